Source: an optimization exercise on an open RTL-to-GDS flow (aim: small area and a short achievable clock period). Production flows keep margins and buffers that such runs may drop.
Where RTL was checked, it was by simulation tests only, not by an equivalence proof against the original.
The runs stand in the order in which they began. Some may have run side by side, so a run need not build on the results above it, and the first need not be the original design.
Not every run is shown, and edits may drop behaviour that the tests do not exercise.
No functional check of the RTL was part of runs 2 to 12, 14 to 17, 23 to 27, 34 to 37, 42, 43 and 46.
Power figures rest on the tool's default switching activity, not on a simulated workload.

`constraint.sdc`:
```
create_clock -name core_clock -period 13.0 [get_ports {clk}]
set_input_delay 2.6000 -clock core_clock [delete_from_list [all_inputs] [get_ports {clk}]]
set_output_delay 2.6000 -clock core_clock [all_outputs]
set_load 0.01 [all_outputs]
```
`design.v`:
```
module lab4(Dout, Din, clk, reset);
parameter b0=7, b1=17, b2=32, b3=46, b4=52, b5=61, b6=73, b7=61, b8=52, b9=46, b10=32, b11=17, b12=7;
output	[17:0]	Dout;
input 	[7:0] 	Din;
input 		clk, reset;
reg [7:0] r0, r1, r2, r3, r4, r5, r6, r7, r8, r9, r10, r11;
always @(posedge clk) begin
    if (!reset) begin
        r0 <= 0; r1 <= 0; r2 <= 0; r3 <= 0; r4 <= 0; r5 <= 0; 
        r6 <= 0; r7 <= 0; r8 <= 0; r9 <= 0; r10 <= 0; r11 <= 0;
    end else begin
        r0  <= Din;
        r1  <= r0;
        r2  <= r1;
        r3  <= r2;
        r4  <= r3;
        r5  <= r4;
        r6  <= r5;
        r7  <= r6;
        r8  <= r7;
        r9  <= r8;
        r10 <= r9;
        r11 <= r10;
    end
end
assign Dout = (Din * b0) + (r0 * b1) + (r1 * b2) + (r2 * b3) + 
              (r3 * b4) + (r4 * b5) + (r5 * b6) + (r6 * b7) + 
              (r7 * b8) + (r8 * b9) + (r9 * b10) + (r10 * b11) + (r11 * b12);
endmodule
```
`run.sh`:
```
#!/bin/bash
# synth_recipe.tcl (not shown) runs the flow's synth.tcl, then flattens the netlist and writes it again
# the make line also repeats each setting of config.mk as NAME=value (left out here)
make -C /OpenROAD-flow-scripts/flow DESIGN_CONFIG=/design/flow/config.mk WORK_HOME=/design/flow/orfs CLKGATE_MAP_FILE= SYNTH_SCRIPT=/design/flow/synth_recipe.tcl finish
```
`config.mk`:
```
export PLATFORM = sky130hd
export DESIGN_NAME = lab4
export DESIGN_NICKNAME = lab4
export VERILOG_FILES = /design/flow/design.v
export SDC_FILE = /design/flow/constraint.sdc
export NUM_CORES = 4
export LEC_CHECK = 0
export CAP_MARGIN = 20
export CORE_MARGIN = 2
export CORE_UTILIZATION = 40
export SLEW_MARGIN = 20
```
==> metrics.md, run 1 <==
| Metric | Value |
|---|---|
| Sw Ratio | between 40 and 50% |
| Critical path destination | Dout[17] |
| Avg WL per Cell | approximately 16 um |
| Hold WC Path Type | reg2reg |
| Rel. slew slack | between 40% and 50% |
| Main combinational cell family by area after synthesis | adder cells |
| Seq pwr share | 20.3% |
| Synth Area in Simple Gates | between 7 and 8% |
| Clock Skew | between 10 and 15 ps |
| Sequential cell area fraction in the yosys report | ~15% |
| F_max | 0.08097 GHz |
| Post-Synth Adder-Cell Area | between 50 and 60% |
| Post-Syn Instances | between 1,000 and 1,500 |
| Outcome | timing/DRC/antenna clean |
| Routed Antenna Nets | 0 |
| DRC errors left | 0 |
| Bufs on Longest Clock Path | 2 |
| Clock tree sinks | 96 |
| Sw Pwr | ~620 uW |
| Lkg Pwr | about 7.6 nW |
| Vias in the first global route | approximately 8,600 |
| Final wirelength | roughly 27,000 um |
| Chip height | 185.9 um |
| Initial Util | about two fifths |
| Row count | 66 |
| Post-Syn Area | 13,230 sq um |
| Fill cell count | ~3,200 |
| Post-synthesis register bit count | 96 |
| Layout cells sized above 1 | 2.133% |
| Critical setup path kind | in2out |
| Fraction of registers with async set/reset | 0% |
| GRT Total Usage | 17.65% |
| Post-Syn Nets | between 1,500 and 2,000 |
| Setup ws final | about 650 ps |
| CTS resizes | 0 |
| Top_reg_cell synth | dfxtp_1 |
| Synth Warn # | 1 |
| Setup_tns | 0 ps |
| Worst r2r src | r6[5]$_SDFF_PN0_ |
| Post-layout min period | 12,350 ps |
| First-pass GRT wire length | between 40,000 and 50,000 um |
| Slew at the pin with the worst max-slew slack | about 810 ps |
| PwrDens | ~110 nW/um^2 |
| Root buffer cell | clkbuf_16 |
| DR pass1 iterations | 4 |
| Period utilisation layout | a little over nine tenths |
| P&R area growth vs syn | 8.236% |
| Initial antenna violation count | 0 |
| Die ar. | about 35,000 sq um |
| Final Hold Fails | 0 |
| Critical Path Fanout Max | 3 |
| Total CTS buffers | 9 |
| Setup violators final | 0 |
| Yosys cell types | between 40 and 50 |
| Placement Setup Slack | between 600 and 700 ps |
| CTS H-Tree Depth | 3 |
| CTS tree | built |
| Largest net degree at the start of global routing | 97 |
| Pint | about 880 uW |
| CP required | approximately 10,000 ps |
| DR vias/cell | around 4.6 |
| Mux share of post-synthesis cell area | less than 1% |
| Flop-to-flop setup slack | around 12,000 ps |
| Number of flops mapped to enable cells by yosys | 0 |
| Peak supply drop | 0.1390 mV |
| Final net count | around 1,800 |
| Clock power frac | between 10% and 20% |
| Die X | between 150 and 200 um |
| Reg2reg end | r7[5]$_SDFF_PN0_ |
| Syn avg cell area | 10.35 sq um |
| Combinational power share | between 60% and 70% |
| CTS Hold Bufs | 0 |
| Critical path arrival | roughly 10000 ps |
| Clk slew on worst S/H paths | around 70 ps |
| Antenna diode count | 0 |
| DR vias | approximately 8,000 |
| # Max-Cap Violations | 0 |
| Total core area | ~33,000 sq um |
| Synth Area in Compound Gates | a little over 4% |
| Post-DP HPWL | about 24,000 um |
| Crit path from | Din[2] |
| Ports | 28 |
| GR Overflow Total | 0 |
| Post-CTS setup buffers | 0 |
| Clock Latency Late Sink | around 360 ps |
| Port bufs | 27 |
| Iter 0 DRT Violations | ~260 |
| R2R depth | 1 |
| Post-Synth XOR/XNOR Area | 2.714% |
| Routability cong. | about 0.83 |
| Max Transition Viols Final | 0 |
| RSZ-0062 raised after global routing | false |
| Critical Path Sink Type | output pin |
| Crit path launch type | input port |
==> final cells by class <==
| type | count | area [sq um] | area share, % |
|---|---|---|---|
| Clock buffer | 9 | 225.2 | 1.573 |
| Timing Repair Buffer | 29 | 282.8 | 1.974 |
| Clock inverter | 7 | 66.31 | 0.4630 |
| Sequential cell | 96 | 1922 | 13.42 |
| Multi-Input combinational cell | 785 | 9819 | 68.57 |
| Tap cell | 442 | 553.0 | 3.862 |
| Inverter | 387 | 1453 | 10.14 |
==> cell families after synthesis <==
kind of cell               after synthesis
AOI/OAI and AO/OA                       80
xor gates and xnor gates                41
adders and majority gates              477
buffers and inverters                  397
DFF                                     96
muxes                                    1
and+or+nand+nor                        186
==> layout by cell type (no fill, tap or decap), types with 9 or more instances in the layout <==
| master | synthesis | routed |
|---|---|---|
| inv_1 | 387 | 387 |
| fa_1 | 252 | 252 |
| ha_1 | 225 | 225 |
| and2_1 | 98 | 98 |
| dfxtp_1 | 96 | 96 |
| nor2_1 | 33 | 33 |
| a21oi_1 | 27 | 27 |
| clkdlybuf4s50_1 | 0 | 26 |
| xnor2_1 | 23 | 23 |
| xor2_1 | 18 | 18 |
| o21ai_0 | 15 | 15 |
| nor3_1 | 13 | 13 |
| nand3_1 | 10 | 10 |
| nand2_1 | 9 | 9 |
| clkbuf_16 | 0 | 9 |
==> worst min path at each step <==
stage | start | end | slack, ps | depth (start not counted)
2_1_floorplan | r9[2]$_SDFF_PN0_ | r10[2]$_SDFF_PN0_ | 430 | 1
4_1_cts | r9[3]$_SDFF_PN0_ | r10[3]$_SDFF_PN0_ | 480 | 1
5_1_grt | r9[2]$_SDFF_PN0_ | r10[2]$_SDFF_PN0_ | 490 | 1
3_3_place_gp | r9[2]$_SDFF_PN0_ | r10[2]$_SDFF_PN0_ | 450 | 1
6_report | r9[3]$_SDFF_PN0_ | r10[3]$_SDFF_PN0_ | 470 | 1
3_5_place_dp | r9[2]$_SDFF_PN0_ | r10[2]$_SDFF_PN0_ | 460 | 1
==> through the flow <==
step	util, %	power (mW)	instances	instance area (sq um)	hold WS (ps)
after floorplan	-	0.9055	1278	13230	429.8
after global placement	43.12	1.248	1739	14030	445.8
after detailed placement	43.12	1.255	1739	14030	457.6
after CTS	44.02	1.532	1755	14320	478.7
after global routing	44.02	1.645	1755	14320	491.4
final	44.02	1.506	1755	14320	467.0
==> worst max-delay path: stages <==
cell             delay (ps)
clkdlybuf4s50_1         520
inv_1                   110
fa_1                    540
inv_1                    50
fa_1                    470
inv_1                    50
fa_1                    550
inv_1                    50
ha_1                    260
inv_1                    50
fa_1                    540
fa_1                    460
fa_1                    540
inv_1                    50
fa_1                    520
fa_1                    500
a211oi_1                540
o21ai_2                 190
a31o_1                  280
a21oi_2                 160
xnor2_1                 130
clkdlybuf4s50_1         570
==> Yosys cell counts (2+ instances only) <==
| cell type | n | share of area [%] |
|---|---|---|
| nand2_1 | 9 | 0.26 |
| nand2b_1 | 2 | 0.095 |
| nor2_1 | 33 | 0.94 |
| a21o_1 | 6 | 0.34 |
| clkbuf_1 | 10 | 0.28 |
| a31o_1 | 2 | 0.13 |
| nor4_1 | 3 | 0.14 |
| inv_1 | 387 | 11 |
| fa_1 | 252 | 38 |
| o311ai_0 | 2 | 0.13 |
| or3_1 | 6 | 0.28 |
| o22ai_1 | 4 | 0.19 |
| ha_1 | 225 | 21 |
| o21ai_0 | 15 | 0.57 |
| a211oi_1 | 5 | 0.28 |
| xor2_1 | 18 | 1.2 |
| o41ai_2 | 3 | 0.37 |
| xnor2_1 | 23 | 1.5 |
| dfxtp_1 | 96 | 15 |
| a21oi_1 | 27 | 1.0 |
| nor3_1 | 13 | 0.49 |
| nor2b_1 | 6 | 0.28 |
| nand3_1 | 10 | 0.38 |
| o21a_1 | 2 | 0.11 |
| and2_1 | 98 | 4.6 |
| o211ai_1 | 3 | 0.17 |
==> routing by layer <==
layer / global-route usage [%] / share of wire [%] / routed length [um] / up-vias
met5: 0 / 0 / 0 / -
met4: 4.031 / 1.8 / 503 / 0
met3: 2.191 / 2.3 / 620 / 23
met2: 30.29 / 51 / 13860 / 76
met1: 23.83 / 45 / 12250 / 4032
li1: - / - / - / 3905
==> power groups by stage <==
stage          clock network (mW)  registers [mW]  logic (mW)
6_report                    0.268           0.306       0.932
5_1_grt                     0.291           0.307        1.05
4_1_cts                     0.278           0.306       0.948
3_5_place_dp                    0           0.313       0.942
3_3_place_gp                    0           0.313       0.935
2_1_floorplan                   0           0.308       0.598
==> inputs of run 2 (changes only) <==
==> design.v (replaced) <==
module lab4(Dout, Din, clk, reset);
parameter b0=7, b1=17, b2=32, b3=46, b4=52, b5=61, b6=73, b7=61, b8=52, b9=46, b10=32, b11=17, b12=7;
output	[17:0]	Dout;
input 	[7:0] 	Din;
input 		clk, reset;
reg [7:0] r0, r1, r2, r3, r4, r5, r6, r7, r8, r9, r10;
reg [16:0] s;
wire [16:0] s_next = (Din * b1) + (r0 * b2) + (r1 * b3) + (r2 * b4) +
                     (r3 * b5) + (r4 * b6) + (r5 * b7) + (r6 * b8) +
                     (r7 * b9) + (r8 * b10) + (r9 * b11) + (r10 * b12);
always @(posedge clk) begin
    if (!reset) begin
        r0 <= 0; r1 <= 0; r2 <= 0; r3 <= 0; r4 <= 0; r5 <= 0;
        r6 <= 0; r7 <= 0; r8 <= 0; r9 <= 0; r10 <= 0;
        s  <= 0;
    end else begin
        r0  <= Din;
        r1  <= r0;
        r2  <= r1;
        r3  <= r2;
        r4  <= r3;
        r5  <= r4;
        r6  <= r5;
        r7  <= r6;
        r8  <= r7;
        r9  <= r8;
        r10 <= r9;
        s   <= s_next;
    end
end
assign Dout = (Din * b0) + s;
endmodule
==> run 2 against run 1 <==
Net effect: clock skew increased by 1.5 ps; combinational power increased by 3.0%; core utilization down 0.11 points; final cell count rose by 3.3%; non-clock buffer count stayed put; sequential share of layout area grew 0.86 points; highest routed layer unchanged; global-route usage grew 0.40 points.
==> metrics.md, run 2 <==
| Metric | Value |
|---|---|
| P&R area growth vs syn | 8.004% (was 8.236%) |
| Max stage delay on crit path | 600 ps (was 570 ps) |
| Post-Syn Instances | 1,331 (was 1,278) |
| Setup violators final | 0 (unchanged) |
| Fill cell count | 3,285 (was 3,169) |
| Largest net degree at the start of global routing | 69 (was 97) |
| Largest Register | s |
| F_max | 0.1087 GHz (was 0.08097 GHz) |
| Post-synthesis register bit count | 105 (was 96) |
| Period utilisation layout | 70.79% (was 95.00%) |
| Post-Syn Area | 13,630 sq um (was 13,230 sq um) |
| Outcome | timing/DRC/antenna clean (unchanged) |
| CP required | 10,400 ps (about the same) |
| Max Transition Viols Final | 0 (unchanged) |
| CP max stage cell | fa_1 (was clkdlybuf4s50_1) |
| Cell mode on critical path | fa_1 (unchanged) |
| GR Overflow Total | 0 (unchanged) |
| DR pass1 iterations | 5 (was 4) |
| Final Hold Fails | 0 (unchanged) |
| Critical Path Sink Type | output pin (unchanged) |
| Initial antenna violation count | 0 (unchanged) |
| Iter 0 DRT Violations | 287 (was 256) |
| Post-Syn Nets | 1,825 (was 1,765) |
| Cell taking the most area after synthesis | fa_1 (unchanged) |
| R2R depth | 28 (was 1) |
| Synth Warn # | 1 (unchanged) |
| Yosys cell types | 49 (was 44) |
| Top_reg_cell synth | dfxtp_1 (unchanged) |
| Max reg flops | 17 |
| CTS resizes | 0 (unchanged) |
| Post-DP HPWL | 25,700 um (was 24,030 um) |
| Critical Path Fanout Max | 6 (was 3) |
| Avg WL per Cell | 16.28 um (was 15.52 um) |
| Final net count | 1,854 (was 1,795) |
| Routed Antenna Nets | 0 (unchanged) |
| Hold WC Path Type | reg2reg (unchanged) |
| Total CTS buffers | 9 (unchanged) |
| CTS tree | built (unchanged) |
| Antenna diode count | 0 (unchanged) |
| Post-CTS setup buffers | 0 (unchanged) |
| Total core area | 33,530 sq um (was 32,540 sq um) |
| Critical setup path kind | in2out (unchanged) |
| Hold path endpoint | r9[0]$_SDFF_PN0_ (was r10[3]$_SDFF_PN0_) |
| PwrDens | 108.9 nW/um^2 (was 105.1 nW/um^2) |
| Root buffer cell | clkbuf_16 (unchanged) |
| Row count | 67 (was 66) |
| Clock Skew | 11.67 ps (was 10.20 ps) |
| Top-count cell post-synth | inv_1 (unchanged) |
| Clock tree sinks | 105 (was 96) |
| Die ar. | 35,570 sq um (was 34,550 sq um) |
| HP Start | r8[0]$_SDFF_PN0_ (was r9[3]$_SDFF_PN0_) |
| Reg2reg end | s[14]$_SDFF_PN0_ (was r7[5]$_SDFF_PN0_) |
| Post-layout min period | 9203 ps (was 12,350 ps) |
| Worst r2r src | r7[0]$_SDFF_PN0_ (was r6[5]$_SDFF_PN0_) |
| Critical path arrival | 6600 ps (was 9750 ps) |
| Setup_tns | 0 ps (unchanged) |
| Synth top area cells | fa_1 36%, ha_1 22%, dfxtp_1 15% (was fa_1 38%, ha_1 21%, dfxtp_1 15%) |
| Layout cells sized above 1 | 2.125% (was 2.133%) |
| Number of flops mapped to enable cells by yosys | 0 (unchanged) |
| RSZ-0062 raised after global routing | false (unchanged) |
| CP bufs+invs | 4 (was 8) |
| Clk slew on worst S/H paths | 70 ps (about the same) |
| Commonest cells post-synth | 368 x inv_1, 246 x fa_1, 238 x ha_1 (was 387 x inv_1, 252 x fa_1, 225 x ha_1) |
| Bufs on Longest Clock Path | 2 (unchanged) |
| Rel. slew slack | 43.39% (was 46.13%) |
| Flop-to-flop setup slack | 4220 ps (was 12,100 ps) |
| Chip height | 188.6 um (was 185.9 um) |
| Sequential cell area fraction in the yosys report | 15.42% (was 14.52%) |
| Initial Util | 40.65% (was 40.67%) |
| Die X | 188.6 um (was 185.9 um) |
| Fraction of registers with async set/reset | 0% (unchanged) |
| DR vias | 8,442 (was 8,036) |
| WHS Path Cells | 1 (unchanged) |
| Commonest non-fill, non-tap cells in the layout | 368 x inv_1, 246 x fa_1, 238 x ha_1, 105 x dfxtp_1, 76 x nor2_1 (was 387 x inv_1, 252 x fa_1, 225 x ha_1, 98 x and2_1, 96 x dfxtp_1) |
| GRT Total Usage | 18.05% (was 17.65%) |
| Design area | 14,720 sq um (was 14,320 sq um) |
| CTS H-Tree Depth | 3 (unchanged) |
| Cells along the critical path | clkdlybuf4s50_1 > fa_1 > inv_1 > fa_1 > inv_1 > fa_1 > a21o_1 > a21oi_1 > o21ai_1 > a21o_1 > a21oi_2 > xnor2_1 > clkdlybuf4s50_1 (was clkdlybuf4s50_1 > inv_1 > fa_1 > inv_1 > fa_1 > inv_1 > fa_1 > inv_1 > ha_1 > inv_1 > fa_1 > fa_1 > fa_1 > inv_1 > fa_1 > fa_1 > a211oi_1 > o21ai_2 > a31o_1 > a21oi_2 > xnor2_1 > clkdlybuf4s50_1) |
| CP top delay family | adder cells (unchanged) |
| Crit path launch type | input port (unchanged) |
| # Max-Cap Violations | 0 (unchanged) |
| Routability cong. | 0.8447 (was 0.8349) |
| Final wirelength | 29,510 um (was 27,230 um) |
| Vias in the first global route | 9,385 (was 8,576) |
| Clock Latency Late Sink | 360 ps (about the same) |
| Ports | 28 (unchanged) |
| Lkg Pwr | 7.634 nW (was 7.558 nW) |
| Peak supply drop | 0.08910 mV (was 0.1390 mV) |
| Syn avg cell area | 10.24 sq um (was 10.35 sq um) |
| Commonest non-fill, non-tap cell in the layout | inv_1 (unchanged) |
| Slew at the pin with the worst max-slew slack | 844.0 ps (was 808.0 ps) |
| DRC errors left | 0 (unchanged) |
| CTS Hold Bufs | 0 (unchanged) |
| Area after DPL | 14,430 sq um (was 14,030 sq um) |
| DR vias/cell | 4.656 (was 4.579) |
| Port bufs | 27 (unchanged) |
| Share of the synthesized area in the top cell type | 36.13% (was 38.13%) |
| First-pass GRT wire length | 49,130 um (was 45,730 um) |
==> run 2: worst max path at each step <==
stage / from / end / cells after the start
after floorplan: r7[1]$_SDFF_PN0_ / s[16]$_SDFF_PN0_ / 28
after global placement: Din[1] / Dout[11] / 13
after detailed placement: Din[1] / Dout[11] / 13
after CTS: Din[1] / Dout[11] / 13
after global routing: Din[1] / Dout[11] / 13
final: Din[0] / Dout[11] / 13
==> run 2: cell families (layout without fill, tap and decap cells) <==
family,count (synthesis),after routing,share of synthesized area [%]
adder cells (fa/ha/maj),484,484,57.97
buffers and inverters,380,414,10.46
AND/OR/NAND/NOR,205,205,7.765
AO/OA/AOI/OAI,106,106,5.094
flip-flops,105,105,15.42
XOR/XNOR,50,50,3.212
multiplexers,1,1,0.07343
==> run 2: power breakdown <==
group | switching, mW | internal, mW
sequential | 0.0172 | 0.344
combinational | 0.518 | 0.442
clock | 0.139 | 0.142
total | 0.675 | 0.928
==> run 2: through the flow <==
step	worst slack [ps]	utilization, %	hold slack, ps	cells	power, mW
after floorplan	4974	-	447.6	1331	1.055
after global placement	3874	43.04	489.2	1797	1.325
after detailed placement	3819	43.04	490.0	1797	1.328
after CTS	3805	43.91	506.7	1813	1.616
after global routing	3636	43.91	526.5	1813	1.747
final	3797	43.91	504.7	1813	1.603
==> run 2: area by class of cell <==
class | instances | area, sq um | share of cell area, %
Clock buffer | 11 | 252.7 | 1.717
Clock inverter | 5 | 38.79 | 0.2634
Inverter | 369 | 1385 | 9.408
Multi-Input combinational cell | 846 | 10100 | 68.62
Sequential cell | 105 | 2102 | 14.28
Tap cell | 448 | 560.5 | 3.807
Timing Repair Buffer | 29 | 280.3 | 1.904
==> run 2: per-layer routing <==
layer / vias to the layer above / share of wire, % / GRT usage (%) / wire length (um)
met5: - / 0 / 0 / 0
met4: 0 / 2.3 / 4.597 / 664
met3: 29 / 1.9 / 2.030 / 556
met2: 79 / 50 / 31.82 / 14890
met1: 4234 / 45 / 23.64 / 13400
li1: 4100 / - / - / -
## Run 3: large edit since run 2, in outline
design.v: 32 -> 418 lines; modules unchanged: 0
  lab4: edited, 32 -> 418 lines, not shown
==> run 3 against run 2 <==
Net effect: critical path depth fell by 1; critical endpoint is now Dout[12]; final cell count fell by 41%; maximum frequency fell by 1.8%; sequential power rose by 1%; core utilization rose by 1.0 points; critical path type unchanged; clock power fell by 6%; still clean on timing, DRC and antenna; die area fell by 39%; first-iteration DRC count fell by 31%.
==> metrics.md, run 3 <==
| Metric | Value |
|---|---|
| DR pass1 iterations | 4 (was 5) |
| Post-Syn Nets | 985 (was 1,825) |
| Hold WC Path Type | reg2reg (unchanged) |
| RSZ-0062 raised after global routing | false (unchanged) |
| Share of the synthesized area in the top cell type | 41.58% (was 36.13%) |
| # Max-Cap Violations | 0 (unchanged) |
| Iter 0 DRT Violations | 197 (was 287) |
| Initial antenna violation count | 0 (unchanged) |
| DR vias | 4,824 (was 8,442) |
| DR vias/cell | 4.483 (was 4.656) |
| Outcome | timing/DRC/antenna clean (unchanged) |
| Synth top area cells | fa_1 42%, dfxtp_1 25%, inv_1 10% (was fa_1 36%, ha_1 22%, dfxtp_1 15%) |
| Ports | 28 (unchanged) |
| Syn avg cell area | 10.68 sq um (was 10.24 sq um) |
| Post-Syn Instances | 775 (was 1,331) |
| GR Overflow Total | 0 (unchanged) |
| Critical Path Fanout Max | 7 (was 6) |
| Setup ws final | 3626 ps (was 3797 ps) |
| Largest net degree at the start of global routing | 108 (was 69) |
| Post-synthesis register bit count | 105 (unchanged) |
| Routed Antenna Nets | 0 (unchanged) |
| Die ar. | 21,870 sq um (was 35,570 sq um) |
| HP Start | r2[2]$_SDFF_PN0_ (was r8[0]$_SDFF_PN0_) |
| Total core area | 20,300 sq um (was 33,530 sq um) |
| Avg WL per Cell | 14.71 um (was 16.28 um) |
| Top-count cell post-synth | inv_1 (unchanged) |
| Max reg flops | 17 (unchanged) |
| GRT Total Usage | 15.78% (was 18.05%) |
| Chip height | 147.9 um (was 188.6 um) |
| WHS Path Cells | 1 (unchanged) |
| F_max | 0.1067 GHz (was 0.1087 GHz) |
| Cell taking the most area after synthesis | fa_1 (unchanged) |
| Post-DP HPWL | 13,360 um (was 25,700 um) |
| Hold path endpoint | r3[2]$_SDFF_PN0_ (was r9[0]$_SDFF_PN0_) |
| Initial Util | 40.79% (was 40.65%) |
| Post-CTS setup buffers | 0 (unchanged) |
| CTS tree | built (unchanged) |
| Rel. slew slack | 41.96% (was 43.39%) |
| CTS resizes | 0 (unchanged) |
| CTS Hold Bufs | 0 (unchanged) |
| Number of flops mapped to enable cells by yosys | 0 (unchanged) |
| Critical path arrival | 6770 ps (was 6600 ps) |
| CTS H-Tree Depth | 3 (unchanged) |
| Final Hold Fails | 0 (unchanged) |
| Commonest non-fill, non-tap cell in the layout | inv_1 (unchanged) |
| Post-layout min period | 9374 ps (was 9203 ps) |
| Synth Warn # | 1 (unchanged) |
| Slew at the pin with the worst max-slew slack | 870.6 ps (was 844.0 ps) |
| Layout cells sized above 1 | 3.350% (was 2.125%) |
| Root buffer cell | clkbuf_16 (unchanged) |
| Final net count | 1,011 (was 1,854) |
| Clock Skew | 12.41 ps (was 11.67 ps) |
| Reg2reg end | s[13]$_SDFF_PN1_ (was s[14]$_SDFF_PN0_) |
| Setup violators final | 0 (unchanged) |
| Largest Register | s (unchanged) |
| Top_reg_cell synth | dfxtp_1 (unchanged) |
| Fraction of registers with async set/reset | 0% (unchanged) |
| Critical Path Sink Type | output pin (unchanged) |
| Worst r2r src | r9[6]$_SDFF_PN0_ (was r7[0]$_SDFF_PN0_) |
| CP required | 10,400 ps (about the same) |
| Lkg Pwr | 4.160 nW (was 7.634 nW) |
| Max Transition Viols Final | 0 (unchanged) |
| Crit path launch type | input port (unchanged) |
| First-pass GRT wire length | 26,180 um (was 49,130 um) |
| Fill cell count | 1,945 (was 3,285) |
| Row count | 52 (was 67) |
| Post-Syn Area | 8280 sq um (was 13,630 sq um) |
| DRC errors left | 0 (unchanged) |
| R2R depth | 22 (was 28) |
| Die X | 147.9 um (was 188.6 um) |
| Placement Setup Slack | 3622 ps (was 3819 ps) |
| Sequential cell area fraction in the yosys report | 25.39% (was 15.42%) |
| Peak supply drop | 0.1182 mV (was 0.08910 mV) |
| P&R area growth vs syn | 10.15% (was 8.004%) |
| Critical setup path kind | in2out (unchanged) |
| Total CTS buffers | 9 (unchanged) |
| Clock tree sinks | 105 (unchanged) |
| Period utilisation layout | 72.11% (was 70.79%) |
| Yosys cell types | 47 (was 49) |
| Final wirelength | 15,830 um (was 29,510 um) |
| Routability cong. | 0.8442 (was 0.8447) |
| Commonest cells post-synth | 227 x inv_1, 172 x fa_1, 105 x dfxtp_1 (was 368 x inv_1, 246 x fa_1, 238 x ha_1) |
| Commonest non-fill, non-tap cells in the layout | 227 x inv_1, 172 x fa_1, 105 x dfxtp_1, 95 x and2_1, 28 x ha_1 (was 368 x inv_1, 246 x fa_1, 238 x ha_1, 105 x dfxtp_1, 76 x nor2_1) |
| Flop-to-flop setup slack | 6000 ps (was 4220 ps) |
| Antenna diode count | 0 (unchanged) |
| Vias in the first global route | 5,197 (was 9,385) |
| PwrDens | 173.0 nW/um^2 (was 108.9 nW/um^2) |
| Bufs on Longest Clock Path | 2 (unchanged) |
| Port bufs | 26 (was 27) |
| Clk slew on worst S/H paths | 80 ps (was 70 ps) |
| Clock Latency Late Sink | 360 ps (about the same) |
| Setup_tns | 0 ps (unchanged) |
| Crit path from | Din[7] (was Din[0]) |
run 3: cell count changes after synthesis, moves of 10 or more:
cell | before | now
ha_1 | 238 | 28
inv_1 | 368 | 227
fa_1 | 246 | 172
nor2_1 | 76 | 5
xnor2_1 | 38 | 6
and2_1 | 66 | 95
o21ai_0 | 25 | 9
a21oi_1 | 29 | 19
nor2b_1 | 12 | 2
run 3: where the power goes:
group | switching, mW | total [mW] | internal, mW
logic | 0.490 | 0.948 | 0.458
clock network | 0.132 | 0.265 | 0.133
registers | 0.0161 | 0.365 | 0.349
total | 0.638 | 1.58 | 0.940
run 3: per-stage QoR:
step / area (sq um) / power, mW / util [%] / cells / hold slack (ps)
final: 9121 / 1.578 / 44.93 / 1076 / 446.7
after floorplan: 8280 / 1.060 / - / 775 / 429.8
after global routing: 9121 / 1.726 / 44.93 / 1076 / 468.9
after CTS: 9121 / 1.597 / 44.93 / 1076 / 453.8
after detailed placement: 8832 / 1.325 / 43.51 / 1060 / 439.5
after global placement: 8832 / 1.314 / 43.51 / 1060 / 435.6
run 3: metal layers:
metal | share of wire [%] | track usage [%] | routed length [um]
met1 | 45 | 21.41 | 7134
met5 | 0 | 0 | 0
met3 | 3.9 | 2.346 | 624
met2 | 49 | 26.56 | 7789
met4 | 1.8 | 4.476 | 279
run 3: logic make-up (layout without fill, tap and decap cells):
logic type | count (synthesis) | in the layout | share of synthesized area, %
flops | 105 | 105 | 25.39
simple gates | 154 | 154 | 11.11
buf+inv | 239 | 270 | 10.88
other cells | 1 | 1 | 0.04529
xor+xnor | 17 | 17 | 1.798
fa+ha+maj | 200 | 200 | 45.81
compound gates | 56 | 56 | 4.518
mux | 3 | 3 | 0.4532
run 3: critical path, cell delays in order:
cell and delay (ps):
clkdlybuf4s50_1 650, inv_1 180, fa_1 420, fa_1 400, fa_1 390, fa_1 630, nand3_1 130, o21a_1 220
a41oi_4 250, nand2_2 110, mux2_4 310, clkdlybuf4s50_1 470
run 3: area by class of cell:
class,count,area [sq um],share of cell area (%)
inverters,227,852.1,9.342
clock buffers,9,225.2,2.469
well taps,270,337.8,3.704
clock inverters,7,63.81,0.6996
repair buffers,27,262.8,2.881
flip-flops and latches,105,2102,23.05
multi-input cells,431,5278,57.86
run 3: worst max path at each step:
stage,endpoint,slack [ps],cells past startpoint
finish,Dout[12],3630,12
global route,Dout[12],3440,12
CTS,Dout[12],3620,12
detailed placement,Dout[12],3620,12
global placement,Dout[12],3690,12
floorplan,Dout[12],5060,10
==> run 4: too many edits to list; what changed since run 3 <==
design.v: 418 -> 449 lines; modules unchanged: 0
  lab4: edited, 418 -> 449 lines, not shown
==> run 4 against run 3 <==
Net effect: still clean; maximum frequency grew 1.9%; register-to-register slack worse by 900 ps; synthesized area fell by 2.2%; core utilization down 0.37 points; first-iteration DRC count fell by 19%; worst setup slack better by 170 ps; global-route usage fell by 0.97 points; sequential share of layout area up 0.49 points; count of clock-buffer cells in the layout is 3 higher; routed wire length is 8.6% lower; combinational power is 27% lower; via count shrank 7.3%; critical path type unchanged; largest power group unchanged.
==> metrics.md, run 4 <==
| Metric | Value |
|---|---|
| Final Hold Fails | 0 (unchanged) |
| Sequential cell area fraction in the yosys report | 25.95% (was 25.39%) |
| Final net count | 980 (was 1,011) |
| Clk slew on worst S/H paths | 60 ps (was 80 ps) |
| DR pass1 iterations | 5 (was 4) |
| CTS resizes | 0 (unchanged) |
| Peak supply drop | 0.09340 mV (was 0.1182 mV) |
| Layout cells sized above 1 | 2.724% (was 3.350%) |
| Max Transition Viols Final | 0 (unchanged) |
| Cell mode on critical path | fa_1 (unchanged) |
| Setup violators final | 0 (unchanged) |
| Bufs on Longest Clock Path | 2 (unchanged) |
| Fraction of registers with async set/reset | 0% (unchanged) |
| Largest net degree at the start of global routing | 106 (was 108) |
| Worst r2r src | r4[6]$_SDFF_PN0_ (was r9[6]$_SDFF_PN0_) |
| Reg area | 2102 sq um (unchanged) |
| Hold_ws | 452.1 ps (was 446.7 ps) |
| CP top delay family | adder cells (unchanged) |
| GR Overflow Total | 0 (unchanged) |
| First-pass GRT wire length | 23,970 um (was 26,180 um) |
| Crit path from | Din[7] (unchanged) |
| Max stage delay on crit path | 720 ps (was 650 ps) |
| Critical Path Sink Type | output pin (unchanged) |
| Clock power frac | 20.3% (was 16.8%) |
| Seq pwr share | 27.5% (was 23.2%) |
| Crit path launch type | input port (unchanged) |
| Fill cell count | 1,953 (was 1,945) |
| Commonest non-fill, non-tap cell in the layout | inv_1 (unchanged) |
| DR vias | 4,471 (was 4,824) |
| F_max | 0.1087 GHz (was 0.1067 GHz) |
| Clock Latency Late Sink | 360 ps (about the same) |
| CTS Hold Bufs | 0 (unchanged) |
| Area of the multi-input gates | 4992 sq um (was 5278 sq um) |
| Period utilisation layout | 70.77% (was 72.11%) |
| Routed Antenna Nets | 0 (unchanged) |
| Commonest non-fill, non-tap cells in the layout | 254 x inv_1, 181 x fa_1, 105 x dfxtp_1, 95 x and2_1, 25 x clkdlybuf4s50_1 (was 227 x inv_1, 172 x fa_1, 105 x dfxtp_1, 95 x and2_1, 28 x ha_1) |
| Share of the synthesized area in the top cell type | 44.73% (was 41.58%) |
| Max reg flops | 17 (unchanged) |
| # Max-Cap Violations | 0 (unchanged) |
| Post-DP HPWL | 12,040 um (was 13,360 um) |
| Port bufs | 26 (unchanged) |
| RSZ-0062 raised after global routing | false (unchanged) |
| CP max stage cell | clkdlybuf4s50_1 (unchanged) |
| Syn avg cell area | 10.92 sq um (was 10.68 sq um) |
| Hold WC Path Type | reg2reg (unchanged) |
| Flop-to-flop setup slack | 5100 ps (was 6000 ps) |
| Post-Route Utilization | 44.57% (was 44.93%) |
| Number of flops mapped to enable cells by yosys | 0 (unchanged) |
| Row count | 52 (unchanged) |
| Post-Syn Instances | 742 (was 775) |
| HP Start | r3[4]$_SDFF_PN0_ (was r2[2]$_SDFF_PN0_) |
| Die X | 146.3 um (was 147.9 um) |
| Initial Util | 40.42% (was 40.79%) |
| Top_reg_cell synth | dfxtp_1 (unchanged) |
| Setup_tns | 0 ps (unchanged) |
| Total core area | 20,040 sq um (was 20,300 sq um) |
| Lkg Pwr | 4.145 nW (was 4.160 nW) |
| Die ar. | 21,410 sq um (was 21,870 sq um) |
| Chip height | 146.3 um (was 147.9 um) |
| Initial antenna violation count | 0 (unchanged) |
| Slew at the pin with the worst max-slew slack | 860.8 ps (was 870.6 ps) |
| Critical setup path kind | in2out (unchanged) |
| Largest Register | s (unchanged) |
| Synth top area cells | fa_1 45%, dfxtp_1 26%, inv_1 12% (was fa_1 42%, dfxtp_1 25%, inv_1 10%) |
| Vias in the first global route | 4,675 (was 5,197) |
| Total CTS buffers | 9 (unchanged) |
| Cell taking the most area after synthesis | fa_1 (unchanged) |
| Ports | 28 (unchanged) |
| Synth Warn # | 1 (unchanged) |
| CP bufs+invs | 3 (unchanged) |
| P&R area growth vs syn | 10.26% (was 10.15%) |
| Antenna diode count | 0 (unchanged) |
| DR vias/cell | 4.295 (was 4.483) |
| Routability cong. | 0.8389 (was 0.8442) |
| Yosys cell types | 36 (was 47) |
| Rel. slew slack | 42.61% (was 41.96%) |
| Critical Path Fanout Max | 6 (was 7) |
| Post-CTS setup buffers | 0 (unchanged) |
| Sw Pwr | 478.2 uW (was 638.1 uW) |
| CP required | 10,400 ps (about the same) |
| Post-Syn Area | 8100 sq um (was 8280 sq um) |
| Combinational power share | 52.2% (was 60.0%) |
| Post-synthesis register bit count | 105 (unchanged) |
| Cells along the critical path | clkdlybuf4s50_1 > fa_1 > inv_1 > fa_1 > fa_1 > fa_1 > and4b_1 > nand2_1 > o21ai_1 > nor3_2 > mux2_1 > clkdlybuf4s50_1 (was clkdlybuf4s50_1 > inv_1 > fa_1 > fa_1 > fa_1 > fa_1 > nand3_1 > o21a_1 > a41oi_4 > nand2_2 > mux2_4 > clkdlybuf4s50_1) |
| Avg WL per Cell | 13.90 um (was 14.71 um) |
| Commonest cells post-synth | 254 x inv_1, 181 x fa_1, 105 x dfxtp_1 (was 227 x inv_1, 172 x fa_1, 105 x dfxtp_1) |
| Sw Ratio | 35.87% (was 40.43%) |
| CTS H-Tree Depth | 3 (unchanged) |
| GRT Total Usage | 14.81% (was 15.78%) |
| Root buffer cell | clkbuf_16 (unchanged) |
| DRC errors left | 0 (unchanged) |
| Pint | 854.8 uW (was 940.2 uW) |
| Top-count cell post-synth | inv_1 (unchanged) |
| PwrDens | 149.3 nW/um^2 (was 173.0 nW/um^2) |
| Outcome | timing/DRC/antenna clean (unchanged) |
| Post-Syn Nets | 956 (was 985) |
| Clock Skew | 6.780 ps (was 12.41 ps) |
| CTS tree | built (unchanged) |
| Clock tree sinks | 105 (unchanged) |
| Iter 0 DRT Violations | 159 (was 197) |
| Critical path arrival | 6600 ps (was 6770 ps) |
| Post-layout min period | 9201 ps (was 9374 ps) |
| Final wirelength | 14,470 um (was 15,830 um) |
==> run 4: changes by cell type in the layout (fill, tap and decap cells not counted), sizes merged, moves of 4 or more <==
cell | before | now
fa | 172 | 181
nand2 | 20 | 12
nand3 | 7 | 2
o211ai | 4 | 0
ha | 28 | 23
nor2 | 5 | 0
o21ai | 10 | 5
xor2 | 11 | 5
a21oi | 19 | 4
inv | 228 | 255
==> run 4: through the flow <==
step / area (sq um) / setup WS, ps / cells / power [mW]
finish: 8931 / 3799 / 1041 / 1.333
global route: 8931 / 3630 / 1041 / 1.483
CTS: 8931 / 3805 / 1041 / 1.360
detailed placement: 8643 / 3809 / 1025 / 1.082
global placement: 8643 / 3886 / 1025 / 1.072
floorplan: 8100 / 5199 / 742 / 0.8649
==> run 4: per-layer routing <==
metal	vias up	share of wire [%]	track usage, %
li1	2101	-	-
met1	2290	44	20.01
met2	67	50	24.36
met3	13	4.4	3.125
met4	0	1.2	4.223
met5	-	0	0
==> run 4: power by group through the flow <==
stage          Combinational, mW  Clock (mW)  Sequential, mW
6_report                   0.696       0.270           0.366
5_1_grt                    0.823       0.291           0.369
4_1_cts                    0.716       0.278           0.366
3_5_place_dp               0.708           0           0.374
3_3_place_gp               0.698           0           0.374
2_1_floorplan              0.497           0           0.368
==> run 4: final cells by class <==
cell class | instances | share of cell area, %
multi-input cells | 370 | 55.90
clock inverters | 4 | 0.5744
well taps | 270 | 3.783
repair buffers | 26 | 2.886
flip-flops and latches | 105 | 23.54
inverters | 254 | 10.68
clock buffers | 12 | 2.648
==> run 4: final timing paths <==
path / cells past startpoint / to
hold reg to reg: 1 / r4[4]$_SDFF_PN0_
setup / recovery: 12 / Dout[12]
setup reg to reg: 28 / s[15]$_SDFF_PN1_
hold / removal: 1 / r4[4]$_SDFF_PN0_
==> run 4: kinds of logic after synthesis <==
kind of cell | Yosys count | share of synthesized area [%]
other | 1 | 0.04629
adder cells (fa/ha/maj) | 204 | 48.29
multiplexers | 1 | 0.1390
AO/OA/AOI/OAI | 21 | 1.699
AND/OR/NAND/NOR | 129 | 9.948
XOR/XNOR | 14 | 1.514
flip-flops | 105 | 25.95
buffers and inverters | 267 | 12.42
==> run 5: too many edits to list; what changed since run 4 <==
design.v: 449 -> 461 lines; modules unchanged: 0
  lab4: edited, 449 -> 449 lines, not shown
  fa: new, 6 lines
  ha: new, 6 lines
==> module fa as of run 5 <==
module fa(a, b, c, s, co);
input a, b, c;
output s, co;
assign s = a ^ b ^ c;
assign co = (a & b) | (c & (a ^ b));
endmodule
==> module ha as of run 5 <==
module ha(a, b, s, co);
input a, b;
output s, co;
assign s = a ^ b;
assign co = a & b;
endmodule
--- a/config.mk
+++ b/config.mk
@@ -11 +11,3 @@
 export SLEW_MARGIN = 20
+export SYNTH_HIERARCHICAL = 1
+export SYNTH_MINIMUM_KEEP_SIZE = 0
==> run 5 against run 4 <==
Net effect: still clean; critical path depth decreased by 1; maximum frequency decreased by 2.3%; routed wire length decreased by 6.0%; synthesized area decreased by 8.7%; critical path type unchanged.
==> metrics.md, run 5 <==
| Metric | Value |
|---|---|
| Outcome | timing/DRC/antenna clean (unchanged) |
| Synth top area cells | fa_1 49%, dfxtp_1 28%, and2_1 8.0% (was fa_1 45%, dfxtp_1 26%, inv_1 12%) |
| Critical setup path kind | in2out (unchanged) |
| Setup_tns | 0 ps (unchanged) |
| Post-synthesis register bit count | 105 (unchanged) |
| Final wirelength | 13,600 um (was 14,470 um) |
| Slew at the pin with the worst max-slew slack | 766.6 ps (was 860.8 ps) |
| Total CTS buffers | 9 (unchanged) |
| Lkg Pwr | 3.526 nW (was 4.145 nW) |
| Synth Warn # | 7 (was 1) |
| Setup violators final | 0 (unchanged) |
| Rel. slew slack | 48.89% (was 42.61%) |
| Commonest non-fill, non-tap cells in the layout | 181 x fa_1, 105 x dfxtp_1, 95 x and2_1, 51 x inv_1, 25 x clkdlybuf4s50_1 (was 254 x inv_1, 181 x fa_1, 105 x dfxtp_1, 95 x and2_1, 25 x clkdlybuf4s50_1) |
| DRC errors left | 0 (unchanged) |
| Final net count | 782 (was 980) |
| Clock tree sinks | 105 (unchanged) |
| Cell taking the most area after synthesis | fa_1 (unchanged) |
| # Max-Cap Violations | 0 (unchanged) |
| Clock Skew | 12.93 ps (was 6.780 ps) |
| Number of flops mapped to enable cells by yosys | 0 (unchanged) |
| Initial antenna violation count | 0 (unchanged) |
| Post-Syn Instances | 543 (was 742) |
| Top-count cell post-synth | fa_1 (was inv_1) |
| Post-CTS setup buffers | 0 (unchanged) |
| GRT Total Usage | 15.39% (was 14.81%) |
| P&R area growth vs syn | 10.95% (was 10.26%) |
| Critical Path Sink Type | output pin (unchanged) |
| Yosys cell types | 37 (was 36) |
| Total Power | 1.351 mW (was 1.333 mW) |
| DR pass1 iterations | 4 (was 5) |
| Initial Util | 41.02% (was 40.42%) |
| DR vias | 3,761 (was 4,471) |
| RSZ-0062 raised after global routing | false (unchanged) |
| GR Overflow Total | 0 (unchanged) |
| Max stage delay on crit path | 700 ps (was 720 ps) |
| Max Transition Viols Final | 0 (unchanged) |
| CTS tree | built (unchanged) |
| Bufs on Longest Clock Path | 2 (unchanged) |
| Die ar. | 19,590 sq um (was 21,410 sq um) |
| Cell mode on critical path | fa_1 (unchanged) |
| Post-layout min period | 9420 ps (was 9201 ps) |
| Period utilisation layout | 72.46% (was 70.77%) |
| Crit path launch type | input port (unchanged) |
| Largest Register | s (unchanged) |
| CP required | 10,400 ps (about the same) |
| Layout cells sized above 1 | 3.665% (was 2.724%) |
| Commonest non-fill, non-tap cell in the layout | fa_1 (was inv_1) |
| Routed Antenna Nets | 0 (unchanged) |
| Commonest cells post-synth | 181 x fa_1, 105 x dfxtp_1, 95 x and2_1 (was 254 x inv_1, 181 x fa_1, 105 x dfxtp_1) |
| F_max | 0.1062 GHz (was 0.1087 GHz) |
| PwrDens | 164.7 nW/um^2 (was 149.3 nW/um^2) |
| Vias in the first global route | 4,474 (was 4,675) |
| First-pass GRT wire length | 22,870 um (was 23,970 um) |
| Clk slew on worst S/H paths | 70 ps (was 60 ps) |
| Critical path arrival | 6820 ps (was 6600 ps) |
| Critical Path Fanout Max | 7 (was 6) |
| Sequential cell area fraction in the yosys report | 28.43% (was 25.95%) |
| Clock Latency Late Sink | 350 ps (was 360 ps) |
| CTS H-Tree Depth | 3 (unchanged) |
| Antenna diode count | 0 (unchanged) |
| DR vias/cell | 4.690 (was 4.295) |
| Dpl cells | 786 (was 1,025) |
| Peak supply drop | 0.1690 mV (was 0.09340 mV) |
| CTS Hold Bufs | 0 (unchanged) |
| CP top delay family | adder cells (unchanged) |
| Syn avg cell area | 13.62 sq um (was 10.92 sq um) |
| Final Hold Fails | 0 (unchanged) |
| Avg WL per Cell | 16.96 um (was 13.90 um) |
| Row count | 49 (was 52) |
| Ports | 28 (unchanged) |
| Post-Syn Area | 7395 sq um (was 8100 sq um) |
| Root buffer cell | clkbuf_16 (unchanged) |
| CP max stage cell | clkdlybuf4s50_1 (unchanged) |
| Cells along the critical path | clkdlybuf4s50_1 > inv_1 > fa_1 > fa_1 > fa_1 > fa_1 > and3_1 > and3_1 > mux2i_1 > xor2_1 > clkdlybuf4s50_1 (was clkdlybuf4s50_1 > fa_1 > inv_1 > fa_1 > fa_1 > fa_1 > and4b_1 > nand2_1 > o21ai_1 > nor3_2 > mux2_1 > clkdlybuf4s50_1) |
| Fill cell count | 1,627 (was 1,953) |
| Post-Syn Nets | 757 (was 956) |
| Total core area | 18,020 sq um (was 20,040 sq um) |
| Hold WC Path Type | reg2reg (unchanged) |
| Design area | 8204 sq um (was 8931 sq um) |
| Share of the synthesized area in the top cell type | 49.00% (was 44.73%) |
| Iter 0 DRT Violations | 130 (was 159) |
| CTS resizes | 0 (unchanged) |
| Chip height | 140.0 um (was 146.3 um) |
| Post-DP HPWL | 11,520 um (was 12,040 um) |
| Area after DPL | 7884 sq um (was 8643 sq um) |
| Routability cong. | 0.8345 (was 0.8389) |
| Max reg flops | 17 (unchanged) |
| Fraction of registers with async set/reset | 0% (unchanged) |
| Top_reg_cell synth | dfxtp_1 (unchanged) |
| Non-Filler Instances | 802 (was 1,041) |
| Largest net degree at the start of global routing | 106 (unchanged) |
| CP bufs+invs | 3 (unchanged) |
| Port bufs | 26 (unchanged) |
| Die X | 140.0 um (was 146.3 um) |
-- run 5: changes by cell type in the layout (fill, tap and decap cells not counted), moves of 2 or more --
| cell | change |
|---|---|
| inv_1 | -203 |
| mux2i_1 | +4 |
| nand2_1 | -5 |
| nand2b_1 | +4 |
| nand4b_1 | +2 |
| nor2_1 | +8 |
| o211ai_1 | +2 |
| o21ai_0 | -2 |
| o31ai_1 | -3 |
-- run 5: cell families (layout without fill, tap and decap cells) --
family | after synthesis | in the layout | synth area share, %
simple gates | 131 | 131 | 10.71
buf+inv | 64 | 94 | 3.401
other cells | 1 | 1 | 0.05071
flops | 105 | 105 | 28.43
xor+xnor | 15 | 15 | 2.031
compound gates | 18 | 18 | 1.793
mux | 5 | 5 | 0.6938
fa+ha+maj | 204 | 204 | 52.89
-- run 5: path summary, 6_finish.rpt --
path | start | to | slack, ps | cells past startpoint
setup / recovery | Din[7] | Dout[15] | 3580 | 11
hold / removal | r8[4]$_SDFF_PN0_ | r9[4]$_SDFF_PN0_ | 460 | 1
setup reg to reg | r1[0]$_SDFF_PN0_ | s[16]$_SDFF_PN1_ | 4860 | 22
hold reg to reg | r8[4]$_SDFF_PN0_ | r9[4]$_SDFF_PN0_ | 460 | 1
-- run 5: layout make-up --
cell class                 count  area, sq um  area share (%)
multi-input combinational    374         5041           61.45
sequential                   105         2102           25.62
tap                          229        286.5           3.492
timing repair buffer          27        262.8           3.203
clock buffer                  12        246.5           3.004
inverter                      51        191.4           2.333
clock inverter                 4        73.82          0.8998
-- run 5: Yosys stat by module (local to each module, per instance) --
module  flip-flops and latches  cell area (sq um)
ha                           0              12.51
fa                           0              20.02
lab4                       105               3679
-- run 5: report_power, final --
| group | switching [mW] | internal [mW] |
|---|---|---|
| Sequential | 0.0174 | 0.350 |
| Combinational | 0.318 | 0.368 |
| Clock | 0.123 | 0.175 |
| Total | 0.458 | 0.893 |
-- run 5: stage by stage --
step	utilization [%]	hold WS, ps	worst slack, ps
after floorplan	-	429.8	5021
after global placement	43.74	443.8	3658
after detailed placement	43.74	440.5	3551
after CTS	45.52	456.5	3543
after global routing	45.52	488.7	3251
final	45.52	455.5	3580
-- run 5: per-layer routing --
metal  wire length [um]  vias to the layer above  share of wire (%)  track usage (%)
met5                  0                        -                  0                0
li1                   -                     1709                  -                -
met1               6255                     1991                 46            20.99
met4                165                        0                1.2            4.316
met3                418                       12                3.1            2.598
met2               6763                       49                 50            25.70
==> inputs of run 6 (changes only) <==
--- a/config.mk
+++ b/config.mk
@@ -10,2 +10,3 @@
 export CORE_UTILIZATION = 40
+export SETUP_SLACK_MARGIN = 5
 export SLEW_MARGIN = 20
==> run 6 against run 5 <==
Net effect: final cell count is 2.2% higher; worst setup slack better by 1400 ps; final area is 3.4% higher; clock skew hardly changed; core utilization is 1.6 points higher; non-clock buffer count is 18 higher; sequential share of layout area is 0.71 points lower; critical endpoint is now Dout[13].
==> metrics.md, run 6 <==
| Metric | Value |
|---|---|
| Initial Util | 41.02% (unchanged) |
| Outcome | timing/DRC/antenna clean (unchanged) |
| Avg WL per Cell | 17.22 um (was 16.96 um) |
| Yosys cell types | 37 (unchanged) |
| Largest Register | s (unchanged) |
| Clock power frac | 21.7% (was 22.0%) |
| Clock tree sinks | 105 (unchanged) |
| Crit path launch type | input port (unchanged) |
| DRC errors left | 0 (unchanged) |
| Sw Ratio | 34.44% (was 33.89%) |
| First-pass GRT wire length | 23,460 um (was 22,870 um) |
| F_max | 0.1241 GHz (was 0.1062 GHz) |
| Fill cell count | 1,589 (was 1,627) |
| Row count | 49 (unchanged) |
| Share of the synthesized area in the top cell type | 49.00% (unchanged) |
| Post-Syn Instances | 543 (unchanged) |
| Period utilisation layout | 61.98% (was 72.46%) |
| Max Transition Viols Final | 0 (unchanged) |
| Slew at the pin with the worst max-slew slack | 789.1 ps (was 766.6 ps) |
| GR Overflow Total | 0 (unchanged) |
| Commonest cells post-synth | 181 x fa_1, 105 x dfxtp_1, 95 x and2_1 (unchanged) |
| Rel. slew slack | 47.39% (was 48.89%) |
| Port bufs | 26 (unchanged) |
| Synth Warn # | 7 (unchanged) |
| Iter 0 DRT Violations | 144 (was 130) |
| Hold WC Path Type | reg2reg (unchanged) |
| Synth top area cells | fa_1 49%, dfxtp_1 28%, and2_1 8.0% (unchanged) |
| Clock Skew | 12.54 ps (was 12.93 ps) |
| DR vias/cell | 4.701 (was 4.690) |
| Largest net degree at the start of global routing | 106 (unchanged) |
| Fraction of registers with async set/reset | 0% (unchanged) |
| Commonest non-fill, non-tap cell in the layout | fa_1 (unchanged) |
| Sw Pwr | 471.4 uW (was 457.9 uW) |
| Post-synthesis register bit count | 105 (unchanged) |
| PwrDens | 161.3 nW/um^2 (was 164.7 nW/um^2) |
| Final Hold Fails | 0 (unchanged) |
| Final net count | 800 (was 782) |
| # Max-Cap Violations | 0 (unchanged) |
| Antenna diode count | 0 (unchanged) |
| Post-layout min period | 8057 ps (was 9420 ps) |
| Critical Path Fanout Max | 4 (was 7) |
| Total core area | 18,020 sq um (unchanged) |
| Top-count cell post-synth | fa_1 (unchanged) |
| Clk slew on worst S/H paths | 70 ps (about the same) |
| Combinational power share | 51.4% (was 50.8%) |
| Die X | 140.0 um (unchanged) |
| Setup_tns | 0 ps (unchanged) |
| Post-DP HPWL | 11,520 um (unchanged) |
| Cell taking the most area after synthesis | fa_1 (unchanged) |
| Critical Path Sink Type | output pin (unchanged) |
| DR pass1 iterations | 4 (unchanged) |
| Post-Syn Nets | 757 (unchanged) |
| Sequential cell area fraction in the yosys report | 28.43% (unchanged) |
| CP required | 10,400 ps (about the same) |
| Ports | 28 (unchanged) |
| GRT Total Usage | 15.81% (was 15.39%) |
| Critical setup path kind | in2out (unchanged) |
| Vias in the first global route | 4,568 (was 4,474) |
| Syn avg cell area | 13.62 sq um (unchanged) |
| Pint | 897.5 uW (was 893.2 uW) |
| CTS H-Tree Depth | 3 (unchanged) |
| Number of flops mapped to enable cells by yosys | 0 (unchanged) |
| Layout cells sized above 1 | 16.24% (was 3.665%) |
| Die ar. | 19,590 sq um (unchanged) |
| Peak supply drop | 0.1766 mV (was 0.1690 mV) |
| Seq pwr share | 26.9% (was 27.2%) |
| Root buffer cell | clkbuf_16 (unchanged) |
| Clock Latency Late Sink | 350 ps (about the same) |
| Post-Syn Area | 7395 sq um (unchanged) |
| Final wirelength | 14,120 um (was 13,600 um) |
| Post-Route Utilization | 47.07% (was 45.52%) |
| Critical path arrival | 5460 ps (was 6820 ps) |
| Routability cong. | 0.8345 (unchanged) |
| Max stage delay on crit path | 570 ps (was 700 ps) |
| RSZ-0062 raised after global routing | true (was false) |
| Setup violators final | 0 (unchanged) |
| Total CTS buffers | 9 (unchanged) |
| Bufs on Longest Clock Path | 2 (unchanged) |
| Cell mode on critical path | fa_2 (was fa_1) |
| DR vias | 3,855 (was 3,761) |
| Top_reg_cell synth | dfxtp_1 (unchanged) |
| Lkg Pwr | 3.605 nW (was 3.526 nW) |
| Commonest non-fill, non-tap cells in the layout | 153 x fa_1, 98 x dfxtp_1, 95 x and2_1, 50 x inv_1, 28 x fa_2 (was 181 x fa_1, 105 x dfxtp_1, 95 x and2_1, 51 x inv_1, 25 x clkdlybuf4s50_1) |
| CP max stage cell | fa_2 (was clkdlybuf4s50_1) |
| Chip height | 140.0 um (unchanged) |
| Max reg flops | 17 (unchanged) |
| Cells along the critical path | buf_12 > fa_2 > fa_2 > fa_2 > fa_2 > and3_1 > and3_4 > buf_6 > buf_6 > mux2i_4 > xor2_1 > buf_2 (was clkdlybuf4s50_1 > inv_1 > fa_1 > fa_1 > fa_1 > fa_1 > and3_1 > and3_1 > mux2i_1 > xor2_1 > clkdlybuf4s50_1) |
| Routed Antenna Nets | 0 (unchanged) |
| Initial antenna violation count | 0 (unchanged) |
| P&R area growth vs syn | 14.74% (was 10.95%) |
| CTS tree | built (unchanged) |
| CTS Hold Bufs | 0 (unchanged) |
## run 6: cell counts after synthesis
Identical to the previous run, type by type.
## run 6: area by class of cell
cell class,count,area (sq um),share of cell area [%]
Inverter,51,191.4,2.256
Tap cell,229,286.5,3.377
Multi-Input combinational cell,374,5164,60.86
Clock inverter,4,73.82,0.8701
Sequential cell,105,2113,24.91
Timing Repair Buffer,45,409.1,4.822
Clock buffer,12,246.5,2.905
## run 6: final timing paths
| kind | to | start | slack (ps) | cells after the start |
|---|---|---|---|---|
| setup / recovery | Dout[13] | Din[4] | 4940 | 12 |
| hold / removal | r9[4]$_SDFF_PN0_ | r8[4]$_SDFF_PN0_ | 450 | 1 |
| setup reg to reg | s[16]$_SDFF_PN1_ | r1[0]$_SDFF_PN0_ | 5210 | 22 |
| hold reg to reg | r9[4]$_SDFF_PN0_ | r8[4]$_SDFF_PN0_ | 450 | 1 |
## run 6: Yosys stat by module (local to each module, per instance)
| module | cells inside | cell area, sq um |
|---|---|---|
| fa | 1 | 20.02 |
| ha | 1 | 12.51 |
| lab4 | 354 | 3679 |
## run 6: metrics by stage
stage / std cells / power [mW] / hold slack [ps] / area (sq um) / worst slack [ps]
global placement: 786 / 1.066 / 443.8 / 7884 / 3658
floorplan: 543 / 0.8588 / 429.8 / 7395 / 5021
finish: 820 / 1.369 / 454.2 / 8484 / 4943
CTS: 812 / 1.378 / 456.5 / 8358 / 4943
detailed placement: 786 / 1.075 / 440.5 / 7884 / 3551
global route: 820 / 1.499 / 488.7 / 8484 / 4847
## run 6: repair_timing
item / CTS / global route
pin swaps: 8 / 6
buffers inserted: 10 / 8
gates resized for setup: 90 / 24
setup endpoints to repair: 13 / 11
## run 6: power by group through the flow
stage | clock, mW | combinational, mW | sequential [mW]
finish | 0.297 | 0.703 | 0.368
global route | 0.315 | 0.812 | 0.371
CTS | 0.304 | 0.706 | 0.368
detailed placement | 0 | 0.700 | 0.375
global placement | 0 | 0.691 | 0.375
floorplan | 0 | 0.488 | 0.371
## run 6: critical path: cells and delay by family
| kind | cells | cell delay (ps) |
|---|---|---|
| fa+ha+maj | 4 | 1630 |
| simple gates | 2 | 400 |
| buf+inv | 4 | 450 |
| xor+xnor | 1 | 160 |
| mux | 1 | 210 |
## run 6: metal layers
layer	track usage (%)	routed length, um	up-vias
met1	22.02	6536	2052
met3	2.222	323	13
met4	4.316	223	0
li1	-	-	1741
met5	0	0	-
met2	26.26	7037	49
## run 6: cells by family (layout without fill, tap and decap cells)
logic type | Yosys count | count (layout) | synth area share [%]
mux | 5 | 5 | 0.6938
compound gates | 18 | 18 | 1.793
buf+inv | 64 | 112 | 3.401
other cells | 1 | 1 | 0.05071
xor+xnor | 15 | 15 | 2.031
fa+ha+maj | 204 | 204 | 52.89
simple gates | 131 | 131 | 10.71
flops | 105 | 105 | 28.43
==> run 7: too many edits to list; what changed since run 6 <==
design.v: 461 -> 430 lines; modules unchanged: 2
  lab4: edited, 449 -> 418 lines, not shown
--- a/config.mk
+++ b/config.mk
@@ -10,3 +10,2 @@
 export CORE_UTILIZATION = 40
-export SETUP_SLACK_MARGIN = 5
 export SLEW_MARGIN = 20
==> run 7 against run 6 <==
Net effect: final cell count increased by 15%; sequential power decreased by 1%; synthesized cell count is 20% higher; sequential share of layout area shrank 0.99 points; register-to-register slack improved by 520 ps; non-clock buffer count shrank 18; global-route usage increased by 0.47 points; clock skew decreased by 3.0 ps; final area up 3.6%; total power grew 30%; die area rose by 7.2%; critical path depth shrank 2; largest power group unchanged.
==> metrics.md, run 7 <==
| Metric | Value |
|---|---|
| Setup_tns | 0 ps (unchanged) |
| F_max | 0.1136 GHz (was 0.1241 GHz) |
| Number of flops mapped to enable cells by yosys | 0 (unchanged) |
| Synth Warn # | 7 (unchanged) |
| First-pass GRT wire length | 26,410 um (was 23,460 um) |
| Critical Path Sink Type | output pin (unchanged) |
| DR pass1 iterations | 4 (unchanged) |
| PwrDens | 201.8 nW/um^2 (was 161.3 nW/um^2) |
| Port bufs | 26 (unchanged) |
| Synth top area cells | fa_1 41%, dfxtp_1 26%, and2_1 7.6% (was fa_1 49%, dfxtp_1 28%, and2_1 8.0%) |
| Antenna diode count | 0 (unchanged) |
| Clock Latency Late Sink | 360 ps (was 350 ps) |
| Critical setup path kind | in2out (unchanged) |
| Critical Path Fanout Max | 5 (was 4) |
| Iter 0 DRT Violations | 155 (was 144) |
| GR Overflow Total | 0 (unchanged) |
| Area after DPL | 8481 sq um (was 7884 sq um) |
| Final wirelength | 15,710 um (was 14,120 um) |
| Sequential cell area fraction in the yosys report | 26.45% (was 28.43%) |
| Hold WC Path Type | reg2reg (unchanged) |
| Clock Skew | 9.528 ps (was 12.54 ps) |
| GR Util met3 | 3.365% (was 2.222%) |
| Post-layout min period | 8803 ps (was 8057 ps) |
| Max stage delay on crit path | 750 ps (was 570 ps) |
| Period utilisation layout | 67.71% (was 61.98%) |
| Clk slew on worst S/H paths | 70 ps (about the same) |
| Final Hold Fails | 0 (unchanged) |
| Cells along the critical path | clkdlybuf4s50_1 > inv_1 > fa_1 > ha_1 > a2111oi_4 > o21ai_2 > a311o_1 > and2_4 > mux2_4 > clkdlybuf4s50_1 (was buf_12 > fa_2 > fa_2 > fa_2 > fa_2 > and3_1 > and3_4 > buf_6 > buf_6 > mux2i_4 > xor2_1 > buf_2) |
| Layout cells sized above 1 | 4.431% (was 16.24%) |
| CTS H-Tree Depth | 3 (unchanged) |
| Die X | 144.9 um (was 140.0 um) |
| Cell mode on critical path | clkdlybuf4s50_1 (was fa_2) |
| Rel. slew slack | 40.55% (was 47.39%) |
| Total CTS buffers | 9 (unchanged) |
| Commonest non-fill, non-tap cells in the layout | 163 x fa_1, 105 x dfxtp_1, 96 x and2_1, 58 x inv_1, 47 x ha_1 (was 153 x fa_1, 98 x dfxtp_1, 95 x and2_1, 50 x inv_1, 28 x fa_2) |
| Crit path launch type | input port (unchanged) |
| Bufs on Longest Clock Path | 2 (unchanged) |
| Chip height | 144.9 um (was 140.0 um) |
| Routed Antenna Nets | 0 (unchanged) |
| # Max-Cap Violations | 0 (unchanged) |
| Post-synthesis register bit count | 105 (unchanged) |
| Routability cong. | 0.8949 (was 0.8345) |
| Largest Register | s (unchanged) |
| CP required | 10,400 ps (about the same) |
| Avg WL per Cell | 16.67 um (was 17.22 um) |
| Design area | 8790 sq um (was 8484 sq um) |
| Largest net degree at the start of global routing | 114 (was 106) |
| Post-CTS setup buffers | 0 (was 10) |
| Outcome | timing/DRC/antenna clean (unchanged) |
| CTS Hold Bufs | 0 (unchanged) |
| Peak supply drop | 0.1253 mV (was 0.1766 mV) |
| GR Util met2 | 27.29% (was 26.26%) |
| Final net count | 892 (was 800) |
| GRT Total Usage | 16.28% (was 15.81%) |
| Die ar. | 21,010 sq um (was 19,590 sq um) |
| DR vias/cell | 4.842 (was 4.701) |
| Total core area | 19,460 sq um (was 18,020 sq um) |
| Commonest non-fill, non-tap cell in the layout | fa_1 (unchanged) |
| DRC errors left | 0 (unchanged) |
| Post-Syn Instances | 649 (was 543) |
| Max Transition Viols Final | 0 (unchanged) |
| Initial antenna violation count | 0 (unchanged) |
| Post-Syn Nets | 869 (was 757) |
| Critical path arrival | 6200 ps (was 5460 ps) |
| CP bufs+invs | 3 (was 4) |
| Syn avg cell area | 12.24 sq um (was 13.62 sq um) |
| Post-Syn Area | 7946 sq um (was 7395 sq um) |
| Post-Route Utilization | 45.16% (was 47.07%) |
| Busiest layer in global routing | met2 (unchanged) |
| Setup violators final | 0 (unchanged) |
| CP top delay family | buffers and inverters (was adder cells) |
| Cell taking the most area after synthesis | fa_1 (unchanged) |
| Yosys cell types | 51 (was 37) |
| P&R area growth vs syn | 10.61% (was 14.74%) |
| Slew at the pin with the worst max-slew slack | 891.7 ps (was 789.1 ps) |
| Grt met1 use | 21.95% (was 22.02%) |
| CTS resizes | 0 (was 90) |
| Initial Util | 40.83% (was 41.02%) |
| Top_reg_cell synth | dfxtp_1 (unchanged) |
| Commonest cells post-synth | 163 x fa_1, 105 x dfxtp_1, 96 x and2_1 (was 181 x fa_1, 105 x dfxtp_1, 95 x and2_1) |
| CTS tree | built (unchanged) |
| Fraction of registers with async set/reset | 0% (unchanged) |
| Clock tree sinks | 105 (unchanged) |
| Row count | 51 (was 49) |
| Ports | 28 (unchanged) |
| Root buffer cell | clkbuf_16 (unchanged) |
| Lkg Pwr | 3.873 nW (was 3.605 nW) |
| DR vias | 4,561 (was 3,855) |
| CP max stage cell | clkdlybuf4s50_1 (was fa_2) |
| RSZ-0062 raised after global routing | false (was true) |
| Hold_ws | 449.3 ps (was 454.2 ps) |
| Total Power | 1.774 mW (was 1.369 mW) |
| Share of the synthesized area in the top cell type | 41.06% (was 49.00%) |
| Post-DP HPWL | 13,280 um (was 11,520 um) |
| Vias in the first global route | 5,107 (was 4,568) |
| Top-count cell post-synth | fa_1 (unchanged) |
| Max reg flops | 17 (unchanged) |
## run 7: layout make-up
class | instances | area [sq um]
clock inverters | 7 | 83.83
inverters | 58 | 217.7
flip-flops and latches | 105 | 2102
repair buffers | 27 | 262.8
multi-input cells | 471 | 5567
well taps | 265 | 331.6
clock buffers | 9 | 225.2
fillers | 1783 | 10670
## run 7: per-module statistics from Yosys (local to each module, per instance)
module,times used,cells inside
lab4,1,475
ha,13,1
fa,161,1
## run 7: report_power, final
| group | internal (mW) | leakage [nW] | switching (mW) |
|---|---|---|---|
| logic | 0.529 | 2.86 | 0.594 |
| clock network | 0.154 | 0.155 | 0.132 |
| registers | 0.350 | 0.855 | 0.0147 |
## run 7: worst register-to-register path: cells and delay by family, from the launching register on
kind                       cells  cell delay [ps]
muxes                          1              350
adders and majority gates     13             5510
AOI/OAI and AO/OA              4              870
buffers and inverters          1              110
DFF                            1              320
## run 7: through the flow
| stage | instances | worst slack, ps |
|---|---|---|
| 2_1_floorplan | 649 | 5701 |
| 3_3_place_gp | 926 | 4281 |
| 3_5_place_dp | 926 | 4150 |
| 4_1_cts | 942 | 4168 |
| 5_1_grt | 942 | 4085 |
| 6_report | 942 | 4197 |
## run 7: cells by family (layout without fill, tap and decap cells)
| group | count (synthesis) | count (layout) | share of synthesized area, % |
|---|---|---|---|
| and+or+nand+nor | 161 | 161 | 11.78 |
| xor gates and xnor gates | 20 | 20 | 2.204 |
| other | 1 | 1 | 0.04719 |
| muxes | 8 | 8 | 1.134 |
| buffers and inverters | 73 | 101 | 3.496 |
| DFF | 105 | 105 | 26.45 |
| adders and majority gates | 210 | 210 | 48.46 |
| AOI/OAI and AO/OA | 71 | 71 | 6.424 |
## run 7: worst paths after layout
kind | endpoint | depth (start not counted) | slack (ps) | startpoint
hold / removal | r9[4]$_SDFF_PN0_ | 1 | 450 | r8[4]$_SDFF_PN0_
hold reg to reg | r9[4]$_SDFF_PN0_ | 1 | 450 | r8[4]$_SDFF_PN0_
setup reg to reg | s[15]$_SDFF_PN1_ | 19 | 5730 | r3[0]$_SDFF_PN0_
setup / recovery | Dout[12] | 10 | 4200 | Din[6]
## run 7: routing by layer
layer  vias up  wire length (um)
met2        67              7939
met4         0               159
met1      2353              6990
met3        11               617
met5         -                 0
li1       2130                 -
==> inputs of run 8 (changes only) <==
--- a/config.mk
+++ b/config.mk
@@ -10,2 +10,3 @@
 export CORE_UTILIZATION = 40
+export SETUP_SLACK_MARGIN = 5
 export SLEW_MARGIN = 20
==> run 8 against run 7 <==
Net effect: hold slack is essentially flat; count of clock-buffer cells in the layout stayed put; combinational power barely moved; synthesized cell count unchanged; final cell count is 0.32% higher; clock power about the same; sequential power is essentially flat; register-to-register slack better by 20 ps; core utilization rose by 0.18 points; total power is 0.76% higher; critical path type unchanged; largest cell class unchanged; highest routed layer unchanged.
==> metrics.md, run 8 <==
| Metric | Value |
|---|---|
| Outcome | timing/DRC/antenna clean (unchanged) |
| Port bufs | 26 (unchanged) |
| Post-synthesis register bit count | 105 (unchanged) |
| WHS Path Cells | 1 (unchanged) |
| Antenna diode count | 0 (unchanged) |
| Post-Syn Instances | 649 (unchanged) |
| RSZ-0062 raised after global routing | false (unchanged) |
| Rel. slew slack | 40.34% (was 40.55%) |
| CP top delay family | compound AO/OA/AOI/OAI gates (was buffers and inverters) |
| R2R depth | 19 (unchanged) |
| Final Hold Fails | 0 (unchanged) |
| Lkg Pwr | 3.892 nW (was 3.873 nW) |
| Commonest non-fill, non-tap cell in the layout | fa_1 (unchanged) |
| Post-Syn Nets | 869 (unchanged) |
| Clock tree sinks | 105 (unchanged) |
| Max stage delay on crit path | 470 ps (was 750 ps) |
| Post-Route Utilization | 45.34% (was 45.16%) |
| Slew at the pin with the worst max-slew slack | 894.9 ps (was 891.7 ps) |
| Iter 0 DRT Violations | 155 (unchanged) |
| Largest net degree at the start of global routing | 114 (unchanged) |
| Number of flops mapped to enable cells by yosys | 0 (unchanged) |
| CP bufs+invs | 3 (unchanged) |
| CTS tree | built (unchanged) |
| GRT Total Usage | 16.30% (was 16.28%) |
| Period utilisation layout | 60.94% (was 67.71%) |
| Sequential cell area fraction in the yosys report | 26.45% (unchanged) |
| Synth top area cells | fa_1 41%, dfxtp_1 26%, and2_1 7.6% (unchanged) |
| Top_reg_cell synth | dfxtp_1 (unchanged) |
| Row count | 51 (unchanged) |
| CP required | 10,400 ps (about the same) |
| Routed Antenna Nets | 0 (unchanged) |
| DR vias/cell | 4.872 (was 4.842) |
| Final net count | 895 (was 892) |
| Setup violators final | 0 (unchanged) |
| Final wirelength | 15,830 um (was 15,710 um) |
| Cell taking the most area after synthesis | fa_1 (unchanged) |
| Commonest cells post-synth | 163 x fa_1, 105 x dfxtp_1, 96 x and2_1 (unchanged) |
| Die ar. | 21,010 sq um (unchanged) |
| # Max-Cap Violations | 0 (unchanged) |
| Area after DPL | 8481 sq um (unchanged) |
| Hold_ws | 449.2 ps (was 449.3 ps) |
| Crit path launch type | input port (unchanged) |
| Vias in the first global route | 5,133 (was 5,107) |
| Critical Path Sink Type | output pin (unchanged) |
| Syn avg cell area | 12.24 sq um (unchanged) |
| PwrDens | 202.5 nW/um^2 (was 201.8 nW/um^2) |
| Initial antenna violation count | 0 (unchanged) |
| Clock Skew | 10.07 ps (was 9.528 ps) |
| P&R area growth vs syn | 11.05% (was 10.61%) |
| Critical path arrival | 5320 ps (was 6200 ps) |
| F_max | 0.1262 GHz (was 0.1136 GHz) |
| First-pass GRT wire length | 26,460 um (was 26,410 um) |
| Routability cong. | 0.8949 (unchanged) |
| Peak supply drop | 0.1301 mV (was 0.1253 mV) |
| Post-layout min period | 7923 ps (was 8803 ps) |
| Clock Latency Late Sink | 360 ps (about the same) |
| Post-DP HPWL | 13,280 um (unchanged) |
| Die X | 144.9 um (unchanged) |
| Layout cells sized above 1 | 6.765% (was 4.431%) |
| Yosys cell types | 51 (unchanged) |
| Setup_tns | 0 ps (unchanged) |
| Initial Util | 40.83% (unchanged) |
| Total core area | 19,460 sq um (unchanged) |
| Root buffer cell | clkbuf_16 (unchanged) |
| CTS Hold Bufs | 0 (unchanged) |
| GR Overflow Total | 0 (unchanged) |
| Bufs on Longest Clock Path | 2 (unchanged) |
| Post-Syn Area | 7946 sq um (unchanged) |
| Clk slew on worst S/H paths | 70 ps (about the same) |
| Max Transition Viols Final | 0 (unchanged) |
| Top-count cell post-synth | fa_1 (unchanged) |
| Hold WC Path Type | reg2reg (unchanged) |
| Share of the synthesized area in the top cell type | 41.06% (unchanged) |
| Critical path depth | 10 (unchanged) |
| Max reg flops | 17 (unchanged) |
| Cells along the critical path | clkdlybuf4s15_2 > fa_2 > ha_1 > a2111oi_4 > o21ai_2 > a311o_1 > buf_4 > and2_4 > mux2_4 > dlygate4sd2_1 (was clkdlybuf4s50_1 > inv_1 > fa_1 > ha_1 > a2111oi_4 > o21ai_2 > a311o_1 > and2_4 > mux2_4 > clkdlybuf4s50_1) |
| Ports | 28 (unchanged) |
| Design area | 8825 sq um (was 8790 sq um) |
| Total CTS buffers | 9 (unchanged) |
| Avg WL per Cell | 16.75 um (was 16.67 um) |
| CTS H-Tree Depth | 3 (unchanged) |
| Chip height | 144.9 um (unchanged) |
| DRC errors left | 0 (unchanged) |
| Critical Path Fanout Max | 5 (unchanged) |
| Critical setup path kind | in2out (unchanged) |
| DR vias | 4,604 (was 4,561) |
| Largest Register | s (unchanged) |
| Commonest non-fill, non-tap cells in the layout | 162 x fa_1, 105 x dfxtp_1, 96 x and2_1, 58 x inv_1, 44 x ha_1 (was 163 x fa_1, 105 x dfxtp_1, 96 x and2_1, 58 x inv_1, 47 x ha_1) |
| Fraction of registers with async set/reset | 0% (unchanged) |
| DR pass1 iterations | 4 (unchanged) |
| CP max stage cell | fa_2 (was clkdlybuf4s50_1) |
| Synth Warn # | 7 (unchanged) |
[run 8: stage by stage]
stage	setup WS, ps	total power, mW	cells
finish	5077	1.787	945
floorplan	5701	1.201	649
CTS	4871	1.787	944
global placement	4281	1.478	926
detailed placement	4150	1.502	926
global route	4995	1.941	945
[run 8: per-layer routing]
layer,vias to the layer above,part of all wire (%),track usage [%]
met2,71,51,27.17
met3,11,3.7,3.365
met5,-,0,0
li1,2134,-,-
met4,0,1.0,3.762
met1,2388,45,22.02
[run 8: layout make-up]
class                           instances  area [sq um]
Inverter                               58         217.7
Tap cell                              265         331.6
Fill cell                            1780         10640
Clock buffer                            9         225.2
Multi-Input combinational cell        471          5605
Clock inverter                          7         83.83
Timing Repair Buffer                   30         259.0
Sequential cell                       105          2102
[run 8: kinds of logic (layout without fill, tap and decap cells)]
kind of cell | after synthesis | in the layout | share of synthesized area, %
fa+ha+maj | 210 | 210 | 48.46
mux | 8 | 8 | 1.134
compound gates | 71 | 71 | 6.424
flops | 105 | 105 | 26.45
simple gates | 161 | 161 | 11.78
other cells | 1 | 1 | 0.04719
buf+inv | 73 | 104 | 3.496
xor+xnor | 20 | 20 | 2.204
[run 8: worst reg2reg max path, delay by kind of cell, from the launching register on]
family,cells,cell delay [ps]
buffers and inverters,1,110
multiplexers,1,350
adder cells (fa/ha/maj),13,5510
flip-flops,1,320
AO/OA/AOI/OAI,4,860
[run 8: Yosys stat by module, one instance, submodules excluded]
module,flip-flops and latches,area [sq um],times used
ha,0,12.51,13
lab4,105,4561,1
fa,0,20.02,161
[run 8: final timing paths]
check	start	end	slack, ps
max	Din[2]	Dout[12]	5080
min	r8[4]$_SDFF_PN0_	r9[4]$_SDFF_PN0_	450
max reg2reg	r3[0]$_SDFF_PN0_	s[15]$_SDFF_PN1_	5750
min reg2reg	r8[4]$_SDFF_PN0_	r9[4]$_SDFF_PN0_	450
[run 8: timing repair]
item,CTS,global route
pin swaps,1,2
endpoints found under the hold margin,0,0
endpoints found under the setup margin,12,4
buffers inserted,2,1
gates resized for setup,37,11
[run 8: power by group]
| group | total [mW] | leakage, nW | internal, mW | switching, mW |
|---|---|---|---|---|
| combinational | 1.14 | 2.88 | 0.532 | 0.604 |
| clock | 0.286 | 0.155 | 0.154 | 0.132 |
| sequential | 0.364 | 0.855 | 0.350 | 0.0148 |
| total | 1.79 | 3.89 | 1.04 | 0.751 |
==> inputs of run 9 (changes only) <==
==> design.v: back to that of run 5 <==
==> flow/run.sh (new file) <==
#!/bin/bash
# Standard layout (standard.sh), with a larger setup-slack margin for
# the resizer's repair_timing so that it keeps shortening the critical paths.
set -euo pipefail
MARGIN=7
sed -e "s/\"\${@:-finish}\"/SETUP_SLACK_MARGIN=$MARGIN \"\${@:-finish}\"/" standard.sh > standard_margin.sh
grep -q "SETUP_SLACK_MARGIN=$MARGIN" standard_margin.sh
bash standard_margin.sh > standard.log 2>&1
==> standard.sh (new file) <==
#!/bin/bash
# synth_recipe.tcl (not shown) runs the flow's synth.tcl, then flattens the netlist and writes it again
# the make line also repeats each setting of config.mk as NAME=value (left out here)
make -C /OpenROAD-flow-scripts/flow DESIGN_CONFIG=/design/flow/config.mk WORK_HOME=/design/flow/orfs CLKGATE_MAP_FILE= SYNTH_SCRIPT=/design/flow/synth_recipe.tcl "${@:-finish}"
--- a/config.mk
+++ b/config.mk
@@ -10,3 +10,2 @@
 export CORE_UTILIZATION = 40
-export SETUP_SLACK_MARGIN = 5
 export SLEW_MARGIN = 20
removed: run.sh
==> run 9 against run 8 <==
Net effect: sequential power is 1% higher; count of clock-buffer cells in the layout is 3 higher; critical path depth is 1 higher; largest power group unchanged; non-clock buffer count is 31 higher; critical path type unchanged.
==> metrics.md, run 9 <==
| Metric | Value |
|---|---|
| Avg WL per Cell | 17.36 um (was 16.75 um) |
| Clk slew on worst S/H paths | 70 ps (about the same) |
| Bufs on Longest Clock Path | 2 (unchanged) |
| Max stage delay on crit path | 570 ps (was 470 ps) |
| Routability cong. | 0.8423 (was 0.8949) |
| DR vias | 3,992 (was 4,604) |
| Root buffer cell | clkbuf_16 (unchanged) |
| Total CTS buffers | 9 (unchanged) |
| Die X | 140.0 um (was 144.9 um) |
| Initial antenna violation count | 0 (unchanged) |
| CP required | 10,400 ps (about the same) |
| Crit path launch type | input port (unchanged) |
| PwrDens | 169.1 nW/um^2 (was 202.5 nW/um^2) |
| F_max | 0.1246 GHz (was 0.1262 GHz) |
| Setup violators final | 0 (unchanged) |
| P&R area growth vs syn | 20.49% (was 11.05%) |
| Post-layout min period | 8025 ps (was 7923 ps) |
| Post-synthesis register bit count | 105 (unchanged) |
| Synth Warn # | 7 (unchanged) |
| Metal3 WL | 715 um (was 585 um) |
| Port bufs | 26 (unchanged) |
| # Max-Cap Violations | 0 (unchanged) |
| First-pass GRT wire length | 24,050 um (was 26,460 um) |
| Max Transition Viols Final | 0 (unchanged) |
| Seq pwr share | 24.5% (was 20.4%) |
| Post-DP HPWL | 11,570 um (was 13,280 um) |
| Met2 routed WL | 7253 um (was 8037 um) |
| DRC errors left | 0 (unchanged) |
| Lkg Pwr | 3.714 nW (was 3.892 nW) |
| Final net count | 816 (was 895) |
| CTS H-Tree Depth | 3 (unchanged) |
| Cell taking the most area after synthesis | fa_1 (unchanged) |
| Post-Route Utilization | 49.43% (was 45.34%) |
| Sw Pwr | 533.4 uW (was 751.2 uW) |
| Total core area | 18,020 sq um (was 19,460 sq um) |
| Setup_tns | 0 ps (unchanged) |
| Final Hold Fails | 0 (unchanged) |
| Top-count cell post-synth | fa_1 (unchanged) |
| Row count | 49 (was 51) |
| GRT Total Usage | 16.29% (was 16.30%) |
| Period utilisation layout | 61.73% (was 60.94%) |
| Max reg flops | 17 (unchanged) |
| Post-Route M1 WL | 6217 um (was 7045 um) |
| Share of the synthesized area in the top cell type | 49.00% (was 41.06%) |
| Yosys cell types | 37 (was 51) |
| Slew at the pin with the worst max-slew slack | 837.6 ps (was 894.9 ps) |
| RSZ-0062 raised after global routing | true (was false) |
| Area after DPL | 8054 sq um (was 8481 sq um) |
| Vias in the first global route | 4,567 (was 5,133) |
| Largest net degree at the start of global routing | 106 (was 114) |
| CP max stage cell | fa_2 (unchanged) |
| Post-Syn Area | 7395 sq um (was 7946 sq um) |
| Clock Latency Late Sink | 360 ps (about the same) |
| Critical Path Sink Type | output pin (unchanged) |
| DR vias/cell | 4.775 (was 4.872) |
| Placement Setup Slack | 3675 ps (was 4150 ps) |
| Critical setup path kind | in2out (unchanged) |
| Clock Skew | 16.17 ps (was 10.07 ps) |
| Die ar. | 19,590 sq um (was 21,010 sq um) |
| Hold WC Path Type | reg2reg (unchanged) |
| Post-Syn Nets | 757 (was 869) |
| Pint | 973.0 uW (was 1.036 mW) |
| Commonest non-fill, non-tap cell in the layout | fa_1 (unchanged) |
| Commonest cells post-synth | 181 x fa_1, 105 x dfxtp_1, 95 x and2_1 (was 163 x fa_1, 105 x dfxtp_1, 96 x and2_1) |
| DR pass1 iterations | 4 (unchanged) |
| Clock tree sinks | 105 (unchanged) |
| Ports | 28 (unchanged) |
| Largest Register | s (unchanged) |
| Top_reg_cell synth | dfxtp_1 (unchanged) |
| Peak supply drop | 0.1578 mV (was 0.1301 mV) |
| Outcome | timing/DRC/antenna clean (unchanged) |
| CTS tree | built (unchanged) |
| Setup ws final | 4975 ps (was 5077 ps) |
| Critical path arrival | 5420 ps (was 5320 ps) |
| Initial Util | 41.02% (was 40.83%) |
| Antenna diode count | 0 (unchanged) |
| Fraction of registers with async set/reset | 0% (unchanged) |
| Layout cells sized above 1 | 29.98% (was 6.765%) |
| Fill cell count | 1,579 (was 1,780) |
| Commonest non-fill, non-tap cells in the layout | 129 x fa_1, 95 x and2_1, 92 x dfxtp_1, 52 x fa_2, 46 x inv_1 (was 162 x fa_1, 105 x dfxtp_1, 96 x and2_1, 58 x inv_1, 44 x ha_1) |
| Chip height | 140.0 um (was 144.9 um) |
| Cells along the critical path | buf_12 > fa_2 > fa_2 > fa_2 > fa_2 > and3_1 > and3_4 > buf_12 > xnor2_4 > mux2_4 > buf_6 (was clkdlybuf4s15_2 > fa_2 > ha_1 > a2111oi_4 > o21ai_2 > a311o_1 > buf_4 > and2_4 > mux2_4 > dlygate4sd2_1) |
| Rel. slew slack | 44.16% (was 40.34%) |
| Synth top area cells | fa_1 49%, dfxtp_1 28%, and2_1 8.0% (was fa_1 41%, dfxtp_1 26%, and2_1 7.6%) |
| Routed Antenna Nets | 0 (unchanged) |
| Combinational power share | 57.0% (was 63.6%) |
| Number of flops mapped to enable cells by yosys | 0 (unchanged) |
| Final wirelength | 14,510 um (was 15,830 um) |
| Critical Path Fanout Max | 5 (unchanged) |
| Syn avg cell area | 13.62 sq um (was 12.24 sq um) |
| Cell mode on critical path | fa_2 |
| GR Overflow Total | 0 (unchanged) |
| Iter 0 DRT Violations | 158 (was 155) |
| Sequential cell area fraction in the yosys report | 28.43% (was 26.45%) |
| Sw Ratio | 35.41% (was 42.03%) |
| Clock power frac | 18.5% (was 16.0%) |
| Design area | 8910 sq um (was 8825 sq um) |
| Highest Signal Layer | met4 (unchanged) |
| Post-Syn Instances | 543 (was 649) |
-- run 9: logic make-up after synthesis --
group / share of synthesized area [%]
fa+ha+maj: 52.89
simple gates: 10.71
flops: 28.43
buf+inv: 3.401
compound gates: 1.793
xor+xnor: 2.031
mux: 0.6938
other cells: 0.05071
-- run 9: per-layer routing --
metal  up-vias  track usage (%)
li1       1777                -
met1      2118            21.79
met2        79            26.19
met3        18            4.342
met4         0            5.158
met5         -                0
-- run 9: modules after synthesis (local to each module, per instance) --
| module | cells inside | cell area (sq um) | copies in the design |
|---|---|---|---|
| lab4 | 354 | 3679 | 1 |
| fa | 1 | 20.02 | 180 |
| ha | 1 | 12.51 | 9 |
-- run 9: worst max-delay path: cells and delay by family --
family | cells | cell delay [ps]
buffers and inverters | 3 | 340
XOR/XNOR | 1 | 110
adder cells (fa/ha/maj) | 4 | 1620
multiplexers | 1 | 320
AND/OR/NAND/NOR | 2 | 410
-- run 9: cell type report --
class | instances | area (sq um) | area share [%]
clock buffers | 12 | 246.5 | 2.766
clock inverters | 4 | 51.30 | 0.5758
inverters | 51 | 211.5 | 2.373
multi-input cells | 374 | 5453 | 61.20
flip-flops and latches | 105 | 2123 | 23.83
well taps | 229 | 286.5 | 3.216
repair buffers | 61 | 538.0 | 6.038
-- run 9: final timing paths --
check,start,end,slack (ps),depth (start not counted)
hold reg to reg,r8[7]$_SDFF_PN0_,r9[7]$_SDFF_PN0_,450,1
setup / recovery,Din[4],Dout[12],4980,11
hold / removal,r8[7]$_SDFF_PN0_,r9[7]$_SDFF_PN0_,450,1
setup reg to reg,r9[6]$_SDFF_PN0_,s[16]$_SDFF_PN1_,5450,20
-- run 9: power groups by stage --
stage,Clock (mW),Sequential [mW],Combinational (mW)
finish,0.279,0.369,0.859
global placement,0,0.375,0.760
floorplan,0,0.372,0.554
global route,0.300,0.372,0.974
detailed placement,0,0.376,0.771
CTS,0.287,0.369,0.827
-- run 9: repair_timing --
item,in CTS,in global routing
pin swaps,39,34
endpoints found under the setup margin,25,23
hold buffers,0,0
resized for setup,191,31
setup buffers,26,8
-- run 9: stage by stage --
step | cells | hold WS [ps] | total power [mW]
2_1_floorplan | 543 | 429.8 | 0.9261
6_report | 836 | 447.2 | 1.506
4_1_cts | 828 | 452.8 | 1.483
5_1_grt | 836 | 476.0 | 1.647
3_3_place_gp | 786 | 443.7 | 1.135
3_5_place_dp | 786 | 438.6 | 1.148
--- run 10: outline of the changes from run 9 ---
design.v: 461 -> 489 lines; modules unchanged: 2
  lab4: edited, 449 -> 477 lines, not shown
removed: flow/run.sh
removed: standard.sh
==> run.sh (new file) <==
#!/bin/bash
# synth_recipe.tcl (not shown) runs the flow's synth.tcl, then flattens the netlist and writes it again
# the make line also repeats each setting of config.mk as NAME=value (left out here)
make -C /OpenROAD-flow-scripts/flow DESIGN_CONFIG=/design/flow/config.mk WORK_HOME=/design/flow/orfs CLKGATE_MAP_FILE= SYNTH_SCRIPT=/design/flow/synth_recipe.tcl finish
--- a/config.mk
+++ b/config.mk
@@ -10,2 +10,4 @@
 export CORE_UTILIZATION = 40
+export CTS_BUF_LIST = sky130_fd_sc_hd__clkbuf_8
+export SETUP_SLACK_MARGIN = 5
 export SLEW_MARGIN = 20
==> run 10 against run 9 <==
Net effect: still clean on timing, DRC and antenna; maximum frequency grew 0.94%; final cell count increased by 5.1%; non-clock buffer count decreased by 29; sequential cell count stayed put; count of clock-buffer cells in the layout is 3 lower; total power grew 17%; critical endpoint unchanged; largest power group unchanged.
==> metrics.md, run 10 <==
| Metric | Value |
|---|---|
| RSZ-0062 raised after global routing | false (was true) |
| DR pass1 iterations | 4 (unchanged) |
| Post-layout min period | 7950 ps (was 8025 ps) |
| Die ar. | 19,960 sq um (was 19,590 sq um) |
| Commonest cells post-synth | 171 x fa_1, 105 x dfxtp_1, 69 x inv_1 (was 181 x fa_1, 105 x dfxtp_1, 95 x and2_1) |
| First-pass GRT wire length | 24,560 um (was 24,050 um) |
| Critical Path Fanout Max | 4 (was 5) |
| CTS tree | built (unchanged) |
| Setup_tns | 0 ps (unchanged) |
| Synth Warn # | 7 (unchanged) |
| Die X | 141.3 um (was 140.0 um) |
| Routed Antenna Nets | 0 (unchanged) |
| Commonest non-fill, non-tap cell in the layout | fa_1 (unchanged) |
| Post-Syn Area | 7538 sq um (was 7395 sq um) |
| Non-Filler Instances | 879 (was 836) |
| F_max | 0.1258 GHz (was 0.1246 GHz) |
| GRT Total Usage | 16.40% (was 16.29%) |
| WHS Path Cells | 1 (unchanged) |
| Critical Path Sink Type | output pin (unchanged) |
| CTS H-Tree Depth | 3 (unchanged) |
| Post-Syn Nets | 837 (was 757) |
| Avg WL per Cell | 17.06 um (was 17.36 um) |
| Share of the synthesized area in the top cell type | 45.41% (was 49.00%) |
| Iter 0 DRT Violations | 186 (was 158) |
| Top-count cell post-synth | fa_1 (unchanged) |
| Synth top area cells | fa_1 45%, dfxtp_1 28%, ha_1 7.8% (was fa_1 49%, dfxtp_1 28%, and2_1 8.0%) |
| Bufs on Longest Clock Path | 2 (unchanged) |
| Critical setup path kind | in2out (unchanged) |
| DR vias/cell | 4.825 (was 4.775) |
| Routability cong. | 0.8657 (was 0.8423) |
| Hold_ws | 394.5 ps (was 447.2 ps) |
| R2R depth | 20 (unchanged) |
| Row count | 50 (was 49) |
| Syn avg cell area | 12.38 sq um (was 13.62 sq um) |
| Post-Route Utilization | 44.98% (was 49.43%) |
| PwrDens | 210.1 nW/um^2 (was 169.1 nW/um^2) |
| Clock Latency Late Sink | 390 ps (was 360 ps) |
| GR Overflow Total | 0 (unchanged) |
| Port bufs | 26 (unchanged) |
| Commonest non-fill, non-tap cells in the layout | 171 x fa_1, 105 x dfxtp_1, 69 x inv_1, 50 x nand2_1, 49 x nor2_1 (was 129 x fa_1, 95 x and2_1, 92 x dfxtp_1, 52 x fa_2, 46 x inv_1) |
| Slew at the pin with the worst max-slew slack | 645.1 ps (was 837.6 ps) |
| Total CTS buffers | 9 (unchanged) |
| DR vias | 4,241 (was 3,992) |
| Cell taking the most area after synthesis | fa_1 (unchanged) |
| Dpl cells | 859 (was 786) |
| Critical path arrival | 5350 ps (was 5420 ps) |
| Crit path launch type | input port (unchanged) |
| Lkg Pwr | 3.619 nW (was 3.714 nW) |
| Layout cells sized above 1 | 6.977% (was 29.98%) |
| HP Start | r4[2]$_SDFF_PN0_ (was r8[7]$_SDFF_PN0_) |
| Antenna diode count | 0 (unchanged) |
| Reg2reg end | s[16]$_SDFF_PN1_ (unchanged) |
| Worst r2r src | r1[0]$_SDFF_PN1_ (was r9[6]$_SDFF_PN0_) |
| Total core area | 18,580 sq um (was 18,020 sq um) |
| Post-DP HPWL | 12,680 um (was 11,570 um) |
| Largest net degree at the start of global routing | 67 (was 106) |
| P&R area growth vs syn | 10.85% (was 20.49%) |
| Clock Skew | 11.68 ps (was 16.17 ps) |
| # Max-Cap Violations | 0 (unchanged) |
| Outcome | timing/DRC/antenna clean (unchanged) |
| Clk slew on worst S/H paths | 100 ps (was 70 ps) |
| Post-Route M1 WL | 6635 um (was 6217 um) |
| Period utilisation layout | 61.15% (was 61.73%) |
| Rel. slew slack | 56.99% (was 44.16%) |
| Final net count | 868 (was 816) |
| Fraction of registers with async set/reset | 0% (unchanged) |
| Max Transition Viols Final | 0 (unchanged) |
| Largest Register | s (unchanged) |
| DRC errors left | 0 (unchanged) |
| Met2 routed WL | 7700 um (was 7253 um) |
| Metal3 WL | 395 um (was 715 um) |
| Hold path endpoint | r5[2]$_SDFF_PN1_ (was r9[7]$_SDFF_PN0_) |
| Setup violators final | 0 (unchanged) |
| Post-synthesis register bit count | 105 (unchanged) |
| Yosys cell types | 43 (was 37) |
| Clock tree sinks | 105 (unchanged) |
| Sequential cell area fraction in the yosys report | 27.88% (was 28.43%) |
| Hold WC Path Type | reg2reg (unchanged) |
| Flop-to-flop setup slack | 5790 ps (was 5450 ps) |
| Top_reg_cell synth | dfxtp_1 (unchanged) |
| Chip height | 141.3 um (was 140.0 um) |
| Post-Syn Instances | 609 (was 543) |
| Root buffer cell | clkbuf_8 (was clkbuf_16) |
| Initial antenna violation count | 0 (unchanged) |
| Initial Util | 40.57% (was 41.02%) |
| Max reg flops | 17 (unchanged) |
| CP required | 10,400 ps (about the same) |
| Final wirelength | 15,000 um (was 14,510 um) |
| Vias in the first global route | 4,837 (was 4,567) |
| Total Power | 1.756 mW (was 1.506 mW) |
| Highest Signal Layer | met4 (unchanged) |
| Number of flops mapped to enable cells by yosys | 0 (unchanged) |
| Final Hold Fails | 0 (unchanged) |
| Ports | 28 (unchanged) |
| Peak supply drop | 0.2125 mV (was 0.1578 mV) |
## run 10: changes by cell type in the layout (fill, tap and decap cells not counted), sizes merged, moves of 9 or more
| cell | change |
|---|---|
| nand2 | +43 |
| clkdlybuf4s50 | +11 |
| o21ai | +9 |
| ha | +24 |
| nor2 | +41 |
| fa | -10 |
| inv | +19 |
| and2 | -78 |
| buf | -48 |
## run 10: layout make-up
cell class              count  area [sq um]
multi-input cells         423          5219
well taps                 234         292.8
fillers                  1688         10220
repair buffers             32         274.0
clock inverters             7         86.33
clock buffers               9         123.9
flip-flops and latches    105          2102
inverters                  69         259.0
## run 10: how the worst max path moves through the flow
stage | startpoint | end | slack, ps | depth (start not counted)
finish | Din[5] | Dout[12] | 5050 | 11
global route | Din[5] | Dout[12] | 4970 | 11
CTS | Din[2] | Dout[13] | 4900 | 10
detailed placement | Din[6] | Dout[12] | 4200 | 11
global placement | Din[6] | Dout[12] | 4310 | 11
floorplan | Din[6] | Dout[12] | 5650 | 9
## run 10: what timing repair did
item	4_1_cts	5_1_grt
hold buffers	0	0
pin swaps	4	4
endpoints found under the setup margin	11	6
gates resized for setup	45	16
setup buffers	0	4
## run 10: critical path, cell delays in order
cell	delay, ps
buf_4	140
inv_1	80
fa_1	570
ha_4	230
and2_1	190
o21ai_2	190
a31oi_4	70
a221o_1	420
or2_4	290
mux2_4	290
dlygate4sd2_1	280
## run 10: per-stage QoR
stage	worst slack (ps)	instance area [sq um]
CTS	4902	8300
finish	5050	8357
global route	4967	8357
global placement	4312	8053
detailed placement	4199	8053
floorplan	5651	7538
## run 10: layer usage
| metal | vias to the layer above | global-route usage [%] |
|---|---|---|
| met5 | - | 0 |
| met4 | 0 | 5.368 |
| met3 | 16 | 1.890 |
| met2 | 47 | 28.16 |
| met1 | 2221 | 21.89 |
| li1 | 1957 | - |
## run 10: modules after synthesis (local to each module, per instance)
module,times used,flip-flops and latches
fa,169,0
lab4,1,105
ha,20,0
## run 10: where the power goes
group / switching, mW / total [mW] / internal, mW
logic: 0.589 / 1.17 / 0.581
clock network: 0.124 / 0.216 / 0.0924
registers: 0.0160 / 0.370 / 0.354
## run 10: logic make-up after synthesis
| logic type | synth area share [%] |
|---|---|
| muxes | 0.3319 |
| xor gates and xnor gates | 2.091 |
| DFF | 27.88 |
| other | 0.04974 |
| AOI/OAI and AO/OA | 4.033 |
| and+or+nand+nor | 8.316 |
| buffers and inverters | 4.083 |
| adders and majority gates | 53.21 |
==> inputs of run 11 (changes only) <==
==> flow/run.sh (new file) <==
#!/bin/bash
# Standard layout (standard.sh), with a larger setup-slack margin for
# the resizer's repair_timing so that it keeps shortening the critical paths.
set -euo pipefail
MARGIN=7
sed -e "s/\"\${@:-finish}\"/SETUP_SLACK_MARGIN=$MARGIN \"\${@:-finish}\"/" standard.sh > standard_margin.sh
grep -q "SETUP_SLACK_MARGIN=$MARGIN" standard_margin.sh
bash standard_margin.sh > standard.log 2>&1
==> standard.sh (new file) <==
#!/bin/bash
# synth_recipe.tcl (not shown) runs the flow's synth.tcl, then flattens the netlist and writes it again
# the make line also repeats each setting of config.mk as NAME=value (left out here)
make -C /OpenROAD-flow-scripts/flow DESIGN_CONFIG=/design/flow/config.mk WORK_HOME=/design/flow/orfs CLKGATE_MAP_FILE= SYNTH_SCRIPT=/design/flow/synth_recipe.tcl "${@:-finish}"
--- a/config.mk
+++ b/config.mk
@@ -10,4 +10,2 @@
 export CORE_UTILIZATION = 40
-export CTS_BUF_LIST = sky130_fd_sc_hd__clkbuf_8
-export SETUP_SLACK_MARGIN = 5
 export SLEW_MARGIN = 20
removed: run.sh
==> run 11 against run 10 <==
Net effect: still clean; clock power up 22%; register-to-register slack better by 360 ps; worst setup slack better by 310 ps; largest cell class unchanged.
==> metrics.md, run 11 <==
| Metric | Value |
|---|---|
| DR vias/cell | 4.806 (was 4.825) |
| Synth Warn # | 7 (unchanged) |
| Top_reg_cell synth | dfxtp_1 (unchanged) |
| Total core area | 18,580 sq um (unchanged) |
| Clock tree sinks | 105 (unchanged) |
| CTS H-Tree Depth | 3 (unchanged) |
| Routability cong. | 0.8533 (was 0.8657) |
| Lkg Pwr | 3.936 nW (was 3.619 nW) |
| Critical setup path kind | in2out (unchanged) |
| DRC errors left | 0 (unchanged) |
| Area of the multi-input gates | 5687 sq um (was 5219 sq um) |
| Critical Path Sink Type | output pin (unchanged) |
| Max reg flops | 17 (unchanged) |
| First-pass GRT wire length | 26,410 um (was 24,560 um) |
| Cells along the critical path | buf_12 > fa_1 > ha_4 > a21o_1 > o21ai_4 > a31oi_4 > a221o_1 > or2_4 > mux2_4 > buf_6 (was buf_4 > inv_1 > fa_1 > ha_4 > and2_1 > o21ai_2 > a31oi_4 > a221o_1 > or2_4 > mux2_4 > dlygate4sd2_1) |
| Post-layout min period | 7637 ps (was 7950 ps) |
| Share of the synthesized area in the top cell type | 45.41% (unchanged) |
| Clock Skew | 7.033 ps (was 11.68 ps) |
| Initial antenna violation count | 0 (unchanged) |
| Max Transition Viols Final | 0 (unchanged) |
| Period utilisation layout | 58.75% (was 61.15%) |
| Iter 0 DRT Violations | 161 (was 186) |
| Rel. slew slack | 53.93% (was 56.99%) |
| Final net count | 913 (was 868) |
| Ports | 28 (unchanged) |
| PwrDens | 246.3 nW/um^2 (was 210.1 nW/um^2) |
| Sequential cell area fraction in the yosys report | 27.88% (unchanged) |
| Avg WL per Cell | 17.79 um (was 17.06 um) |
| Post-Route M1 WL | 7088 um (was 6635 um) |
| Die ar. | 19,960 sq um (unchanged) |
| Clk slew on worst S/H paths | 70 ps (was 100 ps) |
| Initial Util | 40.57% (unchanged) |
| CTS tree | built (unchanged) |
| Slew at the pin with the worst max-slew slack | 691.1 ps (was 645.1 ps) |
| Cell taking the most area after synthesis | fa_1 (unchanged) |
| Layout cells sized above 1 | 31.45% (was 6.977%) |
| Fraction of registers with async set/reset | 0% (unchanged) |
| Root buffer cell | clkbuf_16 (was clkbuf_8) |
| Vias in the first global route | 5,187 (was 4,837) |
| Post-Syn Instances | 609 (unchanged) |
| Final Hold Fails | 0 (unchanged) |
| GR Overflow Total | 0 (unchanged) |
| GRT Total Usage | 17.79% (was 16.40%) |
| Critical Path Fanout Max | 4 (unchanged) |
| F_max | 0.1309 GHz (was 0.1258 GHz) |
| DR pass1 iterations | 4 (unchanged) |
| Metal3 WL | 333 um (was 395 um) |
| RSZ-0062 raised after global routing | true (was false) |
| Bufs on Longest Clock Path | 2 (unchanged) |
| P&R area growth vs syn | 24.02% (was 10.85%) |
| Largest net degree at the start of global routing | 67 (unchanged) |
| Commonest non-fill, non-tap cells in the layout | 124 x fa_1, 96 x dfxtp_1, 56 x inv_1, 48 x nand2_1 (was 171 x fa_1, 105 x dfxtp_1, 69 x inv_1, 50 x nand2_1, 49 x nor2_1) |
| DR vias | 4,441 (was 4,241) |
| Die X | 141.3 um (unchanged) |
| Met2 routed WL | 8614 um (was 7700 um) |
| Outcome | timing/DRC/antenna clean (unchanged) |
| Hold_ws | 390.6 ps (was 394.5 ps) |
| Crit path launch type | input port (unchanged) |
| Peak supply drop | 0.2604 mV (was 0.2125 mV) |
| Routed Antenna Nets | 0 (unchanged) |
| Post-Syn Area | 7538 sq um (unchanged) |
| Clock Latency Late Sink | 360 ps (was 390 ps) |
| # Max-Cap Violations | 0 (unchanged) |
| Row count | 50 (unchanged) |
| Critical path arrival | 5040 ps (was 5350 ps) |
| Syn avg cell area | 12.38 sq um (unchanged) |
| Fill cell count | 1,612 (was 1,688) |
| Reg area | 2126 sq um (was 2102 sq um) |
| Total CTS buffers | 9 (unchanged) |
| Post-synthesis register bit count | 105 (unchanged) |
| Number of flops mapped to enable cells by yosys | 0 (unchanged) |
| Yosys cell types | 43 (unchanged) |
| Setup violators final | 0 (unchanged) |
| Antenna diode count | 0 (unchanged) |
| Synth top area cells | fa_1 45%, dfxtp_1 28%, ha_1 7.8% (unchanged) |
| Post-Route Utilization | 50.32% (was 44.98%) |
| Highest Signal Layer | met4 (unchanged) |
| Commonest non-fill, non-tap cell in the layout | fa_1 (unchanged) |
| Flop-to-flop setup slack | 6150 ps (was 5790 ps) |
| CP max stage cell | fa_1 (unchanged) |
| Hold WC Path Type | reg2reg (unchanged) |
| Final wirelength | 16,440 um (was 15,000 um) |
| Post-DP HPWL | 12,820 um (was 12,680 um) |
| Chip height | 141.3 um (unchanged) |
| Post-Syn Nets | 837 (unchanged) |
| Commonest cells post-synth | 171 x fa_1, 105 x dfxtp_1, 69 x inv_1 (unchanged) |
| Max stage delay on crit path | 540 ps (was 570 ps) |
| Top-count cell post-synth | fa_1 (unchanged) |
| CP required | 10,400 ps (about the same) |
| Largest Register | s (unchanged) |
| Port bufs | 26 (unchanged) |
| Setup_tns | 0 ps (unchanged) |
run 11: cell counts after synthesis:
No cell type changed its count.
run 11: path summary, 6_finish.rpt:
| kind | startpoint | to | cells after the start |
|---|---|---|---|
| worst max-delay path | Din[3] | Dout[12] | 10 |
| worst min-delay path | r0[7]$_SDFF_PN0_ | r1[7]$_SDFF_PN1_ | 1 |
| worst max register to register | r4[7]$_SDFF_PN0_ | s[16]$_SDFF_PN1_ | 20 |
| worst min register to register | r0[7]$_SDFF_PN0_ | r1[7]$_SDFF_PN1_ | 1 |
run 11: final cells by class:
class                           count  area share [%]
Clock buffer                       10           2.449
Timing Repair Buffer               77           7.240
Multi-Input combinational cell    423           60.83
Tap cell                          234           3.132
Inverter                           69           3.038
Clock inverter                      6          0.5755
Sequential cell                   105           22.74
run 11: modules after synthesis (local to each module, per instance):
module / flip-flops and latches / copies in the design
lab4: 105 / 1
fa: 0 / 169
ha: 0 / 20
run 11: power by group:
part | internal (mW) | total, mW | switching, mW
clock | 0.132 | 0.263 | 0.131
combinational | 0.870 | 1.67 | 0.798
sequential | 0.353 | 0.371 | 0.0184
total | 1.36 | 2.30 | 0.947
run 11: cells by family after synthesis:
kind of cell / after synthesis / share of synthesized area (%)
buffers and inverters: 81 / 4.083
DFF: 105 / 27.88
other: 1 / 0.04974
AOI/OAI and AO/OA: 44 / 4.033
adders and majority gates: 218 / 53.21
xor gates and xnor gates: 18 / 2.091
and+or+nand+nor: 140 / 8.316
muxes: 2 / 0.3319
run 11: layer usage:
metal,vias up,global-route usage (%)
met4,0,6.526
met2,47,30.71
met3,24,2.835
met5,-,0
li1,2052,-
met1,2318,22.80
run 11: stage by stage:
| stage | instance area [sq um] | instances | worst slack, ps | power, mW |
|---|---|---|---|---|
| after detailed placement | 8218 | 859 | 4329 | 1.644 |
| after global placement | 8218 | 859 | 4391 | 1.613 |
| after CTS | 9066 | 908 | 5343 | 2.150 |
| after global routing | 9349 | 924 | 5312 | 2.501 |
| final | 9349 | 924 | 5363 | 2.302 |
| after floorplan | 7704 | 609 | 5714 | 1.329 |
run 11: critical path: cells and delay by family:
| family | cells | cell delay [ps] |
|---|---|---|
| AOI/OAI and AO/OA | 4 | 870 |
| and+or+nand+nor | 1 | 270 |
| adders and majority gates | 2 | 760 |
| buffers and inverters | 2 | 220 |
| muxes | 1 | 310 |
run 11: repair_timing:
item / in CTS / in global routing
setup buffers: 33 / 16
endpoints found under the setup margin: 26 / 24
hold buffers: 0 / 0
pin swaps: 51 / 42
resized for setup: 211 / 50
## Run 12: large edit since run 11, in outline
design.v: 489 -> 461 lines; modules unchanged: 2
  lab4: edited, 477 -> 449 lines, not shown
removed: flow/run.sh
removed: standard.sh
==> run.sh (new file) <==
#!/bin/bash
# synth_recipe.tcl (not shown) runs the flow's synth.tcl, then flattens the netlist and writes it again
# the make line also repeats each setting of config.mk as NAME=value (left out here)
make -C /OpenROAD-flow-scripts/flow DESIGN_CONFIG=/design/flow/config.mk WORK_HOME=/design/flow/orfs CLKGATE_MAP_FILE= SYNTH_SCRIPT=/design/flow/synth_recipe.tcl finish
--- a/config.mk
+++ b/config.mk
@@ -10,2 +10,4 @@
 export CORE_UTILIZATION = 40
+export CTS_BUF_LIST = sky130_fd_sc_hd__clkbuf_8
+export SETUP_SLACK_MARGIN = 5
 export SLEW_MARGIN = 20
==> run 12 against run 11 <==
Net effect: still clean on timing, DRC and antenna; final area down 13%; core utilization down 3.5 points; non-clock buffer count down 42; count of clock-buffer cells in the layout unchanged; sequential power down 2%.
==> metrics.md, run 12 <==
| Metric | Value |
|---|---|
| Outcome | timing/DRC/antenna clean (unchanged) |
| Top-count cell post-synth | fa_1 (unchanged) |
| P&R area growth vs syn | 13.89% (was 24.02%) |
| Layout cells sized above 1 | 17.56% (was 31.45%) |
| Cell taking the most area after synthesis | fa_1 (unchanged) |
| Post-DP HPWL | 11,070 um (was 12,820 um) |
| DR pass1 iterations | 4 (unchanged) |
| Critical path arrival | 5270 ps (was 5040 ps) |
| Max reg flops | 17 (unchanged) |
| Period utilisation layout | 60.55% (was 58.75%) |
| Top_reg_cell synth | dfxtp_1 (unchanged) |
| Routed Antenna Nets | 0 (unchanged) |
| Final Hold Fails | 0 (unchanged) |
| GR Overflow Total | 0 (unchanged) |
| Setup_tns | 0 ps (unchanged) |
| Chip height | 137.8 um (was 141.3 um) |
| F_max | 0.1270 GHz (was 0.1309 GHz) |
| Largest net degree at the start of global routing | 106 (was 67) |
| Die X | 137.8 um (was 141.3 um) |
| Total CTS buffers | 9 (unchanged) |
| Syn avg cell area | 12.81 sq um (was 12.38 sq um) |
| Post-Syn Instances | 559 (was 609) |
| Initial antenna violation count | 0 (unchanged) |
| Ports | 28 (unchanged) |
| Sequential cell area fraction in the yosys report | 29.36% (was 27.88%) |
| Total Power | 1.385 mW (was 2.302 mW) |
| Critical setup path kind | in2out (unchanged) |
| CP required | 10,400 ps (about the same) |
| Avg WL per Cell | 15.74 um (was 17.79 um) |
| Hold_ws | 389.2 ps (was 390.6 ps) |
| Max Transition Viols Final | 0 (unchanged) |
| GRT Total Usage | 15.45% (was 17.79%) |
| Iter 0 DRT Violations | 184 (was 161) |
| Commonest cells post-synth | 161 x fa_1, 105 x dfxtp_1, 66 x inv_1 (was 171 x fa_1, 105 x dfxtp_1, 69 x inv_1) |
| First-pass GRT wire length | 21,710 um (was 26,410 um) |
| Total core area | 17,420 sq um (was 18,580 sq um) |
| Rel. slew slack | 39.26% (was 53.93%) |
| Commonest non-fill, non-tap cells in the layout | 121 x fa_1, 98 x dfxtp_1, 66 x inv_1, 50 x nand2_1, 40 x fa_2 (was 124 x fa_1, 96 x dfxtp_1, 56 x inv_1, 48 x nand2_1) |
| Crit path launch type | input port (unchanged) |
| CTS H-Tree Depth | 3 (unchanged) |
| Synth top area cells | fa_1 45%, dfxtp_1 29%, ha_1 6.6% (was fa_1 45%, dfxtp_1 28%, ha_1 7.8%) |
| Largest Register | s (unchanged) |
| PwrDens | 169.9 nW/um^2 (was 246.3 nW/um^2) |
| Clock Latency Late Sink | 380 ps (was 360 ps) |
| Synth Warn # | 7 (unchanged) |
| RSZ-0062 raised after global routing | true (unchanged) |
| Critical Path Sink Type | output pin (unchanged) |
| Commonest non-fill, non-tap cell in the layout | fa_1 (unchanged) |
| DRC errors left | 0 (unchanged) |
| Clock Skew | 9.784 ps (was 7.033 ps) |
| Initial Util | 41.11% (was 40.57%) |
| Root buffer cell | clkbuf_8 (was clkbuf_16) |
| Bufs on Longest Clock Path | 2 (unchanged) |
| # Max-Cap Violations | 0 (unchanged) |
| Critical Path Fanout Max | 5 (was 4) |
| Slew at the pin with the worst max-slew slack | 911.1 ps (was 691.1 ps) |
| Post-Syn Area | 7159 sq um (was 7538 sq um) |
| Vias in the first global route | 4,256 (was 5,187) |
| Final wirelength | 12,950 um (was 16,440 um) |
| Yosys cell types | 39 (was 43) |
| CTS Hold Bufs | 0 (unchanged) |
| Peak supply drop | 0.1280 mV (was 0.2604 mV) |
| DR vias/cell | 4.632 (was 4.806) |
| Row count | 48 (was 50) |
| Die ar. | 18,980 sq um (was 19,960 sq um) |
| Share of the synthesized area in the top cell type | 45.02% (was 45.41%) |
| Number of flops mapped to enable cells by yosys | 0 (unchanged) |
| Post-Syn Nets | 768 (was 837) |
| Final net count | 802 (was 913) |
| Fraction of registers with async set/reset | 0% (unchanged) |
| CTS tree | built (unchanged) |
| Clk slew on worst S/H paths | 90 ps (was 70 ps) |
| Post-layout min period | 7872 ps (was 7637 ps) |
| Routability cong. | 0.8685 (was 0.8533) |
| Port bufs | 26 (unchanged) |
| Hold WC Path Type | reg2reg (unchanged) |
| Lkg Pwr | 3.461 nW (was 3.936 nW) |
| DR vias | 3,812 (was 4,441) |
| Post-synthesis register bit count | 105 (unchanged) |
| Setup violators final | 0 (unchanged) |
| Clock tree sinks | 105 (unchanged) |
| Antenna diode count | 0 (unchanged) |
[run 12: what timing repair did]
| action | CTS | global route |
|---|---|---|
| pin swaps | 4 | 23 |
| hold endpoints to repair | 0 | 0 |
| setup endpoints to repair | 13 | 9 |
| buffers inserted | 5 | 3 |
| gates resized for setup | 66 | 37 |
[run 12: critical path, cell delays in order]
cell and delay (ps):
clkdlybuf4s15_2 260, fa_1 550, ha_4 230, a21oi_1 170
o21ai_2 110, o21ai_4 230, a21oi_4 120, or4b_4 570
xnor2_2 140, dlygate4sd2_1 280
[run 12: report_power, final]
group          leakage [nW]  internal (mW)  switching [mW]
clock                 0.108         0.0951           0.112
sequential            0.860          0.350          0.0152
combinational          2.49          0.444           0.369
[run 12: cell type report]
cell class / instances / area, sq um
clock buffer: 10 / 137.6
clock inverter: 6 / 65.06
fill: 1541 / 9263
inverter: 66 / 247.7
multi-input combinational: 376 / 4999
sequential: 105 / 2116
tap: 225 / 281.5
timing repair buffer: 35 / 307.8
[run 12: per-module statistics from Yosys (local to each module, per instance)]
module | times used | flip-flops and latches
lab4 | 1 | 105
ha | 16 | 0
fa | 160 | 0
[run 12: kinds of logic after synthesis]
kind of cell | Yosys count | share of synthesized area (%)
other cells | 1 | 0.05238
mux | 2 | 0.2971
simple gates | 137 | 10.31
xor+xnor | 13 | 1.695
buf+inv | 78 | 4.142
fa+ha+maj | 199 | 51.66
flops | 105 | 29.36
compound gates | 24 | 2.482
[run 12: final timing paths]
| kind | from | to | slack [ps] | cells past startpoint |
|---|---|---|---|---|
| setup / recovery | Din[1] | Dout[16] | 5130 | 10 |
| hold / removal | r0[7]$_SDFF_PN0_ | r1[7]$_SDFF_PN1_ | 390 | 1 |
| hold reg to reg | r0[7]$_SDFF_PN0_ | r1[7]$_SDFF_PN1_ | 390 | 1 |
| setup reg to reg | r1[0]$_SDFF_PN1_ | s[16]$_SDFF_PN1_ | 5220 | 21 |
[run 12: metal layers]
| metal | up-vias | GRT usage [%] | part of all wire [%] | wire length [um] |
|---|---|---|---|---|
| li1 | 1755 | - | - | - |
| met2 | 49 | 24.93 | 49 | 6408 |
| met5 | - | 0 | 0 | 0 |
| met3 | 11 | 3.054 | 2.8 | 368 |
| met4 | 0 | 3.458 | 1.0 | 132 |
| met1 | 1997 | 21.75 | 47 | 6041 |
[run 12: metrics by stage]
stage	instances	area, sq um	util, %	worst slack (ps)
after floorplan	559	7167	-	5013
after global placement	799	7662	43.99	4241
after detailed placement	799	7662	43.99	4194
after CTS	820	8003	45.95	5000
after global routing	823	8154	46.82	4984
final	823	8154	46.82	5128
## Run 13: large edit since run 12, in outline
design.v: 461 -> 459 lines; modules unchanged: 2
  lab4: edited, 449 -> 447 lines, not shown
==> run 13 against run 12 <==
Net effect: core utilization down 2.0 points; synthesized area up 1.7%; via count up 8.7%; total power up 8.4%; hold slack better by 4.1 ps; largest power group unchanged; first-iteration DRC count down 3.3%; still clean; non-clock buffer count down 4; worst setup slack worse by 47 ps; sequential share of layout area up 0.26 points; clock skew about the same; synthesized cell count up 7.5%.
==> metrics.md, run 13 <==
| Metric | Value |
|---|---|
| Iter 0 DRT Violations | 178 (was 184) |
| Non-Filler Instances | 864 (was 823) |
| Routed Antenna Nets | 0 (unchanged) |
| Port bufs | 26 (unchanged) |
| GR Overflow Total | 0 (unchanged) |
| Row count | 49 (was 48) |
| Fill cell count | 1,657 (was 1,541) |
| Bufs on Longest Clock Path | 2 (unchanged) |
| Commonest cells post-synth | 156 x fa_1, 105 x dfxtp_1, 75 x inv_1 (was 161 x fa_1, 105 x dfxtp_1, 66 x inv_1) |
| Crit path launch type | input port (unchanged) |
| DR vias/cell | 4.795 (was 4.632) |
| Final wirelength | 14,450 um (was 12,950 um) |
| Post-Synth XOR/XNOR Area | 2.164% (was 1.695%) |
| R2R depth | 20 (was 21) |
| DR pass1 iterations | 4 (unchanged) |
| Largest net degree at the start of global routing | 66 (was 106) |
| CTS Hold Bufs | 0 (unchanged) |
| Clock Latency Late Sink | 380 ps (about the same) |
| Setup ws final | 5081 ps (was 5128 ps) |
| Clk slew on worst S/H paths | 100 ps (was 90 ps) |
| RSZ-0062 raised after global routing | false (was true) |
| Root buffer cell | clkbuf_8 (unchanged) |
| Fraction of registers with async set/reset | 0% (unchanged) |
| Commonest non-fill, non-tap cells in the layout | 156 x fa_1, 105 x dfxtp_1, 76 x inv_1, 50 x nor2_1, 50 x nand2_1 (was 121 x fa_1, 98 x dfxtp_1, 66 x inv_1, 50 x nand2_1, 40 x fa_2) |
| Flop-to-flop setup slack | 5840 ps (was 5220 ps) |
| Clock tree sinks | 105 (unchanged) |
| Critical setup path kind | in2out (unchanged) |
| Largest Register | s (unchanged) |
| Post-layout min period | 7919 ps (was 7872 ps) |
| GRT Total Usage | 16.66% (was 15.45%) |
| Design area | 8020 sq um (was 8154 sq um) |
| Peak supply drop | 0.1488 mV (was 0.1280 mV) |
| Setup violators final | 0 (unchanged) |
| Post-Syn Nets | 815 (was 768) |
| Final Hold Fails | 0 (unchanged) |
| Clock power frac | 12.4% (was 14.9%) |
| Dpl cells | 846 (was 799) |
| Area after DPL | 7792 sq um (was 7662 sq um) |
| Critical Path Sink Type | output pin (unchanged) |
| Crit path from | Din[2] (was Din[1]) |
| PwrDens | 187.2 nW/um^2 (was 169.9 nW/um^2) |
| CTS H-Tree Depth | 3 (unchanged) |
| Routability cong. | 0.8549 (was 0.8685) |
| Post-DP HPWL | 12,350 um (was 11,070 um) |
| Layout cells sized above 1 | 6.929% (was 17.56%) |
| Outcome | timing/DRC/antenna clean (unchanged) |
| Placement Setup Slack | 4292 ps (was 4194 ps) |
| Final net count | 845 (was 802) |
| Die ar. | 19,310 sq um (was 18,980 sq um) |
| Clock Skew | 9.364 ps (was 9.784 ps) |
| Post-synthesis register bit count | 105 (unchanged) |
| Top_reg_cell synth | dfxtp_1 (unchanged) |
| Combinational power share | 63.1% (was 58.7%) |
| Max reg flops | 17 (unchanged) |
| Mux share of post-synthesis cell area | 0.3435% (was 0.2971%) |
| Worst r2r src | r1[0]$_SDFF_PN1_ (unchanged) |
| Synth Area in Compound Gates | 4.243% (was 2.482%) |
| Post-Syn Area | 7284 sq um (was 7159 sq um) |
| Max Transition Viols Final | 0 (unchanged) |
| Die X | 139.0 um (was 137.8 um) |
| Avg WL per Cell | 16.72 um (was 15.74 um) |
| Setup_tns | 0 ps (unchanged) |
| DR vias | 4,143 (was 3,812) |
| Post-Syn Instances | 601 (was 559) |
| Max stage delay on crit path | 470 ps (was 570 ps) |
| HP Start | r0[7]$_SDFF_PN0_ (unchanged) |
| Initial Util | 40.69% (was 41.11%) |
| Total core area | 17,900 sq um (was 17,420 sq um) |
| Synth top area cells | fa_1 43%, dfxtp_1 29%, ha_1 8.2% (was fa_1 45%, dfxtp_1 29%, ha_1 6.6%) |
| Critical path arrival | 5320 ps (was 5270 ps) |
| Post-Synth Adder-Cell Area | 51.12% (was 51.66%) |
| Total CTS buffers | 9 (unchanged) |
| Critical Path Fanout Max | 6 (was 5) |
| Main combinational cell family by area after synthesis | adder cells (unchanged) |
| Yosys cell types | 46 (was 39) |
| WHS Path Cells | 1 (unchanged) |
| CP max stage cell | fa_1 (was or4b_4) |
| Share of the synthesized area in the top cell type | 42.87% (was 45.02%) |
| Synth Area in Simple Gates | 8.691% (was 10.31%) |
| Rel. slew slack | 54.89% (was 39.26%) |
| Top-count cell post-synth | fa_1 (unchanged) |
| Reg2reg end | s[16]$_SDFF_PN1_ (unchanged) |
| Period utilisation layout | 60.91% (was 60.55%) |
| Initial antenna violation count | 0 (unchanged) |
| Ports | 28 (unchanged) |
| Vias in the first global route | 4,777 (was 4,256) |
| Number of flops mapped to enable cells by yosys | 0 (unchanged) |
| Hold path endpoint | r1[7]$_SDFF_PN1_ (unchanged) |
| Antenna diode count | 0 (unchanged) |
| # Max-Cap Violations | 0 (unchanged) |
| Sw Ratio | 40.18% (was 35.77%) |
| Cells along the critical path | clkdlybuf4s15_2 > fa_1 > ha_4 > a21o_1 > o21ai_2 > a31oi_4 > a221o_1 > or2_4 > mux2_4 > dlygate4sd2_1 (was clkdlybuf4s15_2 > fa_1 > ha_4 > a21oi_1 > o21ai_2 > o21ai_4 > a21oi_4 > or4b_4 > xnor2_2 > dlygate4sd2_1) |
| Hold WC Path Type | reg2reg (unchanged) |
| P&R area growth vs syn | 10.10% (was 13.89%) |
| Seq pwr share | 24.5% (was 26.4%) |
| Pint | 898.3 uW (was 889.6 uW) |
| Lkg Pwr | 3.627 nW (was 3.461 nW) |
| DRC errors left | 0 (unchanged) |
| Chip height | 139.0 um (was 137.8 um) |
| Synth Warn # | 7 (unchanged) |
| Cell taking the most area after synthesis | fa_1 (unchanged) |
| CTS tree | built (unchanged) |
| Sw Pwr | 603.4 uW (was 495.5 uW) |
| First-pass GRT wire length | 24,790 um (was 21,710 um) |
| CP required | 10,400 ps (about the same) |
| Slew at the pin with the worst max-slew slack | 676.7 ps (was 911.1 ps) |
| Commonest non-fill, non-tap cell in the layout | fa_1 (unchanged) |
| Syn avg cell area | 12.12 sq um (was 12.81 sq um) |
| F_max | 0.1263 GHz (was 0.1270 GHz) |
| Sequential cell area fraction in the yosys report | 28.86% (was 29.36%) |
[run 13: stage by stage]
stage	hold WS, ps	total power, mW	utilization, %
floorplan	357.9	1.062	-
global placement	368.3	1.298	43.53
detailed placement	376.6	1.317	43.53
CTS	394.1	1.511	44.60
global route	420.6	1.668	44.80
finish	393.3	1.502	44.80
[run 13: cell families (layout without fill, tap and decap cells)]
family,Yosys count,after routing
compound gates,44,44
xor+xnor,18,18
fa+ha+maj,204,204
buf+inv,87,121
flops,105,105
mux,2,2
other cells,1,1
simple gates,140,140
[run 13: worst max-delay path by stage]
stage	slack (ps)	end	depth (start not counted)
after floorplan	5650	Dout[12]	9
after global placement	4360	Dout[12]	11
after detailed placement	4290	Dout[12]	11
after CTS	4990	Dout[12]	10
after global routing	5000	Dout[12]	10
final	5080	Dout[12]	10
[run 13: critical path: cells and delay by family]
kind	cells	cell delay, ps
AOI/OAI and AO/OA	4	870
muxes	1	290
buffers and inverters	2	530
and+or+nand+nor	1	260
adders and majority gates	2	760
[run 13: power groups by stage]
stage	clock, mW	sequential (mW)	combinational (mW)
floorplan	0	0.370	0.692
global placement	0	0.374	0.924
detailed placement	0	0.375	0.942
CTS	0.195	0.368	0.948
global route	0.203	0.371	1.09
finish	0.187	0.367	0.948
[run 13: routing by layer]
layer / vias to the layer above / GRT usage, % / routed length (um)
met1: 2152 / 22.82 / 6514
met4: 0 / 4.413 / 200
met2: 53 / 27.17 / 7264
li1: 1926 / - / -
met5: - / 0 / 0
met3: 12 / 3.591 / 466
[run 13: layout make-up]
class                   instances  area [sq um]  share of cell area, %
multi-input cells             409          4923                  61.39
clock buffers                  10         137.6                  1.716
repair buffers                 31         257.7                  3.214
flip-flops and latches        105          2102                  26.21
inverters                      75         281.5                  3.510
clock inverters                 5         31.28                 0.3900
well taps                     229         286.5                  3.573
[run 13: repair_timing]
item | in CTS | in global routing
hold endpoints to repair | 0 | 0
buffers inserted | 1 | 2
pin swaps | 3 | 4
resized for setup | 40 | 18
setup endpoints to repair | 10 | 7
[run 13: modules after synthesis, one instance, submodules excluded]
module / cell area, sq um / copies in the design
fa: 20.02 / 154
ha: 12.51 / 19
lab4: 3964 / 1
==> inputs of run 14 (changes only) <==
--- a/design.v
+++ b/design.v
@@ -116,4 +116,5 @@
 wire n110 = ~r10[7];
-wire ts111 = ~(r9[0] ^ r10[0]);
-wire tc112 = r9[0] | r10[0];
+wire ts111, tc112;
+xnor2m uts111 (.a(r9[0]), .b(r10[0]), .y(ts111));
+or2m utc112 (.a(r9[0]), .b(r10[0]), .y(tc112));
 wire ts113, tc114;
@@ -126,4 +127,5 @@
 ha uts119 (.a(pfs87), .b(ts117), .s(ts119), .co(tc120));
-wire ts121 = ~(r9[2] ^ r10[2]);
-wire tc122 = r9[2] | r10[2];
+wire ts121, tc122;
+xnor2m uts121 (.a(r9[2]), .b(r10[2]), .y(ts121));
+or2m utc122 (.a(r9[2]), .b(r10[2]), .y(tc122));
 wire ts123, tc124;
@@ -136,4 +138,5 @@
 ha uts129 (.a(pfs89), .b(ts127), .s(ts129), .co(tc130));
-wire ts131 = ~(r4[0] ^ r9[3]);
-wire tc132 = r4[0] | r9[3];
+wire ts131, tc132;
+xnor2m uts131 (.a(r4[0]), .b(r9[3]), .y(ts131));
+or2m utc132 (.a(r4[0]), .b(r9[3]), .y(tc132));
 wire ts133, tc134;
@@ -150,4 +153,5 @@
 ha uts143 (.a(Din[3]), .b(tc130), .s(ts143), .co(tc144));
-wire ts145 = ~(r4[1] ^ r9[0]);
-wire tc146 = r4[1] | r9[0];
+wire ts145, tc146;
+xnor2m uts145 (.a(r4[1]), .b(r9[0]), .y(ts145));
+or2m utc146 (.a(r4[1]), .b(r9[0]), .y(tc146));
 wire ts147, tc148;
@@ -216,4 +220,5 @@
 ha uts209 (.a(pfs97), .b(tc184), .s(ts209), .co(tc210));
-wire ts211 = ~(r4[4] ^ r0[2]);
-wire tc212 = r4[4] | r0[2];
+wire ts211, tc212;
+xnor2m uts211 (.a(r4[4]), .b(r0[2]), .y(ts211));
+or2m utc212 (.a(r4[4]), .b(r0[2]), .y(tc212));
 wire ts213, tc214;
@@ -244,4 +249,5 @@
 fa uts237 (.a(tc208), .b(tc210), .c(pfs99), .s(ts237), .co(tc238));
-wire ts239 = ~(r4[5] ^ r0[3]);
-wire tc240 = r4[5] | r0[3];
+wire ts239, tc240;
+xnor2m uts239 (.a(r4[5]), .b(r0[3]), .y(ts239));
+or2m utc240 (.a(r4[5]), .b(r0[3]), .y(tc240));
 wire ts241, tc242;
@@ -332,4 +338,5 @@
 fa uts325 (.a(ts321), .b(tc308), .c(ts323), .s(ts325), .co(tc326));
-wire ts327 = ~(r0[7] ^ r8[7]);
-wire tc328 = r0[7] | r8[7];
+wire ts327, tc328;
+xnor2m uts327 (.a(r0[7]), .b(r8[7]), .y(ts327));
+or2m utc328 (.a(r0[7]), .b(r8[7]), .y(tc328));
 wire ts329, tc330;
@@ -344,4 +351,5 @@
 fa uts337 (.a(ts333), .b(tc324), .c(ts335), .s(ts337), .co(tc338));
-wire ts339 = ~(tc328 ^ tc330);
-wire tc340 = tc328 | tc330;
+wire ts339, tc340;
+xnor2m uts339 (.a(tc328), .b(tc330), .y(ts339));
+or2m utc340 (.a(tc328), .b(tc330), .y(tc340));
 wire ts341, tc342;
@@ -352,4 +360,5 @@
 fa uts345 (.a(ts341), .b(tc336), .c(ts343), .s(ts345), .co(tc346));
-wire ts347 = ~(tc340 ^ pfs101);
-wire tc348 = tc340 | pfs101;
+wire ts347, tc348;
+xnor2m uts347 (.a(tc340), .b(pfs101), .y(ts347));
+or2m utc348 (.a(tc340), .b(pfs101), .y(tc348));
 wire ts349, tc350;
@@ -358,8 +367,10 @@
 ha uts351 (.a(tc344), .b(ts349), .s(ts351), .co(tc352));
-wire ts353 = ~(pfc102 ^ tc348);
-wire tc354 = pfc102 | tc348;
+wire ts353, tc354;
+xnor2m uts353 (.a(pfc102), .b(tc348), .y(ts353));
+or2m utc354 (.a(pfc102), .b(tc348), .y(tc354));
 wire ts355, tc356;
 ha uts355 (.a(ts353), .b(tc350), .s(ts355), .co(tc356));
-wire ts357 = ~(tc354 ^ tc356);
-wire tc358 = tc354 | tc356;
+wire ts357, tc358;
+xnor2m uts357 (.a(tc354), .b(tc356), .y(ts357));
+or2m utc358 (.a(tc354), .b(tc356), .y(tc358));
 wire tls359, tlc360;
@@ -384,6 +395,33 @@
 fa utls377 (.a(tc264), .b(ts287), .c(tlc376), .s(tls377), .co(tlc378));
-wire [6:0] sh_a = {ts357, tc352, tc346, tc338, tc326, tc310, tc288};
-wire [6:0] sh_b = {1'b0, ts355, ts351, ts345, ts337, ts325, ts309};
-wire [6:0] sh0 = sh_a + sh_b;
-wire [6:0] sh1 = sh_a + sh_b + 1'b1;
+wire h0s379, h0c380;
+ha uh0s379 (.a(tc288), .b(ts309), .s(h0s379), .co(h0c380));
+wire h0s381, h0c382;
+fa uh0s381 (.a(tc310), .b(ts325), .c(h0c380), .s(h0s381), .co(h0c382));
+wire h0s383, h0c384;
+fa uh0s383 (.a(tc326), .b(ts337), .c(h0c382), .s(h0s383), .co(h0c384));
+wire h0s385, h0c386;
+fa uh0s385 (.a(tc338), .b(ts345), .c(h0c384), .s(h0s385), .co(h0c386));
+wire h0s387, h0c388;
+fa uh0s387 (.a(ts351), .b(tc346), .c(h0c386), .s(h0s387), .co(h0c388));
+wire h0s389, h0c390;
+fa uh0s389 (.a(tc352), .b(ts355), .c(h0c388), .s(h0s389), .co(h0c390));
+wire h0s391, h0c392;
+ha uh0s391 (.a(ts357), .b(h0c390), .s(h0s391), .co(h0c392));
+wire h1s393, h1c394;
+xnor2m uh1s393 (.a(tc288), .b(ts309), .y(h1s393));
+or2m uh1c394 (.a(tc288), .b(ts309), .y(h1c394));
+wire h1s395, h1c396;
+fa uh1s395 (.a(tc310), .b(ts325), .c(h1c394), .s(h1s395), .co(h1c396));
+wire h1s397, h1c398;
+fa uh1s397 (.a(tc326), .b(ts337), .c(h1c396), .s(h1s397), .co(h1c398));
+wire h1s399, h1c400;
+fa uh1s399 (.a(tc338), .b(ts345), .c(h1c398), .s(h1s399), .co(h1c400));
+wire h1s401, h1c402;
+fa uh1s401 (.a(ts351), .b(tc346), .c(h1c400), .s(h1s401), .co(h1c402));
+wire h1s403, h1c404;
+fa uh1s403 (.a(tc352), .b(ts355), .c(h1c402), .s(h1s403), .co(h1c404));
+wire h1s405, h1c406;
+ha uh1s405 (.a(ts357), .b(h1c404), .s(h1s405), .co(h1c406));
+wire [6:0] sh0 = {h0s391, h0s389, h0s387, h0s385, h0s383, h0s381, h0s379};
+wire [6:0] sh1 = {h1s405, h1s403, h1s401, h1s399, h1s397, h1s395, h1s393};
 wire [16:0] s_next = {tlc378 ? sh1 : sh0, tls377, tls375, tls373, tls371, tls369, tls367, tls365, tls363, tls361, tls359};
@@ -418,30 +456,29 @@
 end
-wire n379 = ~Din[0];
-wire n380 = ~Din[1];
-wire n381 = ~Din[2];
-wire n382 = ~Din[3];
-wire n383 = ~Din[4];
-wire n384 = ~Din[5];
-wire n385 = ~Din[6];
-wire n386 = ~Din[7];
-wire os387, oc388;
-ha uos387 (.a(s[3]), .b(Din[0]), .s(os387), .co(oc388));
-wire os389, oc390;
-fa uos389 (.a(s[4]), .b(Din[1]), .c(n383), .s(os389), .co(oc390));
-wire os391, oc392;
-fa uos391 (.a(s[5]), .b(Din[2]), .c(n384), .s(os391), .co(oc392));
-wire os393, oc394;
-fa uos393 (.a(s[6]), .b(Din[3]), .c(n385), .s(os393), .co(oc394));
-wire os395, oc396;
-fa uos395 (.a(s[7]), .b(Din[4]), .c(n386), .s(os395), .co(oc396));
-wire os397, oc398;
-ha uos397 (.a(s[8]), .b(Din[5]), .s(os397), .co(oc398));
-wire os399, oc400;
-ha uos399 (.a(s[9]), .b(Din[6]), .s(os399), .co(oc400));
-wire os401, oc402;
-ha uos401 (.a(s[10]), .b(Din[7]), .s(os401), .co(oc402));
-wire [11:0] lo = {oc402, oc400, oc398, oc396, oc394, oc392, oc390, oc388, n382, s[2], s[1], s[0]} + {1'b0, os401, os399, os397, os395, os393, os391, os389, os387, n381, n380, n379};
-wire [5:0] hi0 = s[16:11];
-wire [5:0] hi1 = s[16:11] + 6'd1;
-assign Dout = {1'b0, lo[11] ? hi1 : hi0, lo[10:0]};
+wire n407 = ~Din[0];
+wire n408 = ~Din[1];
+wire n409 = ~Din[2];
+wire n410 = ~Din[3];
+wire n411 = ~Din[4];
+wire n412 = ~Din[5];
+wire n413 = ~Din[6];
+wire n414 = ~Din[7];
+wire os415, oc416;
+ha uos415 (.a(s[3]), .b(Din[0]), .s(os415), .co(oc416));
+wire os417, oc418;
+fa uos417 (.a(s[4]), .b(Din[1]), .c(n411), .s(os417), .co(oc418));
+wire os419, oc420;
+fa uos419 (.a(s[5]), .b(Din[2]), .c(n412), .s(os419), .co(oc420));
+wire os421, oc422;
+fa uos421 (.a(s[6]), .b(Din[3]), .c(n413), .s(os421), .co(oc422));
+wire os423, oc424;
+fa uos423 (.a(s[7]), .b(Din[4]), .c(n414), .s(os423), .co(oc424));
+wire os425, oc426;
+ha uos425 (.a(s[8]), .b(Din[5]), .s(os425), .co(oc426));
+wire os427, oc428;
+ha uos427 (.a(s[9]), .b(Din[6]), .s(os427), .co(oc428));
+wire os429, oc430;
+ha uos429 (.a(s[10]), .b(Din[7]), .s(os429), .co(oc430));
+wire [11:0] lo = {oc430, oc428, oc426, oc424, oc422, oc420, oc418, oc416, n410, s[2], s[1], s[0]} + {1'b0, os429, os427, os425, os423, os421, os419, os417, os415, n409, n408, n407};
+wire [5:0] ones = {&s[15:11], &s[14:11], &s[13:11], &s[12:11], s[11], 1'b1};
+assign Dout = {1'b0, s[16:11] ^ (ones & {6{lo[11]}}), lo[10:0]};
 endmodule
@@ -453,2 +490,12 @@
 endmodule
+module xnor2m(a, b, y);
+input a, b;
+output y;
+assign y = ~(a ^ b);
+endmodule
+module or2m(a, b, y);
+input a, b;
+output y;
+assign y = a | b;
+endmodule
 module ha(a, b, s, co);
==> run 14 against run 13 <==
Net effect: sequential power about the same; sequential cell count unchanged; synthesized cell count decreased by 9.8%; first-iteration DRC count increased by 2.2%; hold slack improved by 12 ps; clock skew increased by 13 ps; largest cell class unchanged; maximum frequency increased by 0.38%; critical path depth increased by 1; critical endpoint is now Dout[16]; via count decreased by 9.9%.
==> metrics.md, run 14 <==
| Metric | Value |
|---|---|
| Largest net degree at the start of global routing | 106 (was 66) |
| Initial Util | 40.46% (was 40.69%) |
| F_max | 0.1268 GHz (was 0.1263 GHz) |
| CP max stage cell | fa_1 (unchanged) |
| RSZ-0062 raised after global routing | true (was false) |
| Die ar. | 19,140 sq um (was 19,310 sq um) |
| Cell taking the most area after synthesis | fa_1 (unchanged) |
| Max Transition Viols Final | 0 (unchanged) |
| Share of the synthesized area in the top cell type | 45.76% (was 42.87%) |
| Dpl cells | 785 (was 846) |
| Synth Area in Simple Gates | 10.76% (was 8.691%) |
| Fraction of registers with async set/reset | 0% (unchanged) |
| Chip height | 138.3 um (was 139.0 um) |
| Post-Syn Area | 7218 sq um (was 7284 sq um) |
| Iter 0 DRT Violations | 182 (was 178) |
| Port bufs | 26 (unchanged) |
| Routed Antenna Nets | 0 (unchanged) |
| Layout cells sized above 1 | 10.71% (was 6.929%) |
| DR vias | 3,733 (was 4,143) |
| Clock Skew | 21.99 ps (was 9.364 ps) |
| Crit path launch type | input port (unchanged) |
| P&R area growth vs syn | 11.49% (was 10.10%) |
| CTS tree | built (unchanged) |
| CTS H-Tree Depth | 3 (unchanged) |
| Critical Path Fanout Max | 6 (unchanged) |
| Post-DP HPWL | 11,120 um (was 12,350 um) |
| First-pass GRT wire length | 22,300 um (was 24,790 um) |
| # Max-Cap Violations | 0 (unchanged) |
| Setup_tns | 0 ps (unchanged) |
| Max stage delay on crit path | 500 ps (was 470 ps) |
| Cell mode on critical path | o211ai_1 |
| Commonest non-fill, non-tap cells in the layout | 148 x fa_1, 105 x dfxtp_1, 52 x nand2_1, 34 x inv_1, 32 x nor2b_1 (was 156 x fa_1, 105 x dfxtp_1, 76 x inv_1, 50 x nor2_1, 50 x nand2_1) |
| Total CTS buffers | 9 (unchanged) |
| Lkg Pwr | 3.447 nW (was 3.627 nW) |
| Critical setup path kind | in2out (unchanged) |
| Syn avg cell area | 13.32 sq um (was 12.12 sq um) |
| Met2 routed WL | 6627 um (was 7264 um) |
| Post-Synth XOR/XNOR Area | 3.276% (was 2.164%) |
| Critical path arrival | 5290 ps (was 5320 ps) |
| Crit path from | Din[1] (was Din[2]) |
| Largest Register | s (unchanged) |
| Highest Signal Layer | met4 (unchanged) |
| DRC errors left | 0 (unchanged) |
| Main combinational cell family by area after synthesis | adder cells (unchanged) |
| Sequential cell area fraction in the yosys report | 29.12% (was 28.86%) |
| Mux share of post-synthesis cell area | 0.9707% (was 0.3435%) |
| Avg WL per Cell | 16.24 um (was 16.72 um) |
| Slew at the pin with the worst max-slew slack | 896.8 ps (was 676.7 ps) |
| Root buffer cell | clkbuf_8 (unchanged) |
| Post-Syn Instances | 542 (was 601) |
| Clk slew on worst S/H paths | 100 ps (about the same) |
| Post-Syn Nets | 750 (was 815) |
| DR pass1 iterations | 4 (unchanged) |
| Peak supply drop | 0.1570 mV (was 0.1488 mV) |
| Outcome | timing/DRC/antenna clean (unchanged) |
| Post-Synth Adder-Cell Area | 51.48% (was 51.12%) |
| Critical Path Sink Type | output pin (unchanged) |
| Rel. slew slack | 40.21% (was 54.89%) |
| Period utilisation layout | 60.69% (was 60.91%) |
| Total core area | 17,840 sq um (was 17,900 sq um) |
| Fill cell count | 1,603 (was 1,657) |
| Ports | 28 (unchanged) |
| Post-layout min period | 7889 ps (was 7919 ps) |
| Top_reg_cell synth | dfxtp_1 (unchanged) |
| GR Overflow Total | 0 (unchanged) |
| Metal3 WL | 363 um (was 466 um) |
| Commonest cells post-synth | 165 x fa_1, 105 x dfxtp_1, 52 x nand2_1 (was 156 x fa_1, 105 x dfxtp_1, 75 x inv_1) |
| Synth top area cells | fa_1 46%, dfxtp_1 29%, ha_1 5.7% (was fa_1 43%, dfxtp_1 29%, ha_1 8.2%) |
| PwrDens | 185.1 nW/um^2 (was 187.2 nW/um^2) |
| Antenna diode count | 0 (unchanged) |
| Final net count | 782 (was 845) |
| CP top delay family | adder cells (was compound AO/OA/AOI/OAI gates) |
| Max reg flops | 17 (unchanged) |
| Worst r2r src | r2[0]$_SDFF_PN0_ (was r1[0]$_SDFF_PN1_) |
| Yosys cell types | 31 (was 46) |
| HP Start | r6[5]$_SDFF_PN0_ (was r0[7]$_SDFF_PN0_) |
| CP bufs+invs | 3 (was 2) |
| Hold WC Path Type | reg2reg (unchanged) |
| Post-Route M1 WL | 5911 um (was 6514 um) |
| Number of flops mapped to enable cells by yosys | 0 (unchanged) |
| Synth Warn # | 7 (unchanged) |
| Routability cong. | 0.8651 (was 0.8549) |
| Final wirelength | 13,120 um (was 14,450 um) |
| DR vias/cell | 4.620 (was 4.795) |
| Post-synthesis register bit count | 105 (unchanged) |
| Post-Route Utilization | 45.11% (was 44.80%) |
| Vias in the first global route | 4,362 (was 4,777) |
| CP required | 10,400 ps (about the same) |
| Non-Filler Instances | 808 (was 864) |
| Total Power | 1.490 mW (was 1.502 mW) |
| Bufs on Longest Clock Path | 2 (unchanged) |
| Die X | 138.3 um (was 139.0 um) |
| GRT Total Usage | 15.19% (was 16.66%) |
| Final Hold Fails | 0 (unchanged) |
| Clock Latency Late Sink | 400 ps (was 380 ps) |
| Cells along the critical path | clkdlybuf4s18_2 > fa_1 > ha_4 > o211ai_1 > o211ai_1 > and4b_2 > nor3_4 > buf_4 > nor4b_4 > xor2_1 > clkdlybuf4s15_1 (was clkdlybuf4s15_2 > fa_1 > ha_4 > a21o_1 > o21ai_2 > a31oi_4 > a221o_1 > or2_4 > mux2_4 > dlygate4sd2_1) |
| Synth Area in Compound Gates | 1.837% (was 4.243%) |
| Top-count cell post-synth | fa_1 (unchanged) |
| Commonest non-fill, non-tap cell in the layout | fa_1 (unchanged) |
| Setup violators final | 0 (unchanged) |
| Row count | 49 (unchanged) |
| Clock tree sinks | 105 (unchanged) |
| Initial antenna violation count | 0 (unchanged) |
==> run 14: cell count changes after synthesis, sizes merged, moves of 6 or more <==
| cell | change |
|---|---|
| o21ai | -8 |
| nor2 | -45 |
| nor2b | +28 |
| mux2i | +6 |
| ha | -15 |
| xnor2 | +7 |
| and2 | +8 |
| or2 | +10 |
| fa | +9 |
| inv | -41 |
==> run 14: Yosys stat by module (local to each module, per instance) <==
module | flip-flops and latches | copies in the design | cells inside
xnor2m | 0 | 12 | 1
or2m | 0 | 11 | 1
ha | 0 | 22 | 1
fa | 0 | 164 | 1
lab4 | 105 | 1 | 333
==> run 14: logic make-up after synthesis <==
family                   Yosys count
multiplexers                       7
buffers and inverters             47
adder cells (fa/ha/maj)          198
XOR/XNOR                          27
flip-flops                       105
AND/OR/NAND/NOR                  139
other                              1
AO/OA/AOI/OAI                     18
==> run 14: layer usage <==
layer | vias to the layer above | GRT usage, %
met3 | 13 | 3.395
li1 | 1732 | -
met2 | 41 | 25.35
met1 | 1947 | 20.13
met4 | 0 | 4.296
met5 | - | 0
==> run 14: timing repair <==
item | 4_1_cts | 5_1_grt
hold endpoints to repair | 0 | 0
setup buffers | 7 | 0
pin swaps | 6 | 4
hold buffers | 0 | 0
gates resized for setup | 46 | 17
endpoints found under the setup margin | 13 | 7
==> run 14: worst paths after layout <==
check	end	slack, ps	cells after the start
max	Dout[16]	5110	11
max reg2reg	s[16]$_SDFF_PN1_	5160	21
min reg2reg	r7[5]$_SDFF_PN1_	410	1
min	r7[5]$_SDFF_PN1_	410	1
==> run 14: cell type report <==
class                      count  area (sq um)  share of cell area [%]
clock buffer                   9         123.9                   1.539
clock inverter                 7         87.58                   1.088
inverter                      34         127.6                   1.586
multi-input combinational    390          5022                   62.41
sequential                   105          2102                   26.12
tap                          229         286.5                   3.560
timing repair buffer          34         297.8                   3.700
==> run 14: where the power goes <==
part           internal [mW]  switching, mW
logic                  0.473          0.431
clock network         0.0934          0.126
registers              0.351         0.0153
==> run 14: metrics by stage <==
stage               cell area (sq um)  setup slack [ps]  hold slack [ps]
finish                           8048              5111            405.1
global route                     8048              4861            438.1
CTS                              8014              4863            395.5
detailed placement               7715              4333            386.5
global placement                 7715              4409            376.2
floorplan                        7218              5223            361.7
==> inputs of run 15 (changes only) <==
==> flow/run.sh (new file) <==
#!/bin/bash
# Standard layout (standard.sh), with a larger setup-slack margin for
# the resizer's repair_timing so that it keeps shortening the critical paths.
set -euo pipefail
MARGIN=5.5
sed -e "s/\"\${@:-finish}\"/SETUP_SLACK_MARGIN=$MARGIN \"\${@:-finish}\"/" standard.sh > standard_margin.sh
grep -q "SETUP_SLACK_MARGIN=$MARGIN" standard_margin.sh
bash standard_margin.sh > standard.log 2>&1
==> standard.sh (new file) <==
#!/bin/bash
# synth_recipe.tcl (not shown) runs the flow's synth.tcl, then flattens the netlist and writes it again
# the make line also repeats each setting of config.mk as NAME=value (left out here)
make -C /OpenROAD-flow-scripts/flow DESIGN_CONFIG=/design/flow/config.mk WORK_HOME=/design/flow/orfs CLKGATE_MAP_FILE= SYNTH_SCRIPT=/design/flow/synth_recipe.tcl "${@:-finish}"
--- a/config.mk
+++ b/config.mk
@@ -11,3 +11,2 @@
 export CTS_BUF_LIST = sky130_fd_sc_hd__clkbuf_8
-export SETUP_SLACK_MARGIN = 5
 export SLEW_MARGIN = 20
removed: run.sh
==> run 15 against run 14 <==
Net effect: clock skew down 11 ps; worst setup slack better by 340 ps; via count up 3.0%; total power up 6.6%; core utilization up 1.9 points; maximum frequency up 4.5%; final area up 4.2%; hold slack worse by 6.6 ps; register-to-register slack better by 290 ps; clock power down 5%; sequential share of layout area down 1.0 points; global-route usage up 0.18 points; critical endpoint is now s[16]$_SDFF_PN1_; largest cell class unchanged; highest routed layer unchanged.
==> metrics.md, run 15 <==
| Metric | Value |
|---|---|
| Clock tree sinks | 105 (unchanged) |
| Critical setup path kind | reg2reg (was in2out) |
| CP required | 13,240 ps (was 10,400 ps) |
| Initial antenna violation count | 0 (unchanged) |
| Root buffer cell | clkbuf_8 (unchanged) |
| Number of flops mapped to enable cells by yosys | 0 (unchanged) |
| Cell taking the most area after synthesis | fa_1 (unchanged) |
| Design area | 8383 sq um (was 8048 sq um) |
| Post-Route Utilization | 46.99% (was 45.11%) |
| Routability cong. | 0.8437 (was 0.8651) |
| Max reg flops | 17 (unchanged) |
| Commonest non-fill, non-tap cells in the layout | 114 x fa_1, 102 x dfxtp_1, 52 x nand2_1, 51 x fa_2 (was 148 x fa_1, 105 x dfxtp_1, 52 x nand2_1, 34 x inv_1, 32 x nor2b_1) |
| Total core area | 17,840 sq um (unchanged) |
| Fraction of registers with async set/reset | 0% (unchanged) |
| Critical Path Fanout Max | 3 (was 6) |
| Rel. slew slack | 40.01% (was 40.21%) |
| Avg WL per Cell | 16.56 um (was 16.24 um) |
| Outcome | timing/DRC/antenna clean (unchanged) |
| Layout cells sized above 1 | 23.10% (was 10.71%) |
| Port bufs | 26 (unchanged) |
| DR vias | 3,844 (was 3,733) |
| Reg2reg end | s[16]$_SDFF_PN1_ (unchanged) |
| Vias in the first global route | 4,346 (was 4,362) |
| Sequential cell area fraction in the yosys report | 29.12% (unchanged) |
| RSZ-0062 raised after global routing | true (unchanged) |
| Clk slew on worst S/H paths | 100 ps (about the same) |
| Total Power | 1.588 mW (was 1.490 mW) |
| F_max | 0.1324 GHz (was 0.1268 GHz) |
| CP bufs+invs | 0 (was 3) |
| Setup_tns | 0 ps (unchanged) |
| Max stage delay on crit path | 590 ps (was 500 ps) |
| Placement Setup Slack | 4338 ps (was 4333 ps) |
| Die X | 138.3 um (unchanged) |
| Peak supply drop | 0.1517 mV (was 0.1570 mV) |
| Critical path arrival | 7790 ps (was 5290 ps) |
| GRT Total Usage | 15.38% (was 15.19%) |
| Yosys cell types | 31 (unchanged) |
| First-pass GRT wire length | 22,710 um (was 22,300 um) |
| Ports | 28 (unchanged) |
| Commonest cells post-synth | 165 x fa_1, 105 x dfxtp_1, 52 x nand2_1 (unchanged) |
| GR Overflow Total | 0 (unchanged) |
| Synth Warn # | 7 (unchanged) |
| CP top delay family | adder cells (unchanged) |
| Cells along the critical path | ha_4 > fa_2 > fa_2 > fa_2 > fa_2 > fa_2 > fa_2 > fa_2 > fa_1 > fa_1 > fa_2 > ha_4 > or2_4 > fa_2 > fa_2 > fa_2 > fa_2 > fa_2 > ha_1 > mux2i_1 > nand2_1 (was clkdlybuf4s18_2 > fa_1 > ha_4 > o211ai_1 > o211ai_1 > and4b_2 > nor3_4 > buf_4 > nor4b_4 > xor2_1 > clkdlybuf4s15_1) |
| DRC errors left | 0 (unchanged) |
| Worst r2r src | r3[0]$_SDFF_PN1_ (was r2[0]$_SDFF_PN0_) |
| Non-Filler Instances | 822 (was 808) |
| Top-count cell post-synth | fa_1 (unchanged) |
| Post-synthesis register bit count | 105 (unchanged) |
| P&R area growth vs syn | 16.14% (was 11.49%) |
| CP max stage cell | fa_1 (unchanged) |
| Row count | 49 (unchanged) |
| Hold WC Path Type | reg2reg (unchanged) |
| Final wirelength | 13,620 um (was 13,120 um) |
| Lkg Pwr | 3.509 nW (was 3.447 nW) |
| Area after DPL | 7770 sq um (was 7715 sq um) |
| Dpl cells | 785 (unchanged) |
| Critical Path Sink Type | flop (was output pin) |
| Post-DP HPWL | 11,120 um (about the same) |
| Crit path from | r3[0]$_SDFF_PN1_ (was Din[1]) |
| Chip height | 138.3 um (unchanged) |
| Initial Util | 40.46% (unchanged) |
| Period utilisation layout | 58.08% (was 60.69%) |
| Final net count | 796 (was 782) |
| Setup ws final | 5450 ps (was 5111 ps) |
| Critical path destination | s[16]$_SDFF_PN1_ (was Dout[16]) |
| DR vias/cell | 4.676 (was 4.620) |
| Largest Register | s (unchanged) |
| # Max-Cap Violations | 0 (unchanged) |
| Die ar. | 19,140 sq um (unchanged) |
| Commonest non-fill, non-tap cell in the layout | fa_1 (unchanged) |
| Post-Syn Instances | 542 (unchanged) |
| Max Transition Viols Final | 0 (unchanged) |
| Antenna diode count | 0 (unchanged) |
| DR pass1 iterations | 4 (unchanged) |
| PwrDens | 189.4 nW/um^2 (was 185.1 nW/um^2) |
| Post-layout min period | 7550 ps (was 7889 ps) |
| Synth top area cells | fa_1 46%, dfxtp_1 29%, ha_1 5.7% (unchanged) |
| Hold_ws | 398.5 ps (was 405.1 ps) |
| Share of the synthesized area in the top cell type | 45.76% (unchanged) |
| Iter 0 DRT Violations | 186 (was 182) |
| Clock Latency Late Sink | 390 ps (was 400 ps) |
| Cell mode on critical path | fa_2 (was o211ai_1) |
| Clock Skew | 10.59 ps (was 21.99 ps) |
| Bufs on Longest Clock Path | 2 (unchanged) |
| CTS H-Tree Depth | 3 (unchanged) |
| Top_reg_cell synth | dfxtp_1 (unchanged) |
| Syn avg cell area | 13.32 sq um (unchanged) |
| Routed Antenna Nets | 0 (unchanged) |
| Post-Syn Nets | 750 (unchanged) |
| Crit path launch type | flop (was input port) |
| Flop-to-flop setup slack | 5450 ps (was 5160 ps) |
| Setup violators final | 0 (unchanged) |
| Post-Syn Area | 7218 sq um (unchanged) |
| R2R depth | 21 (unchanged) |
| CTS tree | built (unchanged) |
| Largest net degree at the start of global routing | 106 (unchanged) |
| Critical path depth | 21 (was 11) |
| Final Hold Fails | 0 (unchanged) |
| Slew at the pin with the worst max-slew slack | 899.8 ps (was 896.8 ps) |
| Total CTS buffers | 9 (unchanged) |
[run 15: cell counts after synthesis]
Identical to the previous run, type by type.
[run 15: cell families after synthesis]
family                     synth area share [%]
and+or+nand+nor                           10.76
adders and majority gates                 51.48
xor gates and xnor gates                  3.276
other                                   0.05195
AOI/OAI and AO/OA                         1.837
muxes                                    0.9707
buffers and inverters                     2.496
DFF                                       29.12
[run 15: cell type report]
cell class | instances | area [sq um]
inverter | 34 | 130.1
sequential | 105 | 2106
fill | 1597 | 9458
timing repair buffer | 48 | 409.1
multi-input combinational | 390 | 5254
clock buffer | 10 | 137.6
clock inverter | 6 | 60.06
tap | 229 | 286.5
[run 15: per-layer routing]
metal / GRT usage [%] / routed length [um] / vias to the layer above
li1: - / - / 1765
met3: 3.533 / 357 / 12
met1: 20.77 / 6053 / 2031
met2: 25.27 / 6995 / 36
met5: 0 / 0 / -
met4: 4.028 / 210 / 0
[run 15: report_power, final]
group	leakage, nW	switching [mW]	internal, mW
Sequential	0.857	0.0162	0.351
Combinational	2.54	0.470	0.543
Clock	0.109	0.114	0.0934
Total	3.51	0.601	0.987
[run 15: worst register-to-register path: stages, from the launching register on]
cell and delay (ps):
dfxtp_2 350, ha_4 160, fa_2 340, fa_2 360
fa_2 390, fa_2 410, fa_2 370, fa_2 390
fa_2 410, fa_1 590, fa_1 440, fa_2 560
ha_4 210, or2_4 250, fa_2 340, fa_2 340
fa_2 340, fa_2 340, fa_2 330, ha_1 270
mux2i_1 130, nand2_1 80
[run 15: per-module statistics from Yosys, one instance, submodules excluded]
module	copies in the design	flops+latches	cell area, sq um
lab4	1	105	3486
or2m	11	0	6.256
fa	164	0	20.02
ha	22	0	12.51
xnor2m	12	0	8.758
[run 15: worst min-delay path by stage]
stage,from,endpoint,cells after the start
after CTS,r6[0]$_SDFF_PN0_,r7[0]$_SDFF_PN1_,1
after detailed placement,r6[0]$_SDFF_PN0_,r7[0]$_SDFF_PN1_,1
after global routing,r6[0]$_SDFF_PN0_,r7[0]$_SDFF_PN1_,1
after floorplan,r6[0]$_SDFF_PN0_,r7[0]$_SDFF_PN1_,1
final,r6[0]$_SDFF_PN0_,r7[0]$_SDFF_PN1_,1
after global placement,r6[0]$_SDFF_PN0_,r7[0]$_SDFF_PN1_,1
[run 15: what timing repair did]
action,in CTS,in global routing
cloned,0,0
hold buffers,0,0
endpoints found under the setup margin,15,11
pin swaps,37,46
setup buffers,14,7
gates resized for setup,123,34
==> inputs of run 16 (changes only) <==
==> flow/run.sh (replaced) <==
#!/bin/bash
# The standard layout (standard.sh) with two changes to the resizer's
# settings: the port buffers are plain buffers (BUF) instead of the delay-cell
# footprint-mates buffer_ports picks by default, and repair_timing aims for a
# setup slack margin of MARGIN ns.
set -euo pipefail
MARGIN=5.5
BUF=sky130_fd_sc_hd__buf_2
export BUFFER_PORTS_ARGS="-buffer_cell $BUF"
sed -e "s/\"\${@:-finish}\"/SETUP_SLACK_MARGIN=$MARGIN \"\${@:-finish}\"/" standard.sh > standard_margin.sh
grep -q "SETUP_SLACK_MARGIN=$MARGIN" standard_margin.sh
bash standard_margin.sh > standard.log 2>&1
==> run 16 against run 15 <==
Net effect: total power decreased by 3.8%; worst setup slack worse by 17 ps; largest cell class unchanged; via count is 2.0% lower; non-clock buffer count fell by 3; die area is the same; final cell count is 0.36% lower; global-route usage down 0.28 points.
==> metrics.md, run 16 <==
| Metric | Value |
|---|---|
| Clock power frac | 14.6% (was 13.1%) |
| Top_reg_cell synth | dfxtp_1 (unchanged) |
| Synth top area cells | fa_1 46%, dfxtp_1 29%, ha_1 5.7% (unchanged) |
| Critical path arrival | 4970 ps (was 7790 ps) |
| Total core area | 17,840 sq um (unchanged) |
| Largest Register | s (unchanged) |
| Setup ws final | 5433 ps (was 5450 ps) |
| Seq pwr share | 24.0% (was 23.1%) |
| DRC errors left | 0 (unchanged) |
| Root buffer cell | clkbuf_8 (unchanged) |
| Critical Path Sink Type | output pin (was flop) |
| Combinational power share | 61.4% (was 63.8%) |
| Die X | 138.3 um (unchanged) |
| Syn avg cell area | 13.32 sq um (unchanged) |
| Sequential cell area fraction in the yosys report | 29.12% (unchanged) |
| DR vias | 3,768 (was 3,844) |
| F_max | 0.1321 GHz (was 0.1324 GHz) |
| Crit path launch type | input port (was flop) |
| Period utilisation layout | 58.21% (was 58.08%) |
| Largest net degree at the start of global routing | 106 (unchanged) |
| CTS tree | built (unchanged) |
| Commonest cells post-synth | 165 x fa_1, 105 x dfxtp_1, 52 x nand2_1 (unchanged) |
| P&R area growth vs syn | 14.27% (was 16.14%) |
| Max reg flops | 17 (unchanged) |
| Non-Filler Instances | 819 (was 822) |
| Cell taking the most area after synthesis | fa_1 (unchanged) |
| Share of the synthesized area in the top cell type | 45.76% (unchanged) |
| CP required | 10,400 ps (was 13,240 ps) |
| # Max-Cap Violations | 0 (unchanged) |
| Setup violators final | 0 (unchanged) |
| Ports | 28 (unchanged) |
| Hold WC Path Type | reg2reg (unchanged) |
| Bufs on Longest Clock Path | 2 (unchanged) |
| Initial Util | 40.46% (unchanged) |
| Layout cells sized above 1 | 23.39% (was 23.10%) |
| CTS H-Tree Depth | 3 (unchanged) |
| Outcome | timing/DRC/antenna clean (unchanged) |
| Post-DP HPWL | 11,140 um (was 11,120 um) |
| Initial antenna violation count | 0 (unchanged) |
| Avg WL per Cell | 16.20 um (was 16.56 um) |
| Yosys cell types | 31 (unchanged) |
| Area of the multi-input gates | 5177 sq um (was 5254 sq um) |
| Clock tree sinks | 105 (unchanged) |
| Port bufs | 26 (unchanged) |
| Die ar. | 19,140 sq um (unchanged) |
| PwrDens | 185.1 nW/um^2 (was 189.4 nW/um^2) |
| Synth Warn # | 7 (unchanged) |
| Post-Syn Nets | 750 (unchanged) |
| Commonest non-fill, non-tap cells in the layout | 115 x fa_1, 102 x dfxtp_1, 52 x nand2_1, 50 x fa_2, 32 x nor2b_1 (was 114 x fa_1, 102 x dfxtp_1, 52 x nand2_1, 51 x fa_2) |
| Critical Path Fanout Max | 6 (was 3) |
| Fraction of registers with async set/reset | 0% (unchanged) |
| Clk slew on worst S/H paths | 110 ps (was 100 ps) |
| Post-Syn Instances | 542 (unchanged) |
| CTS Hold Bufs | 0 (unchanged) |
| Max Transition Viols Final | 0 (unchanged) |
| Post-layout min period | 7567 ps (was 7550 ps) |
| Clock Skew | 19.10 ps (was 10.59 ps) |
| Slew at the pin with the worst max-slew slack | 899.7 ps (was 899.8 ps) |
| DR pass1 iterations | 5 (was 4) |
| Setup_tns | 0 ps (unchanged) |
| Clock Latency Late Sink | 390 ps (about the same) |
| Lkg Pwr | 3.481 nW (was 3.509 nW) |
| Placement Setup Slack | 5122 ps (was 4338 ps) |
| Chip height | 138.3 um (unchanged) |
| Iter 0 DRT Violations | 145 (was 186) |
| Post-synthesis register bit count | 105 (unchanged) |
| Peak supply drop | 0.1268 mV (was 0.1517 mV) |
| GRT Total Usage | 15.10% (was 15.38%) |
| Fill cell count | 1,565 (was 1,597) |
| Number of flops mapped to enable cells by yosys | 0 (unchanged) |
| GR Overflow Total | 0 (unchanged) |
| Critical setup path kind | in2out (was reg2reg) |
| Routability cong. | 0.8592 (was 0.8437) |
| Commonest non-fill, non-tap cell in the layout | fa_1 (unchanged) |
| DR vias/cell | 4.601 (was 4.676) |
| Antenna diode count | 0 (unchanged) |
| Final Hold Fails | 0 (unchanged) |
| First-pass GRT wire length | 22,200 um (was 22,710 um) |
| Row count | 49 (unchanged) |
| Pint | 929.0 uW (was 987.1 uW) |
| Final net count | 793 (was 796) |
| Routed Antenna Nets | 0 (unchanged) |
| Rel. slew slack | 40.02% (was 40.01%) |
| Reg area | 2106 sq um (unchanged) |
| Sw Ratio | 39.16% (was 37.82%) |
| Top-count cell post-synth | fa_1 (unchanged) |
| Hold_ws | 390.9 ps (was 398.5 ps) |
| Dpl cells | 785 (unchanged) |
| Total CTS buffers | 9 (unchanged) |
| Sw Pwr | 598.0 uW (was 600.5 uW) |
| Post-Route Utilization | 46.23% (was 46.99%) |
| Post-Syn Area | 7218 sq um (unchanged) |
| Final wirelength | 13,270 um (was 13,620 um) |
| RSZ-0062 raised after global routing | true (unchanged) |
| Vias in the first global route | 4,355 (was 4,346) |
==> run 16: changes by cell type in the layout (fill, tap and decap cells not counted), sizes merged, moves of 2 or more <==
cell           previous run  this run
dlymetal6s2s              2         0
dlygate4sd2               2         0
clkdlybuf4s50             6         0
buf                      37        45
==> run 16: stage by stage <==
step           total power [mW]  instance area, sq um
2_1_floorplan             1.063                  7273
3_3_place_gp              1.243                  7645
3_5_place_dp              1.266                  7645
4_1_cts                   1.522                  8097
5_1_grt                   1.692                  8248
6_report                  1.527                  8248
==> run 16: per-layer routing <==
metal / up-vias / global-route usage [%] / share of wire (%)
met3: 10 / 2.875 / 2.5
met4: 0 / 4.189 / 1.2
met1: 1964 / 20.44 / 44
li1: 1758 / - / -
met2: 36 / 25.12 / 52
met5: - / 0 / 0
==> run 16: final timing paths <==
kind	start	to	slack, ps	depth (start not counted)
min reg2reg	r6[0]$_SDFF_PN0_	r7[0]$_SDFF_PN1_	390	1
min	r6[0]$_SDFF_PN0_	r7[0]$_SDFF_PN1_	390	1
max reg2reg	r3[0]$_SDFF_PN1_	s[16]$_SDFF_PN1_	5470	21
max	Din[1]	Dout[14]	5430	11
==> run 16: power groups by stage <==
stage	clock (mW)	sequential, mW	combinational, mW
detailed placement	0	0.373	0.892
CTS	0.231	0.366	0.925
global placement	0	0.373	0.870
floorplan	0	0.370	0.694
finish	0.224	0.366	0.937
global route	0.242	0.369	1.08
==> run 16: area by class of cell <==
| cell class | count | area share (%) |
|---|---|---|
| inverter | 34 | 1.578 |
| multi-input combinational | 390 | 62.77 |
| clock buffer | 10 | 1.669 |
| tap | 229 | 3.474 |
| sequential | 105 | 25.53 |
| clock inverter | 6 | 1.016 |
| timing repair buffer | 45 | 3.959 |
==> run 16: worst max-delay path, cell delays in order <==
cell and delay [ps]:
buf_12 110, fa_1 490, ha_4 310, o211ai_1 110, o211ai_1 250, and4b_2 320
nor3_4 50, buf_12 150, nor4b_4 260, xor2_1 160, buf_2 150
==> run 16: logic make-up (layout without fill, tap and decap cells) <==
family | after synthesis | in the layout | share of synthesized area (%)
xor+xnor | 27 | 27 | 3.276
buf+inv | 47 | 95 | 2.496
simple gates | 139 | 139 | 10.76
other cells | 1 | 1 | 0.05195
flops | 105 | 105 | 29.12
mux | 7 | 7 | 0.9707
compound gates | 18 | 18 | 1.837
fa+ha+maj | 198 | 198 | 51.48
==> run 16: Yosys stat by module, one instance, submodules excluded <==
module | times used | cells inside
fa | 164 | 1
ha | 22 | 1
lab4 | 1 | 333
or2m | 11 | 1
xnor2m | 12 | 1
==> run 16: what timing repair did <==
item / CTS / global route
setup buffers: 10 / 8
pin swaps: 25 / 32
endpoints found under the setup margin: 8 / 9
gates resized for setup: 48 / 24
==> inputs of run 17 (changes only) <==
--- a/flow/run.sh
+++ b/flow/run.sh
@@ -6,3 +6,3 @@
 set -euo pipefail
-MARGIN=5.5
+MARGIN=5
 BUF=sky130_fd_sc_hd__buf_2
==> run 17 against run 16 <==
Net effect: synthesized area did not move; maximum frequency shrank 2.8%; global-route usage about the same; first-iteration DRC count is 37% lower; core utilization shrank 1.6 points; synthesized cell count unchanged; final area is 3.4% lower; routed wire length is 1.0% higher; register-to-register slack got worse by 250 ps; sequential power is essentially flat; hold slack improved by 11 ps; total power is 5.3% lower; critical path type is now reg2reg.
==> metrics.md, run 17 <==
| Metric | Value |
|---|---|
| CTS Hold Bufs | 0 (unchanged) |
| Dpl cells | 785 (unchanged) |
| Crit path launch type | flop (was input port) |
| Commonest cells post-synth | 165 x fa_1, 105 x dfxtp_1, 52 x nand2_1 (unchanged) |
| Chip height | 138.3 um (unchanged) |
| CP bufs+invs | 0 (was 3) |
| CP max stage cell | fa_2 (was fa_1) |
| Top_reg_cell synth | dfxtp_1 (unchanged) |
| Post-DP HPWL | 11,460 um (was 11,140 um) |
| GR Util met3 | 3.221% (was 2.875%) |
| # Max-Cap Violations | 0 (unchanged) |
| CTS H-Tree Depth | 3 (unchanged) |
| Rel. slew slack | 38.24% (was 40.02%) |
| CTS tree | built (unchanged) |
| Total CTS buffers | 9 (unchanged) |
| Peak supply drop | 0.1251 mV (was 0.1268 mV) |
| PwrDens | 181.6 nW/um^2 (was 185.1 nW/um^2) |
| Worst r2r src | r3[0]$_SDFF_PN1_ (unchanged) |
| Yosys cell types | 31 (unchanged) |
| Critical path arrival | 8040 ps (was 4970 ps) |
| Post-synthesis register bit count | 105 (unchanged) |
| Design area | 7965 sq um (was 8248 sq um) |
| Setup violators final | 0 (unchanged) |
| Final wirelength | 13,410 um (was 13,270 um) |
| Setup_tns | 0 ps (unchanged) |
| Synth Warn # | 7 (unchanged) |
| Lkg Pwr | 3.403 nW (was 3.481 nW) |
| CP top delay family | adder cells (unchanged) |
| Critical Path Fanout Max | 3 (was 6) |
| Hold WC Path Type | reg2reg (unchanged) |
| Total core area | 17,840 sq um (unchanged) |
| Final net count | 783 (was 793) |
| Grt met1 use | 19.63% (was 20.44%) |
| Vias in the first global route | 4,331 (was 4,355) |
| Post-Syn Instances | 542 (unchanged) |
| Initial Util | 40.46% (unchanged) |
| Post-Syn Area | 7218 sq um (unchanged) |
| Outcome | timing/DRC/antenna clean (unchanged) |
| HP Start | r6[0]$_SDFF_PN0_ (unchanged) |
| Post-Route Utilization | 44.65% (was 46.23%) |
| GR Overflow Total | 0 (unchanged) |
| Clock Latency Late Sink | 400 ps (was 390 ps) |
| Sequential cell area fraction in the yosys report | 29.12% (unchanged) |
| P&R area growth vs syn | 10.35% (was 14.27%) |
| Slew at the pin with the worst max-slew slack | 926.3 ps (was 899.7 ps) |
| CP required | 13,250 ps (was 10,400 ps) |
| Die ar. | 19,140 sq um (unchanged) |
| DR vias/cell | 4.674 (was 4.601) |
| Ports | 28 (unchanged) |
| Cell taking the most area after synthesis | fa_1 (unchanged) |
| Routed Antenna Nets | 0 (unchanged) |
| Cell mode on critical path | fa_2 |
| Top-count cell post-synth | fa_1 (unchanged) |
| Layout cells sized above 1 | 17.07% (was 23.39%) |
| Area after DPL | 7590 sq um (was 7645 sq um) |
| Largest Register | s (unchanged) |
| Max stage delay on crit path | 560 ps (was 490 ps) |
| RSZ-0062 raised after global routing | false (was true) |
| Reg2reg end | s[16]$_SDFF_PN1_ (unchanged) |
| Max Transition Viols Final | 0 (unchanged) |
| Cells along the critical path | ha_2 > fa_2 > fa_2 > fa_2 > fa_2 > fa_2 > fa_2 > fa_1 > fa_2 > fa_1 > fa_2 > ha_4 > or2_1 > fa_1 > fa_2 > fa_1 > fa_1 > fa_1 > ha_1 > mux2i_1 > nand2_1 (was buf_12 > fa_1 > ha_4 > o211ai_1 > o211ai_1 > and4b_2 > nor3_4 > buf_12 > nor4b_4 > xor2_1 > buf_2) |
| Iter 0 DRT Violations | 91 (was 145) |
| Syn avg cell area | 13.32 sq um (unchanged) |
| First-pass GRT wire length | 22,050 um (was 22,200 um) |
| Critical Path Sink Type | flop (was output pin) |
| DR pass1 iterations | 4 (was 5) |
| Total Power | 1.447 mW (was 1.527 mW) |
| Non-Filler Instances | 809 (was 819) |
| F_max | 0.1285 GHz (was 0.1321 GHz) |
| Clk slew on worst S/H paths | 110 ps (about the same) |
| Clock Skew | 21.30 ps (was 19.10 ps) |
| GRT Total Usage | 15.08% (was 15.10%) |
| R2R depth | 21 (unchanged) |
| Antenna diode count | 0 (unchanged) |
| Avg WL per Cell | 16.57 um (was 16.20 um) |
| Root buffer cell | clkbuf_8 (unchanged) |
| Hold_ws | 401.8 ps (was 390.9 ps) |
| Bufs on Longest Clock Path | 2 (unchanged) |
| Row count | 49 (unchanged) |
| Fill cell count | 1,588 (was 1,565) |
| Clock tree sinks | 105 (unchanged) |
| Post-layout min period | 7785 ps (was 7567 ps) |
| Fraction of registers with async set/reset | 0% (unchanged) |
| Commonest non-fill, non-tap cell in the layout | fa_1 (unchanged) |
| Critical path depth | 21 (was 11) |
| Final Hold Fails | 0 (unchanged) |
| Post-Syn Nets | 750 (unchanged) |
| Flop-to-flop setup slack | 5220 ps (was 5470 ps) |
| Routability cong. | 0.8575 (was 0.8592) |
| Commonest non-fill, non-tap cells in the layout | 127 x fa_1, 105 x dfxtp_1, 52 x nand2_1, 38 x fa_2, 34 x inv_1 (was 115 x fa_1, 102 x dfxtp_1, 52 x nand2_1, 50 x fa_2, 32 x nor2b_1) |
| Die X | 138.3 um (unchanged) |
| Port bufs | 26 (unchanged) |
| GR Util met2 | 25.61% (was 25.12%) |
| Critical setup path kind | reg2reg (was in2out) |
| DRC errors left | 0 (unchanged) |
| WHS Path Cells | 1 (unchanged) |
| Period utilisation layout | 59.88% (was 58.21%) |
| Initial antenna violation count | 0 (unchanged) |
| DR vias | 3,781 (was 3,768) |
| Number of flops mapped to enable cells by yosys | 0 (unchanged) |
| Placement Setup Slack | 4813 ps (was 5122 ps) |
| Largest net degree at the start of global routing | 106 (unchanged) |
| Busiest layer in global routing | met2 (unchanged) |
| Share of the synthesized area in the top cell type | 45.76% (unchanged) |
| Setup ws final | 5215 ps (was 5433 ps) |
| Hold path endpoint | r7[0]$_SDFF_PN1_ (unchanged) |
| Synth top area cells | fa_1 46%, dfxtp_1 29%, ha_1 5.7% (unchanged) |
| Max reg flops | 17 (unchanged) |
-- run 17: cell counts after synthesis --
No cell type changed its count.
-- run 17: area by class of cell --
cell class              instances  area (sq um)  area share (%)
clock buffers                   9         123.9           1.555
flip-flops and latches        105          2102           26.39
clock inverters                 7         66.31          0.8325
multi-input cells             390          5061           63.54
repair buffers                 35         197.7           2.482
well taps                     229         286.5           3.597
inverters                      34         127.6           1.602
-- run 17: how the worst max path moves through the flow --
stage / start / to / slack (ps)
global route: r3[0]$_SDFF_PN1_ / s[16]$_SDFF_PN1_ / 5010
finish: r3[0]$_SDFF_PN1_ / s[16]$_SDFF_PN1_ / 5220
detailed placement: Din[7] / s[16]$_SDFF_PN1_ / 4810
global placement: Din[3] / s[16]$_SDFF_PN1_ / 4900
floorplan: Din[3] / s[16]$_SDFF_PN1_ / 5220
CTS: r2[0]$_SDFF_PN0_ / s[16]$_SDFF_PN1_ / 5010
-- run 17: cells by family after synthesis --
| logic type | Yosys count | synth area share [%] |
|---|---|---|
| AO/OA/AOI/OAI | 18 | 1.837 |
| other | 1 | 0.05195 |
| buffers and inverters | 47 | 2.496 |
| AND/OR/NAND/NOR | 139 | 10.76 |
| multiplexers | 7 | 0.9707 |
| adder cells (fa/ha/maj) | 198 | 51.48 |
| XOR/XNOR | 27 | 3.276 |
| flip-flops | 105 | 29.12 |
-- run 17: timing repair --
action                                  4_1_cts  5_1_grt
gates cloned                                  0        0
gates resized for setup                      21       22
endpoints found under the setup margin        1        1
setup buffers                                 5        3
pin swaps                                    13       17
-- run 17: power breakdown --
group,switching (mW),internal [mW]
clock network,0.126,0.0736
logic,0.441,0.441
registers,0.0150,0.351
total,0.581,0.865
-- run 17: metal layers --
layer  wire (um)  part of all wire, %
met4         179                  1.3
met1        5908                   44
met3         435                  3.2
met2        6886                   51
met5           0                    0
-- run 17: modules after synthesis, one instance, submodules excluded --
module  area, sq um  flip-flops and latches  copies in the design  cells inside
lab4           3486                     105                     1           333
fa            20.02                       0                   164             1
ha            12.51                       0                    22             1
xnor2m        8.758                       0                    12             1
or2m          6.256                       0                    11             1
-- run 17: worst reg2reg max path, cell delays in order, from the launching register on --
cell and delay [ps]:
dfxtp_1 330, ha_2 200, fa_2 400, fa_2 350, fa_2 370, fa_2 420, fa_2 400, fa_2 520
fa_1 430, fa_2 370, fa_1 500, fa_2 560, ha_4 210, or2_1 240, fa_1 390, fa_2 350
fa_1 380, fa_1 380, fa_1 380, ha_1 280, mux2i_1 130, nand2_1 60
==> run 18: too many edits to list; what changed since run 17 <==
design.v: 506 -> 502 lines; modules unchanged: 4
  lab4: edited, 484 -> 475 lines, not shown
  invm: new, 5 lines
==> module invm as of run 18 <==
module invm(a, y);
input a;
output y;
assign y = ~a;
endmodule
==> run 18 against run 17 <==
Net effect: maximum frequency rose by 0.34%; clock power increased by 3%; synthesized area down 1.2%; register-to-register slack improved by 230 ps; critical endpoint is now Dout[15]; highest routed layer unchanged; final area shrank 3.3%; core utilization down 0.29 points; largest cell class unchanged; clock skew shrank 9.6 ps; total power up 13%; final cell count grew 0.25%; global-route usage grew 1.2 points; routed wire length grew 2.5%.
==> metrics.md, run 18 <==
| Metric | Value |
|---|---|
| Post-layout min period | 7758 ps (was 7785 ps) |
| Avg WL per Cell | 16.95 um (was 16.57 um) |
| Fraction of registers with async set/reset | 0% (unchanged) |
| DRC errors left | 0 (unchanged) |
| Chip height | 137.5 um (was 138.3 um) |
| Cell mode on critical path | buf_2 (was fa_2) |
| Synth top area cells | fa_1 46%, dfxtp_1 29%, ha_1 5.3% (was fa_1 46%, dfxtp_1 29%, ha_1 5.7%) |
| Commonest non-fill, non-tap cell in the layout | fa_1 (unchanged) |
| Root buffer cell | clkbuf_8 (unchanged) |
| Initial antenna violation count | 0 (unchanged) |
| CP max stage cell | fa_1 (was fa_2) |
| Crit path launch type | input port (was flop) |
| Hold WC Path Type | reg2reg (unchanged) |
| Cells along the critical path | buf_2 > inv_1 > fa_1 > ha_1 > a21o_2 > a211oi_2 > nor2_2 > a211oi_4 > nand3_1 > xnor2_1 > buf_2 (was ha_2 > fa_2 > fa_2 > fa_2 > fa_2 > fa_2 > fa_2 > fa_1 > fa_2 > fa_1 > fa_2 > ha_4 > or2_1 > fa_1 > fa_2 > fa_1 > fa_1 > fa_1 > ha_1 > mux2i_1 > nand2_1) |
| Post-DP HPWL | 11,760 um (was 11,460 um) |
| Commonest non-fill, non-tap cells in the layout | 164 x fa_1, 105 x dfxtp_1, 52 x nand2_1, 44 x inv_1, 44 x nor2_1 (was 127 x fa_1, 105 x dfxtp_1, 52 x nand2_1, 38 x fa_2, 34 x inv_1) |
| P&R area growth vs syn | 7.947% (was 10.35%) |
| CTS tree | built (unchanged) |
| Syn avg cell area | 12.85 sq um (was 13.32 sq um) |
| PwrDens | 213.0 nW/um^2 (was 181.6 nW/um^2) |
| Clock tree sinks | 105 (unchanged) |
| Top-count cell post-synth | fa_1 (unchanged) |
| Critical Path Fanout Max | 6 (was 3) |
| Top_reg_cell synth | dfxtp_1 (unchanged) |
| CTS H-Tree Depth | 3 (unchanged) |
| Clock Skew | 11.72 ps (was 21.30 ps) |
| GR Overflow Total | 0 (unchanged) |
| Post-Syn Area | 7132 sq um (was 7218 sq um) |
| Critical path arrival | 5160 ps (was 8040 ps) |
| Row count | 48 (was 49) |
| Main combinational cell family by area after synthesis | adder cells (unchanged) |
| Post-Synth XOR/XNOR Area | 3.193% (was 3.276%) |
| Synth Area in Simple Gates | 9.211% (was 10.76%) |
| Largest net degree at the start of global routing | 67 (was 106) |
| Post-Route Utilization | 44.36% (was 44.65%) |
| Port bufs | 26 (unchanged) |
| Setup_tns | 0 ps (unchanged) |
| F_max | 0.1289 GHz (was 0.1285 GHz) |
| Critical Path Sink Type | output pin (was flop) |
| Bufs on Longest Clock Path | 2 (unchanged) |
| Hold_ws | 416.9 ps (was 401.8 ps) |
| Sequential cell area fraction in the yosys report | 29.47% (was 29.12%) |
| Yosys cell types | 40 (was 31) |
| Vias in the first global route | 4,401 (was 4,331) |
| CTS resizes | 0 (was 21) |
| Die X | 137.5 um (was 138.3 um) |
| CP bufs+invs | 3 (was 0) |
| Cell taking the most area after synthesis | fa_1 (unchanged) |
| First-pass GRT wire length | 22,350 um (was 22,050 um) |
| Layout cells sized above 1 | 8.532% (was 17.07%) |
| Post-CTS setup buffers | 0 (was 5) |
| Total core area | 17,360 sq um (was 17,840 sq um) |
| CP required | 10,400 ps (was 13,250 ps) |
| Iter 0 DRT Violations | 161 (was 91) |
| Slew at the pin with the worst max-slew slack | 667.5 ps (was 926.3 ps) |
| Non-Filler Instances | 811 (was 809) |
| DR vias/cell | 4.794 (was 4.674) |
| Final net count | 785 (was 783) |
| Final Hold Fails | 0 (unchanged) |
| RSZ-0062 raised after global routing | false (unchanged) |
| Final wirelength | 13,740 um (was 13,410 um) |
| Share of the synthesized area in the top cell type | 46.04% (was 45.76%) |
| Routability cong. | 0.8382 (was 0.8575) |
| Post-Syn Nets | 759 (was 750) |
| CP top delay family | compound AO/OA/AOI/OAI gates (was adder cells) |
| Dpl cells | 795 (was 785) |
| Synth Warn # | 7 (unchanged) |
| Post-Synth Adder-Cell Area | 51.30% (was 51.48%) |
| Rel. slew slack | 55.50% (was 38.24%) |
| Antenna diode count | 0 (unchanged) |
| Clock Latency Late Sink | 390 ps (was 400 ps) |
| Post-Syn Instances | 555 (was 542) |
| Die ar. | 18,910 sq um (was 19,140 sq um) |
| Clk slew on worst S/H paths | 100 ps (was 110 ps) |
| DR vias | 3,888 (was 3,781) |
| Max Transition Viols Final | 0 (unchanged) |
| # Max-Cap Violations | 0 (unchanged) |
| DR pass1 iterations | 4 (unchanged) |
| Lkg Pwr | 3.440 nW (was 3.403 nW) |
| Max stage delay on crit path | 440 ps (was 560 ps) |
| Ports | 28 (unchanged) |
| Outcome | timing/DRC/antenna clean (unchanged) |
| Commonest cells post-synth | 164 x fa_1, 105 x dfxtp_1, 52 x nand2_1 (was 165 x fa_1, 105 x dfxtp_1, 52 x nand2_1) |
| Largest Register | s (unchanged) |
| Initial Util | 41.09% (was 40.46%) |
| Period utilisation layout | 59.68% (was 59.88%) |
| Routed Antenna Nets | 0 (unchanged) |
| Number of flops mapped to enable cells by yosys | 0 (unchanged) |
| Post-synthesis register bit count | 105 (unchanged) |
| GRT Total Usage | 16.24% (was 15.08%) |
| Max reg flops | 17 (unchanged) |
| Total CTS buffers | 9 (unchanged) |
| Peak supply drop | 0.1723 mV (was 0.1251 mV) |
| Critical setup path kind | in2out (was reg2reg) |
| Synth Area in Compound Gates | 2.561% (was 1.837%) |
| Setup violators final | 0 (unchanged) |
| Mux share of post-synthesis cell area | 1.263% (was 0.9707%) |
## run 18: cell types whose count changed after synthesis, sizes merged, moves of 3 or more
cell | previous run | this run
nor3 | 5 | 1
xor2 | 9 | 3
o211ai | 3 | 0
nor2 | 5 | 45
inv | 34 | 42
and2 | 25 | 16
nand3 | 0 | 4
ha | 33 | 30
nor2b | 32 | 2
xnor2 | 18 | 23
## run 18: final cells by class
type | count | area (sq um)
Fill cell | 1611 | 9658
Sequential cell | 105 | 2102
Timing Repair Buffer | 28 | 145.1
Inverter | 42 | 157.7
Multi-Input combinational cell | 395 | 4820
Clock buffer | 9 | 123.9
Clock inverter | 7 | 68.82
Tap cell | 225 | 281.5
## run 18: Yosys stat by module, one instance, submodules excluded
module,copies in the design,flip-flops and latches
fa,163,0
ha,19,0
invm,9,0
lab4,1,105
or2m,11,0
xnor2m,12,0
## run 18: cells by family after synthesis
logic type,Yosys count
adder cells (fa/ha/maj),194
flip-flops,105
AO/OA/AOI/OAI,22
buffers and inverters,55
XOR/XNOR,26
multiplexers,9
AND/OR/NAND/NOR,143
other,1
## run 18: what timing repair did
item,CTS,global route
hold buffers,0,0
endpoints found under the hold margin,0,0
endpoints found under the setup margin,0,1
## run 18: through the flow
| step | area [sq um] | setup WS [ps] | power [mW] |
|---|---|---|---|
| 3_5_place_dp | 7506 | 5219 | 1.469 |
| 3_3_place_gp | 7506 | 5285 | 1.423 |
| 2_1_floorplan | 7132 | 5768 | 1.220 |
| 6_report | 7699 | 5242 | 1.640 |
| 5_1_grt | 7699 | 5033 | 1.812 |
| 4_1_cts | 7699 | 5203 | 1.678 |
## run 18: final timing paths
path | start | endpoint | slack, ps | depth (start not counted)
worst min register to register | r6[7]$_DFF_P_ | r7[7]$_DFF_P_ | 420 | 1
worst max-delay path | Din[4] | Dout[15] | 5240 | 11
worst max register to register | r3[0]$_DFF_P_ | s[14]$_SDFF_PN1_ | 5450 | 20
worst min-delay path | r6[7]$_DFF_P_ | r7[7]$_DFF_P_ | 420 | 1
## run 18: where the power goes
part           switching, mW  internal, mW
Combinational          0.545         0.521
Sequential            0.0154         0.353
Clock                  0.116        0.0896
Total                  0.676         0.964
## run 18: routing by layer
layer,up-vias,share of wire [%],wire (um),GRT usage (%)
met4,0,1.4,187,4.811
met5,-,0,0,0
li1,1766,-,-,-
met2,50,51,7012,27.31
met1,2059,44,6051,21.17
met3,13,3.6,492,3.532
==> inputs of run 19 (changes only) <==
==> run.sh (new file) <==
#!/bin/bash
# synth_recipe.tcl (not shown) runs the flow's synth.tcl, then flattens the netlist and writes it again
# the make line also repeats each setting of config.mk as NAME=value (left out here)
make -C /OpenROAD-flow-scripts/flow DESIGN_CONFIG=/design/flow/config.mk WORK_HOME=/design/flow/orfs CLKGATE_MAP_FILE= SYNTH_SCRIPT=/design/flow/synth_recipe.tcl finish
--- a/config.mk
+++ b/config.mk
@@ -11,2 +11,3 @@
 export CTS_BUF_LIST = sky130_fd_sc_hd__clkbuf_8
+export SETUP_SLACK_MARGIN = 5
 export SLEW_MARGIN = 20
removed: flow/run.sh
removed: standard.sh
==> run 19 against run 18 <==
Net effect: still clean; sequential cell count did not move; global-route usage barely moved; clock skew rose by 1.3 ps; critical path type unchanged; critical endpoint is now Dout[10].
==> metrics.md, run 19 <==
| Metric | Value |
|---|---|
| Post-Syn Nets | 759 (unchanged) |
| Main combinational cell family by area after synthesis | adder cells (unchanged) |
| Top_reg_cell synth | dfxtp_1 (unchanged) |
| Critical Path Sink Type | output pin (unchanged) |
| Post-layout min period | 7852 ps (was 7758 ps) |
| CTS Hold Bufs | 0 (unchanged) |
| F_max | 0.1274 GHz (was 0.1289 GHz) |
| Synth Warn # | 7 (unchanged) |
| Fraction of registers with async set/reset | 0% (unchanged) |
| Synth Area in Compound Gates | 2.561% (unchanged) |
| Post-Syn Area | 7132 sq um (unchanged) |
| Rel. slew slack | 57.21% (was 55.50%) |
| Setup_tns | 0 ps (unchanged) |
| Commonest non-fill, non-tap cell in the layout | fa_1 (unchanged) |
| Seq pwr share | 21.4% (was 22.5%) |
| Chip height | 137.5 um (unchanged) |
| DR pass1 iterations | 4 (unchanged) |
| Critical setup path kind | in2out (unchanged) |
| Final wirelength | 13,550 um (was 13,740 um) |
| DR vias | 3,860 (was 3,888) |
| DR vias/cell | 4.754 (was 4.794) |
| Max reg flops | 17 (unchanged) |
| Fill cell count | 1,572 (was 1,611) |
| CTS tree | built (unchanged) |
| Initial antenna violation count | 0 (unchanged) |
| Hold WC Path Type | reg2reg (unchanged) |
| Antenna diode count | 0 (unchanged) |
| Die X | 137.5 um (unchanged) |
| Synth Area in Simple Gates | 9.211% (unchanged) |
| Row count | 48 (unchanged) |
| # Max-Cap Violations | 0 (unchanged) |
| Port bufs | 26 (unchanged) |
| CP top delay family | buffers and inverters (was compound AO/OA/AOI/OAI gates) |
| Combinational power share | 64.8% (was 65.0%) |
| Routability cong. | 0.8763 (was 0.8382) |
| Bufs on Longest Clock Path | 2 (unchanged) |
| Cell taking the most area after synthesis | fa_1 (unchanged) |
| CP required | 10,400 ps (about the same) |
| Pint | 1.041 mW (was 964.1 uW) |
| Cells along the critical path | clkdlybuf4s15_2 > inv_1 > fa_1 > ha_1 > or3_1 > a311o_1 > a211o_1 > nand3_1 > clkdlybuf4s50_1 (was buf_2 > inv_1 > fa_1 > ha_1 > a21o_2 > a211oi_2 > nor2_2 > a211oi_4 > nand3_1 > xnor2_1 > buf_2) |
| Root buffer cell | clkbuf_8 (unchanged) |
| Post-Synth Adder-Cell Area | 51.30% (unchanged) |
| Vias in the first global route | 4,376 (was 4,401) |
| CP max stage cell | clkdlybuf4s50_1 (was fa_1) |
| Ports | 28 (unchanged) |
| CTS H-Tree Depth | 3 (unchanged) |
| Largest net degree at the start of global routing | 67 (unchanged) |
| RSZ-0062 raised after global routing | false (unchanged) |
| PwrDens | 218.7 nW/um^2 (was 213.0 nW/um^2) |
| Commonest cells post-synth | 164 x fa_1, 105 x dfxtp_1, 52 x nand2_1 (unchanged) |
| Period utilisation layout | 60.40% (was 59.68%) |
| Total core area | 17,360 sq um (unchanged) |
| Clock Skew | 12.97 ps (was 11.72 ps) |
| Critical Path Fanout Max | 4 (was 6) |
| GRT Total Usage | 16.22% (was 16.24%) |
| Max Transition Viols Final | 0 (unchanged) |
| Die ar. | 18,910 sq um (unchanged) |
| Synth top area cells | fa_1 46%, dfxtp_1 29%, ha_1 5.3% (unchanged) |
| Sequential cell area fraction in the yosys report | 29.47% (unchanged) |
| Avg WL per Cell | 16.69 um (was 16.95 um) |
| Total CTS buffers | 9 (unchanged) |
| Outcome | timing/DRC/antenna clean (unchanged) |
| Commonest non-fill, non-tap cells in the layout | 164 x fa_1, 105 x dfxtp_1, 52 x nand2_1, 44 x nor2_1, 42 x inv_1 (was 164 x fa_1, 105 x dfxtp_1, 52 x nand2_1, 44 x inv_1, 44 x nor2_1) |
| GR Overflow Total | 0 (unchanged) |
| CP bufs+invs | 3 (unchanged) |
| Clock tree sinks | 105 (unchanged) |
| P&R area growth vs syn | 10.65% (was 7.947%) |
| Slew at the pin with the worst max-slew slack | 641.9 ps (was 667.5 ps) |
| Top-count cell post-synth | fa_1 (unchanged) |
| Mux share of post-synthesis cell area | 1.263% (unchanged) |
| Post-DP HPWL | 11,510 um (was 11,760 um) |
| Final net count | 786 (was 785) |
| Placement Setup Slack | 4296 ps (was 5219 ps) |
| Sw Ratio | 39.67% (was 41.22%) |
| Lkg Pwr | 3.476 nW (was 3.440 nW) |
| Clock power frac | 13.8% (was 12.5%) |
| Largest Register | s (unchanged) |
| Post-Synth XOR/XNOR Area | 3.193% (unchanged) |
| Final Hold Fails | 0 (unchanged) |
| Max stage delay on crit path | 540 ps (was 440 ps) |
| Layout cells sized above 1 | 6.474% (was 8.532%) |
| First-pass GRT wire length | 22,580 um (was 22,350 um) |
| Yosys cell types | 40 (unchanged) |
| Number of flops mapped to enable cells by yosys | 0 (unchanged) |
| Routed Antenna Nets | 0 (unchanged) |
| Initial Util | 41.09% (unchanged) |
| Post-Syn Instances | 555 (unchanged) |
| Clock Latency Late Sink | 390 ps (about the same) |
| Peak supply drop | 0.1935 mV (was 0.1723 mV) |
| Post-synthesis register bit count | 105 (unchanged) |
| DRC errors left | 0 (unchanged) |
| Setup violators final | 0 (unchanged) |
| Crit path launch type | input port (unchanged) |
| Setup ws final | 5148 ps (was 5242 ps) |
| Share of the synthesized area in the top cell type | 46.04% (unchanged) |
| Syn avg cell area | 12.85 sq um (unchanged) |
| Sw Pwr | 684.7 uW (was 675.9 uW) |
| Iter 0 DRT Violations | 164 (was 161) |
| Clk slew on worst S/H paths | 100 ps (about the same) |
| Critical path arrival | 5250 ps (was 5160 ps) |
run 19: changes by cell type in the layout (fill, tap and decap cells not counted), moves of 2 or more:
cell and delta:
buf_2 -22, clkdlybuf4s15_2 +4, clkdlybuf4s50_1 +11, dlygate4sd2_1 +6, ha_1 -2, inv_1 -2
inv_6 -2, inv_8 +2
run 19: worst register-to-register path, stage by stage (launching register included):
cell and delay [ps]:
dfxtp_1 330, ha_1 210, fa_1 390, fa_1 410
fa_1 400, fa_1 410, fa_1 430, fa_1 430
fa_1 550, inv_1 70, fa_1 400, ha_1 270
fa_1 520, fa_1 460, or2_1 270, fa_1 390
fa_1 400, fa_1 370, mux2i_1 470, mux2i_1 240
nand2_1 60
run 19: worst paths after layout:
path         cells after the start           from  slack [ps]                to
max                              9         Din[7]        5150          Dout[10]
min                              1  r6[4]$_DFF_P_         420     r7[4]$_DFF_P_
max reg2reg                     20  r3[0]$_DFF_P_        5400  s[16]$_SDFF_PN1_
min reg2reg                      1  r6[4]$_DFF_P_         420     r7[4]$_DFF_P_
run 19: through the flow:
stage          total power [mW]  hold WS, ps  util, %  std cells  area, sq um
2_1_floorplan             1.220        387.1        -        555         7132
3_3_place_gp              1.491        397.1    43.97        795         7631
3_5_place_dp              1.516        400.7    43.97        795         7631
4_1_cts                   1.758        421.3    45.36        812         7874
5_1_grt                   1.908        438.9    45.47        812         7891
6_report                  1.726        415.5    45.47        812         7891
run 19: timing repair:
action	4_1_cts	5_1_grt
gates resized for setup	36	3
setup buffers	1	0
pin swaps	2	0
setup endpoints to repair	11	1
cloned	0	0
run 19: final cells by class:
cell class	count	area, sq um	share of cell area (%)
well taps	225	281.5	3.567
clock buffers	10	137.6	1.744
repair buffers	29	262.8	3.330
multi-input cells	395	4853	61.50
clock inverters	6	96.34	1.221
flip-flops and latches	105	2102	26.64
inverters	42	157.7	1.998
run 19: per-layer routing:
metal	GRT usage (%)	vias to the layer above	wire length (um)
li1	-	1768	-
met1	21.14	2028	5857
met2	27.22	53	6963
met3	4.084	11	581
met4	4.009	0	147
met5	0	-	0
run 19: per-module statistics from Yosys (local to each module, per instance):
module / flops+latches / cells inside
or2m: 0 / 1
lab4: 105 / 341
fa: 0 / 1
invm: 0 / 1
ha: 0 / 1
xnor2m: 0 / 1
run 19: kinds of logic (layout without fill, tap and decap cells):
family,count (synthesis),after routing
fa+ha+maj,194,194
simple gates,143,143
flops,105,105
buf+inv,55,87
xor+xnor,26,26
compound gates,22,22
mux,9,9
other cells,1,1
run 19: power groups by stage:
stage               clock [mW]  combinational, mW  sequential, mW
floorplan                    0              0.847           0.373
global placement             0               1.11           0.376
CTS                      0.244               1.14           0.369
global route             0.261               1.28           0.372
detailed placement           0               1.14           0.376
finish                   0.239               1.12           0.369
==> inputs of run 20 (changes only) <==
==> flow/run.sh (new file) <==
#!/bin/bash
# The standard layout (standard.sh) with two changes to the resizer's
# settings: the port buffers are plain buffers (BUF) instead of the delay-cell
# footprint-mates buffer_ports picks by default, and repair_timing aims for a
# setup slack margin of MARGIN ns.
set -euo pipefail
MARGIN=5
BUF=sky130_fd_sc_hd__buf_2
export BUFFER_PORTS_ARGS="-buffer_cell $BUF"
sed -e "s/\"\${@:-finish}\"/SETUP_SLACK_MARGIN=$MARGIN \"\${@:-finish}\"/" standard.sh > standard_margin.sh
grep -q "SETUP_SLACK_MARGIN=$MARGIN" standard_margin.sh
bash standard_margin.sh > standard.log 2>&1
==> standard.sh (new file) <==
#!/bin/bash
# synth_recipe.tcl (not shown) runs the flow's synth.tcl, then flattens the netlist and writes it again
# the make line also repeats each setting of config.mk as NAME=value (left out here)
make -C /OpenROAD-flow-scripts/flow DESIGN_CONFIG=/design/flow/config.mk WORK_HOME=/design/flow/orfs CLKGATE_MAP_FILE= SYNTH_SCRIPT=/design/flow/synth_recipe.tcl "${@:-finish}"
--- a/config.mk
+++ b/config.mk
@@ -11,3 +11,4 @@
 export CTS_BUF_LIST = sky130_fd_sc_hd__clkbuf_8
-export SETUP_SLACK_MARGIN = 5
+export CTS_CLUSTER_DIAMETER = 150
+export CTS_CLUSTER_SIZE = 35
 export SLEW_MARGIN = 20
removed: run.sh
==> run 20 against run 19 <==
Net effect: still clean on timing, DRC and antenna; first-iteration DRC count decreased by 1.8%; core utilization down 1.1 points; die area did not move; clock power shrank 14%; critical path type unchanged.
==> metrics.md, run 20 <==
| Metric | Value |
|---|---|
| Sequential cell area fraction in the yosys report | 29.47% (unchanged) |
| Routability cong. | 0.8382 (was 0.8763) |
| Top_reg_cell synth | dfxtp_1 (unchanged) |
| DR pass1 iterations | 4 (unchanged) |
| Iter 0 DRT Violations | 161 (was 164) |
| CTS tree | built (unchanged) |
| Fill cell count | 1,611 (was 1,572) |
| Antenna diode count | 0 (unchanged) |
| Initial Util | 41.09% (unchanged) |
| Post-layout min period | 7758 ps (was 7852 ps) |
| Area of the multi-input gates | 4820 sq um (was 4853 sq um) |
| Die X | 137.5 um (unchanged) |
| Max Transition Viols Final | 0 (unchanged) |
| Commonest cells post-synth | 164 x fa_1, 105 x dfxtp_1, 52 x nand2_1 (unchanged) |
| Post-CTS setup buffers | 0 (was 1) |
| GRT Total Usage | 16.24% (was 16.22%) |
| Post-Syn Nets | 759 (unchanged) |
| Critical setup path kind | in2out (unchanged) |
| Synth Warn # | 7 (unchanged) |
| Top-count cell post-synth | fa_1 (unchanged) |
| Cell taking the most area after synthesis | fa_1 (unchanged) |
| Post-DP HPWL | 11,760 um (was 11,510 um) |
| Peak supply drop | 0.1723 mV (was 0.1935 mV) |
| Cells along the critical path | buf_2 > inv_1 > fa_1 > ha_1 > a21o_2 > a211oi_2 > nor2_2 > a211oi_4 > nand3_1 > xnor2_1 > buf_2 (was clkdlybuf4s15_2 > inv_1 > fa_1 > ha_1 > or3_1 > a311o_1 > a211o_1 > nand3_1 > clkdlybuf4s50_1) |
| CTS resizes | 0 (was 36) |
| Cell mode on critical path | buf_2 |
| CTS Hold Bufs | 0 (unchanged) |
| Max stage delay on crit path | 440 ps (was 540 ps) |
| Largest Register | s (unchanged) |
| CTS H-Tree Depth | 3 (unchanged) |
| Commonest non-fill, non-tap cell in the layout | fa_1 (unchanged) |
| Reg area | 2102 sq um (unchanged) |
| DRC errors left | 0 (unchanged) |
| Worst r2r src | r3[0]$_DFF_P_ (unchanged) |
| Highest Signal Layer | met4 (unchanged) |
| Commonest non-fill, non-tap cells in the layout | 164 x fa_1, 105 x dfxtp_1, 52 x nand2_1, 44 x inv_1, 44 x nor2_1 (was 164 x fa_1, 105 x dfxtp_1, 52 x nand2_1, 44 x nor2_1, 42 x inv_1) |
| CP top delay family | compound AO/OA/AOI/OAI gates (was buffers and inverters) |
| HP Start | r6[7]$_DFF_P_ (was r6[4]$_DFF_P_) |
| Critical Path Fanout Max | 6 (was 4) |
| First-pass GRT wire length | 22,350 um (was 22,580 um) |
| Syn avg cell area | 12.85 sq um (unchanged) |
| Final Hold Fails | 0 (unchanged) |
| Fraction of registers with async set/reset | 0% (unchanged) |
| Routed Antenna Nets | 0 (unchanged) |
| Chip height | 137.5 um (unchanged) |
| DR vias | 3,888 (was 3,860) |
| Rel. slew slack | 55.50% (was 57.21%) |
| F_max | 0.1289 GHz (was 0.1274 GHz) |
| Max reg flops | 17 (unchanged) |
| Lkg Pwr | 3.440 nW (was 3.476 nW) |
| Initial antenna violation count | 0 (unchanged) |
| Largest net degree at the start of global routing | 67 (unchanged) |
| Hold WC Path Type | reg2reg (unchanged) |
| Metal3 WL | 492 um (was 581 um) |
| Layout cells sized above 1 | 8.532% (was 6.474%) |
| Avg WL per Cell | 16.95 um (was 16.69 um) |
| Vias in the first global route | 4,401 (was 4,376) |
| Total Power | 1.640 mW (was 1.726 mW) |
| Bufs on Longest Clock Path | 2 (unchanged) |
| Number of flops mapped to enable cells by yosys | 0 (unchanged) |
| CP max stage cell | fa_1 (was clkdlybuf4s50_1) |
| Setup violators final | 0 (unchanged) |
| Total CTS buffers | 9 (unchanged) |
| Port bufs | 26 (unchanged) |
| Ports | 28 (unchanged) |
| Root buffer cell | clkbuf_8 (unchanged) |
| Slew at the pin with the worst max-slew slack | 667.5 ps (was 641.9 ps) |
| Met2 routed WL | 7012 um (was 6963 um) |
| CP required | 10,400 ps (about the same) |
| Flop-to-flop setup slack | 5450 ps (was 5400 ps) |
| Yosys cell types | 40 (unchanged) |
| Clock Latency Late Sink | 390 ps (about the same) |
| Crit path from | Din[4] (was Din[7]) |
| Share of the synthesized area in the top cell type | 46.04% (unchanged) |
| Clock Skew | 11.72 ps (was 12.97 ps) |
| DR vias/cell | 4.794 (was 4.754) |
| Row count | 48 (unchanged) |
| Critical path arrival | 5160 ps (was 5250 ps) |
| Synth top area cells | fa_1 46%, dfxtp_1 29%, ha_1 5.3% (unchanged) |
| CP bufs+invs | 3 (unchanged) |
| GR Overflow Total | 0 (unchanged) |
| RSZ-0062 raised after global routing | false (unchanged) |
| Crit path launch type | input port (unchanged) |
| Final net count | 785 (was 786) |
| Post-Route M1 WL | 6051 um (was 5857 um) |
| Clock tree sinks | 105 (unchanged) |
| Final wirelength | 13,740 um (was 13,550 um) |
| PwrDens | 213.0 nW/um^2 (was 218.7 nW/um^2) |
| Post-Syn Instances | 555 (unchanged) |
| Clk slew on worst S/H paths | 100 ps (about the same) |
| Critical Path Sink Type | output pin (unchanged) |
| Outcome | timing/DRC/antenna clean (unchanged) |
| P&R area growth vs syn | 7.947% (was 10.65%) |
| Post-synthesis register bit count | 105 (unchanged) |
| Period utilisation layout | 59.68% (was 60.40%) |
| Setup_tns | 0 ps (unchanged) |
| Total core area | 17,360 sq um (unchanged) |
| Die ar. | 18,910 sq um (unchanged) |
| # Max-Cap Violations | 0 (unchanged) |
| Post-Syn Area | 7132 sq um (unchanged) |
[run 20: cell counts after synthesis]
No cell type changed its count.
[run 20: worst paths after layout]
kind	end	cells after the start
max reg2reg	s[14]$_SDFF_PN1_	20
min reg2reg	r7[7]$_DFF_P_	1
max	Dout[15]	11
min	r7[7]$_DFF_P_	1
[run 20: modules after synthesis, one instance, submodules excluded]
| module | flops+latches | copies in the design | cells inside | area [sq um] |
|---|---|---|---|---|
| invm | 0 | 9 | 1 | 3.754 |
| lab4 | 105 | 1 | 341 | 3423 |
| xnor2m | 0 | 12 | 1 | 8.758 |
| ha | 0 | 19 | 1 | 12.51 |
| fa | 0 | 163 | 1 | 20.02 |
| or2m | 0 | 11 | 1 | 6.256 |
[run 20: power breakdown]
| group | internal (mW) | switching [mW] |
|---|---|---|
| Clock | 0.0896 | 0.116 |
| Sequential | 0.353 | 0.0154 |
| Combinational | 0.521 | 0.545 |
| Total | 0.964 | 0.676 |
[run 20: cell families (layout without fill, tap and decap cells)]
group                    Yosys count  count (layout)  share of synthesized area, %
other                              1               1                       0.05258
adder cells (fa/ha/maj)          194             194                         51.30
buffers and inverters             55              86                         2.947
AND/OR/NAND/NOR                  143             143                         9.211
multiplexers                       9               9                         1.263
flip-flops                       105             105                         29.47
XOR/XNOR                          26              26                         3.193
AO/OA/AOI/OAI                     22              22                         2.562
[run 20: final cells by class]
type | instances | area share (%)
clock buffer | 9 | 1.609
clock inverter | 7 | 0.8939
inverter | 42 | 2.048
multi-input combinational | 395 | 62.60
sequential | 105 | 27.30
tap | 225 | 3.657
timing repair buffer | 28 | 1.885
[run 20: worst register-to-register path: cells and delay by family (launching register included)]
kind                     cells  cell delay [ps]
adder cells (fa/ha/maj)     15             5980
multiplexers                 2              710
flip-flops                   1              330
AND/OR/NAND/NOR              2              320
buffers and inverters        1               90
[run 20: per-stage QoR]
step	util [%]	setup WS, ps	hold WS (ps)	area, sq um	instances
floorplan	-	5768	387.1	7132	555
CTS	44.36	5203	420.2	7699	811
global placement	43.25	5285	398.1	7506	795
detailed placement	43.25	5219	397.4	7506	795
global route	44.36	5033	438.6	7699	811
finish	44.36	5242	416.9	7699	811
[run 20: metal layers]
metal | GRT usage (%) | vias up
li1 | - | 1766
met1 | 21.17 | 2059
met2 | 27.31 | 50
met3 | 3.532 | 13
met4 | 4.811 | 0
met5 | 0 | -
==> inputs of run 21 (changes only) <==
--- a/flow/run.sh
+++ b/flow/run.sh
@@ -7,3 +7,3 @@
 MARGIN=5
-BUF=sky130_fd_sc_hd__buf_2
+BUF=sky130_fd_sc_hd__buf_1
 export BUFFER_PORTS_ARGS="-buffer_cell $BUF"
--- a/config.mk
+++ b/config.mk
@@ -11,4 +11,2 @@
 export CTS_BUF_LIST = sky130_fd_sc_hd__clkbuf_8
-export CTS_CLUSTER_DIAMETER = 150
-export CTS_CLUSTER_SIZE = 35
 export SLEW_MARGIN = 20
==> run 21 against run 20 <==
Net effect: sequential share of layout area hardly changed; critical path depth up 1; maximum frequency fell by 0.33%; highest routed layer unchanged; still clean on timing, DRC and antenna; total power is 1.2% higher; largest power group unchanged; clock power rose by about 10%.
==> metrics.md, run 21 <==
| Metric | Value |
|---|---|
| Cells along the critical path | buf_1 > inv_1 > fa_1 > ha_1 > o21a_1 > nor2_1 > o2111a_1 > a211oi_4 > buf_4 > buf_4 > xor2_1 > buf_1 (was buf_2 > inv_1 > fa_1 > ha_1 > a21o_2 > a211oi_2 > nor2_2 > a211oi_4 > nand3_1 > xnor2_1 > buf_2) |
| Final net count | 787 (was 785) |
| Root buffer cell | clkbuf_8 (unchanged) |
| CP bufs+invs | 5 (was 3) |
| Cell taking the most area after synthesis | fa_1 (unchanged) |
| Row count | 48 (unchanged) |
| Post-synthesis register bit count | 105 (unchanged) |
| Lkg Pwr | 3.393 nW (was 3.440 nW) |
| Setup_tns | 0 ps (unchanged) |
| Antenna diode count | 0 (unchanged) |
| Routability cong. | 0.8526 (was 0.8382) |
| Placement Setup Slack | 5020 ps (was 5219 ps) |
| Sequential cell area fraction in the yosys report | 29.47% (unchanged) |
| Hold WC Path Type | reg2reg (unchanged) |
| Peak supply drop | 0.1622 mV (was 0.1723 mV) |
| Hold path endpoint | r8[0]$_DFF_P_ (was r7[7]$_DFF_P_) |
| DR vias | 3,862 (was 3,888) |
| Crit path launch type | input port (unchanged) |
| Critical setup path kind | in2out (unchanged) |
| Clock Skew | 16.11 ps (was 11.72 ps) |
| Synth Warn # | 7 (unchanged) |
| Critical Path Sink Type | output pin (unchanged) |
| Vias in the first global route | 4,453 (was 4,401) |
| Total CTS buffers | 9 (unchanged) |
| First-pass GRT wire length | 22,610 um (was 22,350 um) |
| Fraction of registers with async set/reset | 0% (unchanged) |
| DR pass1 iterations | 4 (unchanged) |
| Outcome | timing/DRC/antenna clean (unchanged) |
| Post-DP HPWL | 11,690 um (was 11,760 um) |
| CTS H-Tree Depth | 3 (unchanged) |
| Bufs on Longest Clock Path | 2 (unchanged) |
| Fill cell count | 1,603 (was 1,611) |
| Hold_ws | 417.2 ps (was 416.9 ps) |
| Avg WL per Cell | 16.84 um (was 16.95 um) |
| GRT Total Usage | 16.50% (was 16.24%) |
| Commonest non-fill, non-tap cells in the layout | 164 x fa_1, 105 x dfxtp_1, 52 x nand2_1, 44 x nor2_1, 43 x inv_1 (was 164 x fa_1, 105 x dfxtp_1, 52 x nand2_1, 44 x inv_1, 44 x nor2_1) |
| R2R depth | 20 (unchanged) |
| DRC errors left | 0 (unchanged) |
| Iter 0 DRT Violations | 170 (was 161) |
| Largest Register | s (unchanged) |
| Yosys cell types | 40 (unchanged) |
| Final wirelength | 13,670 um (was 13,740 um) |
| DR vias/cell | 4.756 (was 4.794) |
| P&R area growth vs syn | 8.070% (was 7.947%) |
| Post-Syn Instances | 555 (unchanged) |
| Max Transition Viols Final | 0 (unchanged) |
| Setup ws final | 5216 ps (was 5242 ps) |
| Period utilisation layout | 59.88% (was 59.68%) |
| Number of flops mapped to enable cells by yosys | 0 (unchanged) |
| Top_reg_cell synth | dfxtp_1 (unchanged) |
| F_max | 0.1285 GHz (was 0.1289 GHz) |
| # Max-Cap Violations | 0 (unchanged) |
| Largest net degree at the start of global routing | 67 (unchanged) |
| HP Start | r7[0]$_DFF_P_ (was r6[7]$_DFF_P_) |
| Layout cells sized above 1 | 4.940% (was 8.532%) |
| Clk slew on worst S/H paths | 100 ps (about the same) |
| Port bufs | 26 (unchanged) |
| Worst r2r src | r3[0]$_DFF_P_ (unchanged) |
| WHS Path Cells | 1 (unchanged) |
| Clock tree sinks | 105 (unchanged) |
| Max reg flops | 17 (unchanged) |
| Post-Syn Nets | 759 (unchanged) |
| Routed Antenna Nets | 0 (unchanged) |
| CP top delay family | buffers and inverters (was compound AO/OA/AOI/OAI gates) |
| Post-layout min period | 7784 ps (was 7758 ps) |
| Initial antenna violation count | 0 (unchanged) |
| Setup violators final | 0 (unchanged) |
| Initial Util | 41.09% (unchanged) |
| CTS tree | built (unchanged) |
| Ports | 28 (unchanged) |
| Post-Syn Area | 7132 sq um (unchanged) |
| CTS Hold Bufs | 0 (unchanged) |
| GR Overflow Total | 0 (unchanged) |
| Commonest non-fill, non-tap cell in the layout | fa_1 (unchanged) |
| Flop-to-flop setup slack | 5400 ps (was 5450 ps) |
| Total core area | 17,360 sq um (unchanged) |
| Chip height | 137.5 um (unchanged) |
| RSZ-0062 raised after global routing | false (unchanged) |
| Commonest cells post-synth | 164 x fa_1, 105 x dfxtp_1, 52 x nand2_1 (unchanged) |
| Die ar. | 18,910 sq um (unchanged) |
| Syn avg cell area | 12.85 sq um (unchanged) |
| Die X | 137.5 um (unchanged) |
| Top-count cell post-synth | fa_1 (unchanged) |
| Synth top area cells | fa_1 46%, dfxtp_1 29%, ha_1 5.3% (unchanged) |
| CP max stage cell | fa_1 (unchanged) |
| Max stage delay on crit path | 450 ps (was 440 ps) |
| Clock Latency Late Sink | 390 ps (about the same) |
| PwrDens | 215.4 nW/um^2 (was 213.0 nW/um^2) |
| Slew at the pin with the worst max-slew slack | 666.2 ps (was 667.5 ps) |
| CP required | 10,400 ps (about the same) |
| Reg2reg end | s[16]$_SDFF_PN1_ (was s[14]$_SDFF_PN1_) |
| Critical path arrival | 5180 ps (was 5160 ps) |
| Final Hold Fails | 0 (unchanged) |
| Share of the synthesized area in the top cell type | 46.04% (unchanged) |
| Rel. slew slack | 55.58% (was 55.50%) |
| Critical Path Fanout Max | 6 (unchanged) |
[run 21: power by group]
group	switching (mW)	leakage, nW	total, mW	internal, mW
clock network	0.117	0.109	0.226	0.109
registers	0.0160	0.857	0.369	0.353
logic	0.552	2.43	1.06	0.513
total	0.685	3.39	1.66	0.975
[run 21: cell type report]
cell class | count | area [sq um] | share of cell area (%)
Multi-Input combinational cell | 395 | 4820 | 62.53
Tap cell | 225 | 281.5 | 3.653
Clock inverter | 6 | 91.34 | 1.185
Sequential cell | 105 | 2102 | 27.27
Timing Repair Buffer | 30 | 131.4 | 1.705
Inverter | 42 | 157.7 | 2.045
Clock buffer | 9 | 123.9 | 1.607
[run 21: routing by layer]
layer / vias up / track usage (%) / wire length, um
met5: - / 0 / 0
met3: 14 / 2.318 / 347
li1: 1766 / - / -
met4: 0 / 6.128 / 235
met1: 2029 / 21.80 / 6177
met2: 53 / 27.78 / 6913
[run 21: cells by family after synthesis]
kind of cell	share of synthesized area, %
buffers and inverters	2.947
other	0.05258
AOI/OAI and AO/OA	2.562
and+or+nand+nor	9.211
muxes	1.263
adders and majority gates	51.30
DFF	29.47
xor gates and xnor gates	3.193
[run 21: worst max-delay path by stage]
stage	startpoint	to	slack, ps	depth (start not counted)
6_report	Din[5]	Dout[11]	5220	12
5_1_grt	Din[5]	Dout[15]	5020	12
4_1_cts	Din[4]	Dout[13]	5020	11
3_5_place_dp	Din[4]	Dout[15]	5020	11
3_3_place_gp	Din[4]	Dout[15]	5070	11
2_1_floorplan	Din[4]	Dout[16]	5770	9
[run 21: stage by stage]
stage	util (%)	instances	power (mW)	cell area (sq um)
global placement	43.07	795	1.410	7475
finish	44.41	812	1.660	7707
global route	44.41	812	1.854	7707
CTS	44.31	810	1.684	7690
floorplan	-	555	1.220	7132
detailed placement	43.07	795	1.454	7475
[run 21: timing repair]
| item | CTS | global route |
|---|---|---|
| gates resized for setup | 0 | 2 |
| buffers inserted | 0 | 2 |
| setup endpoints to repair | 0 | 6 |
[run 21: per-module statistics from Yosys (local to each module, per instance)]
module,times used,cells inside,cell area (sq um)
fa,163,1,20.02
ha,19,1,12.51
invm,9,1,3.754
lab4,1,341,3423
or2m,11,1,6.256
xnor2m,12,1,8.758
==> inputs of run 22 (changes only) <==
--- a/flow/run.sh
+++ b/flow/run.sh
@@ -7,3 +7,3 @@
 MARGIN=5
-BUF=sky130_fd_sc_hd__buf_1
+BUF=sky130_fd_sc_hd__buf_2
 export BUFFER_PORTS_ARGS="-buffer_cell $BUF"
--- a/config.mk
+++ b/config.mk
@@ -9,3 +9,3 @@
 export CORE_MARGIN = 2
-export CORE_UTILIZATION = 40
+export CORE_UTILIZATION = 60
 export CTS_BUF_LIST = sky130_fd_sc_hd__clkbuf_8
==> run 22 against run 21 <==
Net effect: still clean; maximum frequency grew 0.52%; non-clock buffer count is 2 lower; routed wire length shrank 4.0%; sequential cell count stayed put; highest routed layer unchanged.
==> metrics.md, run 22 <==
| Metric | Value |
|---|---|
| Commonest cells post-synth | 164 x fa_1, 105 x dfxtp_1, 52 x nand2_1 (unchanged) |
| Placement Setup Slack | 5287 ps (was 5020 ps) |
| P&R area growth vs syn | 6.877% (was 8.070%) |
| RSZ-0062 raised after global routing | false (unchanged) |
| Period utilisation layout | 59.57% (was 59.88%) |
| Cell taking the most area after synthesis | fa_1 (unchanged) |
| Post-Syn Area | 7132 sq um (unchanged) |
| Iter 0 DRT Violations | 175 (was 170) |
| Final net count | 785 (was 787) |
| Post-synthesis register bit count | 105 (unchanged) |
| Crit path from | Din[7] (was Din[5]) |
| Bufs on Longest Clock Path | 2 (unchanged) |
| Routed Antenna Nets | 0 (unchanged) |
| Rel. slew slack | 55.28% (was 55.58%) |
| Setup_tns | 0 ps (unchanged) |
| Outcome | timing/DRC/antenna clean (unchanged) |
| DR pass1 iterations | 15 (was 4) |
| Synth Warn # | 7 (unchanged) |
| F_max | 0.1291 GHz (was 0.1285 GHz) |
| Clk slew on worst S/H paths | 100 ps (about the same) |
| Top-count cell post-synth | fa_1 (unchanged) |
| Post-layout min period | 7744 ps (was 7784 ps) |
| Lkg Pwr | 3.445 nW (was 3.393 nW) |
| GRT Total Usage | 23.64% (was 16.50%) |
| DR vias/cell | 5.284 (was 4.756) |
| Critical path arrival | 5140 ps (was 5180 ps) |
| Top_reg_cell synth | dfxtp_1 (unchanged) |
| R2R depth | 20 (unchanged) |
| PwrDens | 214.1 nW/um^2 (was 215.4 nW/um^2) |
| DR vias | 3,852 (was 3,862) |
| Number of flops mapped to enable cells by yosys | 0 (unchanged) |
| Die X | 113.0 um (was 137.5 um) |
| Total core area | 11,520 sq um (was 17,360 sq um) |
| HP Start | r5[0]$_DFF_P_ (was r7[0]$_DFF_P_) |
| Chip height | 113.0 um (was 137.5 um) |
| Final wirelength | 13,120 um (was 13,670 um) |
| Routability cong. | 0.8475 (was 0.8526) |
| Clock tree sinks | 105 (unchanged) |
| Initial antenna violation count | 0 (unchanged) |
| Reg area | 2102 sq um (unchanged) |
| Fraction of registers with async set/reset | 0% (unchanged) |
| Commonest non-fill, non-tap cell in the layout | fa_1 (unchanged) |
| CTS H-Tree Depth | 3 (unchanged) |
| Total CTS buffers | 9 (unchanged) |
| Layout cells sized above 1 | 8.874% (was 4.940%) |
| CTS Hold Bufs | 0 (unchanged) |
| Post-DP HPWL | 11,140 um (was 11,690 um) |
| Max Transition Viols Final | 0 (unchanged) |
| CTS resizes | 0 (unchanged) |
| Post-Syn Instances | 555 (unchanged) |
| Initial Util | 61.93% (was 41.09%) |
| Final Hold Fails | 0 (unchanged) |
| Share of the synthesized area in the top cell type | 46.04% (unchanged) |
| CP required | 10,400 ps (about the same) |
| Slew at the pin with the worst max-slew slack | 670.8 ps (was 666.2 ps) |
| WHS Path Cells | 1 (unchanged) |
| Clock Skew | 16.65 ps (was 16.11 ps) |
| Largest net degree at the start of global routing | 67 (unchanged) |
| Worst r2r src | r3[0]$_DFF_P_ (unchanged) |
| CTS tree | built (unchanged) |
| Post-CTS setup buffers | 0 (unchanged) |
| Max reg flops | 17 (unchanged) |
| Synth top area cells | fa_1 46%, dfxtp_1 29%, ha_1 5.3% (unchanged) |
| Crit path launch type | input port (unchanged) |
| Post-Syn Nets | 759 (unchanged) |
| Ports | 28 (unchanged) |
| Clock Latency Late Sink | 390 ps (about the same) |
| Antenna diode count | 0 (unchanged) |
| Critical Path Fanout Max | 7 (was 6) |
| Root buffer cell | clkbuf_8 (unchanged) |
| # Max-Cap Violations | 0 (unchanged) |
| Hold WC Path Type | reg2reg (unchanged) |
| Yosys cell types | 40 (unchanged) |
| Setup ws final | 5256 ps (was 5216 ps) |
| Avg WL per Cell | 18.00 um (was 16.84 um) |
| GR Overflow Total | 0 (unchanged) |
| Peak supply drop | 0.1719 mV (was 0.1622 mV) |
| Commonest non-fill, non-tap cells in the layout | 164 x fa_1, 105 x dfxtp_1, 52 x nand2_1, 44 x nor2_1, 42 x inv_1 (was 164 x fa_1, 105 x dfxtp_1, 52 x nand2_1, 44 x nor2_1, 43 x inv_1) |
| DRC errors left | 0 (unchanged) |
| Syn avg cell area | 12.85 sq um (unchanged) |
| Area of the multi-input gates | 4820 sq um (unchanged) |
| Vias in the first global route | 4,313 (was 4,453) |
| Row count | 39 (was 48) |
| Critical setup path kind | in2out (unchanged) |
| Sequential cell area fraction in the yosys report | 29.47% (unchanged) |
| Fill cell count | 883 (was 1,603) |
| First-pass GRT wire length | 22,410 um (was 22,610 um) |
| Largest Register | s (unchanged) |
| Port bufs | 26 (unchanged) |
| Critical Path Sink Type | output pin (unchanged) |
| Setup violators final | 0 (unchanged) |
| Die ar. | 12,770 sq um (was 18,910 sq um) |
-- run 22: cell counts after synthesis --
Identical to the previous run, type by type.
-- run 22: final timing paths --
check	endpoint	slack [ps]
worst max register to register	s[15]$_SDFF_PN1_	5520
worst min-delay path	r6[0]$_DFF_P_	420
worst max-delay path	Dout[16]	5260
worst min register to register	r6[0]$_DFF_P_	420
-- run 22: logic make-up (layout without fill, tap and decap cells) --
logic type / count (synthesis) / in the layout / synth area share (%)
adder cells (fa/ha/maj): 194 / 194 / 51.30
AND/OR/NAND/NOR: 143 / 143 / 9.211
flip-flops: 105 / 105 / 29.47
buffers and inverters: 55 / 86 / 2.947
XOR/XNOR: 26 / 26 / 3.193
AO/OA/AOI/OAI: 22 / 22 / 2.562
multiplexers: 9 / 9 / 1.263
other: 1 / 1 / 0.05258
-- run 22: Yosys stat by module (local to each module, per instance) --
module / cells / times used
fa: 1 / 163
ha: 1 / 19
invm: 1 / 9
lab4: 341 / 1
or2m: 1 / 11
xnor2m: 1 / 12
-- run 22: critical path: stages --
cell,delay (ps)
buf_2,160
inv_1,100
fa_1,390
ha_1,410
a21oi_1,290
nand4b_1,160
o2111ai_1,180
a211oi_4,410
nand4_2,150
xnor2_1,140
buf_2,140
-- run 22: power by group --
part	internal (mW)	switching (mW)
logic	0.512	0.529
registers	0.353	0.0145
clock network	0.103	0.120
total	0.969	0.663
-- run 22: per-layer routing --
metal / track usage [%] / vias up / share of wire (%)
met1: 32.27 / 2002 / 42
li1: - / 1766 / -
met2: 39.56 / 72 / 52
met4: 4.797 / 0 / 0.95
met5: 0 / - / 0
met3: 5.570 / 12 / 5.0
-- run 22: per-stage QoR --
step | utilization, % | cell area, sq um | power [mW] | hold WS, ps | std cells
global placement | 64.29 | 7403 | 1.416 | 398.5 | 713
global route | 66.19 | 7622 | 1.847 | 438.1 | 729
finish | 66.19 | 7622 | 1.632 | 416.6 | 729
floorplan | - | 7132 | 1.220 | 387.1 | 555
detailed placement | 64.29 | 7403 | 1.439 | 399.6 | 713
CTS | 66.19 | 7622 | 1.668 | 418.0 | 729
-- run 22: layout make-up --
cell class,instances,share of cell area (%)
clock buffers,11,1.986
inverters,42,2.068
multi-input cells,395,63.23
repair buffers,28,1.904
clock inverters,5,0.8864
flip-flops and latches,105,27.58
well taps,143,2.347
==> inputs of run 23 (changes only) <==
--- a/design.v
+++ b/design.v
@@ -401,38 +401,25 @@
 fa ub1as373 (.a(tc316), .b(ts327), .c(b1ac372), .s(b1as373), .co(b1ac374));
-wire b1bs375, b1bc376;
-xnor2m ub1bs375 (.a(tc254), .b(ts277), .y(b1bs375));
-or2m ub1bc376 (.a(tc254), .b(ts277), .y(b1bc376));
-wire b1bs377, b1bc378;
-fa ub1bs377 (.a(tc278), .b(ts299), .c(b1bc376), .s(b1bs377), .co(b1bc378));
-wire b1bs379, b1bc380;
-fa ub1bs379 (.a(tc300), .b(ts315), .c(b1bc378), .s(b1bs379), .co(b1bc380));
-wire b1bs381, b1bc382;
-fa ub1bs381 (.a(tc316), .b(ts327), .c(b1bc380), .s(b1bs381), .co(b1bc382));
-wire m383 = tlc366 ? b1bs375 : b1as367;
-wire m384 = tlc366 ? b1bs377 : b1as369;
-wire m385 = tlc366 ? b1bs379 : b1as371;
-wire m386 = tlc366 ? b1bs381 : b1as373;
-wire k387 = tlc366 ? b1bc382 : b1ac374;
-wire b2as388, b2ac389;
-ha ub2as388 (.a(tc328), .b(ts335), .s(b2as388), .co(b2ac389));
-wire b2as390, b2ac391;
-fa ub2as390 (.a(ts341), .b(tc336), .c(b2ac389), .s(b2as390), .co(b2ac391));
-wire b2as392, b2ac393;
-fa ub2as392 (.a(ts345), .b(tc342), .c(b2ac391), .s(b2as392), .co(b2ac393));
-wire b2as394, b2ac395;
-ha ub2as394 (.a(ts347), .b(b2ac393), .s(b2as394), .co(b2ac395));
-wire b2bs396, b2bc397;
-xnor2m ub2bs396 (.a(tc328), .b(ts335), .y(b2bs396));
-or2m ub2bc397 (.a(tc328), .b(ts335), .y(b2bc397));
-wire b2bs398, b2bc399;
-fa ub2bs398 (.a(ts341), .b(tc336), .c(b2bc397), .s(b2bs398), .co(b2bc399));
-wire b2bs400, b2bc401;
-fa ub2bs400 (.a(ts345), .b(tc342), .c(b2bc399), .s(b2bs400), .co(b2bc401));
-wire b2bs402, b2bc403;
-ha ub2bs402 (.a(ts347), .b(b2bc401), .s(b2bs402), .co(b2bc403));
-wire m404 = k387 ? b2bs396 : b2as388;
-wire m405 = k387 ? b2bs398 : b2as390;
-wire m406 = k387 ? b2bs400 : b2as392;
-wire m407 = k387 ? b2bs402 : b2as394;
-wire [16:0] s_next = {m407, m406, m405, m404, m386, m385, m384, m383, tls365, tls363, tls361, tls359, tls357, tls355, tls353, tls351, tls349};
+wire m375 = b1as367 ^ tlc366;
+wire m376 = b1as369 ^ (tlc366 & b1as367);
+wire p377 = b1as367 & b1as369;
+wire m378 = b1as371 ^ (tlc366 & p377);
+wire p379 = p377 & b1as371;
+wire m380 = b1as373 ^ (tlc366 & p379);
+wire p381 = p379 & b1as373;
+wire k382 = b1ac374 | (tlc366 & p381);
+wire b2as383, b2ac384;
+ha ub2as383 (.a(tc328), .b(ts335), .s(b2as383), .co(b2ac384));
+wire b2as385, b2ac386;
+fa ub2as385 (.a(ts341), .b(tc336), .c(b2ac384), .s(b2as385), .co(b2ac386));
+wire b2as387, b2ac388;
+fa ub2as387 (.a(ts345), .b(tc342), .c(b2ac386), .s(b2as387), .co(b2ac388));
+wire b2as389, b2ac390;
+ha ub2as389 (.a(ts347), .b(b2ac388), .s(b2as389), .co(b2ac390));
+wire m391 = b2as383 ^ k382;
+wire m392 = b2as385 ^ (k382 & b2as383);
+wire p393 = b2as383 & b2as385;
+wire m394 = b2as387 ^ (k382 & p393);
+wire p395 = p393 & b2as387;
+wire m396 = b2as389 ^ (k382 & p395);
+wire [16:0] s_next = {m396, m394, m392, m391, m380, m378, m376, m375, tls365, tls363, tls361, tls359, tls357, tls355, tls353, tls351, tls349};
 always @(posedge clk) begin
@@ -455,19 +442,19 @@
 end
-wire os408, oc409;
-ha uos408 (.a(s[3]), .b(Din[0]), .s(os408), .co(oc409));
-wire os410, oc411;
-fa uos410 (.a(s[4]), .b(Din[1]), .c(nDin[4]), .s(os410), .co(oc411));
-wire os412, oc413;
-fa uos412 (.a(s[5]), .b(Din[2]), .c(nDin[5]), .s(os412), .co(oc413));
-wire os414, oc415;
-fa uos414 (.a(s[6]), .b(Din[3]), .c(nDin[6]), .s(os414), .co(oc415));
-wire os416, oc417;
-fa uos416 (.a(s[7]), .b(Din[4]), .c(nDin[7]), .s(os416), .co(oc417));
-wire os418, oc419;
-ha uos418 (.a(s[8]), .b(Din[5]), .s(os418), .co(oc419));
-wire os420, oc421;
-ha uos420 (.a(s[9]), .b(Din[6]), .s(os420), .co(oc421));
-wire os422, oc423;
-ha uos422 (.a(s[10]), .b(Din[7]), .s(os422), .co(oc423));
-wire [11:0] lo = {oc423, oc421, oc419, oc417, oc415, oc413, oc411, oc409, nDin[3], s[2], s[1], s[0]} + {1'b0, os422, os420, os418, os416, os414, os412, os410, os408, nDin[2], nDin[1], nDin[0]};
+wire os397, oc398;
+ha uos397 (.a(s[3]), .b(Din[0]), .s(os397), .co(oc398));
+wire os399, oc400;
+fa uos399 (.a(s[4]), .b(Din[1]), .c(nDin[4]), .s(os399), .co(oc400));
+wire os401, oc402;
+fa uos401 (.a(s[5]), .b(Din[2]), .c(nDin[5]), .s(os401), .co(oc402));
+wire os403, oc404;
+fa uos403 (.a(s[6]), .b(Din[3]), .c(nDin[6]), .s(os403), .co(oc404));
+wire os405, oc406;
+fa uos405 (.a(s[7]), .b(Din[4]), .c(nDin[7]), .s(os405), .co(oc406));
+wire os407, oc408;
+ha uos407 (.a(s[8]), .b(Din[5]), .s(os407), .co(oc408));
+wire os409, oc410;
+ha uos409 (.a(s[9]), .b(Din[6]), .s(os409), .co(oc410));
+wire os411, oc412;
+ha uos411 (.a(s[10]), .b(Din[7]), .s(os411), .co(oc412));
+wire [11:0] lo = {oc412, oc410, oc408, oc406, oc404, oc402, oc400, oc398, nDin[3], s[2], s[1], s[0]} + {1'b0, os411, os409, os407, os405, os403, os401, os399, os397, nDin[2], nDin[1], nDin[0]};
 wire [5:0] ones = {&s[15:11], &s[14:11], &s[13:11], &s[12:11], s[11], 1'b1};
--- a/config.mk
+++ b/config.mk
@@ -9,3 +9,3 @@
 export CORE_MARGIN = 2
-export CORE_UTILIZATION = 60
+export CORE_UTILIZATION = 40
 export CTS_BUF_LIST = sky130_fd_sc_hd__clkbuf_8
==> run 23 against run 22 <==
Net effect: routed wire length up 1.4%; final area down 0.82%; via count down 2.2%; die area up 45%.
==> metrics.md, run 23 <==
| Metric | Value |
|---|---|
| Row count | 48 (was 39) |
| PwrDens | 192.4 nW/um^2 (was 214.1 nW/um^2) |
| P&R area growth vs syn | 8.183% (was 6.877%) |
| Post-layout min period | 7743 ps (was 7744 ps) |
| Setup_tns | 0 ps (unchanged) |
| Peak supply drop | 0.1459 mV (was 0.1719 mV) |
| # Max-Cap Violations | 0 (unchanged) |
| Layout cells sized above 1 | 8.537% (was 8.874%) |
| Slew at the pin with the worst max-slew slack | 639.0 ps (was 670.8 ps) |
| Top-count cell post-synth | fa_1 (unchanged) |
| GRT Total Usage | 16.31% (was 23.64%) |
| Largest net degree at the start of global routing | 67 (unchanged) |
| Hold_ws | 416.1 ps (was 416.6 ps) |
| Die X | 136.2 um (was 113.0 um) |
| WHS Path Cells | 1 (unchanged) |
| F_max | 0.1291 GHz (about the same) |
| Chip height | 136.2 um (was 113.0 um) |
| Routed Antenna Nets | 0 (unchanged) |
| Fraction of registers with async set/reset | 0% (unchanged) |
| Critical Path Fanout Max | 6 (was 7) |
| Root buffer cell | clkbuf_8 (unchanged) |
| Clock tree sinks | 105 (unchanged) |
| CTS tree | built (unchanged) |
| Bufs on Longest Clock Path | 2 (unchanged) |
| Post-CTS setup buffers | 0 (unchanged) |
| Commonest non-fill, non-tap cells in the layout | 159 x fa_1, 105 x dfxtp_1, 49 x nand2_1, 44 x nor2_1, 40 x inv_1 (was 164 x fa_1, 105 x dfxtp_1, 52 x nand2_1, 44 x nor2_1, 42 x inv_1) |
| Worst r2r src | r3[0]$_DFF_P_ (unchanged) |
| CP required | 10,400 ps (about the same) |
| Setup violators final | 0 (unchanged) |
| Post-DP HPWL | 11,350 um (was 11,140 um) |
| Largest Register | s (unchanged) |
| Hold WC Path Type | reg2reg (unchanged) |
| Total core area | 17,180 sq um (was 11,520 sq um) |
| Critical Path Sink Type | output pin (unchanged) |
| Port bufs | 26 (unchanged) |
| Commonest non-fill, non-tap cell in the layout | fa_1 (unchanged) |
| Design area | 7560 sq um (was 7622 sq um) |
| Cell taking the most area after synthesis | fa_1 (unchanged) |
| DR vias | 3,769 (was 3,852) |
| Post-synthesis register bit count | 105 (unchanged) |
| Clock Latency Late Sink | 390 ps (about the same) |
| GR Overflow Total | 0 (unchanged) |
| Top_reg_cell synth | dfxtp_1 (unchanged) |
| Initial antenna violation count | 0 (unchanged) |
| Lkg Pwr | 3.351 nW (was 3.445 nW) |
| Clk slew on worst S/H paths | 80 ps (was 100 ps) |
| Vias in the first global route | 4,288 (was 4,313) |
| Antenna diode count | 0 (unchanged) |
| DR pass1 iterations | 5 (was 15) |
| Max Transition Viols Final | 0 (unchanged) |
| Critical path arrival | 5140 ps (about the same) |
| Final wirelength | 13,310 um (was 13,120 um) |
| R2R depth | 22 (was 20) |
| Critical setup path kind | in2out (unchanged) |
| Final net count | 769 (was 785) |
| Initial Util | 40.68% (was 61.93%) |
| First-pass GRT wire length | 22,240 um (was 22,410 um) |
| DR vias/cell | 4.717 (was 5.284) |
| Fill cell count | 1,631 (was 883) |
| Post-Syn Instances | 542 (was 555) |
| Share of the synthesized area in the top cell type | 45.55% (was 46.04%) |
| Die ar. | 18,540 sq um (was 12,770 sq um) |
| Period utilisation layout | 59.56% (was 59.57%) |
| DRC errors left | 0 (unchanged) |
| Crit path from | Din[4] (was Din[7]) |
| Rel. slew slack | 57.40% (was 55.28%) |
| Clock Skew | 14.80 ps (was 16.65 ps) |
| Commonest cells post-synth | 159 x fa_1, 105 x dfxtp_1, 49 x nand2_1 (was 164 x fa_1, 105 x dfxtp_1, 52 x nand2_1) |
| CTS H-Tree Depth | 3 (unchanged) |
| Final Hold Fails | 0 (unchanged) |
| Outcome | timing/DRC/antenna clean (unchanged) |
| Post-Syn Nets | 742 (was 759) |
| Max reg flops | 17 (unchanged) |
| Total CTS buffers | 9 (unchanged) |
| Iter 0 DRT Violations | 203 (was 175) |
| Area after DPL | 7366 sq um (was 7403 sq um) |
| CTS resizes | 0 (unchanged) |
| HP Start | r6[5]$_DFF_P_ (was r5[0]$_DFF_P_) |
| Yosys cell types | 38 (was 40) |
| Synth Warn # | 7 (unchanged) |
| Syn avg cell area | 12.89 sq um (was 12.85 sq um) |
| Routability cong. | 0.8191 (was 0.8475) |
| Synth top area cells | fa_1 46%, dfxtp_1 30%, ha_1 5.6% (was fa_1 46%, dfxtp_1 29%, ha_1 5.3%) |
| Ports | 28 (unchanged) |
| Avg WL per Cell | 16.66 um (was 18.00 um) |
| RSZ-0062 raised after global routing | false (unchanged) |
| Post-Syn Area | 6988 sq um (was 7132 sq um) |
| Number of flops mapped to enable cells by yosys | 0 (unchanged) |
| CTS Hold Bufs | 0 (unchanged) |
| Sequential cell area fraction in the yosys report | 30.08% (was 29.47%) |
| Crit path launch type | input port (unchanged) |
run 23: cell families after synthesis:
group / Yosys count / synth area share, %
adders and majority gates: 190 / 51.10
xor gates and xnor gates: 29 / 3.635
and+or+nand+nor: 146 / 10.13
DFF: 105 / 30.08
buffers and inverters: 51 / 2.793
other: 1 / 0.05366
AOI/OAI and AO/OA: 20 / 2.202
run 23: Yosys stat by module (local to each module, per instance):
module	copies in the design	cells	cell area, sq um	flip-flops and latches
ha	18	1	12.51	0
fa	158	1	20.02	0
lab4	1	338	3422	105
invm	9	1	3.754	0
or2m	9	1	6.256	0
xnor2m	10	1	8.758	0
run 23: metrics by stage:
| step | total power, mW | instances | util, % | setup slack (ps) |
|---|---|---|---|---|
| 2_1_floorplan | 1.077 | 542 | - | 5751 |
| 3_3_place_gp | 1.258 | 783 | 42.88 | 5367 |
| 3_5_place_dp | 1.272 | 783 | 42.88 | 5280 |
| 4_1_cts | 1.480 | 799 | 44.01 | 5282 |
| 5_1_grt | 1.628 | 799 | 44.01 | 5067 |
| 6_report | 1.454 | 799 | 44.01 | 5257 |
run 23: layer usage:
metal  vias up  track usage, %  part of all wire, %
met4         0           4.861                  1.8
met5         -               0                    0
met1      1969           20.98                   43
li1       1729               -                    -
met3        18           4.288                  4.7
met2        53           27.16                   50
run 23: cell type report:
class	count	area, sq um	area share, %
clock buffer	9	123.9	1.639
multi-input combinational	386	4691	62.05
sequential	105	2102	27.81
tap	225	281.5	3.724
clock inverter	7	70.07	0.9268
timing repair buffer	28	145.1	1.920
inverter	39	146.4	1.936
run 23: worst paths after layout:
check	slack [ps]	to
setup / recovery	5260	Dout[14]
hold / removal	420	r7[5]$_DFF_P_
setup reg to reg	5540	s[16]$_SDFF_PN1_
hold reg to reg	420	r7[5]$_DFF_P_
run 23: worst max-delay path, stage by stage:
cell and delay, ps:
buf_2 190, inv_1 100, fa_1 440, ha_1 360, a21oi_1 180, o211ai_1 140
and4b_4 250, o21a_4 220, nor4b_2 330, xor2_1 180, buf_2 150
run 23: power breakdown:
group / internal, mW / switching, mW
combinational: 0.441 / 0.444
sequential: 0.353 / 0.0148
clock: 0.0890 / 0.113
==> inputs of run 24 (changes only) <==
--- a/flow/run.sh
+++ b/flow/run.sh
@@ -6,3 +6,3 @@
 set -euo pipefail
-MARGIN=5
+MARGIN=4.5
 BUF=sky130_fd_sc_hd__buf_2
==> run 24 against run 23 <==
Net effect: via count is the same; maximum frequency is the same; synthesized cell count is the same; critical path depth is the same; total power is the same; non-clock buffer count is the same; sequential power is essentially flat; combinational power is essentially flat; clock power is essentially flat; count of clock-buffer cells in the layout is the same; clock skew is the same; core utilization is the same; critical path type unchanged; largest power group unchanged.
==> metrics.md, run 24 <==
| Metric | Value |
|---|---|
| Final wirelength | 13,310 um (unchanged) |
| Port bufs | 26 (unchanged) |
| Total core area | 17,180 sq um (unchanged) |
| Post-Syn Area | 6988 sq um (unchanged) |
| GR Overflow Total | 0 (unchanged) |
| Iter 0 DRT Violations | 203 (unchanged) |
| Critical path depth | 11 (unchanged) |
| Hold_ws | 416.1 ps (unchanged) |
| Post-Syn Nets | 742 (unchanged) |
| Slew at the pin with the worst max-slew slack | 639.0 ps (unchanged) |
| Number of flops mapped to enable cells by yosys | 0 (unchanged) |
| Commonest non-fill, non-tap cell in the layout | fa_1 (unchanged) |
| Peak supply drop | 0.1459 mV (unchanged) |
| Largest net degree at the start of global routing | 67 (unchanged) |
| Synth Area in Simple Gates | 10.13% (unchanged) |
| Clock tree sinks | 105 (unchanged) |
| Setup_tns | 0 ps (unchanged) |
| DRC errors left | 0 (unchanged) |
| Chip height | 136.2 um (unchanged) |
| Post-synthesis register bit count | 105 (unchanged) |
| HP Start | r6[5]$_DFF_P_ (unchanged) |
| Final Hold Fails | 0 (unchanged) |
| Die ar. | 18,540 sq um (unchanged) |
| WHS Path Cells | 1 (unchanged) |
| Routability cong. | 0.8191 (unchanged) |
| Post-CTS setup buffers | 0 (unchanged) |
| Clock Skew | 14.80 ps (unchanged) |
| Max reg flops | 17 (unchanged) |
| Routed Antenna Nets | 0 (unchanged) |
| RSZ-0062 raised after global routing | false (unchanged) |
| Root buffer cell | clkbuf_8 (unchanged) |
| Crit path launch type | input port (unchanged) |
| DR vias | 3,769 (unchanged) |
| Initial antenna violation count | 0 (unchanged) |
| Critical setup path kind | in2out (unchanged) |
| R2R depth | 22 (unchanged) |
| Synth Area in Compound Gates | 2.202% (unchanged) |
| Post-Synth XOR/XNOR Area | 3.635% (unchanged) |
| Period utilisation layout | 59.56% (unchanged) |
| Top-count cell post-synth | fa_1 (unchanged) |
| Post-Syn Instances | 542 (unchanged) |
| CP top delay family | adder cells (unchanged) |
| Final net count | 769 (unchanged) |
| Mux share of post-synthesis cell area | 0% (unchanged) |
| Dpl cells | 783 (unchanged) |
| Layout cells sized above 1 | 8.537% (unchanged) |
| Max Transition Viols Final | 0 (unchanged) |
| Placement Setup Slack | 5280 ps (unchanged) |
| Commonest cells post-synth | 159 x fa_1, 105 x dfxtp_1, 49 x nand2_1 (unchanged) |
| Critical path arrival | 5140 ps (about the same) |
| Vias in the first global route | 4,288 (unchanged) |
| Outcome | timing/DRC/antenna clean (unchanged) |
| Post-DP HPWL | 11,350 um (unchanged) |
| Synth Warn # | 7 (unchanged) |
| Critical Path Fanout Max | 6 (unchanged) |
| Die X | 136.2 um (unchanged) |
| Initial Util | 40.68% (unchanged) |
| Synth top area cells | fa_1 46%, dfxtp_1 30%, ha_1 5.6% (unchanged) |
| Cell mode on critical path | buf_2 (unchanged) |
| Clk slew on worst S/H paths | 80 ps (about the same) |
| Main combinational cell family by area after synthesis | adder cells (unchanged) |
| CTS Hold Bufs | 0 (unchanged) |
| Syn avg cell area | 12.89 sq um (unchanged) |
| Max stage delay on crit path | 440 ps (about the same) |
| First-pass GRT wire length | 22,240 um (unchanged) |
| Share of the synthesized area in the top cell type | 45.55% (unchanged) |
| CP max stage cell | fa_1 (unchanged) |
| Bufs on Longest Clock Path | 2 (unchanged) |
| CTS tree | built (unchanged) |
| CTS resizes | 0 (unchanged) |
| CTS H-Tree Depth | 3 (unchanged) |
| Total CTS buffers | 9 (unchanged) |
| Row count | 48 (unchanged) |
| Yosys cell types | 38 (unchanged) |
| Post-Synth Adder-Cell Area | 51.10% (unchanged) |
| Critical Path Sink Type | output pin (unchanged) |
| Commonest non-fill, non-tap cells in the layout | 159 x fa_1, 105 x dfxtp_1, 49 x nand2_1, 44 x nor2_1, 40 x inv_1 (unchanged) |
| Lkg Pwr | 3.351 nW (unchanged) |
| Crit path from | Din[4] (unchanged) |
| CP required | 10,400 ps (about the same) |
| Avg WL per Cell | 16.66 um (unchanged) |
| DR pass1 iterations | 5 (unchanged) |
| Fill cell count | 1,631 (unchanged) |
| PwrDens | 192.4 nW/um^2 (unchanged) |
| Rel. slew slack | 57.40% (unchanged) |
| F_max | 0.1291 GHz (unchanged) |
| Sequential cell area fraction in the yosys report | 30.08% (unchanged) |
| GRT Total Usage | 16.31% (unchanged) |
| Worst r2r src | r3[0]$_DFF_P_ (unchanged) |
| Antenna diode count | 0 (unchanged) |
| Cells along the critical path | buf_2 > inv_1 > fa_1 > ha_1 > a21oi_1 > o211ai_1 > and4b_4 > o21a_4 > nor4b_2 > xor2_1 > buf_2 (unchanged) |
| Setup violators final | 0 (unchanged) |
| Setup ws final | 5257 ps (unchanged) |
| Largest Register | s (unchanged) |
| Clock Latency Late Sink | 390 ps (about the same) |
| # Max-Cap Violations | 0 (unchanged) |
| P&R area growth vs syn | 8.183% (unchanged) |
| Ports | 28 (unchanged) |
| Hold WC Path Type | reg2reg (unchanged) |
| CP bufs+invs | 3 (unchanged) |
| Post-layout min period | 7743 ps (unchanged) |
| Non-Filler Instances | 799 (unchanged) |
| Top_reg_cell synth | dfxtp_1 (unchanged) |
| Cell taking the most area after synthesis | fa_1 (unchanged) |
| DR vias/cell | 4.717 (unchanged) |
| Fraction of registers with async set/reset | 0% (unchanged) |
## run 24: cell counts after synthesis
No cell type changed its count.
## run 24: cell type report
class | instances | area, sq um | share of cell area, %
clock buffers | 9 | 123.9 | 1.639
clock inverters | 7 | 70.07 | 0.9268
inverters | 39 | 146.4 | 1.936
multi-input cells | 386 | 4691 | 62.05
flip-flops and latches | 105 | 2102 | 27.81
well taps | 225 | 281.5 | 3.724
repair buffers | 28 | 145.1 | 1.920
## run 24: kinds of logic (layout without fill, tap and decap cells)
family | Yosys count | in the layout
compound gates | 20 | 20
simple gates | 146 | 146
fa+ha+maj | 190 | 190
xor+xnor | 29 | 29
other cells | 1 | 1
flops | 105 | 105
buf+inv | 51 | 83
## run 24: layer usage
metal / GRT usage [%] / vias up / share of wire [%]
li1: - / 1729 / -
met1: 20.98 / 1969 / 43
met2: 27.16 / 53 / 50
met3: 4.288 / 18 / 4.7
met4: 4.861 / 0 / 1.8
met5: 0 / - / 0
## run 24: power by group
group          leakage (nW)  switching [mW]  internal (mW)
Combinational          2.39           0.444          0.441
Sequential            0.857          0.0148          0.353
Clock                 0.105           0.113         0.0890
## run 24: path summary, 6_finish.rpt
kind | to | slack [ps]
worst min-delay path | r7[5]$_DFF_P_ | 420
worst max-delay path | Dout[14] | 5260
worst max register to register | s[16]$_SDFF_PN1_ | 5540
worst min register to register | r7[5]$_DFF_P_ | 420
## run 24: modules after synthesis (local to each module, per instance)
module | flip-flops and latches | cell area, sq um | cells inside | copies in the design
fa | 0 | 20.02 | 1 | 158
xnor2m | 0 | 8.758 | 1 | 10
lab4 | 105 | 3422 | 338 | 1
invm | 0 | 3.754 | 1 | 9
or2m | 0 | 6.256 | 1 | 9
ha | 0 | 12.51 | 1 | 18
## run 24: through the flow
stage	instance area (sq um)	util, %	total power [mW]
after floorplan	6988	-	1.077
after global placement	7366	42.88	1.258
after detailed placement	7366	42.88	1.272
after CTS	7560	44.01	1.480
after global routing	7560	44.01	1.628
final	7560	44.01	1.454
## run 24: worst reg2reg max path, cell delays in order (launching register included)
cell and delay (ps):
dfxtp_1 330, ha_1 220, fa_1 390, fa_1 590, inv_1 80, fa_1 430, fa_1 420, fa_1 400
fa_1 400, fa_1 390, fa_1 370, ha_1 260, fa_1 520, fa_1 410, ha_1 210, fa_1 380
fa_1 380, fa_1 480, a21o_1 190, and3_1 200, nand2_1 80, xor2_1 140, nand2_1 60
==> inputs of run 25 (changes only) <==
--- a/flow/run.sh
+++ b/flow/run.sh
@@ -6,3 +6,3 @@
 set -euo pipefail
-MARGIN=4.5
+MARGIN=5
 BUF=sky130_fd_sc_hd__buf_2
--- a/config.mk
+++ b/config.mk
@@ -7,2 +7,3 @@
 export LEC_CHECK = 0
+export ABC_AREA = 1
 export CAP_MARGIN = 20
==> run 25 against run 24 <==
Net effect: final cell count rose by 17%; total power rose by 5.6%; synthesized cell count rose by 24%; via count rose by 13%; sequential cell count did not move; core utilization barely moved; worst setup slack improved by 360 ps; clock power barely moved; die area rose by 4.8%; routed wire length rose by 11%; largest power group unchanged.
==> metrics.md, run 25 <==
| Metric | Value |
|---|---|
| Ports | 28 (unchanged) |
| Number of flops mapped to enable cells by yosys | 0 (unchanged) |
| Top_reg_cell synth | dfxtp_1 (unchanged) |
| Slew at the pin with the worst max-slew slack | 714.7 ps (was 639.0 ps) |
| Period utilisation layout | 56.76% (was 59.56%) |
| Commonest cells post-synth | 159 x fa_1, 130 x nand2_1, 116 x inv_1 (was 159 x fa_1, 105 x dfxtp_1, 49 x nand2_1) |
| Post-CTS setup buffers | 0 (unchanged) |
| Setup_tns | 0 ps (unchanged) |
| Post-synthesis register bit count | 105 (unchanged) |
| Initial antenna violation count | 0 (unchanged) |
| Final wirelength | 14,830 um (was 13,310 um) |
| Critical setup path kind | in2out (unchanged) |
| Antenna diode count | 0 (unchanged) |
| Post-DP HPWL | 12,820 um (was 11,350 um) |
| DR pass1 iterations | 5 (unchanged) |
| Routability cong. | 0.8586 (was 0.8191) |
| Fraction of registers with async set/reset | 0% (unchanged) |
| Avg WL per Cell | 15.93 um (was 16.66 um) |
| CP required | 10,400 ps (about the same) |
| CTS H-Tree Depth | 3 (unchanged) |
| Lkg Pwr | 3.837 nW (was 3.351 nW) |
| Clk slew on worst S/H paths | 90 ps (was 80 ps) |
| Reg area | 2102 sq um (unchanged) |
| First-pass GRT wire length | 24,500 um (was 22,240 um) |
| PwrDens | 193.9 nW/um^2 (was 192.4 nW/um^2) |
| GRT Total Usage | 16.55% (was 16.31%) |
| Clock Skew | 8.994 ps (was 14.80 ps) |
| Commonest non-fill, non-tap cells in the layout | 159 x fa_1, 130 x nand2_1, 118 x inv_1, 105 x dfxtp_1, 46 x nor2_1 (was 159 x fa_1, 105 x dfxtp_1, 49 x nand2_1, 44 x nor2_1, 40 x inv_1) |
| Critical Path Fanout Max | 4 (was 6) |
| # Max-Cap Violations | 0 (unchanged) |
| Worst r2r src | r2[0]$_DFF_P_ (was r3[0]$_DFF_P_) |
| Die X | 139.4 um (was 136.2 um) |
| Outcome | timing/DRC/antenna clean (unchanged) |
| Hold_ws | 413.5 ps (was 416.1 ps) |
| Syn avg cell area | 10.95 sq um (was 12.89 sq um) |
| Crit path launch type | input port (unchanged) |
| Synth top area cells | fa_1 43%, dfxtp_1 29%, nand2_1 6.7% (was fa_1 46%, dfxtp_1 30%, ha_1 5.6%) |
| Post-Syn Area | 7336 sq um (was 6988 sq um) |
| Vias in the first global route | 4,624 (was 4,288) |
| Post-layout min period | 7379 ps (was 7743 ps) |
| GR Overflow Total | 0 (unchanged) |
| Share of the synthesized area in the top cell type | 43.39% (was 45.55%) |
| Bufs on Longest Clock Path | 2 (unchanged) |
| Post-Route Utilization | 44.06% (was 44.01%) |
| DRC errors left | 0 (unchanged) |
| CTS tree | built (unchanged) |
| Sequential cell area fraction in the yosys report | 28.65% (was 30.08%) |
| CTS resizes | 0 (unchanged) |
| Iter 0 DRT Violations | 261 (was 203) |
| P&R area growth vs syn | 7.897% (was 8.183%) |
| Layout cells sized above 1 | 9.259% (was 8.537%) |
| Die ar. | 19,440 sq um (was 18,540 sq um) |
| Total core area | 17,960 sq um (was 17,180 sq um) |
| Hold WC Path Type | reg2reg (unchanged) |
| Root buffer cell | clkbuf_8 (unchanged) |
| Max Transition Viols Final | 0 (unchanged) |
| Chip height | 139.4 um (was 136.2 um) |
| Clock tree sinks | 105 (unchanged) |
| Critical Path Sink Type | output pin (unchanged) |
| DR vias/cell | 4.578 (was 4.717) |
| Rel. slew slack | 52.36% (was 57.40%) |
| Setup violators final | 0 (unchanged) |
| Cell taking the most area after synthesis | fa_1 (unchanged) |
| Flop-to-flop setup slack | 5680 ps (was 5540 ps) |
| HP Start | r7[0]$_DFF_P_ (was r6[5]$_DFF_P_) |
| Final net count | 897 (was 769) |
| Post-Syn Instances | 670 (was 542) |
| Fill cell count | 1,677 (was 1,631) |
| RSZ-0062 raised after global routing | false (unchanged) |
| Total CTS buffers | 9 (unchanged) |
| Commonest non-fill, non-tap cell in the layout | fa_1 (unchanged) |
| Post-Syn Nets | 870 (was 742) |
| Largest Register | s (unchanged) |
| Row count | 49 (was 48) |
| Clock Latency Late Sink | 380 ps (was 390 ps) |
| Largest net degree at the start of global routing | 67 (unchanged) |
| Critical path arrival | 4780 ps (was 5140 ps) |
| F_max | 0.1355 GHz (was 0.1291 GHz) |
| DR vias | 4,262 (was 3,769) |
| Routed Antenna Nets | 0 (unchanged) |
| CTS Hold Bufs | 0 (unchanged) |
| Yosys cell types | 33 (was 38) |
| Synth Warn # | 7 (unchanged) |
| Final Hold Fails | 0 (unchanged) |
| Area of the multi-input gates | 4746 sq um (was 4691 sq um) |
| Crit path from | Din[6] (was Din[4]) |
| Initial Util | 40.84% (was 40.68%) |
| Top-count cell post-synth | fa_1 (unchanged) |
| Max reg flops | 17 (unchanged) |
| Total Power | 1.535 mW (was 1.454 mW) |
| Port bufs | 26 (unchanged) |
| Peak supply drop | 0.1589 mV (was 0.1459 mV) |
run 25: cell types whose count changed after synthesis, sizes merged, moves of 3 or more:
cell    delta
nor2       +4
a21oi      +7
xor2       -7
inv       +78
nand2b     -7
or2        -9
and2      -18
nor2b      -3
xnor2     -10
nor3       -3
nand3     +18
a21o       -3
nand2     +93
run 25: final cells by class:
class                   count  area share, %
multi-input cells         436          59.96
well taps                 229          3.620
flip-flops and latches    105          26.56
clock inverters             6         0.7430
repair buffers             28          1.834
clock buffers              10          1.739
inverters                 117          5.549
run 25: cells by family (layout without fill, tap and decap cells):
| kind of cell | count (synthesis) | in the layout | share of synthesized area [%] |
|---|---|---|---|
| flip-flops | 105 | 105 | 28.65 |
| AND/OR/NAND/NOR | 217 | 217 | 13.00 |
| buffers and inverters | 129 | 161 | 6.652 |
| other | 1 | 1 | 0.05112 |
| AO/OA/AOI/OAI | 16 | 16 | 1.535 |
| XOR/XNOR | 12 | 12 | 1.433 |
| adder cells (fa/ha/maj) | 190 | 190 | 48.68 |
run 25: where the power goes:
part	switching (mW)	internal, mW	leakage [nW]
registers	0.0139	0.353	0.857
logic	0.523	0.442	2.88
clock network	0.110	0.0934	0.105
run 25: stage by stage:
step | setup WS (ps) | instance area, sq um | cells
6_report | 5621 | 7915 | 931
2_1_floorplan | 5850 | 7336 | 670
3_5_place_dp | 5471 | 7719 | 915
5_1_grt | 5315 | 7915 | 931
3_3_place_gp | 5551 | 7719 | 915
4_1_cts | 5602 | 7915 | 931
run 25: Yosys stat by module (local to each module, per instance):
module  times used  flops+latches
invm             9              0
fa             158              0
ha              18              0
lab4             1            105
or2m             9              0
xnor2m          10              0
run 25: per-layer routing:
metal	global-route usage, %	vias up	share of wire, %
li1	-	2026	-
met1	21.91	2174	43
met2	28.59	55	52
met3	3.338	7	3.7
met4	3.137	0	0.90
met5	0	-	0
run 25: worst paths after layout:
check / endpoint / cells after the start
worst max-delay path: Dout[9] / 11
worst min-delay path: r8[0]$_DFF_P_ / 1
worst max register to register: s[14]$_SDFF_PN1_ / 21
worst min register to register: r8[0]$_DFF_P_ / 1
run 25: critical path, cell delays in order:
cell and delay [ps]:
buf_2 160, inv_1 180, fa_1 460, ha_1 370, a21oi_1 200, nand2_2 90
a21oi_1 250, nor2_1 80, nor2_1 120, xnor2_1 130, buf_2 150
==> inputs of run 26 (changes only) <==
--- a/design.v
+++ b/design.v
@@ -443,11 +443,16 @@
 wire os397, oc398;
-ha uos397 (.a(s[3]), .b(Din[0]), .s(os397), .co(oc398));
+xn3 uos397 (.a(s[3]), .b(Din[3]), .c(Din[0]), .y(os397));
+mjn uoc398 (.a(s[3]), .b(Din[3]), .c(Din[0]), .y(oc398));
 wire os399, oc400;
-fa uos399 (.a(s[4]), .b(Din[1]), .c(nDin[4]), .s(os399), .co(oc400));
+xn3 uos399 (.a(s[4]), .b(Din[4]), .c(Din[1]), .y(os399));
+mjn uoc400 (.a(s[4]), .b(Din[4]), .c(Din[1]), .y(oc400));
 wire os401, oc402;
-fa uos401 (.a(s[5]), .b(Din[2]), .c(nDin[5]), .s(os401), .co(oc402));
+xn3 uos401 (.a(s[5]), .b(Din[5]), .c(Din[2]), .y(os401));
+mjn uoc402 (.a(s[5]), .b(Din[5]), .c(Din[2]), .y(oc402));
 wire os403, oc404;
-fa uos403 (.a(s[6]), .b(Din[3]), .c(nDin[6]), .s(os403), .co(oc404));
+xn3 uos403 (.a(s[6]), .b(Din[6]), .c(Din[3]), .y(os403));
+mjn uoc404 (.a(s[6]), .b(Din[6]), .c(Din[3]), .y(oc404));
 wire os405, oc406;
-fa uos405 (.a(s[7]), .b(Din[4]), .c(nDin[7]), .s(os405), .co(oc406));
+xn3 uos405 (.a(s[7]), .b(Din[7]), .c(Din[4]), .y(os405));
+mjn uoc406 (.a(s[7]), .b(Din[7]), .c(Din[4]), .y(oc406));
 wire os407, oc408;
@@ -458,3 +463,64 @@
 ha uos411 (.a(s[10]), .b(Din[7]), .s(os411), .co(oc412));
-wire [11:0] lo = {oc412, oc410, oc408, oc406, oc404, oc402, oc400, oc398, nDin[3], s[2], s[1], s[0]} + {1'b0, os411, os409, os407, os405, os403, os401, os399, os397, nDin[2], nDin[1], nDin[0]};
+wire pp0, gg0;
+xnm upp0 (.a(s[0]), .b(Din[0]), .y(pp0));
+anm ugg0 (.a(s[0]), .b(Din[0]), .y(gg0));
+wire pp1, gg1;
+xnm upp1 (.a(s[1]), .b(Din[1]), .y(pp1));
+anm ugg1 (.a(s[1]), .b(Din[1]), .y(gg1));
+wire pp2, gg2;
+xnm upp2 (.a(s[2]), .b(Din[2]), .y(pp2));
+anm ugg2 (.a(s[2]), .b(Din[2]), .y(gg2));
+wire pp3 = os397;
+wire gg3 = 1'b0;
+wire pp4, gg4;
+ha upp4 (.a(os399), .b(oc398), .s(pp4), .co(gg4));
+wire pp5, gg5;
+ha upp5 (.a(os401), .b(oc400), .s(pp5), .co(gg5));
+wire pp6, gg6;
+ha upp6 (.a(os403), .b(oc402), .s(pp6), .co(gg6));
+wire pp7, gg7;
+ha upp7 (.a(os405), .b(oc404), .s(pp7), .co(gg7));
+wire pp8, gg8;
+ha upp8 (.a(os407), .b(oc406), .s(pp8), .co(gg8));
+wire pp9, gg9;
+ha upp9 (.a(os409), .b(oc408), .s(pp9), .co(gg9));
+wire pp10, gg10;
+ha upp10 (.a(os411), .b(oc410), .s(pp10), .co(gg10));
+wire G0_1 = gg1 | (pp1 & gg0);
+wire P0_1 = pp1 & pp0;
+wire G0_3 = gg3 | (pp3 & gg2);
+wire P0_3 = pp3 & pp2;
+wire G0_5 = gg5 | (pp5 & gg4);
+wire P0_5 = pp5 & pp4;
+wire G0_7 = gg7 | (pp7 & gg6);
+wire P0_7 = pp7 & pp6;
+wire G0_9 = gg9 | (pp9 & gg8);
+wire P0_9 = pp9 & pp8;
+wire G1_2 = gg2 | (pp2 & G0_1);
+wire P1_2 = pp2 & P0_1;
+wire G1_3 = G0_3 | (P0_3 & G0_1);
+wire P1_3 = P0_3 & P0_1;
+wire G1_6 = gg6 | (pp6 & G0_5);
+wire P1_6 = pp6 & P0_5;
+wire G1_7 = G0_7 | (P0_7 & G0_5);
+wire P1_7 = P0_7 & P0_5;
+wire G1_10 = gg10 | (pp10 & G0_9);
+wire P1_10 = pp10 & P0_9;
+wire G2_4 = gg4 | (pp4 & G1_3);
+wire P2_4 = pp4 & P1_3;
+wire G2_5 = G0_5 | (P0_5 & G1_3);
+wire P2_5 = P0_5 & P1_3;
+wire G2_6 = G1_6 | (P1_6 & G1_3);
+wire P2_6 = P1_6 & P1_3;
+wire G2_7 = G1_7 | (P1_7 & G1_3);
+wire P2_7 = P1_7 & P1_3;
+wire G3_8 = gg8 | (pp8 & G2_7);
+wire P3_8 = pp8 & P2_7;
+wire G3_9 = G0_9 | (P0_9 & G2_7);
+wire P3_9 = P0_9 & P2_7;
+wire G3_10 = G1_10 | (P1_10 & G2_7);
+wire P3_10 = P1_10 & P2_7;
+wire [10:0] lo_s = {pp10 ^ G3_9, pp9 ^ G3_8, pp8 ^ G2_7, pp7 ^ G2_6, pp6 ^ G2_5, pp5 ^ G2_4, pp4 ^ G1_3, pp3 ^ G1_2, pp2 ^ G0_1, pp1 ^ gg0, pp0};
+wire lo_c = G3_10 | oc412;
+wire [11:0] lo = {lo_c, lo_s};
 wire [5:0] ones = {&s[15:11], &s[14:11], &s[13:11], &s[12:11], s[11], 1'b1};
@@ -478,2 +544,22 @@
 endmodule
+module xn3(a, b, c, y);
+input a, b, c;
+output y;
+assign y = a ^ ~b ^ c;
+endmodule
+module mjn(a, b, c, y);
+input a, b, c;
+output y;
+assign y = (a & ~b) | (c & (a | ~b));
+endmodule
+module xnm(a, b, y);
+input a, b;
+output y;
+assign y = ~(a ^ b);
+endmodule
+module anm(a, b, y);
+input a, b;
+output y;
+assign y = a & ~b;
+endmodule
 module invm(a, y);
--- a/flow/run.sh
+++ b/flow/run.sh
@@ -6,3 +6,3 @@
 set -euo pipefail
-MARGIN=5
+MARGIN=5.6
 BUF=sky130_fd_sc_hd__buf_2
--- a/config.mk
+++ b/config.mk
@@ -7,3 +7,2 @@
 export LEC_CHECK = 0
-export ABC_AREA = 1
 export CAP_MARGIN = 20
==> run 26 against run 25 <==
Net effect: still clean; synthesized cell count shrank 19%; routed wire length down 5.7%; clock skew increased by 11 ps; maximum frequency up 1.6%; die area is 4.4% lower; critical path depth unchanged; sequential power barely moved; core utilization grew 2.0 points; final cell count fell by 13%; via count fell by 8.9%; worst setup slack better by 110 ps; critical endpoint is now Dout[16]; highest routed layer unchanged.
==> metrics.md, run 26 <==
| Metric | Value |
|---|---|
| Total Power | 1.616 mW (was 1.535 mW) |
| Clk slew on worst S/H paths | 110 ps (was 90 ps) |
| Commonest cells post-synth | 154 x fa_1, 105 x dfxtp_1, 50 x nand2_1 (was 159 x fa_1, 130 x nand2_1, 116 x inv_1) |
| Largest net degree at the start of global routing | 67 (unchanged) |
| Area of the multi-input gates | 4885 sq um (was 4746 sq um) |
| Critical Path Fanout Max | 7 (was 4) |
| Synth Warn # | 7 (unchanged) |
| CTS H-Tree Depth | 3 (unchanged) |
| Avg WL per Cell | 17.17 um (was 15.93 um) |
| Hold WC Path Type | reg2reg (unchanged) |
| Total CTS buffers | 9 (unchanged) |
| Placement Setup Slack | 5364 ps (was 5471 ps) |
| Number of flops mapped to enable cells by yosys | 0 (unchanged) |
| Syn avg cell area | 12.90 sq um (was 10.95 sq um) |
| Share of the synthesized area in the top cell type | 44.02% (was 43.39%) |
| Commonest non-fill, non-tap cells in the layout | 116 x fa_1, 103 x dfxtp_1, 50 x nand2_1, 45 x nor2_1, 44 x inv_1 (was 159 x fa_1, 130 x nand2_1, 118 x inv_1, 105 x dfxtp_1, 46 x nor2_1) |
| PwrDens | 203.4 nW/um^2 (was 193.9 nW/um^2) |
| Routed Antenna Nets | 0 (unchanged) |
| Initial antenna violation count | 0 (unchanged) |
| Initial Util | 40.64% (was 40.84%) |
| CTS tree | built (unchanged) |
| Critical Path Sink Type | output pin (unchanged) |
| Lkg Pwr | 3.460 nW (was 3.837 nW) |
| Iter 0 DRT Violations | 176 (was 261) |
| # Max-Cap Violations | 0 (unchanged) |
| Fraction of registers with async set/reset | 0% (unchanged) |
| RSZ-0062 raised after global routing | true (was false) |
| Largest Register | s (unchanged) |
| Die X | 136.3 um (was 139.4 um) |
| Setup ws final | 5733 ps (was 5621 ps) |
| Sequential cell area fraction in the yosys report | 30.01% (was 28.65%) |
| Commonest non-fill, non-tap cell in the layout | fa_1 (unchanged) |
| Post-layout min period | 7267 ps (was 7379 ps) |
| Cell taking the most area after synthesis | fa_1 (unchanged) |
| Clock Skew | 19.77 ps (was 8.994 ps) |
| Fill cell count | 1,545 (was 1,677) |
| Setup_tns | 0 ps (unchanged) |
| Peak supply drop | 0.1737 mV (was 0.1589 mV) |
| Slew at the pin with the worst max-slew slack | 680.7 ps (was 714.7 ps) |
| Dpl cells | 783 (was 915) |
| DR vias/cell | 4.771 (was 4.578) |
| Port bufs | 26 (unchanged) |
| CTS Hold Bufs | 0 (unchanged) |
| Bufs on Longest Clock Path | 2 (unchanged) |
| Ports | 28 (unchanged) |
| GR Overflow Total | 0 (unchanged) |
| Die ar. | 18,580 sq um (was 19,440 sq um) |
| Post-Syn Instances | 543 (was 670) |
| Critical setup path kind | in2out (unchanged) |
| DR pass1 iterations | 4 (was 5) |
| Post-synthesis register bit count | 105 (unchanged) |
| Final Hold Fails | 0 (unchanged) |
| Setup violators final | 0 (unchanged) |
| Critical path arrival | 4670 ps (was 4780 ps) |
| Final net count | 779 (was 897) |
| Rel. slew slack | 54.62% (was 52.36%) |
| Non-Filler Instances | 814 (was 931) |
| Max Transition Viols Final | 0 (unchanged) |
| Synth top area cells | fa_1 44%, dfxtp_1 30%, ha_1 5.5% (was fa_1 43%, dfxtp_1 29%, nand2_1 6.7%) |
| Total core area | 17,240 sq um (was 17,960 sq um) |
| Reg area | 2105 sq um (was 2102 sq um) |
| Final wirelength | 13,980 um (was 14,830 um) |
| Post-Syn Area | 7004 sq um (was 7336 sq um) |
| Layout cells sized above 1 | 20.88% (was 9.259%) |
| DR vias | 3,884 (was 4,262) |
| Chip height | 136.3 um (was 139.4 um) |
| Top-count cell post-synth | fa_1 (unchanged) |
| Vias in the first global route | 4,375 (was 4,624) |
| Routability cong. | 0.8499 (was 0.8586) |
| Row count | 48 (was 49) |
| GRT Total Usage | 16.80% (was 16.55%) |
| DRC errors left | 0 (unchanged) |
| Max reg flops | 17 (unchanged) |
| First-pass GRT wire length | 22,770 um (was 24,500 um) |
| Design area | 7945 sq um (was 7915 sq um) |
| Post-DP HPWL | 11,500 um (was 12,820 um) |
| Yosys cell types | 38 (was 33) |
| Period utilisation layout | 55.90% (was 56.76%) |
| Post-Syn Nets | 738 (was 870) |
| P&R area growth vs syn | 13.43% (was 7.897%) |
| Clock tree sinks | 105 (unchanged) |
| Outcome | timing/DRC/antenna clean (unchanged) |
| Antenna diode count | 0 (unchanged) |
| F_max | 0.1376 GHz (was 0.1355 GHz) |
| Root buffer cell | clkbuf_8 (unchanged) |
| Clock Latency Late Sink | 400 ps (was 380 ps) |
| Area after DPL | 7375 sq um (was 7719 sq um) |
| CP required | 10,400 ps (about the same) |
| Top_reg_cell synth | dfxtp_1 (unchanged) |
| Crit path launch type | input port (unchanged) |
run 26: critical path: stages:
cell      delay (ps)
buf_4            160
inv_1             60
maj3_2           290
ha_1             320
a21oi_1           90
a21oi_2          240
a32oi_4          180
buf_4            180
a211oi_4         250
xor2_1           150
buf_2            140
run 26: logic make-up (layout without fill, tap and decap cells):
kind of cell / count (synthesis) / after routing / synth area share, %
adder cells (fa/ha/maj): 190 / 190 / 50.36
AND/OR/NAND/NOR: 136 / 136 / 9.146
flip-flops: 105 / 105 / 30.01
buffers and inverters: 56 / 102 / 3.108
XOR/XNOR: 32 / 32 / 4.984
AO/OA/AOI/OAI: 23 / 23 / 2.340
other: 1 / 1 / 0.05354
run 26: stage by stage:
stage                     hold WS, ps  util, %
after floorplan                 387.1        -
after global placement          395.4    42.78
after detailed placement        400.9    42.78
after CTS                       421.7    44.72
after global routing            420.1    46.09
final                           414.7    46.09
run 26: what timing repair did:
action,CTS,global route
pin swaps,9,28
setup buffers,8,7
resized for setup,19,48
setup endpoints to repair,5,9
run 26: power by group:
group	switching, mW	internal [mW]
Sequential	0.0155	0.353
Combinational	0.484	0.533
Clock	0.120	0.110
Total	0.620	0.996
run 26: per-module statistics from Yosys, one instance, submodules excluded, a selection:
module	times used	flops+latches	area [sq um]	cells inside
xnor2m	10	0	8.758	1
fa	154	0	20.02	1
xn3	5	0	22.52	1
ha	24	0	12.51	1
or2m	9	0	6.256	1
invm	9	0	3.754	1
mjn	5	0	15.01	2
run 26: path summary, 6_finish.rpt:
kind / slack (ps) / from / endpoint / depth (start not counted)
worst max register to register: 5780 / r6[0]$_DFF_P_ / s[16]$_SDFF_PN1_ / 19
worst min register to register: 410 / r2[7]$_DFF_P_ / r3[7]$_DFF_P_ / 1
worst max-delay path: 5730 / Din[3] / Dout[16] / 11
worst min-delay path: 410 / r2[7]$_DFF_P_ / r3[7]$_DFF_P_ / 1
run 26: layout make-up:
class,count,area share [%]
multi-input combinational,382,61.48
sequential,105,26.49
timing repair buffer,43,3.606
tap,225,3.543
inverter,43,2.031
clock buffer,9,1.559
clock inverter,7,1.291
run 26: per-layer routing:
metal | vias to the layer above | track usage, % | share of wire, %
li1 | 1755 | - | -
met1 | 2050 | 21.72 | 43
met2 | 60 | 28.59 | 51
met3 | 19 | 3.244 | 4.0
met4 | 0 | 5.266 | 1.7
met5 | - | 0 | 0
==> inputs of run 27 (changes only) <==
--- a/flow/run.sh
+++ b/flow/run.sh
@@ -6,3 +6,3 @@
 set -euo pipefail
-MARGIN=5.6
+MARGIN=5
 BUF=sky130_fd_sc_hd__buf_2
==> run 27 against run 26 <==
Net effect: die area unchanged; register-to-register slack worse by 300 ps; synthesized area unchanged; sequential power about the same; first-iteration DRC count up 11%; clock power about the same.
==> metrics.md, run 27 <==
| Metric | Value |
|---|---|
| Routability cong. | 0.8499 (unchanged) |
| Period utilisation layout | 57.88% (was 55.90%) |
| Post-Syn Area | 7004 sq um (unchanged) |
| Initial antenna violation count | 0 (unchanged) |
| Final wirelength | 13,650 um (was 13,980 um) |
| Dpl cells | 783 (unchanged) |
| DR vias/cell | 4.738 (was 4.771) |
| Clk slew on worst S/H paths | 110 ps (about the same) |
| Chip height | 136.3 um (unchanged) |
| Top-count cell post-synth | fa_1 (unchanged) |
| Peak supply drop | 0.1516 mV (was 0.1737 mV) |
| Share of the synthesized area in the top cell type | 44.02% (unchanged) |
| Port bufs | 26 (unchanged) |
| R2R depth | 21 (was 19) |
| Commonest cells post-synth | 154 x fa_1, 105 x dfxtp_1, 50 x nand2_1 (unchanged) |
| Post-synthesis register bit count | 105 (unchanged) |
| Initial Util | 40.64% (unchanged) |
| WHS Path Cells | 1 (unchanged) |
| Critical Path Fanout Max | 3 (was 7) |
| CP required | 13,260 ps (was 10,400 ps) |
| DR vias | 3,786 (was 3,884) |
| Critical path arrival | 7780 ps (was 4670 ps) |
| Critical setup path kind | reg2reg (was in2out) |
| Crit path launch type | flop (was input port) |
| Clock tree sinks | 105 (unchanged) |
| Post-Syn Nets | 738 (unchanged) |
| Setup_tns | 0 ps (unchanged) |
| Final Hold Fails | 0 (unchanged) |
| DR pass1 iterations | 5 (was 4) |
| CTS Hold Bufs | 0 (unchanged) |
| Commonest non-fill, non-tap cells in the layout | 154 x fa_1, 105 x dfxtp_1, 50 x nand2_1, 45 x nor2_1, 44 x inv_1 (was 116 x fa_1, 103 x dfxtp_1, 50 x nand2_1, 45 x nor2_1, 44 x inv_1) |
| Bufs on Longest Clock Path | 2 (unchanged) |
| Max stage delay on crit path | 560 ps (was 320 ps) |
| Cells along the critical path | ha_1 > fa_1 > fa_1 > inv_1 > fa_1 > fa_1 > fa_1 > fa_1 > fa_1 > fa_1 > ha_1 > fa_1 > fa_1 > ha_1 > fa_1 > fa_1 > fa_1 > a21oi_2 > or3b_4 > xor2_1 > nand2_1 (was buf_4 > inv_1 > maj3_2 > ha_1 > a21oi_1 > a21oi_2 > a32oi_4 > buf_4 > a211oi_4 > xor2_1 > buf_2) |
| Largest Register | s (unchanged) |
| Total Power | 1.505 mW (was 1.616 mW) |
| Fraction of registers with async set/reset | 0% (unchanged) |
| Outcome | timing/DRC/antenna clean (unchanged) |
| DRC errors left | 0 (unchanged) |
| GRT Total Usage | 16.57% (was 16.80%) |
| Final net count | 764 (was 779) |
| Largest net degree at the start of global routing | 67 (unchanged) |
| F_max | 0.1329 GHz (was 0.1376 GHz) |
| PwrDens | 198.0 nW/um^2 (was 203.4 nW/um^2) |
| Ports | 28 (unchanged) |
| Routed Antenna Nets | 0 (unchanged) |
| Hold_ws | 417.3 ps (was 414.7 ps) |
| Synth top area cells | fa_1 44%, dfxtp_1 30%, ha_1 5.5% (unchanged) |
| Hold WC Path Type | reg2reg (unchanged) |
| Iter 0 DRT Violations | 195 (was 176) |
| Sequential cell area fraction in the yosys report | 30.01% (unchanged) |
| Cell mode on critical path | fa_1 (was buf_4) |
| Antenna diode count | 0 (unchanged) |
| Synth Warn # | 7 (unchanged) |
| Top_reg_cell synth | dfxtp_1 (unchanged) |
| Total CTS buffers | 9 (unchanged) |
| Number of flops mapped to enable cells by yosys | 0 (unchanged) |
| Clock Latency Late Sink | 400 ps (about the same) |
| Layout cells sized above 1 | 10.10% (was 20.88%) |
| CTS resizes | 0 (was 19) |
| GR Overflow Total | 0 (unchanged) |
| Post-DP HPWL | 11,500 um (unchanged) |
| Cell taking the most area after synthesis | fa_1 (unchanged) |
| Clock Skew | 19.40 ps (was 19.77 ps) |
| Critical Path Sink Type | flop (was output pin) |
| P&R area growth vs syn | 8.521% (was 13.43%) |
| # Max-Cap Violations | 0 (unchanged) |
| Non-Filler Instances | 799 (was 814) |
| Lkg Pwr | 3.426 nW (was 3.460 nW) |
| Setup violators final | 0 (unchanged) |
| Rel. slew slack | 54.91% (was 54.62%) |
| Commonest non-fill, non-tap cell in the layout | fa_1 (unchanged) |
| First-pass GRT wire length | 22,430 um (was 22,770 um) |
| Yosys cell types | 38 (unchanged) |
| Post-Route Utilization | 44.10% (was 46.09%) |
| Max reg flops | 17 (unchanged) |
| Syn avg cell area | 12.90 sq um (unchanged) |
| Post-layout min period | 7525 ps (was 7267 ps) |
| Die ar. | 18,580 sq um (unchanged) |
| Max Transition Viols Final | 0 (unchanged) |
| Fill cell count | 1,578 (was 1,545) |
| Avg WL per Cell | 17.09 um (was 17.17 um) |
| Post-CTS setup buffers | 0 (was 8) |
| Total core area | 17,240 sq um (unchanged) |
| Slew at the pin with the worst max-slew slack | 676.4 ps (was 680.7 ps) |
| CTS tree | built (unchanged) |
| RSZ-0062 raised after global routing | false (was true) |
| Post-Syn Instances | 543 (unchanged) |
| Row count | 48 (unchanged) |
| Root buffer cell | clkbuf_8 (unchanged) |
| Vias in the first global route | 4,299 (was 4,375) |
| CP max stage cell | fa_1 (was ha_1) |
| Die X | 136.3 um (unchanged) |
| CTS H-Tree Depth | 3 (unchanged) |
run 27: worst max-delay path: cells and delay by family, from the launching register on:
family	cells	cell delay (ps)
AO/OA/AOI/OAI	1	90
flip-flops	1	330
adder cells (fa/ha/maj)	16	6320
buffers and inverters	1	80
AND/OR/NAND/NOR	2	460
XOR/XNOR	1	130
run 27: final timing paths:
| path | end | slack (ps) | startpoint |
|---|---|---|---|
| worst max-delay path | s[16]$_SDFF_PN1_ | 5480 | r3[0]$_DFF_P_ |
| worst min-delay path | r3[7]$_DFF_P_ | 420 | r2[7]$_DFF_P_ |
| worst max register to register | s[16]$_SDFF_PN1_ | 5480 | r3[0]$_DFF_P_ |
| worst min register to register | r3[7]$_DFF_P_ | 420 | r2[7]$_DFF_P_ |
run 27: Yosys stat by module, one instance, submodules excluded:
module / flops+latches / copies in the design / cells inside
lab4: 105 / 1 / 316
xn3: 0 / 5 / 1
fa: 0 / 154 / 1
mjn: 0 / 5 / 2
anm: 0 / 3 / 1
ha: 0 / 24 / 1
xnm: 0 / 3 / 1
xnor2m: 0 / 10 / 1
or2m: 0 / 9 / 1
invm: 0 / 9 / 1
run 27: cells by family after synthesis:
logic type      after synthesis  synth area share, %
simple gates                136                9.146
other cells                   1              0.05354
xor+xnor                     32                4.984
flops                       105                30.01
fa+ha+maj                   190                50.36
buf+inv                      56                3.108
compound gates               23                2.340
run 27: layout make-up:
class	count	area (sq um)	area share [%]
clock buffers	9	123.9	1.630
clock inverters	7	102.6	1.350
inverters	43	161.4	2.123
multi-input cells	382	4684	61.63
flip-flops and latches	105	2102	27.65
well taps	225	281.5	3.704
repair buffers	28	145.1	1.909
run 27: report_power, final:
part | internal (mW) | leakage (nW) | switching [mW] | total [mW]
Combinational | 0.452 | 2.45 | 0.455 | 0.907
Clock | 0.110 | 0.118 | 0.120 | 0.230
Sequential | 0.353 | 0.857 | 0.0154 | 0.368
run 27: per-layer routing:
metal / wire length [um] / up-vias / global-route usage, %
li1: - / 1727 / -
met3: 441 / 19 / 3.132
met5: 0 / - / 0
met1: 6059 / 1989 / 21.42
met4: 236 / 0 / 5.208
met2: 6912 / 51 / 28.25
run 27: through the flow:
stage	setup slack, ps	area (sq um)
after floorplan	5745	7004
after detailed placement	5364	7375
after global routing	5201	7601
after global placement	5428	7375
final	5475	7601
after CTS	5428	7601
==> inputs of run 28 (changes only) <==
--- a/design.v
+++ b/design.v
@@ -389,37 +389,41 @@
 fa utls361 (.a(ts197), .b(ts199), .c(tlc360), .s(tls361), .co(tlc362));
-wire tls363, tlc364;
-fa utls363 (.a(ts225), .b(ts227), .c(tlc362), .s(tls363), .co(tlc364));
-wire tls365, tlc366;
-fa utls365 (.a(ts251), .b(ts253), .c(tlc364), .s(tls365), .co(tlc366));
+wire b1as363, b1ac364;
+ha ub1as363 (.a(ts225), .b(ts227), .s(b1as363), .co(b1ac364));
+wire b1as365, b1ac366;
+fa ub1as365 (.a(ts251), .b(b1ac364), .c(ts253), .s(b1as365), .co(b1ac366));
 wire b1as367, b1ac368;
-ha ub1as367 (.a(tc254), .b(ts277), .s(b1as367), .co(b1ac368));
-wire b1as369, b1ac370;
-fa ub1as369 (.a(tc278), .b(ts299), .c(b1ac368), .s(b1as369), .co(b1ac370));
-wire b1as371, b1ac372;
-fa ub1as371 (.a(tc300), .b(ts315), .c(b1ac370), .s(b1as371), .co(b1ac372));
-wire b1as373, b1ac374;
-fa ub1as373 (.a(tc316), .b(ts327), .c(b1ac372), .s(b1as373), .co(b1ac374));
-wire m375 = b1as367 ^ tlc366;
-wire m376 = b1as369 ^ (tlc366 & b1as367);
-wire p377 = b1as367 & b1as369;
-wire m378 = b1as371 ^ (tlc366 & p377);
-wire p379 = p377 & b1as371;
-wire m380 = b1as373 ^ (tlc366 & p379);
-wire p381 = p379 & b1as373;
-wire k382 = b1ac374 | (tlc366 & p381);
-wire b2as383, b2ac384;
-ha ub2as383 (.a(tc328), .b(ts335), .s(b2as383), .co(b2ac384));
-wire b2as385, b2ac386;
-fa ub2as385 (.a(ts341), .b(tc336), .c(b2ac384), .s(b2as385), .co(b2ac386));
-wire b2as387, b2ac388;
-fa ub2as387 (.a(ts345), .b(tc342), .c(b2ac386), .s(b2as387), .co(b2ac388));
-wire b2as389, b2ac390;
-ha ub2as389 (.a(ts347), .b(b2ac388), .s(b2as389), .co(b2ac390));
-wire m391 = b2as383 ^ k382;
-wire m392 = b2as385 ^ (k382 & b2as383);
-wire p393 = b2as383 & b2as385;
-wire m394 = b2as387 ^ (k382 & p393);
-wire p395 = p393 & b2as387;
-wire m396 = b2as389 ^ (k382 & p395);
-wire [16:0] s_next = {m396, m394, m392, m391, m380, m378, m376, m375, tls365, tls363, tls361, tls359, tls357, tls355, tls353, tls351, tls349};
+fa ub1as367 (.a(tc254), .b(ts277), .c(b1ac366), .s(b1as367), .co(b1ac368));
+wire m369 = b1as363 ^ tlc362;
+wire m370 = b1as365 ^ (tlc362 & b1as363);
+wire p371 = b1as363 & b1as365;
+wire m372 = b1as367 ^ (tlc362 & p371);
+wire p373 = p371 & b1as367;
+wire k374 = b1ac368 | (tlc362 & p373);
+wire b2as375, b2ac376;
+ha ub2as375 (.a(tc278), .b(ts299), .s(b2as375), .co(b2ac376));
+wire b2as377, b2ac378;
+fa ub2as377 (.a(tc300), .b(ts315), .c(b2ac376), .s(b2as377), .co(b2ac378));
+wire b2as379, b2ac380;
+fa ub2as379 (.a(tc316), .b(ts327), .c(b2ac378), .s(b2as379), .co(b2ac380));
+wire m381 = b2as375 ^ k374;
+wire m382 = b2as377 ^ (k374 & b2as375);
+wire p383 = b2as375 & b2as377;
+wire m384 = b2as379 ^ (k374 & p383);
+wire p385 = p383 & b2as379;
+wire k386 = b2ac380 | (k374 & p385);
+wire b3as387, b3ac388;
+ha ub3as387 (.a(tc328), .b(ts335), .s(b3as387), .co(b3ac388));
+wire b3as389, b3ac390;
+fa ub3as389 (.a(ts341), .b(tc336), .c(b3ac388), .s(b3as389), .co(b3ac390));
+wire b3as391, b3ac392;
+fa ub3as391 (.a(ts345), .b(tc342), .c(b3ac390), .s(b3as391), .co(b3ac392));
+wire b3as393, b3ac394;
+ha ub3as393 (.a(ts347), .b(b3ac392), .s(b3as393), .co(b3ac394));
+wire m395 = b3as387 ^ k386;
+wire m396 = b3as389 ^ (k386 & b3as387);
+wire p397 = b3as387 & b3as389;
+wire m398 = b3as391 ^ (k386 & p397);
+wire p399 = p397 & b3as391;
+wire m400 = b3as393 ^ (k386 & p399);
+wire [16:0] s_next = {m400, m398, m396, m395, m384, m382, m381, m372, m370, m369, tls361, tls359, tls357, tls355, tls353, tls351, tls349};
 always @(posedge clk) begin
@@ -442,23 +446,23 @@
 end
-wire os397, oc398;
-xn3 uos397 (.a(s[3]), .b(Din[3]), .c(Din[0]), .y(os397));
-mjn uoc398 (.a(s[3]), .b(Din[3]), .c(Din[0]), .y(oc398));
-wire os399, oc400;
-xn3 uos399 (.a(s[4]), .b(Din[4]), .c(Din[1]), .y(os399));
-mjn uoc400 (.a(s[4]), .b(Din[4]), .c(Din[1]), .y(oc400));
 wire os401, oc402;
-xn3 uos401 (.a(s[5]), .b(Din[5]), .c(Din[2]), .y(os401));
-mjn uoc402 (.a(s[5]), .b(Din[5]), .c(Din[2]), .y(oc402));
+xn3 uos401 (.a(s[3]), .b(Din[3]), .c(Din[0]), .y(os401));
+mjn uoc402 (.a(s[3]), .b(Din[3]), .c(Din[0]), .y(oc402));
 wire os403, oc404;
-xn3 uos403 (.a(s[6]), .b(Din[6]), .c(Din[3]), .y(os403));
-mjn uoc404 (.a(s[6]), .b(Din[6]), .c(Din[3]), .y(oc404));
+xn3 uos403 (.a(s[4]), .b(Din[4]), .c(Din[1]), .y(os403));
+mjn uoc404 (.a(s[4]), .b(Din[4]), .c(Din[1]), .y(oc404));
 wire os405, oc406;
-xn3 uos405 (.a(s[7]), .b(Din[7]), .c(Din[4]), .y(os405));
-mjn uoc406 (.a(s[7]), .b(Din[7]), .c(Din[4]), .y(oc406));
+xn3 uos405 (.a(s[5]), .b(Din[5]), .c(Din[2]), .y(os405));
+mjn uoc406 (.a(s[5]), .b(Din[5]), .c(Din[2]), .y(oc406));
 wire os407, oc408;
-ha uos407 (.a(s[8]), .b(Din[5]), .s(os407), .co(oc408));
+xn3 uos407 (.a(s[6]), .b(Din[6]), .c(Din[3]), .y(os407));
+mjn uoc408 (.a(s[6]), .b(Din[6]), .c(Din[3]), .y(oc408));
 wire os409, oc410;
-ha uos409 (.a(s[9]), .b(Din[6]), .s(os409), .co(oc410));
+xn3 uos409 (.a(s[7]), .b(Din[7]), .c(Din[4]), .y(os409));
+mjn uoc410 (.a(s[7]), .b(Din[7]), .c(Din[4]), .y(oc410));
 wire os411, oc412;
-ha uos411 (.a(s[10]), .b(Din[7]), .s(os411), .co(oc412));
+ha uos411 (.a(s[8]), .b(Din[5]), .s(os411), .co(oc412));
+wire os413, oc414;
+ha uos413 (.a(s[9]), .b(Din[6]), .s(os413), .co(oc414));
+wire os415, oc416;
+ha uos415 (.a(s[10]), .b(Din[7]), .s(os415), .co(oc416));
 wire pp0, gg0;
@@ -472,18 +476,18 @@
 anm ugg2 (.a(s[2]), .b(Din[2]), .y(gg2));
-wire pp3 = os397;
+wire pp3 = os401;
 wire gg3 = 1'b0;
 wire pp4, gg4;
-ha upp4 (.a(os399), .b(oc398), .s(pp4), .co(gg4));
+ha upp4 (.a(os403), .b(oc402), .s(pp4), .co(gg4));
 wire pp5, gg5;
-ha upp5 (.a(os401), .b(oc400), .s(pp5), .co(gg5));
+ha upp5 (.a(os405), .b(oc404), .s(pp5), .co(gg5));
 wire pp6, gg6;
-ha upp6 (.a(os403), .b(oc402), .s(pp6), .co(gg6));
+ha upp6 (.a(os407), .b(oc406), .s(pp6), .co(gg6));
 wire pp7, gg7;
-ha upp7 (.a(os405), .b(oc404), .s(pp7), .co(gg7));
+ha upp7 (.a(os409), .b(oc408), .s(pp7), .co(gg7));
 wire pp8, gg8;
-ha upp8 (.a(os407), .b(oc406), .s(pp8), .co(gg8));
+ha upp8 (.a(os411), .b(oc410), .s(pp8), .co(gg8));
 wire pp9, gg9;
-ha upp9 (.a(os409), .b(oc408), .s(pp9), .co(gg9));
+ha upp9 (.a(os413), .b(oc412), .s(pp9), .co(gg9));
 wire pp10, gg10;
-ha upp10 (.a(os411), .b(oc410), .s(pp10), .co(gg10));
+ha upp10 (.a(os415), .b(oc414), .s(pp10), .co(gg10));
 wire G0_1 = gg1 | (pp1 & gg0);
@@ -523,3 +527,3 @@
 wire [10:0] lo_s = {pp10 ^ G3_9, pp9 ^ G3_8, pp8 ^ G2_7, pp7 ^ G2_6, pp6 ^ G2_5, pp5 ^ G2_4, pp4 ^ G1_3, pp3 ^ G1_2, pp2 ^ G0_1, pp1 ^ gg0, pp0};
-wire lo_c = G3_10 | oc412;
+wire lo_c = G3_10 | oc416;
 wire [11:0] lo = {lo_c, lo_s};
==> run 28 against run 27 <==
Net effect: maximum frequency increased by 1.6%; critical endpoint is now Dout[12]; first-iteration DRC count decreased by 20%; final cell count increased by 0.38%; critical path type is now in2out; largest power group unchanged; synthesized area increased by 0.25%.
==> metrics.md, run 28 <==
| Metric | Value |
|---|---|
| Outcome | timing/DRC/antenna clean (unchanged) |
| Die ar. | 18,630 sq um (was 18,580 sq um) |
| Top_reg_cell synth | dfxtp_1 (unchanged) |
| DRC errors left | 0 (unchanged) |
| Routed Antenna Nets | 0 (unchanged) |
| Commonest non-fill, non-tap cell in the layout | fa_1 (unchanged) |
| Share of the synthesized area in the top cell type | 43.62% (was 44.02%) |
| Ports | 28 (unchanged) |
| Total CTS buffers | 9 (unchanged) |
| Sw Pwr | 624.6 uW (was 590.2 uW) |
| Row count | 48 (unchanged) |
| Clock Latency Late Sink | 400 ps (about the same) |
| Critical Path Sink Type | output pin (was flop) |
| Seq pwr share | 23.8% (was 24.5%) |
| Reg2reg end | s[14]$_SDFF_PN1_ (was s[16]$_SDFF_PN1_) |
| GRT Total Usage | 16.33% (was 16.57%) |
| Post-CTS setup buffers | 0 (unchanged) |
| Final Hold Fails | 0 (unchanged) |
| Post-DP HPWL | 11,290 um (was 11,500 um) |
| DR pass1 iterations | 4 (was 5) |
| Non-Filler Instances | 802 (was 799) |
| Crit path from | Din[7] (was r3[0]$_DFF_P_) |
| DR vias | 3,814 (was 3,786) |
| Critical Path Fanout Max | 6 (was 3) |
| R2R depth | 20 (was 21) |
| Dpl cells | 786 (was 783) |
| Clock tree sinks | 105 (unchanged) |
| Final wirelength | 13,550 um (was 13,650 um) |
| First-pass GRT wire length | 22,200 um (was 22,430 um) |
| Post-Route Utilization | 44.07% (was 44.10%) |
| Routability cong. | 0.8499 (unchanged) |
| Setup violators final | 0 (unchanged) |
| Port bufs | 26 (unchanged) |
| Placement Setup Slack | 5575 ps (was 5364 ps) |
| Bufs on Longest Clock Path | 2 (unchanged) |
| CP bufs+invs | 2 (was 1) |
| Peak supply drop | 0.1344 mV (was 0.1516 mV) |
| Post-Syn Area | 7022 sq um (was 7004 sq um) |
| GR Overflow Total | 0 (unchanged) |
| Post-Syn Nets | 742 (was 738) |
| Max reg flops | 17 (unchanged) |
| RSZ-0062 raised after global routing | false (unchanged) |
| CP required | 10,400 ps (was 13,260 ps) |
| Iter 0 DRT Violations | 156 (was 195) |
| Sw Ratio | 40.28% (was 39.21%) |
| Chip height | 136.5 um (was 136.3 um) |
| F_max | 0.1350 GHz (was 0.1329 GHz) |
| Critical setup path kind | in2out (was reg2reg) |
| Critical path destination | Dout[12] (was s[16]$_SDFF_PN1_) |
| Initial antenna violation count | 0 (unchanged) |
| Crit path launch type | input port (was flop) |
| Yosys cell types | 37 (was 38) |
| DR vias/cell | 4.756 (was 4.738) |
| Max stage delay on crit path | 370 ps (was 560 ps) |
| Commonest cells post-synth | 153 x fa_1, 105 x dfxtp_1, 49 x nand2_1 (was 154 x fa_1, 105 x dfxtp_1, 50 x nand2_1) |
| Antenna diode count | 0 (unchanged) |
| Worst r2r src | r6[0]$_DFF_P_ (was r3[0]$_DFF_P_) |
| Vias in the first global route | 4,371 (was 4,299) |
| Combinational power share | 62.3% (was 60.2%) |
| Hold WC Path Type | reg2reg (unchanged) |
| WHS Path Cells | 1 (unchanged) |
| P&R area growth vs syn | 8.179% (was 8.521%) |
| CP top delay family | adder cells (unchanged) |
| Max Transition Viols Final | 0 (unchanged) |
| CTS tree | built (unchanged) |
| Syn avg cell area | 12.86 sq um (was 12.90 sq um) |
| Clock Skew | 21.68 ps (was 19.40 ps) |
| Critical path arrival | 4810 ps (was 7780 ps) |
| Post-Syn Instances | 546 (was 543) |
| Clock power frac | 13.9% (was 15.3%) |
| PwrDens | 204.2 nW/um^2 (was 198.0 nW/um^2) |
| Lkg Pwr | 3.428 nW (was 3.426 nW) |
| Largest Register | s (unchanged) |
| Die X | 136.5 um (was 136.3 um) |
| Cell taking the most area after synthesis | fa_1 (unchanged) |
| Number of flops mapped to enable cells by yosys | 0 (unchanged) |
| Top-count cell post-synth | fa_1 (unchanged) |
| Rel. slew slack | 54.96% (was 54.91%) |
| Slew at the pin with the worst max-slew slack | 675.6 ps (was 676.4 ps) |
| CTS resizes | 0 (unchanged) |
| Total core area | 17,240 sq um (unchanged) |
| Critical path depth | 10 (was 21) |
| Final net count | 768 (was 764) |
| Initial Util | 40.74% (was 40.64%) |
| CTS H-Tree Depth | 3 (unchanged) |
| # Max-Cap Violations | 0 (unchanged) |
| CP max stage cell | xnor3_1 (was fa_1) |
| Layout cells sized above 1 | 9.879% (was 10.10%) |
| Fill cell count | 1,585 (was 1,578) |
| Flop-to-flop setup slack | 5680 ps (was 5480 ps) |
| Setup_tns | 0 ps (unchanged) |
| Setup ws final | 5591 ps (was 5475 ps) |
| Sequential cell area fraction in the yosys report | 29.94% (was 30.01%) |
| CTS Hold Bufs | 0 (unchanged) |
| Fraction of registers with async set/reset | 0% (unchanged) |
| Root buffer cell | clkbuf_8 (unchanged) |
| Commonest non-fill, non-tap cells in the layout | 153 x fa_1, 105 x dfxtp_1, 49 x nand2_1, 46 x nor2_1, 44 x inv_1 (was 154 x fa_1, 105 x dfxtp_1, 50 x nand2_1, 45 x nor2_1, 44 x inv_1) |
| Avg WL per Cell | 16.89 um (was 17.09 um) |
| Cells along the critical path | buf_2 > xnor3_1 > ha_1 > a21oi_1 > nand2_1 > a32oi_2 > nand2_1 > ha_1 > xor2_1 > buf_2 (was ha_1 > fa_1 > fa_1 > inv_1 > fa_1 > fa_1 > fa_1 > fa_1 > fa_1 > fa_1 > ha_1 > fa_1 > fa_1 > ha_1 > fa_1 > fa_1 > fa_1 > a21oi_2 > or3b_4 > xor2_1 > nand2_1) |
| Clk slew on worst S/H paths | 90 ps (was 110 ps) |
| Post-synthesis register bit count | 105 (unchanged) |
| Post-layout min period | 7409 ps (was 7525 ps) |
| Synth top area cells | fa_1 44%, dfxtp_1 30%, ha_1 5.9% (was fa_1 44%, dfxtp_1 30%, ha_1 5.5%) |
| Synth Warn # | 7 (unchanged) |
| Period utilisation layout | 56.99% (was 57.88%) |
| Largest net degree at the start of global routing | 67 (unchanged) |
| Pint | 926.2 uW (was 915.0 uW) |
==> run 28: metrics by stage <==
stage / total power [mW] / hold WS, ps / area [sq um]
after floorplan: 1.134 / 387.1 / 7022
after global placement: 1.329 / 393.1 / 7392
after detailed placement: 1.361 / 401.2 / 7392
after CTS: 1.584 / 421.2 / 7596
after global routing: 1.719 / 436.3 / 7596
final: 1.551 / 418.4 / 7596
==> run 28: final cells by class <==
type,instances,area (sq um),area share [%]
multi-input cells,385,4702,61.90
flip-flops and latches,105,2102,27.67
well taps,225,281.5,3.706
inverters,43,161.4,2.125
repair buffers,28,145.1,1.911
clock buffers,10,137.6,1.812
clock inverters,6,66.31,0.8730
==> run 28: modules after synthesis (local to each module, per instance) <==
module,copies in the design,cells,flip-flops and latches,area (sq um)
fa,153,1,0,20.02
invm,9,1,0,3.754
xnm,3,1,0,8.758
lab4,1,319,105,3213
mjn,5,2,0,15.01
ha,25,1,0,12.51
or2m,9,1,0,6.256
anm,3,1,0,13.76
xn3,5,1,0,22.52
xnor2m,10,1,0,8.758
==> run 28: routing by layer <==
layer | track usage, % | wire [um] | vias to the layer above
met5 | 0 | 0 | -
met4 | 5.729 | 252 | 0
met3 | 3.407 | 414 | 20
met2 | 26.75 | 6587 | 60
met1 | 21.62 | 6291 | 2003
li1 | - | - | 1731
==> run 28: worst min path at each step <==
stage,start,endpoint
after floorplan,r0[0]$_DFF_P_,r1[0]$_DFF_P_
after global placement,r5[0]$_DFF_P_,r6[0]$_DFF_P_
after detailed placement,r6[3]$_DFF_P_,r7[3]$_DFF_P_
after CTS,r6[7]$_DFF_P_,r7[7]$_DFF_P_
after global routing,r5[0]$_DFF_P_,r6[0]$_DFF_P_
final,r6[7]$_DFF_P_,r7[7]$_DFF_P_
==> run 28: power groups by stage <==
| stage | logic (mW) | registers [mW] | clock network, mW |
|---|---|---|---|
| final | 0.966 | 0.369 | 0.216 |
| after global placement | 0.953 | 0.376 | 0 |
| after CTS | 0.991 | 0.369 | 0.223 |
| after floorplan | 0.762 | 0.372 | 0 |
| after global routing | 1.11 | 0.372 | 0.236 |
| after detailed placement | 0.984 | 0.377 | 0 |
==> run 28: logic make-up after synthesis <==
logic type      share of synthesized area, %
simple gates                           8.945
xor+xnor                               5.221
fa+ha+maj                              50.30
compound gates                         2.441
other cells                          0.05341
flops                                  29.94
buf+inv                                3.100
==> inputs of run 29 (changes only) <==
==> flow/run.sh (replaced) <==
#!/bin/bash
# The standard layout (standard.sh) with these changes to its settings:
#  - the port buffers are plain buffers (BUF) instead of the delay-cell
#    footprint-mates that buffer_ports picks by default;
#  - repair_timing aims for a setup slack margin of MARGIN ns;
#  - clock tree synthesis inserts no dummy loads.
# Everything else (synthesis, floorplan, power grid, placement, routing) is
# the standard flow's.  The make output goes to standard.log; ORFS keeps each
# step's log under orfs/logs.
set -euo pipefail
MARGIN=5
BUF=sky130_fd_sc_hd__buf_2
export BUFFER_PORTS_ARGS="-buffer_cell $BUF"
export CTS_ARGS="-sink_clustering_enable -repair_clock_nets -buf_list sky130_fd_sc_hd__clkbuf_8 -dont_use_dummy_load"
sed -e "s/\"\${@:-finish}\"/SETUP_SLACK_MARGIN=$MARGIN \"\${@:-finish}\"/" standard.sh > standard_margin.sh
grep -q "SETUP_SLACK_MARGIN=$MARGIN" standard_margin.sh
bash standard_margin.sh > standard.log 2>&1
==> run 29 against run 28 <==
Net effect: still clean; total power decreased by 3.0%; count of clock-buffer cells in the layout fell by 1; clock skew increased by 2.0 ps; global-route usage barely moved; combinational power is essentially flat; non-clock buffer count unchanged; routed wire length shrank 0.11%; critical path depth unchanged; final area decreased by 1.1%; via count decreased by 1.0%; maximum frequency is essentially flat; first-iteration DRC count down 21%; critical path type unchanged; largest cell class unchanged; highest routed layer unchanged.
==> metrics.md, run 29 <==
| Metric | Value |
|---|---|
| Total core area | 17,240 sq um (unchanged) |
| Lkg Pwr | 3.387 nW (was 3.428 nW) |
| Commonest cells post-synth | 153 x fa_1, 105 x dfxtp_1, 49 x nand2_1 (unchanged) |
| Critical Path Sink Type | output pin (unchanged) |
| CTS H-Tree Depth | 3 (unchanged) |
| Sw Ratio | 40.59% (was 40.28%) |
| Crit path launch type | input port (unchanged) |
| Routability cong. | 0.8499 (unchanged) |
| Avg WL per Cell | 17.02 um (was 16.89 um) |
| Antenna diode count | 0 (unchanged) |
| Period utilisation layout | 56.98% (was 56.99%) |
| Yosys cell types | 37 (unchanged) |
| Max Transition Viols Final | 0 (unchanged) |
| Clk slew on worst S/H paths | 90 ps (about the same) |
| Root buffer cell | clkbuf_8 (unchanged) |
| Die ar. | 18,630 sq um (unchanged) |
| DRC errors left | 0 (unchanged) |
| DR pass1 iterations | 6 (was 4) |
| Post-Syn Nets | 742 (unchanged) |
| CTS resizes | 0 (unchanged) |
| Die X | 136.5 um (unchanged) |
| Commonest non-fill, non-tap cell in the layout | fa_1 (unchanged) |
| Final wirelength | 13,530 um (was 13,550 um) |
| R2R depth | 19 (was 20) |
| Clock tree sinks | 105 (unchanged) |
| Fraction of registers with async set/reset | 0% (unchanged) |
| Synth top area cells | fa_1 44%, dfxtp_1 30%, ha_1 5.9% (unchanged) |
| Commonest non-fill, non-tap cells in the layout | 153 x fa_1, 105 x dfxtp_1, 49 x nand2_1, 46 x nor2_1, 43 x inv_1 (was 153 x fa_1, 105 x dfxtp_1, 49 x nand2_1, 46 x nor2_1, 44 x inv_1) |
| Number of flops mapped to enable cells by yosys | 0 (unchanged) |
| CTS Hold Bufs | 0 (unchanged) |
| Cell taking the most area after synthesis | fa_1 (unchanged) |
| Post-Syn Area | 7022 sq um (unchanged) |
| Row count | 48 (unchanged) |
| Outcome | timing/DRC/antenna clean (unchanged) |
| CP required | 10,400 ps (about the same) |
| Clock power frac | 11.1% (was 13.9%) |
| Vias in the first global route | 4,365 (was 4,371) |
| GRT Total Usage | 16.31% (was 16.33%) |
| Initial antenna violation count | 0 (unchanged) |
| Bufs on Longest Clock Path | 2 (unchanged) |
| F_max | 0.1350 GHz (about the same) |
| Fill cell count | 1,589 (was 1,585) |
| # Max-Cap Violations | 0 (unchanged) |
| Peak supply drop | 0.1344 mV (about the same) |
| Crit path from | Din[7] (unchanged) |
| Post-CTS setup buffers | 0 (unchanged) |
| Top_reg_cell synth | dfxtp_1 (unchanged) |
| Placement Setup Slack | 5575 ps (unchanged) |
| Hold_ws | 415.0 ps (was 418.4 ps) |
| DR vias/cell | 4.750 (was 4.756) |
| Setup violators final | 0 (unchanged) |
| Post-Route Utilization | 43.60% (was 44.07%) |
| Ports | 28 (unchanged) |
| Post-Syn Instances | 546 (unchanged) |
| Clock Skew | 23.69 ps (was 21.68 ps) |
| Flop-to-flop setup slack | 5650 ps (was 5680 ps) |
| Routed Antenna Nets | 0 (unchanged) |
| Iter 0 DRT Violations | 124 (was 156) |
| Initial Util | 40.74% (unchanged) |
| Synth Warn # | 7 (unchanged) |
| Top-count cell post-synth | fa_1 (unchanged) |
| PwrDens | 200.2 nW/um^2 (was 204.2 nW/um^2) |
| Chip height | 136.5 um (unchanged) |
| Hold WC Path Type | reg2reg (unchanged) |
| RSZ-0062 raised after global routing | false (unchanged) |
| Pint | 894.1 uW (was 926.2 uW) |
| Sequential cell area fraction in the yosys report | 29.94% (unchanged) |
| Slew at the pin with the worst max-slew slack | 668.4 ps (was 675.6 ps) |
| Final Hold Fails | 0 (unchanged) |
| GR Overflow Total | 0 (unchanged) |
| Critical path arrival | 4810 ps (about the same) |
| Seq pwr share | 24.5% (was 23.8%) |
| Largest Register | s (unchanged) |
| Rel. slew slack | 55.44% (was 54.96%) |
| Max reg flops | 17 (unchanged) |
| Total CTS buffers | 9 (unchanged) |
| Syn avg cell area | 12.86 sq um (unchanged) |
| Worst r2r src | r6[0]$_DFF_P_ (unchanged) |
| Critical setup path kind | in2out (unchanged) |
| Critical Path Fanout Max | 6 (unchanged) |
| Post-synthesis register bit count | 105 (unchanged) |
| Post-DP HPWL | 11,290 um (unchanged) |
| Port bufs | 26 (unchanged) |
| CTS tree | built (unchanged) |
| Setup ws final | 5592 ps (was 5591 ps) |
| First-pass GRT wire length | 22,170 um (was 22,200 um) |
| DR vias | 3,776 (was 3,814) |
| Final net count | 768 (unchanged) |
| Combinational power share | 64.4% (was 62.3%) |
| Clock Latency Late Sink | 390 ps (was 400 ps) |
| Setup_tns | 0 ps (unchanged) |
| Layout cells sized above 1 | 8.947% (was 9.879%) |
| Reg2reg end | s[14]$_SDFF_PN1_ (unchanged) |
| P&R area growth vs syn | 7.039% (was 8.179%) |
| Largest net degree at the start of global routing | 67 (unchanged) |
| Sw Pwr | 610.9 uW (was 624.6 uW) |
| Critical path destination | Dout[12] (unchanged) |
| Share of the synthesized area in the top cell type | 43.62% (unchanged) |
| Post-layout min period | 7408 ps (was 7409 ps) |
-- run 29: stage by stage --
step	power, mW	instance area (sq um)	instances
floorplan	1.134	7022	546
global route	1.670	7516	795
CTS	1.537	7516	795
global placement	1.329	7392	786
detailed placement	1.361	7392	786
finish	1.505	7516	795
-- run 29: cell type report --
class	count	area, sq um	share of cell area [%]
repair buffers	28	145.1	1.931
multi-input cells	385	4702	62.56
clock buffers	9	123.9	1.648
well taps	225	281.5	3.746
flip-flops and latches	105	2102	27.97
inverters	43	161.4	2.147
-- run 29: worst max-delay path, stage by stage --
cell and delay, ps:
buf_2 230, xnor3_1 370, ha_1 370, a21oi_1 180
nand2_1 110, a32oi_2 340, nand2_1 100, ha_1 210
xor2_1 150, buf_2 140
-- run 29: worst min path at each step --
stage	start	endpoint	slack (ps)	cells past startpoint
after floorplan	r0[0]$_DFF_P_	r1[0]$_DFF_P_	390	1
after global placement	r5[0]$_DFF_P_	r6[0]$_DFF_P_	390	1
after detailed placement	r6[3]$_DFF_P_	r7[3]$_DFF_P_	400	1
after CTS	r0[5]$_DFF_P_	r1[5]$_DFF_P_	410	1
after global routing	r0[5]$_DFF_P_	r1[5]$_DFF_P_	420	1
final	r0[5]$_DFF_P_	r1[5]$_DFF_P_	420	1
-- run 29: per-module statistics from Yosys, one instance, submodules excluded --
module | cells inside | cell area (sq um) | times used | flops+latches
ha | 1 | 12.51 | 25 | 0
or2m | 1 | 6.256 | 9 | 0
invm | 1 | 3.754 | 9 | 0
anm | 1 | 13.76 | 3 | 0
xn3 | 1 | 22.52 | 5 | 0
fa | 1 | 20.02 | 153 | 0
xnor2m | 1 | 8.758 | 10 | 0
mjn | 2 | 15.01 | 5 | 0
xnm | 1 | 8.758 | 3 | 0
lab4 | 319 | 3213 | 1 | 105
-- run 29: kinds of logic after synthesis --
family	Yosys count	share of synthesized area, %
adders and majority gates	191	50.30
and+or+nand+nor	136	8.945
DFF	105	29.94
buffers and inverters	56	3.100
xor gates and xnor gates	34	5.221
AOI/OAI and AO/OA	23	2.441
other	1	0.05341
-- run 29: power by group through the flow --
stage	combinational, mW	clock [mW]	sequential (mW)
3_3_place_gp	0.953	0	0.376
4_1_cts	0.993	0.174	0.369
2_1_floorplan	0.762	0	0.372
6_report	0.969	0.167	0.369
3_5_place_dp	0.984	0	0.377
5_1_grt	1.11	0.188	0.372
-- run 29: metal layers --
metal  track usage [%]  routed length [um]  vias up
met1             21.51                6244     1978
met5                 0                   0        -
met3             3.407                 431       20
met4             5.440                 231        0
li1                  -                   -     1724
met2             26.94                6623       54
==> inputs of run 30 (changes only) <==
--- a/design.v
+++ b/design.v
@@ -8,11 +8,2 @@
 invm u_nrst (.a(reset), .y(nrst));
-wire [7:0] nDin;
-invm u_nd0 (.a(Din[0]), .y(nDin[0]));
-invm u_nd1 (.a(Din[1]), .y(nDin[1]));
-invm u_nd2 (.a(Din[2]), .y(nDin[2]));
-invm u_nd3 (.a(Din[3]), .y(nDin[3]));
-invm u_nd4 (.a(Din[4]), .y(nDin[4]));
-invm u_nd5 (.a(Din[5]), .y(nDin[5]));
-invm u_nd6 (.a(Din[6]), .y(nDin[6]));
-invm u_nd7 (.a(Din[7]), .y(nDin[7]));
 wire pas1, pac2;
@@ -434,3 +425,3 @@
     end
-    r0 <= ~(nDin | {8{nrst}});
+    r0 <= Din & {8{reset}};
     r1 <= ~(r0 & {8{reset}});
==> run 30 against run 29 <==
Net effect: still clean on timing, DRC and antenna; die area down 0.13%; combinational power up 0.7%; worst setup slack worse by 11 ps; routed wire length down 4.2%; clock power about the same; clock skew down 4.5 ps; global-route usage down 0.53 points; register-to-register slack better by 60 ps; total power up 0.36%; sequential share of layout area up 0.065 points; critical path type unchanged; highest routed layer unchanged.
==> metrics.md, run 30 <==
| Metric | Value |
|---|---|
| Final Hold Fails | 0 (unchanged) |
| Iter 0 DRT Violations | 192 (was 124) |
| Clock tree sinks | 105 (unchanged) |
| Routed Antenna Nets | 0 (unchanged) |
| Post-Synth XOR/XNOR Area | 5.228% (was 5.221%) |
| Vias in the first global route | 4,306 (was 4,365) |
| GRT Total Usage | 15.78% (was 16.31%) |
| Clock Skew | 19.21 ps (was 23.69 ps) |
| Final wirelength | 12,960 um (was 13,530 um) |
| Dpl cells | 777 (was 786) |
| Flop-to-flop setup slack | 5710 ps (was 5650 ps) |
| Crit path launch type | input port (unchanged) |
| Sw Pwr | 616.1 uW (was 610.9 uW) |
| Critical path arrival | 4820 ps (was 4810 ps) |
| Post-Synth Adder-Cell Area | 50.37% (was 50.30%) |
| Final net count | 759 (was 768) |
| Synth Warn # | 7 (unchanged) |
| Port bufs | 26 (unchanged) |
| Routability cong. | 0.8681 (was 0.8499) |
| Bufs on Longest Clock Path | 2 (unchanged) |
| Root buffer cell | clkbuf_8 (unchanged) |
| Post-Syn Nets | 734 (was 742) |
| Initial Util | 40.68% (was 40.74%) |
| Initial antenna violation count | 0 (unchanged) |
| Peak supply drop | 0.1342 mV (was 0.1344 mV) |
| Outcome | timing/DRC/antenna clean (unchanged) |
| Chip height | 136.4 um (was 136.5 um) |
| Syn avg cell area | 13.03 sq um (was 12.86 sq um) |
| Hold WC Path Type | reg2reg (unchanged) |
| Fraction of registers with async set/reset | 0% (unchanged) |
| Synth Area in Compound Gates | 2.445% (was 2.441%) |
| Critical path destination | Dout[12] (unchanged) |
| Critical setup path kind | in2out (unchanged) |
| GR Overflow Total | 0 (unchanged) |
| Ports | 28 (unchanged) |
| DR vias | 3,689 (was 3,776) |
| Clock Latency Late Sink | 380 ps (was 390 ps) |
| Max reg flops | 17 (unchanged) |
| RSZ-0062 raised after global routing | false (unchanged) |
| Share of the synthesized area in the top cell type | 43.68% (was 43.62%) |
| Number of flops mapped to enable cells by yosys | 0 (unchanged) |
| Fill cell count | 1,595 (was 1,589) |
| Synth top area cells | fa_1 44%, dfxtp_1 30%, ha_1 5.9% (unchanged) |
| Clk slew on worst S/H paths | 90 ps (about the same) |
| Commonest cells post-synth | 153 x fa_1, 105 x dfxtp_1, 49 x nand2_1 (unchanged) |
| Post-Syn Instances | 538 (was 546) |
| Post-DP HPWL | 11,020 um (was 11,290 um) |
| Mux share of post-synthesis cell area | 0% (unchanged) |
| DR pass1 iterations | 4 (was 6) |
| Post-synthesis register bit count | 105 (unchanged) |
| CTS tree | built (unchanged) |
| Top-count cell post-synth | fa_1 (unchanged) |
| Crit path from | Din[7] (unchanged) |
| Total CTS buffers | 9 (unchanged) |
| Setup_tns | 0 ps (unchanged) |
| Combinational power share | 64.6% (was 64.4%) |
| Largest Register | s (unchanged) |
| Main combinational cell family by area after synthesis | adder cells (unchanged) |
| Antenna diode count | 0 (unchanged) |
| DR vias/cell | 4.693 (was 4.750) |
| CP required | 10,400 ps (about the same) |
| Layout cells sized above 1 | 8.913% (was 8.947%) |
| Yosys cell types | 38 (was 37) |
| Post-CTS setup buffers | 0 (unchanged) |
| Area after DPL | 7375 sq um (was 7392 sq um) |
| DRC errors left | 0 (unchanged) |
| # Max-Cap Violations | 0 (unchanged) |
| Non-Filler Instances | 786 (was 795) |
| Max Transition Viols Final | 0 (unchanged) |
| Sequential cell area fraction in the yosys report | 29.98% (was 29.94%) |
| Clock power frac | 10.9% (was 11.1%) |
| Post-Syn Area | 7012 sq um (was 7022 sq um) |
| Sw Ratio | 40.79% (was 40.59%) |
| Slew at the pin with the worst max-slew slack | 997.1 ps (was 668.4 ps) |
| Lkg Pwr | 3.345 nW (was 3.387 nW) |
| Row count | 48 (unchanged) |
| Commonest non-fill, non-tap cell in the layout | fa_1 (unchanged) |
| R2R depth | 20 (was 19) |
| P&R area growth vs syn | 6.941% (was 7.039%) |
| Design area | 7498 sq um (was 7516 sq um) |
| Worst r2r src | r6[0]$_DFF_P_ (unchanged) |
| Critical Path Fanout Max | 6 (unchanged) |
| Synth Area in Simple Gates | 9.243% (was 8.945%) |
| Post-layout min period | 7419 ps (was 7408 ps) |
| Period utilisation layout | 57.07% (was 56.98%) |
| Cell taking the most area after synthesis | fa_1 (unchanged) |
| Hold_ws | 411.8 ps (was 415.0 ps) |
| Top_reg_cell synth | dfxtp_1 (unchanged) |
| Rel. slew slack | 33.45% (was 55.44%) |
| Die ar. | 18,610 sq um (was 18,630 sq um) |
| Avg WL per Cell | 16.49 um (was 17.02 um) |
| Largest net degree at the start of global routing | 75 (was 67) |
| Pint | 894.3 uW (was 894.1 uW) |
| First-pass GRT wire length | 21,710 um (was 22,170 um) |
| F_max | 0.1348 GHz (was 0.1350 GHz) |
| Setup violators final | 0 (unchanged) |
| Commonest non-fill, non-tap cells in the layout | 153 x fa_1, 105 x dfxtp_1, 49 x nand2_1, 38 x nor2_1, 35 x inv_1 (was 153 x fa_1, 105 x dfxtp_1, 49 x nand2_1, 46 x nor2_1, 43 x inv_1) |
| CTS resizes | 0 (unchanged) |
| PwrDens | 201.4 nW/um^2 (was 200.2 nW/um^2) |
| Seq pwr share | 24.4% (was 24.5%) |
| Critical Path Sink Type | output pin (unchanged) |
| Die X | 136.4 um (was 136.5 um) |
| Reg2reg end | s[14]$_SDFF_PN1_ (unchanged) |
| CTS H-Tree Depth | 3 (unchanged) |
| Total core area | 17,240 sq um (unchanged) |
| CTS Hold Bufs | 0 (unchanged) |
==> run 30: cell count changes in the layout (fill, tap and decap cells not counted) <==
cell and change:
nor2_1 -8, and2_1 +8, inv_1 -8, buf_4 -1
==> run 30: worst max-delay path, cell delays in order <==
cell and delay (ps):
buf_2 230, xnor3_1 360, ha_1 380, a21oi_1 170, nand2_1 110, a32oi_2 330, nand2_1 120, ha_1 210
xor2_1 160, buf_2 160
==> run 30: worst min-delay path by stage <==
stage                       start       endpoint  slack, ps  cells past startpoint
floorplan           r0[0]$_DFF_P_  r1[0]$_DFF_P_        390                      1
global route        r6[5]$_DFF_P_  r7[5]$_DFF_P_        440                      1
CTS                 r0[4]$_DFF_P_  r1[4]$_DFF_P_        420                      1
global placement    r6[5]$_DFF_P_  r7[5]$_DFF_P_        390                      1
finish              r6[4]$_DFF_P_  r7[4]$_DFF_P_        410                      1
detailed placement  r2[0]$_DFF_P_  r3[0]$_DFF_P_        400                      1
==> run 30: metrics by stage <==
step,power (mW),setup WS [ps],utilization (%)
final,1.510,5581,43.50
after CTS,1.540,5577,43.50
after global placement,1.329,5675,42.78
after detailed placement,1.371,5576,42.78
after global routing,1.661,5381,43.50
after floorplan,1.134,6004,-
==> run 30: Yosys stat by module (local to each module, per instance) <==
module  cell area [sq um]  copies in the design
lab4                 3233                     1
xn3                 22.52                     5
fa                  20.02                   153
ha                  12.51                    25
invm                3.754                     1
or2m                6.256                     9
mjn                 15.01                     5
xnor2m              8.758                    10
xnm                 8.758                     3
anm                 13.76                     3
==> run 30: power by group through the flow <==
stage	Combinational, mW	Clock, mW	Sequential, mW
floorplan	0.762	0	0.372
global placement	0.953	0	0.376
detailed placement	0.994	0	0.377
CTS	1.00	0.170	0.370
global route	1.10	0.184	0.373
finish	0.976	0.165	0.369
==> run 30: final cells by class <==
cell class                 instances  area (sq um)  share of cell area (%)
multi-input combinational        385          4722                   62.97
sequential                       105          2102                   28.03
tap                              225         281.5                   3.754
timing repair buffer              27         137.6                   1.835
inverter                          35         131.4                   1.752
clock buffer                       9         123.9                   1.652
==> run 30: cell families after synthesis <==
family,after synthesis
compound gates,23
flops,105
buf+inv,48
xor+xnor,34
simple gates,136
other cells,1
fa+ha+maj,191
==> run 30: layer usage <==
| layer | wire length [um] | share of wire [%] | vias up | GRT usage, % |
|---|---|---|---|---|
| li1 | - | - | 1710 | - |
| met1 | 6114 | 47 | 1917 | 21.95 |
| met2 | 6254 | 48 | 47 | 25.49 |
| met3 | 412 | 3.2 | 15 | 3.132 |
| met4 | 182 | 1.4 | 0 | 4.051 |
| met5 | 0 | 0 | - | 0 |
==> inputs of run 31 (changes only) <==
--- a/flow/run.sh
+++ b/flow/run.sh
@@ -10,3 +10,3 @@
 set -euo pipefail
-MARGIN=5
+MARGIN=5.8
 BUF=sky130_fd_sc_hd__buf_2
==> run 31 against run 30 <==
Net effect: routed wire length up 2.8%; combinational power is 9.6% higher; non-clock buffer count increased by 15; register-to-register slack better by 320 ps; die area did not move; count of clock-buffer cells in the layout did not move; global-route usage grew 0.12 points; maximum frequency up 4.0%; core utilization rose by 2.1 points; synthesized area stayed put; final cell count increased by 1.9%; largest power group unchanged.
==> metrics.md, run 31 <==
| Metric | Value |
|---|---|
| Outcome | timing/DRC/antenna clean (unchanged) |
| Iter 0 DRT Violations | 209 (was 192) |
| Setup_tns | 0 ps (unchanged) |
| Post-synthesis register bit count | 105 (unchanged) |
| P&R area growth vs syn | 12.08% (was 6.941%) |
| Period utilisation layout | 54.87% (was 57.07%) |
| Post-Syn Area | 7012 sq um (unchanged) |
| Final net count | 774 (was 759) |
| Commonest cells post-synth | 153 x fa_1, 105 x dfxtp_1, 49 x nand2_1 (unchanged) |
| Post-DP HPWL | 11,020 um (unchanged) |
| Post-Syn Instances | 538 (unchanged) |
| Final wirelength | 13,320 um (was 12,960 um) |
| Critical Path Sink Type | output pin (unchanged) |
| Slew at the pin with the worst max-slew slack | 1006 ps (was 997.1 ps) |
| Root buffer cell | clkbuf_8 (unchanged) |
| Chip height | 136.4 um (unchanged) |
| Layout cells sized above 1 | 19.44% (was 8.913%) |
| Total core area | 17,240 sq um (unchanged) |
| Top_reg_cell synth | dfxtp_1 (unchanged) |
| DR vias/cell | 4.713 (was 4.693) |
| Routed Antenna Nets | 0 (unchanged) |
| Ports | 28 (unchanged) |
| # Max-Cap Violations | 0 (unchanged) |
| Crit path launch type | input port (unchanged) |
| Cell taking the most area after synthesis | fa_1 (unchanged) |
| DR vias | 3,775 (was 3,689) |
| CTS tree | built (unchanged) |
| First-pass GRT wire length | 21,850 um (was 21,710 um) |
| Clk slew on worst S/H paths | 90 ps (about the same) |
| Setup violators final | 0 (unchanged) |
| Avg WL per Cell | 16.63 um (was 16.49 um) |
| Rel. slew slack | 32.89% (was 33.45%) |
| Peak supply drop | 0.1521 mV (was 0.1342 mV) |
| Row count | 48 (unchanged) |
| Post-layout min period | 7133 ps (was 7419 ps) |
| F_max | 0.1402 GHz (was 0.1348 GHz) |
| DRC errors left | 0 (unchanged) |
| Max Transition Viols Final | 0 (unchanged) |
| Critical path arrival | 4530 ps (was 4820 ps) |
| Max reg flops | 17 (unchanged) |
| GRT Total Usage | 15.91% (was 15.78%) |
| PwrDens | 204.8 nW/um^2 (was 201.4 nW/um^2) |
| Die ar. | 18,610 sq um (unchanged) |
| Routability cong. | 0.8681 (unchanged) |
| Final Hold Fails | 0 (unchanged) |
| Clock tree sinks | 105 (unchanged) |
| CP required | 10,400 ps (about the same) |
| Post-Route Utilization | 45.59% (was 43.50%) |
| Clock Latency Late Sink | 370 ps (was 380 ps) |
| Number of flops mapped to enable cells by yosys | 0 (unchanged) |
| Port bufs | 26 (unchanged) |
| Antenna diode count | 0 (unchanged) |
| CTS Hold Bufs | 0 (unchanged) |
| Bufs on Longest Clock Path | 2 (unchanged) |
| Top-count cell post-synth | fa_1 (unchanged) |
| Vias in the first global route | 4,326 (was 4,306) |
| Lkg Pwr | 3.397 nW (was 3.345 nW) |
| Commonest non-fill, non-tap cell in the layout | fa_1 (unchanged) |
| Fraction of registers with async set/reset | 0% (unchanged) |
| Die X | 136.4 um (unchanged) |
| Critical Path Fanout Max | 3 (was 6) |
| Share of the synthesized area in the top cell type | 43.68% (unchanged) |
| CTS H-Tree Depth | 3 (unchanged) |
| Largest net degree at the start of global routing | 75 (unchanged) |
| Hold WC Path Type | reg2reg (unchanged) |
| Initial Util | 40.68% (unchanged) |
| Initial antenna violation count | 0 (unchanged) |
| Syn avg cell area | 13.03 sq um (unchanged) |
| Total Power | 1.609 mW (was 1.510 mW) |
| Sequential cell area fraction in the yosys report | 29.98% (unchanged) |
| Post-Syn Nets | 734 (unchanged) |
| Commonest non-fill, non-tap cells in the layout | 122 x fa_1, 105 x dfxtp_1, 48 x nand2_1, 36 x nor2_1, 35 x inv_1 (was 153 x fa_1, 105 x dfxtp_1, 49 x nand2_1, 38 x nor2_1, 35 x inv_1) |
| Yosys cell types | 38 (unchanged) |
| DR pass1 iterations | 4 (unchanged) |
| Clock Skew | 17.23 ps (was 19.21 ps) |
| Synth Warn # | 7 (unchanged) |
| RSZ-0062 raised after global routing | true (was false) |
| Total CTS buffers | 9 (unchanged) |
| GR Overflow Total | 0 (unchanged) |
| Largest Register | s (unchanged) |
| Critical setup path kind | in2out (unchanged) |
| Synth top area cells | fa_1 44%, dfxtp_1 30%, ha_1 5.9% (unchanged) |
==> run 31: cell counts after synthesis <==
Identical to the previous run, type by type.
==> run 31: repair_timing <==
action | CTS | global route
gates resized for setup | 20 | 45
setup buffers | 3 | 12
endpoints found under the setup margin | 10 | 13
endpoints found under the hold margin | 0 | 0
pin swaps | 6 | 21
==> run 31: kinds of logic (layout without fill, tap and decap cells) <==
group,Yosys count,in the layout,share of synthesized area (%)
other cells,1,1,0.05348
buf+inv,48,86,2.677
compound gates,23,23,2.445
simple gates,136,136,9.244
flops,105,105,29.98
xor+xnor,34,34,5.228
fa+ha+maj,191,191,50.37
==> run 31: path summary, 6_finish.rpt <==
kind | from | slack [ps] | to | depth (start not counted)
setup / recovery | Din[5] | 5870 | Dout[9] | 11
hold / removal | r0[4]$_DFF_P_ | 410 | r1[4]$_DFF_P_ | 1
setup reg to reg | r3[0]$_DFF_P_ | 6030 | s[14]$_SDFF_PN1_ | 20
hold reg to reg | r0[4]$_DFF_P_ | 410 | r1[4]$_DFF_P_ | 1
==> run 31: per-module statistics from Yosys, one instance, submodules excluded <==
module  copies in the design  cell area, sq um  flops+latches
lab4                       1              3233            105
xn3                        5             22.52              0
fa                       153             20.02              0
mjn                        5             15.01              0
anm                        3             13.76              0
ha                        25             12.51              0
xnm                        3             8.758              0
xnor2m                    10             8.758              0
or2m                       9             6.256              0
invm                       1             3.754              0
==> run 31: metal layers <==
| layer | vias up | GRT usage, % | wire (um) |
|---|---|---|---|
| li1 | 1737 | - | - |
| met1 | 1961 | 22.01 | 6206 |
| met3 | 14 | 3.132 | 418 |
| met2 | 63 | 25.85 | 6492 |
| met5 | - | 0 | 0 |
| met4 | 0 | 4.051 | 208 |
==> run 31: where the power goes <==
group,leakage (nW),internal [mW],switching [mW],total (mW)
logic,2.48,0.536,0.539,1.07
clock network,0.0647,0.0625,0.102,0.164
registers,0.857,0.353,0.0166,0.370
==> run 31: area by class of cell <==
class	count	area, sq um
Clock buffer	9	123.9
Fill cell	1561	9378
Inverter	35	131.4
Multi-Input combinational cell	385	4926
Sequential cell	105	2102
Tap cell	225	281.5
Timing Repair Buffer	42	294.0
==> run 31: through the flow <==
stage	worst slack [ps]	hold WS [ps]	cell area [sq um]	std cells
floorplan	6004	387.1	7012	538
global placement	5675	393.5	7375	777
detailed placement	5576	400.3	7375	777
CTS	5787	416.1	7616	789
global route	5769	435.7	7859	801
finish	5867	411.4	7859	801
==> run 31: critical path, stage by stage <==
cell      delay (ps)
buf_12           100
xnor3_1          380
ha_4             270
o211ai_1         180
nand2_1          140
buf_4            160
o21a_1           120
ha_2             180
nor2_2           120
xnor2_1          130
buf_2            160
==> inputs of run 32 (changes only) <==
--- a/flow/run.sh
+++ b/flow/run.sh
@@ -10,6 +10,6 @@
 set -euo pipefail
-MARGIN=5.8
+MARGIN=5
 BUF=sky130_fd_sc_hd__buf_2
 export BUFFER_PORTS_ARGS="-buffer_cell $BUF"
-export CTS_ARGS="-sink_clustering_enable -repair_clock_nets -buf_list sky130_fd_sc_hd__clkbuf_8 -dont_use_dummy_load"
+export CTS_ARGS="-sink_clustering_enable -repair_clock_nets -buf_list sky130_fd_sc_hd__clkbuf_4 -root_buf sky130_fd_sc_hd__clkbuf_8 -sink_clustering_size 10 -sink_clustering_max_diameter 60 -dont_use_dummy_load"
 sed -e "s/\"\${@:-finish}\"/SETUP_SLACK_MARGIN=$MARGIN \"\${@:-finish}\"/" standard.sh > standard_margin.sh
==> run 32 against run 31 <==
Net effect: synthesized cell count stayed put; combinational power is 9% lower; worst setup slack worse by 290 ps; sequential cell count stayed put; largest cell class unchanged; highest routed layer unchanged.
==> metrics.md, run 32 <==
| Metric | Value |
|---|---|
| CTS tree | built (unchanged) |
| Post-layout min period | 7419 ps (was 7133 ps) |
| PwrDens | 201.4 nW/um^2 (was 204.8 nW/um^2) |
| CTS Hold Bufs | 0 (unchanged) |
| Crit path launch type | input port (unchanged) |
| Commonest non-fill, non-tap cells in the layout | 153 x fa_1, 105 x dfxtp_1, 49 x nand2_1, 38 x nor2_1, 35 x inv_1 (was 122 x fa_1, 105 x dfxtp_1, 48 x nand2_1, 36 x nor2_1, 35 x inv_1) |
| Chip height | 136.4 um (unchanged) |
| F_max | 0.1348 GHz (was 0.1402 GHz) |
| GR Overflow Total | 0 (unchanged) |
| P&R area growth vs syn | 6.941% (was 12.08%) |
| Post-Syn Nets | 734 (unchanged) |
| Final Hold Fails | 0 (unchanged) |
| Lkg Pwr | 3.345 nW (was 3.397 nW) |
| Post-DP HPWL | 11,020 um (unchanged) |
| Root buffer cell | clkbuf_8 (unchanged) |
| Synth top area cells | fa_1 44%, dfxtp_1 30%, ha_1 5.9% (unchanged) |
| WHS Path Cells | 1 (unchanged) |
| Iter 0 DRT Violations | 192 (was 209) |
| DR vias | 3,689 (was 3,775) |
| Syn avg cell area | 13.03 sq um (unchanged) |
| CP required | 10,400 ps (about the same) |
| Row count | 48 (unchanged) |
| Critical path arrival | 4820 ps (was 4530 ps) |
| Seq pwr share | 24.4% (was 23.0%) |
| Vias in the first global route | 4,306 (was 4,326) |
| Reg2reg end | s[14]$_SDFF_PN1_ (unchanged) |
| Share of the synthesized area in the top cell type | 43.68% (unchanged) |
| Commonest non-fill, non-tap cell in the layout | fa_1 (unchanged) |
| Critical Path Fanout Max | 6 (was 3) |
| Clock tree sinks | 105 (unchanged) |
| Initial antenna violation count | 0 (unchanged) |
| HP Start | r6[4]$_DFF_P_ (was r0[4]$_DFF_P_) |
| DR pass1 iterations | 4 (unchanged) |
| Largest net degree at the start of global routing | 75 (unchanged) |
| Max Transition Viols Final | 0 (unchanged) |
| Yosys cell types | 38 (unchanged) |
| Period utilisation layout | 57.07% (was 54.87%) |
| Placement Setup Slack | 5576 ps (unchanged) |
| DRC errors left | 0 (unchanged) |
| Post-CTS setup buffers | 0 (was 3) |
| Setup_tns | 0 ps (unchanged) |
| Flop-to-flop setup slack | 5710 ps (was 6030 ps) |
| Sw Pwr | 616.1 uW (was 657.1 uW) |
| Slew at the pin with the worst max-slew slack | 997.1 ps (was 1006 ps) |
| Outcome | timing/DRC/antenna clean (unchanged) |
| Post-Syn Instances | 538 (unchanged) |
| Avg WL per Cell | 16.49 um (was 16.63 um) |
| CTS resizes | 0 (was 20) |
| Hold WC Path Type | reg2reg (unchanged) |
| Post-Syn Area | 7012 sq um (unchanged) |
| RSZ-0062 raised after global routing | false (was true) |
| Routed Antenna Nets | 0 (unchanged) |
| Rel. slew slack | 33.45% (was 32.89%) |
| First-pass GRT wire length | 21,710 um (was 21,850 um) |
| Clk slew on worst S/H paths | 90 ps (about the same) |
| Clock Latency Late Sink | 380 ps (was 370 ps) |
| GRT Total Usage | 15.78% (was 15.91%) |
| Dpl cells | 777 (unchanged) |
| Final wirelength | 12,960 um (was 13,320 um) |
| Combinational power share | 64.6% (was 66.8%) |
| Commonest cells post-synth | 153 x fa_1, 105 x dfxtp_1, 49 x nand2_1 (unchanged) |
| Fill cell count | 1,595 (was 1,561) |
| Largest Register | s (unchanged) |
| Area after DPL | 7375 sq um (unchanged) |
| Fraction of registers with async set/reset | 0% (unchanged) |
| Non-Filler Instances | 786 (was 801) |
| Die ar. | 18,610 sq um (unchanged) |
| Design area | 7498 sq um (was 7859 sq um) |
| Total Power | 1.510 mW (was 1.609 mW) |
| Die X | 136.4 um (unchanged) |
| R2R depth | 20 (unchanged) |
| Clock Skew | 19.21 ps (was 17.23 ps) |
| Setup violators final | 0 (unchanged) |
| DR vias/cell | 4.693 (was 4.713) |
| Number of flops mapped to enable cells by yosys | 0 (unchanged) |
| Post-synthesis register bit count | 105 (unchanged) |
| Pint | 894.3 uW (was 952.0 uW) |
| Layout cells sized above 1 | 8.913% (was 19.44%) |
| Critical Path Sink Type | output pin (unchanged) |
| Worst r2r src | r6[0]$_DFF_P_ (was r3[0]$_DFF_P_) |
| Top_reg_cell synth | dfxtp_1 (unchanged) |
| Bufs on Longest Clock Path | 2 (unchanged) |
| Sequential cell area fraction in the yosys report | 29.98% (unchanged) |
| Max reg flops | 17 (unchanged) |
| Initial Util | 40.68% (unchanged) |
| Final net count | 759 (was 774) |
| Port bufs | 26 (unchanged) |
| Total CTS buffers | 9 (unchanged) |
| # Max-Cap Violations | 0 (unchanged) |
| CTS H-Tree Depth | 3 (unchanged) |
| Synth Warn # | 7 (unchanged) |
| Top-count cell post-synth | fa_1 (unchanged) |
| Sw Ratio | 40.79% (was 40.84%) |
| Routability cong. | 0.8681 (unchanged) |
| Antenna diode count | 0 (unchanged) |
| Total core area | 17,240 sq um (unchanged) |
| Setup ws final | 5581 ps (was 5867 ps) |
| Peak supply drop | 0.1342 mV (was 0.1521 mV) |
| Cell taking the most area after synthesis | fa_1 (unchanged) |
| Critical setup path kind | in2out (unchanged) |
| Ports | 28 (unchanged) |
| Hold path endpoint | r7[4]$_DFF_P_ (was r1[4]$_DFF_P_) |
| Clock power frac | 10.9% (was 10.2%) |
## run 32: cell counts after synthesis
Identical to the previous run, type by type.
## run 32: worst max-delay path, cell delays in order
cell and delay, ps:
buf_2 230, xnor3_1 360, ha_1 380, a21oi_1 170, nand2_1 110, a32oi_2 330
nand2_1 120, ha_1 210, xor2_1 160, buf_2 160
## run 32: how the worst max path moves through the flow
stage / start / depth (start not counted) / slack (ps) / endpoint
global placement: Din[6] / 10 / 5680 / Dout[12]
CTS: Din[7] / 10 / 5580 / Dout[12]
finish: Din[7] / 10 / 5580 / Dout[12]
floorplan: Din[3] / 14 / 6000 / s[14]$_SDFF_PN1_
global route: Din[7] / 10 / 5380 / Dout[12]
detailed placement: Din[3] / 15 / 5580 / s[14]$_SDFF_PN1_
## run 32: area by class of cell
cell class / count / area, sq um / share of cell area [%]
multi-input combinational: 385 / 4722 / 62.97
sequential: 105 / 2102 / 28.03
tap: 225 / 281.5 / 3.754
timing repair buffer: 27 / 137.6 / 1.835
inverter: 35 / 131.4 / 1.752
clock buffer: 9 / 123.9 / 1.652
## run 32: layer usage
layer / track usage [%] / up-vias / routed length [um]
met5: 0 / - / 0
met4: 4.051 / 0 / 182
met3: 3.132 / 15 / 412
met2: 25.49 / 47 / 6254
met1: 21.95 / 1917 / 6114
li1: - / 1710 / -
## run 32: stage by stage
| step | util (%) | hold WS [ps] |
|---|---|---|
| final | 43.50 | 411.8 |
| after global routing | 43.50 | 435.6 |
| after CTS | 43.50 | 416.1 |
| after detailed placement | 42.78 | 400.3 |
| after global placement | 42.78 | 393.5 |
| after floorplan | - | 387.1 |
## run 32: power by group through the flow
| stage | clock network [mW] | logic [mW] | registers [mW] |
|---|---|---|---|
| after floorplan | 0 | 0.762 | 0.372 |
| after global placement | 0 | 0.953 | 0.376 |
| after detailed placement | 0 | 0.994 | 0.377 |
| after CTS | 0.170 | 1.00 | 0.370 |
| after global routing | 0.184 | 1.10 | 0.373 |
| final | 0.165 | 0.976 | 0.369 |
## run 32: cells by family (layout without fill, tap and decap cells)
kind of cell / count (synthesis) / after routing / synth area share [%]
fa+ha+maj: 191 / 191 / 50.37
simple gates: 136 / 136 / 9.244
flops: 105 / 105 / 29.98
buf+inv: 48 / 71 / 2.677
xor+xnor: 34 / 34 / 5.228
compound gates: 23 / 23 / 2.445
other cells: 1 / 1 / 0.05348
## run 32: Yosys stat by module (local to each module, per instance)
module  cell area, sq um  cells  flip-flops and latches  copies in the design
mjn                15.01      2                       0                     5
xn3                22.52      1                       0                     5
fa                 20.02      1                       0                   153
invm               3.754      1                       0                     1
xnm                8.758      1                       0                     3
anm                13.76      1                       0                     3
or2m               6.256      1                       0                     9
ha                 12.51      1                       0                    25
lab4                3233    319                     105                     1
xnor2m             8.758      1                       0                    10
==> inputs of run 33 (changes only) <==
--- a/flow/run.sh
+++ b/flow/run.sh
@@ -10,7 +10,7 @@
 set -euo pipefail
-MARGIN=5
+MARGIN=5.4
 BUF=sky130_fd_sc_hd__buf_2
 export BUFFER_PORTS_ARGS="-buffer_cell $BUF"
-export CTS_ARGS="-sink_clustering_enable -repair_clock_nets -buf_list sky130_fd_sc_hd__clkbuf_4 -root_buf sky130_fd_sc_hd__clkbuf_8 -sink_clustering_size 10 -sink_clustering_max_diameter 60 -dont_use_dummy_load"
-sed -e "s/\"\${@:-finish}\"/SETUP_SLACK_MARGIN=$MARGIN \"\${@:-finish}\"/" standard.sh > standard_margin.sh
+export CTS_ARGS="-sink_clustering_enable -repair_clock_nets -buf_list sky130_fd_sc_hd__clkbuf_8 -dont_use_dummy_load"
+sed -e "s/\"\${@:-finish}\"/SETUP_SLACK_MARGIN=$MARGIN RECOVER_POWER=100 \"\${@:-finish}\"/" standard.sh > standard_margin.sh
 grep -q "SETUP_SLACK_MARGIN=$MARGIN" standard_margin.sh
==> run 33 against run 32 <==
Net effect: the layout now fails its checks (capacitance limit, slew limit); die area unchanged; non-clock buffer count unchanged; final area down 0.50%; synthesized area unchanged; final cell count unchanged; critical endpoint unchanged; largest cell class unchanged; largest power group unchanged; highest routed layer unchanged.
==> metrics.md, run 33 <==
| Metric | Value |
|---|---|
| Avg WL per Cell | 16.51 um (was 16.49 um) |
| RSZ-0062 raised after global routing | false (unchanged) |
| Pint | 884.8 uW (was 894.3 uW) |
| GRT Total Usage | 15.78% (unchanged) |
| Die X | 136.4 um (unchanged) |
| Synth Area in Simple Gates | 9.243% (unchanged) |
| Period utilisation layout | 58.47% (was 57.07%) |
| Critical Path Fanout Max | 7 (was 6) |
| Synth Warn # | 7 (unchanged) |
| Post-Syn Nets | 734 (unchanged) |
| Root buffer cell | clkbuf_8 (unchanged) |
| Seq pwr share | 24.6% (was 24.4%) |
| Sequential cell area fraction in the yosys report | 29.98% (unchanged) |
| CP max stage cell | a32oi_1 (was ha_1) |
| Clock tree sinks | 105 (unchanged) |
| Commonest non-fill, non-tap cells in the layout | 153 x fa_1, 105 x dfxtp_1, 49 x nand2_1, 38 x nor2_1, 35 x inv_1 (unchanged) |
| Main combinational cell family by area after synthesis | adder cells (unchanged) |
| DR pass1 iterations | 4 (unchanged) |
| Fraction of registers with async set/reset | 0% (unchanged) |
| Setup_tns | 0 ps (unchanged) |
| Setup ws final | 5399 ps (was 5581 ps) |
| Share of the synthesized area in the top cell type | 43.68% (unchanged) |
| Flop-to-flop setup slack | 5600 ps (was 5710 ps) |
| Post-Syn Area | 7012 sq um (unchanged) |
| Chip height | 136.4 um (unchanged) |
| Synth Area in Compound Gates | 2.445% (unchanged) |
| Slew at the pin with the worst max-slew slack | 3075 ps (was 997.1 ps) |
| CTS H-Tree Depth | 3 (unchanged) |
| Critical Path Sink Type | output pin (unchanged) |
| Peak supply drop | 0.1328 mV (was 0.1342 mV) |
| Post-Route Utilization | 43.29% (was 43.50%) |
| Final Hold Fails | 0 (unchanged) |
| Non-Filler Instances | 786 (unchanged) |
| Routability cong. | 0.8681 (unchanged) |
| Top_reg_cell synth | dfxtp_1 (unchanged) |
| Crit path launch type | input port (unchanged) |
| Post-Synth Adder-Cell Area | 50.37% (unchanged) |
| Max Transition Viols Final | 75 (was 0) |
| Post-DP HPWL | 11,020 um (unchanged) |
| Bufs on Longest Clock Path | 2 (unchanged) |
| P&R area growth vs syn | 6.406% (was 6.941%) |
| Routed Antenna Nets | 0 (unchanged) |
| Failed Checks | capacitance limit, slew limit |
| First-pass GRT wire length | 21,710 um (unchanged) |
| Lkg Pwr | 3.288 nW (was 3.345 nW) |
| Iter 0 DRT Violations | 201 (was 192) |
| Dpl cells | 777 (unchanged) |
| Post-Synth XOR/XNOR Area | 5.228% (unchanged) |
| Sw Ratio | 41.04% (was 40.79%) |
| PwrDens | 201.1 nW/um^2 (was 201.4 nW/um^2) |
| Hold WC Path Type | reg2reg (unchanged) |
| Outcome | failed layout checks (was timing/DRC/antenna clean) |
| Post-synthesis register bit count | 105 (unchanged) |
| Ports | 28 (unchanged) |
| DR vias/cell | 4.714 (was 4.693) |
| Cell taking the most area after synthesis | fa_1 (unchanged) |
| Initial Util | 40.68% (unchanged) |
| Critical path arrival | 5000 ps (was 4820 ps) |
| Commonest non-fill, non-tap cell in the layout | fa_1 (unchanged) |
| Syn avg cell area | 13.03 sq um (unchanged) |
| Largest net degree at the start of global routing | 75 (unchanged) |
| Antenna diode count | 0 (unchanged) |
| F_max | 0.1316 GHz (was 0.1348 GHz) |
| Initial antenna violation count | 0 (unchanged) |
| Row count | 48 (unchanged) |
| Clk slew on worst S/H paths | 90 ps (about the same) |
| Post-layout min period | 7601 ps (was 7419 ps) |
| Max stage delay on crit path | 490 ps (was 380 ps) |
| Post-Syn Instances | 538 (unchanged) |
| Sw Pwr | 615.8 uW (was 616.1 uW) |
| Yosys cell types | 38 (unchanged) |
| Total CTS buffers | 9 (unchanged) |
| GR Overflow Total | 0 (unchanged) |
| Commonest cells post-synth | 153 x fa_1, 105 x dfxtp_1, 49 x nand2_1 (unchanged) |
| Total Power | 1.501 mW (was 1.510 mW) |
| Placement Setup Slack | 5576 ps (unchanged) |
| DR vias | 3,705 (was 3,689) |
| Vias in the first global route | 4,306 (unchanged) |
| Max reg flops | 17 (unchanged) |
| Final net count | 759 (unchanged) |
| Clock Skew | 22.78 ps (was 19.21 ps) |
| Setup violators final | 0 (unchanged) |
| Cells along the critical path | clkbuf_1 > maj3_1 > ha_1 > a21oi_1 > a21oi_1 > a32oi_1 > nand2_1 > ha_1 > xor2_1 > clkbuf_1 (was buf_2 > xnor3_1 > ha_1 > a21oi_1 > nand2_1 > a32oi_2 > nand2_1 > ha_1 > xor2_1 > buf_2) |
| Final wirelength | 12,970 um (was 12,960 um) |
| Clock Latency Late Sink | 380 ps (about the same) |
| CTS tree | built (unchanged) |
| Synth top area cells | fa_1 44%, dfxtp_1 30%, ha_1 5.9% (unchanged) |
| CP required | 10,400 ps (about the same) |
| Port bufs | 26 (unchanged) |
| Critical setup path kind | in2out (unchanged) |
| Rel. slew slack | -105.0% (was 33.45%) |
| Largest Register | s (unchanged) |
| Top-count cell post-synth | fa_1 (unchanged) |
| Total core area | 17,240 sq um (unchanged) |
| Die ar. | 18,610 sq um (unchanged) |
| Layout cells sized above 1 | 5.704% (was 8.913%) |
| Mux share of post-synthesis cell area | 0% (unchanged) |
| Combinational power share | 64.4% (was 64.6%) |
| # Max-Cap Violations | 1 (was 0) |
| Clock power frac | 10.9% (about the same) |
| DRC errors left | 0 (unchanged) |
| Number of flops mapped to enable cells by yosys | 0 (unchanged) |
[run 33: area by class of cell]
cell class | count | area (sq um)
Multi-Input combinational cell | 385 | 4705
Inverter | 35 | 131.4
Sequential cell | 105 | 2102
Tap cell | 225 | 281.5
Fill cell | 1608 | 9776
Clock buffer | 9 | 123.9
Timing Repair Buffer | 27 | 117.6
[run 33: critical path, delay by kind of cell]
| family | cells | cell delay, ps |
|---|---|---|
| XOR/XNOR | 1 | 160 |
| AND/OR/NAND/NOR | 1 | 140 |
| AO/OA/AOI/OAI | 3 | 720 |
| adder cells (fa/ha/maj) | 3 | 950 |
| buffers and inverters | 2 | 420 |
[run 33: per-stage QoR]
stage / hold slack [ps] / cell area, sq um
after floorplan: 387.1 / 7012
after global placement: 393.5 / 7375
after detailed placement: 400.3 / 7375
after CTS: 416.1 / 7498
after global routing: 435.6 / 7461
final: 408.3 / 7461
[run 33: power by group through the flow]
stage,sequential [mW],clock [mW],combinational (mW)
6_report,0.370,0.164,0.967
2_1_floorplan,0.372,0,0.762
3_5_place_dp,0.377,0,0.994
5_1_grt,0.373,0.184,1.09
4_1_cts,0.370,0.170,1.00
3_3_place_gp,0.376,0,0.953
[run 33: per-module statistics from Yosys (local to each module, per instance), a selection]
module	flops+latches	cells
mjn	0	2
fa	0	1
anm	0	1
lab4	105	319
xn3	0	1
ha	0	1
xnor2m	0	1
[run 33: path summary, 6_finish.rpt]
| path | startpoint | end | depth (start not counted) |
|---|---|---|---|
| max | Din[0] | Dout[12] | 10 |
| min | r6[4]$_DFF_P_ | r7[4]$_DFF_P_ | 1 |
| max reg2reg | r6[0]$_DFF_P_ | s[14]$_SDFF_PN1_ | 20 |
| min reg2reg | r6[4]$_DFF_P_ | r7[4]$_DFF_P_ | 1 |
[run 33: logic make-up after synthesis]
kind of cell,Yosys count
fa+ha+maj,191
simple gates,136
flops,105
buf+inv,48
xor+xnor,34
compound gates,23
other cells,1
[run 33: what timing repair did]
action	in CTS	in global routing
endpoints found under the hold margin	0	0
resized for setup	0	1
setup endpoints to repair	0	1
buffers inserted	0	0
hold buffers	0	0
[run 33: routing by layer]
metal	wire (um)	vias to the layer above	global-route usage, %
met3	485	13	3.132
met2	6308	54	25.49
met5	0	-	0
li1	-	1709	-
met4	193	0	4.051
met1	5986	1929	21.95
==> inputs of run 34 (changes only) <==
--- a/design.v
+++ b/design.v
@@ -380,41 +380,57 @@
 fa utls361 (.a(ts197), .b(ts199), .c(tlc360), .s(tls361), .co(tlc362));
-wire b1as363, b1ac364;
-ha ub1as363 (.a(ts225), .b(ts227), .s(b1as363), .co(b1ac364));
-wire b1as365, b1ac366;
-fa ub1as365 (.a(ts251), .b(b1ac364), .c(ts253), .s(b1as365), .co(b1ac366));
-wire b1as367, b1ac368;
-fa ub1as367 (.a(tc254), .b(ts277), .c(b1ac366), .s(b1as367), .co(b1ac368));
-wire m369 = b1as363 ^ tlc362;
-wire m370 = b1as365 ^ (tlc362 & b1as363);
-wire p371 = b1as363 & b1as365;
-wire m372 = b1as367 ^ (tlc362 & p371);
-wire p373 = p371 & b1as367;
-wire k374 = b1ac368 | (tlc362 & p373);
-wire b2as375, b2ac376;
-ha ub2as375 (.a(tc278), .b(ts299), .s(b2as375), .co(b2ac376));
-wire b2as377, b2ac378;
-fa ub2as377 (.a(tc300), .b(ts315), .c(b2ac376), .s(b2as377), .co(b2ac378));
-wire b2as379, b2ac380;
-fa ub2as379 (.a(tc316), .b(ts327), .c(b2ac378), .s(b2as379), .co(b2ac380));
-wire m381 = b2as375 ^ k374;
-wire m382 = b2as377 ^ (k374 & b2as375);
-wire p383 = b2as375 & b2as377;
-wire m384 = b2as379 ^ (k374 & p383);
-wire p385 = p383 & b2as379;
-wire k386 = b2ac380 | (k374 & p385);
-wire b3as387, b3ac388;
-ha ub3as387 (.a(tc328), .b(ts335), .s(b3as387), .co(b3ac388));
-wire b3as389, b3ac390;
-fa ub3as389 (.a(ts341), .b(tc336), .c(b3ac388), .s(b3as389), .co(b3ac390));
-wire b3as391, b3ac392;
-fa ub3as391 (.a(ts345), .b(tc342), .c(b3ac390), .s(b3as391), .co(b3ac392));
-wire b3as393, b3ac394;
-ha ub3as393 (.a(ts347), .b(b3ac392), .s(b3as393), .co(b3ac394));
-wire m395 = b3as387 ^ k386;
-wire m396 = b3as389 ^ (k386 & b3as387);
-wire p397 = b3as387 & b3as389;
-wire m398 = b3as391 ^ (k386 & p397);
-wire p399 = p397 & b3as391;
-wire m400 = b3as393 ^ (k386 & p399);
-wire [16:0] s_next = {m400, m398, m396, m395, m384, m382, m381, m372, m370, m369, tls361, tls359, tls357, tls355, tls353, tls351, tls349};
+wire tls363, tlc364;
+fa utls363 (.a(ts225), .b(ts227), .c(tlc362), .s(tls363), .co(tlc364));
+wire up365, ug366;
+ha uup365 (.a(ts251), .b(ts253), .s(up365), .co(ug366));
+wire up367, ug368;
+ha uup367 (.a(tc254), .b(ts277), .s(up367), .co(ug368));
+wire up369, ug370;
+ha uup369 (.a(tc278), .b(ts299), .s(up369), .co(ug370));
+wire up371, ug372;
+ha uup371 (.a(tc300), .b(ts315), .s(up371), .co(ug372));
+wire up373, ug374;
+ha uup373 (.a(tc316), .b(ts327), .s(up373), .co(ug374));
+wire up375, ug376;
+ha uup375 (.a(tc328), .b(ts335), .s(up375), .co(ug376));
+wire up377, ug378;
+ha uup377 (.a(tc336), .b(ts341), .s(up377), .co(ug378));
+wire up379, ug380;
+ha uup379 (.a(tc342), .b(ts345), .s(up379), .co(ug380));
+wire qg381 = ug366 | (up365 & tlc364);
+wire qg382 = ug368 | (up367 & qg381);
+wire qp383 = up367 & up365;
+wire qg384 = ug372 | (up371 & ug370);
+wire qp385 = up371 & up369;
+wire qg386 = ug376 | (up375 & ug374);
+wire qp387 = up375 & up373;
+wire qg388 = ug380 | (up379 & ug378);
+wire qp389 = up379 & up377;
+wire qg390 = ug370 | (up369 & qg382);
+wire qp391 = up369 & qp383;
+wire qg392 = qg384 | (qp385 & qg382);
+wire qp393 = qp385 & qp383;
+wire qg394 = ug378 | (up377 & qg386);
+wire qp395 = up377 & qp387;
+wire qg396 = qg388 | (qp389 & qg386);
+wire qp397 = qp389 & qp387;
+wire qg398 = ug374 | (up373 & qg392);
+wire qp399 = up373 & qp393;
+wire qg400 = qg386 | (qp387 & qg392);
+wire qp401 = qp387 & qp393;
+wire qg402 = qg394 | (qp395 & qg392);
+wire qp403 = qp395 & qp393;
+wire qg404 = qg396 | (qp397 & qg392);
+wire qp405 = qp397 & qp393;
+wire qg406 = 1'b0 | (ts347 & qg404);
+wire qp407 = ts347 & qp405;
+wire m408 = up365 ^ tlc364;
+wire m409 = up367 ^ qg381;
+wire m410 = up369 ^ qg382;
+wire m411 = up371 ^ qg390;
+wire m412 = up373 ^ qg392;
+wire m413 = up375 ^ qg398;
+wire m414 = up377 ^ qg400;
+wire m415 = up379 ^ qg402;
+wire m416 = ts347 ^ qg404;
+wire [16:0] s_next = {m416, m415, m414, m413, m412, m411, m410, m409, m408, tls363, tls361, tls359, tls357, tls355, tls353, tls351, tls349};
 always @(posedge clk) begin
@@ -437,23 +453,2 @@
 end
-wire os401, oc402;
-xn3 uos401 (.a(s[3]), .b(Din[3]), .c(Din[0]), .y(os401));
-mjn uoc402 (.a(s[3]), .b(Din[3]), .c(Din[0]), .y(oc402));
-wire os403, oc404;
-xn3 uos403 (.a(s[4]), .b(Din[4]), .c(Din[1]), .y(os403));
-mjn uoc404 (.a(s[4]), .b(Din[4]), .c(Din[1]), .y(oc404));
-wire os405, oc406;
-xn3 uos405 (.a(s[5]), .b(Din[5]), .c(Din[2]), .y(os405));
-mjn uoc406 (.a(s[5]), .b(Din[5]), .c(Din[2]), .y(oc406));
-wire os407, oc408;
-xn3 uos407 (.a(s[6]), .b(Din[6]), .c(Din[3]), .y(os407));
-mjn uoc408 (.a(s[6]), .b(Din[6]), .c(Din[3]), .y(oc408));
-wire os409, oc410;
-xn3 uos409 (.a(s[7]), .b(Din[7]), .c(Din[4]), .y(os409));
-mjn uoc410 (.a(s[7]), .b(Din[7]), .c(Din[4]), .y(oc410));
-wire os411, oc412;
-ha uos411 (.a(s[8]), .b(Din[5]), .s(os411), .co(oc412));
-wire os413, oc414;
-ha uos413 (.a(s[9]), .b(Din[6]), .s(os413), .co(oc414));
-wire os415, oc416;
-ha uos415 (.a(s[10]), .b(Din[7]), .s(os415), .co(oc416));
 wire pp0, gg0;
@@ -467,18 +462,27 @@
 anm ugg2 (.a(s[2]), .b(Din[2]), .y(gg2));
-wire pp3 = os401;
+wire pp3;
+xn3 upp3 (.a(s[3]), .b(Din[3]), .c(Din[0]), .y(pp3));
 wire gg3 = 1'b0;
 wire pp4, gg4;
-ha upp4 (.a(os403), .b(oc402), .s(pp4), .co(gg4));
+pm47 upp4 (.s(s[4]), .d(Din[4]), .e(Din[1]), .sp(s[3]), .dp(Din[3]), .ep(Din[0]), .y(pp4));
+gm47 ugg4 (.s(s[4]), .d(Din[4]), .e(Din[1]), .sp(s[3]), .dp(Din[3]), .ep(Din[0]), .y(gg4));
 wire pp5, gg5;
-ha upp5 (.a(os405), .b(oc404), .s(pp5), .co(gg5));
+pm47 upp5 (.s(s[5]), .d(Din[5]), .e(Din[2]), .sp(s[4]), .dp(Din[4]), .ep(Din[1]), .y(pp5));
+gm47 ugg5 (.s(s[5]), .d(Din[5]), .e(Din[2]), .sp(s[4]), .dp(Din[4]), .ep(Din[1]), .y(gg5));
 wire pp6, gg6;
-ha upp6 (.a(os407), .b(oc406), .s(pp6), .co(gg6));
+pm47 upp6 (.s(s[6]), .d(Din[6]), .e(Din[3]), .sp(s[5]), .dp(Din[5]), .ep(Din[2]), .y(pp6));
+gm47 ugg6 (.s(s[6]), .d(Din[6]), .e(Din[3]), .sp(s[5]), .dp(Din[5]), .ep(Din[2]), .y(gg6));
 wire pp7, gg7;
-ha upp7 (.a(os409), .b(oc408), .s(pp7), .co(gg7));
+pm47 upp7 (.s(s[7]), .d(Din[7]), .e(Din[4]), .sp(s[6]), .dp(Din[6]), .ep(Din[3]), .y(pp7));
+gm47 ugg7 (.s(s[7]), .d(Din[7]), .e(Din[4]), .sp(s[6]), .dp(Din[6]), .ep(Din[3]), .y(gg7));
 wire pp8, gg8;
-ha upp8 (.a(os411), .b(oc410), .s(pp8), .co(gg8));
+pm8 upp8 (.s(s[8]), .e(Din[5]), .sp(s[7]), .dp(Din[7]), .ep(Din[4]), .y(pp8));
+gm8 ugg8 (.s(s[8]), .e(Din[5]), .sp(s[7]), .dp(Din[7]), .ep(Din[4]), .y(gg8));
 wire pp9, gg9;
-ha upp9 (.a(os413), .b(oc412), .s(pp9), .co(gg9));
+pm9 upp9 (.s(s[9]), .e(Din[6]), .sp(s[8]), .ep(Din[5]), .y(pp9));
+gm9 ugg9 (.s(s[9]), .e(Din[6]), .sp(s[8]), .ep(Din[5]), .y(gg9));
 wire pp10, gg10;
-ha upp10 (.a(os415), .b(oc414), .s(pp10), .co(gg10));
+pm9 upp10 (.s(s[10]), .e(Din[7]), .sp(s[9]), .ep(Din[6]), .y(pp10));
+gm9 ugg10 (.s(s[10]), .e(Din[7]), .sp(s[9]), .ep(Din[6]), .y(gg10));
+wire b11 = s[10] & Din[7];
 wire G0_1 = gg1 | (pp1 & gg0);
@@ -518,3 +522,3 @@
 wire [10:0] lo_s = {pp10 ^ G3_9, pp9 ^ G3_8, pp8 ^ G2_7, pp7 ^ G2_6, pp6 ^ G2_5, pp5 ^ G2_4, pp4 ^ G1_3, pp3 ^ G1_2, pp2 ^ G0_1, pp1 ^ gg0, pp0};
-wire lo_c = G3_10 | oc416;
+wire lo_c = G3_10 | b11;
 wire [11:0] lo = {lo_c, lo_s};
@@ -539,2 +543,32 @@
 endmodule
+module pm47(s, d, e, sp, dp, ep, y);
+input s, d, e, sp, dp, ep;
+output y;
+assign y = (s ^ ~d ^ e) ^ ((sp & ~dp) | (ep & (sp | ~dp)));
+endmodule
+module gm47(s, d, e, sp, dp, ep, y);
+input s, d, e, sp, dp, ep;
+output y;
+assign y = (s ^ ~d ^ e) & ((sp & ~dp) | (ep & (sp | ~dp)));
+endmodule
+module pm8(s, e, sp, dp, ep, y);
+input s, e, sp, dp, ep;
+output y;
+assign y = (s ^ e) ^ ((sp & ~dp) | (ep & (sp | ~dp)));
+endmodule
+module gm8(s, e, sp, dp, ep, y);
+input s, e, sp, dp, ep;
+output y;
+assign y = (s ^ e) & ((sp & ~dp) | (ep & (sp | ~dp)));
+endmodule
+module pm9(s, e, sp, ep, y);
+input s, e, sp, ep;
+output y;
+assign y = (s ^ e) ^ (sp & ep);
+endmodule
+module gm9(s, e, sp, ep, y);
+input s, e, sp, ep;
+output y;
+assign y = (s ^ e) & (sp & ep);
+endmodule
 module xn3(a, b, c, y);
--- a/flow/run.sh
+++ b/flow/run.sh
@@ -10,3 +10,3 @@
 set -euo pipefail
-MARGIN=5.4
+MARGIN=5
 BUF=sky130_fd_sc_hd__buf_2
@@ -14,3 +14,3 @@
 export CTS_ARGS="-sink_clustering_enable -repair_clock_nets -buf_list sky130_fd_sc_hd__clkbuf_8 -dont_use_dummy_load"
-sed -e "s/\"\${@:-finish}\"/SETUP_SLACK_MARGIN=$MARGIN RECOVER_POWER=100 \"\${@:-finish}\"/" standard.sh > standard_margin.sh
+sed -e "s/\"\${@:-finish}\"/SETUP_SLACK_MARGIN=$MARGIN \"\${@:-finish}\"/" standard.sh > standard_margin.sh
 grep -q "SETUP_SLACK_MARGIN=$MARGIN" standard_margin.sh
==> run 34 against run 33 <==
Net effect: now clean on timing, DRC and antenna; count of clock-buffer cells in the layout did not move; maximum frequency fell by 0.45%; clock power barely moved; sequential cell count did not move; synthesized area rose by 2.3%; highest routed layer unchanged; critical path type unchanged; critical path depth did not move; sequential power rose by 2%; combinational power fell by 12%; global-route usage rose by 0.42 points; non-clock buffer count did not move; clock skew rose by 4.4 ps; final cell count rose by 6.1%.
==> metrics.md, run 34 <==
| Metric | Value |
|---|---|
| Initial Util | 41.19% (was 40.68%) |
| Outcome | timing/DRC/antenna clean (was failed layout checks) |
| Post-Syn Instances | 586 (was 538) |
| Synth top area cells | fa_1 41%, dfxtp_1 29%, xnor2_1 5.5% (was fa_1 44%, dfxtp_1 30%, ha_1 5.9%) |
| Area of the multi-input gates | 4865 sq um (was 4705 sq um) |
| Final wirelength | 13,630 um (was 12,970 um) |
| Post-synthesis register bit count | 105 (unchanged) |
| DR vias/cell | 4.793 (was 4.714) |
| Chip height | 137.9 um (was 136.4 um) |
| Root buffer cell | clkbuf_8 (unchanged) |
| CTS H-Tree Depth | 3 (unchanged) |
| Period utilisation layout | 58.74% (was 58.47%) |
| Clock Skew | 27.19 ps (was 22.78 ps) |
| Lkg Pwr | 3.331 nW (was 3.288 nW) |
| CP required | 10,400 ps (about the same) |
| Setup violators final | 0 (unchanged) |
| Post-DP HPWL | 11,570 um (was 11,020 um) |
| Sw Ratio | 39.57% (was 41.04%) |
| Post-CTS setup buffers | 0 (unchanged) |
| GR Overflow Total | 0 (unchanged) |
| Fill cell count | 1,613 (was 1,608) |
| Peak supply drop | 0.1115 mV (was 0.1328 mV) |
| Hold WC Path Type | reg2reg (unchanged) |
| PwrDens | 181.7 nW/um^2 (was 201.1 nW/um^2) |
| Antenna diode count | 0 (unchanged) |
| Routability cong. | 0.8355 (was 0.8681) |
| Clock Latency Late Sink | 380 ps (about the same) |
| Total core area | 17,420 sq um (was 17,240 sq um) |
| Synth Warn # | 7 (unchanged) |
| Top-count cell post-synth | fa_1 (unchanged) |
| Final Hold Fails | 0 (unchanged) |
| Routed Antenna Nets | 0 (unchanged) |
| Reg area | 2102 sq um (unchanged) |
| DR vias | 3,997 (was 3,705) |
| Critical setup path kind | in2out (unchanged) |
| Total CTS buffers | 9 (unchanged) |
| CTS resizes | 0 (unchanged) |
| Clk slew on worst S/H paths | 100 ps (was 90 ps) |
| Max Transition Viols Final | 0 (was 75) |
| Seq pwr share | 27.0% (was 24.6%) |
| Ports | 28 (unchanged) |
| F_max | 0.1310 GHz (was 0.1316 GHz) |
| First-pass GRT wire length | 22,760 um (was 21,710 um) |
| Rel. slew slack | 33.71% (was -105.0%) |
| Commonest non-fill, non-tap cells in the layout | 148 x fa_1, 105 x dfxtp_1, 58 x nand2_1, 45 x xnor2_1 (was 153 x fa_1, 105 x dfxtp_1, 49 x nand2_1, 38 x nor2_1, 35 x inv_1) |
| Max reg flops | 17 (unchanged) |
| Commonest cells post-synth | 148 x fa_1, 105 x dfxtp_1, 58 x nand2_1 (was 153 x fa_1, 105 x dfxtp_1, 49 x nand2_1) |
| P&R area growth vs syn | 6.785% (was 6.406%) |
| Largest Register | s (unchanged) |
| Critical Path Fanout Max | 12 (was 7) |
| Crit path launch type | input port (unchanged) |
| Post-Syn Area | 7173 sq um (was 7012 sq um) |
| Vias in the first global route | 4,379 (was 4,306) |
| Number of flops mapped to enable cells by yosys | 0 (unchanged) |
| Port bufs | 26 (unchanged) |
| Top_reg_cell synth | dfxtp_1 (unchanged) |
| Iter 0 DRT Violations | 199 (was 201) |
| CTS Hold Bufs | 0 (unchanged) |
| Layout cells sized above 1 | 8.210% (was 5.704%) |
| CTS tree | built (unchanged) |
| Die ar. | 19,020 sq um (was 18,610 sq um) |
| # Max-Cap Violations | 0 (was 1) |
| Row count | 48 (unchanged) |
| Pint | 841.3 uW (was 884.8 uW) |
| Setup_tns | 0 ps (unchanged) |
| Clock tree sinks | 105 (unchanged) |
| Sequential cell area fraction in the yosys report | 29.30% (was 29.98%) |
| Post-layout min period | 7636 ps (was 7601 ps) |
| Slew at the pin with the worst max-slew slack | 993.2 ps (was 3075 ps) |
| Total Power | 1.392 mW (was 1.501 mW) |
| Cell taking the most area after synthesis | fa_1 (unchanged) |
| Initial antenna violation count | 0 (unchanged) |
| Avg WL per Cell | 16.34 um (was 16.51 um) |
| Combinational power share | 61.4% (was 64.4%) |
| Critical Path Sink Type | output pin (unchanged) |
| Bufs on Longest Clock Path | 2 (unchanged) |
| Critical path arrival | 5040 ps (was 5000 ps) |
| Post-Syn Nets | 772 (was 734) |
| Die X | 137.9 um (was 136.4 um) |
| RSZ-0062 raised after global routing | false (unchanged) |
| Clock power frac | 11.6% (was 10.9%) |
| DRC errors left | 0 (unchanged) |
| Sw Pwr | 550.8 uW (was 615.8 uW) |
| DR pass1 iterations | 4 (unchanged) |
| Fraction of registers with async set/reset | 0% (unchanged) |
| Largest net degree at the start of global routing | 79 (was 75) |
| Commonest non-fill, non-tap cell in the layout | fa_1 (unchanged) |
| GRT Total Usage | 16.20% (was 15.78%) |
| Final net count | 797 (was 759) |
| Yosys cell types | 42 (was 38) |
| Syn avg cell area | 12.24 sq um (was 13.03 sq um) |
| Share of the synthesized area in the top cell type | 41.30% (was 43.68%) |
[run 34: final timing paths]
kind | start | endpoint | slack, ps | depth (start not counted)
max | Din[4] | Dout[16] | 5360 | 10
min | r0[4]$_DFF_P_ | r1[4]$_DFF_P_ | 420 | 1
max reg2reg | r1[0]$_DFF_P_ | s[15]$_SDFF_PN1_ | 5960 | 20
min reg2reg | r0[4]$_DFF_P_ | r1[4]$_DFF_P_ | 420 | 1
[run 34: per-stage QoR]
step	instances	hold WS (ps)	area (sq um)	util [%]	worst slack, ps
6_report	834	417.8	7660	43.98	5364
5_1_grt	834	437.4	7660	43.98	5127
4_1_cts	834	419.0	7660	43.98	5383
3_5_place_dp	825	405.9	7536	43.27	5380
3_3_place_gp	825	396.0	7536	43.27	5447
2_1_floorplan	586	387.1	7173	-	5853
[run 34: final cells by class]
class / instances / area share (%)
Multi-Input combinational cell: 428 / 63.51
Sequential cell: 105 / 27.44
Tap cell: 225 / 3.675
Inverter: 40 / 1.960
Timing Repair Buffer: 27 / 1.797
Clock buffer: 9 / 1.617
[run 34: metal layers]
layer	global-route usage [%]	part of all wire (%)	up-vias
met2	27.28	51	57
met3	3.436	3.2	12
li1	-	-	1870
met1	21.65	45	2058
met4	3.571	0.84	0
met5	0	0	-
[run 34: cell families after synthesis]
family	count (synthesis)	share of synthesized area (%)
xor gates and xnor gates	53	6.663
adders and majority gates	181	46.97
buffers and inverters	53	2.878
DFF	105	29.30
and+or+nand+nor	155	10.40
AOI/OAI and AO/OA	37	3.576
other	1	0.05228
muxes	1	0.1570
[run 34: power groups by stage]
stage | Sequential (mW) | Clock (mW) | Combinational (mW)
final | 0.376 | 0.162 | 0.854
after floorplan | 0.378 | 0 | 0.666
after global routing | 0.379 | 0.184 | 1.00
after CTS | 0.376 | 0.171 | 0.880
after global placement | 0.382 | 0 | 0.850
after detailed placement | 0.383 | 0 | 0.864
[run 34: per-module statistics from Yosys (local to each module, per instance)]
| module | cells inside | copies in the design | cell area, sq um |
|---|---|---|---|
| gm47 | 6 | 4 | 35.03 |
| ha | 1 | 19 | 12.51 |
| pm9 | 3 | 2 | 21.27 |
| lab4 | 329 | 1 | 3294 |
| xnm | 1 | 3 | 8.758 |
| xn3 | 1 | 1 | 22.52 |
| anm | 1 | 3 | 13.76 |
| fa | 1 | 148 | 20.02 |
| invm | 1 | 1 | 3.754 |
| pm8 | 4 | 1 | 32.53 |
| or2m | 1 | 9 | 6.256 |
| gm9 | 2 | 2 | 15.01 |
| gm8 | 5 | 1 | 30.03 |
| xnor2m | 1 | 10 | 8.758 |
| pm47 | 5 | 4 | 41.29 |
[run 34: worst max-delay path, stage by stage]
cell	delay (ps)
buf_2	290
inv_1	100
maj3_2	330
xnor2_1	370
and4_1	250
o211ai_1	160
a311oi_2	470
o2111ai_1	180
xnor2_1	150
buf_2	140
==> inputs of run 35 (changes only) <==
--- a/design.v
+++ b/design.v
@@ -453,2 +453,23 @@
 end
+wire os417, oc418;
+xn3 uos417 (.a(s[3]), .b(Din[3]), .c(Din[0]), .y(os417));
+mjn uoc418 (.a(s[3]), .b(Din[3]), .c(Din[0]), .y(oc418));
+wire os419, oc420;
+xn3 uos419 (.a(s[4]), .b(Din[4]), .c(Din[1]), .y(os419));
+mjn uoc420 (.a(s[4]), .b(Din[4]), .c(Din[1]), .y(oc420));
+wire os421, oc422;
+xn3 uos421 (.a(s[5]), .b(Din[5]), .c(Din[2]), .y(os421));
+mjn uoc422 (.a(s[5]), .b(Din[5]), .c(Din[2]), .y(oc422));
+wire os423, oc424;
+xn3 uos423 (.a(s[6]), .b(Din[6]), .c(Din[3]), .y(os423));
+mjn uoc424 (.a(s[6]), .b(Din[6]), .c(Din[3]), .y(oc424));
+wire os425, oc426;
+xn3 uos425 (.a(s[7]), .b(Din[7]), .c(Din[4]), .y(os425));
+mjn uoc426 (.a(s[7]), .b(Din[7]), .c(Din[4]), .y(oc426));
+wire os427, oc428;
+ha uos427 (.a(s[8]), .b(Din[5]), .s(os427), .co(oc428));
+wire os429, oc430;
+ha uos429 (.a(s[9]), .b(Din[6]), .s(os429), .co(oc430));
+wire os431, oc432;
+ha uos431 (.a(s[10]), .b(Din[7]), .s(os431), .co(oc432));
 wire pp0, gg0;
@@ -462,27 +483,18 @@
 anm ugg2 (.a(s[2]), .b(Din[2]), .y(gg2));
-wire pp3;
-xn3 upp3 (.a(s[3]), .b(Din[3]), .c(Din[0]), .y(pp3));
+wire pp3 = os417;
 wire gg3 = 1'b0;
 wire pp4, gg4;
-pm47 upp4 (.s(s[4]), .d(Din[4]), .e(Din[1]), .sp(s[3]), .dp(Din[3]), .ep(Din[0]), .y(pp4));
-gm47 ugg4 (.s(s[4]), .d(Din[4]), .e(Din[1]), .sp(s[3]), .dp(Din[3]), .ep(Din[0]), .y(gg4));
+ha upp4 (.a(os419), .b(oc418), .s(pp4), .co(gg4));
 wire pp5, gg5;
-pm47 upp5 (.s(s[5]), .d(Din[5]), .e(Din[2]), .sp(s[4]), .dp(Din[4]), .ep(Din[1]), .y(pp5));
-gm47 ugg5 (.s(s[5]), .d(Din[5]), .e(Din[2]), .sp(s[4]), .dp(Din[4]), .ep(Din[1]), .y(gg5));
+ha upp5 (.a(os421), .b(oc420), .s(pp5), .co(gg5));
 wire pp6, gg6;
-pm47 upp6 (.s(s[6]), .d(Din[6]), .e(Din[3]), .sp(s[5]), .dp(Din[5]), .ep(Din[2]), .y(pp6));
-gm47 ugg6 (.s(s[6]), .d(Din[6]), .e(Din[3]), .sp(s[5]), .dp(Din[5]), .ep(Din[2]), .y(gg6));
+ha upp6 (.a(os423), .b(oc422), .s(pp6), .co(gg6));
 wire pp7, gg7;
-pm47 upp7 (.s(s[7]), .d(Din[7]), .e(Din[4]), .sp(s[6]), .dp(Din[6]), .ep(Din[3]), .y(pp7));
-gm47 ugg7 (.s(s[7]), .d(Din[7]), .e(Din[4]), .sp(s[6]), .dp(Din[6]), .ep(Din[3]), .y(gg7));
+ha upp7 (.a(os425), .b(oc424), .s(pp7), .co(gg7));
 wire pp8, gg8;
-pm8 upp8 (.s(s[8]), .e(Din[5]), .sp(s[7]), .dp(Din[7]), .ep(Din[4]), .y(pp8));
-gm8 ugg8 (.s(s[8]), .e(Din[5]), .sp(s[7]), .dp(Din[7]), .ep(Din[4]), .y(gg8));
+ha upp8 (.a(os427), .b(oc426), .s(pp8), .co(gg8));
 wire pp9, gg9;
-pm9 upp9 (.s(s[9]), .e(Din[6]), .sp(s[8]), .ep(Din[5]), .y(pp9));
-gm9 ugg9 (.s(s[9]), .e(Din[6]), .sp(s[8]), .ep(Din[5]), .y(gg9));
+ha upp9 (.a(os429), .b(oc428), .s(pp9), .co(gg9));
 wire pp10, gg10;
-pm9 upp10 (.s(s[10]), .e(Din[7]), .sp(s[9]), .ep(Din[6]), .y(pp10));
-gm9 ugg10 (.s(s[10]), .e(Din[7]), .sp(s[9]), .ep(Din[6]), .y(gg10));
-wire b11 = s[10] & Din[7];
+ha upp10 (.a(os431), .b(oc430), .s(pp10), .co(gg10));
 wire G0_1 = gg1 | (pp1 & gg0);
@@ -522,3 +534,3 @@
 wire [10:0] lo_s = {pp10 ^ G3_9, pp9 ^ G3_8, pp8 ^ G2_7, pp7 ^ G2_6, pp6 ^ G2_5, pp5 ^ G2_4, pp4 ^ G1_3, pp3 ^ G1_2, pp2 ^ G0_1, pp1 ^ gg0, pp0};
-wire lo_c = G3_10 | b11;
+wire lo_c = G3_10 | oc432;
 wire [11:0] lo = {lo_c, lo_s};
@@ -543,32 +555,2 @@
 endmodule
-module pm47(s, d, e, sp, dp, ep, y);
-input s, d, e, sp, dp, ep;
-output y;
-assign y = (s ^ ~d ^ e) ^ ((sp & ~dp) | (ep & (sp | ~dp)));
-endmodule
-module gm47(s, d, e, sp, dp, ep, y);
-input s, d, e, sp, dp, ep;
-output y;
-assign y = (s ^ ~d ^ e) & ((sp & ~dp) | (ep & (sp | ~dp)));
-endmodule
-module pm8(s, e, sp, dp, ep, y);
-input s, e, sp, dp, ep;
-output y;
-assign y = (s ^ e) ^ ((sp & ~dp) | (ep & (sp | ~dp)));
-endmodule
-module gm8(s, e, sp, dp, ep, y);
-input s, e, sp, dp, ep;
-output y;
-assign y = (s ^ e) & ((sp & ~dp) | (ep & (sp | ~dp)));
-endmodule
-module pm9(s, e, sp, ep, y);
-input s, e, sp, ep;
-output y;
-assign y = (s ^ e) ^ (sp & ep);
-endmodule
-module gm9(s, e, sp, ep, y);
-input s, e, sp, ep;
-output y;
-assign y = (s ^ e) & (sp & ep);
-endmodule
 module xn3(a, b, c, y);
==> run 35 against run 34 <==
Net effect: register-to-register slack about the same; sequential power down 2%; via count down 5.2%; count of clock-buffer cells in the layout unchanged; routed wire length down 4.0%; sequential share of layout area up 0.45 points; maximum frequency up 2.8%.
==> metrics.md, run 35 <==
| Metric | Value |
|---|---|
| Initial antenna violation count | 0 (unchanged) |
| Commonest non-fill, non-tap cell in the layout | fa_1 (unchanged) |
| Total Power | 1.409 mW (was 1.392 mW) |
| Syn avg cell area | 12.79 sq um (was 12.24 sq um) |
| Post-layout min period | 7431 ps (was 7636 ps) |
| Ports | 28 (unchanged) |
| Setup violators final | 0 (unchanged) |
| Critical setup path kind | in2out (unchanged) |
| Critical Path Sink Type | output pin (unchanged) |
| CTS Hold Bufs | 0 (unchanged) |
| Max Transition Viols Final | 0 (unchanged) |
| Share of the synthesized area in the top cell type | 42.03% (was 41.30%) |
| Routed Antenna Nets | 0 (unchanged) |
| Highest Signal Layer | met4 (unchanged) |
| Max reg flops | 17 (unchanged) |
| Final wirelength | 13,080 um (was 13,630 um) |
| Crit path from | Din[6] (was Din[4]) |
| Post-Syn Instances | 551 (was 586) |
| Post-Syn Nets | 747 (was 772) |
| Setup_tns | 0 ps (unchanged) |
| Iter 0 DRT Violations | 113 (was 199) |
| Final Hold Fails | 0 (unchanged) |
| Synth Warn # | 7 (unchanged) |
| # Max-Cap Violations | 0 (unchanged) |
| Initial Util | 40.90% (was 41.19%) |
| Outcome | timing/DRC/antenna clean (unchanged) |
| Post-Synth XOR/XNOR Area | 4.686% (was 6.663%) |
| Rel. slew slack | 33.33% (was 33.71%) |
| Top-count cell post-synth | fa_1 (unchanged) |
| Hold WC Path Type | reg2reg (unchanged) |
| First-pass GRT wire length | 21,890 um (was 22,760 um) |
| Main combinational cell family by area after synthesis | adder cells (unchanged) |
| DR vias | 3,788 (was 3,997) |
| GRT Total Usage | 15.97% (was 16.20%) |
| Post-Syn Area | 7049 sq um (was 7173 sq um) |
| Bufs on Longest Clock Path | 2 (unchanged) |
| Die X | 136.8 um (was 137.9 um) |
| Sequential cell area fraction in the yosys report | 29.82% (was 29.30%) |
| Lkg Pwr | 3.385 nW (was 3.331 nW) |
| R2R depth | 21 (was 20) |
| CTS tree | built (unchanged) |
| PwrDens | 186.9 nW/um^2 (was 181.7 nW/um^2) |
| Synth Area in Simple Gates | 10.35% (was 10.40%) |
| Metal3 WL | 305 um (was 441 um) |
| Crit path launch type | input port (unchanged) |
| Fill cell count | 1,598 (was 1,613) |
| Layout cells sized above 1 | 9.233% (was 8.210%) |
| Reg2reg end | s[16]$_SDFF_PN1_ (was s[15]$_SDFF_PN1_) |
| Post-synthesis register bit count | 105 (unchanged) |
| Die ar. | 18,700 sq um (was 19,020 sq um) |
| Largest Register | s (unchanged) |
| F_max | 0.1346 GHz (was 0.1310 GHz) |
| Synth top area cells | fa_1 42%, dfxtp_1 30%, ha_1 6.7% (was fa_1 41%, dfxtp_1 29%, xnor2_1 5.5%) |
| Vias in the first global route | 4,308 (was 4,379) |
| Clock Latency Late Sink | 390 ps (was 380 ps) |
| Commonest cells post-synth | 148 x fa_1, 105 x dfxtp_1, 51 x nand2_1 (was 148 x fa_1, 105 x dfxtp_1, 58 x nand2_1) |
| Cell taking the most area after synthesis | fa_1 (unchanged) |
| Synth Area in Compound Gates | 2.858% (was 3.576%) |
| Critical Path Fanout Max | 6 (was 12) |
| Antenna diode count | 0 (unchanged) |
| Met2 routed WL | 6300 um (was 6950 um) |
| Root buffer cell | clkbuf_8 (unchanged) |
| Largest net degree at the start of global routing | 75 (was 79) |
| CTS resizes | 0 (unchanged) |
| Post-Synth Adder-Cell Area | 49.57% (was 46.97%) |
| Port bufs | 26 (unchanged) |
| Peak supply drop | 0.1173 mV (was 0.1115 mV) |
| CP required | 10,400 ps (about the same) |
| Slew at the pin with the worst max-slew slack | 998.9 ps (was 993.2 ps) |
| CTS H-Tree Depth | 3 (unchanged) |
| Final net count | 772 (was 797) |
| Critical path arrival | 4830 ps (was 5040 ps) |
| Total core area | 17,240 sq um (was 17,420 sq um) |
| Period utilisation layout | 57.16% (was 58.74%) |
| Routability cong. | 0.8784 (was 0.8355) |
| P&R area growth vs syn | 6.905% (was 6.785%) |
| Number of flops mapped to enable cells by yosys | 0 (unchanged) |
| Avg WL per Cell | 16.37 um (was 16.34 um) |
| Mux share of post-synthesis cell area | 0% (was 0.1570%) |
| Total CTS buffers | 9 (unchanged) |
| Yosys cell types | 44 (was 42) |
| Commonest non-fill, non-tap cells in the layout | 148 x fa_1, 105 x dfxtp_1, 51 x nand2_1, 42 x nor2_1, 38 x ha_1 (was 148 x fa_1, 105 x dfxtp_1, 58 x nand2_1, 45 x xnor2_1) |
| GR Overflow Total | 0 (unchanged) |
| Flop-to-flop setup slack | 5960 ps (about the same) |
| Worst r2r src | r3[0]$_DFF_P_ (was r1[0]$_DFF_P_) |
| DR pass1 iterations | 4 (unchanged) |
| Post-CTS setup buffers | 0 (unchanged) |
| Top_reg_cell synth | dfxtp_1 (unchanged) |
| DRC errors left | 0 (unchanged) |
| Critical path destination | Dout[9] (was Dout[16]) |
| Clock tree sinks | 105 (unchanged) |
| Row count | 48 (unchanged) |
| RSZ-0062 raised after global routing | false (unchanged) |
| Fraction of registers with async set/reset | 0% (unchanged) |
| Post-Route M1 WL | 6258 um (was 6119 um) |
| Clk slew on worst S/H paths | 100 ps (about the same) |
| Chip height | 136.8 um (was 137.9 um) |
| DR vias/cell | 4.741 (was 4.793) |
| Post-DP HPWL | 11,200 um (was 11,570 um) |
| Clock Skew | 33.80 ps (was 27.19 ps) |
## run 35: changes by cell type in the layout (fill, tap and decap cells not counted), sizes merged, moves of 4 or more
| cell | before | now |
|---|---|---|
| a21oi | 10 | 4 |
| ha | 28 | 38 |
| inv | 40 | 35 |
| nand2 | 58 | 51 |
| nor2 | 40 | 45 |
| o21ai | 9 | 5 |
| xnor2 | 45 | 18 |
| xnor3 | 1 | 5 |
## run 35: cell families after synthesis
logic type | Yosys count
compound gates | 27
xor+xnor | 29
fa+ha+maj | 191
buf+inv | 48
flops | 105
other cells | 1
simple gates | 150
## run 35: power breakdown
part	switching, mW	internal, mW	total (mW)
Sequential	0.0155	0.353	0.369
Combinational	0.441	0.438	0.880
Clock	0.0979	0.0623	0.160
Total	0.555	0.854	1.41
## run 35: cell type report
class | instances | area (sq um) | share of cell area, %
Clock buffer | 9 | 123.9 | 1.644
Multi-Input combinational cell | 398 | 4760 | 63.16
Tap cell | 225 | 281.5 | 3.736
Timing Repair Buffer | 27 | 137.6 | 1.826
Inverter | 35 | 131.4 | 1.743
Sequential cell | 105 | 2102 | 27.89
## run 35: metrics by stage
stage / instance area, sq um / utilization, % / std cells / hold slack [ps] / setup WS [ps]
after CTS: 7536 / 43.72 / 799 / 406.7 / 5547
after global placement: 7412 / 43.00 / 790 / 391.7 / 5513
after detailed placement: 7412 / 43.00 / 790 / 398.5 / 5438
after floorplan: 7049 / - / 551 / 387.1 / 5942
after global routing: 7536 / 43.72 / 799 / 425.4 / 5429
final: 7536 / 43.72 / 799 / 398.9 / 5569
## run 35: how the worst min path moves through the flow
stage	start	to	slack, ps	depth (start not counted)
final	r6[1]$_DFF_P_	r7[1]$_DFF_P_	400	1
after global routing	r5[4]$_DFF_P_	r6[4]$_DFF_P_	430	1
after CTS	r6[1]$_DFF_P_	r7[1]$_DFF_P_	410	1
after detailed placement	r6[5]$_DFF_P_	r7[5]$_DFF_P_	400	1
after global placement	r6[7]$_DFF_P_	r7[7]$_DFF_P_	390	1
after floorplan	r0[0]$_DFF_P_	r1[0]$_DFF_P_	390	1
## run 35: per-layer routing
metal	up-vias	GRT usage [%]
li1	1763	-
met1	1968	21.66
met2	45	26.14
met3	12	2.926
met4	0	4.977
met5	-	0
## run 35: worst max-delay path, cell delays in order
cell and delay (ps):
buf_2 240, xnor3_1 380, ha_1 360, and3_1 180, o211ai_2 150, nand2_1 150
o21ai_1 140, nand2b_1 70, ha_1 170, nor2_1 110, xnor2_1 120, buf_2 140
## run 35: modules after synthesis, one instance, submodules excluded
module  area [sq um]  cells inside  flip-flops and latches  copies in the design
xnm            8.758             1                       0                     3
xnor2m         8.758             1                       0                    10
mjn            15.01             2                       0                     5
lab4            3321           333                     105                     1
ha             12.51             1                       0                    29
invm           3.754             1                       0                     1
fa             20.02             1                       0                   148
anm            13.76             1                       0                     3
xn3            22.52             1                       0                     5
or2m           6.256             1                       0                     9
--- run 36: outline of the changes from run 35 ---
design.v: 586 -> 595 lines; modules unchanged: 9
  lab4: edited, 539 -> 548 lines, shown in part
==> module lab4, changes in run 36, first 41 of 253 lines <==
@@ -380,57 +380,41 @@
 fa utls361 (.a(ts197), .b(ts199), .c(tlc360), .s(tls361), .co(tlc362));
-wire tls363, tlc364;
-fa utls363 (.a(ts225), .b(ts227), .c(tlc362), .s(tls363), .co(tlc364));
-wire up365, ug366;
-ha uup365 (.a(ts251), .b(ts253), .s(up365), .co(ug366));
-wire up367, ug368;
-ha uup367 (.a(tc254), .b(ts277), .s(up367), .co(ug368));
-wire up369, ug370;
-ha uup369 (.a(tc278), .b(ts299), .s(up369), .co(ug370));
-wire up371, ug372;
-ha uup371 (.a(tc300), .b(ts315), .s(up371), .co(ug372));
-wire up373, ug374;
-ha uup373 (.a(tc316), .b(ts327), .s(up373), .co(ug374));
-wire up375, ug376;
-ha uup375 (.a(tc328), .b(ts335), .s(up375), .co(ug376));
-wire up377, ug378;
-ha uup377 (.a(tc336), .b(ts341), .s(up377), .co(ug378));
-wire up379, ug380;
-ha uup379 (.a(tc342), .b(ts345), .s(up379), .co(ug380));
-wire qg381 = ug366 | (up365 & tlc364);
-wire qg382 = ug368 | (up367 & qg381);
-wire qp383 = up367 & up365;
-wire qg384 = ug372 | (up371 & ug370);
-wire qp385 = up371 & up369;
-wire qg386 = ug376 | (up375 & ug374);
-wire qp387 = up375 & up373;
-wire qg388 = ug380 | (up379 & ug378);
-wire qp389 = up379 & up377;
-wire qg390 = ug370 | (up369 & qg382);
-wire qp391 = up369 & qp383;
-wire qg392 = qg384 | (qp385 & qg382);
-wire qp393 = qp385 & qp383;
-wire qg394 = ug378 | (up377 & qg386);
-wire qp395 = up377 & qp387;
-wire qg396 = qg388 | (qp389 & qg386);
-wire qp397 = qp389 & qp387;
-wire qg398 = ug374 | (up373 & qg392);
-wire qp399 = up373 & qp393;
-wire qg400 = qg386 | (qp387 & qg392);
-wire qp401 = qp387 & qp393;
==> run 36 against run 35 <==
Net effect: first-iteration DRC count is 37% higher; still clean on timing, DRC and antenna; global-route usage is 0.25 points lower; count of clock-buffer cells in the layout stayed put; non-clock buffer count stayed put; critical path depth is 2 lower.
==> metrics.md, run 36 <==
| Metric | Value |
|---|---|
| Post-DP HPWL | 11,190 um (was 11,200 um) |
| Critical path arrival | 5080 ps (was 4830 ps) |
| Syn avg cell area | 13.03 sq um (was 12.79 sq um) |
| Yosys cell types | 42 (was 44) |
| Final Hold Fails | 0 (unchanged) |
| F_max | 0.1303 GHz (was 0.1346 GHz) |
| Flop-to-flop setup slack | 5730 ps (was 5960 ps) |
| Clk slew on worst S/H paths | 100 ps (about the same) |
| Die ar. | 18,760 sq um (was 18,700 sq um) |
| Layout cells sized above 1 | 8.319% (was 9.233%) |
| Row count | 48 (unchanged) |
| Critical setup path kind | in2out (unchanged) |
| Period utilisation layout | 59.06% (was 57.16%) |
| Ports | 28 (unchanged) |
| Chip height | 137.0 um (was 136.8 um) |
| HP Start | r0[3]$_DFF_P_ (was r6[1]$_DFF_P_) |
| Commonest non-fill, non-tap cells in the layout | 153 x fa_1, 105 x dfxtp_1, 47 x nand2_1, 38 x nor2_1, 33 x inv_1 (was 148 x fa_1, 105 x dfxtp_1, 51 x nand2_1, 42 x nor2_1, 38 x ha_1) |
| Max reg flops | 17 (unchanged) |
| Routed Antenna Nets | 0 (unchanged) |
| Clock Skew | 24.25 ps (was 33.80 ps) |
| Peak supply drop | 0.1653 mV (was 0.1173 mV) |
| Fill cell count | 1,569 (was 1,598) |
| P&R area growth vs syn | 6.721% (was 6.905%) |
| Rel. slew slack | 32.42% (was 33.33%) |
| Antenna diode count | 0 (unchanged) |
| Top_reg_cell synth | dfxtp_1 (unchanged) |
| Largest net degree at the start of global routing | 75 (unchanged) |
| # Max-Cap Violations | 0 (unchanged) |
| Post-CTS setup buffers | 0 (unchanged) |
| DR vias | 3,755 (was 3,788) |
| Top-count cell post-synth | fa_1 (unchanged) |
| Area after DPL | 7426 sq um (was 7412 sq um) |
| Critical Path Fanout Max | 7 (was 6) |
| GR Overflow Total | 0 (unchanged) |
| Initial antenna violation count | 0 (unchanged) |
| Avg WL per Cell | 16.72 um (was 16.37 um) |
| Commonest non-fill, non-tap cell in the layout | fa_1 (unchanged) |
| Slew at the pin with the worst max-slew slack | 1013 ps (was 998.9 ps) |
| Root buffer cell | clkbuf_8 (unchanged) |
| Final wirelength | 13,210 um (was 13,080 um) |
| Initial Util | 40.90% (about the same) |
| CTS H-Tree Depth | 3 (unchanged) |
| DR pass1 iterations | 4 (unchanged) |
| Port bufs | 26 (unchanged) |
| Setup violators final | 0 (unchanged) |
| WHS Path Cells | 1 (unchanged) |
| CTS resizes | 0 (unchanged) |
| Crit path launch type | input port (unchanged) |
| Die X | 137.0 um (was 136.8 um) |
| Synth top area cells | fa_1 43%, dfxtp_1 30%, ha_1 5.7% (was fa_1 42%, dfxtp_1 30%, ha_1 6.7%) |
| Post-layout min period | 7677 ps (was 7431 ps) |
| Critical Path Sink Type | output pin (unchanged) |
| GRT Total Usage | 15.72% (was 15.97%) |
| Post-synthesis register bit count | 105 (unchanged) |
| Cell taking the most area after synthesis | fa_1 (unchanged) |
| DRC errors left | 0 (unchanged) |
| Placement Setup Slack | 5317 ps (was 5438 ps) |
| Bufs on Longest Clock Path | 2 (unchanged) |
| DR vias/cell | 4.753 (was 4.741) |
| Post-Syn Instances | 543 (was 551) |
| Post-Syn Nets | 738 (was 747) |
| Max Transition Viols Final | 0 (unchanged) |
| First-pass GRT wire length | 21,910 um (was 21,890 um) |
| Worst r2r src | r6[0]$_DFF_P_ (was r3[0]$_DFF_P_) |
| CTS tree | built (unchanged) |
| Design area | 7550 sq um (was 7536 sq um) |
| Reg2reg end | s[13]$_SDFF_PN1_ (was s[16]$_SDFF_PN1_) |
| Fraction of registers with async set/reset | 0% (unchanged) |
| Largest Register | s (unchanged) |
| Total core area | 17,300 sq um (was 17,240 sq um) |
| Reg area | 2102 sq um (unchanged) |
| Sequential cell area fraction in the yosys report | 29.71% (was 29.82%) |
| CTS Hold Bufs | 0 (unchanged) |
| Routability cong. | 0.8460 (was 0.8784) |
| Hold WC Path Type | reg2reg (unchanged) |
| Iter 0 DRT Violations | 155 (was 113) |
| Synth Warn # | 7 (unchanged) |
| R2R depth | 19 (was 21) |
| Vias in the first global route | 4,365 (was 4,308) |
| Clock Latency Late Sink | 380 ps (was 390 ps) |
| CP required | 10,400 ps (about the same) |
| Clock tree sinks | 105 (unchanged) |
| Outcome | timing/DRC/antenna clean (unchanged) |
| Final net count | 762 (was 772) |
| Lkg Pwr | 3.358 nW (was 3.385 nW) |
| Hold path endpoint | r1[3]$_DFF_P_ (was r7[1]$_DFF_P_) |
| Commonest cells post-synth | 153 x fa_1, 105 x dfxtp_1, 47 x nand2_1 (was 148 x fa_1, 105 x dfxtp_1, 51 x nand2_1) |
| Setup_tns | 0 ps (unchanged) |
| PwrDens | 201.4 nW/um^2 (was 186.9 nW/um^2) |
| Share of the synthesized area in the top cell type | 43.30% (was 42.03%) |
| Number of flops mapped to enable cells by yosys | 0 (unchanged) |
| Post-Syn Area | 7074 sq um (was 7049 sq um) |
| Total CTS buffers | 9 (unchanged) |
| Area of the multi-input gates | 4781 sq um (was 4760 sq um) |
| Setup ws final | 5323 ps (was 5569 ps) |
| RSZ-0062 raised after global routing | false (unchanged) |
-- run 36: metal layers --
metal  vias up  global-route usage [%]  routed length, um
li1       1742                       -                  -
met1      1954                   21.02               6120
met2        50                   26.17               6489
met3         9                   3.148                462
met4         0                   4.238                140
met5         -                       0                  0
-- run 36: how the worst max path moves through the flow --
| stage | start | end | slack (ps) | cells past startpoint |
|---|---|---|---|---|
| final | Din[3] | Dout[12] | 5320 | 10 |
| after global routing | Din[3] | Dout[12] | 5210 | 10 |
| after CTS | Din[3] | Dout[12] | 5310 | 10 |
| after detailed placement | Din[3] | Dout[12] | 5320 | 10 |
| after global placement | Din[4] | Dout[13] | 5430 | 9 |
| after floorplan | Din[6] | Dout[12] | 5930 | 7 |
-- run 36: Yosys stat by module, one instance, submodules excluded --
module	copies in the design	area [sq um]
lab4	1	3296
invm	1	3.754
xn3	5	22.52
fa	153	20.02
ha	25	12.51
xnor2m	10	8.758
mjn	5	15.01
xnm	3	8.758
or2m	9	6.256
anm	3	13.76
-- run 36: critical path, cell delays in order --
cell and delay, ps:
buf_2 220, inv_1 80, maj3_2 300, ha_1 340
a31o_1 210, a22oi_1 390, nor2_1 130, or2_1 340
mux2_4 330, buf_2 140
-- run 36: per-stage QoR --
step | power (mW) | util (%) | hold WS (ps) | cells
2_1_floorplan | 1.163 | - | 387.1 | 543
3_3_place_gp | 1.360 | 42.93 | 392.4 | 781
3_5_place_dp | 1.383 | 42.93 | 397.1 | 781
4_1_cts | 1.548 | 43.65 | 403.8 | 790
5_1_grt | 1.682 | 43.65 | 416.7 | 790
6_report | 1.521 | 43.65 | 404.6 | 790
-- run 36: cell families (layout without fill, tap and decap cells) --
logic type,count (synthesis),in the layout,synth area share (%)
XOR/XNOR,34,34,5.182
AND/OR/NAND/NOR,138,138,9.533
adder cells (fa/ha/maj),190,190,49.75
other,1,1,0.05301
AO/OA/AOI/OAI,25,25,2.423
multiplexers,3,3,0.6367
flip-flops,105,105,29.71
buffers and inverters,47,69,2.706
-- run 36: layout make-up --
type	count	area share, %
multi-input cells	391	63.32
flip-flops and latches	105	27.84
well taps	225	3.729
repair buffers	27	1.823
clock buffers	9	1.641
inverters	33	1.641
-- run 36: report_power, final --
part	switching (mW)	internal, mW
sequential	0.0154	0.353
clock	0.0985	0.0623
combinational	0.490	0.501
==> inputs of run 37 (changes only) <==
--- a/design.v
+++ b/design.v
@@ -485,58 +485,34 @@
 wire P0_1 = pp1 & pp0;
-wire G0_2 = gg2 | (pp2 & gg1);
-wire P0_2 = pp2 & pp1;
 wire G0_3 = gg3 | (pp3 & gg2);
 wire P0_3 = pp3 & pp2;
-wire G0_4 = gg4 | (pp4 & gg3);
-wire P0_4 = pp4 & pp3;
 wire G0_5 = gg5 | (pp5 & gg4);
 wire P0_5 = pp5 & pp4;
-wire G0_6 = gg6 | (pp6 & gg5);
-wire P0_6 = pp6 & pp5;
 wire G0_7 = gg7 | (pp7 & gg6);
 wire P0_7 = pp7 & pp6;
-wire G0_8 = gg8 | (pp8 & gg7);
-wire P0_8 = pp8 & pp7;
 wire G0_9 = gg9 | (pp9 & gg8);
 wire P0_9 = pp9 & pp8;
-wire G0_10 = gg10 | (pp10 & gg9);
-wire P0_10 = pp10 & pp9;
-wire G1_2 = G0_2 | (P0_2 & gg0);
-wire P1_2 = P0_2 & pp0;
+wire G1_2 = gg2 | (pp2 & G0_1);
+wire P1_2 = pp2 & P0_1;
 wire G1_3 = G0_3 | (P0_3 & G0_1);
 wire P1_3 = P0_3 & P0_1;
-wire G1_4 = G0_4 | (P0_4 & G0_2);
-wire P1_4 = P0_4 & P0_2;
-wire G1_5 = G0_5 | (P0_5 & G0_3);
-wire P1_5 = P0_5 & P0_3;
-wire G1_6 = G0_6 | (P0_6 & G0_4);
-wire P1_6 = P0_6 & P0_4;
+wire G1_6 = gg6 | (pp6 & G0_5);
+wire P1_6 = pp6 & P0_5;
 wire G1_7 = G0_7 | (P0_7 & G0_5);
 wire P1_7 = P0_7 & P0_5;
-wire G1_8 = G0_8 | (P0_8 & G0_6);
-wire P1_8 = P0_8 & P0_6;
-wire G1_9 = G0_9 | (P0_9 & G0_7);
-wire P1_9 = P0_9 & P0_7;
-wire G1_10 = G0_10 | (P0_10 & G0_8);
-wire P1_10 = P0_10 & P0_8;
-wire G2_4 = G1_4 | (P1_4 & gg0);
-wire P2_4 = P1_4 & pp0;
-wire G2_5 = G1_5 | (P1_5 & G0_1);
-wire P2_5 = P1_5 & P0_1;
-wire G2_6 = G1_6 | (P1_6 & G1_2);
-wire P2_6 = P1_6 & P1_2;
+wire G1_10 = gg10 | (pp10 & G0_9);
+wire P1_10 = pp10 & P0_9;
+wire G2_4 = gg4 | (pp4 & G1_3);
+wire P2_4 = pp4 & P1_3;
+wire G2_5 = G0_5 | (P0_5 & G1_3);
+wire P2_5 = P0_5 & P1_3;
+wire G2_6 = G1_6 | (P1_6 & G1_3);
+wire P2_6 = P1_6 & P1_3;
 wire G2_7 = G1_7 | (P1_7 & G1_3);
 wire P2_7 = P1_7 & P1_3;
-wire G2_8 = G1_8 | (P1_8 & G1_4);
-wire P2_8 = P1_8 & P1_4;
-wire G2_9 = G1_9 | (P1_9 & G1_5);
-wire P2_9 = P1_9 & P1_5;
-wire G2_10 = G1_10 | (P1_10 & G1_6);
-wire P2_10 = P1_10 & P1_6;
-wire G3_8 = G2_8 | (P2_8 & gg0);
-wire P3_8 = P2_8 & pp0;
-wire G3_9 = G2_9 | (P2_9 & G0_1);
-wire P3_9 = P2_9 & P0_1;
-wire G3_10 = G2_10 | (P2_10 & G1_2);
-wire P3_10 = P2_10 & P1_2;
+wire G3_8 = gg8 | (pp8 & G2_7);
+wire P3_8 = pp8 & P2_7;
+wire G3_9 = G0_9 | (P0_9 & G2_7);
+wire P3_9 = P0_9 & P2_7;
+wire G3_10 = G1_10 | (P1_10 & G2_7);
+wire P3_10 = P1_10 & P2_7;
 wire [10:0] lo_s = {pp10 ^ G3_9, pp9 ^ G3_8, pp8 ^ G2_7, pp7 ^ G2_6, pp6 ^ G2_5, pp5 ^ G2_4, pp4 ^ G1_3, pp3 ^ G1_2, pp2 ^ G0_1, pp1 ^ gg0, pp0};
==> run 37 against run 36 <==
Net effect: critical path type unchanged; final area is essentially flat; via count decreased by 2.1%; worst setup slack improved by 170 ps; highest routed layer unchanged; sequential cell count stayed put; total power fell by 0.72%; combinational power down 1%; first-iteration DRC count up 3.2%; die area shrank 0.24%; still clean on timing, DRC and antenna; critical path depth up 2; sequential share of layout area is essentially flat; synthesized area is 0.25% lower.
==> metrics.md, run 37 <==
| Metric | Value |
|---|---|
| Row count | 48 (unchanged) |
| Slew at the pin with the worst max-slew slack | 1014 ps (was 1013 ps) |
| Syn avg cell area | 13.19 sq um (was 13.03 sq um) |
| Bufs on Longest Clock Path | 2 (unchanged) |
| Combinational power share | 64.9% (was 65.2%) |
| CTS resizes | 0 (unchanged) |
| Non-Filler Instances | 783 (was 790) |
| Hold WC Path Type | reg2reg (unchanged) |
| Area after DPL | 7420 sq um (was 7426 sq um) |
| Rel. slew slack | 32.34% (was 32.42%) |
| Total core area | 17,300 sq um (unchanged) |
| RSZ-0062 raised after global routing | false (unchanged) |
| Top_reg_cell synth | dfxtp_1 (unchanged) |
| Clock Latency Late Sink | 380 ps (about the same) |
| Max reg flops | 17 (unchanged) |
| CP top delay family | compound AO/OA/AOI/OAI gates (was adder cells) |
| Largest net degree at the start of global routing | 75 (unchanged) |
| GR Overflow Total | 0 (unchanged) |
| Commonest non-fill, non-tap cells in the layout | 153 x fa_1, 105 x dfxtp_1, 50 x nand2_1, 38 x nor2_1, 35 x ha_1 (was 153 x fa_1, 105 x dfxtp_1, 47 x nand2_1, 38 x nor2_1, 33 x inv_1) |
| Lkg Pwr | 3.355 nW (was 3.358 nW) |
| Root buffer cell | clkbuf_8 (unchanged) |
| DR pass1 iterations | 4 (unchanged) |
| Post-CTS setup buffers | 0 (unchanged) |
| Post-DP HPWL | 11,060 um (was 11,190 um) |
| Final wirelength | 13,030 um (was 13,210 um) |
| Critical Path Sink Type | output pin (unchanged) |
| Commonest non-fill, non-tap cell in the layout | fa_1 (unchanged) |
| Final net count | 758 (was 762) |
| Post-Syn Nets | 733 (was 738) |
| Top-count cell post-synth | fa_1 (unchanged) |
| Post-Syn Instances | 535 (was 543) |
| Max Transition Viols Final | 0 (unchanged) |
| Layout cells sized above 1 | 9.677% (was 8.319%) |
| P&R area growth vs syn | 6.897% (was 6.721%) |
| DR vias/cell | 4.693 (was 4.753) |
| Design area | 7543 sq um (was 7550 sq um) |
| Sequential cell area fraction in the yosys report | 29.79% (was 29.71%) |
| Routability cong. | 0.8320 (was 0.8460) |
| CP bufs+invs | 2 (was 3) |
| Avg WL per Cell | 16.64 um (was 16.72 um) |
| Setup violators final | 0 (unchanged) |
| Synth top area cells | fa_1 43%, dfxtp_1 30%, ha_1 6.2% (was fa_1 43%, dfxtp_1 30%, ha_1 5.7%) |
| Port bufs | 26 (unchanged) |
| Setup ws final | 5490 ps (was 5323 ps) |
| DRC errors left | 0 (unchanged) |
| Yosys cell types | 36 (was 42) |
| Ports | 28 (unchanged) |
| Largest Register | s (unchanged) |
| Iter 0 DRT Violations | 160 (was 155) |
| CP max stage cell | xnor3_1 (was a22oi_1) |
| Synth Warn # | 7 (unchanged) |
| Critical Path Fanout Max | 7 (unchanged) |
| CTS H-Tree Depth | 3 (unchanged) |
| Pint | 903.9 uW (was 916.7 uW) |
| DR vias | 3,675 (was 3,755) |
| Number of flops mapped to enable cells by yosys | 0 (unchanged) |
| Clk slew on worst S/H paths | 70 ps (was 100 ps) |
| GRT Total Usage | 15.60% (was 15.72%) |
| Cells along the critical path | buf_2 > xnor3_1 > ha_1 > a21o_1 > a21oi_2 > nor2_1 > a21oi_1 > o21bai_1 > ha_1 > nor2_1 > xnor2_1 > buf_2 (was buf_2 > inv_1 > maj3_2 > ha_1 > a31o_1 > a22oi_1 > nor2_1 > or2_1 > mux2_4 > buf_2) |
| Critical path arrival | 4910 ps (was 5080 ps) |
| Post-Route Utilization | 43.61% (was 43.65%) |
| Share of the synthesized area in the top cell type | 43.40% (was 43.30%) |
| Outcome | timing/DRC/antenna clean (unchanged) |
| Commonest cells post-synth | 153 x fa_1, 105 x dfxtp_1, 50 x nand2_1 (was 153 x fa_1, 105 x dfxtp_1, 47 x nand2_1) |
| Dpl cells | 774 (was 781) |
| Post-layout min period | 7510 ps (was 7677 ps) |
| Initial Util | 40.80% (was 40.90%) |
| Vias in the first global route | 4,289 (was 4,365) |
| Post-Syn Area | 7057 sq um (was 7074 sq um) |
| # Max-Cap Violations | 0 (unchanged) |
| Crit path launch type | input port (unchanged) |
| Cell taking the most area after synthesis | fa_1 (unchanged) |
| Routed Antenna Nets | 0 (unchanged) |
| Seq pwr share | 24.4% (was 24.3%) |
| Clock tree sinks | 105 (unchanged) |
| Final Hold Fails | 0 (unchanged) |
| Hold_ws | 413.3 ps (was 404.6 ps) |
| Placement Setup Slack | 5467 ps (was 5317 ps) |
| F_max | 0.1332 GHz (was 0.1303 GHz) |
| CTS Hold Bufs | 0 (unchanged) |
| CP required | 10,400 ps (about the same) |
| PwrDens | 200.1 nW/um^2 (was 201.4 nW/um^2) |
| Peak supply drop | 0.1575 mV (was 0.1653 mV) |
| Die X | 136.8 um (was 137.0 um) |
| Antenna diode count | 0 (unchanged) |
| Initial antenna violation count | 0 (unchanged) |
| Setup_tns | 0 ps (unchanged) |
| Clock Skew | 22.46 ps (was 24.25 ps) |
| Sw Pwr | 605.9 uW (was 604.0 uW) |
| Fraction of registers with async set/reset | 0% (unchanged) |
| Max stage delay on crit path | 360 ps (was 390 ps) |
| Sw Ratio | 40.13% (was 39.72%) |
| Total Power | 1.510 mW (was 1.521 mW) |
| Die ar. | 18,720 sq um (was 18,760 sq um) |
| Chip height | 136.8 um (was 137.0 um) |
| Period utilisation layout | 57.77% (was 59.06%) |
| Critical setup path kind | in2out (unchanged) |
| CTS tree | built (unchanged) |
| Clock power frac | 10.7% (was 10.6%) |
| Post-synthesis register bit count | 105 (unchanged) |
| Total CTS buffers | 9 (unchanged) |
| First-pass GRT wire length | 21,560 um (was 21,910 um) |
==> run 37: modules after synthesis (local to each module, per instance), a selection <==
module  cells  copies in the design
mjn         2                     5
fa          1                   153
ha          1                    25
xnor2m      1                    10
invm        1                     1
or2m        1                     9
==> run 37: cell families after synthesis <==
logic type | share of synthesized area (%)
and+or+nand+nor | 9.415
adders and majority gates | 50.41
muxes | 0.4787
DFF | 29.79
other | 0.05314
xor gates and xnor gates | 4.823
AOI/OAI and AO/OA | 2.429
buffers and inverters | 2.606
==> run 37: final timing paths <==
check	from	end	slack, ps	cells past startpoint
max reg2reg	r6[0]$_DFF_P_	s[16]$_SDFF_PN1_	5720	19
min	r6[2]$_DFF_P_	r7[2]$_DFF_P_	410	1
max	Din[4]	Dout[9]	5490	12
min reg2reg	r6[2]$_DFF_P_	r7[2]$_DFF_P_	410	1
==> run 37: metal layers <==
layer  up-vias  track usage [%]  share of wire, %
li1       1706                -                 -
met1      1911            20.83                47
met2        43            26.14                49
met3        15            2.593               2.5
met4         0            4.926               1.5
met5         -                0                 0
==> run 37: power groups by stage <==
stage	Clock, mW	Combinational [mW]	Sequential [mW]
after global routing	0.179	1.12	0.371
after global placement	0	0.960	0.375
after floorplan	0	0.778	0.372
final	0.161	0.980	0.369
after detailed placement	0	0.988	0.376
after CTS	0.168	0.994	0.369
==> run 37: layout make-up <==
class,instances,area [sq um]
fillers,1600,9753
flip-flops and latches,105,2102
repair buffers,27,137.6
clock buffers,9,123.9
well taps,225,281.5
multi-input cells,383,4771
inverters,34,127.6
==> inputs of run 38 (changes only) <==
--- a/design.v
+++ b/design.v
@@ -521,4 +521,3 @@
 wire [5:0] ones = {&s[15:11], &s[14:11], &s[13:11], &s[12:11], s[11], 1'b1};
-wire [5:0] hinc = s[16:11] ^ ones;
-assign Dout = {1'b0, lo[11] ? hinc : s[16:11], lo[10:0]};
+assign Dout = {1'b0, s[16:11] ^ (ones & {6{lo[11]}}), lo[10:0]};
 endmodule
--- a/flow/run.sh
+++ b/flow/run.sh
@@ -11,3 +11,3 @@
 MARGIN=5
-BUF=sky130_fd_sc_hd__buf_2
+BUF=sky130_fd_sc_hd__buf_4
 export BUFFER_PORTS_ARGS="-buffer_cell $BUF"
==> run 38 against run 37 <==
Net effect: sequential share of layout area is essentially flat; clock skew grew 8.5 ps; sequential power is essentially flat; die area shrank 0.61%; combinational power grew 1%; worst setup slack gained 160 ps.
==> metrics.md, run 38 <==
| Metric | Value |
|---|---|
| Seq pwr share | 24.3% (was 24.4%) |
| Pint | 918.3 uW (was 903.9 uW) |
| CTS tree | built (unchanged) |
| Synth Warn # | 7 (unchanged) |
| Clk slew on worst S/H paths | 100 ps (was 70 ps) |
| Total CTS buffers | 9 (unchanged) |
| Area after DPL | 7432 sq um (was 7420 sq um) |
| CP max stage cell | ha_1 (was xnor3_1) |
| Met2 routed WL | 6501 um (was 6436 um) |
| F_max | 0.1361 GHz (was 0.1332 GHz) |
| Lkg Pwr | 3.364 nW (was 3.355 nW) |
| Max stage delay on crit path | 370 ps (was 360 ps) |
| Sw Ratio | 39.71% (was 40.13%) |
| Ports | 28 (unchanged) |
| Port bufs | 26 (unchanged) |
| Final net count | 758 (unchanged) |
| Cell taking the most area after synthesis | fa_1 (unchanged) |
| Iter 0 DRT Violations | 153 (was 160) |
| Combinational power share | 65.1% (was 64.9%) |
| Vias in the first global route | 4,444 (was 4,289) |
| Rel. slew slack | 31.96% (was 32.34%) |
| Avg WL per Cell | 16.98 um (was 16.64 um) |
| Slew at the pin with the worst max-slew slack | 1019 ps (was 1014 ps) |
| DR vias/cell | 4.731 (was 4.693) |
| Commonest cells post-synth | 153 x fa_1, 105 x dfxtp_1, 49 x nand2_1 (was 153 x fa_1, 105 x dfxtp_1, 50 x nand2_1) |
| Top-count cell post-synth | fa_1 (unchanged) |
| Setup violators final | 0 (unchanged) |
| Post-Route M1 WL | 6225 um (was 6068 um) |
| Post-Syn Instances | 538 (was 535) |
| Cells along the critical path | buf_4 > xnor3_1 > ha_1 > a21oi_1 > o211ai_2 > a32oi_2 > nand2_1 > ha_1 > xor2_1 > buf_4 (was buf_2 > xnor3_1 > ha_1 > a21o_1 > a21oi_2 > nor2_1 > a21oi_1 > o21bai_1 > ha_1 > nor2_1 > xnor2_1 > buf_2) |
| Fraction of registers with async set/reset | 0% (unchanged) |
| Post-CTS setup buffers | 0 (unchanged) |
| Setup_tns | 0 ps (unchanged) |
| RSZ-0062 raised after global routing | false (unchanged) |
| Yosys cell types | 38 (was 36) |
| Routed Antenna Nets | 0 (unchanged) |
| PwrDens | 201.6 nW/um^2 (was 200.1 nW/um^2) |
| Post-layout min period | 7349 ps (was 7510 ps) |
| Final wirelength | 13,330 um (was 13,030 um) |
| CP bufs+invs | 2 (unchanged) |
| Antenna diode count | 0 (unchanged) |
| Total core area | 17,240 sq um (was 17,300 sq um) |
| Clock Latency Late Sink | 390 ps (was 380 ps) |
| Post-DP HPWL | 11,290 um (was 11,060 um) |
| GR Overflow Total | 0 (unchanged) |
| Fill cell count | 1,583 (was 1,600) |
| CTS resizes | 0 (unchanged) |
| Outcome | timing/DRC/antenna clean (unchanged) |
| DR vias | 3,714 (was 3,675) |
| Critical Path Sink Type | output pin (unchanged) |
| Crit path launch type | input port (unchanged) |
| CP top delay family | compound AO/OA/AOI/OAI gates (unchanged) |
| Design area | 7556 sq um (was 7543 sq um) |
| Syn avg cell area | 13.03 sq um (was 13.19 sq um) |
| Commonest non-fill, non-tap cell in the layout | fa_1 (unchanged) |
| Clock power frac | 10.6% (was 10.7%) |
| Share of the synthesized area in the top cell type | 43.68% (was 43.40%) |
| CTS H-Tree Depth | 3 (unchanged) |
| CP required | 10,400 ps (about the same) |
| DR pass1 iterations | 4 (unchanged) |
| Initial antenna violation count | 0 (unchanged) |
| GRT Total Usage | 16.24% (was 15.60%) |
| Sequential cell area fraction in the yosys report | 29.98% (was 29.79%) |
| Layout cells sized above 1 | 8.750% (was 9.677%) |
| Max reg flops | 17 (unchanged) |
| Clock tree sinks | 105 (unchanged) |
| Highest Signal Layer | met4 (unchanged) |
| Critical Path Fanout Max | 6 (was 7) |
| DRC errors left | 0 (unchanged) |
| Critical path arrival | 4750 ps (was 4910 ps) |
| First-pass GRT wire length | 22,270 um (was 21,560 um) |
| Period utilisation layout | 56.53% (was 57.77%) |
| Critical setup path kind | in2out (unchanged) |
| Peak supply drop | 0.1493 mV (was 0.1575 mV) |
| # Max-Cap Violations | 0 (unchanged) |
| Row count | 48 (unchanged) |
| Metal3 WL | 400 um (was 331 um) |
| Final Hold Fails | 0 (unchanged) |
| Die X | 136.4 um (was 136.8 um) |
| Post-synthesis register bit count | 105 (unchanged) |
| Synth top area cells | fa_1 44%, dfxtp_1 30%, ha_1 5.9% (was fa_1 43%, dfxtp_1 30%, ha_1 6.2%) |
| Top_reg_cell synth | dfxtp_1 (unchanged) |
| Commonest non-fill, non-tap cells in the layout | 153 x fa_1, 105 x dfxtp_1, 49 x nand2_1, 38 x nor2_1, 35 x inv_1 (was 153 x fa_1, 105 x dfxtp_1, 50 x nand2_1, 38 x nor2_1, 35 x ha_1) |
| Initial Util | 40.68% (was 40.80%) |
| Post-Syn Nets | 734 (was 733) |
| Number of flops mapped to enable cells by yosys | 0 (unchanged) |
| Hold WC Path Type | reg2reg (unchanged) |
| P&R area growth vs syn | 7.762% (was 6.897%) |
| Die ar. | 18,610 sq um (was 18,720 sq um) |
| Routability cong. | 0.8555 (was 0.8320) |
| Bufs on Longest Clock Path | 2 (unchanged) |
| Chip height | 136.4 um (was 136.8 um) |
| Sw Pwr | 604.9 uW (was 605.9 uW) |
| Clock Skew | 30.93 ps (was 22.46 ps) |
| Largest Register | s (unchanged) |
| Post-Syn Area | 7012 sq um (was 7057 sq um) |
| CTS Hold Bufs | 0 (unchanged) |
| Largest net degree at the start of global routing | 75 (unchanged) |
| Max Transition Viols Final | 0 (unchanged) |
| Root buffer cell | clkbuf_8 (unchanged) |
run 38: changes by cell type in the layout (fill, tap and decap cells not counted), moves of 3 or more:
cell     change
a21oi_1      +7
xor2_1       +3
mux2_2       -3
buf_4       +25
buf_2       -26
nand3_1      +4
run 38: worst reg2reg max path, stage by stage (launching register included):
cell	delay, ps
dfxtp_1	320
ha_1	200
fa_1	440
fa_1	600
inv_1	80
fa_1	580
fa_1	480
fa_1	420
fa_1	430
fa_1	460
fa_1	560
fa_1	420
ha_1	290
ha_1	190
fa_1	370
fa_1	470
a41oi_1	260
inv_1	90
ha_1	190
xnor2_1	170
nand2_1	70
run 38: worst paths after layout:
path | startpoint | endpoint | slack, ps | depth (start not counted)
setup reg to reg | r1[0]$_DFF_P_ | s[14]$_SDFF_PN1_ | 5770 | 20
hold / removal | r0[4]$_DFF_P_ | r1[4]$_DFF_P_ | 380 | 1
hold reg to reg | r0[4]$_DFF_P_ | r1[4]$_DFF_P_ | 380 | 1
setup / recovery | Din[6] | Dout[12] | 5650 | 10
run 38: power by group through the flow:
stage	logic [mW]	clock network [mW]	registers [mW]
5_1_grt	1.13	0.179	0.373
6_report	0.992	0.161	0.370
3_3_place_gp	0.980	0	0.376
3_5_place_dp	1.01	0	0.377
4_1_cts	1.02	0.170	0.369
2_1_floorplan	0.762	0	0.372
run 38: cell type report:
type	instances	area [sq um]	area share, %
multi-input cells	385	4722	62.49
flip-flops and latches	105	2102	27.82
well taps	225	281.5	3.726
inverters	35	131.4	1.739
repair buffers	26	195.2	2.583
clock buffers	9	123.9	1.639
run 38: modules after synthesis, one instance, submodules excluded, a selection:
module  cells inside  copies in the design  cell area [sq um]  flops+latches
xnm                1                     3              8.758              0
xnor2m             1                    10              8.758              0
lab4             319                     1               3233            105
invm               1                     1              3.754              0
fa                 1                   153              20.02              0
or2m               1                     9              6.256              0
run 38: cells by family (layout without fill, tap and decap cells):
group | count (synthesis) | in the layout | share of synthesized area (%)
xor gates and xnor gates | 34 | 34 | 5.228
buffers and inverters | 48 | 70 | 2.677
adders and majority gates | 191 | 191 | 50.37
and+or+nand+nor | 136 | 136 | 9.244
other | 1 | 1 | 0.05348
DFF | 105 | 105 | 29.98
AOI/OAI and AO/OA | 23 | 23 | 2.445
run 38: per-stage QoR:
| step | hold slack [ps] | setup WS [ps] | std cells | util [%] | total power, mW |
|---|---|---|---|---|---|
| 5_1_grt | 408.7 | 5473 | 785 | 43.84 | 1.684 |
| 6_report | 384.3 | 5651 | 785 | 43.84 | 1.523 |
| 2_1_floorplan | 387.1 | 6004 | 538 | - | 1.134 |
| 3_5_place_dp | 397.4 | 5635 | 776 | 43.12 | 1.387 |
| 4_1_cts | 392.4 | 5643 | 785 | 43.84 | 1.556 |
| 3_3_place_gp | 393.5 | 5708 | 776 | 43.12 | 1.355 |
run 38: per-layer routing:
metal | global-route usage (%) | up-vias
met4 | 5.613 | 0
met2 | 27.44 | 46
li1 | - | 1705
met3 | 3.020 | 15
met5 | 0 | -
met1 | 21.03 | 1948
==> inputs of run 39 (changes only) <==
--- a/config.mk
+++ b/config.mk
@@ -9,3 +9,3 @@
 export CORE_MARGIN = 2
-export CORE_UTILIZATION = 40
+export CORE_UTILIZATION = 50
 export CTS_BUF_LIST = sky130_fd_sc_hd__clkbuf_8
==> run 39 against run 38 <==
Net effect: maximum frequency is 0.23% higher; final cell count is 5.7% lower; routed wire length is 2.3% lower; sequential power hardly changed; global-route usage is 3.0 points higher; worst setup slack better by 17 ps; clock power hardly changed; synthesized area stayed put; first-iteration DRC count is 2.6% lower; critical endpoint is now s[16]$_SDFF_PN1_; clock skew is 10 ps lower; sequential share of layout area is 0.21 points higher.
==> metrics.md, run 39 <==
| Metric | Value |
|---|---|
| P&R area growth vs syn | 6.959% (was 7.762%) |
| CP required | 13,230 ps (was 10,400 ps) |
| Design area | 7500 sq um (was 7556 sq um) |
| Final wirelength | 13,020 um (was 13,330 um) |
| First-pass GRT wire length | 20,970 um (was 22,270 um) |
| Clock tree sinks | 105 (unchanged) |
| Hold WC Path Type | reg2reg (unchanged) |
| Post-Synth Adder-Cell Area | 50.37% (unchanged) |
| Slew at the pin with the worst max-slew slack | 1037 ps (was 1019 ps) |
| DR pass1 iterations | 4 (unchanged) |
| CTS H-Tree Depth | 3 (unchanged) |
| Antenna diode count | 0 (unchanged) |
| Critical Path Fanout Max | 2 (was 6) |
| Routed Antenna Nets | 0 (unchanged) |
| Non-Filler Instances | 740 (was 785) |
| Max Transition Viols Final | 0 (unchanged) |
| Cell taking the most area after synthesis | fa_1 (unchanged) |
| Critical Path Sink Type | flop (was output pin) |
| Vias in the first global route | 4,058 (was 4,444) |
| Flop-to-flop setup slack | 5670 ps (was 5770 ps) |
| Clock Skew | 20.62 ps (was 30.93 ps) |
| Post-Syn Area | 7012 sq um (unchanged) |
| Main combinational cell family by area after synthesis | adder cells (unchanged) |
| CTS Hold Bufs | 0 (unchanged) |
| Post-Syn Instances | 538 (unchanged) |
| Post-CTS setup buffers | 0 (unchanged) |
| Post-DP HPWL | 11,040 um (was 11,290 um) |
| Commonest non-fill, non-tap cells in the layout | 153 x fa_1, 105 x dfxtp_1, 49 x nand2_1, 38 x nor2_1, 35 x inv_1 (unchanged) |
| Crit path launch type | flop (was input port) |
| Synth top area cells | fa_1 44%, dfxtp_1 30%, ha_1 5.9% (unchanged) |
| Root buffer cell | clkbuf_8 (unchanged) |
| Area after DPL | 7376 sq um (was 7432 sq um) |
| Synth Area in Compound Gates | 2.445% (unchanged) |
| Critical setup path kind | reg2reg (was in2out) |
| Setup violators final | 0 (unchanged) |
| Max reg flops | 17 (unchanged) |
| Top-count cell post-synth | fa_1 (unchanged) |
| Synth Warn # | 7 (unchanged) |
| Largest Register | s (unchanged) |
| Sequential cell area fraction in the yosys report | 29.98% (unchanged) |
| F_max | 0.1364 GHz (was 0.1361 GHz) |
| Ports | 28 (unchanged) |
| Iter 0 DRT Violations | 149 (was 153) |
| Peak supply drop | 0.1463 mV (was 0.1493 mV) |
| DR vias | 3,710 (was 3,714) |
| Syn avg cell area | 13.03 sq um (unchanged) |
| Fraction of registers with async set/reset | 0% (unchanged) |
| Die ar. | 14,990 sq um (was 18,610 sq um) |
| Die X | 122.4 um (was 136.4 um) |
| Share of the synthesized area in the top cell type | 43.68% (unchanged) |
| Post-layout min period | 7332 ps (was 7349 ps) |
| Post-Syn Nets | 734 (unchanged) |
| Total CTS buffers | 9 (unchanged) |
| Initial Util | 50.91% (was 40.68%) |
| Post-Synth XOR/XNOR Area | 5.228% (unchanged) |
| Chip height | 122.4 um (was 136.4 um) |
| GR Overflow Total | 0 (unchanged) |
| Commonest non-fill, non-tap cell in the layout | fa_1 (unchanged) |
| Routability cong. | 0.8488 (was 0.8555) |
| GRT Total Usage | 19.22% (was 16.24%) |
| Top_reg_cell synth | dfxtp_1 (unchanged) |
| Met2 routed WL | 6362 um (was 6501 um) |
| Metal3 WL | 529 um (was 400 um) |
| CTS resizes | 0 (unchanged) |
| Total core area | 13,770 sq um (was 17,240 sq um) |
| Clock Latency Late Sink | 370 ps (was 390 ps) |
| Initial antenna violation count | 0 (unchanged) |
| Commonest cells post-synth | 153 x fa_1, 105 x dfxtp_1, 49 x nand2_1 (unchanged) |
| Number of flops mapped to enable cells by yosys | 0 (unchanged) |
| Layout cells sized above 1 | 8.750% (unchanged) |
| Synth Area in Simple Gates | 9.243% (unchanged) |
| Clk slew on worst S/H paths | 90 ps (was 100 ps) |
| Period utilisation layout | 56.40% (was 56.53%) |
| PwrDens | 200.7 nW/um^2 (was 201.6 nW/um^2) |
| DR vias/cell | 5.014 (was 4.731) |
| Lkg Pwr | 3.364 nW (unchanged) |
| Post-synthesis register bit count | 105 (unchanged) |
| Highest Signal Layer | met4 (unchanged) |
| Critical path arrival | 7560 ps (was 4750 ps) |
| DRC errors left | 0 (unchanged) |
| RSZ-0062 raised after global routing | false (unchanged) |
| Setup_tns | 0 ps (unchanged) |
| Outcome | timing/DRC/antenna clean (unchanged) |
| Avg WL per Cell | 17.60 um (was 16.98 um) |
| CTS tree | built (unchanged) |
| Bufs on Longest Clock Path | 2 (unchanged) |
| Yosys cell types | 38 (unchanged) |
| Largest net degree at the start of global routing | 75 (unchanged) |
| Final net count | 758 (unchanged) |
| Post-Route M1 WL | 6023 um (was 6225 um) |
| Final Hold Fails | 0 (unchanged) |
| Rel. slew slack | 30.79% (was 31.96%) |
| Dpl cells | 731 (was 776) |
| Row count | 43 (was 48) |
| # Max-Cap Violations | 0 (unchanged) |
| Mux share of post-synthesis cell area | 0% (unchanged) |
| Port bufs | 26 (unchanged) |
| Fill cell count | 1,193 (was 1,583) |
[run 39: cell counts after synthesis]
Identical to the previous run, type by type.
[run 39: layout make-up]
cell class	count	area, sq um	share of cell area [%]
multi-input cells	385	4722	62.96
flip-flops and latches	105	2102	28.03
well taps	180	225.2	3.003
repair buffers	26	195.2	2.603
inverters	35	131.4	1.752
clock buffers	9	123.9	1.652
[run 39: final timing paths]
kind                  from                to  depth (start not counted)
max          r1[0]$_DFF_P_  s[16]$_SDFF_PN1_                         20
min          r0[4]$_DFF_P_     r1[4]$_DFF_P_                          1
max reg2reg  r1[0]$_DFF_P_  s[16]$_SDFF_PN1_                         20
min reg2reg  r0[4]$_DFF_P_     r1[4]$_DFF_P_                          1
[run 39: metal layers]
| metal | GRT usage (%) | up-vias |
|---|---|---|
| met1 | 27.46 | 1940 |
| met2 | 31.01 | 57 |
| met5 | 0 | - |
| met4 | 4.310 | 0 |
| li1 | - | 1707 |
| met3 | 3.485 | 6 |
[run 39: stage by stage]
step           total power, mW  setup WS, ps  utilization [%]  hold slack [ps]
2_1_floorplan            1.134          6004                -            387.1
3_3_place_gp             1.347          5709            53.55            391.8
3_5_place_dp             1.372          5622            53.55            402.2
4_1_cts                  1.535          5637            54.45            411.5
5_1_grt                  1.664          5392            54.45            422.5
6_report                 1.505          5668            54.45            404.5
[run 39: cell families after synthesis]
logic type	Yosys count
adders and majority gates	191
and+or+nand+nor	136
other	1
xor gates and xnor gates	34
AOI/OAI and AO/OA	23
buffers and inverters	48
DFF	105
[run 39: report_power, final]
part           internal, mW  switching (mW)
combinational         0.498           0.478
sequential            0.353          0.0158
clock                0.0623          0.0973
[run 39: critical path, cell delays in order, from the launching register on]
cell,delay [ps]
dfxtp_1,340
ha_1,220
fa_1,420
fa_1,410
fa_1,400
fa_1,590
inv_1,90
fa_1,430
fa_1,400
fa_1,520
fa_1,440
fa_1,420
fa_1,520
fa_1,410
ha_1,200
fa_1,380
fa_1,530
nand3_1,80
nor2_1,150
xnor2_1,140
nand2_1,60
[run 39: per-module statistics from Yosys, one instance, submodules excluded]
| module | cells inside | copies in the design |
|---|---|---|
| fa | 1 | 153 |
| ha | 1 | 25 |
| xn3 | 1 | 5 |
| invm | 1 | 1 |
| xnor2m | 1 | 10 |
| anm | 1 | 3 |
| lab4 | 319 | 1 |
| mjn | 2 | 5 |
| xnm | 1 | 3 |
| or2m | 1 | 9 |
==> inputs of run 40 (changes only) <==
--- a/flow/run.sh
+++ b/flow/run.sh
@@ -10,3 +10,3 @@
 set -euo pipefail
-MARGIN=5
+MARGIN=5.7
 BUF=sky130_fd_sc_hd__buf_4
--- a/config.mk
+++ b/config.mk
@@ -9,3 +9,3 @@
 export CORE_MARGIN = 2
-export CORE_UTILIZATION = 50
+export CORE_UTILIZATION = 40
 export CTS_BUF_LIST = sky130_fd_sc_hd__clkbuf_8
==> run 40 against run 39 <==
Net effect: critical path type is now in2out; clock power barely moved; register-to-register slack improved by 270 ps; sequential share of layout area fell by 0.90 points; critical path depth fell by 10; highest routed layer unchanged; largest power group unchanged; largest cell class unchanged; synthesized cell count did not move.
==> metrics.md, run 40 <==
| Metric | Value |
|---|---|
| Largest net degree at the start of global routing | 75 (unchanged) |
| RSZ-0062 raised after global routing | true (was false) |
| Iter 0 DRT Violations | 153 (was 149) |
| Routed Antenna Nets | 0 (unchanged) |
| Initial Util | 40.68% (was 50.91%) |
| Critical Path Sink Type | output pin (was flop) |
| CTS H-Tree Depth | 3 (unchanged) |
| Crit path launch type | input port (was flop) |
| Top_reg_cell synth | dfxtp_1 (unchanged) |
| Post-synthesis register bit count | 105 (unchanged) |
| Share of the synthesized area in the top cell type | 43.68% (unchanged) |
| Lkg Pwr | 3.383 nW (was 3.364 nW) |
| Commonest non-fill, non-tap cells in the layout | 136 x fa_1, 105 x dfxtp_1, 49 x nand2_1, 37 x nor2_1, 35 x inv_1 (was 153 x fa_1, 105 x dfxtp_1, 49 x nand2_1, 38 x nor2_1, 35 x inv_1) |
| DR vias/cell | 4.728 (was 5.014) |
| CTS Hold Bufs | 0 (unchanged) |
| GR Overflow Total | 0 (unchanged) |
| Max Transition Viols Final | 0 (unchanged) |
| Setup_tns | 0 ps (unchanged) |
| F_max | 0.1389 GHz (was 0.1364 GHz) |
| Final wirelength | 13,420 um (was 13,020 um) |
| Rel. slew slack | 31.30% (was 30.79%) |
| Area after DPL | 7432 sq um (was 7376 sq um) |
| Final net count | 764 (was 758) |
| # Max-Cap Violations | 0 (unchanged) |
| GRT Total Usage | 16.29% (was 19.22%) |
| Root buffer cell | clkbuf_8 (unchanged) |
| Peak supply drop | 0.1713 mV (was 0.1463 mV) |
| Hold WC Path Type | reg2reg (unchanged) |
| Avg WL per Cell | 16.96 um (was 17.60 um) |
| Post-Syn Instances | 538 (unchanged) |
| Antenna diode count | 0 (unchanged) |
| Clk slew on worst S/H paths | 100 ps (was 90 ps) |
| DR vias | 3,740 (was 3,710) |
| Final Hold Fails | 0 (unchanged) |
| Slew at the pin with the worst max-slew slack | 1029 ps (was 1037 ps) |
| Layout cells sized above 1 | 14.49% (was 8.750%) |
| Sequential cell area fraction in the yosys report | 29.98% (unchanged) |
| Total CTS buffers | 9 (unchanged) |
| Row count | 48 (was 43) |
| Post-layout min period | 7201 ps (was 7332 ps) |
| Number of flops mapped to enable cells by yosys | 0 (unchanged) |
| Port bufs | 26 (unchanged) |
| Top-count cell post-synth | fa_1 (unchanged) |
| Total core area | 17,240 sq um (was 13,770 sq um) |
| Syn avg cell area | 13.03 sq um (unchanged) |
| Fill cell count | 1,565 (was 1,193) |
| Die X | 136.4 um (was 122.4 um) |
| Total Power | 1.587 mW (was 1.505 mW) |
| Critical Path Fanout Max | 7 (was 2) |
| Routability cong. | 0.8555 (was 0.8488) |
| Die ar. | 18,610 sq um (was 14,990 sq um) |
| Initial antenna violation count | 0 (unchanged) |
| Largest Register | s (unchanged) |
| Synth top area cells | fa_1 44%, dfxtp_1 30%, ha_1 5.9% (unchanged) |
| Max reg flops | 17 (unchanged) |
| Commonest cells post-synth | 153 x fa_1, 105 x dfxtp_1, 49 x nand2_1 (unchanged) |
| PwrDens | 204.8 nW/um^2 (was 200.7 nW/um^2) |
| Setup violators final | 0 (unchanged) |
| Synth Warn # | 7 (unchanged) |
| Outcome | timing/DRC/antenna clean (unchanged) |
| Clock tree sinks | 105 (unchanged) |
| Period utilisation layout | 55.39% (was 56.40%) |
| CP required | 10,400 ps (was 13,230 ps) |
| Post-Syn Area | 7012 sq um (unchanged) |
| Post-Syn Nets | 734 (unchanged) |
| Vias in the first global route | 4,447 (was 4,058) |
| Critical setup path kind | in2out (was reg2reg) |
| Ports | 28 (unchanged) |
| Cell taking the most area after synthesis | fa_1 (unchanged) |
| Chip height | 136.4 um (was 122.4 um) |
| Critical path arrival | 4600 ps (was 7560 ps) |
| Design area | 7747 sq um (was 7500 sq um) |
| Commonest non-fill, non-tap cell in the layout | fa_1 (unchanged) |
| Hold_ws | 382.4 ps (was 404.5 ps) |
| Fraction of registers with async set/reset | 0% (unchanged) |
| DR pass1 iterations | 4 (unchanged) |
| Post-DP HPWL | 11,290 um (was 11,040 um) |
| DRC errors left | 0 (unchanged) |
| P&R area growth vs syn | 10.49% (was 6.959%) |
| Clock Latency Late Sink | 390 ps (was 370 ps) |
| First-pass GRT wire length | 22,340 um (was 20,970 um) |
| CTS tree | built (unchanged) |
| Clock Skew | 32.16 ps (was 20.62 ps) |
| Yosys cell types | 38 (unchanged) |
| Bufs on Longest Clock Path | 2 (unchanged) |
run 40: cell count changes in the layout (fill, tap and decap cells not counted), moves of 3 or more:
cell,before,now
fa_2,0,17
a21oi_2,1,4
ha_1,33,28
fa_1,153,136
a21oi_1,8,5
buf_6,0,5
ha_4,0,4
run 40: path summary, 6_finish.rpt:
check	endpoint	from	cells past startpoint	slack [ps]
setup / recovery	Dout[12]	Din[2]	10	5800
setup reg to reg	s[16]$_SDFF_PN1_	r1[0]$_DFF_P_	20	5940
hold reg to reg	r1[4]$_DFF_P_	r0[4]$_DFF_P_	1	380
hold / removal	r1[4]$_DFF_P_	r0[4]$_DFF_P_	1	380
run 40: logic make-up (layout without fill, tap and decap cells):
kind of cell    Yosys count  after routing  synth area share [%]
compound gates           23             23                 2.445
fa+ha+maj               191            191                 50.37
simple gates            136            136                 9.244
other cells               1              1               0.05348
xor+xnor                 34             34                 5.228
flops                   105            105                 29.98
buf+inv                  48             76                 2.677
run 40: per-layer routing:
metal | share of wire [%] | up-vias | global-route usage (%) | routed length, um
li1 | - | 1716 | - | -
met1 | 47 | 1956 | 21.13 | 6309
met2 | 48 | 51 | 27.55 | 6503
met3 | 3.0 | 17 | 3.020 | 400
met4 | 1.5 | 0 | 5.498 | 206
met5 | 0 | - | 0 | 0
run 40: cell type report:
cell class              count  area, sq um  area share [%]
well taps                 225        281.5           3.634
clock buffers               9        123.9           1.599
flip-flops and latches    105         2102           27.13
inverters                  35        131.4           1.696
multi-input cells         385         4850           62.60
repair buffers             32        259.0           3.343
run 40: repair_timing:
action / 4_1_cts / 5_1_grt
gates resized for setup: 2 / 32
endpoints found under the hold margin: 0 / 0
pin swaps: 1 / 13
setup endpoints to repair: 2 / 9
setup buffers: 2 / 4
run 40: power by group:
group	switching, mW	leakage [nW]	internal, mW
Combinational	0.519	2.46	0.537
Clock	0.0994	0.0647	0.0623
Sequential	0.0163	0.857	0.353
run 40: critical path, cell delays in order:
cell and delay [ps]:
buf_6 130, xnor3_1 380, ha_4 270, o211ai_1 170, nand2_1 130, a32oi_4 300
nand2_1 90, ha_1 200, xor2_1 170, buf_4 150
run 40: Yosys stat by module, one instance, submodules excluded:
module	cells inside	area [sq um]	copies in the design	flops+latches
anm	1	13.76	3	0
fa	1	20.02	153	0
ha	1	12.51	25	0
invm	1	3.754	1	0
lab4	319	3233	1	105
mjn	2	15.01	5	0
or2m	1	6.256	9	0
xn3	1	22.52	5	0
xnm	1	8.758	3	0
xnor2m	1	8.758	10	0
run 40: through the flow:
stage,worst slack [ps],utilization (%),std cells
after floorplan,6004,-,538
after global placement,5708,43.12,776
after detailed placement,5635,43.12,776
after CTS,5715,44.00,787
after global routing,5685,44.95,791
final,5799,44.95,791
==> inputs of run 41 (changes only) <==
--- a/flow/run.sh
+++ b/flow/run.sh
@@ -10,3 +10,3 @@
 set -euo pipefail
-MARGIN=5.7
+MARGIN=5.75
 BUF=sky130_fd_sc_hd__buf_4
==> run 41 against run 40 <==
Net effect: non-clock buffer count up 3; maximum frequency up 0.13%; critical path depth unchanged; routed wire length rose by 1.6%; critical path type unchanged.
==> metrics.md, run 41 <==
| Metric | Value |
|---|---|
| PwrDens | 206.2 nW/um^2 (was 204.8 nW/um^2) |
| Fill cell count | 1,562 (was 1,565) |
| Setup ws final | 5808 ps (was 5799 ps) |
| R2R depth | 20 (unchanged) |
| Routability cong. | 0.8555 (unchanged) |
| Initial antenna violation count | 0 (unchanged) |
| Post-Route Utilization | 45.43% (was 44.95%) |
| P&R area growth vs syn | 11.67% (was 10.49%) |
| CTS tree | built (unchanged) |
| GR Overflow Total | 0 (unchanged) |
| Total Power | 1.615 mW (was 1.587 mW) |
| Critical Path Fanout Max | 7 (unchanged) |
| Top-count cell post-synth | fa_1 (unchanged) |
| Syn avg cell area | 13.03 sq um (unchanged) |
| Critical Path Sink Type | output pin (unchanged) |
| Final Hold Fails | 0 (unchanged) |
| Largest Register | s (unchanged) |
| Post-Syn Nets | 734 (unchanged) |
| Outcome | timing/DRC/antenna clean (unchanged) |
| Flop-to-flop setup slack | 6010 ps (was 5940 ps) |
| WHS Path Cells | 1 (unchanged) |
| Antenna diode count | 0 (unchanged) |
| Post-layout min period | 7192 ps (was 7201 ps) |
| DR pass1 iterations | 4 (unchanged) |
| Cell mode on critical path | nand2_1 (unchanged) |
| Critical setup path kind | in2out (unchanged) |
| # Max-Cap Violations | 0 (unchanged) |
| Synth Warn # | 7 (unchanged) |
| Crit path from | Din[2] (unchanged) |
| Final wirelength | 13,630 um (was 13,420 um) |
| Hold WC Path Type | reg2reg (unchanged) |
| Worst r2r src | r1[0]$_DFF_P_ (unchanged) |
| Clock tree sinks | 105 (unchanged) |
| Max reg flops | 17 (unchanged) |
| Lkg Pwr | 3.395 nW (was 3.383 nW) |
| Root buffer cell | clkbuf_8 (unchanged) |
| Commonest non-fill, non-tap cell in the layout | fa_1 (unchanged) |
| Commonest cells post-synth | 153 x fa_1, 105 x dfxtp_1, 49 x nand2_1 (unchanged) |
| Largest net degree at the start of global routing | 75 (unchanged) |
| Sequential cell area fraction in the yosys report | 29.98% (unchanged) |
| RSZ-0062 raised after global routing | true (unchanged) |
| CTS Hold Bufs | 0 (unchanged) |
| Post-Syn Instances | 538 (unchanged) |
| Cell taking the most area after synthesis | fa_1 (unchanged) |
| Critical path arrival | 4590 ps (was 4600 ps) |
| Cells along the critical path | buf_6 > xnor3_1 > ha_4 > o211ai_1 > nand2_1 > a32oi_4 > nand2_1 > ha_2 > xor2_1 > buf_4 (was buf_6 > xnor3_1 > ha_4 > o211ai_1 > nand2_1 > a32oi_4 > nand2_1 > ha_1 > xor2_1 > buf_4) |
| Commonest non-fill, non-tap cells in the layout | 132 x fa_1, 105 x dfxtp_1, 49 x nand2_1, 37 x nor2_1, 35 x inv_1 (was 136 x fa_1, 105 x dfxtp_1, 49 x nand2_1, 37 x nor2_1, 35 x inv_1) |
| Iter 0 DRT Violations | 156 (was 153) |
| Share of the synthesized area in the top cell type | 43.68% (unchanged) |
| Row count | 48 (unchanged) |
| Clock Latency Late Sink | 390 ps (about the same) |
| Post-Syn Area | 7012 sq um (unchanged) |
| DRC errors left | 0 (unchanged) |
| Post-DP HPWL | 11,290 um (unchanged) |
| Setup_tns | 0 ps (unchanged) |
| Vias in the first global route | 4,460 (was 4,447) |
| Initial Util | 40.68% (unchanged) |
| CP max stage cell | xnor3_1 (unchanged) |
| Max stage delay on crit path | 370 ps (was 380 ps) |
| Die ar. | 18,610 sq um (unchanged) |
| Bufs on Longest Clock Path | 2 (unchanged) |
| Clock Skew | 32.14 ps (was 32.16 ps) |
| Max Transition Viols Final | 0 (unchanged) |
| F_max | 0.1390 GHz (was 0.1389 GHz) |
| Period utilisation layout | 55.32% (was 55.39%) |
| Top_reg_cell synth | dfxtp_1 (unchanged) |
| Routed Antenna Nets | 0 (unchanged) |
| Slew at the pin with the worst max-slew slack | 1019 ps (was 1029 ps) |
| CTS H-Tree Depth | 3 (unchanged) |
| Final net count | 767 (was 764) |
| Critical path destination | Dout[12] (unchanged) |
| Total core area | 17,240 sq um (unchanged) |
| Chip height | 136.4 um (unchanged) |
| Total CTS buffers | 9 (unchanged) |
| Layout cells sized above 1 | 16.34% (was 14.49%) |
| Post-synthesis register bit count | 105 (unchanged) |
| Synth top area cells | fa_1 44%, dfxtp_1 30%, ha_1 5.9% (unchanged) |
| Setup violators final | 0 (unchanged) |
| Ports | 28 (unchanged) |
| Clk slew on worst S/H paths | 100 ps (about the same) |
| DR vias | 3,772 (was 3,740) |
| First-pass GRT wire length | 22,340 um (unchanged) |
| Port bufs | 26 (unchanged) |
| CP required | 10,400 ps (about the same) |
| DR vias/cell | 4.751 (was 4.728) |
| GRT Total Usage | 16.30% (was 16.29%) |
| Peak supply drop | 0.1681 mV (was 0.1713 mV) |
| Yosys cell types | 38 (unchanged) |
| Reg2reg end | s[16]$_SDFF_PN1_ (unchanged) |
| Number of flops mapped to enable cells by yosys | 0 (unchanged) |
| Fraction of registers with async set/reset | 0% (unchanged) |
| Hold_ws | 382.4 ps (about the same) |
| Avg WL per Cell | 17.16 um (was 16.96 um) |
| Rel. slew slack | 31.97% (was 31.30%) |
| Die X | 136.4 um (unchanged) |
| Crit path launch type | input port (unchanged) |
| Placement Setup Slack | 5635 ps (unchanged) |
run 41: cells by family (layout without fill, tap and decap cells):
| group | count (synthesis) | count (layout) | synth area share (%) |
|---|---|---|---|
| compound gates | 23 | 23 | 2.445 |
| flops | 105 | 105 | 29.98 |
| buf+inv | 48 | 79 | 2.677 |
| fa+ha+maj | 191 | 191 | 50.37 |
| other cells | 1 | 1 | 0.05348 |
| xor+xnor | 34 | 34 | 5.228 |
| simple gates | 136 | 136 | 9.244 |
run 41: critical path, delay by kind of cell:
| family | cells | cell delay [ps] |
|---|---|---|
| fa+ha+maj | 2 | 450 |
| buf+inv | 2 | 280 |
| compound gates | 2 | 480 |
| xor+xnor | 2 | 540 |
| simple gates | 2 | 230 |
run 41: power by group:
part	leakage, nW	internal [mW]	switching [mW]
combinational	2.47	0.552	0.532
clock	0.0647	0.0623	0.0991
sequential	0.857	0.353	0.0164
total	3.39	0.968	0.647
run 41: repair_timing:
item	CTS	global route
endpoints found under the setup margin	5	12
gates resized for setup	9	39
pin swaps	3	20
setup buffers	2	7
endpoints found under the hold margin	0	0
run 41: how the worst min path moves through the flow:
stage	end	startpoint
floorplan	r1[0]$_DFF_P_	r0[0]$_DFF_P_
global placement	r7[5]$_DFF_P_	r6[5]$_DFF_P_
detailed placement	r7[6]$_DFF_P_	r6[6]$_DFF_P_
CTS	r1[4]$_DFF_P_	r0[4]$_DFF_P_
global route	r1[4]$_DFF_P_	r0[4]$_DFF_P_
finish	r1[4]$_DFF_P_	r0[4]$_DFF_P_
run 41: final cells by class:
| type | instances | area (sq um) | area share, % |
|---|---|---|---|
| Timing Repair Buffer | 35 | 294.0 | 3.755 |
| Tap cell | 225 | 281.5 | 3.595 |
| Multi-Input combinational cell | 385 | 4897 | 62.54 |
| Inverter | 35 | 131.4 | 1.678 |
| Clock buffer | 9 | 123.9 | 1.582 |
| Sequential cell | 105 | 2102 | 26.85 |
run 41: per-module statistics from Yosys (local to each module, per instance), excerpt:
module | area, sq um | flip-flops and latches | cells | times used
xn3 | 22.52 | 0 | 1 | 5
lab4 | 3233 | 105 | 319 | 1
or2m | 6.256 | 0 | 1 | 9
anm | 13.76 | 0 | 1 | 3
mjn | 15.01 | 0 | 2 | 5
invm | 3.754 | 0 | 1 | 1
ha | 12.51 | 0 | 1 | 25
xnor2m | 8.758 | 0 | 1 | 10
run 41: layer usage:
layer  track usage [%]  up-vias  routed length [um]  part of all wire (%)
met3             3.020       15                 440                   3.2
met5                 0        -                   0                     0
met4             5.498        0                 198                   1.5
met1             21.08     1980                6322                    46
li1                  -     1723                   -                     -
met2             27.64       54                6668                    49
run 41: stage by stage:
step	instances	area, sq um
after global routing	794	7830
after floorplan	538	7012
after CTS	787	7602
after global placement	776	7432
after detailed placement	776	7432
final	794	7830
==> inputs of run 42 (changes only) <==
--- a/design.v
+++ b/design.v
@@ -515,9 +515,13 @@
 wire P3_9 = P0_9 & P2_7;
-wire G3_10 = G1_10 | (P1_10 & G2_7);
 wire P3_10 = P1_10 & P2_7;
 wire [10:0] lo_s = {pp10 ^ G3_9, pp9 ^ G3_8, pp8 ^ G2_7, pp7 ^ G2_6, pp6 ^ G2_5, pp5 ^ G2_4, pp4 ^ G1_3, pp3 ^ G1_2, pp2 ^ G0_1, pp1 ^ gg0, pp0};
-wire lo_c = G3_10 | oc416;
+wire G3_10;
+wire lo_ca, lo_cb;
+cm u_lo_ca (.g(G1_10), .p(P1_10), .c(G2_7), .b(oc416), .y(lo_ca));
+cm u_lo_cb (.g(G1_10), .p(P1_10), .c(G2_7), .b(oc416), .y(lo_cb));
+wire lo_c = lo_ca;
+assign G3_10 = G1_10 | (P1_10 & G2_7);
 wire [11:0] lo = {lo_c, lo_s};
 wire [5:0] ones = {&s[15:11], &s[14:11], &s[13:11], &s[12:11], s[11], 1'b1};
-assign Dout = {1'b0, s[16:11] ^ (ones & {6{lo[11]}}), lo[10:0]};
+assign Dout = {1'b0, s[16:14] ^ (ones[5:3] & {3{lo_cb}}), s[13:11] ^ (ones[2:0] & {3{lo_ca}}), lo[10:0]};
 endmodule
@@ -539,2 +543,7 @@
 endmodule
+module cm(g, p, c, b, y);
+input g, p, c, b;
+output y;
+assign y = g | (p & c) | b;
+endmodule
 module xn3(a, b, c, y);
--- a/flow/run.sh
+++ b/flow/run.sh
@@ -10,3 +10,3 @@
 set -euo pipefail
-MARGIN=5.75
+MARGIN=5
 BUF=sky130_fd_sc_hd__buf_4
==> run 42 against run 41 <==
Net effect: count of clock-buffer cells in the layout is the same; sequential cell count is the same; sequential power is essentially flat; register-to-register slack lost 330 ps; clock skew shrank 5.7 ps; clock power is essentially flat; core utilization shrank 1.5 points; final cell count shrank 1.1%; critical endpoint is now Dout[16]; largest power group unchanged.
==> metrics.md, run 42 <==
| Metric | Value |
|---|---|
| R2R depth | 19 (was 20) |
| Synth top area cells | fa_1 44%, dfxtp_1 30%, ha_1 5.9% (unchanged) |
| CP bufs+invs | 3 (was 2) |
| CTS tree | built (unchanged) |
| Critical setup path kind | in2out (unchanged) |
| Bufs on Longest Clock Path | 2 (unchanged) |
| Commonest non-fill, non-tap cells in the layout | 153 x fa_1, 105 x dfxtp_1, 49 x nand2_1, 37 x nor2_1 (was 132 x fa_1, 105 x dfxtp_1, 49 x nand2_1, 37 x nor2_1, 35 x inv_1) |
| Port bufs | 26 (unchanged) |
| Vias in the first global route | 4,249 (was 4,460) |
| Die ar. | 18,660 sq um (was 18,610 sq um) |
| Total Power | 1.528 mW (was 1.615 mW) |
| Lkg Pwr | 3.377 nW (was 3.395 nW) |
| Row count | 48 (unchanged) |
| Top_reg_cell synth | dfxtp_1 (unchanged) |
| Number of flops mapped to enable cells by yosys | 0 (unchanged) |
| Final net count | 758 (was 767) |
| Commonest non-fill, non-tap cell in the layout | fa_1 (unchanged) |
| Largest Register | s (unchanged) |
| Post-Syn Area | 7034 sq um (was 7012 sq um) |
| Outcome | timing/DRC/antenna clean (unchanged) |
| Final wirelength | 13,190 um (was 13,630 um) |
| CTS H-Tree Depth | 3 (unchanged) |
| Fraction of registers with async set/reset | 0% (unchanged) |
| Final Hold Fails | 0 (unchanged) |
| Initial antenna violation count | 0 (unchanged) |
| Synth Warn # | 7 (unchanged) |
| Clock tree sinks | 105 (unchanged) |
| F_max | 0.1303 GHz (was 0.1390 GHz) |
| Setup violators final | 0 (unchanged) |
| Critical path arrival | 5080 ps (was 4590 ps) |
| Share of the synthesized area in the top cell type | 43.54% (was 43.68%) |
| Routability cong. | 0.8481 (was 0.8555) |
| Iter 0 DRT Violations | 116 (was 156) |
| Post-layout min period | 7676 ps (was 7192 ps) |
| Post-DP HPWL | 11,100 um (was 11,290 um) |
| Clock Latency Late Sink | 390 ps (about the same) |
| PwrDens | 201.7 nW/um^2 (was 206.2 nW/um^2) |
| Cells along the critical path | buf_4 > xnor3_1 > ha_1 > a211oi_1 > nor2_1 > a211oi_1 > inv_1 > a211o_1 > and4_1 > nand3_1 > xnor2_1 > buf_4 (was buf_6 > xnor3_1 > ha_4 > o211ai_1 > nand2_1 > a32oi_4 > nand2_1 > ha_2 > xor2_1 > buf_4) |
| Commonest cells post-synth | 153 x fa_1, 105 x dfxtp_1, 49 x nand2_1 (unchanged) |
| Placement Setup Slack | 5318 ps (was 5635 ps) |
| Root buffer cell | clkbuf_8 (unchanged) |
| Critical path depth | 12 (was 10) |
| Setup_tns | 0 ps (unchanged) |
| Post-synthesis register bit count | 105 (unchanged) |
| Max stage delay on crit path | 380 ps (was 370 ps) |
| GRT Total Usage | 15.76% (was 16.30%) |
| Total CTS buffers | 9 (unchanged) |
| Peak supply drop | 0.1757 mV (was 0.1681 mV) |
| Period utilisation layout | 59.05% (was 55.32%) |
| # Max-Cap Violations | 0 (unchanged) |
| CP top delay family | compound AO/OA/AOI/OAI gates (was XOR/XNOR gates) |
| Largest net degree at the start of global routing | 76 (was 75) |
| Critical Path Fanout Max | 6 (was 7) |
| Cell taking the most area after synthesis | fa_1 (unchanged) |
| GR Overflow Total | 0 (unchanged) |
| Crit path launch type | input port (unchanged) |
| Routed Antenna Nets | 0 (unchanged) |
| Total core area | 17,240 sq um (unchanged) |
| P&R area growth vs syn | 7.737% (was 11.67%) |
| CP required | 10,400 ps (about the same) |
| DR vias/cell | 4.777 (was 4.751) |
| Rel. slew slack | 31.44% (was 31.97%) |
| Sequential cell area fraction in the yosys report | 29.88% (was 29.98%) |
| Antenna diode count | 0 (unchanged) |
| Initial Util | 40.81% (was 40.68%) |
| Fill cell count | 1,575 (was 1,562) |
| DR pass1 iterations | 4 (unchanged) |
| Top-count cell post-synth | fa_1 (unchanged) |
| Critical Path Sink Type | output pin (unchanged) |
| Post-CTS setup buffers | 0 (was 2) |
| WHS Path Cells | 1 (unchanged) |
| Max reg flops | 17 (unchanged) |
| CTS resizes | 0 (was 9) |
| Yosys cell types | 39 (was 38) |
| Clock Skew | 26.44 ps (was 32.14 ps) |
| Clk slew on worst S/H paths | 100 ps (about the same) |
| Slew at the pin with the worst max-slew slack | 1022 ps (was 1019 ps) |
| DRC errors left | 0 (unchanged) |
| First-pass GRT wire length | 21,550 um (was 22,340 um) |
| Chip height | 136.6 um (was 136.4 um) |
| Hold WC Path Type | reg2reg (unchanged) |
| Die X | 136.6 um (was 136.4 um) |
| Post-Syn Instances | 538 (unchanged) |
| Max Transition Viols Final | 0 (unchanged) |
| CP max stage cell | ha_1 (was xnor3_1) |
| DR vias | 3,750 (was 3,772) |
| Avg WL per Cell | 16.80 um (was 17.16 um) |
| Setup ws final | 5324 ps (was 5808 ps) |
| Post-Syn Nets | 734 (unchanged) |
| Ports | 28 (unchanged) |
| CTS Hold Bufs | 0 (unchanged) |
| RSZ-0062 raised after global routing | false (was true) |
| Layout cells sized above 1 | 8.214% (was 16.34%) |
| Syn avg cell area | 13.07 sq um (was 13.03 sq um) |
==> run 42: cell types whose count changed in the layout (fill, tap and decap cells not counted), sizes merged, moves of 3 or more <==
cell	previous run	this run
buf	35	26
a21oi	9	2
nand3	7	4
nand3b	0	3
xor2	7	4
==> run 42: worst paths after layout <==
| kind | to | from | slack, ps |
|---|---|---|---|
| min reg2reg | r1[4]$_DFF_P_ | r0[4]$_DFF_P_ | 390 |
| min | r1[4]$_DFF_P_ | r0[4]$_DFF_P_ | 390 |
| max reg2reg | s[16]$_SDFF_PN1_ | r1[0]$_DFF_P_ | 5680 |
| max | Dout[16] | Din[5] | 5320 |
==> run 42: final cells by class <==
type	count	area, sq um	area share (%)
inverter	34	127.6	1.684
sequential	105	2102	27.74
clock buffer	9	123.9	1.634
multi-input combinational	386	4748	62.65
tap	225	281.5	3.715
timing repair buffer	26	195.2	2.576
==> run 42: per-stage QoR <==
step	utilization (%)	instances	area (sq um)	hold slack, ps
after floorplan	-	538	7034	387.1
after global placement	43.25	776	7455	392.8
after detailed placement	43.25	776	7455	397.4
after CTS	43.97	785	7579	393.1
after global routing	43.97	785	7579	414.3
final	43.97	785	7579	393.6
==> run 42: Yosys stat by module (local to each module, per instance) <==
| module | cells | times used | flops+latches | cell area [sq um] |
|---|---|---|---|---|
| ha | 1 | 25 | 0 | 12.51 |
| invm | 1 | 1 | 0 | 3.754 |
| fa | 1 | 153 | 0 | 20.02 |
| xn3 | 1 | 5 | 0 | 22.52 |
| anm | 1 | 3 | 0 | 13.76 |
| xnor2m | 1 | 10 | 0 | 8.758 |
| cm | 1 | 2 | 0 | 8.758 |
| mjn | 2 | 5 | 0 | 15.01 |
| lab4 | 317 | 1 | 105 | 3238 |
| or2m | 1 | 9 | 0 | 6.256 |
| xnm | 1 | 3 | 0 | 8.758 |
==> run 42: logic make-up (layout without fill, tap and decap cells) <==
| group | after synthesis | after routing | share of synthesized area (%) |
|---|---|---|---|
| AOI/OAI and AO/OA | 22 | 22 | 2.348 |
| other | 1 | 1 | 0.05331 |
| buffers and inverters | 47 | 69 | 2.615 |
| adders and majority gates | 191 | 191 | 50.21 |
| muxes | 1 | 1 | 0.2134 |
| xor gates and xnor gates | 31 | 31 | 4.838 |
| DFF | 105 | 105 | 29.88 |
| and+or+nand+nor | 140 | 140 | 9.836 |
==> run 42: metal layers <==
metal	share of wire, %	global-route usage [%]	up-vias
li1	-	-	1716
met1	46	20.76	1968
met2	49	26.17	51
met3	3.3	2.815	15
met4	1.6	5.729	0
met5	0	0	-
==> run 42: worst register-to-register path, cell delays in order, from the launching register on <==
cell      delay (ps)
dfxtp_1          330
ha_1             210
fa_1             440
fa_1             420
fa_1             400
fa_1             600
inv_1             80
fa_1             530
fa_1             440
fa_1             400
fa_1             400
fa_1             390
fa_1             500
fa_1             410
ha_1             200
fa_1             370
fa_1             370
ha_1             300
nand2b_1         140
mux2_4           280
==> run 42: power breakdown <==
part | leakage, nW | total [mW] | switching [mW] | internal, mW
combinational | 2.46 | 1.00 | 0.485 | 0.515
clock | 0.0647 | 0.160 | 0.0979 | 0.0623
sequential | 0.857 | 0.368 | 0.0149 | 0.353
total | 3.38 | 1.53 | 0.598 | 0.930
==> inputs of run 43 (changes only) <==
--- a/design.v
+++ b/design.v
@@ -380,41 +380,57 @@
 fa utls361 (.a(ts197), .b(ts199), .c(tlc360), .s(tls361), .co(tlc362));
-wire b1as363, b1ac364;
-ha ub1as363 (.a(ts225), .b(ts227), .s(b1as363), .co(b1ac364));
-wire b1as365, b1ac366;
-fa ub1as365 (.a(ts251), .b(b1ac364), .c(ts253), .s(b1as365), .co(b1ac366));
-wire b1as367, b1ac368;
-fa ub1as367 (.a(tc254), .b(ts277), .c(b1ac366), .s(b1as367), .co(b1ac368));
-wire m369 = b1as363 ^ tlc362;
-wire m370 = b1as365 ^ (tlc362 & b1as363);
-wire p371 = b1as363 & b1as365;
-wire m372 = b1as367 ^ (tlc362 & p371);
-wire p373 = p371 & b1as367;
-wire k374 = b1ac368 | (tlc362 & p373);
-wire b2as375, b2ac376;
-ha ub2as375 (.a(tc278), .b(ts299), .s(b2as375), .co(b2ac376));
-wire b2as377, b2ac378;
-fa ub2as377 (.a(tc300), .b(ts315), .c(b2ac376), .s(b2as377), .co(b2ac378));
-wire b2as379, b2ac380;
-fa ub2as379 (.a(tc316), .b(ts327), .c(b2ac378), .s(b2as379), .co(b2ac380));
-wire m381 = b2as375 ^ k374;
-wire m382 = b2as377 ^ (k374 & b2as375);
-wire p383 = b2as375 & b2as377;
-wire m384 = b2as379 ^ (k374 & p383);
-wire p385 = p383 & b2as379;
-wire k386 = b2ac380 | (k374 & p385);
-wire b3as387, b3ac388;
-ha ub3as387 (.a(tc328), .b(ts335), .s(b3as387), .co(b3ac388));
-wire b3as389, b3ac390;
-fa ub3as389 (.a(ts341), .b(tc336), .c(b3ac388), .s(b3as389), .co(b3ac390));
-wire b3as391, b3ac392;
-fa ub3as391 (.a(ts345), .b(tc342), .c(b3ac390), .s(b3as391), .co(b3ac392));
-wire b3as393, b3ac394;
-ha ub3as393 (.a(ts347), .b(b3ac392), .s(b3as393), .co(b3ac394));
-wire m395 = b3as387 ^ k386;
-wire m396 = b3as389 ^ (k386 & b3as387);
-wire p397 = b3as387 & b3as389;
-wire m398 = b3as391 ^ (k386 & p397);
-wire p399 = p397 & b3as391;
-wire m400 = b3as393 ^ (k386 & p399);
-wire [16:0] s_next = {m400, m398, m396, m395, m384, m382, m381, m372, m370, m369, tls361, tls359, tls357, tls355, tls353, tls351, tls349};
+wire tls363, tlc364;
+fa utls363 (.a(ts225), .b(ts227), .c(tlc362), .s(tls363), .co(tlc364));
+wire up365, ug366;
+ha uup365 (.a(ts251), .b(ts253), .s(up365), .co(ug366));
+wire up367, ug368;
+ha uup367 (.a(tc254), .b(ts277), .s(up367), .co(ug368));
+wire up369, ug370;
+ha uup369 (.a(tc278), .b(ts299), .s(up369), .co(ug370));
+wire up371, ug372;
+ha uup371 (.a(tc300), .b(ts315), .s(up371), .co(ug372));
+wire up373, ug374;
+ha uup373 (.a(tc316), .b(ts327), .s(up373), .co(ug374));
+wire up375, ug376;
+ha uup375 (.a(tc328), .b(ts335), .s(up375), .co(ug376));
+wire up377, ug378;
+ha uup377 (.a(tc336), .b(ts341), .s(up377), .co(ug378));
+wire up379, ug380;
+ha uup379 (.a(tc342), .b(ts345), .s(up379), .co(ug380));
+wire qg381 = ug366 | (up365 & tlc364);
+wire qg382 = ug368 | (up367 & qg381);
+wire qp383 = up367 & up365;
+wire qg384 = ug372 | (up371 & ug370);
+wire qp385 = up371 & up369;
+wire qg386 = ug376 | (up375 & ug374);
+wire qp387 = up375 & up373;
+wire qg388 = ug380 | (up379 & ug378);
+wire qp389 = up379 & up377;
+wire qg390 = ug370 | (up369 & qg382);
+wire qp391 = up369 & qp383;
+wire qg392 = qg384 | (qp385 & qg382);
+wire qp393 = qp385 & qp383;
+wire qg394 = ug378 | (up377 & qg386);
+wire qp395 = up377 & qp387;
+wire qg396 = qg388 | (qp389 & qg386);
+wire qp397 = qp389 & qp387;
+wire qg398 = ug374 | (up373 & qg392);
+wire qp399 = up373 & qp393;
+wire qg400 = qg386 | (qp387 & qg392);
+wire qp401 = qp387 & qp393;
+wire qg402 = qg394 | (qp395 & qg392);
+wire qp403 = qp395 & qp393;
+wire qg404 = qg396 | (qp397 & qg392);
+wire qp405 = qp397 & qp393;
+wire qg406 = 1'b0 | (ts347 & qg404);
+wire qp407 = ts347 & qp405;
+wire m408 = up365 ^ tlc364;
+wire m409 = up367 ^ qg381;
+wire m410 = up369 ^ qg382;
+wire m411 = up371 ^ qg390;
+wire m412 = up373 ^ qg392;
+wire m413 = up375 ^ qg398;
+wire m414 = up377 ^ qg400;
+wire m415 = up379 ^ qg402;
+wire m416 = ts347 ^ qg404;
+wire [16:0] s_next = {m416, m415, m414, m413, m412, m411, m410, m409, m408, tls363, tls361, tls359, tls357, tls355, tls353, tls351, tls349};
 always @(posedge clk) begin
@@ -437,23 +453,23 @@
 end
-wire os401, oc402;
-xn3 uos401 (.a(s[3]), .b(Din[3]), .c(Din[0]), .y(os401));
-mjn uoc402 (.a(s[3]), .b(Din[3]), .c(Din[0]), .y(oc402));
-wire os403, oc404;
-xn3 uos403 (.a(s[4]), .b(Din[4]), .c(Din[1]), .y(os403));
-mjn uoc404 (.a(s[4]), .b(Din[4]), .c(Din[1]), .y(oc404));
-wire os405, oc406;
-xn3 uos405 (.a(s[5]), .b(Din[5]), .c(Din[2]), .y(os405));
-mjn uoc406 (.a(s[5]), .b(Din[5]), .c(Din[2]), .y(oc406));
-wire os407, oc408;
-xn3 uos407 (.a(s[6]), .b(Din[6]), .c(Din[3]), .y(os407));
-mjn uoc408 (.a(s[6]), .b(Din[6]), .c(Din[3]), .y(oc408));
-wire os409, oc410;
-xn3 uos409 (.a(s[7]), .b(Din[7]), .c(Din[4]), .y(os409));
-mjn uoc410 (.a(s[7]), .b(Din[7]), .c(Din[4]), .y(oc410));
-wire os411, oc412;
-ha uos411 (.a(s[8]), .b(Din[5]), .s(os411), .co(oc412));
-wire os413, oc414;
-ha uos413 (.a(s[9]), .b(Din[6]), .s(os413), .co(oc414));
-wire os415, oc416;
-ha uos415 (.a(s[10]), .b(Din[7]), .s(os415), .co(oc416));
+wire os417, oc418;
+xn3 uos417 (.a(s[3]), .b(Din[3]), .c(Din[0]), .y(os417));
+mjn uoc418 (.a(s[3]), .b(Din[3]), .c(Din[0]), .y(oc418));
+wire os419, oc420;
+xn3 uos419 (.a(s[4]), .b(Din[4]), .c(Din[1]), .y(os419));
+mjn uoc420 (.a(s[4]), .b(Din[4]), .c(Din[1]), .y(oc420));
+wire os421, oc422;
+xn3 uos421 (.a(s[5]), .b(Din[5]), .c(Din[2]), .y(os421));
+mjn uoc422 (.a(s[5]), .b(Din[5]), .c(Din[2]), .y(oc422));
+wire os423, oc424;
+xn3 uos423 (.a(s[6]), .b(Din[6]), .c(Din[3]), .y(os423));
+mjn uoc424 (.a(s[6]), .b(Din[6]), .c(Din[3]), .y(oc424));
+wire os425, oc426;
+xn3 uos425 (.a(s[7]), .b(Din[7]), .c(Din[4]), .y(os425));
+mjn uoc426 (.a(s[7]), .b(Din[7]), .c(Din[4]), .y(oc426));
+wire os427, oc428;
+ha uos427 (.a(s[8]), .b(Din[5]), .s(os427), .co(oc428));
+wire os429, oc430;
+ha uos429 (.a(s[9]), .b(Din[6]), .s(os429), .co(oc430));
+wire os431, oc432;
+ha uos431 (.a(s[10]), .b(Din[7]), .s(os431), .co(oc432));
 wire pp0, gg0;
@@ -467,18 +483,18 @@
 anm ugg2 (.a(s[2]), .b(Din[2]), .y(gg2));
-wire pp3 = os401;
+wire pp3 = os417;
 wire gg3 = 1'b0;
 wire pp4, gg4;
-ha upp4 (.a(os403), .b(oc402), .s(pp4), .co(gg4));
+ha upp4 (.a(os419), .b(oc418), .s(pp4), .co(gg4));
 wire pp5, gg5;
-ha upp5 (.a(os405), .b(oc404), .s(pp5), .co(gg5));
+ha upp5 (.a(os421), .b(oc420), .s(pp5), .co(gg5));
 wire pp6, gg6;
-ha upp6 (.a(os407), .b(oc406), .s(pp6), .co(gg6));
+ha upp6 (.a(os423), .b(oc422), .s(pp6), .co(gg6));
 wire pp7, gg7;
-ha upp7 (.a(os409), .b(oc408), .s(pp7), .co(gg7));
+ha upp7 (.a(os425), .b(oc424), .s(pp7), .co(gg7));
 wire pp8, gg8;
-ha upp8 (.a(os411), .b(oc410), .s(pp8), .co(gg8));
+ha upp8 (.a(os427), .b(oc426), .s(pp8), .co(gg8));
 wire pp9, gg9;
-ha upp9 (.a(os413), .b(oc412), .s(pp9), .co(gg9));
+ha upp9 (.a(os429), .b(oc428), .s(pp9), .co(gg9));
 wire pp10, gg10;
-ha upp10 (.a(os415), .b(oc414), .s(pp10), .co(gg10));
+ha upp10 (.a(os431), .b(oc430), .s(pp10), .co(gg10));
 wire G0_1 = gg1 | (pp1 & gg0);
@@ -519,4 +535,4 @@
 wire lo_ca, lo_cb;
-cm u_lo_ca (.g(G1_10), .p(P1_10), .c(G2_7), .b(oc416), .y(lo_ca));
-cm u_lo_cb (.g(G1_10), .p(P1_10), .c(G2_7), .b(oc416), .y(lo_cb));
+cm u_lo_ca (.g(G1_10), .p(P1_10), .c(G2_7), .b(oc432), .y(lo_ca));
+cm u_lo_cb (.g(G1_10), .p(P1_10), .c(G2_7), .b(oc432), .y(lo_cb));
 wire lo_c = lo_ca;
==> run 43 against run 42 <==
Net effect: total power is 4.9% lower; largest power group unchanged; hold slack better by 2.7 ps; non-clock buffer count is 1 higher; highest routed layer unchanged; die area is 0.33% higher; clock skew is 5.2 ps higher; via count is 0.91% higher; sequential share of layout area is 0.18 points lower; first-iteration DRC count is 73% higher; maximum frequency is 2.3% higher; routed wire length is 1.3% higher; global-route usage is 0.23 points higher; register-to-register slack better by 440 ps.
==> metrics.md, run 43 <==
| Metric | Value |
|---|---|
| Setup violators final | 0 (unchanged) |
| CP top delay family | compound AO/OA/AOI/OAI gates (unchanged) |
| Post-synthesis register bit count | 105 (unchanged) |
| Post-Syn Nets | 748 (was 734) |
| Largest Register | s (unchanged) |
| Synth Warn # | 7 (unchanged) |
| Clock power frac | 11.2% (was 10.5%) |
| Syn avg cell area | 12.79 sq um (was 13.07 sq um) |
| Die X | 136.8 um (was 136.6 um) |
| Outcome | timing/DRC/antenna clean (unchanged) |
| Combinational power share | 63.5% (was 65.4%) |
| Row count | 48 (unchanged) |
| Die ar. | 18,720 sq um (was 18,660 sq um) |
| Critical Path Sink Type | output pin (unchanged) |
| Total core area | 17,300 sq um (was 17,240 sq um) |
| CTS tree | built (unchanged) |
| Post-Syn Area | 7058 sq um (was 7034 sq um) |
| Worst r2r src | r6[0]$_DFF_P_ (was r1[0]$_DFF_P_) |
| Flop-to-flop setup slack | 6120 ps (was 5680 ps) |
| Top_reg_cell synth | dfxtp_1 (unchanged) |
| R2R depth | 18 (was 19) |
| Rel. slew slack | 51.25% (was 31.44%) |
| CTS Hold Bufs | 0 (unchanged) |
| Peak supply drop | 0.1914 mV (was 0.1757 mV) |
| Hold WC Path Type | reg2reg (unchanged) |
| PwrDens | 190.5 nW/um^2 (was 201.7 nW/um^2) |
| CTS H-Tree Depth | 3 (unchanged) |
| Clock tree sinks | 105 (unchanged) |
| Crit path from | Din[5] (unchanged) |
| WHS Path Cells | 1 (unchanged) |
| Clock Latency Late Sink | 370 ps (was 390 ps) |
| Sequential cell area fraction in the yosys report | 29.78% (was 29.88%) |
| Commonest cells post-synth | 148 x fa_1, 105 x dfxtp_1, 49 x nand2_1 (was 153 x fa_1, 105 x dfxtp_1, 49 x nand2_1) |
| Reg area | 2102 sq um (unchanged) |
| Crit path launch type | input port (unchanged) |
| Yosys cell types | 45 (was 39) |
| Fraction of registers with async set/reset | 0% (unchanged) |
| DR vias/cell | 4.730 (was 4.777) |
| RSZ-0062 raised after global routing | false (unchanged) |
| Max Transition Viols Final | 0 (unchanged) |
| Final Hold Fails | 0 (unchanged) |
| Commonest non-fill, non-tap cell in the layout | fa_1 (unchanged) |
| Initial Util | 40.81% (about the same) |
| Routability cong. | 0.8527 (was 0.8481) |
| Port bufs | 26 (unchanged) |
| CP max stage cell | ha_1 (unchanged) |
| DR pass1 iterations | 4 (unchanged) |
| Iter 0 DRT Violations | 201 (was 116) |
| Post-Syn Instances | 552 (was 538) |
| CTS resizes | 0 (unchanged) |
| Critical path depth | 10 (was 12) |
| Clock Skew | 31.67 ps (was 26.44 ps) |
| Post-DP HPWL | 11,300 um (was 11,100 um) |
| Fill cell count | 1,598 (was 1,575) |
| Post-layout min period | 7502 ps (was 7676 ps) |
| Final wirelength | 13,360 um (was 13,190 um) |
| Period utilisation layout | 57.71% (was 59.05%) |
| Max stage delay on crit path | 360 ps (was 380 ps) |
| Critical path arrival | 4900 ps (was 5080 ps) |
| DRC errors left | 0 (unchanged) |
| Seq pwr share | 25.3% (was 24.1%) |
| Cells along the critical path | buf_4 > xnor3_1 > ha_1 > a21oi_1 > o31a_1 > nand2_1 > a211o_1 > ha_1 > xor2_1 > buf_4 (was buf_4 > xnor3_1 > ha_1 > a211oi_1 > nor2_1 > a211oi_1 > inv_1 > a211o_1 > and4_1 > nand3_1 > xnor2_1 > buf_4) |
| DR vias | 3,784 (was 3,750) |
| Top-count cell post-synth | fa_1 (unchanged) |
| GRT Total Usage | 15.99% (was 15.76%) |
| CP required | 10,400 ps (about the same) |
| Cell taking the most area after synthesis | fa_1 (unchanged) |
| Critical Path Fanout Max | 6 (unchanged) |
| Bufs on Longest Clock Path | 2 (unchanged) |
| Total Power | 1.453 mW (was 1.528 mW) |
| Routed Antenna Nets | 0 (unchanged) |
| F_max | 0.1333 GHz (was 0.1303 GHz) |
| Area of the multi-input gates | 4758 sq um (was 4748 sq um) |
| Lkg Pwr | 3.412 nW (was 3.377 nW) |
| Slew at the pin with the worst max-slew slack | 731.3 ps (was 1022 ps) |
| Total CTS buffers | 9 (unchanged) |
| Commonest non-fill, non-tap cells in the layout | 148 x fa_1, 105 x dfxtp_1, 49 x nand2_1, 38 x ha_1 (was 153 x fa_1, 105 x dfxtp_1, 49 x nand2_1, 37 x nor2_1) |
| Antenna diode count | 0 (unchanged) |
| # Max-Cap Violations | 0 (unchanged) |
| Largest net degree at the start of global routing | 75 (was 76) |
| Initial antenna violation count | 0 (unchanged) |
| First-pass GRT wire length | 22,290 um (was 21,550 um) |
| CP bufs+invs | 2 (was 3) |
| Clk slew on worst S/H paths | 100 ps (about the same) |
| Root buffer cell | clkbuf_8 (unchanged) |
| GR Overflow Total | 0 (unchanged) |
| Sw Ratio | 38.93% (was 39.13%) |
| Non-Filler Instances | 800 (was 785) |
| Pint | 887.5 uW (was 930.3 uW) |
| Synth top area cells | fa_1 42%, dfxtp_1 30%, ha_1 6.7% (was fa_1 44%, dfxtp_1 30%, ha_1 5.9%) |
| Reg2reg end | s[15]$_SDFF_PN1_ (was s[16]$_SDFF_PN1_) |
| P&R area growth vs syn | 8.066% (was 7.737%) |
| Layout cells sized above 1 | 8.522% (was 8.214%) |
| Vias in the first global route | 4,460 (was 4,249) |
| Share of the synthesized area in the top cell type | 41.98% (was 43.54%) |
| Number of flops mapped to enable cells by yosys | 0 (unchanged) |
| Max reg flops | 17 (unchanged) |
| Critical path destination | Dout[12] (was Dout[16]) |
| Sw Pwr | 565.8 uW (was 598.1 uW) |
| Avg WL per Cell | 16.69 um (was 16.80 um) |
| Final net count | 773 (was 758) |
| Setup_tns | 0 ps (unchanged) |
| Dpl cells | 790 (was 776) |
| Critical setup path kind | in2out (unchanged) |
| Ports | 28 (unchanged) |
| Post-CTS setup buffers | 0 (unchanged) |
| Chip height | 136.8 um (was 136.6 um) |
run 43: cell types whose count changed in the layout (fill, tap and decap cells not counted), moves of 2 or more:
cell	before	now
fa_1	153	148
inv_1	33	37
o21ai_0	4	1
nor3_1	1	3
a21oi_1	2	7
or2_2	1	3
ha_1	33	38
o21ai_1	0	3
a211oi_1	2	0
xnor2_1	22	20
a41o_1	2	0
run 43: worst min-delay path by stage:
| stage | slack, ps | to | from |
|---|---|---|---|
| 3_3_place_gp | 390 | r7[5]$_DFF_P_ | r6[5]$_DFF_P_ |
| 4_1_cts | 400 | r1[5]$_DFF_P_ | r0[5]$_DFF_P_ |
| 3_5_place_dp | 400 | r7[6]$_DFF_P_ | r6[6]$_DFF_P_ |
| 5_1_grt | 410 | r1[5]$_DFF_P_ | r0[5]$_DFF_P_ |
| 6_report | 400 | r1[5]$_DFF_P_ | r0[5]$_DFF_P_ |
| 2_1_floorplan | 390 | r1[0]$_DFF_P_ | r0[0]$_DFF_P_ |
run 43: cell families after synthesis:
logic type / synth area share (%)
buffers and inverters: 2.801
xor gates and xnor gates: 4.574
DFF: 29.78
other: 0.05313
AOI/OAI and AO/OA: 2.819
and+or+nand+nor: 10.46
adders and majority gates: 49.51
run 43: area by class of cell:
type,count,area share [%]
timing repair buffer,27,2.920
sequential,105,27.56
inverter,37,1.821
tap,225,3.691
clock buffer,9,1.624
multi-input combinational,397,62.39
run 43: per-stage QoR:
stage | utilization (%) | hold slack, ps | area (sq um) | worst slack (ps)
2_1_floorplan | - | 387.1 | 7058 | 5947
3_5_place_dp | 43.22 | 397.3 | 7476 | 5507
6_report | 44.10 | 396.3 | 7627 | 5498
5_1_grt | 44.10 | 412.7 | 7627 | 5337
4_1_cts | 43.94 | 399.4 | 7600 | 5492
3_3_place_gp | 43.22 | 392.8 | 7476 | 5591
run 43: modules after synthesis, one instance, submodules excluded, excerpt:
module	cells	cell area, sq um	times used	flip-flops and latches
anm	1	13.76	3	0
cm	1	8.758	2	0
fa	1	20.02	148	0
ha	1	12.51	29	0
mjn	2	15.01	5	0
xn3	1	22.52	5	0
xnor2m	1	8.758	10	0
run 43: metal layers:
layer | track usage [%] | wire [um]
met4 | 4.124 | 170
met3 | 2.704 | 327
met2 | 26.19 | 6426
met1 | 22.21 | 6431
met5 | 0 | 0
run 43: power by group through the flow:
| stage | clock, mW | sequential, mW | combinational (mW) |
|---|---|---|---|
| after global placement | 0 | 0.375 | 0.934 |
| after floorplan | 0 | 0.372 | 0.700 |
| after CTS | 0.171 | 0.368 | 0.943 |
| final | 0.162 | 0.368 | 0.923 |
| after detailed placement | 0 | 0.376 | 0.930 |
| after global routing | 0.183 | 0.371 | 1.07 |
run 43: worst reg2reg max path, delay by kind of cell, from the launching register on:
family	cells	cell delay [ps]
AND/OR/NAND/NOR	2	520
adder cells (fa/ha/maj)	12	5040
AO/OA/AOI/OAI	4	840
flip-flops	1	340
==> inputs of run 44 (changes only) <==
==> design.v: back to that of run 30 <==
--- a/config.mk
+++ b/config.mk
@@ -11,2 +11,4 @@
 export CTS_BUF_LIST = sky130_fd_sc_hd__clkbuf_8
+export GPL_ROUTABILITY_DRIVEN = 0
+export PLACE_DENSITY = 0.75
 export SLEW_MARGIN = 20
==> run 44 against run 43 <==
Net effect: sequential share of layout area increased by 0.20 points; clock power about the same; first-iteration DRC count increased by 0.50%.
==> metrics.md, run 44 <==
| Metric | Value |
|---|---|
| Setup violators final | 0 (unchanged) |
| Crit path from | Din[6] (was Din[5]) |
| Final wirelength | 13,220 um (was 13,360 um) |
| R2R depth | 20 (was 18) |
| Iter 0 DRT Violations | 202 (was 201) |
| Bufs on Longest Clock Path | 2 (unchanged) |
| Hold WC Path Type | reg2reg (unchanged) |
| Total CTS buffers | 9 (unchanged) |
| Vias in the first global route | 4,351 (was 4,460) |
| Number of flops mapped to enable cells by yosys | 0 (unchanged) |
| DR vias | 3,847 (was 3,784) |
| Area of the multi-input gates | 4722 sq um (was 4758 sq um) |
| Peak supply drop | 0.1775 mV (was 0.1914 mV) |
| CTS H-Tree Depth | 3 (unchanged) |
| HP Start | r6[2]$_DFF_P_ (was r0[5]$_DFF_P_) |
| Final Hold Fails | 0 (unchanged) |
| Synth top area cells | fa_1 44%, dfxtp_1 30%, ha_1 5.9% (was fa_1 42%, dfxtp_1 30%, ha_1 6.7%) |
| Routed Antenna Nets | 0 (unchanged) |
| Row count | 48 (unchanged) |
| Yosys cell types | 38 (was 45) |
| Share of the synthesized area in the top cell type | 43.68% (was 41.98%) |
| Initial Util | 40.68% (was 40.81%) |
| Reg2reg end | s[14]$_SDFF_PN1_ (was s[15]$_SDFF_PN1_) |
| PwrDens | 204.0 nW/um^2 (was 190.5 nW/um^2) |
| Sequential cell area fraction in the yosys report | 29.98% (was 29.78%) |
| Ports | 28 (unchanged) |
| # Max-Cap Violations | 0 (unchanged) |
| Largest net degree at the start of global routing | 75 (unchanged) |
| Initial antenna violation count | 0 (unchanged) |
| Critical path arrival | 4750 ps (was 4900 ps) |
| Antenna diode count | 0 (unchanged) |
| Slew at the pin with the worst max-slew slack | 712.0 ps (was 731.3 ps) |
| Max Transition Viols Final | 0 (unchanged) |
| Post-Syn Nets | 734 (was 748) |
| CTS tree | built (unchanged) |
| CP required | 10,400 ps (about the same) |
| Lkg Pwr | 3.372 nW (was 3.412 nW) |
| Worst r2r src | r6[0]$_DFF_P_ (unchanged) |
| Cell taking the most area after synthesis | fa_1 (unchanged) |
| F_max | 0.1360 GHz (was 0.1333 GHz) |
| Flop-to-flop setup slack | 5730 ps (was 6120 ps) |
| Top_reg_cell synth | dfxtp_1 (unchanged) |
| Root buffer cell | clkbuf_8 (unchanged) |
| GR Overflow Total | 0 (unchanged) |
| Post-Syn Instances | 538 (was 552) |
| Post-DP HPWL | 11,180 um (was 11,300 um) |
| RSZ-0062 raised after global routing | false (unchanged) |
| Period utilisation layout | 56.56% (was 57.71%) |
| Critical Path Fanout Max | 6 (unchanged) |
| Port bufs | 26 (unchanged) |
| Fraction of registers with async set/reset | 0% (unchanged) |
| Largest Register | s (unchanged) |
| Clock Skew | 25.27 ps (was 31.67 ps) |
| Crit path launch type | input port (unchanged) |
| P&R area growth vs syn | 7.976% (was 8.066%) |
| Setup_tns | 0 ps (unchanged) |
| WHS Path Cells | 1 (unchanged) |
| Syn avg cell area | 13.03 sq um (was 12.79 sq um) |
| Total core area | 17,240 sq um (was 17,300 sq um) |
| Chip height | 136.4 um (was 136.8 um) |
| Synth Warn # | 7 (unchanged) |
| Die X | 136.4 um (was 136.8 um) |
| DR vias/cell | 4.894 (was 4.730) |
| Outcome | timing/DRC/antenna clean (unchanged) |
| Critical path destination | Dout[12] (unchanged) |
| Max reg flops | 17 (unchanged) |
| DR pass1 iterations | 4 (unchanged) |
| Post-synthesis register bit count | 105 (unchanged) |
| Top-count cell post-synth | fa_1 (unchanged) |
| CTS resizes | 0 (unchanged) |
| First-pass GRT wire length | 21,720 um (was 22,290 um) |
| Avg WL per Cell | 16.82 um (was 16.69 um) |
| Reg area | 2102 sq um (unchanged) |
| Critical Path Sink Type | output pin (unchanged) |
| Clock Latency Late Sink | 380 ps (was 370 ps) |
| Commonest non-fill, non-tap cell in the layout | fa_1 (unchanged) |
| Layout cells sized above 1 | 8.913% (was 8.522%) |
| Post-CTS setup buffers | 0 (unchanged) |
| Die ar. | 18,610 sq um (was 18,720 sq um) |
| Post-Syn Area | 7012 sq um (was 7058 sq um) |
| Commonest non-fill, non-tap cells in the layout | 153 x fa_1, 105 x dfxtp_1, 49 x nand2_1, 38 x nor2_1, 35 x inv_1 (was 148 x fa_1, 105 x dfxtp_1, 49 x nand2_1, 38 x ha_1) |
| Fill cell count | 1,497 (was 1,598) |
| Setup ws final | 5647 ps (was 5498 ps) |
| Final net count | 759 (was 773) |
| GRT Total Usage | 15.51% (was 15.99%) |
| Commonest cells post-synth | 153 x fa_1, 105 x dfxtp_1, 49 x nand2_1 (was 148 x fa_1, 105 x dfxtp_1, 49 x nand2_1) |
| Clock tree sinks | 105 (unchanged) |
| Clk slew on worst S/H paths | 90 ps (was 100 ps) |
| DRC errors left | 0 (unchanged) |
| Placement Setup Slack | 5644 ps (was 5507 ps) |
| Critical setup path kind | in2out (unchanged) |
| Rel. slew slack | 52.53% (was 51.25%) |
| Post-layout min period | 7353 ps (was 7502 ps) |
| CTS Hold Bufs | 0 (unchanged) |
| Total Power | 1.544 mW (was 1.453 mW) |
==> run 44: cell types whose count changed after synthesis, moves of 3 or more <==
cell,change
nand3b_1,-3
xor2_1,+3
nor3_1,-3
ha_1,-5
nand3_1,+3
fa_1,+5
clkbuf_1,+3
==> run 44: modules after synthesis (local to each module, per instance) <==
| module | copies in the design | flops+latches | cells | cell area, sq um |
|---|---|---|---|---|
| lab4 | 1 | 105 | 319 | 3233 |
| xn3 | 5 | 0 | 1 | 22.52 |
| fa | 153 | 0 | 1 | 20.02 |
| mjn | 5 | 0 | 2 | 15.01 |
| anm | 3 | 0 | 1 | 13.76 |
| ha | 25 | 0 | 1 | 12.51 |
| xnm | 3 | 0 | 1 | 8.758 |
| xnor2m | 10 | 0 | 1 | 8.758 |
| or2m | 9 | 0 | 1 | 6.256 |
| invm | 1 | 0 | 1 | 3.754 |
==> run 44: worst min path at each step <==
stage	slack [ps]	to
3_5_place_dp	400	r1[5]$_DFF_P_
4_1_cts	410	r1[4]$_DFF_P_
3_3_place_gp	390	r7[7]$_DFF_P_
5_1_grt	430	r8[6]$_DFF_P_
6_report	410	r7[2]$_DFF_P_
2_1_floorplan	390	r1[0]$_DFF_P_
==> run 44: cell type report <==
type	instances	area share (%)
Timing Repair Buffer	27	2.776
Multi-Input combinational cell	385	62.37
Tap cell	225	3.718
Inverter	35	1.735
Clock buffer	9	1.636
Sequential cell	105	27.76
==> run 44: metal layers <==
metal | global-route usage [%] | part of all wire [%] | vias up
met1 | 20.31 | 43 | 2036
li1 | - | - | 1707
met5 | 0 | 0 | -
met4 | 4.977 | 1.8 | 0
met3 | 2.796 | 4.1 | 23
met2 | 26.21 | 51 | 81
==> run 44: report_power, final <==
part / internal, mW / total [mW] / switching (mW)
combinational: 0.509 / 1.01 / 0.502
clock: 0.0625 / 0.163 / 0.101
sequential: 0.353 / 0.370 / 0.0163
==> run 44: logic make-up after synthesis <==
kind of cell	Yosys count	synth area share, %
and+or+nand+nor	136	9.244
buffers and inverters	48	2.677
AOI/OAI and AO/OA	23	2.445
xor gates and xnor gates	34	5.228
DFF	105	29.98
other	1	0.05348
adders and majority gates	191	50.37
==> run 44: worst max-delay path, cell delays in order <==
cell and delay [ps]:
buf_4 150, ha_1 280, ha_1 380, a21oi_1 240, o211ai_2 140, a32oi_2 310, nand2_1 130, ha_1 210
xor2_1 160, buf_4 150
==> run 44: stage by stage <==
step / instance area [sq um] / instances / hold WS (ps) / util [%]
2_1_floorplan: 7012 / 538 / 387.1 / -
4_1_cts: 7556 / 785 / 411.8 / 43.84
3_3_place_gp: 7432 / 776 / 392.2 / 43.12
5_1_grt: 7571 / 786 / 426.3 / 43.92
3_5_place_dp: 7432 / 776 / 399.8 / 43.12
6_report: 7571 / 786 / 413.1 / 43.92
==> inputs of run 45 (changes only) <==
--- a/config.mk
+++ b/config.mk
@@ -11,4 +11,3 @@
 export CTS_BUF_LIST = sky130_fd_sc_hd__clkbuf_8
-export GPL_ROUTABILITY_DRIVEN = 0
-export PLACE_DENSITY = 0.75
+export GPL_TIMING_DRIVEN = 0
 export SLEW_MARGIN = 20
==> run 45 against run 44 <==
Net effect: count of clock-buffer cells in the layout is the same; clock power is essentially flat; sequential cell count is the same; global-route usage up 0.82 points; highest routed layer unchanged.
==> metrics.md, run 45 <==
| Metric | Value |
|---|---|
| Commonest non-fill, non-tap cells in the layout | 153 x fa_1, 105 x dfxtp_1, 49 x nand2_1, 38 x nor2_1, 35 x inv_1 (unchanged) |
| # Max-Cap Violations | 0 (unchanged) |
| CP max stage cell | ha_1 (unchanged) |
| Commonest non-fill, non-tap cell in the layout | fa_1 (unchanged) |
| GR Overflow Total | 0 (unchanged) |
| Post-Syn Instances | 538 (unchanged) |
| Clk slew on worst S/H paths | 80 ps (was 90 ps) |
| Cells along the critical path | buf_4 > xnor3_1 > ha_1 > a21oi_1 > o211ai_2 > a32oi_2 > nand2_1 > ha_1 > xor2_1 > buf_4 (was buf_4 > ha_1 > ha_1 > a21oi_1 > o211ai_2 > a32oi_2 > nand2_1 > ha_1 > xor2_1 > buf_4) |
| Synth Warn # | 7 (unchanged) |
| PwrDens | 200.2 nW/um^2 (was 204.0 nW/um^2) |
| Largest Register | s (unchanged) |
| Initial antenna violation count | 0 (unchanged) |
| Critical path arrival | 4750 ps (about the same) |
| Sw Pwr | 603.9 uW (was 619.2 uW) |
| Total CTS buffers | 9 (unchanged) |
| Routability cong. | slightly below 0.9 |
| Clock Skew | 31.14 ps (was 25.27 ps) |
| Clock tree sinks | 105 (unchanged) |
| Reg area | 2102 sq um (unchanged) |
| Clock power frac | 10.7% (was 10.6%) |
| CP required | 10,400 ps (about the same) |
| Post-CTS setup buffers | 0 (unchanged) |
| Max stage delay on crit path | 360 ps (was 380 ps) |
| RSZ-0062 raised after global routing | false (unchanged) |
| Critical setup path kind | in2out (unchanged) |
| Synth top area cells | fa_1 44%, dfxtp_1 30%, ha_1 5.9% (unchanged) |
| Sw Ratio | 39.63% (was 40.10%) |
| Post-synthesis register bit count | 105 (unchanged) |
| Root buffer cell | clkbuf_8 (unchanged) |
| Post-Syn Area | 7012 sq um (unchanged) |
| Setup_tns | 0 ps (unchanged) |
| Fraction of registers with async set/reset | 0% (unchanged) |
| CP top delay family | compound AO/OA/AOI/OAI gates (was adder cells) |
| Syn avg cell area | 13.03 sq um (unchanged) |
| Post-DP HPWL | 11,840 um (was 11,180 um) |
| CTS resizes | 0 (unchanged) |
| Critical Path Sink Type | output pin (unchanged) |
| Iter 0 DRT Violations | 129 (was 202) |
| DR pass1 iterations | 4 (unchanged) |
| Chip height | 136.4 um (unchanged) |
| DRC errors left | 0 (unchanged) |
| CTS tree | built (unchanged) |
| Critical Path Fanout Max | 6 (unchanged) |
| Avg WL per Cell | 17.19 um (was 16.82 um) |
| Final wirelength | 13,720 um (was 13,220 um) |
| Top-count cell post-synth | fa_1 (unchanged) |
| Clock Latency Late Sink | 380 ps (about the same) |
| Seq pwr share | 24.2% (was 23.9%) |
| Combinational power share | 65.1% (was 65.5%) |
| Hold WC Path Type | reg2reg (unchanged) |
| CP bufs+invs | 2 (unchanged) |
| Cell taking the most area after synthesis | fa_1 (unchanged) |
| First-pass GRT wire length | 22,050 um (was 21,720 um) |
| Commonest cells post-synth | 153 x fa_1, 105 x dfxtp_1, 49 x nand2_1 (unchanged) |
| Dpl cells | 789 (was 776) |
| CTS H-Tree Depth | 3 (unchanged) |
| Port bufs | 26 (unchanged) |
| Sequential cell area fraction in the yosys report | 29.98% (unchanged) |
| Period utilisation layout | 56.56% (about the same) |
| Rel. slew slack | 49.44% (was 52.53%) |
| Peak supply drop | 0.1473 mV (was 0.1775 mV) |
| Setup violators final | 0 (unchanged) |
| Routed Antenna Nets | 0 (unchanged) |
| P&R area growth vs syn | 8.565% (was 7.976%) |
| Row count | 48 (unchanged) |
| Antenna diode count | 0 (unchanged) |
| Final Hold Fails | 0 (unchanged) |
| Vias in the first global route | 4,307 (was 4,351) |
| Fill cell count | 1,560 (was 1,497) |
| Top_reg_cell synth | dfxtp_1 (unchanged) |
| Final net count | 771 (was 759) |
| Total core area | 17,240 sq um (unchanged) |
| Share of the synthesized area in the top cell type | 43.68% (unchanged) |
| Ports | 28 (unchanged) |
| DR vias | 3,808 (was 3,847) |
| Max Transition Viols Final | 0 (unchanged) |
| F_max | 0.1360 GHz (about the same) |
| Post-layout min period | 7353 ps (about the same) |
| Die X | 136.4 um (unchanged) |
| Largest net degree at the start of global routing | 21 (was 75) |
| Layout cells sized above 1 | 8.901% (was 8.913%) |
| CTS Hold Bufs | 0 (unchanged) |
| Yosys cell types | 38 (unchanged) |
| Post-Syn Nets | 734 (unchanged) |
| Outcome | timing/DRC/antenna clean (unchanged) |
| Pint | 919.9 uW (was 924.9 uW) |
| Lkg Pwr | 3.388 nW (was 3.372 nW) |
| GRT Total Usage | 16.34% (was 15.51%) |
| Crit path launch type | input port (unchanged) |
| DR vias/cell | 4.772 (was 4.894) |
| Number of flops mapped to enable cells by yosys | 0 (unchanged) |
| Bufs on Longest Clock Path | 2 (unchanged) |
| Non-Filler Instances | 798 (was 786) |
| Max reg flops | 17 (unchanged) |
| Die ar. | 18,610 sq um (unchanged) |
| Area of the multi-input gates | 4722 sq um (unchanged) |
| Slew at the pin with the worst max-slew slack | 758.4 ps (was 712.0 ps) |
| Initial Util | 40.68% (unchanged) |
run 45: per-stage QoR:
step	setup WS, ps	total power, mW	utilization, %	hold slack [ps]	cell area [sq um]
floorplan	6004	1.134	-	387.1	7012
global placement	5632	1.349	43.45	393.1	7488
detailed placement	5571	1.379	43.45	397.0	7488
CTS	5620	1.543	44.16	402.0	7612
global route	5379	1.677	44.16	413.1	7612
finish	5647	1.524	44.16	400.9	7612
run 45: cells by family (layout without fill, tap and decap cells):
logic type | after synthesis | in the layout | synth area share (%)
fa+ha+maj | 191 | 191 | 50.37
compound gates | 23 | 23 | 2.445
xor+xnor | 34 | 34 | 5.228
flops | 105 | 105 | 29.98
buf+inv | 48 | 83 | 2.677
other cells | 1 | 1 | 0.05348
simple gates | 136 | 136 | 9.244
run 45: power groups by stage:
stage               clock, mW  combinational [mW]  sequential (mW)
CTS                     0.166                1.01            0.369
floorplan                   0               0.762            0.372
finish                  0.162               0.993            0.369
detailed placement          0                1.00            0.376
global route            0.177                1.13            0.371
global placement            0               0.974            0.375
run 45: per-module statistics from Yosys, one instance, submodules excluded:
module	area, sq um	flip-flops and latches	cells inside
lab4	3233	105	319
xn3	22.52	0	1
fa	20.02	0	1
anm	13.76	0	1
or2m	6.256	0	1
invm	3.754	0	1
xnm	8.758	0	1
mjn	15.01	0	2
xnor2m	8.758	0	1
ha	12.51	0	1
run 45: final cells by class:
type,instances,area share [%]
Multi-Input combinational cell,385,62.03
Sequential cell,105,27.61
Clock buffer,9,1.627
Buffer,13,0.7396
Timing Repair Buffer,26,2.564
Tap cell,225,3.698
Inverter,35,1.726
run 45: layer usage:
metal,GRT usage [%],vias to the layer above,routed length [um]
met5,0,-,0
met4,4.861,0,205
met3,2.722,18,495
met2,26.83,68,6596
met1,22.38,1986,6421
li1,-,1736,-
run 45: worst reg2reg max path: stages, from the launching register on:
cell,delay [ps]
dfxtp_1,350
or2_1,240
fa_1,410
fa_1,400
fa_1,400
fa_1,400
fa_1,410
fa_1,410
fa_1,550
fa_1,500
fa_1,530
fa_1,420
ha_1,290
ha_1,190
fa_1,380
fa_1,480
a41oi_1,310
inv_1,100
ha_1,280
nand2b_1,140
run 45: worst paths after layout:
path,startpoint,cells after the start,slack (ps),endpoint
worst min-delay path,r0[5]$_DFF_P_,1,400,r1[5]$_DFF_P_
worst max register to register,r6[0]$_DFF_P_,19,5660,s[13]$_SDFF_PN1_
worst min register to register,r0[5]$_DFF_P_,1,400,r1[5]$_DFF_P_
worst max-delay path,Din[6],10,5650,Dout[12]
==> inputs of run 46 (changes only) <==
--- a/design.v
+++ b/design.v
@@ -438,22 +438,32 @@
 wire os401, oc402;
-xn3 uos401 (.a(s[3]), .b(Din[3]), .c(Din[0]), .y(os401));
+wire ox403;
+xr2 uox403 (.a(Din[3]), .b(Din[0]), .y(ox403));
+xnm uos401 (.a(s[3]), .b(ox403), .y(os401));
 mjn uoc402 (.a(s[3]), .b(Din[3]), .c(Din[0]), .y(oc402));
-wire os403, oc404;
-xn3 uos403 (.a(s[4]), .b(Din[4]), .c(Din[1]), .y(os403));
-mjn uoc404 (.a(s[4]), .b(Din[4]), .c(Din[1]), .y(oc404));
-wire os405, oc406;
-xn3 uos405 (.a(s[5]), .b(Din[5]), .c(Din[2]), .y(os405));
-mjn uoc406 (.a(s[5]), .b(Din[5]), .c(Din[2]), .y(oc406));
+wire os404, oc405;
+wire ox406;
+xr2 uox406 (.a(Din[4]), .b(Din[1]), .y(ox406));
+xnm uos404 (.a(s[4]), .b(ox406), .y(os404));
+mjn uoc405 (.a(s[4]), .b(Din[4]), .c(Din[1]), .y(oc405));
 wire os407, oc408;
-xn3 uos407 (.a(s[6]), .b(Din[6]), .c(Din[3]), .y(os407));
-mjn uoc408 (.a(s[6]), .b(Din[6]), .c(Din[3]), .y(oc408));
-wire os409, oc410;
-xn3 uos409 (.a(s[7]), .b(Din[7]), .c(Din[4]), .y(os409));
-mjn uoc410 (.a(s[7]), .b(Din[7]), .c(Din[4]), .y(oc410));
-wire os411, oc412;
-ha uos411 (.a(s[8]), .b(Din[5]), .s(os411), .co(oc412));
+wire ox409;
+xr2 uox409 (.a(Din[5]), .b(Din[2]), .y(ox409));
+xnm uos407 (.a(s[5]), .b(ox409), .y(os407));
+mjn uoc408 (.a(s[5]), .b(Din[5]), .c(Din[2]), .y(oc408));
+wire os410, oc411;
+wire ox412;
+xr2 uox412 (.a(Din[6]), .b(Din[3]), .y(ox412));
+xnm uos410 (.a(s[6]), .b(ox412), .y(os410));
+mjn uoc411 (.a(s[6]), .b(Din[6]), .c(Din[3]), .y(oc411));
 wire os413, oc414;
-ha uos413 (.a(s[9]), .b(Din[6]), .s(os413), .co(oc414));
-wire os415, oc416;
-ha uos415 (.a(s[10]), .b(Din[7]), .s(os415), .co(oc416));
+wire ox415;
+xr2 uox415 (.a(Din[7]), .b(Din[4]), .y(ox415));
+xnm uos413 (.a(s[7]), .b(ox415), .y(os413));
+mjn uoc414 (.a(s[7]), .b(Din[7]), .c(Din[4]), .y(oc414));
+wire os416, oc417;
+ha uos416 (.a(s[8]), .b(Din[5]), .s(os416), .co(oc417));
+wire os418, oc419;
+ha uos418 (.a(s[9]), .b(Din[6]), .s(os418), .co(oc419));
+wire os420, oc421;
+ha uos420 (.a(s[10]), .b(Din[7]), .s(os420), .co(oc421));
 wire pp0, gg0;
@@ -470,15 +480,15 @@
 wire pp4, gg4;
-ha upp4 (.a(os403), .b(oc402), .s(pp4), .co(gg4));
+ha upp4 (.a(os404), .b(oc402), .s(pp4), .co(gg4));
 wire pp5, gg5;
-ha upp5 (.a(os405), .b(oc404), .s(pp5), .co(gg5));
+ha upp5 (.a(os407), .b(oc405), .s(pp5), .co(gg5));
 wire pp6, gg6;
-ha upp6 (.a(os407), .b(oc406), .s(pp6), .co(gg6));
+ha upp6 (.a(os410), .b(oc408), .s(pp6), .co(gg6));
 wire pp7, gg7;
-ha upp7 (.a(os409), .b(oc408), .s(pp7), .co(gg7));
+ha upp7 (.a(os413), .b(oc411), .s(pp7), .co(gg7));
 wire pp8, gg8;
-ha upp8 (.a(os411), .b(oc410), .s(pp8), .co(gg8));
+ha upp8 (.a(os416), .b(oc414), .s(pp8), .co(gg8));
 wire pp9, gg9;
-ha upp9 (.a(os413), .b(oc412), .s(pp9), .co(gg9));
+ha upp9 (.a(os418), .b(oc417), .s(pp9), .co(gg9));
 wire pp10, gg10;
-ha upp10 (.a(os415), .b(oc414), .s(pp10), .co(gg10));
+ha upp10 (.a(os420), .b(oc419), .s(pp10), .co(gg10));
 wire G0_1 = gg1 | (pp1 & gg0);
@@ -518,3 +528,3 @@
 wire [10:0] lo_s = {pp10 ^ G3_9, pp9 ^ G3_8, pp8 ^ G2_7, pp7 ^ G2_6, pp6 ^ G2_5, pp5 ^ G2_4, pp4 ^ G1_3, pp3 ^ G1_2, pp2 ^ G0_1, pp1 ^ gg0, pp0};
-wire lo_c = G3_10 | oc416;
+wire lo_c = G3_10 | oc421;
 wire [11:0] lo = {lo_c, lo_s};
@@ -549,2 +559,7 @@
 endmodule
+module xr2(a, b, y);
+input a, b;
+output y;
+assign y = a ^ b;
+endmodule
 module xnm(a, b, y);
--- a/config.mk
+++ b/config.mk
@@ -11,3 +11,2 @@
 export CTS_BUF_LIST = sky130_fd_sc_hd__clkbuf_8
-export GPL_TIMING_DRIVEN = 0
 export SLEW_MARGIN = 20
==> run 46 against run 45 <==
Net effect: still clean; non-clock buffer count decreased by 12; hold slack improved by 5.9 ps; sequential power about the same; routed wire length decreased by 5.1%; count of clock-buffer cells in the layout unchanged; register-to-register slack improved by 30 ps; clock skew decreased by 6.6 ps; largest cell class unchanged; largest power group unchanged.
==> metrics.md, run 46 <==
| Metric | Value |
|---|---|
| Critical Path Sink Type | output pin (unchanged) |
| Clk slew on worst S/H paths | 100 ps (was 80 ps) |
| Largest net degree at the start of global routing | 75 (was 21) |
| CTS Hold Bufs | 0 (unchanged) |
| Root buffer cell | clkbuf_8 (unchanged) |
| Top-count cell post-synth | fa_1 (unchanged) |
| Sequential cell area fraction in the yosys report | 30.09% (was 29.98%) |
| Post-Syn Area | 6987 sq um (was 7012 sq um) |
| Number of flops mapped to enable cells by yosys | 0 (unchanged) |
| Synth Warn # | 7 (unchanged) |
| Share of the synthesized area in the top cell type | 43.84% (was 43.68%) |
| Initial Util | 40.68% (about the same) |
| Total CTS buffers | 9 (unchanged) |
| Hold path endpoint | r7[4]$_DFF_P_ (was r1[5]$_DFF_P_) |
| Max stage delay on crit path | 340 ps (was 360 ps) |
| RSZ-0062 raised after global routing | false (unchanged) |
| R2R depth | 20 (was 19) |
| Clock Latency Late Sink | 380 ps (about the same) |
| Row count | 48 (unchanged) |
| Rel. slew slack | 52.51% (was 49.44%) |
| Crit path from | Din[5] (was Din[6]) |
| Setup violators final | 0 (unchanged) |
| Yosys cell types | 37 (was 38) |
| Worst r2r src | r1[0]$_DFF_P_ (was r6[0]$_DFF_P_) |
| Routed Antenna Nets | 0 (unchanged) |
| Max reg flops | 17 (unchanged) |
| Post-Syn Instances | 543 (was 538) |
| DR vias | 3,705 (was 3,808) |
| Post-Syn Nets | 739 (was 734) |
| Total Power | 1.499 mW (was 1.524 mW) |
| Post-CTS setup buffers | 0 (unchanged) |
| Lkg Pwr | 3.327 nW (was 3.388 nW) |
| HP Start | r6[4]$_DFF_P_ (was r0[5]$_DFF_P_) |
| P&R area growth vs syn | 8.184% (was 8.565%) |
| Total core area | 17,180 sq um (was 17,240 sq um) |
| Setup_tns | 0 ps (unchanged) |
| WHS Path Cells | 1 (unchanged) |
| F_max | 0.1364 GHz (was 0.1360 GHz) |
| Critical setup path kind | in2out (unchanged) |
| Outcome | timing/DRC/antenna clean (unchanged) |
| CTS H-Tree Depth | 3 (unchanged) |
| Syn avg cell area | 12.87 sq um (was 13.03 sq um) |
| Iter 0 DRT Violations | 155 (was 129) |
| Top_reg_cell synth | dfxtp_1 (unchanged) |
| Max Transition Viols Final | 0 (unchanged) |
| DR pass1 iterations | 4 (unchanged) |
| Routability cong. | 0.8310 (was 0.8811) |
| Synth top area cells | fa_1 44%, dfxtp_1 30%, ha_1 5.9% (unchanged) |
| Slew at the pin with the worst max-slew slack | 712.3 ps (was 758.4 ps) |
| DRC errors left | 0 (unchanged) |
| CTS resizes | 0 (unchanged) |
| GRT Total Usage | 15.67% (was 16.34%) |
| Peak supply drop | 0.1451 mV (was 0.1473 mV) |
| Layout cells sized above 1 | 8.834% (was 8.901%) |
| # Max-Cap Violations | 0 (unchanged) |
| Initial antenna violation count | 0 (unchanged) |
| Clock Skew | 24.57 ps (was 31.14 ps) |
| Commonest non-fill, non-tap cell in the layout | fa_1 (unchanged) |
| Post-DP HPWL | 11,050 um (was 11,840 um) |
| CTS tree | built (unchanged) |
| Cell taking the most area after synthesis | fa_1 (unchanged) |
| PwrDens | 198.3 nW/um^2 (was 200.2 nW/um^2) |
| Critical Path Fanout Max | 6 (unchanged) |
| Die X | 136.2 um (was 136.4 um) |
| Cells along the critical path | buf_4 > inv_1 > maj3_2 > ha_1 > a21oi_1 > o211ai_2 > a32oi_2 > nand2_1 > ha_1 > xor2_1 > buf_4 (was buf_4 > xnor3_1 > ha_1 > a21oi_1 > o211ai_2 > a32oi_2 > nand2_1 > ha_1 > xor2_1 > buf_4) |
| First-pass GRT wire length | 21,600 um (was 22,050 um) |
| Reg2reg end | s[16]$_SDFF_PN1_ (was s[13]$_SDFF_PN1_) |
| Antenna diode count | 0 (unchanged) |
| Final Hold Fails | 0 (unchanged) |
| Crit path launch type | input port (unchanged) |
| Critical path arrival | 4730 ps (was 4750 ps) |
| Fraction of registers with async set/reset | 0% (unchanged) |
| Ports | 28 (unchanged) |
| CP max stage cell | ha_1 (unchanged) |
| Final net count | 764 (was 771) |
| Bufs on Longest Clock Path | 2 (unchanged) |
| Port bufs | 26 (unchanged) |
| Die ar. | 18,540 sq um (was 18,610 sq um) |
| Chip height | 136.2 um (was 136.4 um) |
| Commonest cells post-synth | 153 x fa_1, 105 x dfxtp_1, 49 x nand2_1 (unchanged) |
| Commonest non-fill, non-tap cells in the layout | 153 x fa_1, 105 x dfxtp_1, 49 x nand2_1, 38 x nor2_1, 35 x inv_1 (unchanged) |
| Largest Register | s (unchanged) |
| Period utilisation layout | 56.39% (was 56.56%) |
| GR Overflow Total | 0 (unchanged) |
| Final wirelength | 13,030 um (was 13,720 um) |
| Post-synthesis register bit count | 105 (unchanged) |
| Avg WL per Cell | 16.47 um (was 17.19 um) |
| Clock tree sinks | 105 (unchanged) |
| Vias in the first global route | 4,230 (was 4,307) |
| Post-layout min period | 7331 ps (was 7353 ps) |
| Hold_ws | 406.9 ps (was 400.9 ps) |
| CP required | 10,400 ps (about the same) |
| DR vias/cell | 4.684 (was 4.772) |
| Flop-to-flop setup slack | 5690 ps (was 5660 ps) |
| Hold WC Path Type | reg2reg (unchanged) |
run 46: cell count changes after synthesis, sizes merged:
cell / before / now
xor2: 7 / 12
xnor2: 22 / 27
xnor3: 5 / 0
run 46: through the flow:
step | setup slack (ps) | cell area [sq um] | util, % | std cells
after floorplan | 6004 | 6987 | - | 543
after global placement | 5699 | 7407 | 43.12 | 781
after detailed placement | 5631 | 7407 | 43.12 | 781
after CTS | 5663 | 7531 | 43.84 | 790
after global routing | 5362 | 7559 | 44.01 | 791
final | 5669 | 7559 | 44.01 | 791
run 46: cell families after synthesis:
group | after synthesis | share of synthesized area [%]
flops | 105 | 30.09
buf+inv | 48 | 2.686
xor+xnor | 39 | 4.889
fa+ha+maj | 191 | 50.56
compound gates | 23 | 2.454
simple gates | 136 | 9.277
other cells | 1 | 0.05367
run 46: routing by layer:
metal | up-vias | track usage [%] | part of all wire, %
met4 | 0 | 4.167 | 1.1
met2 | 45 | 26.27 | 50
met1 | 1927 | 21.09 | 45
met3 | 17 | 2.796 | 3.0
li1 | 1716 | - | -
met5 | - | 0 | 0
run 46: power by group:
group          leakage, nW  switching (mW)  total, mW  internal (mW)
Sequential           0.857          0.0163      0.370          0.353
Combinational         2.41           0.478      0.966          0.488
Clock               0.0647           0.101      0.163         0.0624
Total                 3.33           0.595       1.50          0.904
run 46: worst max path at each step:
stage,end,slack [ps]
6_report,Dout[12],5670
5_1_grt,s[16]$_SDFF_PN1_,5360
4_1_cts,Dout[12],5660
3_5_place_dp,s[14]$_SDFF_PN1_,5630
3_3_place_gp,s[14]$_SDFF_PN1_,5700
2_1_floorplan,s[14]$_SDFF_PN1_,6000
run 46: area by class of cell:
class	instances	area, sq um
Inverter	35	131.4
Sequential cell	105	2102
Timing Repair Buffer	27	222.7
Multi-Input combinational cell	390	4697
Fill cell	1590	9618
Tap cell	225	281.5
Clock buffer	9	123.9
run 46: per-module statistics from Yosys (local to each module, per instance), a selection:
| module | area (sq um) | flops+latches |
|---|---|---|
| ha | 12.51 | 0 |
| anm | 13.76 | 0 |
| lab4 | 3233 | 105 |
| xr2 | 8.758 | 0 |
| xnor2m | 8.758 | 0 |
| invm | 3.754 | 0 |
| mjn | 15.01 | 0 |
run 46: worst max-delay path, delay by kind of cell:
family / cells / cell delay (ps)
and+or+nand+nor: 1 / 100
adders and majority gates: 3 / 830
xor gates and xnor gates: 1 / 170
AOI/OAI and AO/OA: 3 / 680
buffers and inverters: 3 / 360

==> separate check: timing with driven ports <==
In the flow no input, the clock included, has a driving cell. The finished layouts below were timed again as built, in two steps. Step 1 assumes that a clkbuf_16 drives the clock port and a buf_2 every other input. Step 2 adds t to the input delays and takes it off the output delays; t is the mean of the earliest and latest rising clock arrival at the registers after step 1. Input paths then give back, and output paths get back, about the clock's delay inside the block. Three values: ideal, step 1, step 2; two values: the first two.
run	t, ns	slack for setup (ns)	worst setup path after step 2	slew at the worst register clock pin (ns)	pins driven straight from the clock port
run 1	0.404	0.650 / 0.618 / 0.618	input to output	0.08 / 0.08	1
run 2	0.408	3.797 / 3.774 / 3.774	input to output	0.08 / 0.08	1
run 3	0.391	3.626 / 3.602 / 3.602	input to output	0.08 / 0.08	1
run 4	0.398	3.799 / 3.776 / 3.776	input to output	0.07 / 0.07	1
run 5	0.388	3.580 / 3.557 / 3.557	input to output	0.08 / 0.08	1
run 6	0.387	4.943 / 4.884 / 4.784	input to register	0.07 / 0.07	1
run 7	0.397	4.197 / 4.171 / 4.171	input to output	0.08 / 0.08	1
run 8	0.397	5.077 / 5.050 / 5.050	input to output	0.08 / 0.08	1
run 9	0.390	4.975 / 4.921 / 4.921	input to output	0.08 / 0.08	1
run 10	0.425	5.050 / 5.016 / 5.016	input to output	0.12 / 0.12	1
run 11	0.402	5.363 / 5.309 / 5.309	input to output	0.08 / 0.08	1
run 12	0.407	5.128 / 5.097 / 4.852	input to register	0.10 / 0.10	1
run 13	0.419	5.081 / 5.055 / 5.055	input to output	0.10 / 0.10	1
run 14	0.427	5.111 / 5.086 / 4.761	input to register	0.12 / 0.12	1
run 15	0.420	5.450 / 5.406 / 5.197	input to register	0.10 / 0.10	1
run 16	0.424	5.433 / 5.376 / 5.171	input to register	0.12 / 0.12	1
run 17	0.426	5.215 / 5.198 / 4.982	input to register	0.12 / 0.12	1
run 18	0.416	5.242 / 5.210 / 5.210	input to output	0.10 / 0.10	1
run 19	0.421	5.148 / 5.117 / 5.117	input to output	0.11 / 0.11	1
run 20	0.416	5.242 / 5.210 / 5.210	input to output	0.10 / 0.10	1
run 21	0.425	5.216 / 5.190 / 5.190	input to output	0.11 / 0.11	1
run 22	0.412	5.256 / 5.236 / 5.236	input to output	0.11 / 0.11	1
run 23	0.417	5.257 / 5.234 / 5.234	input to output	0.10 / 0.10	1
run 24	0.417	5.257 / 5.234 / 5.234	input to output	0.10 / 0.10	1
run 25	0.413	5.621 / 5.600 / 5.501	input to register	0.10 / 0.10	1
run 26	0.424	5.733 / 5.707 / 5.600	input to register	0.11 / 0.11	1
run 27	0.424	5.475 / 5.475 / 5.396	input to register	0.11 / 0.11	1
run 28	0.426	5.591 / 5.570 / 5.570	input to output	0.11 / 0.11	1
run 29	0.415	5.592 / 5.572 / 5.572	input to output	0.10 / 0.10	1
run 30	0.403	5.581 / 5.558 / 5.558	input to output	0.10 / 0.10	1
run 31	0.400	5.867 / 5.819 / 5.731	input to register	0.10 / 0.10	1
run 32	0.403	5.581 / 5.558 / 5.558	input to output	0.10 / 0.10	1
run 33	0.402	5.399 / 5.379 / 5.379	input to output	0.10 / 0.10	1
run 34	0.405	5.364 / 5.339 / 5.339	input to output	0.10 / 0.10	1
run 35	0.413	5.569 / 5.545 / 5.508	input to register	0.11 / 0.11	1
run 36	0.408	5.323 / 5.299 / 5.299	input to output	0.10 / 0.10	1
run 37	0.405	5.490 / 5.468 / 5.468	input to output	0.10 / 0.10	1
run 38	0.410	5.651 / 5.627 / 5.627	input to output	0.10 / 0.10	1
run 39	0.398	5.668 / 5.668 / 5.632	input to register	0.09 / 0.09	1
run 40	0.409	5.799 / 5.766 / 5.758	input to register	0.10 / 0.10	1
run 41	0.409	5.808 / 5.761 / 5.761	input to output	0.10 / 0.10	1
run 42	0.416	5.324 / 5.299 / 5.299	input to output	0.10 / 0.10	1
run 43	0.392	5.498 / 5.475 / 5.475	input to output	0.10 / 0.10	1
run 44	0.400	5.647 / 5.625 / 5.625	input to output	0.10 / 0.10	1
run 45	0.408	5.647 / 5.621 / 5.577	input to register	0.11 / 0.11	1
run 46	0.405	5.669 / 5.644 / 5.644	input to output	0.10 / 0.10	1
For run 14, which loses most, drivers alone change the setup slack by -0.025 ns; drivers and shift together by -0.350 ns.
